Context: an optimization exercise on an open-source flow, tuned for small area and a short achievable clock period. The choices shown serve that exercise and are no tape-out recipe.
Where RTL was checked, it was by simulation tests only, not by an equivalence proof against the original.
Runs are listed by start time; runs that overlapped did not see each other's results, and the first one shown may already differ from the original design.
Not every run is shown, and edits may drop behaviour that the tests do not exercise.
Only the layout flow was run in runs 1 to 4, 7 to 18, 21 to 28, 34 to 42, 44, 45, 48 to 51, 56, 58, 59, 61 to 63, 65, 66, 69 and 72 to 79; the RTL was not checked for function there.
Power is estimated from default activity; no workload was simulated.

<file path="design/flow/config.mk">
export PLATFORM = sky130hd
export DESIGN_NAME = multiplier
export DESIGN_NICKNAME = multiplier
export VERILOG_FILES = /design/flow/design.v
export SDC_FILE = /design/flow/constraint.sdc
export NUM_CORES = 8
export LEC_CHECK = 0
export CAP_MARGIN = 20
export CORE_MARGIN = 2
export CORE_UTILIZATION = 40
export SLEW_MARGIN = 20
</file>
<file path="design/flow/constraint.sdc">
create_clock -name core_clock -period 5.0 [get_ports {clk}]
set_input_delay 1.0000 -clock core_clock [delete_from_list [all_inputs] [get_ports {clk}]]
set_output_delay 1.0000 -clock core_clock [all_outputs]
set_load 0.01 [all_outputs]
</file>
<file path="design/flow/design.v">
module multiplier (
    input clk,
    input rst,
    input start,
    input [31:0] A,
    input [31:0] B,
    input [7:0] Physical_address_in,
    input [31:0] PC_in,
    output [63:0] Product,
    output reg done,
    output reg [7:0] Physical_address_out,
    output reg [31:0] PC_out
);
  reg r0_0;
  reg r0_1;
  reg r1_0;
  reg r2_0;
  reg r3_0;
  reg r4_0;
  reg r4_1;
  reg r4_2;
  reg r5_0;
  reg r5_1;
  reg r6_0;
  reg r6_1;
  reg r7_0;
  reg r7_1;
  reg r8_0;
  reg r8_1;
  reg r9_0;
  reg r9_1;
  reg r9_2;
  reg r9_3;
  reg r10_0;
  reg r10_1;
  reg r10_2;
  reg r11_0;
  reg r11_1;
  reg r11_2;
  reg r12_0;
  reg r12_1;
  reg r12_2;
  reg r13_0;
  reg r13_1;
  reg r13_2;
  reg r13_3;
  reg r13_4;
  reg r14_0;
  reg r14_1;
  reg r14_2;
  reg r14_3;
  reg r15_0;
  reg r15_1;
  reg r15_2;
  reg r15_3;
  reg r16_0;
  reg r16_1;
  reg r16_2;
  reg r16_3;
  reg r17_0;
  reg r17_1;
  reg r17_2;
  reg r17_3;
  reg r18_0;
  reg r18_1;
  reg r18_2;
  reg r18_3;
  reg r18_4;
  reg r18_5;
  reg r19_0;
  reg r19_1;
  reg r19_2;
  reg r19_3;
  reg r19_4;
  reg r20_0;
  reg r20_1;
  reg r20_2;
  reg r20_3;
  reg r20_4;
  reg r21_0;
  reg r21_1;
  reg r21_2;
  reg r21_3;
  reg r21_4;
  reg r22_0;
  reg r22_1;
  reg r22_2;
  reg r22_3;
  reg r22_4;
  reg r22_5;
  reg r22_6;
  reg r23_0;
  reg r23_1;
  reg r23_2;
  reg r23_3;
  reg r23_4;
  reg r23_5;
  reg r24_0;
  reg r24_1;
  reg r24_2;
  reg r24_3;
  reg r24_4;
  reg r24_5;
  reg r25_0;
  reg r25_1;
  reg r25_2;
  reg r25_3;
  reg r25_4;
  reg r25_5;
  reg r26_0;
  reg r26_1;
  reg r26_2;
  reg r26_3;
  reg r26_4;
  reg r26_5;
  reg r27_0;
  reg r27_1;
  reg r27_2;
  reg r27_3;
  reg r27_4;
  reg r27_5;
  reg r27_6;
  reg r27_7;
  reg r28_0;
  reg r28_1;
  reg r28_2;
  reg r28_3;
  reg r28_4;
  reg r28_5;
  reg r28_6;
  reg r29_0;
  reg r29_1;
  reg r29_2;
  reg r29_3;
  reg r29_4;
  reg r29_5;
  reg r29_6;
  reg r30_0;
  reg r30_1;
  reg r30_2;
  reg r30_3;
  reg r30_4;
  reg r30_5;
  reg r30_6;
  reg r31_0;
  reg r31_1;
  reg r31_2;
  reg r31_3;
  reg r31_4;
  reg r31_5;
  reg r31_6;
  reg r31_7;
  reg r31_8;
  reg r32_0;
  reg r32_1;
  reg r32_2;
  reg r32_3;
  reg r32_4;
  reg r32_5;
  reg r32_6;
  reg r33_0;
  reg r33_1;
  reg r33_2;
  reg r33_3;
  reg r33_4;
  reg r33_5;
  reg r33_6;
  reg r33_7;
  reg r33_8;
  reg r34_0;
  reg r34_1;
  reg r34_2;
  reg r34_3;
  reg r34_4;
  reg r34_5;
  reg r34_6;
  reg r34_7;
  reg r35_0;
  reg r35_1;
  reg r35_2;
  reg r35_3;
  reg r35_4;
  reg r35_5;
  reg r35_6;
  reg r36_0;
  reg r36_1;
  reg r36_2;
  reg r36_3;
  reg r36_4;
  reg r36_5;
  reg r36_6;
  reg r36_7;
  reg r36_8;
  reg r37_0;
  reg r37_1;
  reg r37_2;
  reg r37_3;
  reg r37_4;
  reg r37_5;
  reg r37_6;
  reg r38_0;
  reg r38_1;
  reg r38_2;
  reg r38_3;
  reg r38_4;
  reg r38_5;
  reg r38_6;
  reg r39_0;
  reg r39_1;
  reg r39_2;
  reg r39_3;
  reg r39_4;
  reg r39_5;
  reg r39_6;
  reg r39_7;
  reg r40_0;
  reg r40_1;
  reg r40_2;
  reg r40_3;
  reg r40_4;
  reg r40_5;
  reg r40_6;
  reg r41_0;
  reg r41_1;
  reg r41_2;
  reg r41_3;
  reg r41_4;
  reg r41_5;
  reg r42_0;
  reg r42_1;
  reg r42_2;
  reg r42_3;
  reg r42_4;
  reg r42_5;
  reg r43_0;
  reg r43_1;
  reg r43_2;
  reg r43_3;
  reg r43_4;
  reg r43_5;
  reg r43_6;
  reg r44_0;
  reg r44_1;
  reg r44_2;
  reg r44_3;
  reg r44_4;
  reg r44_5;
  reg r45_0;
  reg r45_1;
  reg r45_2;
  reg r45_3;
  reg r45_4;
  reg r46_0;
  reg r46_1;
  reg r46_2;
  reg r46_3;
  reg r46_4;
  reg r46_5;
  reg r46_6;
  reg r47_0;
  reg r47_1;
  reg r47_2;
  reg r47_3;
  reg r47_4;
  reg r48_0;
  reg r48_1;
  reg r48_2;
  reg r48_3;
  reg r48_4;
  reg r49_0;
  reg r49_1;
  reg r49_2;
  reg r49_3;
  reg r50_0;
  reg r50_1;
  reg r50_2;
  reg r50_3;
  reg r51_0;
  reg r51_1;
  reg r51_2;
  reg r51_3;
  reg r51_4;
  reg r52_0;
  reg r52_1;
  reg r52_2;
  reg r52_3;
  reg r53_0;
  reg r53_1;
  reg r53_2;
  reg r53_3;
  reg r53_4;
  reg r54_0;
  reg r54_1;
  reg r54_2;
  reg r54_3;
  reg r55_0;
  reg r55_1;
  reg r55_2;
  reg r56_0;
  reg r56_1;
  reg r56_2;
  reg r57_0;
  reg r57_1;
  reg r57_2;
  reg r57_3;
  reg r58_0;
  reg r58_1;
  reg r58_2;
  reg r59_0;
  reg r59_1;
  reg r60_0;
  reg r60_1;
  reg r61_0;
  reg r61_1;
  reg r61_2;
  reg r62_0;
  reg r62_1;
  reg r63_0;
  wire one0 = B[0] ^ 1'b0;
  wire two0 = B[1] ? (~B[0] & ~1'b0) : (B[0] & 1'b0);
  wire neg0 = B[1];
  wire pp0_0 = ((one0 & A[0]) | (two0 & 1'b0)) ^ neg0;
  wire pp0_1 = ((one0 & A[1]) | (two0 & A[0])) ^ neg0;
  wire pp0_2 = ((one0 & A[2]) | (two0 & A[1])) ^ neg0;
  wire pp0_3 = ((one0 & A[3]) | (two0 & A[2])) ^ neg0;
  wire pp0_4 = ((one0 & A[4]) | (two0 & A[3])) ^ neg0;
  wire pp0_5 = ((one0 & A[5]) | (two0 & A[4])) ^ neg0;
  wire pp0_6 = ((one0 & A[6]) | (two0 & A[5])) ^ neg0;
  wire pp0_7 = ((one0 & A[7]) | (two0 & A[6])) ^ neg0;
  wire pp0_8 = ((one0 & A[8]) | (two0 & A[7])) ^ neg0;
  wire pp0_9 = ((one0 & A[9]) | (two0 & A[8])) ^ neg0;
  wire pp0_10 = ((one0 & A[10]) | (two0 & A[9])) ^ neg0;
  wire pp0_11 = ((one0 & A[11]) | (two0 & A[10])) ^ neg0;
  wire pp0_12 = ((one0 & A[12]) | (two0 & A[11])) ^ neg0;
  wire pp0_13 = ((one0 & A[13]) | (two0 & A[12])) ^ neg0;
  wire pp0_14 = ((one0 & A[14]) | (two0 & A[13])) ^ neg0;
  wire pp0_15 = ((one0 & A[15]) | (two0 & A[14])) ^ neg0;
  wire pp0_16 = ((one0 & A[16]) | (two0 & A[15])) ^ neg0;
  wire pp0_17 = ((one0 & A[17]) | (two0 & A[16])) ^ neg0;
  wire pp0_18 = ((one0 & A[18]) | (two0 & A[17])) ^ neg0;
  wire pp0_19 = ((one0 & A[19]) | (two0 & A[18])) ^ neg0;
  wire pp0_20 = ((one0 & A[20]) | (two0 & A[19])) ^ neg0;
  wire pp0_21 = ((one0 & A[21]) | (two0 & A[20])) ^ neg0;
  wire pp0_22 = ((one0 & A[22]) | (two0 & A[21])) ^ neg0;
  wire pp0_23 = ((one0 & A[23]) | (two0 & A[22])) ^ neg0;
  wire pp0_24 = ((one0 & A[24]) | (two0 & A[23])) ^ neg0;
  wire pp0_25 = ((one0 & A[25]) | (two0 & A[24])) ^ neg0;
  wire pp0_26 = ((one0 & A[26]) | (two0 & A[25])) ^ neg0;
  wire pp0_27 = ((one0 & A[27]) | (two0 & A[26])) ^ neg0;
  wire pp0_28 = ((one0 & A[28]) | (two0 & A[27])) ^ neg0;
  wire pp0_29 = ((one0 & A[29]) | (two0 & A[28])) ^ neg0;
  wire pp0_30 = ((one0 & A[30]) | (two0 & A[29])) ^ neg0;
  wire pp0_31 = ((one0 & A[31]) | (two0 & A[30])) ^ neg0;
  wire pp0_32 = ((one0 & 1'b0) | (two0 & A[31])) ^ neg0;
  wire ns0 = ~B[1];
  wire one1 = B[2] ^ B[1];
  wire two1 = B[3] ? (~B[2] & ~B[1]) : (B[2] & B[1]);
  wire neg1 = B[3];
  wire pp1_0 = ((one1 & A[0]) | (two1 & 1'b0)) ^ neg1;
  wire pp1_1 = ((one1 & A[1]) | (two1 & A[0])) ^ neg1;
  wire pp1_2 = ((one1 & A[2]) | (two1 & A[1])) ^ neg1;
  wire pp1_3 = ((one1 & A[3]) | (two1 & A[2])) ^ neg1;
  wire pp1_4 = ((one1 & A[4]) | (two1 & A[3])) ^ neg1;
  wire pp1_5 = ((one1 & A[5]) | (two1 & A[4])) ^ neg1;
  wire pp1_6 = ((one1 & A[6]) | (two1 & A[5])) ^ neg1;
  wire pp1_7 = ((one1 & A[7]) | (two1 & A[6])) ^ neg1;
  wire pp1_8 = ((one1 & A[8]) | (two1 & A[7])) ^ neg1;
  wire pp1_9 = ((one1 & A[9]) | (two1 & A[8])) ^ neg1;
  wire pp1_10 = ((one1 & A[10]) | (two1 & A[9])) ^ neg1;
  wire pp1_11 = ((one1 & A[11]) | (two1 & A[10])) ^ neg1;
  wire pp1_12 = ((one1 & A[12]) | (two1 & A[11])) ^ neg1;
  wire pp1_13 = ((one1 & A[13]) | (two1 & A[12])) ^ neg1;
  wire pp1_14 = ((one1 & A[14]) | (two1 & A[13])) ^ neg1;
  wire pp1_15 = ((one1 & A[15]) | (two1 & A[14])) ^ neg1;
  wire pp1_16 = ((one1 & A[16]) | (two1 & A[15])) ^ neg1;
  wire pp1_17 = ((one1 & A[17]) | (two1 & A[16])) ^ neg1;
  wire pp1_18 = ((one1 & A[18]) | (two1 & A[17])) ^ neg1;
  wire pp1_19 = ((one1 & A[19]) | (two1 & A[18])) ^ neg1;
  wire pp1_20 = ((one1 & A[20]) | (two1 & A[19])) ^ neg1;
  wire pp1_21 = ((one1 & A[21]) | (two1 & A[20])) ^ neg1;
  wire pp1_22 = ((one1 & A[22]) | (two1 & A[21])) ^ neg1;
  wire pp1_23 = ((one1 & A[23]) | (two1 & A[22])) ^ neg1;
  wire pp1_24 = ((one1 & A[24]) | (two1 & A[23])) ^ neg1;
  wire pp1_25 = ((one1 & A[25]) | (two1 & A[24])) ^ neg1;
  wire pp1_26 = ((one1 & A[26]) | (two1 & A[25])) ^ neg1;
  wire pp1_27 = ((one1 & A[27]) | (two1 & A[26])) ^ neg1;
  wire pp1_28 = ((one1 & A[28]) | (two1 & A[27])) ^ neg1;
  wire pp1_29 = ((one1 & A[29]) | (two1 & A[28])) ^ neg1;
  wire pp1_30 = ((one1 & A[30]) | (two1 & A[29])) ^ neg1;
  wire pp1_31 = ((one1 & A[31]) | (two1 & A[30])) ^ neg1;
  wire pp1_32 = ((one1 & 1'b0) | (two1 & A[31])) ^ neg1;
  wire ns1 = ~B[3];
  wire one2 = B[4] ^ B[3];
  wire two2 = B[5] ? (~B[4] & ~B[3]) : (B[4] & B[3]);
  wire neg2 = B[5];
  wire pp2_0 = ((one2 & A[0]) | (two2 & 1'b0)) ^ neg2;
  wire pp2_1 = ((one2 & A[1]) | (two2 & A[0])) ^ neg2;
  wire pp2_2 = ((one2 & A[2]) | (two2 & A[1])) ^ neg2;
  wire pp2_3 = ((one2 & A[3]) | (two2 & A[2])) ^ neg2;
  wire pp2_4 = ((one2 & A[4]) | (two2 & A[3])) ^ neg2;
  wire pp2_5 = ((one2 & A[5]) | (two2 & A[4])) ^ neg2;
  wire pp2_6 = ((one2 & A[6]) | (two2 & A[5])) ^ neg2;
  wire pp2_7 = ((one2 & A[7]) | (two2 & A[6])) ^ neg2;
  wire pp2_8 = ((one2 & A[8]) | (two2 & A[7])) ^ neg2;
  wire pp2_9 = ((one2 & A[9]) | (two2 & A[8])) ^ neg2;
  wire pp2_10 = ((one2 & A[10]) | (two2 & A[9])) ^ neg2;
  wire pp2_11 = ((one2 & A[11]) | (two2 & A[10])) ^ neg2;
  wire pp2_12 = ((one2 & A[12]) | (two2 & A[11])) ^ neg2;
  wire pp2_13 = ((one2 & A[13]) | (two2 & A[12])) ^ neg2;
  wire pp2_14 = ((one2 & A[14]) | (two2 & A[13])) ^ neg2;
  wire pp2_15 = ((one2 & A[15]) | (two2 & A[14])) ^ neg2;
  wire pp2_16 = ((one2 & A[16]) | (two2 & A[15])) ^ neg2;
  wire pp2_17 = ((one2 & A[17]) | (two2 & A[16])) ^ neg2;
  wire pp2_18 = ((one2 & A[18]) | (two2 & A[17])) ^ neg2;
  wire pp2_19 = ((one2 & A[19]) | (two2 & A[18])) ^ neg2;
  wire pp2_20 = ((one2 & A[20]) | (two2 & A[19])) ^ neg2;
  wire pp2_21 = ((one2 & A[21]) | (two2 & A[20])) ^ neg2;
  wire pp2_22 = ((one2 & A[22]) | (two2 & A[21])) ^ neg2;
  wire pp2_23 = ((one2 & A[23]) | (two2 & A[22])) ^ neg2;
  wire pp2_24 = ((one2 & A[24]) | (two2 & A[23])) ^ neg2;
  wire pp2_25 = ((one2 & A[25]) | (two2 & A[24])) ^ neg2;
  wire pp2_26 = ((one2 & A[26]) | (two2 & A[25])) ^ neg2;
  wire pp2_27 = ((one2 & A[27]) | (two2 & A[26])) ^ neg2;
  wire pp2_28 = ((one2 & A[28]) | (two2 & A[27])) ^ neg2;
  wire pp2_29 = ((one2 & A[29]) | (two2 & A[28])) ^ neg2;
  wire pp2_30 = ((one2 & A[30]) | (two2 & A[29])) ^ neg2;
  wire pp2_31 = ((one2 & A[31]) | (two2 & A[30])) ^ neg2;
  wire pp2_32 = ((one2 & 1'b0) | (two2 & A[31])) ^ neg2;
  wire ns2 = ~B[5];
  wire one3 = B[6] ^ B[5];
  wire two3 = B[7] ? (~B[6] & ~B[5]) : (B[6] & B[5]);
  wire neg3 = B[7];
  wire pp3_0 = ((one3 & A[0]) | (two3 & 1'b0)) ^ neg3;
  wire pp3_1 = ((one3 & A[1]) | (two3 & A[0])) ^ neg3;
  wire pp3_2 = ((one3 & A[2]) | (two3 & A[1])) ^ neg3;
  wire pp3_3 = ((one3 & A[3]) | (two3 & A[2])) ^ neg3;
  wire pp3_4 = ((one3 & A[4]) | (two3 & A[3])) ^ neg3;
  wire pp3_5 = ((one3 & A[5]) | (two3 & A[4])) ^ neg3;
  wire pp3_6 = ((one3 & A[6]) | (two3 & A[5])) ^ neg3;
  wire pp3_7 = ((one3 & A[7]) | (two3 & A[6])) ^ neg3;
  wire pp3_8 = ((one3 & A[8]) | (two3 & A[7])) ^ neg3;
  wire pp3_9 = ((one3 & A[9]) | (two3 & A[8])) ^ neg3;
  wire pp3_10 = ((one3 & A[10]) | (two3 & A[9])) ^ neg3;
  wire pp3_11 = ((one3 & A[11]) | (two3 & A[10])) ^ neg3;
  wire pp3_12 = ((one3 & A[12]) | (two3 & A[11])) ^ neg3;
  wire pp3_13 = ((one3 & A[13]) | (two3 & A[12])) ^ neg3;
  wire pp3_14 = ((one3 & A[14]) | (two3 & A[13])) ^ neg3;
  wire pp3_15 = ((one3 & A[15]) | (two3 & A[14])) ^ neg3;
  wire pp3_16 = ((one3 & A[16]) | (two3 & A[15])) ^ neg3;
  wire pp3_17 = ((one3 & A[17]) | (two3 & A[16])) ^ neg3;
  wire pp3_18 = ((one3 & A[18]) | (two3 & A[17])) ^ neg3;
  wire pp3_19 = ((one3 & A[19]) | (two3 & A[18])) ^ neg3;
  wire pp3_20 = ((one3 & A[20]) | (two3 & A[19])) ^ neg3;
  wire pp3_21 = ((one3 & A[21]) | (two3 & A[20])) ^ neg3;
  wire pp3_22 = ((one3 & A[22]) | (two3 & A[21])) ^ neg3;
  wire pp3_23 = ((one3 & A[23]) | (two3 & A[22])) ^ neg3;
  wire pp3_24 = ((one3 & A[24]) | (two3 & A[23])) ^ neg3;
  wire pp3_25 = ((one3 & A[25]) | (two3 & A[24])) ^ neg3;
  wire pp3_26 = ((one3 & A[26]) | (two3 & A[25])) ^ neg3;
  wire pp3_27 = ((one3 & A[27]) | (two3 & A[26])) ^ neg3;
  wire pp3_28 = ((one3 & A[28]) | (two3 & A[27])) ^ neg3;
  wire pp3_29 = ((one3 & A[29]) | (two3 & A[28])) ^ neg3;
  wire pp3_30 = ((one3 & A[30]) | (two3 & A[29])) ^ neg3;
  wire pp3_31 = ((one3 & A[31]) | (two3 & A[30])) ^ neg3;
  wire pp3_32 = ((one3 & 1'b0) | (two3 & A[31])) ^ neg3;
  wire ns3 = ~B[7];
  wire one4 = B[8] ^ B[7];
  wire two4 = B[9] ? (~B[8] & ~B[7]) : (B[8] & B[7]);
  wire neg4 = B[9];
  wire pp4_0 = ((one4 & A[0]) | (two4 & 1'b0)) ^ neg4;
  wire pp4_1 = ((one4 & A[1]) | (two4 & A[0])) ^ neg4;
  wire pp4_2 = ((one4 & A[2]) | (two4 & A[1])) ^ neg4;
  wire pp4_3 = ((one4 & A[3]) | (two4 & A[2])) ^ neg4;
  wire pp4_4 = ((one4 & A[4]) | (two4 & A[3])) ^ neg4;
  wire pp4_5 = ((one4 & A[5]) | (two4 & A[4])) ^ neg4;
  wire pp4_6 = ((one4 & A[6]) | (two4 & A[5])) ^ neg4;
  wire pp4_7 = ((one4 & A[7]) | (two4 & A[6])) ^ neg4;
  wire pp4_8 = ((one4 & A[8]) | (two4 & A[7])) ^ neg4;
  wire pp4_9 = ((one4 & A[9]) | (two4 & A[8])) ^ neg4;
  wire pp4_10 = ((one4 & A[10]) | (two4 & A[9])) ^ neg4;
  wire pp4_11 = ((one4 & A[11]) | (two4 & A[10])) ^ neg4;
  wire pp4_12 = ((one4 & A[12]) | (two4 & A[11])) ^ neg4;
  wire pp4_13 = ((one4 & A[13]) | (two4 & A[12])) ^ neg4;
  wire pp4_14 = ((one4 & A[14]) | (two4 & A[13])) ^ neg4;
  wire pp4_15 = ((one4 & A[15]) | (two4 & A[14])) ^ neg4;
  wire pp4_16 = ((one4 & A[16]) | (two4 & A[15])) ^ neg4;
  wire pp4_17 = ((one4 & A[17]) | (two4 & A[16])) ^ neg4;
  wire pp4_18 = ((one4 & A[18]) | (two4 & A[17])) ^ neg4;
  wire pp4_19 = ((one4 & A[19]) | (two4 & A[18])) ^ neg4;
  wire pp4_20 = ((one4 & A[20]) | (two4 & A[19])) ^ neg4;
  wire pp4_21 = ((one4 & A[21]) | (two4 & A[20])) ^ neg4;
  wire pp4_22 = ((one4 & A[22]) | (two4 & A[21])) ^ neg4;
  wire pp4_23 = ((one4 & A[23]) | (two4 & A[22])) ^ neg4;
  wire pp4_24 = ((one4 & A[24]) | (two4 & A[23])) ^ neg4;
  wire pp4_25 = ((one4 & A[25]) | (two4 & A[24])) ^ neg4;
  wire pp4_26 = ((one4 & A[26]) | (two4 & A[25])) ^ neg4;
  wire pp4_27 = ((one4 & A[27]) | (two4 & A[26])) ^ neg4;
  wire pp4_28 = ((one4 & A[28]) | (two4 & A[27])) ^ neg4;
  wire pp4_29 = ((one4 & A[29]) | (two4 & A[28])) ^ neg4;
  wire pp4_30 = ((one4 & A[30]) | (two4 & A[29])) ^ neg4;
  wire pp4_31 = ((one4 & A[31]) | (two4 & A[30])) ^ neg4;
  wire pp4_32 = ((one4 & 1'b0) | (two4 & A[31])) ^ neg4;
  wire ns4 = ~B[9];
  wire one5 = B[10] ^ B[9];
  wire two5 = B[11] ? (~B[10] & ~B[9]) : (B[10] & B[9]);
  wire neg5 = B[11];
  wire pp5_0 = ((one5 & A[0]) | (two5 & 1'b0)) ^ neg5;
  wire pp5_1 = ((one5 & A[1]) | (two5 & A[0])) ^ neg5;
  wire pp5_2 = ((one5 & A[2]) | (two5 & A[1])) ^ neg5;
  wire pp5_3 = ((one5 & A[3]) | (two5 & A[2])) ^ neg5;
  wire pp5_4 = ((one5 & A[4]) | (two5 & A[3])) ^ neg5;
  wire pp5_5 = ((one5 & A[5]) | (two5 & A[4])) ^ neg5;
  wire pp5_6 = ((one5 & A[6]) | (two5 & A[5])) ^ neg5;
  wire pp5_7 = ((one5 & A[7]) | (two5 & A[6])) ^ neg5;
  wire pp5_8 = ((one5 & A[8]) | (two5 & A[7])) ^ neg5;
  wire pp5_9 = ((one5 & A[9]) | (two5 & A[8])) ^ neg5;
  wire pp5_10 = ((one5 & A[10]) | (two5 & A[9])) ^ neg5;
  wire pp5_11 = ((one5 & A[11]) | (two5 & A[10])) ^ neg5;
  wire pp5_12 = ((one5 & A[12]) | (two5 & A[11])) ^ neg5;
  wire pp5_13 = ((one5 & A[13]) | (two5 & A[12])) ^ neg5;
  wire pp5_14 = ((one5 & A[14]) | (two5 & A[13])) ^ neg5;
  wire pp5_15 = ((one5 & A[15]) | (two5 & A[14])) ^ neg5;
  wire pp5_16 = ((one5 & A[16]) | (two5 & A[15])) ^ neg5;
  wire pp5_17 = ((one5 & A[17]) | (two5 & A[16])) ^ neg5;
  wire pp5_18 = ((one5 & A[18]) | (two5 & A[17])) ^ neg5;
  wire pp5_19 = ((one5 & A[19]) | (two5 & A[18])) ^ neg5;
  wire pp5_20 = ((one5 & A[20]) | (two5 & A[19])) ^ neg5;
  wire pp5_21 = ((one5 & A[21]) | (two5 & A[20])) ^ neg5;
  wire pp5_22 = ((one5 & A[22]) | (two5 & A[21])) ^ neg5;
  wire pp5_23 = ((one5 & A[23]) | (two5 & A[22])) ^ neg5;
  wire pp5_24 = ((one5 & A[24]) | (two5 & A[23])) ^ neg5;
  wire pp5_25 = ((one5 & A[25]) | (two5 & A[24])) ^ neg5;
  wire pp5_26 = ((one5 & A[26]) | (two5 & A[25])) ^ neg5;
  wire pp5_27 = ((one5 & A[27]) | (two5 & A[26])) ^ neg5;
  wire pp5_28 = ((one5 & A[28]) | (two5 & A[27])) ^ neg5;
  wire pp5_29 = ((one5 & A[29]) | (two5 & A[28])) ^ neg5;
  wire pp5_30 = ((one5 & A[30]) | (two5 & A[29])) ^ neg5;
  wire pp5_31 = ((one5 & A[31]) | (two5 & A[30])) ^ neg5;
  wire pp5_32 = ((one5 & 1'b0) | (two5 & A[31])) ^ neg5;
  wire ns5 = ~B[11];
  wire one6 = B[12] ^ B[11];
  wire two6 = B[13] ? (~B[12] & ~B[11]) : (B[12] & B[11]);
  wire neg6 = B[13];
  wire pp6_0 = ((one6 & A[0]) | (two6 & 1'b0)) ^ neg6;
  wire pp6_1 = ((one6 & A[1]) | (two6 & A[0])) ^ neg6;
  wire pp6_2 = ((one6 & A[2]) | (two6 & A[1])) ^ neg6;
  wire pp6_3 = ((one6 & A[3]) | (two6 & A[2])) ^ neg6;
  wire pp6_4 = ((one6 & A[4]) | (two6 & A[3])) ^ neg6;
  wire pp6_5 = ((one6 & A[5]) | (two6 & A[4])) ^ neg6;
  wire pp6_6 = ((one6 & A[6]) | (two6 & A[5])) ^ neg6;
  wire pp6_7 = ((one6 & A[7]) | (two6 & A[6])) ^ neg6;
  wire pp6_8 = ((one6 & A[8]) | (two6 & A[7])) ^ neg6;
  wire pp6_9 = ((one6 & A[9]) | (two6 & A[8])) ^ neg6;
  wire pp6_10 = ((one6 & A[10]) | (two6 & A[9])) ^ neg6;
  wire pp6_11 = ((one6 & A[11]) | (two6 & A[10])) ^ neg6;
  wire pp6_12 = ((one6 & A[12]) | (two6 & A[11])) ^ neg6;
  wire pp6_13 = ((one6 & A[13]) | (two6 & A[12])) ^ neg6;
  wire pp6_14 = ((one6 & A[14]) | (two6 & A[13])) ^ neg6;
  wire pp6_15 = ((one6 & A[15]) | (two6 & A[14])) ^ neg6;
  wire pp6_16 = ((one6 & A[16]) | (two6 & A[15])) ^ neg6;
  wire pp6_17 = ((one6 & A[17]) | (two6 & A[16])) ^ neg6;
  wire pp6_18 = ((one6 & A[18]) | (two6 & A[17])) ^ neg6;
  wire pp6_19 = ((one6 & A[19]) | (two6 & A[18])) ^ neg6;
  wire pp6_20 = ((one6 & A[20]) | (two6 & A[19])) ^ neg6;
  wire pp6_21 = ((one6 & A[21]) | (two6 & A[20])) ^ neg6;
  wire pp6_22 = ((one6 & A[22]) | (two6 & A[21])) ^ neg6;
  wire pp6_23 = ((one6 & A[23]) | (two6 & A[22])) ^ neg6;
  wire pp6_24 = ((one6 & A[24]) | (two6 & A[23])) ^ neg6;
  wire pp6_25 = ((one6 & A[25]) | (two6 & A[24])) ^ neg6;
  wire pp6_26 = ((one6 & A[26]) | (two6 & A[25])) ^ neg6;
  wire pp6_27 = ((one6 & A[27]) | (two6 & A[26])) ^ neg6;
  wire pp6_28 = ((one6 & A[28]) | (two6 & A[27])) ^ neg6;
  wire pp6_29 = ((one6 & A[29]) | (two6 & A[28])) ^ neg6;
  wire pp6_30 = ((one6 & A[30]) | (two6 & A[29])) ^ neg6;
  wire pp6_31 = ((one6 & A[31]) | (two6 & A[30])) ^ neg6;
  wire pp6_32 = ((one6 & 1'b0) | (two6 & A[31])) ^ neg6;
  wire ns6 = ~B[13];
  wire one7 = B[14] ^ B[13];
  wire two7 = B[15] ? (~B[14] & ~B[13]) : (B[14] & B[13]);
  wire neg7 = B[15];
  wire pp7_0 = ((one7 & A[0]) | (two7 & 1'b0)) ^ neg7;
  wire pp7_1 = ((one7 & A[1]) | (two7 & A[0])) ^ neg7;
  wire pp7_2 = ((one7 & A[2]) | (two7 & A[1])) ^ neg7;
  wire pp7_3 = ((one7 & A[3]) | (two7 & A[2])) ^ neg7;
  wire pp7_4 = ((one7 & A[4]) | (two7 & A[3])) ^ neg7;
  wire pp7_5 = ((one7 & A[5]) | (two7 & A[4])) ^ neg7;
  wire pp7_6 = ((one7 & A[6]) | (two7 & A[5])) ^ neg7;
  wire pp7_7 = ((one7 & A[7]) | (two7 & A[6])) ^ neg7;
  wire pp7_8 = ((one7 & A[8]) | (two7 & A[7])) ^ neg7;
  wire pp7_9 = ((one7 & A[9]) | (two7 & A[8])) ^ neg7;
  wire pp7_10 = ((one7 & A[10]) | (two7 & A[9])) ^ neg7;
  wire pp7_11 = ((one7 & A[11]) | (two7 & A[10])) ^ neg7;
  wire pp7_12 = ((one7 & A[12]) | (two7 & A[11])) ^ neg7;
  wire pp7_13 = ((one7 & A[13]) | (two7 & A[12])) ^ neg7;
  wire pp7_14 = ((one7 & A[14]) | (two7 & A[13])) ^ neg7;
  wire pp7_15 = ((one7 & A[15]) | (two7 & A[14])) ^ neg7;
  wire pp7_16 = ((one7 & A[16]) | (two7 & A[15])) ^ neg7;
  wire pp7_17 = ((one7 & A[17]) | (two7 & A[16])) ^ neg7;
  wire pp7_18 = ((one7 & A[18]) | (two7 & A[17])) ^ neg7;
  wire pp7_19 = ((one7 & A[19]) | (two7 & A[18])) ^ neg7;
  wire pp7_20 = ((one7 & A[20]) | (two7 & A[19])) ^ neg7;
  wire pp7_21 = ((one7 & A[21]) | (two7 & A[20])) ^ neg7;
  wire pp7_22 = ((one7 & A[22]) | (two7 & A[21])) ^ neg7;
  wire pp7_23 = ((one7 & A[23]) | (two7 & A[22])) ^ neg7;
  wire pp7_24 = ((one7 & A[24]) | (two7 & A[23])) ^ neg7;
  wire pp7_25 = ((one7 & A[25]) | (two7 & A[24])) ^ neg7;
  wire pp7_26 = ((one7 & A[26]) | (two7 & A[25])) ^ neg7;
  wire pp7_27 = ((one7 & A[27]) | (two7 & A[26])) ^ neg7;
  wire pp7_28 = ((one7 & A[28]) | (two7 & A[27])) ^ neg7;
  wire pp7_29 = ((one7 & A[29]) | (two7 & A[28])) ^ neg7;
  wire pp7_30 = ((one7 & A[30]) | (two7 & A[29])) ^ neg7;
  wire pp7_31 = ((one7 & A[31]) | (two7 & A[30])) ^ neg7;
  wire pp7_32 = ((one7 & 1'b0) | (two7 & A[31])) ^ neg7;
  wire ns7 = ~B[15];
  wire one8 = B[16] ^ B[15];
  wire two8 = B[17] ? (~B[16] & ~B[15]) : (B[16] & B[15]);
  wire neg8 = B[17];
  wire pp8_0 = ((one8 & A[0]) | (two8 & 1'b0)) ^ neg8;
  wire pp8_1 = ((one8 & A[1]) | (two8 & A[0])) ^ neg8;
  wire pp8_2 = ((one8 & A[2]) | (two8 & A[1])) ^ neg8;
  wire pp8_3 = ((one8 & A[3]) | (two8 & A[2])) ^ neg8;
  wire pp8_4 = ((one8 & A[4]) | (two8 & A[3])) ^ neg8;
  wire pp8_5 = ((one8 & A[5]) | (two8 & A[4])) ^ neg8;
  wire pp8_6 = ((one8 & A[6]) | (two8 & A[5])) ^ neg8;
  wire pp8_7 = ((one8 & A[7]) | (two8 & A[6])) ^ neg8;
  wire pp8_8 = ((one8 & A[8]) | (two8 & A[7])) ^ neg8;
  wire pp8_9 = ((one8 & A[9]) | (two8 & A[8])) ^ neg8;
  wire pp8_10 = ((one8 & A[10]) | (two8 & A[9])) ^ neg8;
  wire pp8_11 = ((one8 & A[11]) | (two8 & A[10])) ^ neg8;
  wire pp8_12 = ((one8 & A[12]) | (two8 & A[11])) ^ neg8;
  wire pp8_13 = ((one8 & A[13]) | (two8 & A[12])) ^ neg8;
  wire pp8_14 = ((one8 & A[14]) | (two8 & A[13])) ^ neg8;
  wire pp8_15 = ((one8 & A[15]) | (two8 & A[14])) ^ neg8;
  wire pp8_16 = ((one8 & A[16]) | (two8 & A[15])) ^ neg8;
  wire pp8_17 = ((one8 & A[17]) | (two8 & A[16])) ^ neg8;
  wire pp8_18 = ((one8 & A[18]) | (two8 & A[17])) ^ neg8;
  wire pp8_19 = ((one8 & A[19]) | (two8 & A[18])) ^ neg8;
  wire pp8_20 = ((one8 & A[20]) | (two8 & A[19])) ^ neg8;
  wire pp8_21 = ((one8 & A[21]) | (two8 & A[20])) ^ neg8;
  wire pp8_22 = ((one8 & A[22]) | (two8 & A[21])) ^ neg8;
  wire pp8_23 = ((one8 & A[23]) | (two8 & A[22])) ^ neg8;
  wire pp8_24 = ((one8 & A[24]) | (two8 & A[23])) ^ neg8;
  wire pp8_25 = ((one8 & A[25]) | (two8 & A[24])) ^ neg8;
  wire pp8_26 = ((one8 & A[26]) | (two8 & A[25])) ^ neg8;
  wire pp8_27 = ((one8 & A[27]) | (two8 & A[26])) ^ neg8;
  wire pp8_28 = ((one8 & A[28]) | (two8 & A[27])) ^ neg8;
  wire pp8_29 = ((one8 & A[29]) | (two8 & A[28])) ^ neg8;
  wire pp8_30 = ((one8 & A[30]) | (two8 & A[29])) ^ neg8;
  wire pp8_31 = ((one8 & A[31]) | (two8 & A[30])) ^ neg8;
  wire pp8_32 = ((one8 & 1'b0) | (two8 & A[31])) ^ neg8;
  wire ns8 = ~B[17];
  wire one9 = B[18] ^ B[17];
  wire two9 = B[19] ? (~B[18] & ~B[17]) : (B[18] & B[17]);
  wire neg9 = B[19];
  wire pp9_0 = ((one9 & A[0]) | (two9 & 1'b0)) ^ neg9;
  wire pp9_1 = ((one9 & A[1]) | (two9 & A[0])) ^ neg9;
  wire pp9_2 = ((one9 & A[2]) | (two9 & A[1])) ^ neg9;
  wire pp9_3 = ((one9 & A[3]) | (two9 & A[2])) ^ neg9;
  wire pp9_4 = ((one9 & A[4]) | (two9 & A[3])) ^ neg9;
  wire pp9_5 = ((one9 & A[5]) | (two9 & A[4])) ^ neg9;
  wire pp9_6 = ((one9 & A[6]) | (two9 & A[5])) ^ neg9;
  wire pp9_7 = ((one9 & A[7]) | (two9 & A[6])) ^ neg9;
  wire pp9_8 = ((one9 & A[8]) | (two9 & A[7])) ^ neg9;
  wire pp9_9 = ((one9 & A[9]) | (two9 & A[8])) ^ neg9;
  wire pp9_10 = ((one9 & A[10]) | (two9 & A[9])) ^ neg9;
  wire pp9_11 = ((one9 & A[11]) | (two9 & A[10])) ^ neg9;
  wire pp9_12 = ((one9 & A[12]) | (two9 & A[11])) ^ neg9;
  wire pp9_13 = ((one9 & A[13]) | (two9 & A[12])) ^ neg9;
  wire pp9_14 = ((one9 & A[14]) | (two9 & A[13])) ^ neg9;
  wire pp9_15 = ((one9 & A[15]) | (two9 & A[14])) ^ neg9;
  wire pp9_16 = ((one9 & A[16]) | (two9 & A[15])) ^ neg9;
  wire pp9_17 = ((one9 & A[17]) | (two9 & A[16])) ^ neg9;
  wire pp9_18 = ((one9 & A[18]) | (two9 & A[17])) ^ neg9;
  wire pp9_19 = ((one9 & A[19]) | (two9 & A[18])) ^ neg9;
  wire pp9_20 = ((one9 & A[20]) | (two9 & A[19])) ^ neg9;
  wire pp9_21 = ((one9 & A[21]) | (two9 & A[20])) ^ neg9;
  wire pp9_22 = ((one9 & A[22]) | (two9 & A[21])) ^ neg9;
  wire pp9_23 = ((one9 & A[23]) | (two9 & A[22])) ^ neg9;
  wire pp9_24 = ((one9 & A[24]) | (two9 & A[23])) ^ neg9;
  wire pp9_25 = ((one9 & A[25]) | (two9 & A[24])) ^ neg9;
  wire pp9_26 = ((one9 & A[26]) | (two9 & A[25])) ^ neg9;
  wire pp9_27 = ((one9 & A[27]) | (two9 & A[26])) ^ neg9;
  wire pp9_28 = ((one9 & A[28]) | (two9 & A[27])) ^ neg9;
  wire pp9_29 = ((one9 & A[29]) | (two9 & A[28])) ^ neg9;
  wire pp9_30 = ((one9 & A[30]) | (two9 & A[29])) ^ neg9;
  wire pp9_31 = ((one9 & A[31]) | (two9 & A[30])) ^ neg9;
  wire pp9_32 = ((one9 & 1'b0) | (two9 & A[31])) ^ neg9;
  wire ns9 = ~B[19];
  wire one10 = B[20] ^ B[19];
  wire two10 = B[21] ? (~B[20] & ~B[19]) : (B[20] & B[19]);
  wire neg10 = B[21];
  wire pp10_0 = ((one10 & A[0]) | (two10 & 1'b0)) ^ neg10;
  wire pp10_1 = ((one10 & A[1]) | (two10 & A[0])) ^ neg10;
  wire pp10_2 = ((one10 & A[2]) | (two10 & A[1])) ^ neg10;
  wire pp10_3 = ((one10 & A[3]) | (two10 & A[2])) ^ neg10;
  wire pp10_4 = ((one10 & A[4]) | (two10 & A[3])) ^ neg10;
  wire pp10_5 = ((one10 & A[5]) | (two10 & A[4])) ^ neg10;
  wire pp10_6 = ((one10 & A[6]) | (two10 & A[5])) ^ neg10;
  wire pp10_7 = ((one10 & A[7]) | (two10 & A[6])) ^ neg10;
  wire pp10_8 = ((one10 & A[8]) | (two10 & A[7])) ^ neg10;
  wire pp10_9 = ((one10 & A[9]) | (two10 & A[8])) ^ neg10;
  wire pp10_10 = ((one10 & A[10]) | (two10 & A[9])) ^ neg10;
  wire pp10_11 = ((one10 & A[11]) | (two10 & A[10])) ^ neg10;
  wire pp10_12 = ((one10 & A[12]) | (two10 & A[11])) ^ neg10;
  wire pp10_13 = ((one10 & A[13]) | (two10 & A[12])) ^ neg10;
  wire pp10_14 = ((one10 & A[14]) | (two10 & A[13])) ^ neg10;
  wire pp10_15 = ((one10 & A[15]) | (two10 & A[14])) ^ neg10;
  wire pp10_16 = ((one10 & A[16]) | (two10 & A[15])) ^ neg10;
  wire pp10_17 = ((one10 & A[17]) | (two10 & A[16])) ^ neg10;
  wire pp10_18 = ((one10 & A[18]) | (two10 & A[17])) ^ neg10;
  wire pp10_19 = ((one10 & A[19]) | (two10 & A[18])) ^ neg10;
  wire pp10_20 = ((one10 & A[20]) | (two10 & A[19])) ^ neg10;
  wire pp10_21 = ((one10 & A[21]) | (two10 & A[20])) ^ neg10;
  wire pp10_22 = ((one10 & A[22]) | (two10 & A[21])) ^ neg10;
  wire pp10_23 = ((one10 & A[23]) | (two10 & A[22])) ^ neg10;
  wire pp10_24 = ((one10 & A[24]) | (two10 & A[23])) ^ neg10;
  wire pp10_25 = ((one10 & A[25]) | (two10 & A[24])) ^ neg10;
  wire pp10_26 = ((one10 & A[26]) | (two10 & A[25])) ^ neg10;
  wire pp10_27 = ((one10 & A[27]) | (two10 & A[26])) ^ neg10;
  wire pp10_28 = ((one10 & A[28]) | (two10 & A[27])) ^ neg10;
  wire pp10_29 = ((one10 & A[29]) | (two10 & A[28])) ^ neg10;
  wire pp10_30 = ((one10 & A[30]) | (two10 & A[29])) ^ neg10;
  wire pp10_31 = ((one10 & A[31]) | (two10 & A[30])) ^ neg10;
  wire pp10_32 = ((one10 & 1'b0) | (two10 & A[31])) ^ neg10;
  wire ns10 = ~B[21];
  wire one11 = B[22] ^ B[21];
  wire two11 = B[23] ? (~B[22] & ~B[21]) : (B[22] & B[21]);
  wire neg11 = B[23];
  wire pp11_0 = ((one11 & A[0]) | (two11 & 1'b0)) ^ neg11;
  wire pp11_1 = ((one11 & A[1]) | (two11 & A[0])) ^ neg11;
  wire pp11_2 = ((one11 & A[2]) | (two11 & A[1])) ^ neg11;
  wire pp11_3 = ((one11 & A[3]) | (two11 & A[2])) ^ neg11;
  wire pp11_4 = ((one11 & A[4]) | (two11 & A[3])) ^ neg11;
  wire pp11_5 = ((one11 & A[5]) | (two11 & A[4])) ^ neg11;
  wire pp11_6 = ((one11 & A[6]) | (two11 & A[5])) ^ neg11;
  wire pp11_7 = ((one11 & A[7]) | (two11 & A[6])) ^ neg11;
  wire pp11_8 = ((one11 & A[8]) | (two11 & A[7])) ^ neg11;
  wire pp11_9 = ((one11 & A[9]) | (two11 & A[8])) ^ neg11;
  wire pp11_10 = ((one11 & A[10]) | (two11 & A[9])) ^ neg11;
  wire pp11_11 = ((one11 & A[11]) | (two11 & A[10])) ^ neg11;
  wire pp11_12 = ((one11 & A[12]) | (two11 & A[11])) ^ neg11;
  wire pp11_13 = ((one11 & A[13]) | (two11 & A[12])) ^ neg11;
  wire pp11_14 = ((one11 & A[14]) | (two11 & A[13])) ^ neg11;
  wire pp11_15 = ((one11 & A[15]) | (two11 & A[14])) ^ neg11;
  wire pp11_16 = ((one11 & A[16]) | (two11 & A[15])) ^ neg11;
  wire pp11_17 = ((one11 & A[17]) | (two11 & A[16])) ^ neg11;
  wire pp11_18 = ((one11 & A[18]) | (two11 & A[17])) ^ neg11;
  wire pp11_19 = ((one11 & A[19]) | (two11 & A[18])) ^ neg11;
  wire pp11_20 = ((one11 & A[20]) | (two11 & A[19])) ^ neg11;
  wire pp11_21 = ((one11 & A[21]) | (two11 & A[20])) ^ neg11;
  wire pp11_22 = ((one11 & A[22]) | (two11 & A[21])) ^ neg11;
  wire pp11_23 = ((one11 & A[23]) | (two11 & A[22])) ^ neg11;
  wire pp11_24 = ((one11 & A[24]) | (two11 & A[23])) ^ neg11;
  wire pp11_25 = ((one11 & A[25]) | (two11 & A[24])) ^ neg11;
  wire pp11_26 = ((one11 & A[26]) | (two11 & A[25])) ^ neg11;
  wire pp11_27 = ((one11 & A[27]) | (two11 & A[26])) ^ neg11;
  wire pp11_28 = ((one11 & A[28]) | (two11 & A[27])) ^ neg11;
  wire pp11_29 = ((one11 & A[29]) | (two11 & A[28])) ^ neg11;
  wire pp11_30 = ((one11 & A[30]) | (two11 & A[29])) ^ neg11;
  wire pp11_31 = ((one11 & A[31]) | (two11 & A[30])) ^ neg11;
  wire pp11_32 = ((one11 & 1'b0) | (two11 & A[31])) ^ neg11;
  wire ns11 = ~B[23];
  wire one12 = B[24] ^ B[23];
  wire two12 = B[25] ? (~B[24] & ~B[23]) : (B[24] & B[23]);
  wire neg12 = B[25];
  wire pp12_0 = ((one12 & A[0]) | (two12 & 1'b0)) ^ neg12;
  wire pp12_1 = ((one12 & A[1]) | (two12 & A[0])) ^ neg12;
  wire pp12_2 = ((one12 & A[2]) | (two12 & A[1])) ^ neg12;
  wire pp12_3 = ((one12 & A[3]) | (two12 & A[2])) ^ neg12;
  wire pp12_4 = ((one12 & A[4]) | (two12 & A[3])) ^ neg12;
  wire pp12_5 = ((one12 & A[5]) | (two12 & A[4])) ^ neg12;
  wire pp12_6 = ((one12 & A[6]) | (two12 & A[5])) ^ neg12;
  wire pp12_7 = ((one12 & A[7]) | (two12 & A[6])) ^ neg12;
  wire pp12_8 = ((one12 & A[8]) | (two12 & A[7])) ^ neg12;
  wire pp12_9 = ((one12 & A[9]) | (two12 & A[8])) ^ neg12;
  wire pp12_10 = ((one12 & A[10]) | (two12 & A[9])) ^ neg12;
  wire pp12_11 = ((one12 & A[11]) | (two12 & A[10])) ^ neg12;
  wire pp12_12 = ((one12 & A[12]) | (two12 & A[11])) ^ neg12;
  wire pp12_13 = ((one12 & A[13]) | (two12 & A[12])) ^ neg12;
  wire pp12_14 = ((one12 & A[14]) | (two12 & A[13])) ^ neg12;
  wire pp12_15 = ((one12 & A[15]) | (two12 & A[14])) ^ neg12;
  wire pp12_16 = ((one12 & A[16]) | (two12 & A[15])) ^ neg12;
  wire pp12_17 = ((one12 & A[17]) | (two12 & A[16])) ^ neg12;
  wire pp12_18 = ((one12 & A[18]) | (two12 & A[17])) ^ neg12;
  wire pp12_19 = ((one12 & A[19]) | (two12 & A[18])) ^ neg12;
  wire pp12_20 = ((one12 & A[20]) | (two12 & A[19])) ^ neg12;
  wire pp12_21 = ((one12 & A[21]) | (two12 & A[20])) ^ neg12;
  wire pp12_22 = ((one12 & A[22]) | (two12 & A[21])) ^ neg12;
  wire pp12_23 = ((one12 & A[23]) | (two12 & A[22])) ^ neg12;
  wire pp12_24 = ((one12 & A[24]) | (two12 & A[23])) ^ neg12;
  wire pp12_25 = ((one12 & A[25]) | (two12 & A[24])) ^ neg12;
  wire pp12_26 = ((one12 & A[26]) | (two12 & A[25])) ^ neg12;
  wire pp12_27 = ((one12 & A[27]) | (two12 & A[26])) ^ neg12;
  wire pp12_28 = ((one12 & A[28]) | (two12 & A[27])) ^ neg12;
  wire pp12_29 = ((one12 & A[29]) | (two12 & A[28])) ^ neg12;
  wire pp12_30 = ((one12 & A[30]) | (two12 & A[29])) ^ neg12;
  wire pp12_31 = ((one12 & A[31]) | (two12 & A[30])) ^ neg12;
  wire pp12_32 = ((one12 & 1'b0) | (two12 & A[31])) ^ neg12;
  wire ns12 = ~B[25];
  wire one13 = B[26] ^ B[25];
  wire two13 = B[27] ? (~B[26] & ~B[25]) : (B[26] & B[25]);
  wire neg13 = B[27];
  wire pp13_0 = ((one13 & A[0]) | (two13 & 1'b0)) ^ neg13;
  wire pp13_1 = ((one13 & A[1]) | (two13 & A[0])) ^ neg13;
  wire pp13_2 = ((one13 & A[2]) | (two13 & A[1])) ^ neg13;
  wire pp13_3 = ((one13 & A[3]) | (two13 & A[2])) ^ neg13;
  wire pp13_4 = ((one13 & A[4]) | (two13 & A[3])) ^ neg13;
  wire pp13_5 = ((one13 & A[5]) | (two13 & A[4])) ^ neg13;
  wire pp13_6 = ((one13 & A[6]) | (two13 & A[5])) ^ neg13;
  wire pp13_7 = ((one13 & A[7]) | (two13 & A[6])) ^ neg13;
  wire pp13_8 = ((one13 & A[8]) | (two13 & A[7])) ^ neg13;
  wire pp13_9 = ((one13 & A[9]) | (two13 & A[8])) ^ neg13;
  wire pp13_10 = ((one13 & A[10]) | (two13 & A[9])) ^ neg13;
  wire pp13_11 = ((one13 & A[11]) | (two13 & A[10])) ^ neg13;
  wire pp13_12 = ((one13 & A[12]) | (two13 & A[11])) ^ neg13;
  wire pp13_13 = ((one13 & A[13]) | (two13 & A[12])) ^ neg13;
  wire pp13_14 = ((one13 & A[14]) | (two13 & A[13])) ^ neg13;
  wire pp13_15 = ((one13 & A[15]) | (two13 & A[14])) ^ neg13;
  wire pp13_16 = ((one13 & A[16]) | (two13 & A[15])) ^ neg13;
  wire pp13_17 = ((one13 & A[17]) | (two13 & A[16])) ^ neg13;
  wire pp13_18 = ((one13 & A[18]) | (two13 & A[17])) ^ neg13;
  wire pp13_19 = ((one13 & A[19]) | (two13 & A[18])) ^ neg13;
  wire pp13_20 = ((one13 & A[20]) | (two13 & A[19])) ^ neg13;
  wire pp13_21 = ((one13 & A[21]) | (two13 & A[20])) ^ neg13;
  wire pp13_22 = ((one13 & A[22]) | (two13 & A[21])) ^ neg13;
  wire pp13_23 = ((one13 & A[23]) | (two13 & A[22])) ^ neg13;
  wire pp13_24 = ((one13 & A[24]) | (two13 & A[23])) ^ neg13;
  wire pp13_25 = ((one13 & A[25]) | (two13 & A[24])) ^ neg13;
  wire pp13_26 = ((one13 & A[26]) | (two13 & A[25])) ^ neg13;
  wire pp13_27 = ((one13 & A[27]) | (two13 & A[26])) ^ neg13;
  wire pp13_28 = ((one13 & A[28]) | (two13 & A[27])) ^ neg13;
  wire pp13_29 = ((one13 & A[29]) | (two13 & A[28])) ^ neg13;
  wire pp13_30 = ((one13 & A[30]) | (two13 & A[29])) ^ neg13;
  wire pp13_31 = ((one13 & A[31]) | (two13 & A[30])) ^ neg13;
  wire pp13_32 = ((one13 & 1'b0) | (two13 & A[31])) ^ neg13;
  wire ns13 = ~B[27];
  wire one14 = B[28] ^ B[27];
  wire two14 = B[29] ? (~B[28] & ~B[27]) : (B[28] & B[27]);
  wire neg14 = B[29];
  wire pp14_0 = ((one14 & A[0]) | (two14 & 1'b0)) ^ neg14;
  wire pp14_1 = ((one14 & A[1]) | (two14 & A[0])) ^ neg14;
  wire pp14_2 = ((one14 & A[2]) | (two14 & A[1])) ^ neg14;
  wire pp14_3 = ((one14 & A[3]) | (two14 & A[2])) ^ neg14;
  wire pp14_4 = ((one14 & A[4]) | (two14 & A[3])) ^ neg14;
  wire pp14_5 = ((one14 & A[5]) | (two14 & A[4])) ^ neg14;
  wire pp14_6 = ((one14 & A[6]) | (two14 & A[5])) ^ neg14;
  wire pp14_7 = ((one14 & A[7]) | (two14 & A[6])) ^ neg14;
  wire pp14_8 = ((one14 & A[8]) | (two14 & A[7])) ^ neg14;
  wire pp14_9 = ((one14 & A[9]) | (two14 & A[8])) ^ neg14;
  wire pp14_10 = ((one14 & A[10]) | (two14 & A[9])) ^ neg14;
  wire pp14_11 = ((one14 & A[11]) | (two14 & A[10])) ^ neg14;
  wire pp14_12 = ((one14 & A[12]) | (two14 & A[11])) ^ neg14;
  wire pp14_13 = ((one14 & A[13]) | (two14 & A[12])) ^ neg14;
  wire pp14_14 = ((one14 & A[14]) | (two14 & A[13])) ^ neg14;
  wire pp14_15 = ((one14 & A[15]) | (two14 & A[14])) ^ neg14;
  wire pp14_16 = ((one14 & A[16]) | (two14 & A[15])) ^ neg14;
  wire pp14_17 = ((one14 & A[17]) | (two14 & A[16])) ^ neg14;
  wire pp14_18 = ((one14 & A[18]) | (two14 & A[17])) ^ neg14;
  wire pp14_19 = ((one14 & A[19]) | (two14 & A[18])) ^ neg14;
  wire pp14_20 = ((one14 & A[20]) | (two14 & A[19])) ^ neg14;
  wire pp14_21 = ((one14 & A[21]) | (two14 & A[20])) ^ neg14;
  wire pp14_22 = ((one14 & A[22]) | (two14 & A[21])) ^ neg14;
  wire pp14_23 = ((one14 & A[23]) | (two14 & A[22])) ^ neg14;
  wire pp14_24 = ((one14 & A[24]) | (two14 & A[23])) ^ neg14;
  wire pp14_25 = ((one14 & A[25]) | (two14 & A[24])) ^ neg14;
  wire pp14_26 = ((one14 & A[26]) | (two14 & A[25])) ^ neg14;
  wire pp14_27 = ((one14 & A[27]) | (two14 & A[26])) ^ neg14;
  wire pp14_28 = ((one14 & A[28]) | (two14 & A[27])) ^ neg14;
  wire pp14_29 = ((one14 & A[29]) | (two14 & A[28])) ^ neg14;
  wire pp14_30 = ((one14 & A[30]) | (two14 & A[29])) ^ neg14;
  wire pp14_31 = ((one14 & A[31]) | (two14 & A[30])) ^ neg14;
  wire pp14_32 = ((one14 & 1'b0) | (two14 & A[31])) ^ neg14;
  wire ns14 = ~B[29];
  wire one15 = B[30] ^ B[29];
  wire two15 = B[31] ? (~B[30] & ~B[29]) : (B[30] & B[29]);
  wire neg15 = B[31];
  wire pp15_0 = ((one15 & A[0]) | (two15 & 1'b0)) ^ neg15;
  wire pp15_1 = ((one15 & A[1]) | (two15 & A[0])) ^ neg15;
  wire pp15_2 = ((one15 & A[2]) | (two15 & A[1])) ^ neg15;
  wire pp15_3 = ((one15 & A[3]) | (two15 & A[2])) ^ neg15;
  wire pp15_4 = ((one15 & A[4]) | (two15 & A[3])) ^ neg15;
  wire pp15_5 = ((one15 & A[5]) | (two15 & A[4])) ^ neg15;
  wire pp15_6 = ((one15 & A[6]) | (two15 & A[5])) ^ neg15;
  wire pp15_7 = ((one15 & A[7]) | (two15 & A[6])) ^ neg15;
  wire pp15_8 = ((one15 & A[8]) | (two15 & A[7])) ^ neg15;
  wire pp15_9 = ((one15 & A[9]) | (two15 & A[8])) ^ neg15;
  wire pp15_10 = ((one15 & A[10]) | (two15 & A[9])) ^ neg15;
  wire pp15_11 = ((one15 & A[11]) | (two15 & A[10])) ^ neg15;
  wire pp15_12 = ((one15 & A[12]) | (two15 & A[11])) ^ neg15;
  wire pp15_13 = ((one15 & A[13]) | (two15 & A[12])) ^ neg15;
  wire pp15_14 = ((one15 & A[14]) | (two15 & A[13])) ^ neg15;
  wire pp15_15 = ((one15 & A[15]) | (two15 & A[14])) ^ neg15;
  wire pp15_16 = ((one15 & A[16]) | (two15 & A[15])) ^ neg15;
  wire pp15_17 = ((one15 & A[17]) | (two15 & A[16])) ^ neg15;
  wire pp15_18 = ((one15 & A[18]) | (two15 & A[17])) ^ neg15;
  wire pp15_19 = ((one15 & A[19]) | (two15 & A[18])) ^ neg15;
  wire pp15_20 = ((one15 & A[20]) | (two15 & A[19])) ^ neg15;
  wire pp15_21 = ((one15 & A[21]) | (two15 & A[20])) ^ neg15;
  wire pp15_22 = ((one15 & A[22]) | (two15 & A[21])) ^ neg15;
  wire pp15_23 = ((one15 & A[23]) | (two15 & A[22])) ^ neg15;
  wire pp15_24 = ((one15 & A[24]) | (two15 & A[23])) ^ neg15;
  wire pp15_25 = ((one15 & A[25]) | (two15 & A[24])) ^ neg15;
  wire pp15_26 = ((one15 & A[26]) | (two15 & A[25])) ^ neg15;
  wire pp15_27 = ((one15 & A[27]) | (two15 & A[26])) ^ neg15;
  wire pp15_28 = ((one15 & A[28]) | (two15 & A[27])) ^ neg15;
  wire pp15_29 = ((one15 & A[29]) | (two15 & A[28])) ^ neg15;
  wire pp15_30 = ((one15 & A[30]) | (two15 & A[29])) ^ neg15;
  wire pp15_31 = ((one15 & A[31]) | (two15 & A[30])) ^ neg15;
  wire pp15_32 = ((one15 & 1'b0) | (two15 & A[31])) ^ neg15;
  wire ns15 = ~B[31];
  wire pp16_0 = B[31] & A[0];
  wire pp16_1 = B[31] & A[1];
  wire pp16_2 = B[31] & A[2];
  wire pp16_3 = B[31] & A[3];
  wire pp16_4 = B[31] & A[4];
  wire pp16_5 = B[31] & A[5];
  wire pp16_6 = B[31] & A[6];
  wire pp16_7 = B[31] & A[7];
  wire pp16_8 = B[31] & A[8];
  wire pp16_9 = B[31] & A[9];
  wire pp16_10 = B[31] & A[10];
  wire pp16_11 = B[31] & A[11];
  wire pp16_12 = B[31] & A[12];
  wire pp16_13 = B[31] & A[13];
  wire pp16_14 = B[31] & A[14];
  wire pp16_15 = B[31] & A[15];
  wire pp16_16 = B[31] & A[16];
  wire pp16_17 = B[31] & A[17];
  wire pp16_18 = B[31] & A[18];
  wire pp16_19 = B[31] & A[19];
  wire pp16_20 = B[31] & A[20];
  wire pp16_21 = B[31] & A[21];
  wire pp16_22 = B[31] & A[22];
  wire pp16_23 = B[31] & A[23];
  wire pp16_24 = B[31] & A[24];
  wire pp16_25 = B[31] & A[25];
  wire pp16_26 = B[31] & A[26];
  wire pp16_27 = B[31] & A[27];
  wire pp16_28 = B[31] & A[28];
  wire pp16_29 = B[31] & A[29];
  wire pp16_30 = B[31] & A[30];
  wire pp16_31 = B[31] & A[31];
  wire s1 = B[3] ^ pp0_2 ^ pp1_0;
  wire c2 = (B[3] & pp0_2) | (B[3] & pp1_0) | (pp0_2 & pp1_0);
  wire s3 = pp0_3 ^ pp1_1 ^ c2;
  wire c4 = (pp0_3 & pp1_1) | (pp0_3 & c2) | (pp1_1 & c2);
  wire s5 = B[5] ^ pp0_4 ^ pp1_2;
  wire c6 = (B[5] & pp0_4) | (B[5] & pp1_2) | (pp0_4 & pp1_2);
  wire s7 = pp0_5 ^ pp1_3 ^ pp2_1;
  wire c8 = (pp0_5 & pp1_3) | (pp0_5 & pp2_1) | (pp1_3 & pp2_1);
  wire s9 = B[7] ^ pp0_6 ^ pp1_4;
  wire c10 = (B[7] & pp0_6) | (B[7] & pp1_4) | (pp0_6 & pp1_4);
  wire s11 = pp2_2 ^ pp3_0 ^ c8;
  wire c12 = (pp2_2 & pp3_0) | (pp2_2 & c8) | (pp3_0 & c8);
  wire s13 = pp0_7 ^ pp1_5 ^ pp2_3;
  wire c14 = (pp0_7 & pp1_5) | (pp0_7 & pp2_3) | (pp1_5 & pp2_3);
  wire s15 = pp3_1 ^ c10 ^ s13;
  wire c16 = (pp3_1 & c10) | (pp3_1 & s13) | (c10 & s13);
  wire s17 = B[9] ^ pp0_8 ^ pp1_6;
  wire c18 = (B[9] & pp0_8) | (B[9] & pp1_6) | (pp0_8 & pp1_6);
  wire s19 = pp2_4 ^ pp3_2 ^ pp4_0;
  wire c20 = (pp2_4 & pp3_2) | (pp2_4 & pp4_0) | (pp3_2 & pp4_0);
  wire s21 = c14 ^ s17 ^ s19;
  wire c22 = (c14 & s17) | (c14 & s19) | (s17 & s19);
  wire s23 = pp0_9 ^ pp1_7 ^ pp2_5;
  wire c24 = (pp0_9 & pp1_7) | (pp0_9 & pp2_5) | (pp1_7 & pp2_5);
  wire s25 = pp3_3 ^ pp4_1 ^ c18;
  wire c26 = (pp3_3 & pp4_1) | (pp3_3 & c18) | (pp4_1 & c18);
  wire s27 = B[11] ^ pp0_10 ^ pp1_8;
  wire c28 = (B[11] & pp0_10) | (B[11] & pp1_8) | (pp0_10 & pp1_8);
  wire s29 = pp2_6 ^ pp3_4 ^ pp4_2;
  wire c30 = (pp2_6 & pp3_4) | (pp2_6 & pp4_2) | (pp3_4 & pp4_2);
  wire s31 = pp5_0 ^ c24 ^ s27;
  wire c32 = (pp5_0 & c24) | (pp5_0 & s27) | (c24 & s27);
  wire s33 = pp0_11 ^ pp1_9 ^ pp2_7;
  wire c34 = (pp0_11 & pp1_9) | (pp0_11 & pp2_7) | (pp1_9 & pp2_7);
  wire s35 = pp3_5 ^ pp4_3 ^ pp5_1;
  wire c36 = (pp3_5 & pp4_3) | (pp3_5 & pp5_1) | (pp4_3 & pp5_1);
  wire s37 = c28 ^ c30 ^ s33;
  wire c38 = (c28 & c30) | (c28 & s33) | (c30 & s33);
  wire s39 = B[13] ^ pp0_12 ^ pp1_10;
  wire c40 = (B[13] & pp0_12) | (B[13] & pp1_10) | (pp0_12 & pp1_10);
  wire s41 = pp2_8 ^ pp3_6 ^ pp4_4;
  wire c42 = (pp2_8 & pp3_6) | (pp2_8 & pp4_4) | (pp3_6 & pp4_4);
  wire s43 = pp5_2 ^ pp6_0 ^ c34;
  wire c44 = (pp5_2 & pp6_0) | (pp5_2 & c34) | (pp6_0 & c34);
  wire s45 = c36 ^ s39 ^ s41;
  wire c46 = (c36 & s39) | (c36 & s41) | (s39 & s41);
  wire s47 = pp0_13 ^ pp1_11 ^ pp2_9;
  wire c48 = (pp0_13 & pp1_11) | (pp0_13 & pp2_9) | (pp1_11 & pp2_9);
  wire s49 = pp3_7 ^ pp4_5 ^ pp5_3;
  wire c50 = (pp3_7 & pp4_5) | (pp3_7 & pp5_3) | (pp4_5 & pp5_3);
  wire s51 = pp6_1 ^ c40 ^ c42;
  wire c52 = (pp6_1 & c40) | (pp6_1 & c42) | (c40 & c42);
  wire s53 = B[15] ^ pp0_14 ^ pp1_12;
  wire c54 = (B[15] & pp0_14) | (B[15] & pp1_12) | (pp0_14 & pp1_12);
  wire s55 = pp2_10 ^ pp3_8 ^ pp4_6;
  wire c56 = (pp2_10 & pp3_8) | (pp2_10 & pp4_6) | (pp3_8 & pp4_6);
  wire s57 = pp5_4 ^ pp6_2 ^ pp7_0;
  wire c58 = (pp5_4 & pp6_2) | (pp5_4 & pp7_0) | (pp6_2 & pp7_0);
  wire s59 = c48 ^ c50 ^ s53;
  wire c60 = (c48 & c50) | (c48 & s53) | (c50 & s53);
  wire s61 = pp0_15 ^ pp1_13 ^ pp2_11;
  wire c62 = (pp0_15 & pp1_13) | (pp0_15 & pp2_11) | (pp1_13 & pp2_11);
  wire s63 = pp3_9 ^ pp4_7 ^ pp5_5;
  wire c64 = (pp3_9 & pp4_7) | (pp3_9 & pp5_5) | (pp4_7 & pp5_5);
  wire s65 = pp6_3 ^ pp7_1 ^ c54;
  wire c66 = (pp6_3 & pp7_1) | (pp6_3 & c54) | (pp7_1 & c54);
  wire s67 = c56 ^ c58 ^ s61;
  wire c68 = (c56 & c58) | (c56 & s61) | (c58 & s61);
  wire s69 = B[17] ^ pp0_16 ^ pp1_14;
  wire c70 = (B[17] & pp0_16) | (B[17] & pp1_14) | (pp0_16 & pp1_14);
  wire s71 = pp2_12 ^ pp3_10 ^ pp4_8;
  wire c72 = (pp2_12 & pp3_10) | (pp2_12 & pp4_8) | (pp3_10 & pp4_8);
  wire s73 = pp5_6 ^ pp6_4 ^ pp7_2;
  wire c74 = (pp5_6 & pp6_4) | (pp5_6 & pp7_2) | (pp6_4 & pp7_2);
  wire s75 = pp8_0 ^ c62 ^ c64;
  wire c76 = (pp8_0 & c62) | (pp8_0 & c64) | (c62 & c64);
  wire s77 = s69 ^ s71 ^ s73;
  wire c78 = (s69 & s71) | (s69 & s73) | (s71 & s73);
  wire s79 = pp0_17 ^ pp1_15 ^ pp2_13;
  wire c80 = (pp0_17 & pp1_15) | (pp0_17 & pp2_13) | (pp1_15 & pp2_13);
  wire s81 = pp3_11 ^ pp4_9 ^ pp5_7;
  wire c82 = (pp3_11 & pp4_9) | (pp3_11 & pp5_7) | (pp4_9 & pp5_7);
  wire s83 = pp6_5 ^ pp7_3 ^ pp8_1;
  wire c84 = (pp6_5 & pp7_3) | (pp6_5 & pp8_1) | (pp7_3 & pp8_1);
  wire s85 = c70 ^ c72 ^ c74;
  wire c86 = (c70 & c72) | (c70 & c74) | (c72 & c74);
  wire s87 = s79 ^ s81 ^ s83;
  wire c88 = (s79 & s81) | (s79 & s83) | (s81 & s83);
  wire s89 = B[19] ^ pp0_18 ^ pp1_16;
  wire c90 = (B[19] & pp0_18) | (B[19] & pp1_16) | (pp0_18 & pp1_16);
  wire s91 = pp2_14 ^ pp3_12 ^ pp4_10;
  wire c92 = (pp2_14 & pp3_12) | (pp2_14 & pp4_10) | (pp3_12 & pp4_10);
  wire s93 = pp5_8 ^ pp6_6 ^ pp7_4;
  wire c94 = (pp5_8 & pp6_6) | (pp5_8 & pp7_4) | (pp6_6 & pp7_4);
  wire s95 = pp8_2 ^ pp9_0 ^ c80;
  wire c96 = (pp8_2 & pp9_0) | (pp8_2 & c80) | (pp9_0 & c80);
  wire s97 = c82 ^ c84 ^ s89;
  wire c98 = (c82 & c84) | (c82 & s89) | (c84 & s89);
  wire s99 = pp0_19 ^ pp1_17 ^ pp2_15;
  wire c100 = (pp0_19 & pp1_17) | (pp0_19 & pp2_15) | (pp1_17 & pp2_15);
  wire s101 = pp3_13 ^ pp4_11 ^ pp5_9;
  wire c102 = (pp3_13 & pp4_11) | (pp3_13 & pp5_9) | (pp4_11 & pp5_9);
  wire s103 = pp6_7 ^ pp7_5 ^ pp8_3;
  wire c104 = (pp6_7 & pp7_5) | (pp6_7 & pp8_3) | (pp7_5 & pp8_3);
  wire s105 = pp9_1 ^ c90 ^ c92;
  wire c106 = (pp9_1 & c90) | (pp9_1 & c92) | (c90 & c92);
  wire s107 = c94 ^ s99 ^ s101;
  wire c108 = (c94 & s99) | (c94 & s101) | (s99 & s101);
  wire s109 = B[21] ^ pp0_20 ^ pp1_18;
  wire c110 = (B[21] & pp0_20) | (B[21] & pp1_18) | (pp0_20 & pp1_18);
  wire s111 = pp2_16 ^ pp3_14 ^ pp4_12;
  wire c112 = (pp2_16 & pp3_14) | (pp2_16 & pp4_12) | (pp3_14 & pp4_12);
  wire s113 = pp5_10 ^ pp6_8 ^ pp7_6;
  wire c114 = (pp5_10 & pp6_8) | (pp5_10 & pp7_6) | (pp6_8 & pp7_6);
  wire s115 = pp8_4 ^ pp9_2 ^ pp10_0;
  wire c116 = (pp8_4 & pp9_2) | (pp8_4 & pp10_0) | (pp9_2 & pp10_0);
  wire s117 = c100 ^ c102 ^ c104;
  wire c118 = (c100 & c102) | (c100 & c104) | (c102 & c104);
  wire s119 = s109 ^ s111 ^ s113;
  wire c120 = (s109 & s111) | (s109 & s113) | (s111 & s113);
  wire s121 = pp0_21 ^ pp1_19 ^ pp2_17;
  wire c122 = (pp0_21 & pp1_19) | (pp0_21 & pp2_17) | (pp1_19 & pp2_17);
  wire s123 = pp3_15 ^ pp4_13 ^ pp5_11;
  wire c124 = (pp3_15 & pp4_13) | (pp3_15 & pp5_11) | (pp4_13 & pp5_11);
  wire s125 = pp6_9 ^ pp7_7 ^ pp8_5;
  wire c126 = (pp6_9 & pp7_7) | (pp6_9 & pp8_5) | (pp7_7 & pp8_5);
  wire s127 = pp9_3 ^ pp10_1 ^ c110;
  wire c128 = (pp9_3 & pp10_1) | (pp9_3 & c110) | (pp10_1 & c110);
  wire s129 = c112 ^ c114 ^ c116;
  wire c130 = (c112 & c114) | (c112 & c116) | (c114 & c116);
  wire s131 = s121 ^ s123 ^ s125;
  wire c132 = (s121 & s123) | (s121 & s125) | (s123 & s125);
  wire s133 = B[23] ^ pp0_22 ^ pp1_20;
  wire c134 = (B[23] & pp0_22) | (B[23] & pp1_20) | (pp0_22 & pp1_20);
  wire s135 = pp2_18 ^ pp3_16 ^ pp4_14;
  wire c136 = (pp2_18 & pp3_16) | (pp2_18 & pp4_14) | (pp3_16 & pp4_14);
  wire s137 = pp5_12 ^ pp6_10 ^ pp7_8;
  wire c138 = (pp5_12 & pp6_10) | (pp5_12 & pp7_8) | (pp6_10 & pp7_8);
  wire s139 = pp8_6 ^ pp9_4 ^ pp10_2;
  wire c140 = (pp8_6 & pp9_4) | (pp8_6 & pp10_2) | (pp9_4 & pp10_2);
  wire s141 = pp11_0 ^ c122 ^ c124;
  wire c142 = (pp11_0 & c122) | (pp11_0 & c124) | (c122 & c124);
  wire s143 = c126 ^ s133 ^ s135;
  wire c144 = (c126 & s133) | (c126 & s135) | (s133 & s135);
  wire s145 = pp0_23 ^ pp1_21 ^ pp2_19;
  wire c146 = (pp0_23 & pp1_21) | (pp0_23 & pp2_19) | (pp1_21 & pp2_19);
  wire s147 = pp3_17 ^ pp4_15 ^ pp5_13;
  wire c148 = (pp3_17 & pp4_15) | (pp3_17 & pp5_13) | (pp4_15 & pp5_13);
  wire s149 = pp6_11 ^ pp7_9 ^ pp8_7;
  wire c150 = (pp6_11 & pp7_9) | (pp6_11 & pp8_7) | (pp7_9 & pp8_7);
  wire s151 = pp9_5 ^ pp10_3 ^ pp11_1;
  wire c152 = (pp9_5 & pp10_3) | (pp9_5 & pp11_1) | (pp10_3 & pp11_1);
  wire s153 = c134 ^ c136 ^ c138;
  wire c154 = (c134 & c136) | (c134 & c138) | (c136 & c138);
  wire s155 = c140 ^ s145 ^ s147;
  wire c156 = (c140 & s145) | (c140 & s147) | (s145 & s147);
  wire s157 = B[25] ^ pp0_24 ^ pp1_22;
  wire c158 = (B[25] & pp0_24) | (B[25] & pp1_22) | (pp0_24 & pp1_22);
  wire s159 = pp2_20 ^ pp3_18 ^ pp4_16;
  wire c160 = (pp2_20 & pp3_18) | (pp2_20 & pp4_16) | (pp3_18 & pp4_16);
  wire s161 = pp5_14 ^ pp6_12 ^ pp7_10;
  wire c162 = (pp5_14 & pp6_12) | (pp5_14 & pp7_10) | (pp6_12 & pp7_10);
  wire s163 = pp8_8 ^ pp9_6 ^ pp10_4;
  wire c164 = (pp8_8 & pp9_6) | (pp8_8 & pp10_4) | (pp9_6 & pp10_4);
  wire s165 = pp11_2 ^ pp12_0 ^ c146;
  wire c166 = (pp11_2 & pp12_0) | (pp11_2 & c146) | (pp12_0 & c146);
  wire s167 = c148 ^ c150 ^ c152;
  wire c168 = (c148 & c150) | (c148 & c152) | (c150 & c152);
  wire s169 = s157 ^ s159 ^ s161;
  wire c170 = (s157 & s159) | (s157 & s161) | (s159 & s161);
  wire s171 = pp0_25 ^ pp1_23 ^ pp2_21;
  wire c172 = (pp0_25 & pp1_23) | (pp0_25 & pp2_21) | (pp1_23 & pp2_21);
  wire s173 = pp3_19 ^ pp4_17 ^ pp5_15;
  wire c174 = (pp3_19 & pp4_17) | (pp3_19 & pp5_15) | (pp4_17 & pp5_15);
  wire s175 = pp6_13 ^ pp7_11 ^ pp8_9;
  wire c176 = (pp6_13 & pp7_11) | (pp6_13 & pp8_9) | (pp7_11 & pp8_9);
  wire s177 = pp9_7 ^ pp10_5 ^ pp11_3;
  wire c178 = (pp9_7 & pp10_5) | (pp9_7 & pp11_3) | (pp10_5 & pp11_3);
  wire s179 = pp12_1 ^ c158 ^ c160;
  wire c180 = (pp12_1 & c158) | (pp12_1 & c160) | (c158 & c160);
  wire s181 = c162 ^ c164 ^ s171;
  wire c182 = (c162 & c164) | (c162 & s171) | (c164 & s171);
  wire s183 = s173 ^ s175 ^ s177;
  wire c184 = (s173 & s175) | (s173 & s177) | (s175 & s177);
  wire s185 = B[27] ^ pp0_26 ^ pp1_24;
  wire c186 = (B[27] & pp0_26) | (B[27] & pp1_24) | (pp0_26 & pp1_24);
  wire s187 = pp2_22 ^ pp3_20 ^ pp4_18;
  wire c188 = (pp2_22 & pp3_20) | (pp2_22 & pp4_18) | (pp3_20 & pp4_18);
  wire s189 = pp5_16 ^ pp6_14 ^ pp7_12;
  wire c190 = (pp5_16 & pp6_14) | (pp5_16 & pp7_12) | (pp6_14 & pp7_12);
  wire s191 = pp8_10 ^ pp9_8 ^ pp10_6;
  wire c192 = (pp8_10 & pp9_8) | (pp8_10 & pp10_6) | (pp9_8 & pp10_6);
  wire s193 = pp11_4 ^ pp12_2 ^ pp13_0;
  wire c194 = (pp11_4 & pp12_2) | (pp11_4 & pp13_0) | (pp12_2 & pp13_0);
  wire s195 = c172 ^ c174 ^ c176;
  wire c196 = (c172 & c174) | (c172 & c176) | (c174 & c176);
  wire s197 = c178 ^ s185 ^ s187;
  wire c198 = (c178 & s185) | (c178 & s187) | (s185 & s187);
  wire s199 = s189 ^ s191 ^ s193;
  wire c200 = (s189 & s191) | (s189 & s193) | (s191 & s193);
  wire s201 = pp0_27 ^ pp1_25 ^ pp2_23;
  wire c202 = (pp0_27 & pp1_25) | (pp0_27 & pp2_23) | (pp1_25 & pp2_23);
  wire s203 = pp3_21 ^ pp4_19 ^ pp5_17;
  wire c204 = (pp3_21 & pp4_19) | (pp3_21 & pp5_17) | (pp4_19 & pp5_17);
  wire s205 = pp6_15 ^ pp7_13 ^ pp8_11;
  wire c206 = (pp6_15 & pp7_13) | (pp6_15 & pp8_11) | (pp7_13 & pp8_11);
  wire s207 = pp9_9 ^ pp10_7 ^ pp11_5;
  wire c208 = (pp9_9 & pp10_7) | (pp9_9 & pp11_5) | (pp10_7 & pp11_5);
  wire s209 = pp12_3 ^ pp13_1 ^ c186;
  wire c210 = (pp12_3 & pp13_1) | (pp12_3 & c186) | (pp13_1 & c186);
  wire s211 = c188 ^ c190 ^ c192;
  wire c212 = (c188 & c190) | (c188 & c192) | (c190 & c192);
  wire s213 = c194 ^ s201 ^ s203;
  wire c214 = (c194 & s201) | (c194 & s203) | (s201 & s203);
  wire s215 = B[29] ^ pp0_28 ^ pp1_26;
  wire c216 = (B[29] & pp0_28) | (B[29] & pp1_26) | (pp0_28 & pp1_26);
  wire s217 = pp2_24 ^ pp3_22 ^ pp4_20;
  wire c218 = (pp2_24 & pp3_22) | (pp2_24 & pp4_20) | (pp3_22 & pp4_20);
  wire s219 = pp5_18 ^ pp6_16 ^ pp7_14;
  wire c220 = (pp5_18 & pp6_16) | (pp5_18 & pp7_14) | (pp6_16 & pp7_14);
  wire s221 = pp8_12 ^ pp9_10 ^ pp10_8;
  wire c222 = (pp8_12 & pp9_10) | (pp8_12 & pp10_8) | (pp9_10 & pp10_8);
  wire s223 = pp11_6 ^ pp12_4 ^ pp13_2;
  wire c224 = (pp11_6 & pp12_4) | (pp11_6 & pp13_2) | (pp12_4 & pp13_2);
  wire s225 = pp14_0 ^ c202 ^ c204;
  wire c226 = (pp14_0 & c202) | (pp14_0 & c204) | (c202 & c204);
  wire s227 = c206 ^ c208 ^ s215;
  wire c228 = (c206 & c208) | (c206 & s215) | (c208 & s215);
  wire s229 = s217 ^ s219 ^ s221;
  wire c230 = (s217 & s219) | (s217 & s221) | (s219 & s221);
  wire s231 = pp0_29 ^ pp1_27 ^ pp2_25;
  wire c232 = (pp0_29 & pp1_27) | (pp0_29 & pp2_25) | (pp1_27 & pp2_25);
  wire s233 = pp3_23 ^ pp4_21 ^ pp5_19;
  wire c234 = (pp3_23 & pp4_21) | (pp3_23 & pp5_19) | (pp4_21 & pp5_19);
  wire s235 = pp6_17 ^ pp7_15 ^ pp8_13;
  wire c236 = (pp6_17 & pp7_15) | (pp6_17 & pp8_13) | (pp7_15 & pp8_13);
  wire s237 = pp9_11 ^ pp10_9 ^ pp11_7;
  wire c238 = (pp9_11 & pp10_9) | (pp9_11 & pp11_7) | (pp10_9 & pp11_7);
  wire s239 = pp12_5 ^ pp13_3 ^ pp14_1;
  wire c240 = (pp12_5 & pp13_3) | (pp12_5 & pp14_1) | (pp13_3 & pp14_1);
  wire s241 = c216 ^ c218 ^ c220;
  wire c242 = (c216 & c218) | (c216 & c220) | (c218 & c220);
  wire s243 = c222 ^ c224 ^ s231;
  wire c244 = (c222 & c224) | (c222 & s231) | (c224 & s231);
  wire s245 = s233 ^ s235 ^ s237;
  wire c246 = (s233 & s235) | (s233 & s237) | (s235 & s237);
  wire s247 = B[31] ^ pp0_30 ^ pp1_28;
  wire c248 = (B[31] & pp0_30) | (B[31] & pp1_28) | (pp0_30 & pp1_28);
  wire s249 = pp2_26 ^ pp3_24 ^ pp4_22;
  wire c250 = (pp2_26 & pp3_24) | (pp2_26 & pp4_22) | (pp3_24 & pp4_22);
  wire s251 = pp5_20 ^ pp6_18 ^ pp7_16;
  wire c252 = (pp5_20 & pp6_18) | (pp5_20 & pp7_16) | (pp6_18 & pp7_16);
  wire s253 = pp8_14 ^ pp9_12 ^ pp10_10;
  wire c254 = (pp8_14 & pp9_12) | (pp8_14 & pp10_10) | (pp9_12 & pp10_10);
  wire s255 = pp11_8 ^ pp12_6 ^ pp13_4;
  wire c256 = (pp11_8 & pp12_6) | (pp11_8 & pp13_4) | (pp12_6 & pp13_4);
  wire s257 = pp14_2 ^ pp15_0 ^ c232;
  wire c258 = (pp14_2 & pp15_0) | (pp14_2 & c232) | (pp15_0 & c232);
  wire s259 = c234 ^ c236 ^ c238;
  wire c260 = (c234 & c236) | (c234 & c238) | (c236 & c238);
  wire s261 = c240 ^ s247 ^ s249;
  wire c262 = (c240 & s247) | (c240 & s249) | (s247 & s249);
  wire s263 = s251 ^ s253 ^ s255;
  wire c264 = (s251 & s253) | (s251 & s255) | (s253 & s255);
  wire s265 = pp0_31 ^ pp1_29 ^ pp2_27;
  wire c266 = (pp0_31 & pp1_29) | (pp0_31 & pp2_27) | (pp1_29 & pp2_27);
  wire s267 = pp3_25 ^ pp4_23 ^ pp5_21;
  wire c268 = (pp3_25 & pp4_23) | (pp3_25 & pp5_21) | (pp4_23 & pp5_21);
  wire s269 = pp6_19 ^ pp7_17 ^ pp8_15;
  wire c270 = (pp6_19 & pp7_17) | (pp6_19 & pp8_15) | (pp7_17 & pp8_15);
  wire s271 = pp9_13 ^ pp10_11 ^ pp11_9;
  wire c272 = (pp9_13 & pp10_11) | (pp9_13 & pp11_9) | (pp10_11 & pp11_9);
  wire s273 = pp12_7 ^ pp13_5 ^ pp14_3;
  wire c274 = (pp12_7 & pp13_5) | (pp12_7 & pp14_3) | (pp13_5 & pp14_3);
  wire s275 = pp15_1 ^ c248 ^ c250;
  wire c276 = (pp15_1 & c248) | (pp15_1 & c250) | (c248 & c250);
  wire s277 = c252 ^ c254 ^ c256;
  wire c278 = (c252 & c254) | (c252 & c256) | (c254 & c256);
  wire s279 = s265 ^ s267 ^ s269;
  wire c280 = (s265 & s267) | (s265 & s269) | (s267 & s269);
  wire s281 = pp16_0 ^ pp0_32 ^ pp1_30;
  wire c282 = (pp16_0 & pp0_32) | (pp16_0 & pp1_30) | (pp0_32 & pp1_30);
  wire s283 = pp2_28 ^ pp3_26 ^ pp4_24;
  wire c284 = (pp2_28 & pp3_26) | (pp2_28 & pp4_24) | (pp3_26 & pp4_24);
  wire s285 = pp5_22 ^ pp6_20 ^ pp7_18;
  wire c286 = (pp5_22 & pp6_20) | (pp5_22 & pp7_18) | (pp6_20 & pp7_18);
  wire s287 = pp8_16 ^ pp9_14 ^ pp10_12;
  wire c288 = (pp8_16 & pp9_14) | (pp8_16 & pp10_12) | (pp9_14 & pp10_12);
  wire s289 = pp11_10 ^ pp12_8 ^ pp13_6;
  wire c290 = (pp11_10 & pp12_8) | (pp11_10 & pp13_6) | (pp12_8 & pp13_6);
  wire s291 = pp14_4 ^ pp15_2 ^ c266;
  wire c292 = (pp14_4 & pp15_2) | (pp14_4 & c266) | (pp15_2 & c266);
  wire s293 = c268 ^ c270 ^ c272;
  wire c294 = (c268 & c270) | (c268 & c272) | (c270 & c272);
  wire s295 = c274 ^ s281 ^ s283;
  wire c296 = (c274 & s281) | (c274 & s283) | (s281 & s283);
  wire s297 = s285 ^ s287 ^ s289;
  wire c298 = (s285 & s287) | (s285 & s289) | (s287 & s289);
  wire s299 = 1'b1 ^ ns0 ^ pp16_1;
  wire c300 = (1'b1 & ns0) | (1'b1 & pp16_1) | (ns0 & pp16_1);
  wire s301 = s299 ^ pp1_31 ^ pp2_29;
  wire c302 = (s299 & pp1_31) | (s299 & pp2_29) | (pp1_31 & pp2_29);
  wire s303 = pp3_27 ^ pp4_25 ^ pp5_23;
  wire c304 = (pp3_27 & pp4_25) | (pp3_27 & pp5_23) | (pp4_25 & pp5_23);
  wire s305 = pp6_21 ^ pp7_19 ^ pp8_17;
  wire c306 = (pp6_21 & pp7_19) | (pp6_21 & pp8_17) | (pp7_19 & pp8_17);
  wire s307 = pp9_15 ^ pp10_13 ^ pp11_11;
  wire c308 = (pp9_15 & pp10_13) | (pp9_15 & pp11_11) | (pp10_13 & pp11_11);
  wire s309 = pp12_9 ^ pp13_7 ^ pp14_5;
  wire c310 = (pp12_9 & pp13_7) | (pp12_9 & pp14_5) | (pp13_7 & pp14_5);
  wire s311 = pp15_3 ^ c282 ^ c284;
  wire c312 = (pp15_3 & c282) | (pp15_3 & c284) | (c282 & c284);
  wire s313 = c286 ^ c288 ^ c290;
  wire c314 = (c286 & c288) | (c286 & c290) | (c288 & c290);
  wire s315 = s301 ^ s303 ^ s305;
  wire c316 = (s301 & s303) | (s301 & s305) | (s303 & s305);
  wire s317 = 1'b1 ^ pp16_2 ^ c300;
  wire c318 = (1'b1 & pp16_2) | (1'b1 & c300) | (pp16_2 & c300);
  wire s319 = pp1_32 ^ pp2_30 ^ pp3_28;
  wire c320 = (pp1_32 & pp2_30) | (pp1_32 & pp3_28) | (pp2_30 & pp3_28);
  wire s321 = pp4_26 ^ pp5_24 ^ pp6_22;
  wire c322 = (pp4_26 & pp5_24) | (pp4_26 & pp6_22) | (pp5_24 & pp6_22);
  wire s323 = pp7_20 ^ pp8_18 ^ pp9_16;
  wire c324 = (pp7_20 & pp8_18) | (pp7_20 & pp9_16) | (pp8_18 & pp9_16);
  wire s325 = pp10_14 ^ pp11_12 ^ pp12_10;
  wire c326 = (pp10_14 & pp11_12) | (pp10_14 & pp12_10) | (pp11_12 & pp12_10);
  wire s327 = pp13_8 ^ pp14_6 ^ pp15_4;
  wire c328 = (pp13_8 & pp14_6) | (pp13_8 & pp15_4) | (pp14_6 & pp15_4);
  wire s329 = s317 ^ c302 ^ c304;
  wire c330 = (s317 & c302) | (s317 & c304) | (c302 & c304);
  wire s331 = c306 ^ c308 ^ c310;
  wire c332 = (c306 & c308) | (c306 & c310) | (c308 & c310);
  wire s333 = s319 ^ s321 ^ s323;
  wire c334 = (s319 & s321) | (s319 & s323) | (s321 & s323);
  wire s335 = ns1 ^ pp16_3 ^ pp2_31;
  wire c336 = (ns1 & pp16_3) | (ns1 & pp2_31) | (pp16_3 & pp2_31);
  wire s337 = pp3_29 ^ pp4_27 ^ pp5_25;
  wire c338 = (pp3_29 & pp4_27) | (pp3_29 & pp5_25) | (pp4_27 & pp5_25);
  wire s339 = pp6_23 ^ pp7_21 ^ pp8_19;
  wire c340 = (pp6_23 & pp7_21) | (pp6_23 & pp8_19) | (pp7_21 & pp8_19);
  wire s341 = pp9_17 ^ pp10_15 ^ pp11_13;
  wire c342 = (pp9_17 & pp10_15) | (pp9_17 & pp11_13) | (pp10_15 & pp11_13);
  wire s343 = pp12_11 ^ pp13_9 ^ pp14_7;
  wire c344 = (pp12_11 & pp13_9) | (pp12_11 & pp14_7) | (pp13_9 & pp14_7);
  wire s345 = pp15_5 ^ c318 ^ c320;
  wire c346 = (pp15_5 & c318) | (pp15_5 & c320) | (c318 & c320);
  wire s347 = c322 ^ c324 ^ c326;
  wire c348 = (c322 & c324) | (c322 & c326) | (c324 & c326);
  wire s349 = c328 ^ s335 ^ s337;
  wire c350 = (c328 & s335) | (c328 & s337) | (s335 & s337);
  wire s351 = s339 ^ s341 ^ s343;
  wire c352 = (s339 & s341) | (s339 & s343) | (s341 & s343);
  wire s353 = 1'b1 ^ pp16_4 ^ pp2_32;
  wire c354 = (1'b1 & pp16_4) | (1'b1 & pp2_32) | (pp16_4 & pp2_32);
  wire s355 = pp3_30 ^ pp4_28 ^ pp5_26;
  wire c356 = (pp3_30 & pp4_28) | (pp3_30 & pp5_26) | (pp4_28 & pp5_26);
  wire s357 = pp6_24 ^ pp7_22 ^ pp8_20;
  wire c358 = (pp6_24 & pp7_22) | (pp6_24 & pp8_20) | (pp7_22 & pp8_20);
  wire s359 = pp9_18 ^ pp10_16 ^ pp11_14;
  wire c360 = (pp9_18 & pp10_16) | (pp9_18 & pp11_14) | (pp10_16 & pp11_14);
  wire s361 = pp12_12 ^ pp13_10 ^ pp14_8;
  wire c362 = (pp12_12 & pp13_10) | (pp12_12 & pp14_8) | (pp13_10 & pp14_8);
  wire s363 = pp15_6 ^ c336 ^ c338;
  wire c364 = (pp15_6 & c336) | (pp15_6 & c338) | (c336 & c338);
  wire s365 = c340 ^ c342 ^ c344;
  wire c366 = (c340 & c342) | (c340 & c344) | (c342 & c344);
  wire s367 = s353 ^ s355 ^ s357;
  wire c368 = (s353 & s355) | (s353 & s357) | (s355 & s357);
  wire s369 = ns2 ^ pp16_5 ^ pp3_31;
  wire c370 = (ns2 & pp16_5) | (ns2 & pp3_31) | (pp16_5 & pp3_31);
  wire s371 = pp4_29 ^ pp5_27 ^ pp6_25;
  wire c372 = (pp4_29 & pp5_27) | (pp4_29 & pp6_25) | (pp5_27 & pp6_25);
  wire s373 = pp7_23 ^ pp8_21 ^ pp9_19;
  wire c374 = (pp7_23 & pp8_21) | (pp7_23 & pp9_19) | (pp8_21 & pp9_19);
  wire s375 = pp10_17 ^ pp11_15 ^ pp12_13;
  wire c376 = (pp10_17 & pp11_15) | (pp10_17 & pp12_13) | (pp11_15 & pp12_13);
  wire s377 = pp13_11 ^ pp14_9 ^ pp15_7;
  wire c378 = (pp13_11 & pp14_9) | (pp13_11 & pp15_7) | (pp14_9 & pp15_7);
  wire s379 = c354 ^ c356 ^ c358;
  wire c380 = (c354 & c356) | (c354 & c358) | (c356 & c358);
  wire s381 = c360 ^ c362 ^ s369;
  wire c382 = (c360 & c362) | (c360 & s369) | (c362 & s369);
  wire s383 = s371 ^ s373 ^ s375;
  wire c384 = (s371 & s373) | (s371 & s375) | (s373 & s375);
  wire s385 = 1'b1 ^ pp16_6 ^ pp3_32;
  wire c386 = (1'b1 & pp16_6) | (1'b1 & pp3_32) | (pp16_6 & pp3_32);
  wire s387 = pp4_30 ^ pp5_28 ^ pp6_26;
  wire c388 = (pp4_30 & pp5_28) | (pp4_30 & pp6_26) | (pp5_28 & pp6_26);
  wire s389 = pp7_24 ^ pp8_22 ^ pp9_20;
  wire c390 = (pp7_24 & pp8_22) | (pp7_24 & pp9_20) | (pp8_22 & pp9_20);
  wire s391 = pp10_18 ^ pp11_16 ^ pp12_14;
  wire c392 = (pp10_18 & pp11_16) | (pp10_18 & pp12_14) | (pp11_16 & pp12_14);
  wire s393 = pp13_12 ^ pp14_10 ^ pp15_8;
  wire c394 = (pp13_12 & pp14_10) | (pp13_12 & pp15_8) | (pp14_10 & pp15_8);
  wire s395 = c370 ^ c372 ^ c374;
  wire c396 = (c370 & c372) | (c370 & c374) | (c372 & c374);
  wire s397 = c376 ^ c378 ^ s385;
  wire c398 = (c376 & c378) | (c376 & s385) | (c378 & s385);
  wire s399 = s387 ^ s389 ^ s391;
  wire c400 = (s387 & s389) | (s387 & s391) | (s389 & s391);
  wire s401 = ns3 ^ pp16_7 ^ pp4_31;
  wire c402 = (ns3 & pp16_7) | (ns3 & pp4_31) | (pp16_7 & pp4_31);
  wire s403 = pp5_29 ^ pp6_27 ^ pp7_25;
  wire c404 = (pp5_29 & pp6_27) | (pp5_29 & pp7_25) | (pp6_27 & pp7_25);
  wire s405 = pp8_23 ^ pp9_21 ^ pp10_19;
  wire c406 = (pp8_23 & pp9_21) | (pp8_23 & pp10_19) | (pp9_21 & pp10_19);
  wire s407 = pp11_17 ^ pp12_15 ^ pp13_13;
  wire c408 = (pp11_17 & pp12_15) | (pp11_17 & pp13_13) | (pp12_15 & pp13_13);
  wire s409 = pp14_11 ^ pp15_9 ^ c386;
  wire c410 = (pp14_11 & pp15_9) | (pp14_11 & c386) | (pp15_9 & c386);
  wire s411 = c388 ^ c390 ^ c392;
  wire c412 = (c388 & c390) | (c388 & c392) | (c390 & c392);
  wire s413 = c394 ^ s401 ^ s403;
  wire c414 = (c394 & s401) | (c394 & s403) | (s401 & s403);
  wire s415 = 1'b1 ^ pp16_8 ^ pp4_32;
  wire c416 = (1'b1 & pp16_8) | (1'b1 & pp4_32) | (pp16_8 & pp4_32);
  wire s417 = pp5_30 ^ pp6_28 ^ pp7_26;
  wire c418 = (pp5_30 & pp6_28) | (pp5_30 & pp7_26) | (pp6_28 & pp7_26);
  wire s419 = pp8_24 ^ pp9_22 ^ pp10_20;
  wire c420 = (pp8_24 & pp9_22) | (pp8_24 & pp10_20) | (pp9_22 & pp10_20);
  wire s421 = pp11_18 ^ pp12_16 ^ pp13_14;
  wire c422 = (pp11_18 & pp12_16) | (pp11_18 & pp13_14) | (pp12_16 & pp13_14);
  wire s423 = pp14_12 ^ pp15_10 ^ c402;
  wire c424 = (pp14_12 & pp15_10) | (pp14_12 & c402) | (pp15_10 & c402);
  wire s425 = c404 ^ c406 ^ c408;
  wire c426 = (c404 & c406) | (c404 & c408) | (c406 & c408);
  wire s427 = s415 ^ s417 ^ s419;
  wire c428 = (s415 & s417) | (s415 & s419) | (s417 & s419);
  wire s429 = ns4 ^ pp16_9 ^ pp5_31;
  wire c430 = (ns4 & pp16_9) | (ns4 & pp5_31) | (pp16_9 & pp5_31);
  wire s431 = pp6_29 ^ pp7_27 ^ pp8_25;
  wire c432 = (pp6_29 & pp7_27) | (pp6_29 & pp8_25) | (pp7_27 & pp8_25);
  wire s433 = pp9_23 ^ pp10_21 ^ pp11_19;
  wire c434 = (pp9_23 & pp10_21) | (pp9_23 & pp11_19) | (pp10_21 & pp11_19);
  wire s435 = pp12_17 ^ pp13_15 ^ pp14_13;
  wire c436 = (pp12_17 & pp13_15) | (pp12_17 & pp14_13) | (pp13_15 & pp14_13);
  wire s437 = pp15_11 ^ c416 ^ c418;
  wire c438 = (pp15_11 & c416) | (pp15_11 & c418) | (c416 & c418);
  wire s439 = c420 ^ c422 ^ s429;
  wire c440 = (c420 & c422) | (c420 & s429) | (c422 & s429);
  wire s441 = s431 ^ s433 ^ s435;
  wire c442 = (s431 & s433) | (s431 & s435) | (s433 & s435);
  wire s443 = 1'b1 ^ pp16_10 ^ pp5_32;
  wire c444 = (1'b1 & pp16_10) | (1'b1 & pp5_32) | (pp16_10 & pp5_32);
  wire s445 = pp6_30 ^ pp7_28 ^ pp8_26;
  wire c446 = (pp6_30 & pp7_28) | (pp6_30 & pp8_26) | (pp7_28 & pp8_26);
  wire s447 = pp9_24 ^ pp10_22 ^ pp11_20;
  wire c448 = (pp9_24 & pp10_22) | (pp9_24 & pp11_20) | (pp10_22 & pp11_20);
  wire s449 = pp12_18 ^ pp13_16 ^ pp14_14;
  wire c450 = (pp12_18 & pp13_16) | (pp12_18 & pp14_14) | (pp13_16 & pp14_14);
  wire s451 = pp15_12 ^ c430 ^ c432;
  wire c452 = (pp15_12 & c430) | (pp15_12 & c432) | (c430 & c432);
  wire s453 = c434 ^ c436 ^ s443;
  wire c454 = (c434 & c436) | (c434 & s443) | (c436 & s443);
  wire s455 = s445 ^ s447 ^ s449;
  wire c456 = (s445 & s447) | (s445 & s449) | (s447 & s449);
  wire s457 = ns5 ^ pp16_11 ^ pp6_31;
  wire c458 = (ns5 & pp16_11) | (ns5 & pp6_31) | (pp16_11 & pp6_31);
  wire s459 = pp7_29 ^ pp8_27 ^ pp9_25;
  wire c460 = (pp7_29 & pp8_27) | (pp7_29 & pp9_25) | (pp8_27 & pp9_25);
  wire s461 = pp10_23 ^ pp11_21 ^ pp12_19;
  wire c462 = (pp10_23 & pp11_21) | (pp10_23 & pp12_19) | (pp11_21 & pp12_19);
  wire s463 = pp13_17 ^ pp14_15 ^ pp15_13;
  wire c464 = (pp13_17 & pp14_15) | (pp13_17 & pp15_13) | (pp14_15 & pp15_13);
  wire s465 = c444 ^ c446 ^ c448;
  wire c466 = (c444 & c446) | (c444 & c448) | (c446 & c448);
  wire s467 = c450 ^ s457 ^ s459;
  wire c468 = (c450 & s457) | (c450 & s459) | (s457 & s459);
  wire s469 = 1'b1 ^ pp16_12 ^ pp6_32;
  wire c470 = (1'b1 & pp16_12) | (1'b1 & pp6_32) | (pp16_12 & pp6_32);
  wire s471 = pp7_30 ^ pp8_28 ^ pp9_26;
  wire c472 = (pp7_30 & pp8_28) | (pp7_30 & pp9_26) | (pp8_28 & pp9_26);
  wire s473 = pp10_24 ^ pp11_22 ^ pp12_20;
  wire c474 = (pp10_24 & pp11_22) | (pp10_24 & pp12_20) | (pp11_22 & pp12_20);
  wire s475 = pp13_18 ^ pp14_16 ^ pp15_14;
  wire c476 = (pp13_18 & pp14_16) | (pp13_18 & pp15_14) | (pp14_16 & pp15_14);
  wire s477 = c458 ^ c460 ^ c462;
  wire c478 = (c458 & c460) | (c458 & c462) | (c460 & c462);
  wire s479 = c464 ^ s469 ^ s471;
  wire c480 = (c464 & s469) | (c464 & s471) | (s469 & s471);
  wire s481 = ns6 ^ pp16_13 ^ pp7_31;
  wire c482 = (ns6 & pp16_13) | (ns6 & pp7_31) | (pp16_13 & pp7_31);
  wire s483 = pp8_29 ^ pp9_27 ^ pp10_25;
  wire c484 = (pp8_29 & pp9_27) | (pp8_29 & pp10_25) | (pp9_27 & pp10_25);
  wire s485 = pp11_23 ^ pp12_21 ^ pp13_19;
  wire c486 = (pp11_23 & pp12_21) | (pp11_23 & pp13_19) | (pp12_21 & pp13_19);
  wire s487 = pp14_17 ^ pp15_15 ^ c470;
  wire c488 = (pp14_17 & pp15_15) | (pp14_17 & c470) | (pp15_15 & c470);
  wire s489 = c472 ^ c474 ^ c476;
  wire c490 = (c472 & c474) | (c472 & c476) | (c474 & c476);
  wire s491 = s481 ^ s483 ^ s485;
  wire c492 = (s481 & s483) | (s481 & s485) | (s483 & s485);
  wire s493 = 1'b1 ^ pp16_14 ^ pp7_32;
  wire c494 = (1'b1 & pp16_14) | (1'b1 & pp7_32) | (pp16_14 & pp7_32);
  wire s495 = pp8_30 ^ pp9_28 ^ pp10_26;
  wire c496 = (pp8_30 & pp9_28) | (pp8_30 & pp10_26) | (pp9_28 & pp10_26);
  wire s497 = pp11_24 ^ pp12_22 ^ pp13_20;
  wire c498 = (pp11_24 & pp12_22) | (pp11_24 & pp13_20) | (pp12_22 & pp13_20);
  wire s499 = pp14_18 ^ pp15_16 ^ c482;
  wire c500 = (pp14_18 & pp15_16) | (pp14_18 & c482) | (pp15_16 & c482);
  wire s501 = c484 ^ c486 ^ s493;
  wire c502 = (c484 & c486) | (c484 & s493) | (c486 & s493);
  wire s503 = ns7 ^ pp16_15 ^ pp8_31;
  wire c504 = (ns7 & pp16_15) | (ns7 & pp8_31) | (pp16_15 & pp8_31);
  wire s505 = pp9_29 ^ pp10_27 ^ pp11_25;
  wire c506 = (pp9_29 & pp10_27) | (pp9_29 & pp11_25) | (pp10_27 & pp11_25);
  wire s507 = pp12_23 ^ pp13_21 ^ pp14_19;
  wire c508 = (pp12_23 & pp13_21) | (pp12_23 & pp14_19) | (pp13_21 & pp14_19);
  wire s509 = pp15_17 ^ c494 ^ c496;
  wire c510 = (pp15_17 & c494) | (pp15_17 & c496) | (c494 & c496);
  wire s511 = c498 ^ s503 ^ s505;
  wire c512 = (c498 & s503) | (c498 & s505) | (s503 & s505);
  wire s513 = 1'b1 ^ pp16_16 ^ pp8_32;
  wire c514 = (1'b1 & pp16_16) | (1'b1 & pp8_32) | (pp16_16 & pp8_32);
  wire s515 = pp9_30 ^ pp10_28 ^ pp11_26;
  wire c516 = (pp9_30 & pp10_28) | (pp9_30 & pp11_26) | (pp10_28 & pp11_26);
  wire s517 = pp12_24 ^ pp13_22 ^ pp14_20;
  wire c518 = (pp12_24 & pp13_22) | (pp12_24 & pp14_20) | (pp13_22 & pp14_20);
  wire s519 = pp15_18 ^ c504 ^ c506;
  wire c520 = (pp15_18 & c504) | (pp15_18 & c506) | (c504 & c506);
  wire s521 = c508 ^ s513 ^ s515;
  wire c522 = (c508 & s513) | (c508 & s515) | (s513 & s515);
  wire s523 = ns8 ^ pp16_17 ^ pp9_31;
  wire c524 = (ns8 & pp16_17) | (ns8 & pp9_31) | (pp16_17 & pp9_31);
  wire s525 = pp10_29 ^ pp11_27 ^ pp12_25;
  wire c526 = (pp10_29 & pp11_27) | (pp10_29 & pp12_25) | (pp11_27 & pp12_25);
  wire s527 = pp13_23 ^ pp14_21 ^ pp15_19;
  wire c528 = (pp13_23 & pp14_21) | (pp13_23 & pp15_19) | (pp14_21 & pp15_19);
  wire s529 = c514 ^ c516 ^ c518;
  wire c530 = (c514 & c516) | (c514 & c518) | (c516 & c518);
  wire s531 = s523 ^ s525 ^ s527;
  wire c532 = (s523 & s525) | (s523 & s527) | (s525 & s527);
  wire s533 = 1'b1 ^ pp16_18 ^ pp9_32;
  wire c534 = (1'b1 & pp16_18) | (1'b1 & pp9_32) | (pp16_18 & pp9_32);
  wire s535 = pp10_30 ^ pp11_28 ^ pp12_26;
  wire c536 = (pp10_30 & pp11_28) | (pp10_30 & pp12_26) | (pp11_28 & pp12_26);
  wire s537 = pp13_24 ^ pp14_22 ^ pp15_20;
  wire c538 = (pp13_24 & pp14_22) | (pp13_24 & pp15_20) | (pp14_22 & pp15_20);
  wire s539 = c524 ^ c526 ^ c528;
  wire c540 = (c524 & c526) | (c524 & c528) | (c526 & c528);
  wire s541 = s533 ^ s535 ^ s537;
  wire c542 = (s533 & s535) | (s533 & s537) | (s535 & s537);
  wire s543 = ns9 ^ pp16_19 ^ pp10_31;
  wire c544 = (ns9 & pp16_19) | (ns9 & pp10_31) | (pp16_19 & pp10_31);
  wire s545 = pp11_29 ^ pp12_27 ^ pp13_25;
  wire c546 = (pp11_29 & pp12_27) | (pp11_29 & pp13_25) | (pp12_27 & pp13_25);
  wire s547 = pp14_23 ^ pp15_21 ^ c534;
  wire c548 = (pp14_23 & pp15_21) | (pp14_23 & c534) | (pp15_21 & c534);
  wire s549 = c536 ^ c538 ^ s543;
  wire c550 = (c536 & c538) | (c536 & s543) | (c538 & s543);
  wire s551 = 1'b1 ^ pp16_20 ^ pp10_32;
  wire c552 = (1'b1 & pp16_20) | (1'b1 & pp10_32) | (pp16_20 & pp10_32);
  wire s553 = pp11_30 ^ pp12_28 ^ pp13_26;
  wire c554 = (pp11_30 & pp12_28) | (pp11_30 & pp13_26) | (pp12_28 & pp13_26);
  wire s555 = pp14_24 ^ pp15_22 ^ c544;
  wire c556 = (pp14_24 & pp15_22) | (pp14_24 & c544) | (pp15_22 & c544);
  wire s557 = c546 ^ s551 ^ s553;
  wire c558 = (c546 & s551) | (c546 & s553) | (s551 & s553);
  wire s559 = ns10 ^ pp16_21 ^ pp11_31;
  wire c560 = (ns10 & pp16_21) | (ns10 & pp11_31) | (pp16_21 & pp11_31);
  wire s561 = pp12_29 ^ pp13_27 ^ pp14_25;
  wire c562 = (pp12_29 & pp13_27) | (pp12_29 & pp14_25) | (pp13_27 & pp14_25);
  wire s563 = pp15_23 ^ c552 ^ c554;
  wire c564 = (pp15_23 & c552) | (pp15_23 & c554) | (c552 & c554);
  wire s565 = 1'b1 ^ pp16_22 ^ pp11_32;
  wire c566 = (1'b1 & pp16_22) | (1'b1 & pp11_32) | (pp16_22 & pp11_32);
  wire s567 = pp12_30 ^ pp13_28 ^ pp14_26;
  wire c568 = (pp12_30 & pp13_28) | (pp12_30 & pp14_26) | (pp13_28 & pp14_26);
  wire s569 = pp15_24 ^ c560 ^ c562;
  wire c570 = (pp15_24 & c560) | (pp15_24 & c562) | (c560 & c562);
  wire s571 = ns11 ^ pp16_23 ^ pp12_31;
  wire c572 = (ns11 & pp16_23) | (ns11 & pp12_31) | (pp16_23 & pp12_31);
  wire s573 = pp13_29 ^ pp14_27 ^ pp15_25;
  wire c574 = (pp13_29 & pp14_27) | (pp13_29 & pp15_25) | (pp14_27 & pp15_25);
  wire s575 = c566 ^ c568 ^ s571;
  wire c576 = (c566 & c568) | (c566 & s571) | (c568 & s571);
  wire s577 = 1'b1 ^ pp16_24 ^ pp12_32;
  wire c578 = (1'b1 & pp16_24) | (1'b1 & pp12_32) | (pp16_24 & pp12_32);
  wire s579 = pp13_30 ^ pp14_28 ^ pp15_26;
  wire c580 = (pp13_30 & pp14_28) | (pp13_30 & pp15_26) | (pp14_28 & pp15_26);
  wire s581 = c572 ^ c574 ^ s577;
  wire c582 = (c572 & c574) | (c572 & s577) | (c574 & s577);
  wire s583 = ns12 ^ pp16_25 ^ pp13_31;
  wire c584 = (ns12 & pp16_25) | (ns12 & pp13_31) | (pp16_25 & pp13_31);
  wire s585 = pp14_29 ^ pp15_27 ^ c578;
  wire c586 = (pp14_29 & pp15_27) | (pp14_29 & c578) | (pp15_27 & c578);
  wire s587 = 1'b1 ^ pp16_26 ^ pp13_32;
  wire c588 = (1'b1 & pp16_26) | (1'b1 & pp13_32) | (pp16_26 & pp13_32);
  wire s589 = pp14_30 ^ pp15_28 ^ c584;
  wire c590 = (pp14_30 & pp15_28) | (pp14_30 & c584) | (pp15_28 & c584);
  wire s591 = ns13 ^ pp16_27 ^ pp14_31;
  wire c592 = (ns13 & pp16_27) | (ns13 & pp14_31) | (pp16_27 & pp14_31);
  wire s593 = pp15_29 ^ c588 ^ s591;
  wire c594 = (pp15_29 & c588) | (pp15_29 & s591) | (c588 & s591);
  wire s595 = 1'b1 ^ pp16_28 ^ pp14_32;
  wire c596 = (1'b1 & pp16_28) | (1'b1 & pp14_32) | (pp16_28 & pp14_32);
  wire s597 = pp15_30 ^ c592 ^ s595;
  wire c598 = (pp15_30 & c592) | (pp15_30 & s595) | (c592 & s595);
  wire s599 = ns14 ^ pp16_29 ^ pp15_31;
  wire c600 = (ns14 & pp16_29) | (ns14 & pp15_31) | (pp16_29 & pp15_31);
  wire s601 = 1'b1 ^ pp16_30 ^ pp15_32;
  wire c602 = (1'b1 & pp16_30) | (1'b1 & pp15_32) | (pp16_30 & pp15_32);
  wire s603 = ns15 ^ pp16_31 ^ c602;
  wire c604 = (ns15 & pp16_31) | (ns15 & c602) | (pp16_31 & c602);
  wire s605 = r4_0 ^ r4_1;
  wire c606 = r4_0 & r4_1;
  wire s607 = r5_0 ^ r5_1;
  wire c608 = r5_0 & r5_1;
  wire s609 = r6_0 ^ r6_1;
  wire c610 = r6_0 & r6_1;
  wire s611 = r7_0 ^ r7_1;
  wire c612 = r7_0 & r7_1;
  wire s613 = r8_0 ^ r8_1;
  wire c614 = r8_0 & r8_1;
  wire s615 = r9_0 ^ r9_1 ^ r9_2;
  wire c616 = (r9_0 & r9_1) | (r9_0 & r9_2) | (r9_1 & r9_2);
  wire s617 = r9_3 ^ c614;
  wire c618 = r9_3 & c614;
  wire s619 = r10_0 ^ r10_1 ^ r10_2;
  wire c620 = (r10_0 & r10_1) | (r10_0 & r10_2) | (r10_1 & r10_2);
  wire s621 = c616 ^ c618;
  wire c622 = c616 & c618;
  wire s623 = r11_0 ^ r11_1 ^ r11_2;
  wire c624 = (r11_0 & r11_1) | (r11_0 & r11_2) | (r11_1 & r11_2);
  wire s625 = c620 ^ s623;
  wire c626 = c620 & s623;
  wire s627 = r12_0 ^ r12_1 ^ r12_2;
  wire c628 = (r12_0 & r12_1) | (r12_0 & r12_2) | (r12_1 & r12_2);
  wire s629 = c624 ^ s627;
  wire c630 = c624 & s627;
  wire s631 = r13_0 ^ r13_1 ^ r13_2;
  wire c632 = (r13_0 & r13_1) | (r13_0 & r13_2) | (r13_1 & r13_2);
  wire s633 = r13_3 ^ r13_4 ^ c628;
  wire c634 = (r13_3 & r13_4) | (r13_3 & c628) | (r13_4 & c628);
  wire s635 = s631 ^ c630;
  wire c636 = s631 & c630;
  wire s637 = r14_0 ^ r14_1 ^ r14_2;
  wire c638 = (r14_0 & r14_1) | (r14_0 & r14_2) | (r14_1 & r14_2);
  wire s639 = r14_3 ^ c632 ^ s637;
  wire c640 = (r14_3 & c632) | (r14_3 & s637) | (c632 & s637);
  wire s641 = c634 ^ c636;
  wire c642 = c634 & c636;
  wire s643 = r15_0 ^ r15_1 ^ r15_2;
  wire c644 = (r15_0 & r15_1) | (r15_0 & r15_2) | (r15_1 & r15_2);
  wire s645 = r15_3 ^ c638 ^ s643;
  wire c646 = (r15_3 & c638) | (r15_3 & s643) | (c638 & s643);
  wire s647 = c640 ^ s645;
  wire c648 = c640 & s645;
  wire s649 = r16_0 ^ r16_1 ^ r16_2;
  wire c650 = (r16_0 & r16_1) | (r16_0 & r16_2) | (r16_1 & r16_2);
  wire s651 = r16_3 ^ c644 ^ s649;
  wire c652 = (r16_3 & c644) | (r16_3 & s649) | (c644 & s649);
  wire s653 = c646 ^ s651;
  wire c654 = c646 & s651;
  wire s655 = r17_0 ^ r17_1 ^ r17_2;
  wire c656 = (r17_0 & r17_1) | (r17_0 & r17_2) | (r17_1 & r17_2);
  wire s657 = r17_3 ^ c650 ^ s655;
  wire c658 = (r17_3 & c650) | (r17_3 & s655) | (c650 & s655);
  wire s659 = c652 ^ s657;
  wire c660 = c652 & s657;
  wire s661 = r18_0 ^ r18_1 ^ r18_2;
  wire c662 = (r18_0 & r18_1) | (r18_0 & r18_2) | (r18_1 & r18_2);
  wire s663 = r18_3 ^ r18_4 ^ r18_5;
  wire c664 = (r18_3 & r18_4) | (r18_3 & r18_5) | (r18_4 & r18_5);
  wire s665 = c656 ^ s661 ^ s663;
  wire c666 = (c656 & s661) | (c656 & s663) | (s661 & s663);
  wire s667 = c658 ^ s665;
  wire c668 = c658 & s665;
  wire s669 = r19_0 ^ r19_1 ^ r19_2;
  wire c670 = (r19_0 & r19_1) | (r19_0 & r19_2) | (r19_1 & r19_2);
  wire s671 = r19_3 ^ r19_4 ^ c662;
  wire c672 = (r19_3 & r19_4) | (r19_3 & c662) | (r19_4 & c662);
  wire s673 = c664 ^ s669 ^ c666;
  wire c674 = (c664 & s669) | (c664 & c666) | (s669 & c666);
  wire s675 = s671 ^ c668;
  wire c676 = s671 & c668;
  wire s677 = r20_0 ^ r20_1 ^ r20_2;
  wire c678 = (r20_0 & r20_1) | (r20_0 & r20_2) | (r20_1 & r20_2);
  wire s679 = r20_3 ^ r20_4 ^ c670;
  wire c680 = (r20_3 & r20_4) | (r20_3 & c670) | (r20_4 & c670);
  wire s681 = s677 ^ c672 ^ s679;
  wire c682 = (s677 & c672) | (s677 & s679) | (c672 & s679);
  wire s683 = c674 ^ s681;
  wire c684 = c674 & s681;
  wire s685 = r21_0 ^ r21_1 ^ r21_2;
  wire c686 = (r21_0 & r21_1) | (r21_0 & r21_2) | (r21_1 & r21_2);
  wire s687 = r21_3 ^ r21_4 ^ c678;
  wire c688 = (r21_3 & r21_4) | (r21_3 & c678) | (r21_4 & c678);
  wire s689 = s685 ^ c680 ^ s687;
  wire c690 = (s685 & c680) | (s685 & s687) | (c680 & s687);
  wire s691 = c682 ^ s689;
  wire c692 = c682 & s689;
  wire s693 = r22_0 ^ r22_1 ^ r22_2;
  wire c694 = (r22_0 & r22_1) | (r22_0 & r22_2) | (r22_1 & r22_2);
  wire s695 = r22_3 ^ r22_4 ^ r22_5;
  wire c696 = (r22_3 & r22_4) | (r22_3 & r22_5) | (r22_4 & r22_5);
  wire s697 = r22_6 ^ c686 ^ s693;
  wire c698 = (r22_6 & c686) | (r22_6 & s693) | (c686 & s693);
  wire s699 = s695 ^ c688 ^ s697;
  wire c700 = (s695 & c688) | (s695 & s697) | (c688 & s697);
  wire s701 = c690 ^ s699;
  wire c702 = c690 & s699;
  wire s703 = r23_0 ^ r23_1 ^ r23_2;
  wire c704 = (r23_0 & r23_1) | (r23_0 & r23_2) | (r23_1 & r23_2);
  wire s705 = r23_3 ^ r23_4 ^ r23_5;
  wire c706 = (r23_3 & r23_4) | (r23_3 & r23_5) | (r23_4 & r23_5);
  wire s707 = c694 ^ c696 ^ s703;
  wire c708 = (c694 & c696) | (c694 & s703) | (c696 & s703);
  wire s709 = s705 ^ c698 ^ s707;
  wire c710 = (s705 & c698) | (s705 & s707) | (c698 & s707);
  wire s711 = c700 ^ s709;
  wire c712 = c700 & s709;
  wire s713 = r24_0 ^ r24_1 ^ r24_2;
  wire c714 = (r24_0 & r24_1) | (r24_0 & r24_2) | (r24_1 & r24_2);
  wire s715 = r24_3 ^ r24_4 ^ r24_5;
  wire c716 = (r24_3 & r24_4) | (r24_3 & r24_5) | (r24_4 & r24_5);
  wire s717 = c704 ^ c706 ^ s713;
  wire c718 = (c704 & c706) | (c704 & s713) | (c706 & s713);
  wire s719 = s715 ^ c708 ^ s717;
  wire c720 = (s715 & c708) | (s715 & s717) | (c708 & s717);
  wire s721 = c710 ^ s719;
  wire c722 = c710 & s719;
  wire s723 = r25_0 ^ r25_1 ^ r25_2;
  wire c724 = (r25_0 & r25_1) | (r25_0 & r25_2) | (r25_1 & r25_2);
  wire s725 = r25_3 ^ r25_4 ^ r25_5;
  wire c726 = (r25_3 & r25_4) | (r25_3 & r25_5) | (r25_4 & r25_5);
  wire s727 = c714 ^ c716 ^ s723;
  wire c728 = (c714 & c716) | (c714 & s723) | (c716 & s723);
  wire s729 = s725 ^ c718 ^ s727;
  wire c730 = (s725 & c718) | (s725 & s727) | (c718 & s727);
  wire s731 = c720 ^ s729;
  wire c732 = c720 & s729;
  wire s733 = r26_0 ^ r26_1 ^ r26_2;
  wire c734 = (r26_0 & r26_1) | (r26_0 & r26_2) | (r26_1 & r26_2);
  wire s735 = r26_3 ^ r26_4 ^ r26_5;
  wire c736 = (r26_3 & r26_4) | (r26_3 & r26_5) | (r26_4 & r26_5);
  wire s737 = c724 ^ c726 ^ s733;
  wire c738 = (c724 & c726) | (c724 & s733) | (c726 & s733);
  wire s739 = s735 ^ c728 ^ s737;
  wire c740 = (s735 & c728) | (s735 & s737) | (c728 & s737);
  wire s741 = c730 ^ s739;
  wire c742 = c730 & s739;
  wire s743 = r27_0 ^ r27_1 ^ r27_2;
  wire c744 = (r27_0 & r27_1) | (r27_0 & r27_2) | (r27_1 & r27_2);
  wire s745 = r27_3 ^ r27_4 ^ r27_5;
  wire c746 = (r27_3 & r27_4) | (r27_3 & r27_5) | (r27_4 & r27_5);
  wire s747 = r27_6 ^ r27_7 ^ c734;
  wire c748 = (r27_6 & r27_7) | (r27_6 & c734) | (r27_7 & c734);
  wire s749 = c736 ^ s743 ^ s745;
  wire c750 = (c736 & s743) | (c736 & s745) | (s743 & s745);
  wire s751 = c738 ^ s747 ^ s749;
  wire c752 = (c738 & s747) | (c738 & s749) | (s747 & s749);
  wire s753 = c740 ^ s751;
  wire c754 = c740 & s751;
  wire s755 = r28_0 ^ r28_1 ^ r28_2;
  wire c756 = (r28_0 & r28_1) | (r28_0 & r28_2) | (r28_1 & r28_2);
  wire s757 = r28_3 ^ r28_4 ^ r28_5;
  wire c758 = (r28_3 & r28_4) | (r28_3 & r28_5) | (r28_4 & r28_5);
  wire s759 = r28_6 ^ c744 ^ c746;
  wire c760 = (r28_6 & c744) | (r28_6 & c746) | (c744 & c746);
  wire s761 = s755 ^ s757 ^ c748;
  wire c762 = (s755 & s757) | (s755 & c748) | (s757 & c748);
  wire s763 = c750 ^ s759 ^ s761;
  wire c764 = (c750 & s759) | (c750 & s761) | (s759 & s761);
  wire s765 = c752 ^ c754;
  wire c766 = c752 & c754;
  wire s767 = r29_0 ^ r29_1 ^ r29_2;
  wire c768 = (r29_0 & r29_1) | (r29_0 & r29_2) | (r29_1 & r29_2);
  wire s769 = r29_3 ^ r29_4 ^ r29_5;
  wire c770 = (r29_3 & r29_4) | (r29_3 & r29_5) | (r29_4 & r29_5);
  wire s771 = r29_6 ^ c756 ^ c758;
  wire c772 = (r29_6 & c756) | (r29_6 & c758) | (c756 & c758);
  wire s773 = s767 ^ s769 ^ c760;
  wire c774 = (s767 & s769) | (s767 & c760) | (s769 & c760);
  wire s775 = s771 ^ c762 ^ s773;
  wire c776 = (s771 & c762) | (s771 & s773) | (c762 & s773);
  wire s777 = c764 ^ s775;
  wire c778 = c764 & s775;
  wire s779 = r30_0 ^ r30_1 ^ r30_2;
  wire c780 = (r30_0 & r30_1) | (r30_0 & r30_2) | (r30_1 & r30_2);
  wire s781 = r30_3 ^ r30_4 ^ r30_5;
  wire c782 = (r30_3 & r30_4) | (r30_3 & r30_5) | (r30_4 & r30_5);
  wire s783 = r30_6 ^ c768 ^ c770;
  wire c784 = (r30_6 & c768) | (r30_6 & c770) | (c768 & c770);
  wire s785 = s779 ^ s781 ^ c772;
  wire c786 = (s779 & s781) | (s779 & c772) | (s781 & c772);
  wire s787 = s783 ^ c774 ^ s785;
  wire c788 = (s783 & c774) | (s783 & s785) | (c774 & s785);
  wire s789 = c776 ^ s787;
  wire c790 = c776 & s787;
  wire s791 = r31_0 ^ r31_1 ^ r31_2;
  wire c792 = (r31_0 & r31_1) | (r31_0 & r31_2) | (r31_1 & r31_2);
  wire s793 = r31_3 ^ r31_4 ^ r31_5;
  wire c794 = (r31_3 & r31_4) | (r31_3 & r31_5) | (r31_4 & r31_5);
  wire s795 = r31_6 ^ r31_7 ^ r31_8;
  wire c796 = (r31_6 & r31_7) | (r31_6 & r31_8) | (r31_7 & r31_8);
  wire s797 = c780 ^ c782 ^ s791;
  wire c798 = (c780 & c782) | (c780 & s791) | (c782 & s791);
  wire s799 = s793 ^ s795 ^ c784;
  wire c800 = (s793 & s795) | (s793 & c784) | (s795 & c784);
  wire s801 = s797 ^ c786 ^ s799;
  wire c802 = (s797 & c786) | (s797 & s799) | (c786 & s799);
  wire s803 = c788 ^ s801;
  wire c804 = c788 & s801;
  wire s805 = r32_0 ^ r32_1 ^ r32_2;
  wire c806 = (r32_0 & r32_1) | (r32_0 & r32_2) | (r32_1 & r32_2);
  wire s807 = r32_3 ^ r32_4 ^ r32_5;
  wire c808 = (r32_3 & r32_4) | (r32_3 & r32_5) | (r32_4 & r32_5);
  wire s809 = r32_6 ^ c792 ^ c794;
  wire c810 = (r32_6 & c792) | (r32_6 & c794) | (c792 & c794);
  wire s811 = c796 ^ s805 ^ s807;
  wire c812 = (c796 & s805) | (c796 & s807) | (s805 & s807);
  wire s813 = c798 ^ s809 ^ s811;
  wire c814 = (c798 & s809) | (c798 & s811) | (s809 & s811);
  wire s815 = c800 ^ s813 ^ c802;
  wire c816 = (c800 & s813) | (c800 & c802) | (s813 & c802);
  wire s817 = r33_0 ^ r33_1 ^ r33_2;
  wire c818 = (r33_0 & r33_1) | (r33_0 & r33_2) | (r33_1 & r33_2);
  wire s819 = r33_3 ^ r33_4 ^ r33_5;
  wire c820 = (r33_3 & r33_4) | (r33_3 & r33_5) | (r33_4 & r33_5);
  wire s821 = r33_6 ^ r33_7 ^ r33_8;
  wire c822 = (r33_6 & r33_7) | (r33_6 & r33_8) | (r33_7 & r33_8);
  wire s823 = c806 ^ c808 ^ s817;
  wire c824 = (c806 & c808) | (c806 & s817) | (c808 & s817);
  wire s825 = s819 ^ s821 ^ c810;
  wire c826 = (s819 & s821) | (s819 & c810) | (s821 & c810);
  wire s827 = c812 ^ s823 ^ s825;
  wire c828 = (c812 & s823) | (c812 & s825) | (s823 & s825);
  wire s829 = c814 ^ s827;
  wire c830 = c814 & s827;
  wire s831 = r34_0 ^ r34_1 ^ r34_2;
  wire c832 = (r34_0 & r34_1) | (r34_0 & r34_2) | (r34_1 & r34_2);
  wire s833 = r34_3 ^ r34_4 ^ r34_5;
  wire c834 = (r34_3 & r34_4) | (r34_3 & r34_5) | (r34_4 & r34_5);
  wire s835 = r34_6 ^ r34_7 ^ c818;
  wire c836 = (r34_6 & r34_7) | (r34_6 & c818) | (r34_7 & c818);
  wire s837 = c820 ^ c822 ^ s831;
  wire c838 = (c820 & c822) | (c820 & s831) | (c822 & s831);
  wire s839 = s833 ^ c824 ^ s835;
  wire c840 = (s833 & c824) | (s833 & s835) | (c824 & s835);
  wire s841 = s837 ^ c826 ^ s839;
  wire c842 = (s837 & c826) | (s837 & s839) | (c826 & s839);
  wire s843 = c828 ^ s841;
  wire c844 = c828 & s841;
  wire s845 = r35_0 ^ r35_1 ^ r35_2;
  wire c846 = (r35_0 & r35_1) | (r35_0 & r35_2) | (r35_1 & r35_2);
  wire s847 = r35_3 ^ r35_4 ^ r35_5;
  wire c848 = (r35_3 & r35_4) | (r35_3 & r35_5) | (r35_4 & r35_5);
  wire s849 = r35_6 ^ c832 ^ c834;
  wire c850 = (r35_6 & c832) | (r35_6 & c834) | (c832 & c834);
  wire s851 = s845 ^ s847 ^ c836;
  wire c852 = (s845 & s847) | (s845 & c836) | (s847 & c836);
  wire s853 = c838 ^ s849 ^ c840;
  wire c854 = (c838 & s849) | (c838 & c840) | (s849 & c840);
  wire s855 = s851 ^ c842 ^ s853;
  wire c856 = (s851 & c842) | (s851 & s853) | (c842 & s853);
  wire s857 = r36_0 ^ r36_1 ^ r36_2;
  wire c858 = (r36_0 & r36_1) | (r36_0 & r36_2) | (r36_1 & r36_2);
  wire s859 = r36_3 ^ r36_4 ^ r36_5;
  wire c860 = (r36_3 & r36_4) | (r36_3 & r36_5) | (r36_4 & r36_5);
  wire s861 = r36_6 ^ r36_7 ^ r36_8;
  wire c862 = (r36_6 & r36_7) | (r36_6 & r36_8) | (r36_7 & r36_8);
  wire s863 = c846 ^ c848 ^ s857;
  wire c864 = (c846 & c848) | (c846 & s857) | (c848 & s857);
  wire s865 = s859 ^ s861 ^ c850;
  wire c866 = (s859 & s861) | (s859 & c850) | (s861 & c850);
  wire s867 = s863 ^ c852 ^ s865;
  wire c868 = (s863 & c852) | (s863 & s865) | (c852 & s865);
  wire s869 = c854 ^ s867;
  wire c870 = c854 & s867;
  wire s871 = r37_0 ^ r37_1 ^ r37_2;
  wire c872 = (r37_0 & r37_1) | (r37_0 & r37_2) | (r37_1 & r37_2);
  wire s873 = r37_3 ^ r37_4 ^ r37_5;
  wire c874 = (r37_3 & r37_4) | (r37_3 & r37_5) | (r37_4 & r37_5);
  wire s875 = r37_6 ^ c858 ^ c860;
  wire c876 = (r37_6 & c858) | (r37_6 & c860) | (c858 & c860);
  wire s877 = c862 ^ s871 ^ s873;
  wire c878 = (c862 & s871) | (c862 & s873) | (s871 & s873);
  wire s879 = c864 ^ s875 ^ s877;
  wire c880 = (c864 & s875) | (c864 & s877) | (s875 & s877);
  wire s881 = c866 ^ s879 ^ c868;
  wire c882 = (c866 & s879) | (c866 & c868) | (s879 & c868);
  wire s883 = r38_0 ^ r38_1 ^ r38_2;
  wire c884 = (r38_0 & r38_1) | (r38_0 & r38_2) | (r38_1 & r38_2);
  wire s885 = r38_3 ^ r38_4 ^ r38_5;
  wire c886 = (r38_3 & r38_4) | (r38_3 & r38_5) | (r38_4 & r38_5);
  wire s887 = r38_6 ^ c872 ^ c874;
  wire c888 = (r38_6 & c872) | (r38_6 & c874) | (c872 & c874);
  wire s889 = s883 ^ s885 ^ c876;
  wire c890 = (s883 & s885) | (s883 & c876) | (s885 & c876);
  wire s891 = c878 ^ s887 ^ s889;
  wire c892 = (c878 & s887) | (c878 & s889) | (s887 & s889);
  wire s893 = c880 ^ s891;
  wire c894 = c880 & s891;
  wire s895 = r39_0 ^ r39_1 ^ r39_2;
  wire c896 = (r39_0 & r39_1) | (r39_0 & r39_2) | (r39_1 & r39_2);
  wire s897 = r39_3 ^ r39_4 ^ r39_5;
  wire c898 = (r39_3 & r39_4) | (r39_3 & r39_5) | (r39_4 & r39_5);
  wire s899 = r39_6 ^ r39_7 ^ c884;
  wire c900 = (r39_6 & r39_7) | (r39_6 & c884) | (r39_7 & c884);
  wire s901 = c886 ^ s895 ^ s897;
  wire c902 = (c886 & s895) | (c886 & s897) | (s895 & s897);
  wire s903 = c888 ^ s899 ^ s901;
  wire c904 = (c888 & s899) | (c888 & s901) | (s899 & s901);
  wire s905 = c890 ^ s903 ^ c892;
  wire c906 = (c890 & s903) | (c890 & c892) | (s903 & c892);
  wire s907 = r40_0 ^ r40_1 ^ r40_2;
  wire c908 = (r40_0 & r40_1) | (r40_0 & r40_2) | (r40_1 & r40_2);
  wire s909 = r40_3 ^ r40_4 ^ r40_5;
  wire c910 = (r40_3 & r40_4) | (r40_3 & r40_5) | (r40_4 & r40_5);
  wire s911 = r40_6 ^ c896 ^ c898;
  wire c912 = (r40_6 & c896) | (r40_6 & c898) | (c896 & c898);
  wire s913 = s907 ^ s909 ^ c900;
  wire c914 = (s907 & s909) | (s907 & c900) | (s909 & c900);
  wire s915 = c902 ^ s911 ^ s913;
  wire c916 = (c902 & s911) | (c902 & s913) | (s911 & s913);
  wire s917 = c904 ^ s915;
  wire c918 = c904 & s915;
  wire s919 = r41_0 ^ r41_1 ^ r41_2;
  wire c920 = (r41_0 & r41_1) | (r41_0 & r41_2) | (r41_1 & r41_2);
  wire s921 = r41_3 ^ r41_4 ^ r41_5;
  wire c922 = (r41_3 & r41_4) | (r41_3 & r41_5) | (r41_4 & r41_5);
  wire s923 = c908 ^ c910 ^ s919;
  wire c924 = (c908 & c910) | (c908 & s919) | (c910 & s919);
  wire s925 = s921 ^ c912 ^ s923;
  wire c926 = (s921 & c912) | (s921 & s923) | (c912 & s923);
  wire s927 = c914 ^ s925 ^ c916;
  wire c928 = (c914 & s925) | (c914 & c916) | (s925 & c916);
  wire s929 = r42_0 ^ r42_1 ^ r42_2;
  wire c930 = (r42_0 & r42_1) | (r42_0 & r42_2) | (r42_1 & r42_2);
  wire s931 = r42_3 ^ r42_4 ^ r42_5;
  wire c932 = (r42_3 & r42_4) | (r42_3 & r42_5) | (r42_4 & r42_5);
  wire s933 = c920 ^ c922 ^ s929;
  wire c934 = (c920 & c922) | (c920 & s929) | (c922 & s929);
  wire s935 = s931 ^ c924 ^ s933;
  wire c936 = (s931 & c924) | (s931 & s933) | (c924 & s933);
  wire s937 = c926 ^ s935;
  wire c938 = c926 & s935;
  wire s939 = r43_0 ^ r43_1 ^ r43_2;
  wire c940 = (r43_0 & r43_1) | (r43_0 & r43_2) | (r43_1 & r43_2);
  wire s941 = r43_3 ^ r43_4 ^ r43_5;
  wire c942 = (r43_3 & r43_4) | (r43_3 & r43_5) | (r43_4 & r43_5);
  wire s943 = r43_6 ^ c930 ^ c932;
  wire c944 = (r43_6 & c930) | (r43_6 & c932) | (c930 & c932);
  wire s945 = s939 ^ s941 ^ c934;
  wire c946 = (s939 & s941) | (s939 & c934) | (s941 & c934);
  wire s947 = s943 ^ c936 ^ s945;
  wire c948 = (s943 & c936) | (s943 & s945) | (c936 & s945);
  wire s949 = r44_0 ^ r44_1 ^ r44_2;
  wire c950 = (r44_0 & r44_1) | (r44_0 & r44_2) | (r44_1 & r44_2);
  wire s951 = r44_3 ^ r44_4 ^ r44_5;
  wire c952 = (r44_3 & r44_4) | (r44_3 & r44_5) | (r44_4 & r44_5);
  wire s953 = c940 ^ c942 ^ s949;
  wire c954 = (c940 & c942) | (c940 & s949) | (c942 & s949);
  wire s955 = s951 ^ c944 ^ s953;
  wire c956 = (s951 & c944) | (s951 & s953) | (c944 & s953);
  wire s957 = c946 ^ s955;
  wire c958 = c946 & s955;
  wire s959 = r45_0 ^ r45_1 ^ r45_2;
  wire c960 = (r45_0 & r45_1) | (r45_0 & r45_2) | (r45_1 & r45_2);
  wire s961 = r45_3 ^ r45_4 ^ c950;
  wire c962 = (r45_3 & r45_4) | (r45_3 & c950) | (r45_4 & c950);
  wire s963 = c952 ^ s959 ^ c954;
  wire c964 = (c952 & s959) | (c952 & c954) | (s959 & c954);
  wire s965 = s961 ^ c956 ^ s963;
  wire c966 = (s961 & c956) | (s961 & s963) | (c956 & s963);
  wire s967 = r46_0 ^ r46_1 ^ r46_2;
  wire c968 = (r46_0 & r46_1) | (r46_0 & r46_2) | (r46_1 & r46_2);
  wire s969 = r46_3 ^ r46_4 ^ r46_5;
  wire c970 = (r46_3 & r46_4) | (r46_3 & r46_5) | (r46_4 & r46_5);
  wire s971 = r46_6 ^ c960 ^ s967;
  wire c972 = (r46_6 & c960) | (r46_6 & s967) | (c960 & s967);
  wire s973 = s969 ^ c962 ^ s971;
  wire c974 = (s969 & c962) | (s969 & s971) | (c962 & s971);
  wire s975 = c964 ^ s973;
  wire c976 = c964 & s973;
  wire s977 = r47_0 ^ r47_1 ^ r47_2;
  wire c978 = (r47_0 & r47_1) | (r47_0 & r47_2) | (r47_1 & r47_2);
  wire s979 = r47_3 ^ r47_4 ^ c968;
  wire c980 = (r47_3 & r47_4) | (r47_3 & c968) | (r47_4 & c968);
  wire s981 = c970 ^ s977 ^ c972;
  wire c982 = (c970 & s977) | (c970 & c972) | (s977 & c972);
  wire s983 = s979 ^ c974 ^ s981;
  wire c984 = (s979 & c974) | (s979 & s981) | (c974 & s981);
  wire s985 = r48_0 ^ r48_1 ^ r48_2;
  wire c986 = (r48_0 & r48_1) | (r48_0 & r48_2) | (r48_1 & r48_2);
  wire s987 = r48_3 ^ r48_4 ^ c978;
  wire c988 = (r48_3 & r48_4) | (r48_3 & c978) | (r48_4 & c978);
  wire s989 = s985 ^ c980 ^ s987;
  wire c990 = (s985 & c980) | (s985 & s987) | (c980 & s987);
  wire s991 = c982 ^ s989;
  wire c992 = c982 & s989;
  wire s993 = r49_0 ^ r49_1 ^ r49_2;
  wire c994 = (r49_0 & r49_1) | (r49_0 & r49_2) | (r49_1 & r49_2);
  wire s995 = r49_3 ^ c986 ^ s993;
  wire c996 = (r49_3 & c986) | (r49_3 & s993) | (c986 & s993);
  wire s997 = c988 ^ s995 ^ c990;
  wire c998 = (c988 & s995) | (c988 & c990) | (s995 & c990);
  wire s999 = r50_0 ^ r50_1 ^ r50_2;
  wire c1000 = (r50_0 & r50_1) | (r50_0 & r50_2) | (r50_1 & r50_2);
  wire s1001 = r50_3 ^ c994 ^ s999;
  wire c1002 = (r50_3 & c994) | (r50_3 & s999) | (c994 & s999);
  wire s1003 = c996 ^ s1001;
  wire c1004 = c996 & s1001;
  wire s1005 = r51_0 ^ r51_1 ^ r51_2;
  wire c1006 = (r51_0 & r51_1) | (r51_0 & r51_2) | (r51_1 & r51_2);
  wire s1007 = r51_3 ^ r51_4 ^ c1000;
  wire c1008 = (r51_3 & r51_4) | (r51_3 & c1000) | (r51_4 & c1000);
  wire s1009 = s1005 ^ c1002 ^ s1007;
  wire c1010 = (s1005 & c1002) | (s1005 & s1007) | (c1002 & s1007);
  wire s1011 = r52_0 ^ r52_1 ^ r52_2;
  wire c1012 = (r52_0 & r52_1) | (r52_0 & r52_2) | (r52_1 & r52_2);
  wire s1013 = r52_3 ^ c1006 ^ s1011;
  wire c1014 = (r52_3 & c1006) | (r52_3 & s1011) | (c1006 & s1011);
  wire s1015 = c1008 ^ s1013;
  wire c1016 = c1008 & s1013;
  wire s1017 = r53_0 ^ r53_1 ^ r53_2;
  wire c1018 = (r53_0 & r53_1) | (r53_0 & r53_2) | (r53_1 & r53_2);
  wire s1019 = r53_3 ^ r53_4 ^ c1012;
  wire c1020 = (r53_3 & r53_4) | (r53_3 & c1012) | (r53_4 & c1012);
  wire s1021 = s1017 ^ c1014 ^ s1019;
  wire c1022 = (s1017 & c1014) | (s1017 & s1019) | (c1014 & s1019);
  wire s1023 = r54_0 ^ r54_1 ^ r54_2;
  wire c1024 = (r54_0 & r54_1) | (r54_0 & r54_2) | (r54_1 & r54_2);
  wire s1025 = r54_3 ^ c1018 ^ s1023;
  wire c1026 = (r54_3 & c1018) | (r54_3 & s1023) | (c1018 & s1023);
  wire s1027 = c1020 ^ s1025;
  wire c1028 = c1020 & s1025;
  wire s1029 = r55_0 ^ r55_1 ^ r55_2;
  wire c1030 = (r55_0 & r55_1) | (r55_0 & r55_2) | (r55_1 & r55_2);
  wire s1031 = c1024 ^ s1029 ^ c1026;
  wire c1032 = (c1024 & s1029) | (c1024 & c1026) | (s1029 & c1026);
  wire s1033 = r56_0 ^ r56_1 ^ r56_2;
  wire c1034 = (r56_0 & r56_1) | (r56_0 & r56_2) | (r56_1 & r56_2);
  wire s1035 = c1030 ^ s1033;
  wire c1036 = c1030 & s1033;
  wire s1037 = r57_0 ^ r57_1 ^ r57_2;
  wire c1038 = (r57_0 & r57_1) | (r57_0 & r57_2) | (r57_1 & r57_2);
  wire s1039 = r57_3 ^ c1034 ^ s1037;
  wire c1040 = (r57_3 & c1034) | (r57_3 & s1037) | (c1034 & s1037);
  wire s1041 = r58_0 ^ r58_1 ^ r58_2;
  wire c1042 = (r58_0 & r58_1) | (r58_0 & r58_2) | (r58_1 & r58_2);
  wire s1043 = c1038 ^ s1041;
  wire c1044 = c1038 & s1041;
  wire s1045 = r59_0 ^ r59_1 ^ c1042;
  wire c1046 = (r59_0 & r59_1) | (r59_0 & c1042) | (r59_1 & c1042);
  wire s1047 = r60_0 ^ r60_1;
  wire c1048 = r60_0 & r60_1;
  wire s1049 = r61_0 ^ r61_1 ^ r61_2;
  wire c1050 = (r61_0 & r61_1) | (r61_0 & r61_2) | (r61_1 & r61_2);
  wire s1051 = r62_0 ^ r62_1;
  wire c1052 = r62_0 & r62_1;
  always @(posedge clk) begin
    done <= start & ~rst;
    Physical_address_out <= Physical_address_in;
    PC_out <= PC_in;
    r0_0 <= B[1];
    r0_1 <= pp0_0;
    r1_0 <= pp0_1;
    r2_0 <= s1;
    r3_0 <= s3;
    r4_0 <= pp2_0;
    r4_1 <= s5;
    r4_2 <= c4;
    r5_0 <= c6;
    r5_1 <= s7;
    r6_0 <= s9;
    r6_1 <= s11;
    r7_0 <= c12;
    r7_1 <= s15;
    r8_0 <= c16;
    r8_1 <= s21;
    r9_0 <= c20;
    r9_1 <= s23;
    r9_2 <= c22;
    r9_3 <= s25;
    r10_0 <= s29;
    r10_1 <= c26;
    r10_2 <= s31;
    r11_0 <= s35;
    r11_1 <= c32;
    r11_2 <= s37;
    r12_0 <= c38;
    r12_1 <= s43;
    r12_2 <= s45;
    r13_0 <= s47;
    r13_1 <= s49;
    r13_2 <= c44;
    r13_3 <= c46;
    r13_4 <= s51;
    r14_0 <= s55;
    r14_1 <= s57;
    r14_2 <= c52;
    r14_3 <= s59;
    r15_0 <= s63;
    r15_1 <= c60;
    r15_2 <= s65;
    r15_3 <= s67;
    r16_0 <= c66;
    r16_1 <= c68;
    r16_2 <= s75;
    r16_3 <= s77;
    r17_0 <= c76;
    r17_1 <= c78;
    r17_2 <= s85;
    r17_3 <= s87;
    r18_0 <= s91;
    r18_1 <= s93;
    r18_2 <= c86;
    r18_3 <= c88;
    r18_4 <= s95;
    r18_5 <= s97;
    r19_0 <= s103;
    r19_1 <= c96;
    r19_2 <= c98;
    r19_3 <= s105;
    r19_4 <= s107;
    r20_0 <= s115;
    r20_1 <= c106;
    r20_2 <= c108;
    r20_3 <= s117;
    r20_4 <= s119;
    r21_0 <= c118;
    r21_1 <= c120;
    r21_2 <= s127;
    r21_3 <= s129;
    r21_4 <= s131;
    r22_0 <= s137;
    r22_1 <= s139;
    r22_2 <= c128;
    r22_3 <= c130;
    r22_4 <= c132;
    r22_5 <= s141;
    r22_6 <= s143;
    r23_0 <= s149;
    r23_1 <= s151;
    r23_2 <= c142;
    r23_3 <= c144;
    r23_4 <= s153;
    r23_5 <= s155;
    r24_0 <= s163;
    r24_1 <= c154;
    r24_2 <= c156;
    r24_3 <= s165;
    r24_4 <= s167;
    r24_5 <= s169;
    r25_0 <= c166;
    r25_1 <= c168;
    r25_2 <= c170;
    r25_3 <= s179;
    r25_4 <= s181;
    r25_5 <= s183;
    r26_0 <= c180;
    r26_1 <= c182;
    r26_2 <= c184;
    r26_3 <= s195;
    r26_4 <= s197;
    r26_5 <= s199;
    r27_0 <= s205;
    r27_1 <= s207;
    r27_2 <= c196;
    r27_3 <= c198;
    r27_4 <= c200;
    r27_5 <= s209;
    r27_6 <= s211;
    r27_7 <= s213;
    r28_0 <= s223;
    r28_1 <= c210;
    r28_2 <= c212;
    r28_3 <= c214;
    r28_4 <= s225;
    r28_5 <= s227;
    r28_6 <= s229;
    r29_0 <= s239;
    r29_1 <= c226;
    r29_2 <= c228;
    r29_3 <= c230;
    r29_4 <= s241;
    r29_5 <= s243;
    r29_6 <= s245;
    r30_0 <= c242;
    r30_1 <= c244;
    r30_2 <= c246;
    r30_3 <= s257;
    r30_4 <= s259;
    r30_5 <= s261;
    r30_6 <= s263;
    r31_0 <= s271;
    r31_1 <= s273;
    r31_2 <= c258;
    r31_3 <= c260;
    r31_4 <= c262;
    r31_5 <= c264;
    r31_6 <= s275;
    r31_7 <= s277;
    r31_8 <= s279;
    r32_0 <= c276;
    r32_1 <= c278;
    r32_2 <= c280;
    r32_3 <= s291;
    r32_4 <= s293;
    r32_5 <= s295;
    r32_6 <= s297;
    r33_0 <= s307;
    r33_1 <= s309;
    r33_2 <= c292;
    r33_3 <= c294;
    r33_4 <= c296;
    r33_5 <= c298;
    r33_6 <= s311;
    r33_7 <= s313;
    r33_8 <= s315;
    r34_0 <= s325;
    r34_1 <= s327;
    r34_2 <= c312;
    r34_3 <= c314;
    r34_4 <= c316;
    r34_5 <= s329;
    r34_6 <= s331;
    r34_7 <= s333;
    r35_0 <= c330;
    r35_1 <= c332;
    r35_2 <= c334;
    r35_3 <= s345;
    r35_4 <= s347;
    r35_5 <= s349;
    r35_6 <= s351;
    r36_0 <= s359;
    r36_1 <= s361;
    r36_2 <= c346;
    r36_3 <= c348;
    r36_4 <= c350;
    r36_5 <= c352;
    r36_6 <= s363;
    r36_7 <= s365;
    r36_8 <= s367;
    r37_0 <= s377;
    r37_1 <= c364;
    r37_2 <= c366;
    r37_3 <= c368;
    r37_4 <= s379;
    r37_5 <= s381;
    r37_6 <= s383;
    r38_0 <= s393;
    r38_1 <= c380;
    r38_2 <= c382;
    r38_3 <= c384;
    r38_4 <= s395;
    r38_5 <= s397;
    r38_6 <= s399;
    r39_0 <= s405;
    r39_1 <= s407;
    r39_2 <= c396;
    r39_3 <= c398;
    r39_4 <= c400;
    r39_5 <= s409;
    r39_6 <= s411;
    r39_7 <= s413;
    r40_0 <= s421;
    r40_1 <= c410;
    r40_2 <= c412;
    r40_3 <= c414;
    r40_4 <= s423;
    r40_5 <= s425;
    r40_6 <= s427;
    r41_0 <= c424;
    r41_1 <= c426;
    r41_2 <= c428;
    r41_3 <= s437;
    r41_4 <= s439;
    r41_5 <= s441;
    r42_0 <= c438;
    r42_1 <= c440;
    r42_2 <= c442;
    r42_3 <= s451;
    r42_4 <= s453;
    r42_5 <= s455;
    r43_0 <= s461;
    r43_1 <= s463;
    r43_2 <= c452;
    r43_3 <= c454;
    r43_4 <= c456;
    r43_5 <= s465;
    r43_6 <= s467;
    r44_0 <= s473;
    r44_1 <= s475;
    r44_2 <= c466;
    r44_3 <= c468;
    r44_4 <= s477;
    r44_5 <= s479;
    r45_0 <= c478;
    r45_1 <= c480;
    r45_2 <= s487;
    r45_3 <= s489;
    r45_4 <= s491;
    r46_0 <= s495;
    r46_1 <= s497;
    r46_2 <= c488;
    r46_3 <= c490;
    r46_4 <= c492;
    r46_5 <= s499;
    r46_6 <= s501;
    r47_0 <= s507;
    r47_1 <= c500;
    r47_2 <= c502;
    r47_3 <= s509;
    r47_4 <= s511;
    r48_0 <= s517;
    r48_1 <= c510;
    r48_2 <= c512;
    r48_3 <= s519;
    r48_4 <= s521;
    r49_0 <= c520;
    r49_1 <= c522;
    r49_2 <= s529;
    r49_3 <= s531;
    r50_0 <= c530;
    r50_1 <= c532;
    r50_2 <= s539;
    r50_3 <= s541;
    r51_0 <= s545;
    r51_1 <= c540;
    r51_2 <= c542;
    r51_3 <= s547;
    r51_4 <= s549;
    r52_0 <= c548;
    r52_1 <= c550;
    r52_2 <= s555;
    r52_3 <= s557;
    r53_0 <= s559;
    r53_1 <= s561;
    r53_2 <= c556;
    r53_3 <= c558;
    r53_4 <= s563;
    r54_0 <= s565;
    r54_1 <= s567;
    r54_2 <= c564;
    r54_3 <= s569;
    r55_0 <= s573;
    r55_1 <= c570;
    r55_2 <= s575;
    r56_0 <= s579;
    r56_1 <= c576;
    r56_2 <= s581;
    r57_0 <= c580;
    r57_1 <= s583;
    r57_2 <= c582;
    r57_3 <= s585;
    r58_0 <= s587;
    r58_1 <= c586;
    r58_2 <= s589;
    r59_0 <= c590;
    r59_1 <= s593;
    r60_0 <= c594;
    r60_1 <= s597;
    r61_0 <= c596;
    r61_1 <= s599;
    r61_2 <= c598;
    r62_0 <= c600;
    r62_1 <= s601;
    r63_0 <= s603;
  end
  wire [63:0] X = {r63_0, s1051, c1048, s1047, c1044, s1043, c1036, s1035, c1028, s1027, c1016, s1015, c1004, s1003, c992, s991, c976, s975, c958, s957, c938, s937, c918, s917, c894, s893, c870, s869, c844, c830, s829, c804, c790, c778, c766, s763, c742, c732, c722, c712, c702, c692, c684, c676, s673, c660, c654, c648, c642, s639, s633, c626, c622, s619, s615, c612, c610, c608, c606, r4_2, r3_0, r2_0, r1_0, r0_0};
  wire [63:0] Y = {c1052, c1050, s1049, c1046, s1045, c1040, s1039, c1032, s1031, c1022, s1021, c1010, s1009, c998, s997, c984, s983, c966, s965, c948, s947, c928, s927, c906, s905, c882, s881, c856, s855, s843, c816, s815, s803, s789, s777, s765, s753, s741, s731, s721, s711, s701, s691, s683, s675, s667, s659, s653, s647, s641, s635, s629, s625, s621, s617, s613, s611, s609, s607, s605, 1'b0, 1'b0, 1'b0, r0_1};
  assign Product = X + Y;
endmodule
</file>
<file path="design/flow/run.sh">
#!/bin/bash
# synth_recipe.tcl (not shown) runs the flow's synth.tcl, then flattens the netlist and writes it again
# the make line also repeats each setting of config.mk as NAME=value (left out here)
make -C /OpenROAD-flow-scripts/flow DESIGN_CONFIG=/design/flow/config.mk WORK_HOME=/design/flow/orfs CLKGATE_MAP_FILE= SYNTH_SCRIPT=/design/flow/synth_recipe.tcl finish
</file>
==> flow_summary_export.csv, run 1 <==
group,metric,value,unit
worst_setup_path,endpoint,"Product[56]",
floorplan,die_area,0.08423,sq mm
cells_and_area,largest_reg_flops,32,
floorplan,num_rows,104,
outcome,status,"complete, but fails checks",
hold_path,hold_class,"in2reg",
drt,firstDrtPassIters,6,
sta,relSlewSlack,0.2475,
synth,synth_edf_count,0,
synth,synth_warnings,1,
drt,viasPerCell,5.665,
cts,cts_buffers,40,
synth,seq_area_frac_synth,0.2114,
sta,fin_crit,6.311,ns
worst_setup_path,path_depth,20,
worst_setup_path,crit_top_cell,"fa_1",
drt,drt_iter0_drc,2880,
run,drv_cap,0,
floorplan,fp.coreArea,0.08081,sq mm
grt,grt_max_degree,47,
synth,synth-async-reset-ratio,0,
synth,synthCells,3341,
synth,synth-seq-cells,346,
placement,globalplace.congestion,0.9011,
cts,cts_hold_buffers,0,
cts,clockBufferDepth,3,
worst_setup_path,crit_slowest_cell,"fa_1",
grt,grt_pass1_wl,176800,um
grt,antenna_found_initial,9,
worst_setup_path,critPathKind,"reg2out",
cells_and_area,final_nets,4362,
worst_setup_path,worstSetupStartpointType,"register",
sta,worstMarginPinSlew,1.129,ns
floorplan,die_x,290.2,um
worst_setup_path,crit_family,"adder cells",
synth,ys_types,59,
synth,synthFlopType,"dfxtp_1",
cts,clk_root_buffer_cell,"clkbuf_16",
grt,globalRouteOverflowTotal,0,
worst_setup_path,worstPathRequired,4.00,ns
sta,whs,0.8536,ns
worst_setup_path,crit_fanout,4,
worst_setup_path,max_stage_delay,0.53,ns
grt,grt_usage,0.2794,
cts,clk_pin_slew_worst_paths,0.07,ns
floorplan,initial_core_util,0.4055,
worst_setup_path,cp-end-kind,"output port",
drt,wire_per_inst,25.16,um
drt,vias,26800,
worst_setup_path,cp_cell_sequence,"inv_2 -> fa_1 -> inv_1 -> fa_1 -> inv_1 -> fa_1 -> inv_2 -> ha_4 -> ha_4 -> nand2_2 -> o211ai_1 -> a41o_1 -> nand3_4 -> nor4_4 -> a21oi_4 -> o31a_1 -> buf_12 -> o21a_1 -> o311a_1 -> buf_2",
grt,grt_pass1_vias,28120,
sta,rsz0062_at_grt,"yes",
drt,drt-total-wl,119000,um
sta,max_freq,158.5,MHz
sta,setup_viol,43,
cells_and_area,drive_gt1_frac,0.2256,
drt,ant_nets,0,
outcome,so.violations,"setup timing",
sta,drv_slew,0,
synth,netlist_area,0.03277,sq mm
cells_and_area,regMostFlops,"PC_out",
drt,post-route-drc-count,0,
cells_and_area,reg_top3,"PC_out (32), Physical_address_out (8)",
cells_and_area,area_growth,24.60,%
cts,clock_sinks,346,
floorplan,die_h,290.2,um
worst_setup_path,cp.arrival,5.31,ns
synth,avgSynthCellArea,9.808,sq um
worst_setup_path,crit_start,"r22_2$_DFF_P_",
sta,worst_slack,-1.311,ns
floorplan,num_io_pins,212,
sta,period_share,1.262,
placement,port_buffers,211,
cts,tritoncts,"yes",
cts,h-tree-depth,2,
sta,final-hold-violation-count,0,
placement,hpwlAfterDp,83380,um
worst_setup_path,critPathBufInv,6,
synth_stat cells (6+ instances only):
| master | instances | area (sq um) |
|---|---|---|
| buf_1 | 39 | 146.4 |
| clkinv_1 | 6 | 22.52 |
| o21ai_0 | 41 | 205.2 |
| a22oi_1 | 466 | 3498 |
| o21bai_1 | 22 | 165.2 |
| mux2_2 | 16 | 180.2 |
| clkbuf_1 | 259 | 972.2 |
| nor2_1 | 29 | 108.9 |
| xnor2_1 | 514 | 4502 |
| and3_1 | 8 | 50.05 |
| nand4_1 | 18 | 112.6 |
| ha_1 | 151 | 1889 |
| a31oi_1 | 15 | 93.84 |
| fa_1 | 464 | 9289 |
| o211ai_1 | 6 | 45.04 |
| nor3_1 | 19 | 95.09 |
| nand2_1 | 104 | 390.4 |
| a21oi_1 | 96 | 480.5 |
| xor2_1 | 59 | 516.8 |
| and4_1 | 6 | 52.55 |
| a21o_1 | 22 | 165.2 |
| nand3_1 | 12 | 60.06 |
| and2_1 | 19 | 118.9 |
| clkbuf_2 | 9 | 45.04 |
| a31o_2 | 15 | 131.4 |
| inv_1 | 487 | 1828 |
| buf_2 | 12 | 60.06 |
| dfxtp_1 | 346 | 6927 |
| o31ai_1 | 23 | 172.7 |
how the worst min path moves through the flow:
stage | from | endpoint | cells past startpoint
3_3_place_gp | Physical_address_in[2] | Physical_address_out[2]$_DFF_P_ | 1
5_1_grt | PC_in[13] | PC_out[13]$_DFF_P_ | 1
2_1_floorplan | PC_in[0] | PC_out[0]$_DFF_P_ | 0
6_report | PC_in[6] | PC_out[6]$_DFF_P_ | 1
3_5_place_dp | PC_in[0] | PC_out[0]$_DFF_P_ | 1
4_1_cts | PC_in[13] | PC_out[13]$_DFF_P_ | 1
kinds of logic (layout without fill, tap and decap cells):
logic type | count (synthesis) | after routing | share of synthesized area
AND/OR/NAND/NOR | 236 | 236 | 0.03448
other | 0 | 1 | 0
adder cells (fa/ha/maj) | 615 | 615 | 0.3411
XOR/XNOR | 573 | 573 | 0.1532
AO/OA/AOI/OAI | 739 | 739 | 0.1601
flip-flops | 346 | 346 | 0.2114
buffers and inverters | 816 | 1145 | 0.09427
multiplexers | 16 | 16 | 0.005498
cell usage in the layout, fill, tap and decap left out, types with 55 or more instances in the layout:
cell type,count
ha_1,106
fa_1,433
buf_2,68
xor2_1,55
buf_4,302
dfxtp_1,324
xnor2_1,503
inv_1,451
buf_6,56
nand2_1,91
clkdlybuf4s50_1,128
a22oi_1,465
a21oi_1,71
layer usage:
metal  up-vias  wire length (um)  GRT usage
met2      1655             53160     0.4362
met4        10              6755     0.1447
met5         -                68          0
met3       401             13470    0.08122
li1      11440                 -          -
met1     13290             45590     0.3514
metrics by stage:
stage	TNS (ns)	instance area [sq um]	instances	util	worst slack [ns]
2_1_floorplan	-2.077	33230	3341	-	-0.2886
3_3_place_gp	-41.40	37830	4614	0.4681	-1.506
3_5_place_dp	-41.66	37830	4614	0.4681	-1.504
6_report	-37.60	40830	4731	0.5053	-1.311
5_1_grt	-45.94	40830	4730	0.5052	-1.496
4_1_cts	-39.46	40430	4715	0.5003	-1.477
layout make-up:
type                       instances  area, sq um
inverter                         497         1871
tap                             1060         1326
sequential                       346         6954
clock inverter                    19        193.9
clock buffer                      53         1162
timing repair buffer             576         4911
multi-input combinational       2179        24410
antenna                            1        2.502
fill                            7309        39980
what timing repair did:
action	in CTS	in global routing
pin swaps	128	107
endpoints found under the setup margin	49	48
buffers inserted	36	24
resized for setup	442	89
Power of run 1 is left out: the tool's default activity adds up to more than one toggle a clock period on the data nets, which glitch-free logic cannot reach.
## Run 2: large edit since run 1, in outline
design/flow/design.v: 2308 -> 2148 lines; modules unchanged: 0
  multiplier: edited, 2308 -> 2148 lines, shown in part
==> module multiplier as of run 2, first 86 of 2148 lines <==
module multiplier (
    input clk,
    input rst,
    input start,
    input [31:0] A,
    input [31:0] B,
    input [7:0] Physical_address_in,
    input [31:0] PC_in,
    output [63:0] Product,
    output reg done,
    output reg [7:0] Physical_address_out,
    output reg [31:0] PC_out
);
  reg r0_0;
  reg r0_1;
  reg r1_0;
  reg r2_0;
  reg r3_0;
  reg r4_0;
  reg r5_0;
  reg r5_1;
  reg r5_2;
  reg r6_0;
  reg r6_1;
  reg r7_0;
  reg r7_1;
  reg r8_0;
  reg r8_1;
  reg r9_0;
  reg r9_1;
  reg r10_0;
  reg r10_1;
  reg r11_0;
  reg r11_1;
  reg r12_0;
  reg r12_1;
  reg r13_0;
  reg r13_1;
  reg r13_2;
  reg r13_3;
  reg r14_0;
  reg r14_1;
  reg r14_2;
  reg r15_0;
  reg r15_1;
  reg r15_2;
  reg r16_0;
  reg r16_1;
  reg r16_2;
  reg r17_0;
  reg r17_1;
  reg r17_2;
  reg r18_0;
  reg r18_1;
  reg r18_2;
  reg r19_0;
  reg r19_1;
  reg r19_2;
  reg r19_3;
  reg r19_4;
  reg r20_0;
  reg r20_1;
  reg r20_2;
  reg r20_3;
  reg r21_0;
  reg r21_1;
  reg r21_2;
  reg r21_3;
  reg r22_0;
  reg r22_1;
  reg r22_2;
  reg r22_3;
  reg r23_0;
  reg r23_1;
  reg r23_2;
  reg r23_3;
  reg r24_0;
  reg r24_1;
  reg r24_2;
  reg r24_3;
  reg r25_0;
  reg r25_1;
  reg r25_2;
  reg r25_3;
  reg r26_0;
  reg r26_1;
==> flow_summary_export.csv, run 2 <==
group,metric,value,unit
cells_and_area,non_clock_buffer_count,581,
hold_path,hold_class,"in2reg",
placement,globalplace.congestion,0.9701,
synth,avgSynthCellArea,9.541,sq um
cells_and_area,num_antenna_cells,0,
outcome,so.violations,"setup timing",
cells_and_area,area_growth,23.86,%
grt,grt_max_degree,68,
sta,fin_tns_setup,-19.56,ns
worst_setup_path,critPathBufInv,9,
drt,drt_iter0_drc,2894,
sta,setup_viol,33,
drt,met3_length,13060,um
cts,clk_root_buffer_cell,"clkbuf_16",
sta,worst_slack,-0.9393,ns
synth,synth_top_area_frac,0.2985,
worst_setup_path,path_depth,21,
sta,drv_slew,0,
placement,hpwlAfterDp,82970,um
cells_and_area,nFlopsAndLatches,266,
hold_path,min_from,"PC_in[30]",
cells_and_area,fillers,7095,
placement,port_buffers,211,
floorplan,die_area,0.08022,sq mm
sta,max_freq,168.4,MHz
outcome,status,"complete, but fails checks",
cells_and_area,final_cells,4640,
placement,dpl.cell_count,4552,
grt,met2_usage,0.3951,
cells_and_area,layout.nonclk_buf_frac,0.1313,
cts,h-tree-depth,1,
worst_setup_path,crit_slowest_cell,"fa_1",
hold_path,whs_endpoint,"PC_out[30]$_DFF_P_",
drt,m1WireLength,47000,um
[run 2: cell types whose count changed after synthesis, moves of 9 or more]
cell | before | now
dfxtp_1 | 346 | 266
inv_1 | 487 | 509
nor2_1 | 29 | 43
buf_2 | 12 | 1
clkbuf_2 | 9 | 0
o21ai_0 | 41 | 32
[run 2: kinds of logic after synthesis]
family,count (synthesis),synth area share
xor gates and xnor gates,576,0.1617
AOI/OAI and AO/OA,733,0.1675
DFF,266,0.1707
buffers and inverters,820,0.09909
and+or+nand+nor,245,0.03727
muxes,15,0.005416
adders and majority gates,614,0.3582
[run 2: worst max-delay path by stage]
stage,start,endpoint,slack (ns)
after global routing,r34_2$_DFF_P_,Product[63],-1.11
after CTS,r34_2$_DFF_P_,Product[61],-0.90
final,r34_2$_DFF_P_,Product[56],-0.94
after floorplan,r34_2$_DFF_P_,Product[57],-0.07
after detailed placement,r28_0$_DFF_P_,Product[54],-0.90
after global placement,r29_0$_DFF_P_,Product[54],-0.88
Power of run 2 is left out for the same reason.
## Run 3: large edit since run 2, in outline
design/flow/design.v: 2148 -> 2156 lines; modules unchanged: 0
  multiplier: edited, 2148 -> 2148 lines, shown in part
  FA: new, 4 lines
  HA: new, 4 lines
==> module multiplier as of run 3, first 48 of 2148 lines <==
module multiplier (
    input clk,
    input rst,
    input start,
    input [31:0] A,
    input [31:0] B,
    input [7:0] Physical_address_in,
    input [31:0] PC_in,
    output [63:0] Product,
    output reg done,
    output reg [7:0] Physical_address_out,
    output reg [31:0] PC_out
);
  reg r0_0;
  reg r0_1;
  reg r1_0;
  reg r2_0;
  reg r3_0;
  reg r4_0;
  reg r5_0;
  reg r5_1;
  reg r5_2;
  reg r6_0;
  reg r6_1;
  reg r7_0;
  reg r7_1;
  reg r8_0;
  reg r8_1;
  reg r9_0;
  reg r9_1;
  reg r10_0;
  reg r10_1;
  reg r11_0;
  reg r11_1;
  reg r12_0;
  reg r12_1;
  reg r13_0;
  reg r13_1;
  reg r13_2;
  reg r13_3;
  reg r14_0;
  reg r14_1;
  reg r14_2;
  reg r15_0;
  reg r15_1;
  reg r15_2;
  reg r16_0;
  reg r16_1;
==> module FA as of run 3 <==
module FA (input a, input b, input c, output s, output co);
  assign s = a ^ b ^ c;
  assign co = (a & b) | (a & c) | (b & c);
endmodule
==> module HA as of run 3 <==
module HA (input a, input b, output s, output co);
  assign s = a ^ b;
  assign co = a & b;
endmodule
--- a/design/flow/config.mk
+++ b/design/flow/config.mk
@@ -9,3 +9,5 @@
 export CORE_MARGIN = 2
 export CORE_UTILIZATION = 40
 export SLEW_MARGIN = 20
+export SYNTH_HIERARCHICAL = 1
+export SYNTH_MINIMUM_KEEP_SIZE = 0
==> flow_summary_export.csv, run 3 <==
group,metric,value,unit
floorplan,die_area,0.07672,sq mm
floorplan,die_h,277.0,um
drt,drt_iter0_drc,2865,
synth,synth.largest_area_cell,"fa_1",
synth,yosys.area_share.simple,0.05084,
sta,fin_tns_setup,-18.35,ns
sta,worst_slack,-0.8810,ns
synth,synthAdderAreaFrac,0.3802,
cells_and_area,fillers,6703,
placement,port_buffers,211,
cells_and_area,area_growth,23.07,%
grt,globalRouteOverflowTotal,0,
worst_setup_path,crit_start,"r34_0$_DFF_P_",
drt,met3_length,12960,um
grt,grt_pass1_wl,166200,um
drt,wl_met2,49790,um
placement,dpl.cell_count,4009,
sta,drv_slew,0,
placement,dp_slack,-0.8653,ns
cts,clk_root_buffer_cell,"clkbuf_16",
grt,met2_usage,0.4429,
sta,setup_viol,32,
outcome,status,"complete, but fails checks",
synth,synth-xor-area-share,0.1581,
synth,synthMuxAreaShare,0.006423,
hold_path,hold_class,"in2reg",
synth,synthCells,2876,
cts,h-tree-depth,1,
cells_and_area,final_cells,4094,
synth,synth_top_area_frac,0.3244,
worst_setup_path,critPathBufInv,1,
drt,top_layer,"met5",
sta,max_freq,170.0,MHz
drt,drt-total-wl,111600,um
cts,cts_resized,313,
cts,tritoncts,"yes",
synth,synth_compound_area_frac,0.1785,
drt,m1WireLength,44170,um
placement,globalplace.congestion,0.9037,
synth,synth_top_family_by_area,"adder cells",
synth,avgSynthCellArea,10.36,sq um
placement,hpwlAfterDp,76990,um
hold_path,min_from,"Physical_address_in[5]",
cells_and_area,reg_top3,"PC_out (32), Physical_address_out (8)",
grt,grt_max_degree,68,
grt,grt_usage,0.2846,
worst_setup_path,crit_slowest_cell,"fa_1",
outcome,so.violations,"setup timing",
synth,synthFlopType,"dfxtp_1",
==> run 3: changes by cell type after synthesis, moves of 11 or more <==
cell      before  now
a21o_1        22   42
and2_1        18   37
xor2_1        62   24
o21ai_0       32   63
nand3_1       13   46
ha_1         149  133
a21oi_1      104   89
buf_2          1   12
nand2_1      108  147
a31o_2        15    0
clkbuf_1     263  284
o31ai_1       17    5
inv_1        509   44
fa_1         465  483
==> run 3: cell type report <==
| class | count | area share |
|---|---|---|
| Antenna cell | 2 | 0.0001364 |
| Clock buffer | 32 | 0.02125 |
| Clock inverter | 24 | 0.008562 |
| Inverter | 44 | 0.004502 |
| Multi-Input combinational cell | 2256 | 0.6639 |
| Sequential cell | 266 | 0.1455 |
| Tap cell | 969 | 0.03305 |
| Timing Repair Buffer | 501 | 0.1231 |
==> run 3: worst paths after layout <==
kind                                           to  slack (ns)  cells after the start
setup / recovery                      Product[60]       -0.88                     13
hold / removal    Physical_address_out[5]$_DFF_P_        0.83                      1
Power of run 3 is left out for the same reason.
--- run 4: outline of the changes from run 3 ---
design/flow/design.v: 2156 -> 2050 lines; modules unchanged: 2
  multiplier: edited, 2148 -> 2042 lines, shown in part
==> module multiplier as of run 4, first 86 of 2042 lines <==
module multiplier (
    input clk,
    input rst,
    input start,
    input [31:0] A,
    input [31:0] B,
    input [7:0] Physical_address_in,
    input [31:0] PC_in,
    output [63:0] Product,
    output reg done,
    output reg [7:0] Physical_address_out,
    output reg [31:0] PC_out
);
  reg r0_0;
  reg r0_1;
  reg r1_0;
  reg r2_0;
  reg r3_0;
  reg r4_0;
  reg r5_0;
  reg r6_0;
  reg r7_0;
  reg r7_1;
  reg r7_2;
  reg r8_0;
  reg r8_1;
  reg r9_0;
  reg r9_1;
  reg r10_0;
  reg r10_1;
  reg r11_0;
  reg r11_1;
  reg r12_0;
  reg r12_1;
  reg r13_0;
  reg r13_1;
  reg r14_0;
  reg r14_1;
  reg r15_0;
  reg r15_1;
  reg r16_0;
  reg r16_1;
  reg r17_0;
  reg r17_1;
  reg r18_0;
  reg r18_1;
  reg r19_0;
  reg r19_1;
  reg r19_2;
  reg r19_3;
  reg r20_0;
  reg r20_1;
  reg r20_2;
  reg r21_0;
  reg r21_1;
  reg r21_2;
  reg r22_0;
  reg r22_1;
  reg r22_2;
  reg r23_0;
  reg r23_1;
  reg r23_2;
  reg r24_0;
  reg r24_1;
  reg r24_2;
  reg r25_0;
  reg r25_1;
  reg r25_2;
  reg r26_0;
  reg r26_1;
  reg r26_2;
  reg r27_0;
  reg r27_1;
  reg r27_2;
  reg r28_0;
  reg r28_1;
  reg r28_2;
  reg r28_3;
  reg r28_4;
  reg r29_0;
  reg r29_1;
  reg r29_2;
  reg r29_3;
  reg r30_0;
  reg r30_1;
  reg r30_2;
==> flow_summary_export.csv, run 4 <==
group,metric,value,unit
grt,grt_pass1_wl,158500,um
floorplan,die_area,0.07327,sq mm
synth,synth-xor-area-share,0.1675,
hold_path,hold_class,"in2reg",
synth,synth_top_area_frac,0.3420,
sta,whs,0.8480,ns
synth,avgSynthCellArea,10.26,sq um
grt,grt_usage,0.2830,
cts,h-tree-depth,1,
cts,clk_root_buffer_cell,"clkbuf_16",
hold_path,whs_endpoint,"PC_out[29]$_DFF_P_",
hold_path,min_from,"PC_in[29]",
sta,worst_slack,-0.4699,ns
drt,top_layer,"met5",
hold_path,hold_depth,1,
synth,synthCells,2772,
grt,grt_max_degree,61,
outcome,so.violations,"setup timing",
sta,setup_viol,26,
worst_setup_path,crit_start,"r27_2$_DFF_P_",
cts,cts_hold_buffers,0,
synth,synth_compound_area_frac,0.1786,
sta,drv_slew,0,
floorplan,die_h,270.7,um
synth,synthFlopType,"dfxtp_1",
drt,m1WireLength,40120,um
cts,cts_resized,281,
cells_and_area,fillers,6170,
placement,globalplace.congestion,0.9031,
cells_and_area,area_growth,23.60,%
cells_and_area,design_area,0.03516,sq mm
synth,synth.most_common_cell,"xnor2_1",
sta,fin_tns_setup,-6.276,ns
grt,globalRouteOverflowTotal,0,
drt,drt_iter0_drc,2615,
synth,synth_area_leaders,"fa_1 34%, xnor2_1 16%, dfxtp_1 15%",
synth,synth.largest_area_cell,"fa_1",
sta,max_freq,182.8,MHz
synth,synthMuxAreaShare,0.005937,
synth,synth_top_family_by_area,"adder cells",
worst_setup_path,crit_slowest_cell,"fa_1",
cells_and_area,reg_top3,"PC_out (32), Physical_address_out (8)",
drt,met3_length,11180,um
drt,wl_met2,49610,um
outcome,status,"complete, but fails checks",
worst_setup_path,critPathBufInv,5,
synth,yosys.area_share.simple,0.05154,
placement,port_buffers,211,
synth,synthAdderAreaFrac,0.3978,
## run 4: cell count changes in the layout (fill, tap and decap cells not counted), moves of 9 or more
cell     previous run  this run
fa_2               20        11
buf_4             227       215
ha_4               32        20
xor2_1             20        30
nand2_1           132       118
buf_12             28        50
fa_1              463       475
a21o_1             42        21
dfxtp_1           257       207
## run 4: area by class of cell
class	count	area share
inverter	44	0.004697
sequential	213	0.1215
antenna	6	0.0004270
clock inverter	10	0.005480
multi-input combinational	2209	0.6756
timing repair buffer	508	0.1383
clock buffer	35	0.02060
tap	940	0.03345
## run 4: through the flow
stage                     cells    util  setup slack, ns
final                      3965  0.5004          -0.4699
after global routing       3963  0.5003          -0.6144
after CTS                  3946  0.4955          -0.5171
after detailed placement   3878  0.4705          -0.7734
after global placement     3878  0.4705          -0.7582
after floorplan            2787       -          0.04740
## run 4: modules after synthesis, one instance, submodules excluded
module	area (sq um)	flops+latches	times used	cells inside
HA	12.51	0	40	1
multiplier	18220	213	1	2246
FA	20.02	0	486	1
Power of run 4 is left out for the same reason.
--- run 5: outline of the changes from run 4 ---
design/flow/design.v: 2050 -> 4238 lines; modules unchanged: 2
  multiplier: edited, 2042 -> 2554 lines, not shown
  FAX: new, 6 lines, not shown
  XOR2: new, 3 lines
  MAJ: new, 3 lines, not shown
  BENC: new, 5 lines, not shown
  PPSEL: new, 3 lines, not shown
  CPA: new, 1638 lines, not shown
  INV: new, 3 lines
  NAND2: new, 3 lines, not shown
  NOR2: new, 3 lines
  XNOR2: new, 3 lines, not shown
  AOI21: new, 3 lines, not shown
  OAI21: new, 3 lines, not shown
==> module XOR2 as of run 5 <==
module XOR2 (input a, input b, output y);
  assign y = a ^ b;
endmodule
==> module INV as of run 5 <==
module INV (input a, output y);
  assign y = ~a;
endmodule
==> module NOR2 as of run 5 <==
module NOR2 (input a, input b, output y);
  assign y = ~(a | b);
endmodule
--- a/design/flow/config.mk
+++ b/design/flow/config.mk
@@ -8,6 +8,7 @@
 export CAP_MARGIN = 20
 export CORE_MARGIN = 2
 export CORE_UTILIZATION = 40
+export SETUP_SLACK_MARGIN = 0
 export SLEW_MARGIN = 20
 export SYNTH_HIERARCHICAL = 1
 export SYNTH_MINIMUM_KEEP_SIZE = 0
==> flow_summary_export.csv, run 5 <==
group,metric,value,unit
outcome,status,"no timing/DRC/antenna violations",
synth,synth_area_leaders,"fa_1 31%, a22oi_2 20%, xnor2_1 16%",
cells_and_area,final_util,0.4894,
worst_setup_path,critPathBufInv,2,
worst_setup_path,crit_slowest_cell,"fa_1",
floorplan,tapCellCount,1040,
drt,m1WireLength,48960,um
sta,worst_slack,0.07997,ns
cells_and_area,reg_top3,"PC_out (32), Physical_address_out (8)",
cells_and_area,num_antenna_cells,7,
cells_and_area,non_clock_buffer_count,395,
cells_and_area,final-clk-cell-share,0.02254,
cells_and_area,area_growth,21.07,%
synth,synth_compound_area_frac,0.2693,
grt,grt_max_degree,39,
synth,synthCells,2786,
cells_and_area,multi_input_area_share,0.7161,
cells_and_area,num-nonclk-inverters,94,
cells_and_area,nFlopsAndLatches,229,
floorplan,die_h,283.8,um
drt,met3_length,7981,um
sta,whs,0.8873,ns
synth,synthAdderAreaFrac,0.3252,
synth,synthMuxAreaShare,0,
hold_path,hold_depth,1,
drt,top_layer,"met5",
placement,dpl.cell_count,4216,
cells_and_area,dominant_cells,"multi-input gates",
placement,dp_slack,-0.01527,ns
cells_and_area,clkbuf_count,34,
cells_and_area,multi_input_gates,2458,
synth,synth_top_area_frac,0.3068,
sta,max_freq,203.3,MHz
grt,grt_usage,0.2787,
synth,synth.largest_area_cell,"fa_1",
grt,globalRouteOverflowTotal,0,
synth,synth_top_family_by_area,"adder cells",
cts,clk_root_buffer_cell,"clkbuf_16",
floorplan,die_area,0.08055,sq mm
placement,globalplace.congestion,0.9697,
cells_and_area,final_cells,4271,
cells_and_area,fillers,7097,
synth,yosys.area_share.simple,0.05366,
cts,cts_resized,19,
drt,wl_met2,52350,um
sta,setup_viol,0,
cells_and_area,seq_share,0.1209,
worst_setup_path,crit_start,"r26_0$_DFF_P_",
hold_path,min_from,"PC_in[30]",
-- run 5: kinds of logic (layout without fill, tap and decap cells) --
logic type,after synthesis,after routing
xor gates and xnor gates,671,671
adders and majority gates,526,526
DFF,229,229
buffers and inverters,118,537
and+or+nand+nor,413,413
AOI/OAI and AO/OA,827,827
other,2,28
-- run 5: per-module statistics from Yosys, one instance, submodules excluded --
module | copies in the design | cells inside | flip-flops and latches | area, sq um
XNOR2 | 42 | 1 | 0 | 8.758
NOR2 | 147 | 1 | 0 | 3.754
CPA | 1 | 1 | 0 | 7.507
HA | 46 | 1 | 0 | 12.51
OAI21 | 168 | 1 | 0 | 5.005
XOR2 | 85 | 1 | 0 | 8.758
INV | 78 | 1 | 0 | 3.754
PPSEL | 496 | 2 | 0 | 21.27
BENC | 16 | 5 | 0 | 32.53
multiplier | 1 | 351 | 229 | 5334
AOI21 | 147 | 1 | 0 | 8.758
FA | 480 | 1 | 0 | 20.02
NAND2 | 169 | 1 | 0 | 3.754
Testbench counts for the RTL of run 5, summed over its fixed seeds: latency 24,000, ops 24,000.
Power of run 5 is not shown: the default activity estimate is doubtful for this run.
==> run 6: changes to the inputs <==
--- a/design/flow/config.mk
+++ b/design/flow/config.mk
@@ -8,7 +8,7 @@
 export CAP_MARGIN = 20
 export CORE_MARGIN = 2
 export CORE_UTILIZATION = 40
-export SETUP_SLACK_MARGIN = 0
+export SETUP_SLACK_MARGIN = 1
 export SLEW_MARGIN = 20
 export SYNTH_HIERARCHICAL = 1
 export SYNTH_MINIMUM_KEEP_SIZE = 0
==> flow_summary_export.csv, run 6 <==
group,metric,value,unit
outcome,status,"no timing/DRC/antenna violations",
cells_and_area,final_common_cell,"xnor2_1",
synth,yosys.area_share.simple,0.05366,
floorplan,tapCellCount,1040,
cells_and_area,final_cells,4499,
cells_and_area,area_growth,38.78,%
cells_and_area,dominant_cells,"multi-input gates",
cells_and_area,fillers,6486,
cells_and_area,num-nonclk-inverters,94,
synth,synthAdderAreaFrac,0.3252,
grt,grt_max_degree,41,
sta,final-hold-violation-count,0,
synth,synthCells,2786,
grt,globalRouteOverflowTotal,0,
cells_and_area,multi_input_area_share,0.7000,
cells_and_area,multi_input_gates,2458,
worst_setup_path,crit_slowest_cell,"fa_1",
placement,globalplace.congestion,0.9464,
cells_and_area,nFlopsAndLatches,229,
worst_setup_path,cp-end-kind,"output port",
cells_and_area,drive_gt1_frac,0.5428,
floorplan,num_rows,102,
cells_and_area,seq_share,0.1059,
hold_path,hold_depth,1,
cells_and_area,final_util,0.5610,
cells_and_area,clkbuf_count,30,
floorplan,die_h,283.8,um
worst_setup_path,worstSetupStartpointType,"register",
synth,synth_area_leaders,"fa_1 31%, a22oi_2 20%, xnor2_1 16%",
cts,cts_resized,751,
placement,dpl.cell_count,4222,
worst_setup_path,crit_start,"r29_2$_DFF_P_",
synth,synth_top_family_by_area,"adder cells",
floorplan,num_io_pins,212,
synth,synth.largest_area_cell,"fa_1",
sta,relSlewSlack,0.4994,
sta,drv_slew,0,
worst_setup_path,critPathBufInv,4,
cells_and_area,reg_top3,"PC_out (32), Physical_address_out (8)",
worst_setup_path,max_stage_delay,0.57,ns
floorplan,die_area,0.08055,sq mm
sta,max_freq,232.8,MHz
sta,setup_viol,0,
synth,synth_top_area_frac,0.3068,
cells_and_area,final-seq-area,0.004601,sq mm
synth,synth_compound_area_frac,0.2693,
grt,grt_usage,0.2866,
hold_path,min_from,"PC_in[6]",
synth,synthMuxAreaShare,0,
-- run 6: cell counts after synthesis --
No cell type changed its count.
-- run 6: Yosys stat by module (local to each module, per instance), a selection --
module	cells	area (sq um)	times used
XNOR2	1	8.758	42
XOR2	1	8.758	85
AOI21	1	8.758	147
PPSEL	2	21.27	496
OAI21	1	5.005	168
BENC	5	32.53	16
CPA	1	7.507	1
NAND2	1	3.754	169
-- run 6: stage by stage --
| stage | hold WS (ns) | setup WS (ns) | cell area (sq um) |
|---|---|---|---|
| 2_1_floorplan | 1.028 | 0.4492 | 32270 |
| 3_3_place_gp | 1.450 | -0.02549 | 37070 |
| 3_5_place_dp | 1.452 | -0.03967 | 37070 |
| 4_1_cts | 0.8704 | 0.7382 | 40990 |
| 5_1_grt | 0.8775 | 0.6279 | 43460 |
| 6_report | 0.8956 | 0.7053 | 43460 |
-- run 6: metal layers --
metal | track usage | wire [um]
met1 | 0.3950 | 51300
met2 | 0.4668 | 56880
met3 | 0.04574 | 9222
met4 | 0.07804 | 5122
met5 | 0 | 85
Power of run 6 is left out: the tool's default activity adds up to more than one toggle a clock period on the data nets, which glitch-free logic cannot reach.
--- run 7: outline of the changes from run 6 ---
design/flow/design.v: 4238 -> 3988 lines; modules unchanged: 13
  multiplier: edited, 2554 -> 2432 lines, shown in part
  CPA: edited, 1638 -> 1510 lines, not shown
==> module multiplier as of run 7, first 60 of 2432 lines <==
module multiplier (
    input clk,
    input rst,
    input start,
    input [31:0] A,
    input [31:0] B,
    input [7:0] Physical_address_in,
    input [31:0] PC_in,
    output [63:0] Product,
    output reg done,
    output reg [7:0] Physical_address_out,
    output reg [31:0] PC_out
);
  reg r0_0;
  reg r0_1;
  reg r1_0;
  reg r2_0;
  reg r2_1;
  reg r3_0;
  reg r3_1;
  reg r4_0;
  reg r4_1;
  reg r5_0;
  reg r5_1;
  reg r6_0;
  reg r6_1;
  reg r7_0;
  reg r7_1;
  reg r8_0;
  reg r8_1;
  reg r9_0;
  reg r9_1;
  reg r10_0;
  reg r10_1;
  reg r11_0;
  reg r11_1;
  reg r12_0;
  reg r12_1;
  reg r13_0;
  reg r13_1;
  reg r14_0;
  reg r14_1;
  reg r15_0;
  reg r15_1;
  reg r16_0;
  reg r16_1;
  reg r17_0;
  reg r17_1;
  reg r18_0;
  reg r18_1;
  reg r19_0;
  reg r19_1;
  reg r20_0;
  reg r20_1;
  reg r21_0;
  reg r21_1;
  reg r22_0;
  reg r22_1;
  reg r23_0;
  reg r23_1;
--- a/design/flow/config.mk
+++ b/design/flow/config.mk
@@ -8,7 +8,7 @@
 export CAP_MARGIN = 20
 export CORE_MARGIN = 2
 export CORE_UTILIZATION = 40
-export SETUP_SLACK_MARGIN = 1
+export SETUP_SLACK_MARGIN = 0.5
 export SLEW_MARGIN = 20
 export SYNTH_HIERARCHICAL = 1
 export SYNTH_MINIMUM_KEEP_SIZE = 0
==> flow_summary_export.csv, run 7 <==
group,metric,value,unit
outcome,status,"no timing/DRC/antenna violations",
worst_setup_path,cp-end-kind,"register",
grt,met2_usage,0.4138,
hold_path,min_from,"PC_in[7]",
cells_and_area,seq_share,0.08134,
placement,placed_area,0.03971,sq mm
worst_setup_path,worstSetupStartpointType,"input pin",
cts,cts_resized,4,
cts,tritoncts,"yes",
drt,ant_nets,0,
hold_path,hold_depth,1,
cells_and_area,reg_top3,"PC_out (32), Physical_address_out (8)",
cells_and_area,dominant_cells,"multi-input gates",
cts,clockBufferDepth,2,
cells_and_area,area_growth,21.44,%
grt,grt_max_degree,37,
floorplan,die_h,295.8,um
sta,final-hold-violation-count,0,
grt,antenna_found_initial,5,
sta,max_freq,226.6,MHz
worst_setup_path,max_stage_delay,0.51,ns
cells_and_area,multi_input_gates,3431,
cells_and_area,clkbuf_count,18,
cells_and_area,multi_input_area_share,0.7666,
grt,grt_busiest_layer,"met2",
grt,use_met1,0.3661,
placement,globalplace.congestion,0.9482,
grt,use_met3,0.04077,
grt,globalRouteOverflowTotal,0,
drt,met3_length,8318,um
cells_and_area,fillers,8016,
sta,drv_slew,0,
sta,setup_viol,0,
cells_and_area,drive_gt1_frac,0.3788,
cells_and_area,num-nonclk-inverters,32,
worst_setup_path,critPathBufInv,2,
drt,top_layer,"met5",
synth,synthCells,3621,
sta,relSlewSlack,0.4480,
worst_setup_path,crit_slowest_cell,"clkdlybuf4s50_1",
floorplan,num_io_pins,212,
run,drv_cap,0,
cells_and_area,final_common_cell,"xor2_1",
cells_and_area,design_area,0.04135,sq mm
drt,m1WireLength,54390,um
floorplan,tapCellCount,1134,
floorplan,die_area,0.08747,sq mm
floorplan,num_rows,106,
cells_and_area,final-seq-area,0.003363,sq mm
## run 7: metrics by stage
step                setup slack [ns]  instances  TNS [ns]  utilization  hold slack, ns
CTS                           0.5083       5209         0       0.4802          0.9534
floorplan                     0.5227       3654         0            -           1.028
finish                        0.5876       5236         0       0.4925          0.9842
global route                  0.4569       5235         0       0.4925          0.9637
detailed placement          -0.02643       5176  -0.02643       0.4730           1.452
global placement            -0.01702       5176  -0.01702       0.4730           1.449
## run 7: how the worst max path moves through the flow
stage                     start       endpoint  slack (ns)  cells after the start
after floorplan           B[30]  r44_1$_DFF_P_        0.52                     12
after global placement    B[12]  r32_0$_DFF_P_       -0.02                     16
after detailed placement  B[12]  r32_0$_DFF_P_       -0.03                     16
after CTS                 B[12]  r32_0$_DFF_P_        0.51                     16
after global routing      B[22]  r38_1$_DFF_P_        0.46                     15
final                     B[22]  r38_1$_DFF_P_        0.59                     15
Power of run 7 is not shown: the default activity estimate is doubtful for this run.
--- run 8: outline of the changes from run 7 ---
design/flow/design.v: 3988 -> 3988 lines; modules unchanged: 14
  multiplier: edited, 2432 -> 2432 lines, not shown
==> flow_summary_export.csv, run 8 <==
group,metric,value,unit
sta,setup_viol,0,
worst_setup_path,cp-end-kind,"register",
sta,rsz0062_at_grt,"yes",
drt,top_layer,"met4",
cells_and_area,reg_top3,"PC_out (32), Physical_address_out (8)",
cells_and_area,final-seq-area,0.003363,sq mm
worst_setup_path,critPathKind,"in2reg",
cells_and_area,area_growth,28.17,%
hold_path,min_from,"PC_in[10]",
cells_and_area,fillers,7111,
outcome,status,"no timing/DRC/antenna violations",
run,drv_cap,0,
worst_setup_path,max_stage_delay,0.55,ns
cells_and_area,final_util,0.5183,
cells_and_area,final_cells,4627,
placement,dpl.cell_count,4489,
sta,worst_slack,0.5311,ns
cts,clockBufferDepth,2,
worst_setup_path,worstPathRequired,5.35,ns
worst_setup_path,crit_slowest_cell,"fa_1",
cells_and_area,num_antenna_cells,0,
sta,final-hold-violation-count,0,
drt,met3_length,7213,um
cells_and_area,final_common_cell,"xnor2_1",
worst_setup_path,crit_start,"B[18]",
worst_setup_path,endpoint,"r51_1$_DFF_P_",
sta,relSlewSlack,0.4653,
floorplan,die_area,0.08057,sq mm
cells_and_area,drive_gt1_frac,0.3934,
grt,grt_max_degree,60,
synth,synthCells,2998,
floorplan,num_rows,102,
placement,placed_area,0.03765,sq mm
grt,globalRouteOverflowTotal,0,
drt,ant_nets,0,
floorplan,die_h,283.9,um
cts,tritoncts,"yes",
cells_and_area,design_area,0.04015,sq mm
hold_path,hold_class,"in2reg",
hold_path,hold_depth,1,
drt,m1WireLength,52430,um
floorplan,num_io_pins,212,
placement,dp_slack,-0.1137,ns
placement,globalplace.congestion,0.9412,
sta,fin_tns_setup,0,ns
grt,antenna_found_initial,1,
sta,max_freq,223.8,MHz
sta,drv_slew,0,
drt,viasPerCell,5.663,
run 8: layout make-up:
class                      count  share of cell area
multi-input combinational   2797              0.7235
tap                         1040             0.03241
sequential                   168             0.08376
clock inverter                14            0.003957
timing repair buffer         558              0.1424
clock buffer                  18             0.01094
inverter                      32            0.002991
run 8: routing by layer:
metal  global-route usage  vias up
li1                     -    11700
met1               0.3821    13390
met2               0.4299      967
met3              0.03473      144
met4              0.06786        0
met5                    0        -
run 8: worst max-delay path, delay by kind of cell:
| kind | cells | cell delay (ns) |
|---|---|---|
| buffers and inverters | 4 | 1.02 |
| adder cells (fa/ha/maj) | 5 | 2.27 |
| AO/OA/AOI/OAI | 1 | 0.20 |
| XOR/XNOR | 2 | 0.31 |
run 8: what timing repair did:
action                                  4_1_cts  5_1_grt
gates cloned                                  1       13
setup buffers                                 5       87
endpoints found under the setup margin        9       54
resized for setup                             8      107
pin swaps                                     4       97
hold buffers                                  0        0
Power of run 8 is not shown: the default activity estimate is doubtful for this run.
==> run 9: changes to the inputs <==
==> design/flow/design.v: back to that of run 7 <==
--- a/design/flow/config.mk
+++ b/design/flow/config.mk
@@ -8,7 +8,7 @@
 export CAP_MARGIN = 20
 export CORE_MARGIN = 2
 export CORE_UTILIZATION = 40
-export SETUP_SLACK_MARGIN = 0.5
+export SETUP_SLACK_MARGIN = 1.0
 export SLEW_MARGIN = 20
 export SYNTH_HIERARCHICAL = 1
 export SYNTH_MINIMUM_KEEP_SIZE = 0
==> flow_summary_export.csv, run 9 <==
group,metric,value,unit
outcome,status,"no timing/DRC/antenna violations",
grt,grt_max_degree,51,
sta,setup_viol,0,
sta,max_freq,249.4,MHz
floorplan,num_io_pins,212,
cells_and_area,design_area,0.04449,sq mm
placement,placed_area,0.04023,sq mm
drt,met3_length,8939,um
worst_setup_path,critPathKind,"reg2out",
sta,worst_slack,0.9909,ns
cells_and_area,final_util,0.5299,
run,drv_cap,0,
sta,rsz0062_at_grt,"yes",
placement,dp_slack,0.03846,ns
sta,fin_tns_setup,0,ns
floorplan,die_area,0.08747,sq mm
sta,drv_slew,0,
floorplan,num_rows,106,
cells_and_area,final_common_cell,"xor2_1",
grt,grt_pass1_vias,29350,
drt,top_layer,"met4",
worst_setup_path,crit_family,"buffers and inverters",
cts,h-tree-depth,4,
sta,period_share,0.8018,
cts,clock_sinks,168,
cells_and_area,num_antenna_cells,0,
cts,clockBufferDepth,2,
grt,antenna_found_initial,0,
hold_path,hold_class,"in2reg",
drt,viasPerCell,5.622,
cells_and_area,drive_gt1_frac,0.4631,
placement,globalplace.congestion,0.9398,
sta,relSlewSlack,0.4586,
grt,globalRouteOverflowTotal,0,
sta,final-hold-violation-count,0,
worst_setup_path,crit_slowest_cell,"clkdlybuf4s50_1",
worst_setup_path,worstPathRequired,4.00,ns
worst_setup_path,crit_top_cell,"o21ai_2",
drt,m1WireLength,55970,um
worst_setup_path,max_stage_delay,0.58,ns
synth,synthCells,3621,
cts,tritoncts,"yes",
worst_setup_path,critPathBufInv,2,
worst_setup_path,cp-end-kind,"output port",
cells_and_area,reg_top3,"PC_out (32), Physical_address_out (8)",
floorplan,die_h,295.8,um
cts,cts_hold_buffers,0,
cells_and_area,area_growth,30.66,%
drt,ant_nets,0,
## run 9: metal layers
layer  up-vias  global-route usage
met1     14760              0.3722
met2      1143              0.4490
met5         -                   0
li1      14000                   -
met3       259             0.04639
met4         0              0.1019
## run 9: final cells by class
| class | instances | area (sq um) |
|---|---|---|
| repair buffers | 567 | 5505 |
| fillers | 7719 | 39470 |
| well taps | 1134 | 1419 |
| inverters | 32 | 120.1 |
| clock buffers | 17 | 425.4 |
| clock inverters | 15 | 182.7 |
| flip-flops and latches | 168 | 3392 |
| multi-input cells | 3431 | 33440 |
## run 9: worst paths after layout
path                           from                 end  slack, ns  depth (start not counted)
worst max-delay path  r12_0$_DFF_P_         Product[61]       0.99                         10
worst min-delay path      PC_in[13]  PC_out[13]$_DFF_P_       0.95                          1
## run 9: timing repair
item                       in CTS  in global routing
gates resized for setup       219                298
setup endpoints to repair     125                112
pin swaps                      30                119
setup buffers                  29                101
cloned                          4                  4
Power of run 9 is not shown: the default activity estimate is doubtful for this run.
==> run 10: changes to the inputs <==
--- a/design/flow/config.mk
+++ b/design/flow/config.mk
@@ -8,7 +8,7 @@
 export CAP_MARGIN = 20
 export CORE_MARGIN = 2
 export CORE_UTILIZATION = 40
-export SETUP_SLACK_MARGIN = 1.0
+export SETUP_SLACK_MARGIN = 1.5
 export SLEW_MARGIN = 20
 export SYNTH_HIERARCHICAL = 1
 export SYNTH_MINIMUM_KEEP_SIZE = 0
==> flow_summary_export.csv, run 10 <==
group,metric,value,unit
outcome,status,"no timing/DRC/antenna violations",
worst_setup_path,critPathKind,"in2reg",
run,drv_cap,0,
sta,period_share,0.8065,
cts,cts_resized,881,
synth,synth_warnings,7,
cts,clockBufferDepth,2,
sta,rsz0062_at_grt,"yes",
placement,dp_slack,-0.02274,ns
placement,placed_area,0.04034,sq mm
drt,ant_nets,0,
floorplan,num_rows,106,
sta,fin_tns_setup,0,ns
cts,h-tree-depth,4,
drt,viasPerCell,5.669,
worst_setup_path,cp-end-kind,"register",
cts,cts_setup_buffers,298,
sta,setup_viol,0,
grt,globalRouteOverflowTotal,0,
cts,tritoncts,"yes",
worst_setup_path,crit_start,"B[8]",
worst_setup_path,cp_cell_sequence,"buf_12 -> nand2b_4 -> o22ai_4 -> buf_12 -> buf_12 -> a22oi_2 -> xnor2_2 -> xor2_1 -> xor2_1 -> xor2_1 -> xor2_2 -> maj3_2 -> maj3_2 -> xor2_1 -> xor2_1 -> buf_4 -> maj3_2",
floorplan,die_area,0.08747,sq mm
sta,final-hold-violation-count,0,
grt,grt_max_degree,37,
cells_and_area,reg_top3,"PC_out (32), Physical_address_out (8)",
cells_and_area,final_common_cell,"xor2_1",
floorplan,num_io_pins,212,
sta,drv_slew,0,
cts,clock_sinks,168,
floorplan,die_h,295.8,um
worst_setup_path,worstPathRequired,5.34,ns
floorplan,die_x,295.8,um
sta,max_freq,248.0,MHz
worst_setup_path,crit_family,"XOR/XNOR gates",
worst_setup_path,critPathBufInv,4,
cells_and_area,drive_gt1_frac,0.5830,
cts,cts_hold_buffers,0,
hold_path,hold_depth,1,
worst_setup_path,path_depth,17,
hold_path,hold_class,"in2reg",
cells_and_area,design_area,0.05023,sq mm
cells_and_area,area_growth,47.54,%
worst_setup_path,endpoint,"r37_0$_DFF_P_",
worst_setup_path,max_stage_delay,0.34,ns
worst_setup_path,crit_top_cell,"xor2_1",
placement,globalplace.congestion,0.9487,
cells_and_area,final_util,0.5984,
sta,worst_slack,0.9676,ns
==> run 10: cell types whose count changed in the layout (fill, tap and decap cells not counted), sizes merged <==
cell | previous run | this run
buf | 397 | 739
bufinv | 1 | 3
clkbuf | 35 | 31
clkdlybuf4s15 | 0 | 1
clkdlybuf4s50 | 128 | 87
clkinv | 7 | 3
clkinvlp | 1 | 2
diode | 0 | 1
dlymetal6s2s | 14 | 5
==> run 10: cell type report <==
type / count / area, sq um
Antenna cell: 1 / 2.502
Inverter: 32 / 127.6
Clock buffer: 18 / 439.2
Multi-Input combinational cell: 3431 / 35930
Clock inverter: 14 / 185.2
Fill cell: 6958 / 33720
Timing Repair Buffer: 855 / 8671
Sequential cell: 168 / 3461
Tap cell: 1134 / 1419
==> run 10: per-layer routing <==
layer  GRT usage  wire (um)  share of wire
met1      0.3954      57580           0.42
met2      0.4789      61730           0.45
met3     0.05306      11260          0.082
met4      0.1174       6237          0.046
met5           0          0              0
Power of run 10 is not shown: the default activity estimate is doubtful for this run.
==> run 11: changes to the inputs <==
==> design/flow/flow/run.sh (new file) <==
#!/bin/bash
# Layout flow: the standard ORFS flow (standard.sh) with extra ORFS
# settings read from flow/knobs.txt (one VAR=value per line).
set -euo pipefail
knobs=()
while IFS= read -r line; do
  [[ -z "$line" || "$line" == \#* ]] && continue
  knobs+=("$line")
done < flow/knobs.txt
bash standard.sh "${knobs[@]}" finish > standard.log 2>&1
==> design/flow/flow/knobs.txt (new file) <==
RECOVER_POWER=100
BUFFER_PORTS_ARGS=-buffer_cell sky130_fd_sc_hd__buf_2
==> design/flow/standard.sh (new file) <==
#!/bin/bash
# synth_recipe.tcl (not shown) runs the flow's synth.tcl, then flattens the netlist and writes it again
# the make line also repeats each setting of config.mk as NAME=value (left out here)
make -C /OpenROAD-flow-scripts/flow DESIGN_CONFIG=/design/flow/config.mk WORK_HOME=/design/flow/orfs CLKGATE_MAP_FILE= SYNTH_SCRIPT=/design/flow/synth_recipe.tcl "${@:-finish}"
--- a/design/flow/config.mk
+++ b/design/flow/config.mk
@@ -8,7 +8,7 @@
 export CAP_MARGIN = 20
 export CORE_MARGIN = 2
 export CORE_UTILIZATION = 40
-export SETUP_SLACK_MARGIN = 1.5
+export SETUP_SLACK_MARGIN = 1.0
 export SLEW_MARGIN = 20
 export SYNTH_HIERARCHICAL = 1
 export SYNTH_MINIMUM_KEEP_SIZE = 0
removed: design/flow/run.sh
==> flow_summary_export.csv, run 11 <==
group,metric,value,unit
outcome,status,"no timing/DRC/antenna violations",
worst_setup_path,endpoint,"r45_1$_DFF_P_",
worst_setup_path,cp_cell_sequence,"buf_6 -> nand2b_4 -> o22ai_1 -> buf_12 -> buf_12 -> nand2_2 -> xnor2_2 -> xor2_1 -> xor2_1 -> buf_4 -> maj3_2 -> xor2_2 -> xor2_1 -> xor2_1 -> xor2_1 -> xor2_1 -> xor2_1",
cells_and_area,clkbuf_count,18,
cts,clock_sinks,168,
cells_and_area,fillers,7920,
sta,final-hold-violation-count,0,
grt,use_met1,0.3798,
drt,top_layer,"met5",
run,drv_cap,0,
drt,met3_length,9614,um
placement,globalplace.congestion,0.9464,
worst_setup_path,crit_family,"XOR/XNOR gates",
cells_and_area,multi_input_area_share,0.7625,
sta,worst_slack,0.5270,ns
worst_setup_path,worstPathRequired,5.31,ns
grt,globalRouteOverflowTotal,0,
floorplan,tapCellCount,1134,
floorplan,num_rows,106,
cts,clockBufferDepth,2,
cts,tritoncts,"yes",
sta,rsz0062_at_grt,"yes",
placement,dp_slack,0.2689,ns
synth,synth_warnings,7,
worst_setup_path,crit_top_cell,"xor2_1",
worst_setup_path,max_stage_delay,0.53,ns
drt,wl_met2,55830,um
sta,max_freq,223.6,MHz
floorplan,die_x,295.8,um
cells_and_area,multi_input_gates,3431,
drt,viasPerCell,5.705,
worst_setup_path,path_depth,17,
cells_and_area,layout.nonclk_buf_frac,0.1087,
drt,ant_nets,0,
-- run 11: per-stage QoR --
step,hold WS (ns),area [sq um],util
2_1_floorplan,1.028,35060,-
3_3_place_gp,1.103,38790,0.4621
3_5_place_dp,1.104,38790,0.4621
4_1_cts,0.6230,40040,0.4770
5_1_grt,0.6236,42450,0.5057
6_report,0.6517,42460,0.5057
-- run 11: timing repair --
action / CTS / global route
gates cloned: 8 / 15
endpoints found under the setup margin: 47 / 57
buffers inserted: 17 / 132
resized for setup: 44 / 211
pin swaps: 8 / 154
-- run 11: worst min-delay path by stage --
stage,end,start,slack [ns],cells past startpoint
after floorplan,PC_out[0]$_DFF_P_,PC_in[0],1.03,0
after global placement,PC_out[8]$_DFF_P_,PC_in[8],1.10,1
after detailed placement,PC_out[2]$_DFF_P_,PC_in[2],1.10,1
after CTS,PC_out[8]$_DFF_P_,PC_in[8],0.62,1
after global routing,PC_out[8]$_DFF_P_,PC_in[8],0.62,1
final,PC_out[2]$_DFF_P_,PC_in[2],0.65,1
Power of run 11 is not shown: the default activity estimate is doubtful for this run.
## Run 12: large edit since run 11, in outline
design/flow/design.v: 3988 -> 5044 lines; modules unchanged: 12
  multiplier: edited, 2432 -> 3488 lines, not shown
  BENC: edited, 5 -> 5 lines
  PPSEL: edited, 3 -> 3 lines
==> module BENC as of run 12 <==
module BENC (input x2, input x1, input x0, output one, output two, output sgn);
  assign one = x1 ^ x0;
  assign two = ~one & (x2 ^ x1);
  assign sgn = x2 & ~(x1 & x0);
endmodule
==> module PPSEL as of run 12 <==
module PPSEL (input one, input two, input x, input xm, output pp);
  assign pp = (one & x) | (two & xm);
endmodule
removed: design/flow/flow/run.sh
removed: design/flow/flow/knobs.txt
removed: design/flow/standard.sh
==> design/flow/run.sh (new file) <==
#!/bin/bash
# synth_recipe.tcl (not shown) runs the flow's synth.tcl, then flattens the netlist and writes it again
# the make line also repeats each setting of config.mk as NAME=value (left out here)
make -C /OpenROAD-flow-scripts/flow DESIGN_CONFIG=/design/flow/config.mk WORK_HOME=/design/flow/orfs CLKGATE_MAP_FILE= SYNTH_SCRIPT=/design/flow/synth_recipe.tcl finish
==> flow_summary_export.csv, run 12 <==
group,metric,value,unit
outcome,status,"no timing/DRC/antenna violations",
cts,clk_pin_slew_worst_paths,0.08,ns
sta,whs,0.9396,ns
drt,viasPerCell,5.694,
drt,wire_per_inst,23.33,um
synth,avgSynthCellArea,8.972,sq um
cells_and_area,final_common_cell,"xor2_1",
sta,fin_tns_setup,0,ns
cells_and_area,final_cells,5286,
cells_and_area,clkbuf_count,17,
cts,clock_sinks,168,
drt,firstDrtPassIters,6,
worst_setup_path,worstPathRequired,4.00,ns
placement,dp_slack,0.05194,ns
cells_and_area,multi_input_area_share,0.7357,
placement,globalplace.congestion,0.9549,
cells_and_area,fillers,7267,
cells_and_area,num_antenna_cells,0,
drt,top_layer,"met5",
cells_and_area,largest_reg_flops,32,
drt,wl_met2,54880,um
floorplan,die_x,287.6,um
sta,rsz0062_at_grt,"yes",
synth,netlist_area,0.03217,sq mm
drt,met3_length,9198,um
drt,ant_nets,0,
cells_and_area,final_util,0.5345,
hold_path,hold_class,"in2reg",
floorplan,num_rows,103,
cts,clk_root_buffer_cell,"clkbuf_16",
grt,globalRouteOverflowTotal,0,
floorplan,die_h,287.6,um
cts,clockBufferDepth,2,
sta,worst_slack,1.021,ns
cells_and_area,layout.nonclk_buf_frac,0.1365,
run,drv_cap,0,
placement,placed_area,0.03747,sq mm
floorplan,tapCellCount,1050,
cts,h-tree-depth,4,
drt,drt-total-wl,123300,um
cts,tritoncts,"yes",
sta,max_freq,251.3,MHz
sta,final-hold-violation-count,0,
cells_and_area,design_area,0.04236,sq mm
cells_and_area,multi_input_gates,3419,
placement,hpwlAfterDp,97810,um
worst_setup_path,critPathKind,"reg2out",
floorplan,die_area,0.08270,sq mm
synth,synth_warnings,7,
run 12: final timing paths:
path	startpoint	end	slack [ns]	cells past startpoint
setup / recovery	r19_0$_DFF_P_	Product[53]	1.02	9
hold / removal	B[1]	r0_0$_DFF_P_	0.94	2
run 12: timing repair:
item                       in CTS  in global routing
setup endpoints to repair     120                105
setup buffers                  70                123
gates cloned                    6                 13
gates resized for setup       192                271
pin swaps                      58                191
run 12: critical path, stage by stage (launching register included):
cell,delay [ns]
dfxtp_1,0.36
xnor2_2,0.31
nor2_1,0.14
nand2_1,0.22
o21ai_2,0.12
a21oi_2,0.21
o21ai_4,0.12
a21oi_2,0.22
xor2_1,0.23
clkdlybuf4s50_1,0.58
run 12: layer usage:
layer	up-vias	track usage
met5	-	0
met4	2	0.08763
met3	209	0.04382
met2	1193	0.4456
met1	14690	0.3693
li1	14000	-
Power of run 12 is not shown: the default activity estimate is doubtful for this run.
==> run 13: changes to the inputs <==
--- a/design/flow/config.mk
+++ b/design/flow/config.mk
@@ -8,7 +8,7 @@
 export CAP_MARGIN = 20
 export CORE_MARGIN = 2
 export CORE_UTILIZATION = 40
-export SETUP_SLACK_MARGIN = 1.0
+export SETUP_SLACK_MARGIN = 0.5
 export SLEW_MARGIN = 20
 export SYNTH_HIERARCHICAL = 1
 export SYNTH_MINIMUM_KEEP_SIZE = 0
==> flow_summary_export.csv, run 13 <==
group,metric,value,unit
worst_setup_path,endpoint,"Product[57]",
sta,whs,0.9804,ns
cts,clock_sinks,168,
cells_and_area,final_common_cell,"xor2_1",
hold_path,hold_depth,1,
placement,hpwlAfterDp,99690,um
floorplan,die_h,287.6,um
cts,clk_pin_slew_worst_paths,0.07,ns
worst_setup_path,critPathKind,"reg2out",
outcome,status,"no timing/DRC/antenna violations",
worst_setup_path,crit_top_cell,"a21oi_2",
grt,met2_usage,0.4379,
cts,h-tree-depth,4,
sta,max_freq,226.2,MHz
drt,top_layer,"met4",
grt,grt_busiest_layer,"met2",
grt,use_met3,0.03693,
synth,netlist_area,0.03217,sq mm
hold_path,whs_endpoint,"PC_out[24]$_DFF_P_",
sta,rsz0062_at_grt,"no",
synth,synth_warnings,7,
worst_setup_path,critPathBufInv,1,
cells_and_area,design_area,0.03832,sq mm
worst_setup_path,crit_family,"compound AO/OA/AOI/OAI gates",
drt,drt-total-wl,115100,um
drt,firstDrtPassIters,5,
floorplan,num_rows,103,
cts,clk_root_buffer_cell,"clkbuf_16",
drt,ant_nets,0,
hold_path,hold_class,"in2reg",
worst_setup_path,worstPathRequired,4.00,ns
cells_and_area,final_cells,5120,
sta,final-hold-violation-count,0,
cells_and_area,largest_reg_flops,32,
worst_setup_path,max_stage_delay,0.59,ns
placement,dp_slack,0.1352,ns
grt,use_met1,0.3666,
cts,tritoncts,"yes",
drt,wire_per_inst,22.48,um
floorplan,die_area,0.08270,sq mm
cts,clockBufferDepth,2,
sta,worst_slack,0.5790,ns
hold_path,min_from,"PC_in[24]",
placement,globalplace.congestion,0.9428,
run,drv_cap,0,
grt,globalRouteOverflowTotal,0,
drt,wl_met2,50640,um
floorplan,fp.coreArea,0.07926,sq mm
sta,fin_tns_setup,0,ns
==> run 13: cell types whose count changed in the layout (fill, tap and decap cells not counted), moves of 24 or more <==
cell             before   now
xor2_2              110    10
buf_12               44    20
o21ai_1             126   167
dlymetal6s2s_1       30     1
xnor2_4              28     0
xnor2_1              44    90
o21ai_2              33     1
buf_4               294   191
nor2_1              101   147
nor2_2               41     1
clkdlybuf4s50_1     145   194
xor2_1             1405  1505
==> run 13: layout make-up <==
class                           instances  area (sq um)
Fill cell                            7809         40940
Tap cell                             1050          1314
Timing Repair Buffer                  425          3902
Multi-Input combinational cell       3413         29060
Clock buffer                           17         425.4
Sequential cell                       168          3363
Clock inverter                         15         137.6
Inverter                               32         120.1
==> run 13: what timing repair did <==
item / in CTS / in global routing
resized for setup: 2 / 24
gates cloned: 0 / 0
hold buffers: 0 / 0
pin swaps: 0 / 7
setup endpoints to repair: 2 / 27
setup buffers: 0 / 6
Power of run 13 is not shown: the default activity estimate is doubtful for this run.
==> run 14: changes to the inputs <==
==> design/flow/flow/run.sh (new file) <==
#!/bin/bash
# Layout flow: the standard ORFS flow (standard.sh) with extra ORFS
# settings read from flow/knobs.txt (one VAR=value per line).
set -euo pipefail
knobs=()
while IFS= read -r line; do
  [[ -z "$line" || "$line" == \#* ]] && continue
  knobs+=("$line")
done < flow/knobs.txt
bash standard.sh "${knobs[@]}" finish > standard.log 2>&1
==> design/flow/flow/knobs.txt (new file) <==
BUFFER_PORTS_ARGS=-buffer_cell sky130_fd_sc_hd__buf_4
==> design/flow/standard.sh (new file) <==
#!/bin/bash
# synth_recipe.tcl (not shown) runs the flow's synth.tcl, then flattens the netlist and writes it again
# the make line also repeats each setting of config.mk as NAME=value (left out here)
make -C /OpenROAD-flow-scripts/flow DESIGN_CONFIG=/design/flow/config.mk WORK_HOME=/design/flow/orfs CLKGATE_MAP_FILE= SYNTH_SCRIPT=/design/flow/synth_recipe.tcl "${@:-finish}"
removed: design/flow/run.sh
==> flow_summary_export.csv, run 14 <==
group,metric,value,unit
outcome,status,"no timing/DRC/antenna violations",
drt,m1WireLength,53080,um
worst_setup_path,max_stage_delay,0.55,ns
placement,hpwlAfterDp,96080,um
sta,final-hold-violation-count,0,
placement,dp_slack,0.1345,ns
floorplan,die_h,287.6,um
cells_and_area,largest_reg_flops,32,
drt,wire_per_inst,22.64,um
drt,ant_nets,0,
drt,wl_met2,48430,um
floorplan,num_rows,103,
sta,whs,0.6312,ns
cts,h-tree-depth,4,
cells_and_area,final_common_cell,"xor2_1",
drt,drt-total-wl,112800,um
floorplan,die_area,0.08270,sq mm
drt,firstDrtPassIters,6,
cts,clockBufferDepth,2,
floorplan,initial_core_util,0.4058,
sta,rsz0062_at_grt,"no",
sta,max_freq,230.0,MHz
placement,globalplace.congestion,0.9199,
cts,clk_pin_slew_worst_paths,0.08,ns
worst_setup_path,crit_family,"XOR/XNOR gates",
cts,cts_hold_buffers,0,
hold_path,hold_class,"in2reg",
worst_setup_path,critPathBufInv,3,
worst_setup_path,worstPathRequired,5.40,ns
worst_setup_path,cp_cell_sequence,"buf_4 -> buf_4 -> nor2b_1 -> inv_1 -> maj3_2 -> xor2_1 -> xor2_1 -> xor2_1 -> xor2_1 -> maj3_2 -> xor2_1 -> xor2_1 -> maj3_2",
run,drv_cap,0,
cells_and_area,final_cell_mix,"1515 x xor2_1, 528 x a22o_1, 479 x maj3_2",
cts,cts_setup_buffers,0,
sta,relSlewSlack,0.4092,
synth,netlist_area,0.03217,sq mm
sta,worst_slack,0.6515,ns
grt,use_met1,0.3681,
sta,fin_tns_setup,0,ns
grt,use_met3,0.04136,
cts,clk_root_buffer_cell,"clkbuf_16",
synth,synth_warnings,7,
cells_and_area,fillers,7912,
worst_setup_path,critPathKind,"in2reg",
drt,top_layer,"met5",
grt,met2_usage,0.4153,
floorplan,fp.coreArea,0.07926,sq mm
cts,tritoncts,"yes",
cts,clock_sinks,168,
grt,globalRouteOverflowTotal,0,
## run 14: area by class of cell
cell class	instances	area, sq um	share of cell area
antenna	1	2.502	0.00006857
clock buffer	17	425.4	0.01166
clock inverter	15	200.2	0.005486
inverter	32	120.1	0.003291
multi-input combinational	3413	28900	0.7920
sequential	168	3363	0.09216
tap	1050	1314	0.03600
timing repair buffer	287	2167	0.05938
## run 14: final timing paths
kind / start / to / slack (ns) / depth (start not counted)
max: B[5] / r40_0$_DFF_P_ / 0.65 / 13
min: Physical_address_in[2] / Physical_address_out[2]$_DFF_P_ / 0.63 / 1
## run 14: through the flow
step,instance area (sq um),cells
2_1_floorplan,32400,3616
3_3_place_gp,35860,4950
3_5_place_dp,35860,4950
4_1_cts,36490,4982
5_1_grt,36490,4982
6_report,36490,4983
## run 14: timing repair
| action | 4_1_cts | 5_1_grt |
|---|---|---|
| setup endpoints to repair | 0 | 2 |
| endpoints found under the hold margin | 0 | 0 |
| resized for setup | 0 | 1 |
Power of run 14 is not shown: the default activity estimate is doubtful for this run.
==> run 15: changes to the inputs <==
--- a/design/flow/config.mk
+++ b/design/flow/config.mk
@@ -8,7 +8,7 @@
 export CAP_MARGIN = 20
 export CORE_MARGIN = 2
 export CORE_UTILIZATION = 40
-export SETUP_SLACK_MARGIN = 0.5
+export SETUP_SLACK_MARGIN = 1.0
 export SLEW_MARGIN = 20
 export SYNTH_HIERARCHICAL = 1
 export SYNTH_MINIMUM_KEEP_SIZE = 0
==> flow_summary_export.csv, run 15 <==
group,metric,value,unit
outcome,status,"no timing/DRC/antenna violations",
synth,synth_warnings,7,
sta,max_freq,248.7,MHz
cells_and_area,final_common_cell,"xor2_1",
drt,wire_per_inst,22.87,um
placement,globalplace.congestion,0.9678,
cells_and_area,fillers,7705,
floorplan,tapCellCount,1050,
cells_and_area,num-nonclk-inverters,32,
cells_and_area,nFlopsAndLatches,168,
cells_and_area,largest_reg_flops,32,
cells_and_area,final-clk-cell-share,0.01587,
worst_setup_path,worstPathRequired,5.30,ns
run,drv_cap,0,
floorplan,fp.coreArea,0.07926,sq mm
cells_and_area,dominant_cells,"multi-input gates",
placement,dpl.cell_count,4948,
cts,cts_resized,23,
floorplan,die_h,287.6,um
cells_and_area,clkbuf_count,18,
cts,clk_pin_slew_worst_paths,0.08,ns
worst_setup_path,critPathKind,"in2reg",
synth,netlist_area,0.03217,sq mm
sta,rsz0062_at_grt,"yes",
cts,cts_hold_buffers,0,
floorplan,num_rows,103,
drt,ant_nets,0,
floorplan,initial_core_util,0.4058,
cells_and_area,num_antenna_cells,1,
cells_and_area,multi_input_area_share,0.7860,
placement,placed_area,0.03603,sq mm
cells_and_area,multiInputGateArea,0.02986,sq mm
hold_path,hold_class,"in2reg",
cts,clock_sinks,168,
cells_and_area,non_clock_buffer_count,333,
cells_and_area,final_cell_mix,"1466 x xor2_1, 528 x a22o_1, 479 x maj3_2",
cells_and_area,layout.nonclk_buf_frac,0.07185,
sta,relSlewSlack,0.4434,
placement,hpwlAfterDp,95260,um
cells_and_area,final_cells,5037,
cells_and_area,seq_share,0.08851,
cts,cts_setup_buffers,8,
cts,h-tree-depth,4,
cells_and_area,multi_input_gates,3421,
sta,fin_tns_setup,0,ns
floorplan,die_area,0.08270,sq mm
drt,drt-total-wl,115200,um
drt,firstDrtPassIters,5,
cells_and_area,design_area,0.03800,sq mm
[run 15: worst paths after layout]
check	cells past startpoint	slack, ns	end	from
worst max-delay path	13	0.98	r23_1$_DFF_P_	B[0]
worst min-delay path	1	0.63	Physical_address_out[7]$_DFF_P_	Physical_address_in[7]
[run 15: worst max-delay path: stages]
cell and delay (ns):
buf_4 0.15, ha_4 0.33, nor2_4 0.26, buf_4 0.19
a22o_1 0.17, xor2_1 0.19, xor2_1 0.39, xor2_1 0.21
xor2_1 0.12, maj3_2 0.35, maj3_2 0.36, xor2_1 0.19
xor2_1 0.42
[run 15: per-stage QoR]
step	setup slack, ns	utilization
5_1_grt	0.9723	0.4794
3_3_place_gp	0.4106	0.4546
3_5_place_dp	0.3811	0.4546
6_report	0.9786	0.4794
2_1_floorplan	0.9230	-
4_1_cts	0.9547	0.4655
[run 15: layer usage]
metal / global-route usage / part of all wire
met5: 0 / 0
met3: 0.04739 / 0.076
met2: 0.4284 / 0.44
met4: 0.08932 / 0.037
met1: 0.3604 / 0.45
Power of run 15 is not shown: the default activity estimate is doubtful for this run.
==> run 16: changes to the inputs <==
--- a/design/flow/config.mk
+++ b/design/flow/config.mk
@@ -8,7 +8,7 @@
 export CAP_MARGIN = 20
 export CORE_MARGIN = 2
 export CORE_UTILIZATION = 40
-export SETUP_SLACK_MARGIN = 1.0
+export SETUP_SLACK_MARGIN = 1.4
 export SLEW_MARGIN = 20
 export SYNTH_HIERARCHICAL = 1
 export SYNTH_MINIMUM_KEEP_SIZE = 0
==> flow_summary_export.csv, run 16 <==
group,metric,value,unit
cells_and_area,final_util,0.5563,
placement,hpwlAfterDp,94890,um
drt,wire_per_inst,23.56,um
cells_and_area,num_antenna_cells,0,
worst_setup_path,max_stage_delay,0.35,ns
floorplan,tapCellCount,1050,
worst_setup_path,critPathKind,"in2reg",
drt,ant_nets,0,
placement,globalplace.congestion,0.9873,
cells_and_area,num-nonclk-inverters,32,
worst_setup_path,cp_cell_sequence,"buf_12 -> ha_4 -> nor2_4 -> a22o_1 -> xor2_1 -> xor2_1 -> xor2_1 -> xor2_2 -> maj3_2 -> maj3_2 -> maj3_2 -> xor2_1 -> xor2_1",
cts,clock_sinks,168,
cells_and_area,multi_input_area_share,0.7575,
cells_and_area,final_common_cell,"xor2_1",
floorplan,num_rows,103,
cells_and_area,final_cell_mix,"1296 x xor2_1, 478 x maj3_2, 468 x a22o_1",
drt,drt-total-wl,123900,um
outcome,status,"no timing/DRC/antenna violations",
floorplan,fp.coreArea,0.07926,sq mm
sta,rsz0062_at_grt,"yes",
worst_setup_path,crit_family,"adder cells",
cells_and_area,largest_reg_flops,32,
cells_and_area,nFlopsAndLatches,168,
floorplan,die_area,0.08270,sq mm
worst_setup_path,crit_slowest_cell,"maj3_2",
worst_setup_path,critPathBufInv,1,
floorplan,initial_core_util,0.4058,
floorplan,die_h,287.6,um
cells_and_area,final-clk-cell-share,0.01351,
cts,h-tree-depth,4,
cells_and_area,fillers,6981,
cells_and_area,non_clock_buffer_count,553,
worst_setup_path,crit_top_cell,"xor2_1",
cells_and_area,layout.nonclk_buf_frac,0.1194,
[run 16: stage by stage]
stage               hold WS [ns]  area [sq um]  instances  setup slack, ns
floorplan                  1.028         32650       3616           0.9230
global route              0.6072         44090       5258            1.021
CTS                       0.6044         39750       5117            1.229
finish                    0.6395         44090       5258            1.064
global placement           1.105         36030       4940           0.1766
detailed placement         1.106         36030       4940           0.1614
[run 16: routing by layer]
layer,up-vias,GRT usage,routed length (um)
met5,-,0,13
met4,2,0.08854,5113
li1,13860,-,-
met3,244,0.03914,9927
met2,1263,0.4445,54350
met1,14900,0.3876,54480
[run 16: final timing paths]
path | endpoint | start | slack, ns | depth (start not counted)
worst max-delay path | r41_1$_DFF_P_ | B[6] | 1.06 | 13
worst min-delay path | PC_out[5]$_DFF_P_ | PC_in[5] | 0.64 | 1
[run 16: timing repair]
action,4_1_cts,5_1_grt
hold endpoints to repair,0,0
pin swaps,183,433
gates cloned,13,9
endpoints found under the setup margin,119,116
setup buffers,132,132
resized for setup,292,521
Power of run 16 is not shown: the default activity estimate is doubtful for this run.
--- run 17: outline of the changes from run 16 ---
design/flow/design.v: 5044 -> 5057 lines; modules unchanged: 13
  multiplier: edited, 3488 -> 3490 lines, not shown
  HAN: new, 4 lines
  FA1: new, 4 lines
  PPSELN: new, 3 lines
  CPA: edited, 1510 -> 1510 lines, not shown
==> module HAN as of run 17 <==
module HAN (input a, input b, output s, output co);
  assign s = ~(a ^ b);
  assign co = a | b;
endmodule
==> module FA1 as of run 17 <==
module FA1 (input a, input b, output s, output co);
  assign s = ~(a ^ b);
  assign co = a | b;
endmodule
==> module PPSELN as of run 17 <==
module PPSELN (input one, input two, input x, input xm, output pp);
  assign pp = ~((one & x) | (two & xm));
endmodule
--- a/design/flow/config.mk
+++ b/design/flow/config.mk
@@ -8,7 +8,7 @@
 export CAP_MARGIN = 20
 export CORE_MARGIN = 2
 export CORE_UTILIZATION = 40
-export SETUP_SLACK_MARGIN = 1.4
+export SETUP_SLACK_MARGIN = 1.0
 export SLEW_MARGIN = 20
 export SYNTH_HIERARCHICAL = 1
 export SYNTH_MINIMUM_KEEP_SIZE = 0
==> flow_summary_export.csv, run 17 <==
group,metric,value,unit
grt,met2_usage,0.4237,
worst_setup_path,cp.arrival,2.99,ns
cts,clock_sinks,168,
cells_and_area,final_util,0.4789,
sta,worst_slack,1.012,ns
cells_and_area,final_cell_mix,"1482 x xor2_1, 528 x a22oi_2, 465 x maj3_2",
hold_path,min_from,"PC_in[29]",
floorplan,die_x,298.0,um
cells_and_area,largest_reg_flops,32,
cts,h-tree-depth,4,
worst_setup_path,critPathKind,"reg2out",
placement,hpwlAfterDp,99890,um
placement,dpl.cell_count,5195,
floorplan,fp.coreArea,0.08541,sq mm
drt,wire_per_inst,23.00,um
drt,met3_length,6687,um
drt,drt-total-wl,121800,um
worst_setup_path,crit_top_cell,"nand2_1",
placement,port_buffers,211,
cells_and_area,num_antenna_cells,0,
drt,m1WireLength,56310,um
grt,use_met3,0.03179,
worst_setup_path,critPathBufInv,2,
cells_and_area,design_area,0.04090,sq mm
grt,grt_busiest_layer,"met2",
worst_setup_path,crit_family,"simple AND/OR/NAND/NOR gates",
placement,placed_area,0.03876,sq mm
worst_setup_path,max_stage_delay,0.52,ns
sta,rsz0062_at_grt,"yes",
floorplan,die_area,0.08882,sq mm
floorplan,num_rows,107,
grt,use_met1,0.3639,
placement,globalplace.congestion,0.9305,
floorplan,die_h,298.0,um
cells_and_area,final_common_cell,"xor2_1",
cells_and_area,final_cells,5294,
sta,whs,0.6187,ns
drt,ant_nets,0,
cells_and_area,final_nets,4318,
hold_path,hold_depth,1,
hold_path,whs_endpoint,"PC_out[29]$_DFF_P_",
cells_and_area,fillers,8362,
outcome,status,"no timing/DRC/antenna violations",
worst_setup_path,crit_slowest_cell,"dfxtp_1",
drt,wl_met2,54600,um
placement,dp_slack,0.2790,ns
worst_setup_path,cp_cell_sequence,"xor2_1 -> buf_4 -> nand2_1 -> nor2_1 -> nand2_1 -> nor2_1 -> nand2_1 -> o21ai_1 -> xor2_1 -> buf_4",
drt,top_layer,"met4",
floorplan,initial_core_util,0.4049,
==> run 17: timing repair <==
item	CTS	global route
setup buffers	13	53
pin swaps	5	29
resized for setup	41	112
endpoints found under the setup margin	74	81
gates cloned	1	0
==> run 17: worst max-delay path by stage <==
stage | slack [ns] | start | to | depth (start not counted)
after CTS | 0.94 | r48_0$_DFF_P_ | Product[49] | 9
after floorplan | 0.61 | B[3] | r39_1$_DFF_P_ | 12
after global placement | 0.34 | B[1] | r35_1$_DFF_P_ | 13
final | 1.01 | r41_0$_DFF_P_ | Product[49] | 10
after detailed placement | 0.28 | B[11] | r44_1$_DFF_P_ | 15
after global routing | 0.94 | B[9] | r39_0$_DFF_P_ | 13
==> run 17: final cells by class <==
class | count | share of cell area
Clock buffer | 17 | 0.01040
Multi-Input combinational cell | 3356 | 0.7686
Tap cell | 1144 | 0.03499
Inverter | 208 | 0.01909
Timing Repair Buffer | 386 | 0.08033
Clock inverter | 15 | 0.004283
Sequential cell | 168 | 0.08235
Power of run 17 is not shown: the default activity estimate is doubtful for this run.
--- run 18: outline of the changes from run 17 ---
design/flow/design.v: 5057 -> 5066 lines; modules unchanged: 15
  HAN: edited, 4 -> 4 lines, not shown
  OR2: new, 3 lines, not shown
  FA1: edited, 4 -> 4 lines, not shown
  BENC: edited, 5 -> 5 lines, not shown
  BTWO: new, 3 lines, not shown
  BSGN: new, 3 lines, not shown
==> design/flow/flow/run.sh (replaced) <==
#!/bin/bash
# Layout flow: the standard ORFS flow (standard.sh) with extra ORFS
# settings read from flow/knobs.txt (one VAR=value per line; @FLOW@ stands
# for this flow folder). Its output goes to standard.log.
set -euo pipefail
flowdir="$(pwd)/flow"
knobs=()
while IFS= read -r line; do
  [[ -z "$line" || "$line" == \#* ]] && continue
  knobs+=("${line//@FLOW@/$flowdir}")
done < flow/knobs.txt
bash standard.sh "${knobs[@]}" finish > standard.log 2>&1
==> design/flow/flow/downsize.tcl (new file) <==
# Start the layout from the smallest drive strength of every logic cell that
# synthesis sized up; the flow's timing repair then sizes up what needs it.
set n 0
foreach inst [[ord::get_db_block] getInsts] {
  set m [[$inst getMaster] getName]
  if {![regexp {^(sky130_fd_sc_hd__[a-z0-9]+)_([0-9]+)$} $m -> base size]} { continue }
  if {$size <= 1} { continue }
  if {[string match "*df*" $base] || [string match "*conb*" $base] || [string match "*clk*" $base]} { continue }
  set small [get_lib_cells -quiet ${base}_1]
  if {$small == ""} { continue }
  replace_cell [$inst getName] $small
  incr n
}
puts "downsize: $n cells set to drive strength 1"
==> design/flow/flow/knobs.txt (replaced) <==
BUFFER_PORTS_ARGS=-buffer_cell sky130_fd_sc_hd__buf_4
PRE_FLOORPLAN_TCL=@FLOW@/downsize.tcl
==> flow_summary_export.csv, run 18 <==
group,metric,value,unit
outcome,status,"no timing/DRC/antenna violations",
cells_and_area,final_util,0.4987,
floorplan,die_area,0.07757,sq mm
placement,hpwlAfterDp,95530,um
floorplan,tapCellCount,969,
cells_and_area,final_nets,4148,
worst_setup_path,cp.arrival,4.29,ns
drt,wl_met2,51880,um
cts,h-tree-depth,4,
drt,drt-total-wl,117200,um
cells_and_area,final_common_cell,"xor2_1",
worst_setup_path,critPathBufInv,2,
worst_setup_path,max_stage_delay,0.42,ns
floorplan,initial_core_util,0.4042,
sta,rsz0062_at_grt,"yes",
floorplan,fp.coreArea,0.07457,sq mm
cells_and_area,multi_input_area_share,0.7663,
cells_and_area,seq_share,0.09043,
floorplan,die_x,278.5,um
placement,globalplace.congestion,0.9739,
cells_and_area,nFlopsAndLatches,168,
cts,clock_sinks,168,
floorplan,die_h,278.5,um
worst_setup_path,crit_family,"XOR/XNOR gates",
cells_and_area,final-clk-cell-share,0.01521,
cells_and_area,multi_input_gates,3418,
cells_and_area,fillers,7240,
cells_and_area,dominant_cells,"multi-input gates",
cells_and_area,num_antenna_cells,0,
cells_and_area,final_cells,5009,
sta,whs,0.6453,ns
worst_setup_path,crit_top_cell,"xor2_1",
cells_and_area,largest_reg_flops,32,
cells_and_area,final_cell_mix,"1476 x xor2_1, 438 x a22oi_1, 338 x buf_4",
## run 18: metal layers
layer	vias to the layer above	track usage
met1	14060	0.3898
li1	13610	-
met2	1219	0.4590
met4	0	0.1175
met5	-	0
met3	242	0.03669
## run 18: path summary, 6_finish.rpt
check | end | cells past startpoint | startpoint
worst max-delay path | r35_0$_DFF_P_ | 13 | B[15]
worst min-delay path | Physical_address_out[5]$_DFF_P_ | 1 | Physical_address_in[5]
## run 18: metrics by stage
| step | instance area (sq um) | setup WS, ns |
|---|---|---|
| 2_1_floorplan | 31310 | 0.9704 |
| 3_3_place_gp | 35010 | 0.3564 |
| 3_5_place_dp | 35010 | 0.3276 |
| 4_1_cts | 36010 | 0.9543 |
| 5_1_grt | 37190 | 0.9558 |
| 6_report | 37190 | 1.013 |
## run 18: repair_timing
| item | CTS | global route |
|---|---|---|
| setup endpoints to repair | 67 | 78 |
| resized for setup | 22 | 117 |
| hold buffers | 0 | 0 |
| buffers inserted | 25 | 39 |
| pin swaps | 13 | 30 |
| cloned | 0 | 4 |
Power of run 18 is not shown: the default activity estimate is doubtful for this run.
==> run 19: too many edits to list; what changed since run 18 <==
design/flow/design.v: 5066 -> 5066 lines; modules unchanged: 19
  multiplier: edited, 3490 -> 3490 lines, not shown
  CPA: edited, 1510 -> 1510 lines, not shown
==> flow_summary_export.csv, run 19 <==
group,metric,value,unit
worst_setup_path,max_stage_delay,0.42,ns
cells_and_area,final_util,0.4922,
cells_and_area,final_cells,5023,
hold_path,hold_class,"in2reg",
cells_and_area,final_common_cell,"xor2_1",
sta,worst_slack,1.022,ns
placement,port_buffers,211,
cells_and_area,design_area,0.03744,sq mm
worst_setup_path,cp.arrival,4.32,ns
grt,grt_max_degree,43,
floorplan,die_area,0.07923,sq mm
worst_setup_path,crit_start,"B[10]",
floorplan,die_x,281.5,um
placement,dpl.cell_count,4913,
placement,placed_area,0.03498,sq mm
sta,fin_tns_setup,0,ns
drt,drt-total-wl,116400,um
sta,drv_slew,0,
cts,cts_setup_buffers,17,
grt,grt_pass1_vias,27250,
hold_path,whs_endpoint,"PC_out[11]$_DFF_P_",
drt,post-route-drc-count,0,
outcome,status,"no timing/DRC/antenna violations",
hold_path,hold_depth,1,
floorplan,die_h,281.5,um
cells_and_area,largest_reg_flops,32,
cts,clock_sinks,168,
sta,rsz0062_at_grt,"yes",
placement,hpwlAfterDp,94070,um
hold_path,min_from,"PC_in[11]",
sta,setup_viol,0,
cells_and_area,final_nets,4131,
cts,cts_hold_buffers,0,
sta,final-hold-violation-count,0,
placement,globalplace.congestion,0.9637,
cells_and_area,final_cell_mix,"1450 x xor2_1, 527 x a22o_1, 383 x maj3_1",
cells_and_area,num_antenna_cells,0,
cts,h-tree-depth,4,
cts,cts_resized,52,
worst_setup_path,endpoint,"r24_1$_DFF_P_",
drt,vias,28750,
floorplan,initial_core_util,0.4048,
worst_setup_path,crit_top_cell,"maj3_1",
cts,clk_root_buffer_cell,"clkbuf_16",
floorplan,fp.coreArea,0.07608,sq mm
sta,whs,0.6339,ns
run,drv_cap,0,
placement,dp_slack,0.3027,ns
cts,clk_pin_slew_worst_paths,0.08,ns
## run 19: critical path, delay by kind of cell
kind,cells,cell delay [ns]
adders and majority gates,4,1.66
xor gates and xnor gates,2,0.56
AOI/OAI and AO/OA,2,0.37
buffers and inverters,3,0.54
and+or+nand+nor,1,0.19
## run 19: layer usage
| metal | part of all wire | GRT usage | wire length (um) |
|---|---|---|---|
| met1 | 0.45 | 0.3871 | 52690 |
| met2 | 0.44 | 0.4478 | 50740 |
| met3 | 0.076 | 0.04284 | 8878 |
| met4 | 0.035 | 0.09070 | 4018 |
| met5 | 0.00023 | 0 | 27 |
## run 19: final cells by class
type / instances / area [sq um]
well taps: 1030 / 1289
multi-input cells: 3400 / 28920
fillers: 7413 / 38630
flip-flops and latches: 168 / 3363
clock inverters: 15 / 200.2
repair buffers: 361 / 3128
clock buffers: 17 / 425.4
inverters: 32 / 120.1
Testbench counts for the RTL of run 19, summed over its fixed seeds: latency 24,000, ops 24,000.
Power of run 19 is not shown: the default activity estimate is doubtful for this run.
==> run 20: changes to the inputs <==
--- a/design/flow/config.mk
+++ b/design/flow/config.mk
@@ -8,7 +8,7 @@
 export CAP_MARGIN = 20
 export CORE_MARGIN = 2
 export CORE_UTILIZATION = 40
-export SETUP_SLACK_MARGIN = 1.0
+export SETUP_SLACK_MARGIN = 1.2
 export SLEW_MARGIN = 20
 export SYNTH_HIERARCHICAL = 1
 export SYNTH_MINIMUM_KEEP_SIZE = 0
==> flow_summary_export.csv, run 20 <==
group,metric,value,unit
cts,clk_root_buffer_cell,"clkbuf_16",
worst_setup_path,critPathBufInv,4,
grt,grt_max_degree,43,
placement,hpwlAfterDp,94020,um
cells_and_area,final_nets,4225,
drt,post-route-drc-count,0,
run,drv_cap,0,
outcome,status,"no timing/DRC/antenna violations",
floorplan,fp.coreArea,0.07608,sq mm
sta,setup_viol,0,
grt,use_met1,0.3858,
drt,met3_length,10460,um
cts,h-tree-depth,4,
placement,port_buffers,211,
sta,fin_tns_setup,0,ns
cts,cts_resized,192,
sta,final-hold-violation-count,0,
drt,m1WireLength,52210,um
cells_and_area,largest_reg_flops,32,
drt,drt-total-wl,122800,um
floorplan,die_area,0.07923,sq mm
drt,wl_met2,54640,um
cts,clk_pin_slew_worst_paths,0.08,ns
worst_setup_path,cp-end-kind,"register",
drt,top_layer,"met5",
synth,synth_warnings,7,
worst_setup_path,crit_start,"B[9]",
worst_setup_path,max_stage_delay,0.36,ns
worst_setup_path,endpoint,"r36_1$_DFF_P_",
sta,rsz0062_at_grt,"yes",
grt,grt_pass1_vias,28260,
grt,met2_usage,0.4732,
floorplan,initial_core_util,0.4048,
sta,drv_slew,0,
floorplan,die_h,281.5,um
placement,dp_slack,0.3304,ns
floorplan,die_x,281.5,um
cts,cts_hold_buffers,0,
sta,whs,0.6244,ns
cells_and_area,final_util,0.5314,
cts,clock_sinks,168,
hold_path,min_from,"PC_in[29]",
cells_and_area,final_cell_mix,"1361 x xor2_1, 508 x a22o_1, 356 x buf_4",
cells_and_area,num_antenna_cells,0,
grt,grt_busiest_layer,"met2",
cells_and_area,final_common_cell,"xor2_1",
worst_setup_path,cp.arrival,4.28,ns
worst_setup_path,crit_family,"XOR/XNOR gates",
placement,globalplace.congestion,0.9535,
## run 20: worst min path at each step
stage	slack, ns	end	cells past startpoint
floorplan	1.03	PC_out[0]$_DFF_P_	0
CTS	0.59	PC_out[29]$_DFF_P_	1
global route	0.60	PC_out[28]$_DFF_P_	1
finish	0.62	PC_out[29]$_DFF_P_	1
global placement	1.10	PC_out[4]$_DFF_P_	1
detailed placement	1.11	PC_out[18]$_DFF_P_	1
## run 20: area by class of cell
cell class	count	area, sq um
Clock buffer	18	429.2
Sequential cell	168	3374
Multi-Input combinational cell	3401	30490
Inverter	32	120.1
Fill cell	7038	35650
Tap cell	1030	1289
Clock inverter	14	183.9
Timing Repair Buffer	454	4544
## run 20: per-stage QoR
stage	cell area [sq um]	cells
after floorplan	31560	3591
after global placement	35160	4918
after detailed placement	35160	4918
after CTS	37970	5033
after global routing	40430	5117
final	40430	5117
Power of run 20 is not shown: the default activity estimate is doubtful for this run.
--- run 21: outline of the changes from run 20 ---
design/flow/design.v: 5066 -> 5066 lines; modules unchanged: 20
  multiplier: edited, 3490 -> 3490 lines, not shown
--- a/design/flow/config.mk
+++ b/design/flow/config.mk
@@ -8,7 +8,7 @@
 export CAP_MARGIN = 20
 export CORE_MARGIN = 2
 export CORE_UTILIZATION = 40
-export SETUP_SLACK_MARGIN = 1.2
+export SETUP_SLACK_MARGIN = 1.0
 export SLEW_MARGIN = 20
 export SYNTH_HIERARCHICAL = 1
 export SYNTH_MINIMUM_KEEP_SIZE = 0
==> flow_summary_export.csv, run 21 <==
group,metric,value,unit
placement,port_buffers,211,
cells_and_area,largest_reg_flops,32,
floorplan,die_x,272.4,um
sta,setup_viol,0,
drt,met3_length,10870,um
hold_path,min_from,"Physical_address_in[1]",
placement,globalplace.congestion,0.9809,
floorplan,fp.coreArea,0.07136,sq mm
grt,met2_usage,0.4476,
sta,drv_slew,0,
hold_path,whs_endpoint,"Physical_address_out[1]$_DFF_P_",
cells_and_area,final_common_cell,"xor2_1",
placement,placed_area,0.03332,sq mm
cells_and_area,final_util,0.5012,
cts,clock_sinks,168,
worst_setup_path,cp-end-kind,"register",
sta,rsz0062_at_grt,"yes",
cts,clk_root_buffer_cell,"clkbuf_16",
cells_and_area,final_nets,3863,
floorplan,num_rows,98,
sta,whs,0.6166,ns
cts,cts_hold_buffers,0,
cts,cts_resized,61,
drt,wl_met2,49300,um
floorplan,die_h,272.4,um
drt,top_layer,"met4",
hold_path,hold_depth,1,
cts,h-tree-depth,4,
floorplan,die_area,0.07423,sq mm
drt,drt-total-wl,111200,um
floorplan,initial_core_util,0.4039,
worst_setup_path,max_stage_delay,0.44,ns
outcome,status,"no timing/DRC/antenna violations",
sta,final-hold-violation-count,0,
cells_and_area,design_area,0.03577,sq mm
sta,fin_tns_setup,0,ns
drt,m1WireLength,47590,um
worst_setup_path,critPathBufInv,1,
drt,post-route-drc-count,0,
cells_and_area,final_cell_mix,"928 x xor2_1, 528 x a22o_1, 298 x buf_4",
grt,grt_pass1_vias,25890,
run,drv_cap,0,
grt,use_met1,0.3887,
sta,fin_crit,3.991,ns
placement,hpwlAfterDp,89120,um
worst_setup_path,crit_family,"adder cells",
grt,grt_busiest_layer,"met2",
synth,synth_warnings,7,
cts,clk_pin_slew_worst_paths,0.08,ns
run 21: area by class of cell:
type	count	area (sq um)	area share
Multi-Input combinational cell	2871	27170	0.7595
Sequential cell	168	3369	0.09420
Timing Repair Buffer	358	3297	0.09217
Tap cell	950	1189	0.03323
Clock buffer	17	425.4	0.01189
Clock inverter	15	201.4	0.005632
Inverter	32	120.1	0.003358
Antenna cell	1	2.502	0.00006996
run 21: worst max path at each step:
stage	startpoint	depth (start not counted)	to
after global placement	B[1]	12	r39_0$_DFF_P_
final	B[2]	11	r27_1$_DFF_P_
after CTS	B[5]	13	r27_1$_DFF_P_
after detailed placement	B[11]	13	r34_1$_DFF_P_
after floorplan	B[10]	8	r22_0$_DFF_P_
after global routing	B[2]	13	r27_1$_DFF_P_
run 21: per-stage QoR:
stage,instances,setup WS [ns]
floorplan,3064,0.9552
global placement,4320,0.3416
detailed placement,4320,0.3440
CTS,4368,0.9269
global route,4411,0.9101
finish,4412,1.009
Power of run 21 is not shown: the default activity estimate is doubtful for this run.
==> run 22: too many edits to list; what changed since run 21 <==
design/flow/design.v: 5066 -> 4550 lines; modules unchanged: 20
  CPA: edited, 1510 -> 994 lines, not shown
==> flow_summary_export.csv, run 22 <==
group,metric,value,unit
sta,drv_slew,0,
drt,wl_met2,49400,um
grt,use_met1,0.3846,
placement,placed_area,0.03234,sq mm
cts,clk_root_buffer_cell,"clkbuf_16",
worst_setup_path,crit_family,"adder cells",
outcome,status,"no timing/DRC/antenna violations",
grt,grt_busiest_layer,"met2",
synth,synth_warnings,7,
placement,port_buffers,211,
hold_path,hold_depth,1,
sta,worst_slack,0.9613,ns
worst_setup_path,cp-end-kind,"register",
drt,post-route-drc-count,0,
placement,globalplace.congestion,0.9403,
placement,hpwlAfterDp,84920,um
cells_and_area,largest_reg_flops,32,
drt,m1WireLength,44620,um
cells_and_area,design_area,0.03510,sq mm
cts,h-tree-depth,4,
cells_and_area,final_util,0.5118,
grt,grt_usage,0.3015,
cells_and_area,final_cell_mix,"902 x xor2_1, 527 x a22o_1, 314 x buf_4",
grt,grt_pass1_vias,24990,
cells_and_area,final_nets,3634,
placement,dp_slack,0.1821,ns
floorplan,die_area,0.07136,sq mm
floorplan,fp.coreArea,0.06859,sq mm
hold_path,min_from,"PC_in[20]",
drt,top_layer,"met5",
cells_and_area,final_common_cell,"xor2_1",
sta,final-hold-violation-count,0,
hold_path,whs_endpoint,"PC_out[20]$_DFF_P_",
cts,clock_sinks,168,
sta,rsz0062_at_grt,"yes",
worst_setup_path,max_stage_delay,0.41,ns
floorplan,die_h,267.1,um
floorplan,num_rows,96,
cts,cts_resized,97,
floorplan,initial_core_util,0.4038,
placement,dpl.cell_count,4055,
cts,clk_pin_slew_worst_paths,0.08,ns
sta,fin_tns_setup,0,ns
run,drv_cap,0,
worst_setup_path,critPathBufInv,1,
drt,firstDrtPassIters,6,
floorplan,die_x,267.1,um
grt,met2_usage,0.4713,
sta,setup_viol,0,
run 22: changes by cell type in the layout (fill, tap and decap cells not counted), moves of 8 or more:
cell,previous run,this run
a21oi_1,134,40
a21oi_2,13,25
buf_4,298,314
buf_6,17,30
nand2_1,185,130
nor2_1,147,48
nor2_2,0,18
o21ai_1,163,94
o21ai_4,1,9
xnor2_1,50,86
xnor2_2,39,29
xor2_1,928,902
run 22: worst max path at each step:
stage	start	endpoint	cells after the start
finish	A[29]	r43_1$_DFF_P_	11
CTS	r44_1$_DFF_P_	Product[47]	10
floorplan	B[10]	r22_0$_DFF_P_	8
global placement	B[7]	r22_0$_DFF_P_	10
global route	A[29]	r43_1$_DFF_P_	11
detailed placement	B[9]	r42_1$_DFF_P_	12
run 22: final cells by class:
cell class	count	area [sq um]
Fill cell	6278	33490
Multi-Input combinational cell	2606	26110
Timing Repair Buffer	394	3751
Sequential cell	168	3368
Tap cell	931	1165
Clock buffer	18	439.2
Clock inverter	14	146.4
Inverter	32	120.1
Antenna cell	1	2.502
Power of run 22 is not shown: the default activity estimate is doubtful for this run.
## Run 23: large edit since run 22, in outline
design/flow/design.v: 4550 -> 5066 lines; modules unchanged: 19
  multiplier: edited, 3490 -> 3490 lines, not shown
  CPA: edited, 994 -> 1510 lines, not shown
==> flow_summary_export.csv, run 23 <==
group,metric,value,unit
floorplan,die_area,0.07352,sq mm
floorplan,num_rows,97,
sta,drv_slew,0,
cells_and_area,final_cell_mix,"831 x xor2_1, 525 x a22o_1, 296 x buf_4",
cells_and_area,dominant_cells,"multi-input gates",
cells_and_area,non_clock_buffer_count,381,
worst_setup_path,critPathBufInv,2,
worst_setup_path,cp.arrival,4.33,ns
worst_setup_path,cp-end-kind,"register",
sta,final-hold-violation-count,0,
cells_and_area,multi_input_gates,2795,
worst_setup_path,crit_fanout,6,
sta,setup_viol,0,
cells_and_area,layout.nonclk_buf_frac,0.1051,
placement,hpwlAfterDp,87930,um
floorplan,tapCellCount,940,
cells_and_area,fillers,6590,
cts,cts_resized,69,
cells_and_area,final_util,0.5137,
floorplan,initial_core_util,0.4055,
run,drv_cap,0,
cells_and_area,largest_reg_flops,32,
outcome,status,"no timing/DRC/antenna violations",
cts,clock_sinks,168,
cells_and_area,multiInputGateArea,0.02707,sq mm
floorplan,die_h,271.2,um
cells_and_area,final-seq-area,0.003366,sq mm
worst_setup_path,max_stage_delay,0.56,ns
cells_and_area,final_common_cell,"xor2_1",
floorplan,fp.coreArea,0.07039,sq mm
cts,clk_root_buffer_cell,"clkbuf_16",
sta,rsz0062_at_grt,"yes",
drt,firstDrtPassIters,6,
cells_and_area,nFlopsAndLatches,168,
cells_and_area,final_nets,3847,
cells_and_area,num-nonclk-inverters,32,
drt,post-route-drc-count,0,
cts,cts_hold_buffers,0,
grt,grt_usage,0.2889,
cells_and_area,seq_share,0.09307,
cells_and_area,multi_input_area_share,0.7486,
floorplan,die_x,271.2,um
cts,h-tree-depth,4,
placement,port_buffers,211,
cells_and_area,clkbuf_count,18,
synth,synth_warnings,7,
cells_and_area,final-clk-cell-share,0.01702,
cts,clk_pin_slew_worst_paths,0.08,ns
cells_and_area,num_antenna_cells,5,
==> run 23: through the flow <==
stage	setup WS [ns]	instance area, sq um	setup TNS (ns)	std cells
after floorplan	0.8738	29410	0	2990
after global placement	-0.03158	33080	-0.03158	4230
after detailed placement	-0.05270	33080	-0.07333	4230
after CTS	0.9229	34560	0	4299
after global routing	0.9445	36150	0	4348
final	1.012	36160	0	4353
==> run 23: worst paths after layout <==
kind | from | to | slack [ns] | cells past startpoint
min | Physical_address_in[7] | Physical_address_out[7]$_DFF_P_ | 0.64 | 1
max | B[0] | r35_0$_DFF_P_ | 1.01 | 11
==> run 23: per-layer routing <==
layer	wire length, um	vias to the layer above	global-route usage
met2	49500	1491	0.4460
met3	11290	262	0.06174
li1	-	11480	-
met1	47940	13000	0.3992
met5	48	-	0
met4	4367	4	0.1016
Power of run 23 is not shown: the default activity estimate is doubtful for this run.
==> run 24: changes to the inputs <==
==> design/flow/design.v: back to that of run 22 <==
==> design/flow/flow/knobs.txt (replaced) <==
BUFFER_PORTS_ARGS=-buffer_cell sky130_fd_sc_hd__buf_1
PRE_FLOORPLAN_TCL=@FLOW@/downsize.tcl
==> flow_summary_export.csv, run 24 <==
group,metric,value,unit
cells_and_area,design_area,0.03564,sq mm
sta,final-hold-violation-count,0,
floorplan,die_area,0.07136,sq mm
worst_setup_path,cp-end-kind,"register",
hold_path,hold_depth,1,
cells_and_area,num_antenna_cells,0,
cts,clock_sinks,168,
cts,tritoncts,"yes",
sta,worst_slack,1.016,ns
hold_path,whs_endpoint,"PC_out[20]$_DFF_P_",
cts,cts_hold_buffers,0,
cts,clk_root_buffer_cell,"clkbuf_16",
sta,rsz0062_at_grt,"yes",
cells_and_area,largest_reg_flops,32,
worst_setup_path,critPathBufInv,5,
placement,dpl.cell_count,4116,
cts,cts_resized,109,
floorplan,num_rows,96,
sta,relSlewSlack,0.4069,
drt,firstDrtPassIters,6,
cells_and_area,fillers,6213,
cells_and_area,final_cells,4256,
placement,placed_area,0.03235,sq mm
floorplan,initial_core_util,0.4038,
cts,h-tree-depth,4,
cells_and_area,reg_top3,"PC_out (32), Physical_address_out (8)",
cts,clk_pin_slew_worst_paths,0.08,ns
synth,synth_warnings,7,
drt,post-route-drc-count,0,
drt,vias,25780,
worst_setup_path,max_stage_delay,0.39,ns
outcome,status,"no timing/DRC/antenna violations",
grt,grt_pass1_wl,165000,um
placement,dp_slack,-0.02642,ns
sta,setup_viol,0,
floorplan,die_h,267.1,um
placement,hpwlAfterDp,87460,um
sta,drv_slew,0,
cells_and_area,final_nets,3727,
worst_setup_path,cp.arrival,4.36,ns
run,drv_cap,0,
floorplan,die_x,267.1,um
placement,port_buffers,211,
hold_path,min_from,"PC_in[20]",
sta,fin_tns_setup,0,ns
worst_setup_path,crit_fanout,16,
sta,fin_crit,3.984,ns
grt,grt_usage,0.3141,
cells_and_area,final_common_cell,"xor2_1",
-- run 24: per-layer routing --
layer,routed length (um),global-route usage
met5,0,0
met1,47010,0.4121
met2,52100,0.4873
met4,6111,0.1465
met3,12090,0.07448
-- run 24: worst max path at each step --
stage                  start       endpoint  slack (ns)  depth (start not counted)
2_1_floorplan          B[10]  r22_0$_DFF_P_        0.96                          8
3_3_place_gp            B[9]  r42_1$_DFF_P_        0.04                         14
3_5_place_dp            B[9]  r42_1$_DFF_P_       -0.03                         14
4_1_cts        r30_1$_DFF_P_    Product[45]        0.96                         11
5_1_grt        r25_0$_DFF_P_    Product[49]        0.94                         11
6_report               B[13]  r37_0$_DFF_P_        1.02                         15
-- run 24: cell type report --
class | count | area [sq um] | share of cell area
timing repair buffer | 484 | 4155 | 0.1166
sequential | 168 | 3369 | 0.09455
clock buffer | 17 | 425.4 | 0.01194
inverter | 32 | 120.1 | 0.003370
tap | 931 | 1165 | 0.03269
clock inverter | 15 | 170.2 | 0.004775
multi-input combinational | 2609 | 26230 | 0.7361
Power of run 24 is not shown: the default activity estimate is doubtful for this run.
==> run 25: changes to the inputs <==
==> design/flow/flow/knobs.txt (replaced) <==
BUFFER_PORTS_ARGS=-buffer_cell sky130_fd_sc_hd__buf_2
PRE_FLOORPLAN_TCL=@FLOW@/downsize.tcl
==> flow_summary_export.csv, run 25 <==
group,metric,value,unit
floorplan,die_x,267.1,um
sta,setup_viol,0,
cts,clk_root_buffer_cell,"clkbuf_16",
drt,vias,25930,
cells_and_area,reg_top3,"PC_out (32), Physical_address_out (8)",
run,drv_cap,0,
floorplan,die_h,267.1,um
cts,clock_sinks,168,
sta,whs,0.5969,ns
hold_path,min_from,"PC_in[5]",
hold_path,whs_endpoint,"PC_out[5]$_DFF_P_",
drt,post-route-drc-count,0,
floorplan,die_area,0.07136,sq mm
sta,relSlewSlack,0.2813,
placement,port_buffers,211,
cts,tritoncts,"yes",
worst_setup_path,endpoint,"r53_1$_DFF_P_",
floorplan,initial_core_util,0.4038,
sta,rsz0062_at_grt,"yes",
cts,cts_hold_buffers,0,
cts,cts_resized,116,
cts,h-tree-depth,4,
sta,final-hold-violation-count,0,
cells_and_area,design_area,0.03604,sq mm
sta,worst_slack,0.9644,ns
cts,cts_buffers,17,
placement,placed_area,0.03204,sq mm
cells_and_area,final_common_cell,"xor2_1",
sta,fin_tns_setup,0,ns
sta,drv_slew,0,
cells_and_area,final_nets,3736,
placement,dp_slack,0.02413,ns
grt,grt_pass1_wl,167100,um
cells_and_area,largest_reg_flops,32,
synth,synth_warnings,7,
floorplan,num_rows,96,
worst_setup_path,crit_start,"B[23]",
worst_setup_path,cp-end-kind,"register",
cells_and_area,final_cells,4266,
grt,globalRouteOverflowTotal,0,
outcome,status,"no timing/DRC/antenna violations",
placement,dpl.cell_count,4087,
drt,firstDrtPassIters,6,
grt,grt_usage,0.3206,
cts,clk_pin_slew_worst_paths,0.08,ns
cells_and_area,final_cell_mix,"888 x xor2_1, 518 x a22o_1, 230 x fa_1",
hold_path,hold_depth,1,
worst_setup_path,cp.arrival,4.38,ns
worst_setup_path,crit_fanout,13,
[run 25: layout make-up]
| class | count | area, sq um |
|---|---|---|
| clock inverter | 15 | 156.4 |
| inverter | 32 | 120.1 |
| multi-input combinational | 2611 | 26430 |
| timing repair buffer | 491 | 4382 |
| antenna | 1 | 2.502 |
| clock buffer | 17 | 425.4 |
| fill | 6181 | 32540 |
| sequential | 168 | 3367 |
| tap | 931 | 1165 |
[run 25: critical path, cell delays in order]
cell and delay (ns):
buf_4 0.24, xor2_2 0.83, a22o_1 0.37, fa_1 0.48
fa_1 0.46, fa_1 0.47, fa_1 0.51
[run 25: routing by layer]
| layer | GRT usage | routed length [um] |
|---|---|---|
| met3 | 0.07494 | 12810 |
| met5 | 0 | 16 |
| met2 | 0.4878 | 52110 |
| met1 | 0.4193 | 47250 |
| met4 | 0.1760 | 7273 |
Power of run 25 is not shown: the default activity estimate is doubtful for this run.
==> run 26: changes to the inputs <==
==> design/flow/flow/knobs.txt (replaced) <==
BUFFER_PORTS_ARGS=-buffer_cell sky130_fd_sc_hd__buf_1
PRE_FLOORPLAN_TCL=@FLOW@/downsize.tcl
--- a/design/flow/config.mk
+++ b/design/flow/config.mk
@@ -12,3 +12,4 @@
 export SLEW_MARGIN = 20
 export SYNTH_HIERARCHICAL = 1
 export SYNTH_MINIMUM_KEEP_SIZE = 0
+export TNS_END_PERCENT = 5
==> flow_summary_export.csv, run 26 <==
group,metric,value,unit
outcome,status,"no timing/DRC/antenna violations",
hold_path,min_from,"PC_in[6]",
floorplan,num_rows,96,
drt,vias,25590,
drt,met3_length,12320,um
floorplan,initial_core_util,0.4038,
grt,met2_usage,0.4932,
sta,whs,0.5731,ns
hold_path,hold_depth,1,
drt,post-route-drc-count,0,
cells_and_area,final_common_cell,"xor2_1",
placement,dpl.cell_count,4098,
cells_and_area,num_antenna_cells,0,
grt,use_met1,0.4029,
placement,dp_slack,0.01957,ns
floorplan,die_area,0.07136,sq mm
placement,placed_area,0.03212,sq mm
cts,clock_sinks,168,
grt,grt_usage,0.3131,
drt,m1WireLength,46530,um
grt,use_met3,0.07282,
sta,final-hold-violation-count,0,
worst_setup_path,cp-end-kind,"output port",
cells_and_area,design_area,0.03540,sq mm
cells_and_area,largest_reg_flops,32,
grt,grt_pass1_wl,163800,um
floorplan,die_h,267.1,um
sta,drv_slew,0,
sta,setup_viol,0,
sta,relSlewSlack,0.2235,
cells_and_area,fillers,6211,
cts,cts_buffers,17,
sta,worst_slack,0.9451,ns
sta,rsz0062_at_grt,"yes",
grt,grt_busiest_layer,"met2",
worst_setup_path,cp.arrival,3.05,ns
cells_and_area,reg_top3,"PC_out (32), Physical_address_out (8)",
worst_setup_path,cp_cell_sequence,"xnor2_2 -> buf_4 -> nor2_4 -> a21oi_1 -> o21ai_2 -> a21oi_2 -> o21ai_1 -> a21oi_2 -> o21ai_1 -> xnor2_1 -> clkbuf_2",
drt,wl_met2,53370,um
worst_setup_path,crit_family,"compound AO/OA/AOI/OAI gates",
worst_setup_path,max_stage_delay,0.35,ns
run,drv_cap,0,
cells_and_area,final_cell_mix,"896 x xor2_1, 525 x a22o_1, 235 x fa_1",
grt,globalRouteOverflowTotal,0,
placement,port_buffers,211,
worst_setup_path,crit_start,"r29_0$_DFF_P_",
worst_setup_path,critPathBufInv,2,
drt,firstDrtPassIters,6,
sta,fin_tns_setup,0,ns
==> run 26: cell type report <==
cell class,count,area [sq um],area share
multi-input cells,2612,26280,0.7424
clock inverters,14,146.4,0.004136
clock buffers,18,439.2,0.01241
inverters,32,120.1,0.003393
repair buffers,456,3875,0.1095
flip-flops and latches,168,3372,0.09526
well taps,931,1165,0.03291
==> run 26: repair_timing <==
action                     4_1_cts  5_1_grt
gates resized for setup        108      197
buffers inserted                34       39
hold buffers                     0        0
hold endpoints to repair         0        0
setup endpoints to repair      122      107
gates cloned                     9       19
pin swaps                       22       76
==> run 26: how the worst max path moves through the flow <==
| stage | end | cells past startpoint |
|---|---|---|
| CTS | r43_0$_DFF_P_ | 14 |
| global route | Product[21] | 10 |
| floorplan | r22_0$_DFF_P_ | 8 |
| finish | Product[39] | 11 |
| detailed placement | r45_0$_DFF_P_ | 12 |
| global placement | r45_0$_DFF_P_ | 12 |
Power of run 26 is not shown: the default activity estimate is doubtful for this run.
==> run 27: changes to the inputs <==
--- a/design/flow/config.mk
+++ b/design/flow/config.mk
@@ -12,4 +12,4 @@
 export SLEW_MARGIN = 20
 export SYNTH_HIERARCHICAL = 1
 export SYNTH_MINIMUM_KEEP_SIZE = 0
-export TNS_END_PERCENT = 5
+export TNS_END_PERCENT = 30
==> flow_summary_export.csv, run 27 <==
group,metric,value,unit
outcome,status,"no timing/DRC/antenna violations",
floorplan,die_area,0.07136,sq mm
worst_setup_path,cp_cell_sequence,"nand2_1 -> o21ai_4 -> a21oi_1 -> o21ai_1 -> a21oi_1 -> o21ai_1 -> a21oi_1 -> buf_4 -> o21ai_1 -> xnor2_1 -> buf_1",
cells_and_area,largest_reg_flops,32,
sta,whs,0.5855,ns
worst_setup_path,crit_family,"compound AO/OA/AOI/OAI gates",
drt,vias,25660,
cts,cts_buffers,17,
sta,relSlewSlack,0.4020,
sta,fin_tns_setup,0,ns
sta,rsz0062_at_grt,"yes",
grt,grt_usage,0.3169,
cts,cts_setup_buffers,25,
sta,drv_slew,0,
cells_and_area,num_antenna_cells,0,
worst_setup_path,path_depth,11,
grt,use_met1,0.4084,
grt,antenna_found_initial,3,
floorplan,die_h,267.1,um
floorplan,num_rows,96,
worst_setup_path,critPathBufInv,2,
grt,use_met3,0.08339,
cts,cts_hold_buffers,0,
worst_setup_path,crit_start,"r26_0$_DFF_P_",
cts,clock_sinks,168,
worst_setup_path,cp-end-kind,"output port",
cells_and_area,final_cell_mix,"890 x xor2_1, 525 x a22o_1, 231 x fa_1",
cts,cts_resized,117,
grt,met2_usage,0.4913,
grt,grt_pass1_wl,165600,um
cts,clk_pin_slew_worst_paths,0.08,ns
cells_and_area,final_common_cell,"xor2_1",
worst_setup_path,endpoint,"Product[51]",
sta,setup_viol,0,
hold_path,hold_depth,1,
drt,post-route-drc-count,0,
cells_and_area,fillers,6194,
grt,globalRouteOverflowTotal,0,
grt,grt_pass1_vias,25430,
grt,grt_busiest_layer,"met2",
placement,dp_slack,0.04467,ns
sta,worst_slack,0.9906,ns
hold_path,min_from,"PC_in[24]",
sta,final-hold-violation-count,0,
run,drv_cap,0,
worst_setup_path,max_stage_delay,0.40,ns
placement,port_buffers,211,
worst_setup_path,cp.arrival,3.01,ns
drt,firstDrtPassIters,7,
==> run 27: metrics by stage <==
| step | area [sq um] | utilization | cells |
|---|---|---|---|
| 2_1_floorplan | 28510 | - | 2806 |
| 3_3_place_gp | 32250 | 0.4703 | 4105 |
| 3_5_place_dp | 32250 | 0.4703 | 4105 |
| 4_1_cts | 33890 | 0.4941 | 4173 |
| 5_1_grt | 35830 | 0.5223 | 4256 |
| 6_report | 35830 | 0.5223 | 4256 |
==> run 27: per-layer routing <==
metal | wire, um | up-vias
met4 | 7154 | 2
li1 | - | 11000
met2 | 52240 | 1547
met5 | 17 | -
met3 | 11630 | 345
met1 | 47510 | 12770
==> run 27: final cells by class <==
class	count	area, sq um	area share
clock buffer	17	425.4	0.01187
tap	931	1165	0.03252
clock inverter	15	155.1	0.004331
inverter	32	120.1	0.003353
timing repair buffer	484	4184	0.1168
multi-input combinational	2609	26400	0.7370
sequential	168	3372	0.09412
Power of run 27 is not shown: the default activity estimate is doubtful for this run.
==> run 28: changes to the inputs <==
--- a/design/flow/config.mk
+++ b/design/flow/config.mk
@@ -7,9 +7,9 @@
 export LEC_CHECK = 0
 export CAP_MARGIN = 20
 export CORE_MARGIN = 2
-export CORE_UTILIZATION = 40
+export CORE_UTILIZATION = 55
+export PLACE_DENSITY = 0.7
 export SETUP_SLACK_MARGIN = 1.0
 export SLEW_MARGIN = 20
 export SYNTH_HIERARCHICAL = 1
 export SYNTH_MINIMUM_KEEP_SIZE = 0
-export TNS_END_PERCENT = 30
==> flow_summary_export.csv, run 28 <==
group,metric,value,unit
outcome,status,"no timing/DRC/antenna violations",
grt,grt_usage,0.4053,
cts,cts_hold_buffers,0,
cts,clk_pin_slew_worst_paths,0.08,ns
placement,dp_slack,0.08557,ns
worst_setup_path,critPathBufInv,3,
sta,rsz0062_at_grt,"yes",
placement,dpl.cell_count,3836,
synth,synth_warnings,7,
worst_setup_path,cp_cell_sequence,"buf_4 -> buf_8 -> buf_12 -> xor2_1 -> a22o_1 -> fa_1 -> xor2_2 -> xor2_1 -> xor2_1 -> maj3_2 -> xor2_1 -> xor2_1 -> xor2_1",
sta,drv_slew,0,
cells_and_area,final_common_cell,"xor2_1",
sta,setup_viol,0,
drt,vias,26560,
grt,grt_pass1_wl,158700,um
cells_and_area,final_util,0.7122,
sta,relSlewSlack,0.4649,
worst_setup_path,cp.arrival,4.50,ns
hold_path,hold_depth,1,
cts,h-tree-depth,4,
drt,firstDrtPassIters,6,
cells_and_area,largest_reg_flops,32,
cells_and_area,final_cell_mix,"887 x xor2_1, 516 x a22o_1, 229 x fa_1",
sta,fin_tns_setup,0,ns
grt,use_met3,0.1614,
grt,grt_busiest_layer,"met2",
floorplan,num_rows,82,
grt,antenna_found_initial,3,
floorplan,die_h,228.4,um
grt,globalRouteOverflowTotal,0,
drt,drt-total-wl,112900,um
cells_and_area,design_area,0.03558,sq mm
run,drv_cap,0,
sta,final-hold-violation-count,0,
worst_setup_path,crit_family,"XOR/XNOR gates",
worst_setup_path,path_depth,13,
grt,grt_pass1_vias,25840,
cells_and_area,final_cells,3985,
drt,post-route-drc-count,0,
grt,use_met1,0.5052,
floorplan,die_area,0.05217,sq mm
worst_setup_path,max_stage_delay,0.49,ns
grt,grt_max_degree,49,
sta,whs,0.5923,ns
placement,placed_area,0.03178,sq mm
placement,port_buffers,211,
cts,clock_sinks,168,
cells_and_area,fillers,3722,
grt,met2_usage,0.5986,
-- run 28: worst paths after layout --
check	end	from	slack, ns
max	r29_1$_DFF_P_	B[9]	0.88
min	PC_out[10]$_DFF_P_	PC_in[10]	0.59
-- run 28: layout make-up --
cell class	count	area [sq um]	share of cell area
inverters	32	120.1	0.003376
clock inverters	15	200.2	0.005626
clock buffers	17	425.4	0.01196
diodes	3	7.507	0.0002110
repair buffers	469	4223	0.1187
flip-flops and latches	168	3364	0.09455
well taps	672	840.8	0.02363
multi-input cells	2609	26400	0.7420
-- run 28: what timing repair did --
action / CTS / global route
endpoints found under the hold margin: 0 / 0
buffers inserted: 23 / 61
setup endpoints to repair: 110 / 96
pin swaps: 29 / 139
cloned: 15 / 15
resized for setup: 121 / 223
-- run 28: per-layer routing --
metal | routed length, um | share of wire
met1 | 40890 | 0.36
met2 | 46830 | 0.41
met4 | 8029 | 0.071
met5 | 158 | 0.0014
met3 | 16990 | 0.15
Power of run 28 is not shown: the default activity estimate is doubtful for this run.
==> run 29: too many edits to list; what changed since run 28 <==
design/flow/design.v: 4550 -> 4550 lines; modules unchanged: 19
  multiplier: edited, 3490 -> 3490 lines, not shown
  CPA: edited, 994 -> 994 lines, not shown
==> design/flow/config.mk (replaced) <==
export PLATFORM = sky130hd
export DESIGN_NAME = multiplier
export DESIGN_NICKNAME = multiplier
export VERILOG_FILES = /design/flow/design.v
export SDC_FILE = /design/flow/constraint.sdc
export NUM_CORES = 8
export LEC_CHECK = 0
export CAP_MARGIN = 5
export CORE_MARGIN = 2
export CORE_UTILIZATION = 40
export SETUP_SLACK_MARGIN = 1.0
export SLEW_MARGIN = 5
export SYNTH_HIERARCHICAL = 1
export SYNTH_MINIMUM_KEEP_SIZE = 0
==> flow_summary_export.csv, run 29 <==
group,metric,value,unit
outcome,status,"no timing/DRC/antenna violations",
synth,synth_warnings,7,
cells_and_area,largest_reg_flops,32,
cells_and_area,clkbuf_count,17,
cts,cts_setup_buffers,14,
cells_and_area,multi_input_gates,2633,
drt,drt-total-wl,109600,um
cells_and_area,final_util,0.5190,
floorplan,die_h,264,um
cells_and_area,non_clock_buffer_count,443,
grt,grt_max_degree,38,
cts,cts_resized,122,
run,drv_cap,0,
placement,port_buffers,211,
drt,vias,24950,
cells_and_area,multi_input_area_share,0.7384,
sta,final-hold-violation-count,0,
hold_path,whs_endpoint,"PC_out[28]$_DFF_P_",
worst_setup_path,cp.arrival,4.39,ns
sta,fin_tns_setup,0,ns
cells_and_area,multiInputGateArea,0.02569,sq mm
hold_path,min_from,"PC_in[28]",
grt,antenna_found_initial,3,
worst_setup_path,critPathBufInv,4,
floorplan,tapCellCount,873,
worst_setup_path,crit_start,"B[12]",
cells_and_area,seq_share,0.09687,
cells_and_area,dominant_cells,"multi-input gates",
drt,firstDrtPassIters,7,
sta,whs,0.5579,ns
floorplan,die_area,0.06970,sq mm
grt,globalRouteOverflowTotal,0,
sta,rsz0062_at_grt,"yes",
drt,post-route-drc-count,0,
run 29: where the power goes:
group	total [W]	switching [W]	internal [W]
logic	0.0210	0.0124	0.00867
registers	0.00271	0.000497	0.00221
clock network	0.00148	0.000789	0.000694
total	0.0252	0.0137	0.0116
run 29: through the flow:
step                      std cells  setup slack, ns
after floorplan                2837           0.7619
after global placement         4077           0.1551
after detailed placement       4077           0.1363
after CTS                      4131           0.9181
after global routing           4183           0.9144
final                          4184            1.004
run 29: how the worst max path moves through the flow:
stage,end,cells after the start
6_report,r44_0$_DFF_P_,13
5_1_grt,r27_1$_DFF_P_,15
4_1_cts,Product[57],10
3_5_place_dp,r42_1$_DFF_P_,15
3_3_place_gp,r42_1$_DFF_P_,15
2_1_floorplan,r43_0$_DFF_P_,9
run 29: routing by layer:
metal  track usage  vias up  wire length, um  share of wire
met5             0        -                0              0
met4        0.1731        0             6771          0.062
met3       0.05863      277            10300          0.094
met2        0.4752     1449            49140           0.45
met1        0.3862    12270            43410           0.40
li1              -    10950                -              -
Testbench counts for the RTL of run 29, summed over its fixed seeds: latency 24,000, ops 24,000.
==> run 30: changes to the inputs <==
--- a/design/flow/config.mk
+++ b/design/flow/config.mk
@@ -5,10 +5,11 @@
 export SDC_FILE = /design/flow/constraint.sdc
 export NUM_CORES = 8
 export LEC_CHECK = 0
-export CAP_MARGIN = 5
+export CAP_MARGIN = 20
 export CORE_MARGIN = 2
 export CORE_UTILIZATION = 40
+export PLACE_DENSITY = 0.5
 export SETUP_SLACK_MARGIN = 1.0
-export SLEW_MARGIN = 5
+export SLEW_MARGIN = 20
 export SYNTH_HIERARCHICAL = 1
 export SYNTH_MINIMUM_KEEP_SIZE = 0
==> flow_summary_export.csv, run 30 <==
group,metric,value,unit
outcome,status,"no timing/DRC/antenna violations",
grt,grt_max_degree,70,
sta,worst_slack,1.005,ns
cells_and_area,non_clock_buffer_count,488,
cts,tritoncts,"yes",
power,switching_share,0.5407,
sta,rsz0062_at_grt,"yes",
drt,firstDrtPassIters,6,
placement,dp_slack,0.002994,ns
drt,drt-total-wl,120400,um
power,p_sw,0.01391,W
grt,antenna_found_initial,2,
floorplan,die_area,0.06970,sq mm
power,powerDensity,724.8,mW/mm^2
hold_path,hold_class,"in2reg",
drt,post-route-drc-count,0,
grt,globalRouteOverflowTotal,0,
worst_setup_path,max_stage_delay,0.41,ns
cells_and_area,dominant_cells,"multi-input gates",
power,clkPwrFrac,0.057,
drt,viasPerCell,6.034,
worst_setup_path,crit_start,"B[9]",
floorplan,num_rows,95,
sta,whs,0.5807,ns
run,drv_cap,0,
hold_path,min_from,"PC_in[0]",
power,intPower,0.01181,W
power,top_power_group,"combinational cells",
drt,vias,25500,
worst_setup_path,worstPathRequired,5.39,ns
cells_and_area,clkbuf_count,17,
power,seqPwrFrac,0.106,
sta,fin_tns_setup,0,ns
floorplan,die_h,264,um
power,p_comb_frac,0.836,
placement,port_buffers,211,
cells_and_area,reg_top3,"PC_out (32), Physical_address_out (8)",
cells_and_area,multiInputGateArea,0.02596,sq mm
cells_and_area,multi_input_gates,2633,
floorplan,tapCellCount,873,
power,comb-power,0.0215,W
cells_and_area,multi_input_area_share,0.7315,
cells_and_area,seq_share,0.09520,
worst_setup_path,cp.arrival,4.39,ns
sta,final-hold-violation-count,0,
worst_setup_path,critPathBufInv,2,
cells_and_area,largest_reg_flops,32,
synth,synth_warnings,7,
power,seq-power,0.00274,W
[run 30: repair_timing]
item	in CTS	in global routing
hold buffers	0	0
gates resized for setup	165	264
endpoints found under the setup margin	106	96
buffers inserted	24	44
pin swaps	14	112
cloned	8	7
[run 30: path summary, 6_finish.rpt]
check	to	depth (start not counted)	slack, ns
setup / recovery	r43_0$_DFF_P_	13	1.00
hold / removal	PC_out[0]$_DFF_P_	1	0.58
[run 30: stage by stage]
step / std cells / area [sq um] / power, W / util
2_1_floorplan: 2837 / 27860 / 0.01622 / -
3_3_place_gp: 4111 / 31960 / 0.02202 / 0.4768
3_5_place_dp: 4111 / 31960 / 0.02229 / 0.4768
4_1_cts: 4175 / 33770 / 0.02453 / 0.5037
5_1_grt: 4226 / 35490 / 0.02751 / 0.5293
6_report: 4226 / 35490 / 0.02572 / 0.5293
[run 30: layer usage]
layer,up-vias,wire length (um),global-route usage
met1,12940,50210,0.4463
met4,2,6632,0.1594
met2,1291,54170,0.5316
met3,268,9298,0.05639
met5,-,103,0
li1,11000,-,-
==> run 31: changes to the inputs <==
--- a/design/flow/config.mk
+++ b/design/flow/config.mk
@@ -8,7 +8,6 @@
 export CAP_MARGIN = 20
 export CORE_MARGIN = 2
 export CORE_UTILIZATION = 40
-export PLACE_DENSITY = 0.5
 export SETUP_SLACK_MARGIN = 1.0
 export SLEW_MARGIN = 20
 export SYNTH_HIERARCHICAL = 1
==> flow_summary_export.csv, run 31 <==
group,metric,value,unit
worst_setup_path,endpoint,"r44_0$_DFF_P_",
synth,synth_warnings,7,
hold_path,min_from,"PC_in[28]",
hold_path,hold_depth,1,
sta,final-hold-violation-count,0,
placement,dpl.cell_count,4077,
power,p_total,0.02523,W
grt,use_met3,0.05863,
drt,drt-total-wl,109600,um
worst_setup_path,crit_start,"B[12]",
grt,met2_usage,0.4752,
cells_and_area,final_nets,3680,
cts,tritoncts,"yes",
drt,post-route-drc-count,0,
drt,viasPerCell,5.964,
worst_setup_path,critPathBufInv,4,
sta,rsz0062_at_grt,"yes",
power,comb-power,0.0210,W
worst_setup_path,worstPathRequired,5.40,ns
drt,top_layer,"met4",
floorplan,num_rows,95,
floorplan,die_h,264,um
grt,grt_busiest_layer,"met2",
grt,globalRouteOverflowTotal,0,
cells_and_area,reg_top3,"PC_out (32), Physical_address_out (8)",
power,seqPwrFrac,0.107,
drt,m1WireLength,43410,um
power,top_power_group,"combinational cells",
drt,wl_met2,49140,um
power,switching_share,0.5415,
outcome,status,"no timing/DRC/antenna violations",
worst_setup_path,cp.arrival,4.39,ns
power,p_comb_frac,0.834,
cells_and_area,largest_reg_flops,32,
hold_path,whs_endpoint,"PC_out[28]$_DFF_P_",
hold_path,hold_class,"in2reg",
worst_setup_path,max_stage_delay,0.43,ns
cells_and_area,drive_gt1_frac,0.2037,
grt,use_met1,0.3862,
drt,firstDrtPassIters,7,
placement,port_buffers,211,
power,clkPwrFrac,0.059,
cts,clockBufferDepth,2,
sta,fin_tns_setup,0,ns
worst_setup_path,path_depth,13,
cells_and_area,final_cells,4184,
drt,met3_length,10300,um
worst_setup_path,crit_slowest_cell,"maj3_1",
power,intPower,0.01157,W
run 31: metrics by stage:
step | utilization | area [sq um] | hold slack (ns) | worst slack, ns
finish | 0.5190 | 34800 | 0.5579 | 1.004
global route | 0.5190 | 34790 | 0.5478 | 0.9144
CTS | 0.4941 | 33120 | 0.5339 | 0.9181
detailed placement | 0.4705 | 31550 | 1.093 | 0.1363
global placement | 0.4705 | 31550 | 1.091 | 0.1551
floorplan | - | 27860 | 1.028 | 0.7619
run 31: repair_timing:
action | CTS | global route
cloned | 8 | 9
gates resized for setup | 122 | 257
pin swaps | 15 | 91
setup buffers | 14 | 41
setup endpoints to repair | 104 | 91
run 31: cell type report:
cell class,instances,area [sq um],area share
repair buffers,443,3871,0.1113
clock inverters,15,214.0,0.006149
inverters,32,120.1,0.003452
well taps,873,1092,0.03139
diodes,3,7.507,0.0002157
multi-input cells,2633,25690,0.7384
flip-flops and latches,168,3371,0.09687
clock buffers,17,425.4,0.01223
==> run 32: changes to the inputs <==
--- a/design/flow/config.mk
+++ b/design/flow/config.mk
@@ -8,7 +8,7 @@
 export CAP_MARGIN = 20
 export CORE_MARGIN = 2
 export CORE_UTILIZATION = 40
-export SETUP_SLACK_MARGIN = 1.0
+export SETUP_SLACK_MARGIN = 0.9
 export SLEW_MARGIN = 20
 export SYNTH_HIERARCHICAL = 1
 export SYNTH_MINIMUM_KEEP_SIZE = 0
==> flow_summary_export.csv, run 32 <==
group,metric,value,unit
sta,rsz0062_at_grt,"yes",
drt,wl_met2,48320,um
worst_setup_path,crit_slowest_cell,"buf_1",
drt,viasPerCell,5.915,
cells_and_area,nFlopsAndLatches,168,
cells_and_area,final_cells,4155,
cells_and_area,num-nonclk-inverters,32,
cells_and_area,multiInputGateArea,0.02527,sq mm
grt,use_met1,0.3854,
cells_and_area,largest_reg_flops,32,
cells_and_area,final-clk-cell-share,0.01876,
cells_and_area,final_util,0.5043,
worst_setup_path,endpoint,"r26_0$_DFF_P_",
cells_and_area,multi_input_area_share,0.7475,
power,clkPwrFrac,0.060,
drt,m1WireLength,44230,um
worst_setup_path,cp.arrival,4.48,ns
hold_path,hold_class,"in2reg",
cts,cts_resized,59,
power,seqPwrFrac,0.108,
power,top_power_group,"combinational cells",
drt,post-route-drc-count,0,
grt,met2_usage,0.4701,
sta,fin_tns_setup,0,ns
cells_and_area,design_area,0.03381,sq mm
sta,whs,0.5680,ns
drt,drt-total-wl,107600,um
drt,top_layer,"met5",
cells_and_area,multi_input_gates,2633,
cells_and_area,seq_share,0.09963,
worst_setup_path,crit_start,"A[1]",
power,switching_share,0.5468,
placement,placed_area,0.03162,sq mm
cells_and_area,reg_top3,"PC_out (32), Physical_address_out (8)",
power,p_total,0.02472,W
sta,final-hold-violation-count,0,
cells_and_area,dominant_cells,"multi-input gates",
power,p_comb_frac,0.833,
grt,globalRouteOverflowTotal,0,
outcome,status,"no timing/DRC/antenna violations",
floorplan,tapCellCount,873,
cells_and_area,clkbuf_count,17,
cts,cts_setup_buffers,5,
sta,worst_slack,0.9112,ns
placement,port_buffers,211,
floorplan,num_rows,95,
worst_setup_path,max_stage_delay,0.68,ns
cells_and_area,drive_gt1_frac,0.1579,
synth,synth_warnings,7,
run 32: cell types whose count changed in the layout (fill, tap and decap cells not counted), moves of 11 or more:
cell     delta
maj3_1     +48
o21ai_1    +13
nor2_1     +12
xor2_2     -19
maj3_2     -48
a22oi_1    +11
a22oi_2    -11
xor2_1     +17
run 32: worst min-delay path by stage:
| stage | start | depth (start not counted) | endpoint | slack, ns |
|---|---|---|---|---|
| 2_1_floorplan | PC_in[0] | 0 | PC_out[0]$_DFF_P_ | 1.03 |
| 3_3_place_gp | PC_in[26] | 1 | PC_out[26]$_DFF_P_ | 1.09 |
| 3_5_place_dp | PC_in[0] | 1 | PC_out[0]$_DFF_P_ | 1.09 |
| 4_1_cts | PC_in[0] | 1 | PC_out[0]$_DFF_P_ | 0.55 |
| 5_1_grt | PC_in[23] | 1 | PC_out[23]$_DFF_P_ | 0.55 |
| 6_report | PC_in[31] | 1 | PC_out[31]$_DFF_P_ | 0.57 |
==> run 33: changes to the inputs <==
--- a/design/flow/config.mk
+++ b/design/flow/config.mk
@@ -8,7 +8,7 @@
 export CAP_MARGIN = 20
 export CORE_MARGIN = 2
 export CORE_UTILIZATION = 40
-export SETUP_SLACK_MARGIN = 0.9
+export SETUP_SLACK_MARGIN = 1.1
 export SLEW_MARGIN = 20
 export SYNTH_HIERARCHICAL = 1
 export SYNTH_MINIMUM_KEEP_SIZE = 0
==> flow_summary_export.csv, run 33 <==
group,metric,value,unit
floorplan,fp.coreArea,0.06704,sq mm
worst_setup_path,cp.arrival,3.00,ns
drt,drt-total-wl,113200,um
cells_and_area,final_util,0.5465,
sta,fin_tns_setup,0,ns
power,top_power_group,"combinational cells",
grt,use_met1,0.3840,
drt,m1WireLength,44530,um
cells_and_area,final_cell_mix,"885 x xor2_1, 445 x a22oi_1, 224 x fa_1",
placement,placed_area,0.03174,sq mm
grt,met2_usage,0.4693,
cts,clk_pin_slew_worst_paths,0.08,ns
sta,worstMarginPinSlew,0.5503,ns
drt,post-route-drc-count,0,
cells_and_area,design_area,0.03663,sq mm
grt,grt_max_degree,41,
floorplan,initial_core_util,0.4033,
floorplan,num_rows,95,
drt,top_layer,"met4",
sta,worst_slack,0.9976,ns
hold_path,hold_class,"in2reg",
drt,wl_met2,49770,um
grt,antenna_found_initial,3,
power,p_comb_frac,0.845,
synth,synth_warnings,7,
cts,h-tree-depth,4,
power,clkPwrFrac,0.054,
outcome,status,"no timing/DRC/antenna violations",
cells_and_area,largest_reg_flops,32,
sta,whs,0.5672,ns
placement,port_buffers,211,
power,p_leak,13.15,nW
drt,viasPerCell,5.996,
sta,final-hold-violation-count,0,
grt,globalRouteOverflowTotal,0,
power,p_total,0.02754,W
power,switching_share,0.5313,
placement,dpl.cell_count,4095,
drt,met3_length,10410,um
sta,rsz0062_at_grt,"yes",
drt,wire_per_inst,26.52,um
cells_and_area,final_cells,4269,
floorplan,num_io_pins,212,
power,seqPwrFrac,0.101,
run,drv_cap,0,
cells_and_area,reg_top3,"PC_out (32), Physical_address_out (8)",
power,comb-power,0.0233,W
cells_and_area,drive_gt1_frac,0.2841,
cts,clockBufferDepth,2,
[run 33: timing repair]
action	CTS	global route
gates resized for setup	201	435
buffers inserted	28	93
pin swaps	34	202
cloned	7	11
endpoints found under the setup margin	118	102
[run 33: worst max-delay path, stage by stage (launching register included)]
cell and delay [ns]:
dfxtp_1 0.39, xor2_2 0.27, nand2_1 0.24, nor2_2 0.22, nand2_1 0.15, nor2_2 0.18, nand2_1 0.11, o21ai_4 0.21
a21oi_2 0.10, xnor2_2 0.42, buf_1 0.20
[run 33: layout make-up]
class	instances	area, sq um	area share
Inverter	32	120.1	0.003279
Antenna cell	3	7.507	0.0002049
Clock buffer	17	425.4	0.01161
Sequential cell	168	3395	0.09266
Tap cell	873	1092	0.02982
Multi-Input combinational cell	2633	26660	0.7279
Timing Repair Buffer	528	4721	0.1289
Clock inverter	15	209.0	0.005704
[run 33: final timing paths]
path     startpoint           endpoint  cells after the start
max   r27_1$_DFF_P_        Product[35]                     10
min        PC_in[2]  PC_out[2]$_DFF_P_                      1
## Run 34: large edit since run 33, in outline
design/flow/design.v: 4550 -> 4553 lines; modules unchanged: 20
  multiplier: edited, 3490 -> 3493 lines, not shown
--- a/design/flow/config.mk
+++ b/design/flow/config.mk
@@ -8,7 +8,7 @@
 export CAP_MARGIN = 20
 export CORE_MARGIN = 2
 export CORE_UTILIZATION = 40
-export SETUP_SLACK_MARGIN = 1.1
+export SETUP_SLACK_MARGIN = 0.9
 export SLEW_MARGIN = 20
 export SYNTH_HIERARCHICAL = 1
 export SYNTH_MINIMUM_KEEP_SIZE = 0
==> flow_summary_export.csv, run 34 <==
group,metric,value,unit
floorplan,num_io_pins,212,
synth,synth_warnings,7,
cells_and_area,largest_reg_flops,32,
hold_path,hold_depth,1,
cts,cts_setup_buffers,2,
sta,worstMarginPinSlew,0.9013,ns
placement,port_buffers,211,
sta,final-hold-violation-count,0,
cts,clockBufferDepth,2,
placement,placed_area,0.03360,sq mm
cts,cts_resized,36,
worst_setup_path,cp_cell_sequence,"xor2_4 -> a21oi_2 -> o21ai_1 -> a21oi_1 -> o21ai_1 -> a21oi_1 -> buf_4 -> o21ai_2 -> a21oi_1 -> xnor2_1 -> buf_1",
cells_and_area,design_area,0.03528,sq mm
worst_setup_path,max_stage_delay,0.37,ns
drt,wire_per_inst,22.07,um
floorplan,initial_core_util,0.4047,
hold_path,hold_class,"in2reg",
outcome,status,"no timing/DRC/antenna violations",
worst_setup_path,crit_start,"r21_0$_DFF_P_",
worst_setup_path,critPathBufInv,2,
hold_path,min_from,"Physical_address_in[0]",
worst_setup_path,crit_family,"compound AO/OA/AOI/OAI gates",
worst_setup_path,crit_top_cell,"a21oi_1",
drt,viasPerCell,5.674,
worst_setup_path,cp.arrival,3.04,ns
cells_and_area,final_cell_mix,"1504 x xor2_1, 465 x a22oi_1, 395 x maj3_1",
sta,fin_tns_setup,0,ns
worst_setup_path,crit_slowest_cell,"dfxtp_1",
cells_and_area,final-seq-area,0.003363,sq mm
worst_setup_path,path_depth,11,
drt,drt-total-wl,105500,um
worst_setup_path,endpoint,"Product[59]",
cts,clk_pin_slew_worst_paths,0.09,ns
grt,grt_max_degree,39,
==> run 34: through the flow <==
step | cells | worst slack (ns) | utilization | hold slack (ns)
2_1_floorplan | 3367 | 0.8739 | - | 1.028
3_3_place_gp | 4713 | 0.3888 | 0.4684 | 1.092
3_5_place_dp | 4713 | 0.3447 | 0.4684 | 1.093
4_1_cts | 4747 | 0.8988 | 0.4792 | 0.5945
5_1_grt | 4781 | 0.8457 | 0.4918 | 0.5964
6_report | 4782 | 0.9556 | 0.4918 | 0.6159
==> run 34: cell type report <==
cell class	count	share of cell area
diodes	1	0.00007094
clock buffers	17	0.01206
clock inverters	15	0.005037
inverters	32	0.003405
multi-input cells	3164	0.7637
flip-flops and latches	168	0.09534
well taps	950	0.03370
repair buffers	435	0.08672
==> run 34: routing by layer <==
metal,global-route usage,wire (um),up-vias
met2,0.4320,47280,1029
met1,0.3719,47690,13160
met5,0,0,-
li1,-,-,12810
met4,0.08801,3004,0
met3,0.03842,7545,139
Power of run 34 is not shown: the default activity estimate is doubtful for this run.
==> run 35: too many edits to list; what changed since run 34 <==
design/flow/design.v: 4553 -> 4553 lines; modules unchanged: 20
  multiplier: edited, 3493 -> 3493 lines, not shown
==> flow_summary_export.csv, run 35 <==
group,metric,value,unit
outcome,status,"no timing/DRC/antenna violations",
worst_setup_path,path_depth,11,
worst_setup_path,cp.arrival,4.49,ns
placement,placed_area,0.03200,sq mm
sta,worstMarginPinSlew,0.7728,ns
floorplan,num_io_pins,212,
power,p_leak,12.32,nW
synth,synth_warnings,7,
cts,tritoncts,"yes",
worst_setup_path,cp_cell_sequence,"clkbuf_4 -> buf_12 -> a21boi_1 -> inv_1 -> fa_2 -> maj3_2 -> xor2_1 -> xor2_1 -> maj3_2 -> maj3_2 -> maj3_1",
cts,clk_root_buffer_cell,"clkbuf_16",
worst_setup_path,max_stage_delay,0.52,ns
worst_setup_path,crit_top_cell,"maj3_2",
worst_setup_path,worstSetupStartpointType,"input pin",
grt,grt_max_degree,42,
grt,globalRouteOverflowTotal,0,
grt,grt_usage,0.3126,
sta,worst_slack,0.8950,ns
sta,fin_tns_setup,0,ns
floorplan,die_x,263.0,um
placement,dp_slack,0.2176,ns
worst_setup_path,crit_family,"adder cells",
sta,final-hold-violation-count,0,
placement,dpl.cell_count,4035,
cts,clockBufferDepth,2,
sta,fin_crit,4.105,ns
drt,viasPerCell,6.125,
cells_and_area,final_cell_mix,"877 x xor2_1, 418 x a22oi_1, 265 x fa_1",
worst_setup_path,crit_slowest_cell,"a21boi_1",
worst_setup_path,crit_start,"B[27]",
run,drv_cap,0,
cells_and_area,design_area,0.03451,sq mm
sta,relSlewSlack,0.4848,
sta,whs,0.5869,ns
worst_setup_path,endpoint,"r31_0$_DFF_P_",
placement,hpwlAfterDp,87470,um
floorplan,initial_core_util,0.4058,
placement,port_buffers,211,
cells_and_area,final_cells,4134,
cells_and_area,final-seq-area,0.003367,sq mm
hold_path,hold_depth,1,
drt,wire_per_inst,27.78,um
drt,drt-total-wl,114800,um
power,p_total,0.02560,W
hold_path,min_from,"PC_in[5]",
cells_and_area,final_util,0.5221,
hold_path,hold_class,"in2reg",
cells_and_area,largest_reg_flops,32,
worst_setup_path,critPathBufInv,3,
## run 35: what timing repair did
action                                  CTS  global route
pin swaps                                 3            35
buffers inserted                          5            48
cloned                                    1            12
endpoints found under the setup margin   49            79
gates resized for setup                  55           169
## run 35: layer usage
metal / vias up / global-route usage / part of all wire
met1: 12630 / 0.4072 / 0.40
met3: 288 / 0.07805 / 0.11
met5: - / 0.004158 / 0
met2: 1626 / 0.4765 / 0.44
met4: 0 / 0.1668 / 0.056
li1: 10780 / - / -
## run 35: cell type report
cell class | instances | area share
diodes | 1 | 0.00007252
clock buffers | 18 | 0.01273
clock inverters | 14 | 0.004025
inverters | 32 | 0.003481
multi-input cells | 2574 | 0.7409
flip-flops and latches | 168 | 0.09757
well taps | 864 | 0.03133
repair buffers | 463 | 0.1099
## run 35: where the power goes
group          leakage (nW)  switching, W  internal (W)
logic                  10.6        0.0126       0.00893
clock network         0.278      0.000682      0.000669
registers              1.42      0.000507       0.00219
total                  12.3        0.0138        0.0118
==> run 36: too many edits to list; what changed since run 35 <==
design/flow/design.v: 4553 -> 4644 lines; modules unchanged: 19
  multiplier: edited, 3493 -> 3589 lines, not shown
  removed: BENC
==> flow_summary_export.csv, run 36 <==
group,metric,value,unit
cts,tritoncts,"yes",
hold_path,min_from,"Physical_address_in[6]",
worst_setup_path,worstSetupStartpointType,"input pin",
run,drv_cap,0,
grt,grt_usage,0.2787,
sta,relSlewSlack,0.4429,
floorplan,num_io_pins,212,
drt,wl_met2,48250,um
drt,wire_per_inst,22.48,um
cells_and_area,largest_reg_flops,32,
placement,hpwlAfterDp,92200,um
worst_setup_path,crit_family,"XOR/XNOR gates",
drt,viasPerCell,5.648,
outcome,status,"no timing/DRC/antenna violations",
cts,clk_root_buffer_cell,"clkbuf_16",
worst_setup_path,cp.arrival,4.44,ns
worst_setup_path,max_stage_delay,0.53,ns
grt,globalRouteOverflowTotal,0,
cells_and_area,final_cell_mix,"1514 x xor2_1, 519 x a22oi_1, 463 x maj3_1",
grt,grt_busiest_layer,"met2",
cells_and_area,design_area,0.03533,sq mm
hold_path,hold_class,"in2reg",
cts,clockBufferDepth,2,
drt,top_layer,"met5",
synth,synth_warnings,7,
worst_setup_path,endpoint,"r38_0$_DFF_P_",
sta,worstMarginPinSlew,0.8339,ns
sta,fin_tns_setup,0,ns
worst_setup_path,critPathBufInv,2,
placement,port_buffers,211,
worst_setup_path,cp_cell_sequence,"clkbuf_4 -> buf_6 -> a21boi_1 -> xor2_1 -> xor2_1 -> xor2_1 -> xor2_1 -> xor2_1 -> xor2_1 -> maj3_1 -> maj3_1 -> maj3_1",
grt,grt_max_degree,46,
worst_setup_path,crit_top_cell,"xor2_1",
sta,final-hold-violation-count,0,
## run 36: cell type report
type | count | area, sq um | area share
multi-input combinational | 3233 | 26910 | 0.7619
sequential | 168 | 3363 | 0.09521
timing repair buffer | 449 | 3167 | 0.08965
tap | 959 | 1200 | 0.03397
clock buffer | 19 | 442.9 | 0.01254
inverter | 32 | 120.1 | 0.003400
clock inverter | 13 | 112.6 | 0.003188
antenna | 2 | 5.005 | 0.0001417
## run 36: timing repair
action / in CTS / in global routing
setup buffers: 7 / 13
cloned: 1 / 7
pin swaps: 6 / 21
gates resized for setup: 43 / 144
endpoints found under the setup margin: 55 / 76
## run 36: metrics by stage
step | cells | hold slack, ns | setup WS, ns | utilization
after CTS | 4853 | 0.5777 | 0.8825 | 0.4728
after detailed placement | 4813 | 1.093 | 0.2123 | 0.4608
final | 4875 | 0.6134 | 0.9096 | 0.4842
after floorplan | 3434 | 1.028 | 0.9055 | -
after global routing | 4875 | 0.5818 | 0.8494 | 0.4842
after global placement | 4813 | 1.092 | 0.1897 | 0.4608
Power of run 36 is not shown: the default activity estimate is doubtful for this run.
==> run 37: too many edits to list; what changed since run 36 <==
design/flow/design.v: 4644 -> 4644 lines; modules unchanged: 19
  multiplier: edited, 3589 -> 3589 lines, not shown
==> flow_summary_export.csv, run 37 <==
group,metric,value,unit
outcome,status,"no timing/DRC/antenna violations",
placement,dp_slack,0.1389,ns
sta,whs,0.6320,ns
hold_path,hold_class,"in2reg",
worst_setup_path,cp.arrival,4.47,ns
drt,viasPerCell,5.847,
grt,globalRouteOverflowTotal,0,
cells_and_area,largest_reg_flops,32,
worst_setup_path,cp_cell_sequence,"clkbuf_4 -> buf_6 -> o22ai_4 -> buf_4 -> a22oi_1 -> xor2_1 -> xor2_2 -> maj3_1 -> maj3_1 -> maj3_1 -> maj3_1 -> maj3_1",
placement,dpl.cell_count,4142,
worst_setup_path,crit_top_cell,"maj3_1",
sta,worstMarginPinSlew,0.7375,ns
hold_path,min_from,"Physical_address_in[4]",
worst_setup_path,max_stage_delay,0.43,ns
cells_and_area,multiInputGateArea,0.02507,sq mm
synth,synth_warnings,7,
placement,hpwlAfterDp,83900,um
floorplan,initial_core_util,0.4047,
placement,port_buffers,211,
cells_and_area,final-seq-area,0.003368,sq mm
sta,worst_slack,0.8668,ns
grt,grt_max_degree,47,
cts,clockBufferDepth,2,
worst_setup_path,critPathKind,"in2reg",
cells_and_area,design_area,0.03384,sq mm
cells_and_area,final_cells,4225,
cts,clk_root_buffer_cell,"clkbuf_16",
run,drv_cap,0,
cells_and_area,final_cell_mix,"909 x xor2_1, 505 x a22oi_1, 284 x fa_1",
sta,final-hold-violation-count,0,
worst_setup_path,worstSetupStartpointType,"input pin",
cts,tritoncts,"yes",
power,p_sw,0.01295,W
sta,relSlewSlack,0.5084,
[run 37: what timing repair did]
item | 4_1_cts | 5_1_grt
cloned | 2 | 9
gates resized for setup | 65 | 159
pin swaps | 8 | 31
hold buffers | 0 | 0
endpoints found under the setup margin | 82 | 80
buffers inserted | 16 | 22
[run 37: layout make-up]
class	count	area share
inverter	32	0.003550
sequential	168	0.09955
tap	873	0.03228
clock buffer	17	0.01257
timing repair buffer	475	0.1056
antenna	2	0.0001479
clock inverter	15	0.005214
multi-input combinational	2643	0.7410
[run 37: metal layers]
metal,GRT usage,vias to the layer above,routed length (um)
met5,0,-,0
met3,0.05351,166,8840
met4,0.1054,0,4061
met2,0.4395,1291,45450
li1,-,11050,-
met1,0.3898,12200,44510
[run 37: critical path, delay by kind of cell]
family                   cells  cell delay (ns)
adder cells (fa/ha/maj)      5             2.02
buffers and inverters        3             0.57
XOR/XNOR                     2             0.48
AO/OA/AOI/OAI                2             0.39
==> run 38: changes to the inputs <==
--- a/design/flow/config.mk
+++ b/design/flow/config.mk
@@ -8,7 +8,7 @@
 export CAP_MARGIN = 20
 export CORE_MARGIN = 2
 export CORE_UTILIZATION = 40
-export SETUP_SLACK_MARGIN = 0.9
+export SETUP_SLACK_MARGIN = 0.6
 export SLEW_MARGIN = 20
 export SYNTH_HIERARCHICAL = 1
 export SYNTH_MINIMUM_KEEP_SIZE = 0
==> flow_summary_export.csv, run 38 <==
group,metric,value,unit
cells_and_area,num_antenna_cells,1,
cells_and_area,num-nonclk-inverters,32,
power,seqPwrFrac,0.110,
cells_and_area,multi_input_gates,2641,
cells_and_area,layout.nonclk_buf_frac,0.08776,
cts,clockBufferDepth,2,
placement,hpwlAfterDp,83340,um
cells_and_area,largest_reg_flops,32,
cells_and_area,non_clock_buffer_count,426,
cells_and_area,clkbuf_count,18,
grt,grt_pass1_wl,145300,um
cts,cts_resized,3,
worst_setup_path,crit_top_cell,"maj3_1",
worst_setup_path,critPathKind,"in2reg",
sta,relSlewSlack,0.4583,
placement,port_buffers,211,
worst_setup_path,crit_family,"adder cells",
cts,clk_root_buffer_cell,"clkbuf_16",
grt,use_met3,0.06660,
power,p_sw,0.01231,W
cells_and_area,nFlopsAndLatches,168,
cts,cts_hold_buffers,0,
power,clock_power,0.00130,W
drt,viasPerCell,5.783,
cells_and_area,final_cell_mix,"971 x xor2_1, 528 x a22oi_1, 295 x fa_1",
cells_and_area,dominant_cells,"multi-input gates",
grt,globalRouteOverflowTotal,0,
cells_and_area,final-clk-cell-share,0.01781,
cts,tritoncts,"yes",
floorplan,tapCellCount,873,
cells_and_area,multi_input_area_share,0.7509,
power,p_comb_frac,0.833,
grt,met2_usage,0.4170,
grt,grt_max_degree,46,
synth,synth_warnings,7,
worst_setup_path,worstSetupStartpointType,"input pin",
sta,final-hold-violation-count,0,
grt,use_met1,0.3852,
worst_setup_path,max_stage_delay,0.53,ns
grt,grt_busiest_layer,"met2",
cts,cts_setup_buffers,0,
cells_and_area,final-seq-area,0.003363,sq mm
cells_and_area,seq_share,0.1055,
cells_and_area,multiInputGateArea,0.02395,sq mm
sta,worstMarginPinSlew,0.8125,ns
run,drv_cap,0,
outcome,status,"no timing/DRC/antenna violations",
worst_setup_path,critPathBufInv,2,
hold_path,hold_class,"in2reg",
[run 38: layer usage]
metal	part of all wire	vias to the layer above
li1	-	10970
met1	0.44	11790
met2	0.43	1219
met3	0.10	152
met4	0.028	4
met5	0.00031	-
[run 38: final timing paths]
path,startpoint,end,slack [ns]
max,B[7],r42_0$_DFF_P_,0.68
min,PC_in[8],PC_out[8]$_DFF_P_,0.64
[run 38: stage by stage]
stage / total power, W / instances / instance area, sq um / worst slack (ns) / hold WS (ns)
5_1_grt: 0.02487 / 4172 / 31890 / 0.5179 / 0.6145
2_1_floorplan: 0.01587 / 2845 / 27360 / 0.5589 / 1.028
3_5_place_dp: 0.02147 / 4140 / 31230 / 0.1435 / 1.093
6_report: 0.02293 / 4173 / 31890 / 0.6843 / 0.6376
4_1_cts: 0.02284 / 4172 / 31810 / 0.5543 / 0.6084
3_3_place_gp: 0.02122 / 4140 / 31230 / 0.1180 / 1.091
==> run 39: changes to the inputs <==
--- a/design/flow/config.mk
+++ b/design/flow/config.mk
@@ -8,7 +8,7 @@
 export CAP_MARGIN = 20
 export CORE_MARGIN = 2
 export CORE_UTILIZATION = 40
-export SETUP_SLACK_MARGIN = 0.6
+export SETUP_SLACK_MARGIN = 0.75
 export SLEW_MARGIN = 20
 export SYNTH_HIERARCHICAL = 1
 export SYNTH_MINIMUM_KEEP_SIZE = 0
==> flow_summary_export.csv, run 39 <==
group,metric,value,unit
sta,relSlewSlack,0.3973,
placement,hpwlAfterDp,83150,um
cts,tritoncts,"yes",
cts,clockBufferDepth,2,
placement,port_buffers,211,
synth,synth_warnings,7,
run,drv_cap,0,
grt,grt_max_degree,76,
worst_setup_path,worstSetupStartpointType,"input pin",
power,p_sw,0.01257,W
grt,antenna_found_initial,2,
cells_and_area,multiInputGateArea,0.02434,sq mm
cells_and_area,drive_gt1_frac,0.1116,
sta,worstMarginPinSlew,0.9022,ns
power,seqPwrFrac,0.109,
cts,h-tree-depth,4,
cts,cts_resized,15,
worst_setup_path,crit_start,"B[4]",
worst_setup_path,endpoint,"r38_0$_DFF_P_",
power,p_comb_frac,0.831,
hold_path,whs_endpoint,"PC_out[22]$_DFF_P_",
power,clock_power,0.00141,W
power,vdd_drop_max,0.4420,mV
grt,grt_pass1_wl,146500,um
cells_and_area,final_cell_mix,"942 x xor2_1, 520 x a22oi_1, 295 x fa_1",
power,p_total,0.02356,W
drt,viasPerCell,5.760,
sta,worst_slack,0.7799,ns
cells_and_area,largest_reg_flops,32,
sta,whs,0.6447,ns
hold_path,min_from,"PC_in[22]",
cells_and_area,design_area,0.03246,sq mm
sta,final-hold-violation-count,0,
drt,post-route-drc-count,0,
worst_setup_path,critPathKind,"in2reg",
power,clkPwrFrac,0.060,
cells_and_area,final-seq-area,0.003363,sq mm
cts,cts_setup_buffers,0,
placement,dp_slack,0.1420,ns
cts,clk_root_buffer_cell,"clkbuf_16",
grt,globalRouteOverflowTotal,0,
cells_and_area,final_cells,4180,
cts,clk_pin_slew_worst_paths,0.07,ns
hold_path,hold_class,"in2reg",
placement,dpl.cell_count,4143,
outcome,status,"no timing/DRC/antenna violations",
placement,globalplace.congestion,0.9723,
placement,placed_area,0.03141,sq mm
cts,cts_hold_buffers,0,
==> run 39: cell type report <==
cell class                      instances  share of cell area
Inverter                               32            0.003700
Antenna cell                            1          0.00007708
Sequential cell                       168              0.1036
Clock inverter                         14            0.005627
Clock buffer                           18             0.01353
Multi-Input combinational cell       2641              0.7499
Tap cell                              873             0.03365
Timing Repair Buffer                  433             0.08996
==> run 39: metal layers <==
metal	wire, um	global-route usage	vias to the layer above
met5	25	0	-
met4	3233	0.09162	4
met3	9679	0.06196	150
met2	42750	0.4210	1090
met1	43410	0.3857	11900
li1	-	-	10930
==> run 39: worst max-delay path, stage by stage <==
cell and delay [ns]:
buf_1 0.07, buf_4 0.21, nand2b_1 0.14, o22ai_2 0.08, clkbuf_4 0.20, a22oi_1 0.27, xor2_1 0.29, xor2_2 0.26
xor2_1 0.20, xor2_1 0.15, maj3_1 0.40, maj3_1 0.45, maj3_1 0.42, maj3_1 0.35
==> run 40: changes to the inputs <==
--- a/design/flow/config.mk
+++ b/design/flow/config.mk
@@ -8,7 +8,7 @@
 export CAP_MARGIN = 20
 export CORE_MARGIN = 2
 export CORE_UTILIZATION = 40
-export SETUP_SLACK_MARGIN = 0.75
+export SETUP_SLACK_MARGIN = 0.45
 export SLEW_MARGIN = 20
 export SYNTH_HIERARCHICAL = 1
 export SYNTH_MINIMUM_KEEP_SIZE = 0
==> flow_summary_export.csv, run 40 <==
group,metric,value,unit
power,clock_power,0.00140,W
power,clkPwrFrac,0.061,
cells_and_area,multiInputGateArea,0.02377,sq mm
cells_and_area,final-clk-cell-share,0.01972,
drt,top_layer,"met5",
hold_path,min_from,"Physical_address_in[1]",
cells_and_area,non_clock_buffer_count,411,
cells_and_area,layout.nonclk_buf_frac,0.08273,
cts,tritoncts,"yes",
grt,grt_busiest_layer,"met2",
cts,clockBufferDepth,2,
cells_and_area,final_cell_mix,"977 x xor2_1, 528 x a22oi_1, 295 x fa_1",
drt,viasPerCell,5.770,
sta,worstMarginPinSlew,0.7889,ns
power,p_sw,0.01234,W
power,seqPwrFrac,0.110,
grt,use_met3,0.04468,
grt,grt_pass1_wl,144400,um
worst_setup_path,critPathKind,"in2reg",
cells_and_area,nFlopsAndLatches,168,
placement,globalplace.congestion,0.9906,
grt,use_met1,0.3946,
power,p_comb_frac,0.830,
worst_setup_path,critPathBufInv,2,
power,vdd_drop_max,0.4112,mV
cells_and_area,drive_gt1_frac,0.07674,
cells_and_area,final-seq-area,0.003363,sq mm
grt,met2_usage,0.4119,
grt,antenna_found_initial,6,
hold_path,hold_class,"in2reg",
cts,h-tree-depth,4,
cells_and_area,seq_share,0.1065,
worst_setup_path,worstSetupStartpointType,"input pin",
cts,clk_pin_slew_worst_paths,0.07,ns
worst_setup_path,crit_family,"adder cells",
floorplan,tapCellCount,873,
outcome,status,"no timing/DRC/antenna violations",
cts,cts_resized,3,
drt,met3_length,9099,um
cts,cts_setup_buffers,0,
cells_and_area,multi_input_area_share,0.7523,
cts,cts_hold_buffers,0,
placement,port_buffers,211,
worst_setup_path,cp_cell_sequence,"clkbuf_2 -> buf_4 -> xor2_1 -> a22oi_1 -> fa_1 -> fa_1 -> fa_1 -> maj3_1 -> maj3_1",
drt,m1WireLength,43940,um
cts,clk_root_buffer_cell,"clkbuf_16",
cells_and_area,dominant_cells,"multi-input gates",
drt,post-route-drc-count,0,
cells_and_area,num-nonclk-inverters,32,
run 40: cell types whose count changed in the layout (fill, tap and decap cells not counted), sizes merged:
cell,before,now
inv,39,40
buf,418,396
clkinv,2,3
clkinvlp,2,0
diode,1,5
run 40: worst max-delay path by stage:
| stage | startpoint | to | slack [ns] | cells after the start |
|---|---|---|---|---|
| floorplan | B[10] | r39_0$_DFF_P_ | 0.45 | 9 |
| CTS | r23_1$_DFF_P_ | Product[61] | 0.55 | 10 |
| global route | r23_1$_DFF_P_ | Product[61] | 0.47 | 10 |
| finish | B[5] | r24_0$_DFF_P_ | 0.50 | 9 |
| global placement | B[4] | r26_0$_DFF_P_ | 0.21 | 11 |
| detailed placement | B[4] | r26_0$_DFF_P_ | 0.19 | 11 |
run 40: stage by stage:
stage | hold WS (ns) | std cells
4_1_cts | 0.6242 | 4157
2_1_floorplan | 1.028 | 2845
6_report | 0.6494 | 4162
3_3_place_gp | 1.092 | 4125
3_5_place_dp | 1.093 | 4125
5_1_grt | 0.6289 | 4159
==> run 41: changes to the inputs <==
--- a/design/flow/config.mk
+++ b/design/flow/config.mk
@@ -8,7 +8,7 @@
 export CAP_MARGIN = 20
 export CORE_MARGIN = 2
 export CORE_UTILIZATION = 40
-export SETUP_SLACK_MARGIN = 0.45
+export SETUP_SLACK_MARGIN = 0.3
 export SLEW_MARGIN = 20
 export SYNTH_HIERARCHICAL = 1
 export SYNTH_MINIMUM_KEEP_SIZE = 0
==> flow_summary_export.csv, run 41 <==
group,metric,value,unit
outcome,status,"no timing/DRC/antenna violations",
sta,fin_tns_setup,0,ns
worst_setup_path,critPathBufInv,1,
grt,grt_busiest_layer,"met2",
placement,globalplace.congestion,0.9906,
synth,synth_warnings,7,
cells_and_area,drive_gt1_frac,0.07613,
hold_path,hold_class,"in2reg",
power,clkPwrFrac,0.061,
cts,cts_buffers,17,
power,intPower,0.01068,W
worst_setup_path,critPathKind,"reg2out",
power,comb-power,0.0191,W
grt,met2_usage,0.4118,
cells_and_area,final_cells,4161,
grt,grt_pass1_wl,144400,um
cts,cts_resized,0,
drt,post-route-drc-count,0,
cts,tritoncts,"yes",
drt,m1WireLength,44040,um
grt,grt_max_degree,46,
grt,antenna_found_initial,6,
cells_and_area,final_nets,3684,
power,seqPwrFrac,0.110,
placement,dpl.cell_count,4125,
cts,clockBufferDepth,2,
cts,clk_pin_slew_worst_paths,0.08,ns
sta,period_share,0.9200,
worst_setup_path,worstSetupStartpointType,"register",
grt,use_met1,0.3946,
cells_and_area,fillers,6558,
power,p_comb_frac,0.829,
power,p_sw,0.01233,W
sta,worstMarginPinSlew,0.7895,ns
cells_and_area,largest_reg_flops,32,
placement,port_buffers,211,
power,switching_share,0.5358,
power,vdd_drop_max,0.4103,mV
cts,cts_setup_buffers,0,
cts,h-tree-depth,4,
drt,top_layer,"met5",
worst_setup_path,cp_cell_sequence,"xor2_1 -> a21oi_1 -> o21ai_1 -> a21oi_1 -> o21ai_1 -> a21oi_1 -> o21ai_1 -> a21oi_1 -> xnor2_1 -> buf_1",
grt,use_met3,0.04468,
sta,final-hold-violation-count,0,
cts,clk_root_buffer_cell,"clkbuf_16",
drt,viasPerCell,5.779,
drt,met3_length,8883,um
worst_setup_path,crit_family,"compound AO/OA/AOI/OAI gates",
cts,cts_hold_buffers,0,
==> run 41: metrics by stage <==
step	worst slack (ns)	hold WS [ns]	total power (W)	util	area, sq um
floorplan	0.4518	1.028	0.01586	-	27250
global placement	0.2072	1.092	0.02125	0.4599	30940
detailed placement	0.1933	1.093	0.02151	0.4599	30940
CTS	0.4181	0.6242	0.02294	0.4692	31570
global route	0.2600	0.6289	0.02489	0.4694	31580
finish	0.4000	0.6484	0.02301	0.4695	31580
==> run 41: cell type report <==
type,instances,area (sq um),share of cell area
tap,873,1092,0.03458
timing repair buffer,411,2614,0.08276
clock inverter,14,183.9,0.005823
sequential,168,3363,0.1065
multi-input combinational,2641,23760,0.7523
clock buffer,18,439.2,0.01390
antenna,4,10.01,0.0003169
inverter,32,120.1,0.003803
==> run 41: final timing paths <==
kind | start | endpoint | slack, ns | depth (start not counted)
max | r23_1$_DFF_P_ | Product[59] | 0.40 | 10
min | Physical_address_in[1] | Physical_address_out[1]$_DFF_P_ | 0.65 | 1
## Run 42: large edit since run 41, in outline
design/flow/design.v: 4644 -> 4644 lines; modules unchanged: 19
  multiplier: edited, 3589 -> 3589 lines, not shown
--- a/design/flow/config.mk
+++ b/design/flow/config.mk
@@ -8,7 +8,7 @@
 export CAP_MARGIN = 20
 export CORE_MARGIN = 2
 export CORE_UTILIZATION = 40
-export SETUP_SLACK_MARGIN = 0.3
+export SETUP_SLACK_MARGIN = 0.6
 export SLEW_MARGIN = 20
 export SYNTH_HIERARCHICAL = 1
 export SYNTH_MINIMUM_KEEP_SIZE = 0
==> flow_summary_export.csv, run 42 <==
group,metric,value,unit
cells_and_area,design_area,0.03159,sq mm
cells_and_area,final_util,0.4787,
cells_and_area,drive_gt1_frac,0.09784,
cts,clockBufferDepth,2,
sta,fin_tns_setup,0,ns
sta,period_share,0.8729,
grt,use_met1,0.4067,
outcome,status,"no timing/DRC/antenna violations",
drt,m1WireLength,45330,um
drt,top_layer,"met4",
hold_path,hold_class,"in2reg",
floorplan,fp.coreArea,0.06598,sq mm
worst_setup_path,cp_cell_sequence,"buf_2 -> buf_12 -> buf_4 -> xor2_1 -> a22oi_1 -> fa_1 -> fa_1 -> maj3_1 -> maj3_1 -> xor2_1 -> xor2_1 -> xor2_1",
worst_setup_path,crit_family,"adder cells",
cells_and_area,largest_reg_flops,32,
cts,h-tree-depth,4,
power,vdd_drop_max,0.4816,mV
floorplan,die_h,262.4,um
grt,grt_pass1_wl,155400,um
grt,grt_max_degree,41,
grt,antenna_found_initial,2,
synth,synth_warnings,7,
cells_and_area,fillers,6194,
cts,cts_buffers,17,
cells_and_area,final_cells,4015,
sta,whs,0.6170,ns
worst_setup_path,critPathBufInv,3,
grt,grt_busiest_layer,"met2",
grt,grt_pass1_vias,24460,
placement,placed_area,0.03066,sq mm
drt,post-route-drc-count,0,
placement,dp_slack,0.03228,ns
drt,ant_nets,0,
sta,worstMarginPinSlew,0.7967,ns
power,p_total,0.02424,W
worst_setup_path,worstSetupStartpointType,"input pin",
drt,drt_iter0_drc,2792,
cts,clk_pin_slew_worst_paths,0.08,ns
placement,dpl.cell_count,3977,
grt,met2_usage,0.4769,
cts,tritoncts,"yes",
cells_and_area,final_nets,3616,
drt,met3_length,9116,um
cts,cts_hold_buffers,0,
sta,worst_slack,0.6357,ns
placement,port_buffers,211,
cts,clk_root_buffer_cell,"clkbuf_16",
drt,viasPerCell,5.958,
worst_setup_path,critPathKind,"in2reg",
run 42: power by group:
group / switching (W) / internal (W)
registers: 0.000366 / 0.00219
clock network: 0.000717 / 0.000736
logic: 0.0123 / 0.00792
total: 0.0134 / 0.0109
run 42: final cells by class:
type	instances	area (sq um)	share of cell area
Multi-Input combinational cell	2505	23610	0.7476
Sequential cell	168	3363	0.1065
Timing Repair Buffer	411	2760	0.08738
Tap cell	864	1081	0.03422
Clock buffer	17	425.4	0.01347
Clock inverter	15	215.2	0.006813
Inverter	32	120.1	0.003803
Antenna cell	3	7.507	0.0002377
run 42: what timing repair did:
action                                  CTS  global route
setup buffers                             0             1
pin swaps                                 0             3
resized for setup                         7            51
endpoints found under the setup margin   13            61
gates cloned                              0             2
endpoints found under the hold margin     0             0
run 42: path summary, 6_finish.rpt:
check / startpoint / to / slack [ns] / cells after the start
hold / removal: PC_in[12] / PC_out[12]$_DFF_P_ / 0.62 / 1
setup / recovery: B[15] / r39_1$_DFF_P_ / 0.64 / 12
## Run 43: large edit since run 42, in outline
design/flow/design.v: 4644 -> 4644 lines; modules unchanged: 19
  multiplier: edited, 3589 -> 3589 lines, not shown
==> flow_summary_export.csv, run 43 <==
group,metric,value,unit
power,clock_power,0.00138,W
power,top_power_group,"combinational cells",
power,seq-power,0.00252,W
cells_and_area,multi_input_gates,2433,
cts,clockBufferDepth,2,
cts,clk_root_buffer_cell,"clkbuf_16",
drt,drt_iter0_drc,2558,
hold_path,hold_class,"in2reg",
hold_path,min_from,"PC_in[5]",
placement,port_buffers,211,
power,seqPwrFrac,0.112,
cells_and_area,num_antenna_cells,0,
power,p_comb_frac,0.826,
cells_and_area,layout.nonclk_buf_frac,0.09043,
drt,m1WireLength,42540,um
worst_setup_path,crit_family,"adder cells",
drt,viasPerCell,5.924,
drt,post-route-drc-count,0,
grt,grt_pass1_vias,23520,
outcome,status,"no timing/DRC/antenna violations",
power,p_total,0.02238,W
sta,worstMarginPinSlew,0.8114,ns
grt,grt_busiest_layer,"met2",
worst_setup_path,critPathBufInv,2,
floorplan,tapCellCount,864,
grt,use_met1,0.3993,
cts,cts_hold_buffers,0,
cts,cts_resized,10,
cells_and_area,seq_share,0.1073,
hold_path,hold_depth,1,
grt,met2_usage,0.4436,
sta,period_share,0.8675,
cells_and_area,nFlopsAndLatches,168,
sta,fin_tns_setup,0,ns
floorplan,fp.coreArea,0.06563,sq mm
power,comb-power,0.0185,W
power,clkPwrFrac,0.062,
cells_and_area,clkbuf_count,17,
power,p_sw,0.01201,W
floorplan,die_h,261.1,um
power,switching_share,0.5366,
cells_and_area,drive_gt1_frac,0.1020,
cells_and_area,multi_input_area_share,0.7443,
drt,ant_nets,0,
cts,tritoncts,"yes",
grt,grt_max_degree,44,
cells_and_area,final_nets,3581,
cells_and_area,fillers,6353,
cells_and_area,final-seq-area,0.003363,sq mm
-- run 43: how the worst max path moves through the flow --
| stage | start | end | slack [ns] | depth (start not counted) |
|---|---|---|---|---|
| after floorplan | B[6] | r40_0$_DFF_P_ | 0.60 | 9 |
| after global placement | B[19] | r46_1$_DFF_P_ | 0.09 | 10 |
| after detailed placement | B[19] | r45_1$_DFF_P_ | 0.03 | 10 |
| after CTS | r1_0$_DFF_P_ | Product[57] | 0.62 | 10 |
| after global routing | r19_1$_DFF_P_ | Product[29] | 0.54 | 10 |
| final | B[25] | r28_0$_DFF_P_ | 0.66 | 9 |
-- run 43: stage by stage --
step	setup WS, ns	hold slack (ns)	instance area, sq um	utilization	std cells
6_report	0.6623	0.6211	31350	0.4777	3941
2_1_floorplan	0.6048	1.028	26730	-	2637
3_3_place_gp	0.08779	1.093	30580	0.4660	3909
3_5_place_dp	0.03048	1.093	30580	0.4660	3909
4_1_cts	0.6241	0.5965	31240	0.4759	3941
5_1_grt	0.5417	0.6053	31350	0.4777	3941
Testbench counts for the RTL of run 43, summed over its fixed seeds: latency 24,000, ops 24,000.
==> run 44: changes to the inputs <==
==> design/flow/design.v: back to that of run 37 <==
--- a/design/flow/flow/downsize.tcl
+++ b/design/flow/flow/downsize.tcl
@@ -5,7 +5,7 @@
   set m [[$inst getMaster] getName]
   if {![regexp {^(sky130_fd_sc_hd__[a-z0-9]+)_([0-9]+)$} $m -> base size]} { continue }
   if {$size <= 1} { continue }
-  if {[string match "*df*" $base] || [string match "*conb*" $base] || [string match "*clk*" $base]} { continue }
+  if {[string match "*df*" $base] || [string match "*conb*" $base] || [string match "*clk*" $base] || [string match "*maj3*" $base]} { continue }
   set small [get_lib_cells -quiet ${base}_1]
   if {$small == ""} { continue }
   replace_cell [$inst getName] $small
==> flow_summary_export.csv, run 44 <==
group,metric,value,unit
outcome,status,"no timing/DRC/antenna violations",
grt,use_met1,0.3795,
worst_setup_path,max_stage_delay,0.55,ns
power,p_total,0.02356,W
drt,post-route-drc-count,0,
power,seq-power,0.00255,W
power,clkPwrFrac,0.061,
placement,placed_area,0.03092,sq mm
power,seqPwrFrac,0.108,
hold_path,min_from,"PC_in[10]",
cts,cts_hold_buffers,0,
floorplan,num_io_pins,212,
drt,viasPerCell,5.815,
grt,grt_pass1_vias,23330,
sta,period_share,0.8530,
worst_setup_path,worstPathRequired,5.42,ns
hold_path,hold_depth,1,
floorplan,die_h,265.9,um
grt,grt_busiest_layer,"met2",
cts,cts_resized,7,
power,clock_power,0.00143,W
power,p_sw,0.01250,W
sta,fin_tns_setup,0,ns
placement,port_buffers,211,
grt,met2_usage,0.4331,
drt,drt_iter0_drc,2794,
worst_setup_path,endpoint,"r37_1$_DFF_P_",
hold_path,hold_class,"in2reg",
floorplan,fp.coreArea,0.06823,sq mm
worst_setup_path,crit_start,"B[7]",
cts,tritoncts,"yes",
cells_and_area,final_util,0.4634,
cells_and_area,design_area,0.03161,sq mm
sta,worst_slack,0.7350,ns
cells_and_area,final_cells,4144,
cells_and_area,final_nets,3662,
cells_and_area,reg_top3,"PC_out (32), Physical_address_out (8)",
cts,clk_root_buffer_cell,"clkbuf_16",
placement,dpl.cell_count,4112,
sta,whs,0.5979,ns
power,top_power_group,"combinational cells",
cts,clockBufferDepth,2,
sta,max_freq,234.5,MHz
placement,dp_slack,0.2403,ns
grt,grt_max_degree,41,
sta,fin_crit,4.265,ns
power,p_comb_frac,0.831,
drt,ant_nets,0,
cells_and_area,drive_gt1_frac,0.1273,
-- run 44: cell count changes in the layout (fill, tap and decap cells not counted), sizes merged --
cell	delta
clkbuf	-7
diode	+1
bufinv	+3
maj3	+104
fa	-104
inv	-4
buf	-14
xor2	+208
clkinv	-5
clkinvlp	+3
-- run 44: final cells by class --
class / count / area [sq um]
diodes: 1 / 2.502
clock buffers: 19 / 442.9
clock inverters: 12 / 166.4
fillers: 6664 / 36610
inverters: 32 / 120.1
multi-input cells: 2641 / 24050
flip-flops and latches: 168 / 3363
well taps: 882 / 1104
repair buffers: 389 / 2364
-- run 44: worst max-delay path: cells and delay by family --
family	cells	cell delay, ns
AOI/OAI and AO/OA	1	0.49
xor gates and xnor gates	9	1.87
buffers and inverters	2	0.76
adders and majority gates	1	0.55
-- run 44: routing by layer --
layer,up-vias,part of all wire
met5,-,0.00041
met1,11770,0.43
met2,1200,0.44
li1,10930,-
met3,193,0.088
met4,6,0.039
==> run 45: too many edits to list; what changed since run 44 <==
design/flow/design.v: 4644 -> 4644 lines; modules unchanged: 19
  multiplier: edited, 3589 -> 3589 lines, not shown
--- a/design/flow/flow/downsize.tcl
+++ b/design/flow/flow/downsize.tcl
@@ -5,7 +5,7 @@
   set m [[$inst getMaster] getName]
   if {![regexp {^(sky130_fd_sc_hd__[a-z0-9]+)_([0-9]+)$} $m -> base size]} { continue }
   if {$size <= 1} { continue }
-  if {[string match "*df*" $base] || [string match "*conb*" $base] || [string match "*clk*" $base] || [string match "*maj3*" $base]} { continue }
+  if {[string match "*df*" $base] || [string match "*conb*" $base] || [string match "*clk*" $base]} { continue }
   set small [get_lib_cells -quiet ${base}_1]
   if {$small == ""} { continue }
   replace_cell [$inst getName] $small
==> flow_summary_export.csv, run 45 <==
group,metric,value,unit
floorplan,fp.coreArea,0.06423,sq mm
synth,synth_warnings,7,
floorplan,num_io_pins,212,
drt,viasPerCell,5.980,
placement,dpl.cell_count,3821,
cells_and_area,largest_reg_flops,32,
hold_path,hold_class,"in2reg",
sta,fin_crit,4.509,ns
cts,cts_resized,94,
cells_and_area,nFlopsAndLatches,168,
cts,clk_root_buffer_cell,"clkbuf_16",
power,p_total,0.02140,W
cells_and_area,num-nonclk-inverters,32,
cells_and_area,reg_top3,"PC_out (32), Physical_address_out (8)",
placement,placed_area,0.03097,sq mm
floorplan,die_h,258.6,um
cells_and_area,dominant_cells,"multi-input gates",
power,p_leak,12.14,nW
drt,ant_nets,0,
cells_and_area,multi_input_gates,2293,
cells_and_area,fillers,5844,
sta,whs,0.6166,ns
cts,cts_hold_buffers,0,
worst_setup_path,worstPathRequired,5.34,ns
floorplan,tapCellCount,855,
cts,clockBufferDepth,2,
worst_setup_path,crit_top_cell,"fa_2",
cells_and_area,drive_gt1_frac,0.1894,
sta,max_freq,221.8,MHz
worst_setup_path,crit_family,"adder cells",
cts,tritoncts,"yes",
cells_and_area,clkbuf_count,17,
sta,period_share,0.9018,
grt,grt_pass1_vias,24320,
grt,grt_max_degree,38,
cells_and_area,final_nets,3637,
placement,port_buffers,211,
cells_and_area,layout.nonclk_buf_frac,0.1291,
cells_and_area,multi_input_area_share,0.7154,
worst_setup_path,max_stage_delay,0.58,ns
outcome,status,"no timing/DRC/antenna violations",
cells_and_area,non_clock_buffer_count,538,
drt,post-route-drc-count,0,
cells_and_area,final-clk-cell-share,0.01818,
cells_and_area,design_area,0.03318,sq mm
placement,dp_slack,-0.1323,ns
sta,fin_tns_setup,0,ns
synth,synthCells,2490,
cells_and_area,final_cells,3920,
[run 45: changes by cell type in the layout (fill, tap and decap cells not counted), sizes merged, moves of 3 or more]
| cell | delta |
|---|---|
| xor2 | -348 |
| fa | +174 |
| maj3 | -174 |
| buf | +145 |
| clkinv | +5 |
| bufinv | -3 |
[run 45: per-layer routing]
metal  global-route usage  share of wire  up-vias
met2               0.4997           0.46     1266
met4               0.1336          0.045        6
met1               0.4128           0.40    11990
met5                    0        0.00027        -
met3              0.05800          0.090      253
li1                     -              -     9930
[run 45: path summary, 6_finish.rpt]
check	startpoint	end	cells past startpoint
max	B[7]	r38_1$_DFF_P_	11
min	PC_in[5]	PC_out[5]$_DFF_P_	1
[run 45: power breakdown]
group	switching [W]	internal, W	leakage (nW)
clock network	0.000687	0.000674	0.287
registers	0.000415	0.00219	1.42
logic	0.0103	0.00709	10.4
total	0.0114	0.00995	12.1
==> run 46: changes to the inputs <==
==> design/flow/design.v: back to that of run 43 <==
--- a/design/flow/config.mk
+++ b/design/flow/config.mk
@@ -8,7 +8,7 @@
 export CAP_MARGIN = 20
 export CORE_MARGIN = 2
 export CORE_UTILIZATION = 40
-export SETUP_SLACK_MARGIN = 0.6
+export SETUP_SLACK_MARGIN = 0.7
 export SLEW_MARGIN = 20
 export SYNTH_HIERARCHICAL = 1
 export SYNTH_MINIMUM_KEEP_SIZE = 0
==> flow_summary_export.csv, run 46 <==
group,metric,value,unit
drt,post-route-drc-count,0,
hold_path,min_from,"PC_in[14]",
outcome,status,"no timing/DRC/antenna violations",
grt,met2_usage,0.4665,
grt,grt_pass1_vias,24150,
grt,grt_busiest_layer,"met2",
sta,fin_tns_setup,0,ns
floorplan,die_h,261.1,um
hold_path,hold_class,"in2reg",
worst_setup_path,worstPathRequired,5.34,ns
cells_and_area,drive_gt1_frac,0.1419,
cts,cts_resized,28,
drt,top_layer,"met5",
cells_and_area,dominant_cells,"multi-input gates",
floorplan,die_x,261.1,um
drt,ant_nets,0,
floorplan,fp.coreArea,0.06563,sq mm
grt,grt_max_degree,48,
sta,max_freq,231.9,MHz
cts,tritoncts,"yes",
cells_and_area,fillers,6108,
grt,use_met3,0.05778,
worst_setup_path,crit_top_cell,"maj3_1",
cells_and_area,layout.nonclk_buf_frac,0.1044,
placement,port_buffers,211,
cts,cts_hold_buffers,0,
floorplan,num_io_pins,212,
cells_and_area,non_clock_buffer_count,469,
drt,m1WireLength,44740,um
sta,period_share,0.8625,
grt,grt_pass1_wl,152900,um
placement,dp_slack,-0.003601,ns
cells_and_area,final-clk-cell-share,0.01882,
cells_and_area,largest_reg_flops,32,
synth,synthCells,2630,
cells_and_area,nFlopsAndLatches,168,
floorplan,tapCellCount,864,
grt,use_met1,0.4192,
cells_and_area,reg_top3,"PC_out (32), Physical_address_out (8)",
grt,antenna_found_initial,1,
synth,synth_warnings,7,
cells_and_area,multi_input_area_share,0.7365,
power,p_leak,11.86,nW
drt,met3_length,9628,um
drt,viasPerCell,5.932,
cts,clk_root_buffer_cell,"clkbuf_16",
sta,whs,0.6185,ns
worst_setup_path,crit_start,"B[5]",
worst_setup_path,max_stage_delay,0.65,ns
run 46: where the power goes:
group / leakage (nW) / switching (W) / internal [W]
Sequential: 1.42 / 0.000398 / 0.00219
Combinational: 10.1 / 0.0117 / 0.00797
Clock: 0.298 / 0.000642 / 0.000760
run 46: worst paths after layout:
path	end	slack, ns	cells past startpoint
setup / recovery	r34_0$_DFF_P_	0.69	10
hold / removal	PC_out[14]$_DFF_P_	0.62	1
run 46: metrics by stage:
stage | util | total power [W] | area, sq um | cells
3_3_place_gp | 0.4717 | 0.02126 | 30960 | 3942
6_report | 0.4955 | 0.02366 | 32520 | 4000
5_1_grt | 0.4955 | 0.02546 | 32520 | 4000
4_1_cts | 0.4849 | 0.02310 | 31830 | 3985
2_1_floorplan | - | 0.01488 | 26950 | 2637
3_5_place_dp | 0.4717 | 0.02156 | 30960 | 3942
run 46: worst max-delay path, delay by kind of cell:
family	cells	cell delay [ns]
xor+xnor	1	0.27
buf+inv	2	0.45
fa+ha+maj	6	2.73
compound gates	1	0.17
Testbench counts for the RTL of run 46, summed over its fixed seeds: latency 24,000, ops 24,000.
==> run 47: changes to the inputs <==
--- a/design/flow/flow/downsize.tcl
+++ b/design/flow/flow/downsize.tcl
@@ -5,7 +5,7 @@
   set m [[$inst getMaster] getName]
   if {![regexp {^(sky130_fd_sc_hd__[a-z0-9]+)_([0-9]+)$} $m -> base size]} { continue }
   if {$size <= 1} { continue }
-  if {[string match "*df*" $base] || [string match "*conb*" $base] || [string match "*clk*" $base]} { continue }
+  if {[string match "*df*" $base] || [string match "*conb*" $base] || [string match "*clk*" $base] || [string match "*maj3*" $base]} { continue }
   set small [get_lib_cells -quiet ${base}_1]
   if {$small == ""} { continue }
   replace_cell [$inst getName] $small
--- a/design/flow/config.mk
+++ b/design/flow/config.mk
@@ -8,7 +8,7 @@
 export CAP_MARGIN = 20
 export CORE_MARGIN = 2
 export CORE_UTILIZATION = 40
-export SETUP_SLACK_MARGIN = 0.7
+export SETUP_SLACK_MARGIN = 0.6
 export SLEW_MARGIN = 20
 export SYNTH_HIERARCHICAL = 1
 export SYNTH_MINIMUM_KEEP_SIZE = 0
==> flow_summary_export.csv, run 47 <==
group,metric,value,unit
placement,dpl.cell_count,3879,
grt,grt_pass1_vias,23790,
drt,post-route-drc-count,0,
synth,synthCells,2630,
floorplan,die_area,0.06841,sq mm
worst_setup_path,critPathBufInv,2,
floorplan,die_x,261.6,um
sta,worst_slack,0.6079,ns
cts,tritoncts,"yes",
worst_setup_path,crit_top_cell,"fa_1",
floorplan,num_io_pins,212,
grt,use_met1,0.3768,
sta,relSlewSlack,0.4048,
cts,cts_resized,6,
sta,fin_tns_setup,0,ns
drt,viasPerCell,5.917,
sta,max_freq,227.7,MHz
cells_and_area,drive_gt1_frac,0.1074,
sta,worstMarginPinSlew,0.8898,ns
hold_path,hold_class,"in2reg",
outcome,status,"no timing/DRC/antenna violations",
drt,m1WireLength,41740,um
sta,period_share,0.8784,
cells_and_area,final_cells,3915,
drt,wl_met2,46160,um
grt,antenna_found_initial,7,
hold_path,hold_depth,1,
worst_setup_path,crit_family,"adder cells",
cts,cts_hold_buffers,0,
cells_and_area,final_util,0.4698,
synth,synth_warnings,7,
worst_setup_path,path_depth,9,
drt,met3_length,8959,um
cts,clk_root_buffer_cell,"clkbuf_16",
floorplan,die_h,261.6,um
placement,dp_slack,0.08358,ns
grt,grt_pass1_wl,148500,um
worst_setup_path,max_stage_delay,0.57,ns
sta,whs,0.6243,ns
grt,met2_usage,0.4722,
drt,ant_nets,0,
placement,port_buffers,211,
cells_and_area,largest_reg_flops,32,
grt,use_met3,0.06978,
cells_and_area,reg_top3,"PC_out (32), Physical_address_out (8)",
power,p_leak,11.25,nW
grt,grt_busiest_layer,"met2",
grt,grt_max_degree,42,
cts,clockBufferDepth,2,
==> run 47: worst paths after layout <==
| check | startpoint | to |
|---|---|---|
| max | B[15] | r23_1$_DFF_P_ |
| min | PC_in[0] | PC_out[0]$_DFF_P_ |
==> run 47: where the power goes <==
part           switching, W  internal, W  leakage [nW]
clock              0.000658     0.000718         0.296
combinational        0.0114      0.00771          9.54
sequential         0.000385      0.00219          1.42
total                0.0124       0.0106          11.3
==> run 47: through the flow <==
stage                     power (W)  instance area, sq um
after CTS                   0.02286                 30800
after global placement      0.02106                 30170
after floorplan             0.01530                 26710
after detailed placement    0.02142                 30170
final                       0.02302                 30880
after global routing        0.02486                 30880
==> run 47: cell type report <==
type                    count  area [sq um]  share of cell area
clock inverters            14         178.9            0.005793
inverters                  32         120.1            0.003889
repair buffers            382          2414             0.07815
clock buffers              17         425.4             0.01377
diodes                      5         12.51           0.0004051
flip-flops and latches    168          3363              0.1089
multi-input cells        2433         23290              0.7541
well taps                 864          1081             0.03500
--- run 48: outline of the changes from run 47 ---
design/flow/design.v: 4644 -> 4596 lines; modules unchanged: 19
  multiplier: edited, 3589 -> 3541 lines, not shown
==> flow_summary_export.csv, run 48 <==
group,metric,value,unit
hold_path,hold_class,"in2reg",
worst_setup_path,crit_top_cell,"fa_1",
cts,cts_resized,6,
worst_setup_path,crit_family,"adder cells",
sta,fin_tns_setup,0,ns
cts,clk_pin_slew_worst_paths,0.08,ns
sta,whs,0.5812,ns
drt,viasPerCell,6.176,
floorplan,die_x,259.6,um
cts,clockBufferDepth,2,
worst_setup_path,critPathBufInv,3,
sta,relSlewSlack,0.5346,
cts,tritoncts,"yes",
cells_and_area,final_util,0.4804,
worst_setup_path,path_depth,11,
grt,grt_max_degree,41,
synth,synth_warnings,7,
cells_and_area,final_nets,3460,
sta,max_freq,228.3,MHz
cells_and_area,final_common_cell,"xor2_1",
cells_and_area,design_area,0.03102,sq mm
floorplan,die_h,259.6,um
floorplan,die_area,0.06739,sq mm
floorplan,num_io_pins,212,
grt,antenna_found_initial,2,
cts,clk_root_buffer_cell,"clkbuf_16",
worst_setup_path,max_stage_delay,0.59,ns
drt,vias,23540,
outcome,status,"no timing/DRC/antenna violations",
power,p_leak,11.14,nW
grt,grt_pass1_wl,153400,um
cells_and_area,final_cells,3812,
cts,cts_hold_buffers,0,
sta,worstMarginPinSlew,0.6966,ns
placement,dp_slack,0.005346,ns
drt,ant_nets,0,
cells_and_area,largest_reg_flops,32,
cells_and_area,reg_top3,"PC_out (32), Physical_address_out (8)",
placement,port_buffers,211,
placement,dpl.cell_count,3779,
hold_path,hold_depth,1,
grt,grt_pass1_vias,23700,
sta,worst_slack,0.6199,ns
power,p_total,0.02359,W
synth,synthCells,2566,
sta,period_share,0.8760,
cells_and_area,drive_gt1_frac,0.1086,
drt,post-route-drc-count,0,
placement,placed_area,0.03032,sq mm
==> run 48: where the power goes <==
part,leakage [nW],internal [W],switching (W)
combinational,9.43,0.00799,0.0116
sequential,1.42,0.00219,0.000427
clock,0.288,0.000679,0.000700
==> run 48: final cells by class <==
class                      count  area (sq um)  share of cell area
sequential                   168          3363              0.1084
multi-input combinational   2366         23220              0.7486
inverter                      32         120.1            0.003872
tap                          855          1070             0.03448
antenna                        1         2.502          0.00008066
timing repair buffer         358          2653             0.08550
clock buffer                  18         439.2             0.01416
clock inverter                14         150.1            0.004840
==> run 48: final timing paths <==
kind / end / from
worst min-delay path: PC_out[21]$_DFF_P_ / PC_in[21]
worst max-delay path: r26_1$_DFF_P_ / B[21]
==> run 48: metal layers <==
metal  vias to the layer above  GRT usage  wire (um)
met3                       259    0.08382      12180
met5                         -          0          0
met1                     11760     0.4209      42740
met2                      1651     0.4581      45370
li1                       9879          -          -
met4                         0     0.1367       4744
## Run 49: large edit since run 48, in outline
design/flow/design.v: 4596 -> 4644 lines; modules unchanged: 18
  multiplier: edited, 3541 -> 3589 lines, not shown
  CPA: edited, 994 -> 994 lines, not shown
==> flow_summary_export.csv, run 49 <==
group,metric,value,unit
worst_setup_path,crit_family,"adder cells",
cells_and_area,design_area,0.03180,sq mm
worst_setup_path,crit_start,"B[8]",
cts,clockBufferDepth,2,
drt,viasPerCell,6.013,
floorplan,die_area,0.07005,sq mm
cts,tritoncts,"yes",
outcome,status,"no timing/DRC/antenna violations",
power,p_total,0.02315,W
grt,grt_busiest_layer,"met2",
drt,ant_nets,0,
grt,grt_pass1_vias,24440,
sta,whs,0.6199,ns
drt,met3_length,9695,um
sta,period_share,0.8841,
cells_and_area,final_nets,3574,
synth,synth_warnings,7,
placement,port_buffers,211,
worst_setup_path,crit_top_cell,"xor2_1",
grt,antenna_found_initial,3,
grt,met2_usage,0.4536,
hold_path,whs_endpoint,"PC_out[16]$_DFF_P_",
drt,post-route-drc-count,0,
cells_and_area,final_util,0.4726,
cts,cts_resized,10,
grt,grt_pass1_wl,152000,um
cells_and_area,final-seq-area,0.003363,sq mm
power,p_leak,13.24,nW
drt,m1WireLength,42650,um
worst_setup_path,endpoint,"r41_1$_DFF_P_",
sta,worstMarginPinSlew,0.7828,ns
sta,fin_tns_setup,0,ns
cells_and_area,final_common_cell,"xor2_1",
grt,globalRouteOverflowTotal,0,
worst_setup_path,max_stage_delay,0.57,ns
drt,top_layer,"met4",
drt,vias,23540,
cts,cts_hold_buffers,0,
sta,relSlewSlack,0.4777,
worst_setup_path,path_depth,12,
grt,use_met3,0.06400,
cts,clk_pin_slew_worst_paths,0.08,ns
cells_and_area,drive_gt1_frac,0.1158,
drt,wl_met2,45450,um
hold_path,min_from,"PC_in[16]",
floorplan,die_x,264.7,um
hold_path,hold_depth,1,
worst_setup_path,critPathBufInv,1,
floorplan,num_io_pins,212,
run 49: through the flow:
| stage | cells | worst slack, ns |
|---|---|---|
| 4_1_cts | 3902 | 0.5659 |
| 3_3_place_gp | 3870 | -0.3360 |
| 3_5_place_dp | 3870 | -0.4268 |
| 5_1_grt | 3914 | 0.4907 |
| 2_1_floorplan | 2606 | 0.6093 |
| 6_report | 3915 | 0.5797 |
run 49: report_power, final:
group | total [W] | switching (W) | internal (W)
clock network | 0.00140 | 0.000680 | 0.000718
logic | 0.0191 | 0.0111 | 0.00800
registers | 0.00262 | 0.000430 | 0.00219
run 49: final cells by class:
class / count / area share
Multi-Input combinational cell: 2403 / 0.7549
Sequential cell: 168 / 0.1058
Timing Repair Buffer: 405 / 0.08204
Tap cell: 873 / 0.03435
Clock buffer: 17 / 0.01338
Clock inverter: 15 / 0.005627
Inverter: 32 / 0.003778
Antenna cell: 2 / 0.0001574
==> run 50: too many edits to list; what changed since run 49 <==
design/flow/design.v: 4644 -> 5160 lines; modules unchanged: 18
  multiplier: edited, 3589 -> 3589 lines, not shown
  CPA: edited, 994 -> 1510 lines, not shown
==> flow_summary_export.csv, run 50 <==
group,metric,value,unit
cells_and_area,drive_gt1_frac,0.1041,
cells_and_area,clkbuf_count,17,
worst_setup_path,path_depth,9,
sta,fin_tns_setup,0,ns
cells_and_area,final_cells,4257,
grt,globalRouteOverflowTotal,0,
hold_path,hold_depth,1,
grt,grt_pass1_vias,24910,
worst_setup_path,crit_start,"r9_0$_DFF_P_",
power,seqPwrFrac,0.106,
floorplan,num_io_pins,212,
synth,synth_warnings,7,
hold_path,whs_endpoint,"Physical_address_out[5]$_DFF_P_",
floorplan,die_x,267.0,um
cells_and_area,dominant_cells,"multi-input gates",
cells_and_area,multi_input_area_share,0.7591,
drt,ant_nets,0,
cells_and_area,layout.nonclk_buf_frac,0.07899,
drt,met3_length,8584,um
outcome,status,"no timing/DRC/antenna violations",
power,clkPwrFrac,0.052,
worst_setup_path,max_stage_delay,0.50,ns
grt,antenna_found_initial,2,
worst_setup_path,endpoint,"Product[59]",
floorplan,tapCellCount,931,
worst_setup_path,crit_family,"compound AO/OA/AOI/OAI gates",
cts,tritoncts,"yes",
worst_setup_path,critPathBufInv,1,
cells_and_area,non_clock_buffer_count,402,
cells_and_area,seq_share,0.1045,
cells_and_area,design_area,0.03217,sq mm
cells_and_area,final_common_cell,"xor2_1",
grt,met2_usage,0.4547,
sta,relSlewSlack,0.5047,
cells_and_area,num-nonclk-inverters,32,
cells_and_area,final-clk-cell-share,0.01735,
power,p_sw,0.01330,W
hold_path,min_from,"Physical_address_in[5]",
floorplan,die_area,0.07128,sq mm
drt,top_layer,"met5",
sta,worstMarginPinSlew,0.7404,ns
cells_and_area,final_nets,3829,
power,p_comb_frac,0.842,
power,p_leak,11.63,nW
grt,grt_busiest_layer,"met2",
drt,vias,24570,
cts,cts_hold_buffers,0,
placement,dpl.cell_count,4224,
cts,clockBufferDepth,2,
==> run 50: timing repair <==
action,in CTS,in global routing
pin swaps,0,0
endpoints found under the setup margin,4,28
buffers inserted,0,0
resized for setup,1,23
==> run 50: per-stage QoR <==
stage	total power (W)	utilization	setup WS [ns]
2_1_floorplan	0.01619	-	0.5846
3_3_place_gp	0.02241	0.4594	0.08862
3_5_place_dp	0.02271	0.4594	0.04929
4_1_cts	0.02404	0.4676	0.6157
5_1_grt	0.02629	0.4690	0.6060
6_report	0.02421	0.4691	0.6205
==> run 50: power groups by stage <==
stage / combinational (W) / sequential (W) / clock, W
floorplan: 0.0137 / 0.00249 / 0
global placement: 0.0198 / 0.00260 / 0
detailed placement: 0.0201 / 0.00261 / 0
CTS: 0.0202 / 0.00257 / 0.00129
global route: 0.0223 / 0.00264 / 0.00134
finish: 0.0204 / 0.00257 / 0.00125
==> run 51: too many edits to list; what changed since run 50 <==
design/flow/design.v: 5160 -> 4644 lines; modules unchanged: 18
  multiplier: edited, 3589 -> 3589 lines, not shown
  CPA: edited, 1510 -> 994 lines, not shown
==> flow_summary_export.csv, run 51 <==
group,metric,value,unit
cells_and_area,final_cells,3896,
floorplan,die_x,260.7,um
cells_and_area,final_common_cell,"xor2_1",
sta,worstMarginPinSlew,0.7394,ns
sta,worst_slack,0.6336,ns
drt,firstDrtPassIters,6,
sta,relSlewSlack,0.5071,
floorplan,die_area,0.06794,sq mm
grt,use_met1,0.4285,
cts,cts_resized,6,
worst_setup_path,crit_start,"B[25]",
worst_setup_path,endpoint,"r45_1$_DFF_P_",
floorplan,num_io_pins,212,
hold_path,hold_depth,1,
cts,tritoncts,"yes",
cells_and_area,drive_gt1_frac,0.1178,
grt,globalRouteOverflowTotal,0,
placement,dpl.cell_count,3860,
grt,grt_busiest_layer,"met2",
grt,met2_usage,0.4597,
cts,cts_setup_buffers,0,
drt,vias,23170,
sta,fin_tns_setup,0,ns
synth,synth_warnings,7,
cts,clk_root_buffer_cell,"clkbuf_16",
cts,clockBufferDepth,2,
placement,dp_slack,-0.08782,ns
cts,cts_hold_buffers,0,
grt,antenna_found_initial,2,
cells_and_area,multiInputGateArea,0.02328,sq mm
placement,port_buffers,211,
worst_setup_path,critPathKind,"in2reg",
floorplan,die_h,260.7,um
drt,ant_nets,0,
drt,met3_length,8778,um
sta,final-hold-violation-count,0,
cts,clk_pin_slew_worst_paths,0.07,ns
cells_and_area,final_nets,3555,
grt,grt_pass1_vias,23650,
outcome,status,"no timing/DRC/antenna violations",
power,p_leak,11.45,nW
worst_setup_path,worstSetupStartpointType,"input pin",
cts,h-tree-depth,4,
drt,viasPerCell,5.946,
hold_path,whs_endpoint,"PC_out[31]$_DFF_P_",
hold_path,min_from,"PC_in[31]",
drt,top_layer,"met4",
cells_and_area,regMostFlops,"PC_out",
power,p_total,0.02303,W
==> run 51: final cells by class <==
cell class / instances / share of cell area
antenna: 2 / 0.0001599
clock buffer: 18 / 0.01403
clock inverter: 14 / 0.005635
inverter: 32 / 0.003836
multi-input combinational: 2391 / 0.7434
sequential: 168 / 0.1074
tap: 864 / 0.03453
timing repair buffer: 407 / 0.09096
==> run 51: report_power, final <==
part	internal [W]	leakage [nW]	switching, W	total, W
Combinational	0.00770	9.73	0.0114	0.0191
Clock	0.000733	0.302	0.000658	0.00139
Sequential	0.00219	1.42	0.000364	0.00255
==> run 51: stage by stage <==
step	utilization	cell area [sq um]
floorplan	-	26580
global placement	0.4640	30400
detailed placement	0.4640	30400
CTS	0.4738	31040
global route	0.4779	31310
finish	0.4779	31310
==> run 51: critical path: stages <==
cell	delay (ns)
clkbuf_2	0.26
buf_4	0.41
nand2_1	0.13
o22ai_2	0.33
a22oi_1	0.16
fa_1	0.51
fa_1	0.42
fa_1	0.53
fa_1	0.53
fa_1	0.42
==> run 52: changes to the inputs <==
==> design/flow/design.v: back to that of run 43 <==
--- a/design/flow/config.mk
+++ b/design/flow/config.mk
@@ -8,6 +8,7 @@
 export CAP_MARGIN = 20
 export CORE_MARGIN = 2
 export CORE_UTILIZATION = 40
+export GPL_ROUTABILITY_DRIVEN = 0
 export SETUP_SLACK_MARGIN = 0.6
 export SLEW_MARGIN = 20
 export SYNTH_HIERARCHICAL = 1
==> flow_summary_export.csv, run 52 <==
group,metric,value,unit
placement,port_buffers,211,
grt,met2_usage,0.4605,
worst_setup_path,crit_family,"adder cells",
cells_and_area,multiInputGateArea,0.02328,sq mm
cells_and_area,final_nets,3561,
grt,globalRouteOverflowTotal,0,
power,switching_share,0.5403,
worst_setup_path,critPathBufInv,1,
floorplan,die_h,261.6,um
drt,top_layer,"met5",
drt,met3_length,10100,um
sta,fin_tns_setup,0,ns
cells_and_area,final_util,0.4707,
power,p_leak,11.30,nW
floorplan,die_x,261.6,um
cells_and_area,regMostFlops,"PC_out",
power,clock_power,0.00129,W
outcome,status,"no timing/DRC/antenna violations",
power,seqPwrFrac,0.110,
cells_and_area,multi_input_area_share,0.7522,
cts,h-tree-depth,4,
worst_setup_path,cp_cell_sequence,"buf_1 -> nand2_1 -> o22ai_2 -> a22oi_1 -> fa_1 -> fa_1 -> fa_1 -> xor2_1 -> xor2_1 -> xor2_1 -> xor2_1",
sta,final-hold-violation-count,0,
worst_setup_path,max_stage_delay,0.63,ns
cts,clk_root_buffer_cell,"clkbuf_16",
power,top_power_group,"combinational cells",
cells_and_area,num_antenna_cells,2,
drt,viasPerCell,6.005,
sta,relSlewSlack,0.5374,
cells_and_area,clkbuf_count,18,
power,intPower,0.01063,W
cts,clk_pin_slew_worst_paths,0.08,ns
cells_and_area,non_clock_buffer_count,392,
cells_and_area,dominant_cells,"multi-input gates",
cells_and_area,layout.nonclk_buf_frac,0.08203,
cells_and_area,nFlopsAndLatches,168,
floorplan,die_area,0.06841,sq mm
grt,antenna_found_initial,6,
cts,tritoncts,"yes",
worst_setup_path,critPathKind,"in2reg",
worst_setup_path,worstSetupStartpointType,"input pin",
cells_and_area,final_common_cell,"xor2_1",
drt,firstDrtPassIters,9,
worst_setup_path,crit_slowest_cell,"fa_1",
cells_and_area,num-nonclk-inverters,32,
power,p_comb_frac,0.834,
worst_setup_path,crit_top_cell,"xor2_1",
drt,vias,23560,
sta,worstMarginPinSlew,0.6924,ns
## run 52: cell count changes in the layout (fill, tap and decap cells not counted), sizes merged
cell      before  now
fa           420  399
xor2         727  769
bufinv         1    0
buf          383  374
inv           41   39
clkinv         4    6
clkbuf        42   36
clkinvlp       0    1
maj3          49   70
## run 52: per-stage QoR
step / cell area, sq um / setup WS, ns / instances
after CTS: 30840 / 0.5739 / 3920
final: 30950 / 0.6310 / 3923
after floorplan: 26710 / 0.5846 / 2637
after global placement: 30260 / 0.1960 / 3888
after detailed placement: 30260 / 0.1248 / 3888
after global routing: 30940 / 0.5094 / 3922
## run 52: path summary, 6_finish.rpt
check | start | end | slack [ns] | cells past startpoint
setup / recovery | B[16] | r29_1$_DFF_P_ | 0.63 | 11
hold / removal | PC_in[23] | PC_out[23]$_DFF_P_ | 0.64 | 1
## run 52: timing repair
item	CTS	global route
hold buffers	0	0
pin swaps	0	1
gates resized for setup	6	27
endpoints found under the setup margin	9	30
gates cloned	0	1
Testbench counts for the RTL of run 52, summed over its fixed seeds: latency 24,000, ops 24,000.
==> run 53: changes to the inputs <==
--- a/design/flow/config.mk
+++ b/design/flow/config.mk
@@ -8,7 +8,7 @@
 export CAP_MARGIN = 20
 export CORE_MARGIN = 2
 export CORE_UTILIZATION = 40
-export GPL_ROUTABILITY_DRIVEN = 0
+export PLACE_DENSITY = 0.7
 export SETUP_SLACK_MARGIN = 0.6
 export SLEW_MARGIN = 20
 export SYNTH_HIERARCHICAL = 1
==> flow_summary_export.csv, run 53 <==
group,metric,value,unit
cells_and_area,num_antenna_cells,4,
grt,antenna_found_initial,6,
floorplan,die_area,0.06841,sq mm
cts,cts_resized,1,
grt,grt_pass1_wl,140000,um
drt,wire_per_inst,23.99,um
drt,viasPerCell,5.876,
worst_setup_path,crit_start,"B[23]",
worst_setup_path,endpoint,"r46_1$_DFF_P_",
placement,placed_area,0.03024,sq mm
cells_and_area,final_util,0.4701,
cts,clk_pin_slew_worst_paths,0.08,ns
cells_and_area,multiInputGateArea,0.02326,sq mm
cells_and_area,regMostFlops,"PC_out",
cells_and_area,dominant_cells,"multi-input gates",
drt,firstDrtPassIters,6,
power,p_leak,11.29,nW
floorplan,die_x,261.6,um
cells_and_area,nFlopsAndLatches,168,
drt,drt_iter0_drc,2877,
hold_path,min_from,"Physical_address_in[4]",
hold_path,hold_depth,1,
sta,final-hold-violation-count,0,
grt,globalRouteOverflowTotal,0,
grt,met2_usage,0.4256,
outcome,status,"no timing/DRC/antenna violations",
cells_and_area,layout.nonclk_buf_frac,0.08064,
floorplan,die_h,261.6,um
cts,clk_root_buffer_cell,"clkbuf_16",
placement,dpl.cell_count,3892,
cells_and_area,final_common_cell,"xor2_1",
cells_and_area,clkbuf_count,19,
sta,worstMarginPinSlew,0.6799,ns
cells_and_area,final_cells,3928,
drt,vias,23080,
cells_and_area,design_area,0.03091,sq mm
sta,fin_tns_setup,0,ns
worst_setup_path,critPathKind,"in2reg",
placement,port_buffers,211,
cts,tritoncts,"yes",
cts,h-tree-depth,4,
sta,worst_slack,0.6648,ns
worst_setup_path,worstSetupStartpointType,"input pin",
cells_and_area,num-nonclk-inverters,32,
cells_and_area,multi_input_area_share,0.7526,
cells_and_area,final_nets,3564,
hold_path,whs_endpoint,"Physical_address_out[4]$_DFF_P_",
cts,cts_hold_buffers,0,
placement,dp_slack,-0.06623,ns
-- run 53: cell types whose count changed in the layout (fill, tap and decap cells not counted), sizes merged --
cell,change
buf,+5
clkinv,-3
clkinvlp,+2
diode,+2
bufinv,+1
clkbuf,-1
inv,-1
-- run 53: critical path: stages --
cell	delay, ns
clkbuf_2	0.40
buf_4	0.38
xor2_1	0.25
a22oi_1	0.15
fa_1	0.60
fa_1	0.44
fa_1	0.39
fa_1	0.51
fa_1	0.49
-- run 53: metal layers --
layer / wire length [um] / part of all wire / vias to the layer above
met5: 13 / 0.00014 / -
met3: 10340 / 0.11 / 207
met4: 3995 / 0.042 / 2
met2: 42070 / 0.45 / 1329
li1: - / - / 10170
met1: 37810 / 0.40 / 11370
-- run 53: power by group --
group,leakage (nW),internal (W),switching (W)
Sequential,1.42,0.00219,0.000375
Combinational,9.59,0.00782,0.0110
Clock,0.276,0.000713,0.000621
Total,11.3,0.0107,0.0120
==> run 54: changes to the inputs <==
--- a/design/flow/config.mk
+++ b/design/flow/config.mk
@@ -8,7 +8,7 @@
 export CAP_MARGIN = 20
 export CORE_MARGIN = 2
 export CORE_UTILIZATION = 40
-export PLACE_DENSITY = 0.7
+export PLACE_DENSITY = 0.8
 export SETUP_SLACK_MARGIN = 0.6
 export SLEW_MARGIN = 20
 export SYNTH_HIERARCHICAL = 1
==> flow_summary_export.csv, run 54 <==
group,metric,value,unit
outcome,status,"no timing/DRC/antenna violations",
sta,final-hold-violation-count,0,
grt,antenna_found_initial,3,
worst_setup_path,crit_family,"adder cells",
drt,vias,23580,
cells_and_area,regMostFlops,"PC_out",
placement,port_buffers,211,
cts,clk_pin_slew_worst_paths,0.08,ns
worst_setup_path,critPathKind,"in2reg",
worst_setup_path,crit_slowest_cell,"fa_1",
cells_and_area,final_nets,3551,
worst_setup_path,critPathBufInv,3,
grt,globalRouteOverflowTotal,0,
grt,grt_pass1_wl,138300,um
placement,placed_area,0.03014,sq mm
drt,wl_met2,40920,um
worst_setup_path,worstSetupStartpointType,"input pin",
cells_and_area,final_cells,3915,
worst_setup_path,crit_top_cell,"fa_1",
floorplan,die_area,0.06841,sq mm
cts,h-tree-depth,4,
floorplan,die_x,261.6,um
sta,fin_tns_setup,0,ns
cells_and_area,design_area,0.03093,sq mm
floorplan,die_h,261.6,um
drt,firstDrtPassIters,6,
drt,wire_per_inst,23.61,um
grt,met2_usage,0.4158,
sta,worst_slack,0.6497,ns
cts,tritoncts,"yes",
drt,m1WireLength,34660,um
cts,cts_hold_buffers,0,
cells_and_area,final_util,0.4704,
placement,dp_slack,-0.04810,ns
power,p_leak,11.26,nW
drt,top_layer,"met4",
drt,viasPerCell,6.023,
hold_path,hold_depth,1,
worst_setup_path,cp_cell_sequence,"clkbuf_2 -> buf_4 -> buf_4 -> xor2_1 -> a22oi_1 -> fa_1 -> fa_1 -> fa_1 -> fa_1 -> xor2_1 -> xor2_1",
drt,drt_iter0_drc,3258,
cts,clk_root_buffer_cell,"clkbuf_16",
sta,max_freq,229.9,MHz
placement,dpl.cell_count,3878,
sta,worstMarginPinSlew,0.7383,ns
placement,globalplace.congestion,1.023,
drt,met3_length,11260,um
cells_and_area,final_common_cell,"xor2_1",
cells_and_area,largest_reg_flops,32,
worst_setup_path,path_depth,11,
[run 54: path summary, 6_finish.rpt]
kind	startpoint	to	slack, ns
worst min-delay path	PC_in[5]	PC_out[5]$_DFF_P_	0.63
worst max-delay path	B[9]	r26_1$_DFF_P_	0.65
[run 54: power breakdown]
part / switching, W / leakage [nW] / internal (W)
registers: 0.000365 / 1.42 / 0.00219
clock network: 0.000680 / 0.297 / 0.000685
logic: 0.0112 / 9.55 / 0.00770
[run 54: cell type report]
type / instances / area (sq um) / area share
multi-input combinational: 2433 / 23300 / 0.7533
timing repair buffer: 382 / 2427 / 0.07849
sequential: 168 / 3363 / 0.1087
clock inverter: 15 / 202.7 / 0.006554
inverter: 32 / 120.1 / 0.003884
antenna: 4 / 10.01 / 0.0003237
tap: 864 / 1081 / 0.03495
clock buffer: 17 / 425.4 / 0.01376
[run 54: timing repair]
action                                  4_1_cts  5_1_grt
resized for setup                             6       31
cloned                                        0        1
pin swaps                                     0        2
endpoints found under the setup margin       12       37
==> run 55: changes to the inputs <==
--- a/design/flow/config.mk
+++ b/design/flow/config.mk
@@ -8,7 +8,8 @@
 export CAP_MARGIN = 20
 export CORE_MARGIN = 2
 export CORE_UTILIZATION = 40
-export PLACE_DENSITY = 0.8
+export CTS_BUF_LIST = sky130_fd_sc_hd__clkbuf_4 sky130_fd_sc_hd__clkbuf_8
+export PLACE_DENSITY = 0.7
 export SETUP_SLACK_MARGIN = 0.6
 export SLEW_MARGIN = 20
 export SYNTH_HIERARCHICAL = 1
==> flow_summary_export.csv, run 55 <==
group,metric,value,unit
cts,tritoncts,"yes",
cts,cts_hold_buffers,0,
drt,top_layer,"met5",
cells_and_area,final_nets,3564,
worst_setup_path,critPathBufInv,1,
hold_path,min_from,"Physical_address_in[4]",
floorplan,die_area,0.06841,sq mm
grt,antenna_found_initial,6,
placement,dp_slack,-0.06623,ns
cells_and_area,final-seq-area,0.003363,sq mm
worst_setup_path,endpoint,"r28_0$_DFF_P_",
sta,max_freq,228.4,MHz
power,clkPwrFrac,0.045,
placement,globalplace.congestion,0.9663,
hold_path,whs_endpoint,"Physical_address_out[4]$_DFF_P_",
drt,viasPerCell,5.844,
placement,port_buffers,211,
grt,grt_pass1_wl,139000,um
drt,met3_length,10700,um
cells_and_area,final_common_cell,"xor2_1",
cells_and_area,final_cells,3927,
placement,dpl.cell_count,3892,
power,intPower,0.01043,W
drt,wire_per_inst,23.87,um
power,seqPwrFrac,0.114,
grt,globalRouteOverflowTotal,0,
drt,m1WireLength,37100,um
worst_setup_path,critPathKind,"in2reg",
cells_and_area,largest_reg_flops,32,
cells_and_area,multiInputGateArea,0.02325,sq mm
outcome,status,"no timing/DRC/antenna violations",
grt,met2_usage,0.4227,
power,comb-power,0.0188,W
power,p_sw,0.01197,W
power,seq-power,0.00256,W
sta,worst_slack,0.6208,ns
worst_setup_path,worstSetupStartpointType,"input pin",
floorplan,die_h,261.6,um
power,p_leak,11.19,nW
drt,wl_met2,41720,um
worst_setup_path,crit_slowest_cell,"xor2_1",
sta,worstMarginPinSlew,0.8574,ns
sta,fin_tns_setup,0,ns
power,top_power_group,"combinational cells",
worst_setup_path,cp_cell_sequence,"clkbuf_2 -> xor2_1 -> a22oi_1 -> fa_1 -> fa_1 -> fa_1 -> fa_1 -> maj3_2",
drt,drt_iter0_drc,2800,
power,p_comb_frac,0.841,
power,switching_share,0.5342,
worst_setup_path,crit_start,"B[9]",
==> run 55: what timing repair did <==
item                       CTS  global route
cloned                       0             0
buffers inserted             0             0
setup endpoints to repair    8            13
resized for setup            2            11
==> run 55: metrics by stage <==
step / cell area [sq um] / total power, W / util / hold slack, ns
2_1_floorplan: 26710 / 0.01530 / - / 1.028
3_3_place_gp: 30240 / 0.02077 / 0.4600 / 1.092
3_5_place_dp: 30240 / 0.02123 / 0.4600 / 1.093
4_1_cts: 30640 / 0.02227 / 0.4660 / 0.5229
5_1_grt: 30680 / 0.02429 / 0.4667 / 0.5372
6_report: 30690 / 0.02240 / 0.4668 / 0.5718
==> run 55: layout make-up <==
| class | count | area share |
|---|---|---|
| Antenna cell | 3 | 0.0002446 |
| Clock buffer | 19 | 0.008317 |
| Clock inverter | 13 | 0.004403 |
| Inverter | 32 | 0.003914 |
| Multi-Input combinational cell | 2433 | 0.7577 |
| Sequential cell | 168 | 0.1096 |
| Tap cell | 864 | 0.03523 |
| Timing Repair Buffer | 395 | 0.08060 |
## Run 56: large edit since run 55, in outline
design/flow/design.v: 4644 -> 4726 lines; modules unchanged: 19
  CPA: edited, 994 -> 1076 lines, shown in part
==> module CPA, changes in run 56, first 25 of 1033 lines <==
@@ -380,615 +380,697 @@
   wire n190;
   NAND2 u_n190 (.a(n127), .b(n126), .y(n190));
   wire n191;
-  OAI21 u_n191 (.a(n130), .b(n128), .c(n129), .y(n191));
+  INV u_n191 (.a(n128), .y(n191));
   wire n192;
-  OAI21 u_n192 (.a(n132), .b(n129), .c(n131), .y(n192));
+  AOI21 u_n192 (.a(n66), .b(n191), .c(n3), .y(n192));
   wire n193;
-  NOR2 u_n193 (.a(n132), .b(n130), .y(n193));
+  OAI21 u_n193 (.a(n130), .b(n128), .c(n129), .y(n193));
   wire n194;
-  OAI21 u_n194 (.a(n134), .b(n131), .c(n133), .y(n194));
+  INV u_n194 (.a(n131), .y(n194));
   wire n195;
-  NOR2 u_n195 (.a(n134), .b(n132), .y(n195));
+  AOI21 u_n195 (.a(n70), .b(n194), .c(n7), .y(n195));
   wire n196;
-  OAI21 u_n196 (.a(n136), .b(n133), .c(n135), .y(n196));
+  INV u_n196 (.a(n132), .y(n196));
   wire n197;
-  NOR2 u_n197 (.a(n136), .b(n134), .y(n197));
+  NAND2 u_n197 (.a(n70), .b(n196), .y(n197));
   wire n198;
--- a/design/flow/config.mk
+++ b/design/flow/config.mk
@@ -8,7 +8,6 @@
 export CAP_MARGIN = 20
 export CORE_MARGIN = 2
 export CORE_UTILIZATION = 40
-export CTS_BUF_LIST = sky130_fd_sc_hd__clkbuf_4 sky130_fd_sc_hd__clkbuf_8
 export PLACE_DENSITY = 0.7
 export SETUP_SLACK_MARGIN = 0.6
 export SLEW_MARGIN = 20
==> flow_summary_export.csv, run 56 <==
group,metric,value,unit
worst_setup_path,crit_slowest_cell,"buf_1",
cells_and_area,seq_share,0.1086,
worst_setup_path,critPathBufInv,2,
drt,drt_iter0_drc,2556,
sta,worstMarginPinSlew,0.9775,ns
cells_and_area,final_nets,3595,
cells_and_area,non_clock_buffer_count,385,
cells_and_area,multi_input_area_share,0.7504,
cells_and_area,clkbuf_count,17,
floorplan,die_x,262.3,um
cells_and_area,dominant_cells,"multi-input gates",
cells_and_area,num-nonclk-inverters,73,
placement,port_buffers,211,
cells_and_area,num_antenna_cells,4,
cells_and_area,multi_input_gates,2433,
worst_setup_path,cp_cell_sequence,"buf_1 -> buf_4 -> xor2_1 -> a22oi_1 -> fa_1 -> fa_1 -> fa_1 -> xor2_1 -> xor2_1 -> xor2_1 -> xor2_1",
outcome,status,"no timing/DRC/antenna violations",
cells_and_area,largest_reg_flops,32,
floorplan,tapCellCount,864,
cells_and_area,final-clk-cell-share,0.01940,
sta,whs,0.5833,ns
cells_and_area,final_common_cell,"xor2_1",
cts,clk_root_buffer_cell,"clkbuf_16",
worst_setup_path,cp.arrival,4.71,ns
cells_and_area,final_util,0.4701,
sta,fin_tns_setup,0,ns
placement,placed_area,0.03030,sq mm
cells_and_area,final-seq-area,0.003363,sq mm
worst_setup_path,critPathKind,"in2reg",
grt,antenna_found_initial,8,
cells_and_area,regMostFlops,"PC_out",
cells_and_area,layout.nonclk_buf_frac,0.07742,
grt,globalRouteOverflowTotal,0,
cells_and_area,design_area,0.03096,sq mm
drt,viasPerCell,5.786,
grt,grt_pass1_wl,134700,um
cells_and_area,nFlopsAndLatches,168,
drt,wire_per_inst,21.80,um
power,p_leak,11.53,nW
worst_setup_path,worstSetupStartpointType,"input pin",
cells_and_area,final_cells,3959,
placement,dpl.cell_count,3921,
cells_and_area,multiInputGateArea,0.02323,sq mm
floorplan,die_h,262.3,um
sta,max_freq,233.1,MHz
cts,cts_hold_buffers,0,
cts,cts_resized,3,
cts,cts_setup_buffers,1,
worst_setup_path,crit_top_cell,"xor2_1",
[run 56: final timing paths]
check / start / end / slack [ns] / cells after the start
worst max-delay path: A[0] / r30_1$_DFF_P_ / 0.71 / 11
worst min-delay path: PC_in[13] / PC_out[13]$_DFF_P_ / 0.58 / 1
[run 56: power by group]
group / switching, W / internal [W]
clock network: 0.000716 / 0.000672
registers: 0.000340 / 0.00219
logic: 0.0100 / 0.00762
total: 0.0111 / 0.0105
[run 56: metal layers]
layer | global-route usage | up-vias | share of wire
met1 | 0.3200 | 11320 | 0.40
met4 | 0.1050 | 6 | 0.038
met3 | 0.06222 | 193 | 0.094
li1 | - | 10240 | -
met5 | 0 | - | 0.00047
met2 | 0.4030 | 1149 | 0.46
[run 56: metrics by stage]
stage                     setup WS [ns]  total power, W
after floorplan                  0.5846         0.01539
after global placement           0.2446         0.01964
after detailed placement         0.2389         0.02003
after CTS                        0.5930         0.02163
after global routing             0.6130         0.02386
final                            0.7100         0.02154
==> run 57: changes to the inputs <==
==> design/flow/design.v: back to that of run 43 <==
--- a/design/flow/config.mk
+++ b/design/flow/config.mk
@@ -9,7 +9,7 @@
 export CORE_MARGIN = 2
 export CORE_UTILIZATION = 40
 export PLACE_DENSITY = 0.7
-export SETUP_SLACK_MARGIN = 0.6
+export SETUP_SLACK_MARGIN = 0.7
 export SLEW_MARGIN = 20
 export SYNTH_HIERARCHICAL = 1
 export SYNTH_MINIMUM_KEEP_SIZE = 0
==> flow_summary_export.csv, run 57 <==
group,metric,value,unit
placement,placed_area,0.03050,sq mm
grt,use_met3,0.06785,
worst_setup_path,critPathKind,"in2reg",
power,p_leak,11.43,nW
cts,cts_hold_buffers,0,
floorplan,die_h,261.6,um
power,p_total,0.02256,W
sta,worst_slack,0.7125,ns
grt,met2_usage,0.4222,
hold_path,hold_depth,1,
worst_setup_path,crit_slowest_cell,"fa_1",
cells_and_area,dominant_cells,"multi-input gates",
cells_and_area,final_common_cell,"xor2_1",
hold_path,whs_endpoint,"PC_out[10]$_DFF_P_",
grt,globalRouteOverflowTotal,0,
grt,grt_pass1_wl,141000,um
cells_and_area,seq_share,0.1073,
drt,top_layer,"met5",
drt,m1WireLength,39030,um
sta,worstMarginPinSlew,0.6182,ns
cells_and_area,layout.nonclk_buf_frac,0.08458,
cells_and_area,final-seq-area,0.003363,sq mm
cells_and_area,regMostFlops,"PC_out",
drt,wire_per_inst,24.29,um
worst_setup_path,crit_top_cell,"fa_1",
hold_path,min_from,"PC_in[10]",
worst_setup_path,cp_cell_sequence,"clkbuf_4 -> buf_4 -> xor2_1 -> a22oi_1 -> fa_1 -> fa_1 -> fa_1 -> fa_1 -> maj3_2 -> maj3_2",
cells_and_area,final_cells,3927,
grt,use_met1,0.3740,
grt,grt_busiest_layer,"met2",
placement,port_buffers,211,
floorplan,tapCellCount,864,
cells_and_area,num_antenna_cells,3,
cells_and_area,multiInputGateArea,0.02355,sq mm
sta,fin_tns_setup,0,ns
cells_and_area,multi_input_gates,2433,
outcome,status,"no timing/DRC/antenna violations",
sta,whs,0.5971,ns
drt,wl_met2,41880,um
grt,antenna_found_initial,5,
cells_and_area,nFlopsAndLatches,168,
cells_and_area,design_area,0.03135,sq mm
drt,drt_iter0_drc,2718,
cells_and_area,final_util,0.4768,
cells_and_area,largest_reg_flops,32,
worst_setup_path,worstSetupStartpointType,"input pin",
floorplan,die_x,261.6,um
placement,dp_slack,-0.2323,ns
cells_and_area,multi_input_area_share,0.7511,
-- run 57: power breakdown --
| part | switching [W] | internal (W) | total, W |
|---|---|---|---|
| logic | 0.0109 | 0.00772 | 0.0186 |
| clock network | 0.000635 | 0.000714 | 0.00135 |
| registers | 0.000385 | 0.00219 | 0.00257 |
-- run 57: worst max-delay path by stage --
| stage | end | slack (ns) | depth (start not counted) | start |
|---|---|---|---|---|
| 2_1_floorplan | r45_1$_DFF_P_ | 0.72 | 8 | B[30] |
| 6_report | r42_0$_DFF_P_ | 0.71 | 10 | B[17] |
| 5_1_grt | Product[63] | 0.68 | 11 | r21_1$_DFF_P_ |
| 3_3_place_gp | r49_1$_DFF_P_ | -0.24 | 8 | B[17] |
| 3_5_place_dp | r49_1$_DFF_P_ | -0.23 | 8 | B[17] |
| 4_1_cts | r35_1$_DFF_P_ | 0.72 | 13 | B[9] |
-- run 57: timing repair --
action,CTS,global route
setup endpoints to repair,20,53
gates resized for setup,7,48
pin swaps,0,1
gates cloned,0,2
buffers inserted,0,1
Testbench counts for the RTL of run 57, summed over its fixed seeds: latency 24,000, ops 24,000.
==> run 58: changes to the inputs <==
==> design/flow/design.v: back to that of run 56 <==
--- a/design/flow/config.mk
+++ b/design/flow/config.mk
@@ -9,7 +9,7 @@
 export CORE_MARGIN = 2
 export CORE_UTILIZATION = 40
 export PLACE_DENSITY = 0.7
-export SETUP_SLACK_MARGIN = 0.7
+export SETUP_SLACK_MARGIN = 0.65
 export SLEW_MARGIN = 20
 export SYNTH_HIERARCHICAL = 1
 export SYNTH_MINIMUM_KEEP_SIZE = 0
==> flow_summary_export.csv, run 58 <==
group,metric,value,unit
floorplan,die_h,262.3,um
cells_and_area,final_cells,3971,
drt,wire_per_inst,22.04,um
sta,drv_slew,0,
grt,antenna_found_initial,5,
placement,port_buffers,211,
cts,cts_setup_buffers,1,
worst_setup_path,critPathKind,"in2reg",
worst_setup_path,worstSetupStartpointType,"input pin",
floorplan,tapCellCount,864,
cells_and_area,final_util,0.4740,
power,p_total,0.02160,W
worst_setup_path,crit_top_cell,"fa_1",
worst_setup_path,crit_start,"B[17]",
cells_and_area,multi_input_area_share,0.7512,
drt,ant_nets,0,
cells_and_area,final_common_cell,"xor2_1",
sta,fin_tns_setup,0,ns
outcome,status,"no timing/DRC/antenna violations",
sta,worstMarginPinSlew,0.8572,ns
cells_and_area,clkbuf_count,17,
power,vdd_drop_max,0.5609,mV
cts,cts_hold_buffers,0,
cells_and_area,drive_gt1_frac,0.1171,
grt,globalRouteOverflowTotal,0,
sta,whs,0.5730,ns
hold_path,whs_endpoint,"Physical_address_out[7]$_DFF_P_",
cells_and_area,seq_share,0.1077,
worst_setup_path,cp_cell_sequence,"clkbuf_2 -> buf_4 -> a21boi_1 -> fa_1 -> fa_1 -> fa_1 -> fa_1 -> fa_1",
cells_and_area,final-seq-area,0.003363,sq mm
cells_and_area,design_area,0.03122,sq mm
sta,worst_slack,0.7282,ns
placement,placed_area,0.03046,sq mm
cells_and_area,largest_reg_flops,32,
cts,cts_resized,3,
worst_setup_path,crit_slowest_cell,"a21boi_1",
drt,drt_iter0_drc,2500,
placement,dp_slack,0.1118,ns
hold_path,min_from,"Physical_address_in[7]",
drt,viasPerCell,5.809,
cells_and_area,regMostFlops,"PC_out",
cells_and_area,multi_input_gates,2433,
hold_path,hold_depth,1,
cells_and_area,num_antenna_cells,6,
cells_and_area,layout.nonclk_buf_frac,0.07839,
cells_and_area,nFlopsAndLatches,168,
synth,synthCells,2671,
cells_and_area,multiInputGateArea,0.02345,sq mm
power,p_leak,11.62,nW
-- run 58: layer usage --
| metal | vias up | GRT usage | part of all wire |
|---|---|---|---|
| li1 | 10250 | - | - |
| met1 | 11440 | 0.3270 | 0.41 |
| met2 | 1179 | 0.4056 | 0.46 |
| met3 | 201 | 0.06803 | 0.093 |
| met4 | 4 | 0.09536 | 0.035 |
| met5 | - | 0 | 0.00030 |
-- run 58: worst max path at each step --
stage,endpoint,slack [ns],cells past startpoint
2_1_floorplan,r39_0$_DFF_P_,0.65,8
3_3_place_gp,r35_1$_DFF_P_,0.19,12
3_5_place_dp,r35_1$_DFF_P_,0.11,12
4_1_cts,Product[45],0.64,13
5_1_grt,Product[36],0.64,13
6_report,r49_1$_DFF_P_,0.73,8
-- run 58: power breakdown --
part	switching (W)	leakage, nW	total (W)	internal, W
clock	0.000677	0.284	0.00138	0.000704
combinational	0.0100	9.92	0.0177	0.00763
sequential	0.000354	1.42	0.00254	0.00219
total	0.0111	11.6	0.0216	0.0105
--- run 59: outline of the changes from run 58 ---
design/flow/design.v: 4726 -> 4774 lines; modules unchanged: 19
  multiplier: edited, 3589 -> 3637 lines, not shown
--- a/design/flow/config.mk
+++ b/design/flow/config.mk
@@ -9,7 +9,7 @@
 export CORE_MARGIN = 2
 export CORE_UTILIZATION = 40
 export PLACE_DENSITY = 0.7
-export SETUP_SLACK_MARGIN = 0.65
+export SETUP_SLACK_MARGIN = 0.6
 export SLEW_MARGIN = 20
 export SYNTH_HIERARCHICAL = 1
 export SYNTH_MINIMUM_KEEP_SIZE = 0
==> flow_summary_export.csv, run 59 <==
group,metric,value,unit
outcome,status,"no timing/DRC/antenna violations",
cells_and_area,final_cells,4076,
worst_setup_path,crit_slowest_cell,"xor2_1",
sta,final-hold-violation-count,0,
cells_and_area,nFlopsAndLatches,168,
cells_and_area,layout.nonclk_buf_frac,0.08602,
cells_and_area,largest_reg_flops,32,
cells_and_area,design_area,0.03161,sq mm
worst_setup_path,cp.arrival,4.72,ns
sta,worst_slack,0.6609,ns
grt,antenna_found_initial,7,
cts,cts_resized,6,
synth,synthCells,2735,
drt,vias,23470,
sta,drv_slew,0,
cells_and_area,num_antenna_cells,5,
cts,clockBufferDepth,2,
placement,hpwlAfterDp,71380,um
cts,cts_buffers,17,
drt,drt_iter0_drc,2330,
sta,fin_tns_setup,0,ns
power,p_total,0.02158,W
cells_and_area,drive_gt1_frac,0.1094,
placement,dp_slack,0.1398,ns
placement,port_buffers,211,
cells_and_area,seq_share,0.1064,
worst_setup_path,crit_top_cell,"fa_1",
hold_path,whs_endpoint,"PC_out[24]$_DFF_P_",
cells_and_area,multi_input_gates,2500,
cts,cts_hold_buffers,0,
floorplan,tapCellCount,873,
worst_setup_path,critPathKind,"in2reg",
worst_setup_path,crit_start,"B[21]",
hold_path,hold_depth,1,
placement,placed_area,0.03089,sq mm
worst_setup_path,cp_cell_sequence,"clkbuf_2 -> xor2_1 -> a22oi_1 -> fa_1 -> fa_1 -> fa_1 -> fa_1 -> fa_1",
drt,viasPerCell,5.758,
cells_and_area,final_common_cell,"xor2_1",
cells_and_area,clkbuf_count,17,
floorplan,die_h,264.2,um
cells_and_area,multi_input_area_share,0.7455,
cells_and_area,multiInputGateArea,0.02356,sq mm
sta,worstMarginPinSlew,0.7893,ns
cells_and_area,final_util,0.4706,
cells_and_area,regMostFlops,"PC_out",
power,vdd_drop_max,0.3983,mV
drt,wire_per_inst,21.17,um
hold_path,min_from,"PC_in[24]",
grt,globalRouteOverflowTotal,0,
run 59: cell count changes in the layout (fill, tap and decap cells not counted), moves of 3 or more:
| cell | previous run | this run |
|---|---|---|
| clkbuf_2 | 9 | 15 |
| buf_12 | 18 | 23 |
| a21oi_1 | 103 | 106 |
| nand2b_1 | 32 | 48 |
| o22ai_2 | 25 | 2 |
| nand2_1 | 140 | 156 |
| buf_4 | 162 | 189 |
| clkbuf_4 | 5 | 1 |
| xor2_2 | 20 | 4 |
| o22ai_1 | 6 | 46 |
| xor2_1 | 759 | 791 |
| conb_1 | 9 | 12 |
run 59: where the power goes:
group	switching [W]	total [W]	internal, W
registers	0.000358	0.00255	0.00219
clock network	0.000692	0.00136	0.000664
logic	0.0100	0.0177	0.00764
run 59: routing by layer:
layer	track usage	vias to the layer above	wire length, um
met5	0	-	42
met4	0.1060	6	3491
met3	0.05565	191	7672
met2	0.4031	1126	40060
met1	0.3231	11620	35010
li1	-	10530	-
==> run 60: too many edits to list; what changed since run 59 <==
design/flow/design.v: 4774 -> 4758 lines; modules unchanged: 19
  multiplier: edited, 3637 -> 3621 lines, not shown
==> flow_summary_export.csv, run 60 <==
group,metric,value,unit
outcome,status,"no timing/DRC/antenna violations",
worst_setup_path,cp_cell_sequence,"xor2_1 -> xor2_1 -> xor2_2 -> nand2_1 -> nor2_2 -> a21oi_1 -> buf_4 -> o21ai_4 -> inv_4 -> o21ai_1 -> a21oi_1 -> xnor2_1 -> clkbuf_2",
grt,met2_usage,0.4099,
drt,m1WireLength,37500,um
floorplan,die_h,265.4,um
power,seqPwrFrac,0.118,
synth,synthCells,2759,
sta,final-hold-violation-count,0,
grt,grt_busiest_layer,"met2",
power,clkPwrFrac,0.065,
power,switching_share,0.5268,
power,vdd_drop_max,0.5218,mV
power,seq-power,0.00269,W
drt,firstDrtPassIters,8,
cts,cts_buffers,17,
power,top_power_group,"combinational cells",
cts,clockBufferDepth,2,
hold_path,min_from,"PC_in[16]",
drt,vias,23390,
cells_and_area,final_common_cell,"xor2_1",
cells_and_area,regMostFlops,"PC_out",
placement,hpwlAfterDp,72210,um
sta,drv_slew,0,
worst_setup_path,crit_start,"r36_0$_DFF_P_",
placement,port_buffers,211,
hold_path,hold_depth,1,
grt,antenna_found_initial,7,
grt,use_met1,0.3350,
drt,top_layer,"met5",
power,clock_power,0.00147,W
cells_and_area,largest_reg_flops,32,
drt,ant_nets,0,
cells_and_area,multiInputGateArea,0.02351,sq mm
drt,wire_per_inst,22.11,um
cts,cts_hold_buffers,0,
power,p_comb_frac,0.817,
worst_setup_path,crit_slowest_cell,"dfxtp_1",
cts,cts_resized,13,
sta,worstMarginPinSlew,0.8420,ns
cells_and_area,drive_gt1_frac,0.1099,
power,intPower,0.01076,W
power,p_sw,0.01198,W
drt,met3_length,7615,um
grt,globalRouteOverflowTotal,0,
sta,fin_tns_setup,0,ns
worst_setup_path,cp.arrival,3.22,ns
hold_path,whs_endpoint,"PC_out[16]$_DFF_P_",
power,comb-power,0.0186,W
grt,use_met3,0.04582,
run 60: area by class of cell:
class | count | share of cell area
diodes | 3 | 0.0002387
clock buffers | 17 | 0.01353
clock inverters | 15 | 0.006485
inverters | 73 | 0.008793
multi-input cells | 2505 | 0.7476
flip-flops and latches | 184 | 0.1171
well taps | 873 | 0.03473
repair buffers | 381 | 0.07149
run 60: per-stage QoR:
| step | worst slack, ns | util | power [W] | area (sq um) |
|---|---|---|---|---|
| 2_1_floorplan | 0.7500 | - | 0.01567 | 27350 |
| 3_3_place_gp | 0.5039 | 0.4539 | 0.02049 | 30590 |
| 3_5_place_dp | 0.3970 | 0.4539 | 0.02079 | 30590 |
| 4_1_cts | 0.6101 | 0.4640 | 0.02250 | 31280 |
| 5_1_grt | 0.5440 | 0.4666 | 0.02493 | 31450 |
| 6_report | 0.7837 | 0.4666 | 0.02275 | 31450 |
Testbench counts for the RTL of run 60, summed over its fixed seeds: latency 24,000, ops 24,000.
==> run 61: changes to the inputs <==
==> design/flow/design.v: back to that of run 56 <==
--- a/design/flow/config.mk
+++ b/design/flow/config.mk
@@ -9,7 +9,7 @@
 export CORE_MARGIN = 2
 export CORE_UTILIZATION = 40
 export PLACE_DENSITY = 0.7
-export SETUP_SLACK_MARGIN = 0.6
+export SETUP_SLACK_MARGIN = 0.5
 export SLEW_MARGIN = 20
 export SYNTH_HIERARCHICAL = 1
 export SYNTH_MINIMUM_KEEP_SIZE = 0
==> flow_summary_export.csv, run 61 <==
group,metric,value,unit
outcome,status,"no timing/DRC/antenna violations",
grt,antenna_found_initial,14,
cells_and_area,regMostFlops,"PC_out",
cells_and_area,clkbuf_count,17,
cts,clockBufferDepth,2,
power,vdd_drop_max,0.4942,mV
placement,hpwlAfterDp,69150,um
cells_and_area,dominant_cells,"multi-input gates",
cts,clk_pin_slew_worst_paths,0.08,ns
cells_and_area,multi_input_area_share,0.7482,
cells_and_area,final_common_cell,"xor2_1",
worst_setup_path,cp_cell_sequence,"clkbuf_2 -> buf_4 -> a21boi_1 -> inv_1 -> fa_1 -> fa_1 -> fa_1 -> fa_1 -> fa_1",
cells_and_area,layout.nonclk_buf_frac,0.07982,
floorplan,die_h,262.3,um
placement,dp_slack,0.2214,ns
cts,cts_buffers,17,
cells_and_area,drive_gt1_frac,0.09744,
cells_and_area,design_area,0.03090,sq mm
cells_and_area,largest_reg_flops,32,
placement,placed_area,0.03026,sq mm
hold_path,hold_class,"in2reg",
drt,ant_nets,0,
sta,drv_slew,0,
sta,fin_tns_setup,0,ns
grt,globalRouteOverflowTotal,0,
drt,firstDrtPassIters,8,
worst_setup_path,crit_slowest_cell,"fa_1",
placement,port_buffers,211,
power,p_total,0.02138,W
drt,wire_per_inst,21.95,um
sta,final-hold-violation-count,0,
sta,worstMarginPinSlew,0.9444,ns
cells_and_area,num_antenna_cells,6,
grt,grt_usage,0.2510,
cells_and_area,non_clock_buffer_count,383,
cells_and_area,num-nonclk-inverters,73,
worst_setup_path,worstSetupStartpointType,"input pin",
drt,vias,23060,
synth,synthCells,2671,
cells_and_area,final-seq-area,0.003363,sq mm
floorplan,tapCellCount,864,
sta,setup_viol,0,
worst_setup_path,cp.arrival,4.70,ns
cts,cts_hold_buffers,0,
sta,worst_slack,0.6767,ns
cells_and_area,final-clk-cell-share,0.01871,
cells_and_area,nFlopsAndLatches,168,
cells_and_area,multiInputGateArea,0.02312,sq mm
cells_and_area,seq_share,0.1089,
[run 61: final timing paths]
path	startpoint	endpoint	slack [ns]	cells after the start
worst min-delay path	PC_in[8]	PC_out[8]$_DFF_P_	0.58	1
worst max-delay path	B[17]	r19_1$_DFF_P_	0.68	9
[run 61: through the flow]
step | cells | utilization
2_1_floorplan | 2678 | -
3_3_place_gp | 3919 | 0.4594
3_5_place_dp | 3919 | 0.4594
4_1_cts | 3952 | 0.4685
5_1_grt | 3959 | 0.4691
6_report | 3959 | 0.4691
[run 61: timing repair]
action	4_1_cts	5_1_grt
resized for setup	3	4
buffers inserted	1	1
endpoints found under the setup margin	29	30
pin swaps	0	1
[run 61: metal layers]
layer,share of wire,global-route usage
met1,0.40,0.3197
met2,0.47,0.4098
met3,0.085,0.05519
met4,0.039,0.1084
met5,0.00082,0
[run 61: report_power, final]
group,internal [W],switching (W)
logic,0.00753,0.00997
clock network,0.000663,0.000686
registers,0.00219,0.000339
--- run 62: outline of the changes from run 61 ---
design/flow/design.v: 4726 -> 4758 lines; modules unchanged: 19
  multiplier: edited, 3589 -> 3621 lines, not shown
--- a/design/flow/config.mk
+++ b/design/flow/config.mk
@@ -9,7 +9,7 @@
 export CORE_MARGIN = 2
 export CORE_UTILIZATION = 40
 export PLACE_DENSITY = 0.7
-export SETUP_SLACK_MARGIN = 0.5
+export SETUP_SLACK_MARGIN = 0.6
 export SLEW_MARGIN = 20
 export SYNTH_HIERARCHICAL = 1
 export SYNTH_MINIMUM_KEEP_SIZE = 0
==> flow_summary_export.csv, run 62 <==
group,metric,value,unit
outcome,status,"no timing/DRC/antenna violations",
worst_setup_path,crit_slowest_cell,"a21boi_1",
cells_and_area,multi_input_area_share,0.7451,
cells_and_area,dominant_cells,"multi-input gates",
drt,wire_per_inst,22.27,um
hold_path,min_from,"Physical_address_in[2]",
placement,dp_slack,0.3044,ns
cells_and_area,largest_reg_flops,32,
sta,final-hold-violation-count,0,
power,p_comb_frac,0.810,
cells_and_area,multiInputGateArea,0.02317,sq mm
cells_and_area,clkbuf_count,17,
grt,met2_usage,0.4043,
grt,use_met3,0.06295,
cts,cts_buffers,17,
worst_setup_path,endpoint,"r37_0$_DFF_P_",
hold_path,whs_endpoint,"Physical_address_out[2]$_DFF_P_",
power,intPower,0.01058,W
drt,ant_nets,0,
sta,fin_tns_setup,0,ns
sta,worst_slack,0.7843,ns
worst_setup_path,cp.arrival,4.61,ns
placement,port_buffers,211,
cells_and_area,regMostFlops,"PC_out",
drt,m1WireLength,34790,um
cells_and_area,num_antenna_cells,7,
cts,clockBufferDepth,2,
sta,drv_slew,0,
sta,setup_viol,0,
cells_and_area,seq_share,0.1185,
sta,worstMarginPinSlew,0.9002,ns
cells_and_area,non_clock_buffer_count,381,
cells_and_area,drive_gt1_frac,0.1010,
drt,met3_length,8442,um
hold_path,hold_depth,1,
floorplan,tapCellCount,873,
cts,cts_hold_buffers,0,
cells_and_area,final-clk-cell-share,0.02080,
power,seqPwrFrac,0.124,
drt,firstDrtPassIters,7,
worst_setup_path,cp_cell_sequence,"clkbuf_2 -> buf_4 -> a21boi_1 -> fa_1 -> fa_1 -> fa_1 -> fa_1 -> maj3_2",
power,seq-power,0.00274,W
grt,use_met1,0.3190,
power,clkPwrFrac,0.066,
grt,antenna_found_initial,11,
placement,hpwlAfterDp,69230,um
drt,top_layer,"met5",
floorplan,die_h,263.3,um
cells_and_area,final-seq-area,0.003684,sq mm
==> run 62: cell types whose count changed in the layout (fill, tap and decap cells not counted), sizes merged, moves of 4 or more <==
cell    before  now
fa         399  411
xor2       779  755
inv         81   77
clkinv       6   10
dfxtp      168  184
maj3        70   58
==> run 62: per-stage QoR <==
| step | total power, W | area (sq um) | instances | util |
|---|---|---|---|---|
| final | 0.02207 | 31100 | 3959 | 0.4647 |
| after global routing | 0.02412 | 31090 | 3957 | 0.4646 |
| after CTS | 0.02165 | 30850 | 3943 | 0.4610 |
| after detailed placement | 0.01984 | 30120 | 3909 | 0.4500 |
| after global placement | 0.01951 | 30120 | 3909 | 0.4500 |
| after floorplan | 0.01487 | 26930 | 2670 | - |
==> run 62: repair_timing <==
item	in CTS	in global routing
gates resized for setup	16	32
pin swaps	4	21
setup endpoints to repair	23	23
endpoints found under the hold margin	0	0
setup buffers	2	9
==> run 63: changes to the inputs <==
--- a/design/flow/config.mk
+++ b/design/flow/config.mk
@@ -9,7 +9,7 @@
 export CORE_MARGIN = 2
 export CORE_UTILIZATION = 40
 export PLACE_DENSITY = 0.7
-export SETUP_SLACK_MARGIN = 0.6
+export SETUP_SLACK_MARGIN = 0.8
 export SLEW_MARGIN = 20
 export SYNTH_HIERARCHICAL = 1
 export SYNTH_MINIMUM_KEEP_SIZE = 0
==> flow_summary_export.csv, run 63 <==
group,metric,value,unit
outcome,status,"no timing/DRC/antenna violations",
worst_setup_path,endpoint,"Product[53]",
worst_setup_path,cp.arrival,3.15,ns
cts,cts_buffers,17,
cells_and_area,final-seq-area,0.003699,sq mm
placement,globalplace.congestion,0.9547,
cells_and_area,regMostFlops,"PC_out",
sta,drv_slew,0,
drt,met3_length,7939,um
hold_path,hold_depth,1,
cells_and_area,final-clk-cell-share,0.01989,
grt,antenna_found_initial,8,
cells_and_area,final_cell_mix,"735 x xor2_1, 528 x a22oi_1, 411 x fa_1",
drt,wl_met2,41460,um
worst_setup_path,crit_top_cell,"xor2_1",
placement,dp_slack,0.2847,ns
cells_and_area,clkbuf_count,17,
drt,m1WireLength,36010,um
drt,wire_per_inst,22.27,um
cells_and_area,seq_share,0.1160,
cells_and_area,drive_gt1_frac,0.1397,
hold_path,whs_endpoint,"PC_out[26]$_DFF_P_",
drt,firstDrtPassIters,6,
floorplan,tapCellCount,873,
cells_and_area,dominant_cells,"multi-input gates",
cells_and_area,final_cells,4002,
worst_setup_path,crit_family,"compound AO/OA/AOI/OAI gates",
cts,cts_hold_buffers,0,
grt,use_met3,0.05378,
worst_setup_path,crit_slowest_cell,"dfxtp_1",
sta,setup_viol,0,
cells_and_area,multiInputGateArea,0.02348,sq mm
sta,final-hold-violation-count,0,
placement,hpwlAfterDp,70110,um
drt,top_layer,"met5",
cells_and_area,multi_input_area_share,0.7363,
cts,tritoncts,"yes",
sta,fin_tns_setup,0,ns
hold_path,min_from,"PC_in[26]",
sta,worstMarginPinSlew,0.9186,ns
cells_and_area,num_antenna_cells,7,
cts,clockBufferDepth,2,
floorplan,die_h,263.3,um
drt,post-route-drc-count,0,
cells_and_area,final_util,0.4765,
sta,worst_slack,0.8542,ns
grt,use_met1,0.3275,
drt,ant_nets,0,
grt,met2_usage,0.4090,
==> run 63: cell types whose count changed in the layout (fill, tap and decap cells not counted), sizes merged <==
cell      before  now
clkbuf        33   36
buf          365  405
clkinvlp       1    2
inv           77   81
clkinv        10    5
==> run 63: where the power goes <==
part | leakage, nW | switching [W] | internal, W
Clock | 0.306 | 0.000777 | 0.000697
Sequential | 1.55 | 0.000444 | 0.00232
Combinational | 10.1 | 0.0107 | 0.00819
Total | 11.9 | 0.0120 | 0.0112
==> run 63: per-stage QoR <==
stage | hold WS [ns] | instance area, sq um
floorplan | 1.028 | 27070
global placement | 1.091 | 30500
detailed placement | 1.094 | 30500
CTS | 0.5192 | 31380
global route | 0.5267 | 31890
finish | 0.5655 | 31890
==> run 63: what timing repair did <==
item,CTS,global route
buffers inserted,17,20
gates resized for setup,31,94
pin swaps,17,58
setup endpoints to repair,40,53
==> run 64: changes to the inputs <==
==> design/flow/design.v: back to that of run 60 <==
--- a/design/flow/config.mk
+++ b/design/flow/config.mk
@@ -9,7 +9,7 @@
 export CORE_MARGIN = 2
 export CORE_UTILIZATION = 40
 export PLACE_DENSITY = 0.7
-export SETUP_SLACK_MARGIN = 0.8
+export SETUP_SLACK_MARGIN = 0.9
 export SLEW_MARGIN = 20
 export SYNTH_HIERARCHICAL = 1
 export SYNTH_MINIMUM_KEEP_SIZE = 0
==> flow_summary_export.csv, run 64 <==
group,metric,value,unit
sta,max_freq,240.9,MHz
floorplan,die_h,265.4,um
cells_and_area,final_cells,4088,
power,clkPwrFrac,0.059,
cells_and_area,final_cell_mix,"829 x xor2_1, 528 x a22oi_1, 363 x fa_1",
placement,placed_area,0.03068,sq mm
grt,antenna_found_initial,11,
cts,clk_root_buffer_cell,"clkbuf_16",
power,p_comb_frac,0.830,
drt,top_layer,"met5",
cells_and_area,drive_gt1_frac,0.1629,
drt,met3_length,8013,um
drt,m1WireLength,36100,um
floorplan,initial_core_util,0.4054,
drt,wire_per_inst,21.78,um
sta,worst_slack,0.8491,ns
worst_setup_path,crit_slowest_cell,"dfxtp_2",
drt,ant_nets,0,
sta,drv_slew,0,
cells_and_area,design_area,0.03232,sq mm
worst_setup_path,cp.arrival,3.15,ns
cells_and_area,regMostFlops,"PC_out",
placement,hpwlAfterDp,70710,um
floorplan,num_io_pins,212,
power,top_power_group,"combinational cells",
drt,firstDrtPassIters,7,
cells_and_area,final_util,0.4795,
power,clock_power,0.00146,W
cells_and_area,final_common_cell,"xor2_1",
placement,globalplace.congestion,0.9381,
placement,dp_slack,0.3589,ns
outcome,status,"no timing/DRC/antenna violations",
sta,fin_tns_setup,0,ns
power,switching_share,0.5160,
power,p_sw,0.01273,W
power,intPower,0.01195,W
worst_setup_path,crit_family,"XOR/XNOR gates",
sta,fin_crit,4.151,ns
cts,clockBufferDepth,2,
power,comb-power,0.0205,W
cts,cts_hold_buffers,0,
sta,whs,0.5747,ns
sta,worstMarginPinSlew,0.8410,ns
grt,grt_pass1_wl,136900,um
sta,final-hold-violation-count,0,
cts,tritoncts,"yes",
sta,setup_viol,0,
worst_setup_path,cp_cell_sequence,"xor2_1 -> xor2_1 -> xor2_1 -> a21oi_2 -> o21ai_2 -> a21oi_2 -> buf_6 -> o21ai_4 -> buf_8 -> a21oi_2 -> o21ai_1 -> xor2_1 -> buf_2",
power,seq-power,0.00273,W
-- run 64: final timing paths --
kind | startpoint | to | slack (ns) | cells after the start
max | r33_0$_DFF_P_ | Product[61] | 0.85 | 13
min | PC_in[21] | PC_out[21]$_DFF_P_ | 0.57 | 1
-- run 64: metal layers --
| metal | up-vias | global-route usage |
|---|---|---|
| met2 | 1161 | 0.4104 |
| met3 | 179 | 0.05462 |
| met4 | 10 | 0.09406 |
| met1 | 11720 | 0.3257 |
| li1 | 10590 | - |
| met5 | - | 0 |
-- run 64: layout make-up --
type,instances,area (sq um)
Tap cell,873,1092
Inverter,73,284.0
Antenna cell,4,10.01
Sequential cell,184,3701
Clock inverter,15,205.2
Multi-Input combinational cell,2505,24050
Fill cell,6244,35080
Timing Repair Buffer,417,2552
Clock buffer,17,425.4
-- run 64: timing repair --
action / in CTS / in global routing
resized for setup: 53 / 142
endpoints found under the hold margin: 0 / 0
pin swaps: 33 / 53
setup buffers: 32 / 14
setup endpoints to repair: 44 / 65
Testbench counts for the RTL of run 64, summed over its fixed seeds: latency 24,000, ops 24,000.
--- run 65: outline of the changes from run 64 ---
design/flow/design.v: 4758 -> 4766 lines; modules unchanged: 19
  multiplier: edited, 3621 -> 3629 lines, shown in part
==> module multiplier, changes in run 65, first 48 of 207 lines <==
@@ -11,6 +11,12 @@
     output reg [7:0] Physical_address_out,
     output reg [31:0] PC_out
 );
+  reg r26_0;
+  reg r26_1;
+  reg r26_2;
+  reg r27_0;
+  reg r27_1;
+  reg r27_2;
   reg r28_0;
   reg r28_1;
   reg r28_2;
@@ -59,6 +65,12 @@
   reg r43_0;
   reg r43_1;
   reg r43_2;
+  reg r44_0;
+  reg r44_1;
+  reg r44_2;
+  reg r45_0;
+  reg r45_1;
+  reg r45_2;
   reg r0_0;
   reg r0_1;
   reg r1_0;
@@ -110,16 +122,8 @@
   reg r24_1;
   reg r25_0;
   reg r25_1;
-  reg r26_0;
-  reg r26_1;
-  reg r27_0;
-  reg r27_1;
-  reg r28_3;
-  reg r44_0;
-  reg r45_0;
-  reg r45_1;
+  reg r26_3;
   reg r46_0;
-  reg r46_1;
   reg r47_0;
   reg r47_1;
   reg r48_0;
@@ -3152,7 +3156,7 @@
   FA u_211 (.a(s79), .b(s80), .c(s81), .s(s211), .co(c211));
   FA u_212 (.a(c78), .b(c79), .c(c80), .s(s212), .co(c212));
   FA u_213 (.a(s82), .b(s83), .c(s84), .s(s213), .co(c213));
--- a/design/flow/config.mk
+++ b/design/flow/config.mk
@@ -9,7 +9,7 @@
 export CORE_MARGIN = 2
 export CORE_UTILIZATION = 40
 export PLACE_DENSITY = 0.7
-export SETUP_SLACK_MARGIN = 0.9
+export SETUP_SLACK_MARGIN = 0.75
 export SLEW_MARGIN = 20
 export SYNTH_HIERARCHICAL = 1
 export SYNTH_MINIMUM_KEEP_SIZE = 0
==> flow_summary_export.csv, run 65 <==
group,metric,value,unit
worst_setup_path,crit_slowest_cell,"dfxtp_1",
sta,final-hold-violation-count,0,
worst_setup_path,crit_family,"compound AO/OA/AOI/OAI gates",
sta,rsz0062_at_grt,"yes",
sta,max_freq,241.4,MHz
cells_and_area,drive_gt1_frac,0.1258,
power,intPower,0.01108,W
floorplan,die_h,265.2,um
grt,grt_max_degree,32,
worst_setup_path,cp_cell_sequence,"xor2_1 -> xor2_1 -> xor2_2 -> a21oi_1 -> o21ai_1 -> a21oi_1 -> o21ai_1 -> a21oi_2 -> inv_1 -> buf_12 -> a21oi_1 -> xnor2_1 -> buf_1",
power,p_sw,0.01231,W
cells_and_area,final_cell_mix,"804 x xor2_1, 528 x a22oi_1, 377 x fa_1",
placement,hpwlAfterDp,71100,um
cts,cts_buffers,17,
cells_and_area,final_common_cell,"xor2_1",
cts,clockBufferDepth,2,
sta,worstMarginPinSlew,0.8355,ns
power,clock_power,0.00150,W
floorplan,num_io_pins,212,
worst_setup_path,cp.arrival,3.14,ns
cts,tritoncts,"yes",
sta,drv_slew,0,
drt,wire_per_inst,22.10,um
outcome,status,"no timing/DRC/antenna violations",
sta,setup_viol,0,
power,switching_share,0.5264,
worst_setup_path,path_depth,13,
power,seq-power,0.00277,W
placement,globalplace.congestion,0.9628,
drt,ant_nets,0,
grt,grt_pass1_wl,136300,um
cells_and_area,design_area,0.03169,sq mm
placement,placed_area,0.03053,sq mm
sta,fin_tns_setup,0,ns
power,top_power_group,"combinational cells",
sta,fin_crit,4.143,ns
drt,firstDrtPassIters,7,
cts,clk_root_buffer_cell,"clkbuf_16",
power,clkPwrFrac,0.064,
floorplan,initial_core_util,0.4048,
grt,antenna_found_initial,10,
cells_and_area,final_cells,4047,
sta,whs,0.5707,ns
sta,worst_slack,0.8575,ns
hold_path,hold_depth,1,
cells_and_area,regMostFlops,"PC_out",
power,comb-power,0.0191,W
worst_setup_path,crit_top_cell,"a21oi_1",
power,p_leak,11.86,nW
==> run 65: metal layers <==
| layer | up-vias | share of wire | global-route usage |
|---|---|---|---|
| met4 | 14 | 0.033 | 0.09620 |
| met2 | 1177 | 0.47 | 0.4114 |
| met1 | 11660 | 0.41 | 0.3271 |
| met3 | 189 | 0.087 | 0.05517 |
| li1 | 10480 | - | - |
| met5 | - | 0.0011 | 0 |
==> run 65: worst paths after layout <==
check	startpoint	end	slack (ns)
max	r29_0$_DFF_P_	Product[48]	0.86
min	PC_in[4]	PC_out[4]$_DFF_P_	0.57
==> run 65: area by class of cell <==
type,count,area (sq um)
antenna,3,7.507
tap,873,1092
clock buffer,17,425.4
fill,6342,35710
inverter,73,280.3
multi-input combinational,2477,23530
timing repair buffer,401,2361
sequential,188,3779
clock inverter,15,212.7
==> run 65: timing repair <==
item | 4_1_cts | 5_1_grt
resized for setup | 25 | 62
buffers inserted | 5 | 19
pin swaps | 14 | 44
endpoints found under the setup margin | 32 | 31
--- run 66: outline of the changes from run 65 ---
design/flow/design.v: 4766 -> 4754 lines; modules unchanged: 19
  multiplier: edited, 3629 -> 3617 lines, not shown
==> flow_summary_export.csv, run 66 <==
group,metric,value,unit
outcome,status,"no timing/DRC/antenna violations",
power,switching_share,0.5236,
cts,clockBufferDepth,2,
power,comb-power,0.0193,W
sta,rsz0062_at_grt,"yes",
sta,drv_slew,0,
floorplan,initial_core_util,0.4053,
placement,hpwlAfterDp,71050,um
cells_and_area,multiInputGateArea,0.02366,sq mm
cells_and_area,clkbuf_count,17,
power,p_sw,0.01227,W
power,p_leak,11.88,nW
power,seq-power,0.00268,W
cells_and_area,drive_gt1_frac,0.1274,
cells_and_area,nFlopsAndLatches,182,
power,intPower,0.01116,W
grt,antenna_found_initial,7,
cts,tritoncts,"yes",
cells_and_area,final_cell_mix,"848 x xor2_1, 528 x a22oi_1, 359 x fa_1",
grt,grt_max_degree,46,
cells_and_area,multi_input_area_share,0.7480,
cells_and_area,dominant_cells,"multi-input gates",
sta,worstMarginPinSlew,0.7937,ns
floorplan,num_io_pins,212,
cts,clk_root_buffer_cell,"clkbuf_16",
cells_and_area,layout.nonclk_buf_frac,0.07356,
power,clkPwrFrac,0.061,
drt,wire_per_inst,22.16,um
cells_and_area,multi_input_gates,2513,
sta,worst_slack,0.8363,ns
placement,globalplace.congestion,0.9351,
floorplan,die_h,265.3,um
cells_and_area,final-clk-cell-share,0.01914,
cells_and_area,fillers,6327,
## run 66: path summary, 6_finish.rpt
path,start,end,depth (start not counted)
worst max-delay path,r33_1$_DFF_P_,Product[54],13
worst min-delay path,PC_in[15],PC_out[15]$_DFF_P_,1
## run 66: layer usage
metal  GRT usage  vias to the layer above  part of all wire
li1            -                    10580                 -
met1      0.3286                    11810              0.41
met2      0.4104                     1212              0.47
met3     0.05434                      235             0.085
met4      0.1096                        6             0.039
met5    0.004158                        -           0.00073
## run 66: repair_timing
| action | 4_1_cts | 5_1_grt |
|---|---|---|
| setup buffers | 9 | 17 |
| pin swaps | 13 | 29 |
| resized for setup | 25 | 71 |
| endpoints found under the setup margin | 34 | 35 |
## run 66: through the flow
step                      utilization  hold slack [ns]  cells  area, sq um
after CTS                      0.4642           0.5194   4050        31280
after detailed placement       0.4527            1.093   4009        30510
after global routing           0.4693           0.5330   4072        31630
after global placement         0.4527            1.091   4009        30510
after floorplan                     -            1.028   2772        27350
final                          0.4694           0.5615   4074        31640
==> run 67: changes to the inputs <==
==> design/flow/design.v: back to that of run 60 <==
==> flow_summary_export.csv, run 67 <==
group,metric,value,unit
drt,top_layer,"met5",
grt,use_met3,0.07119,
drt,drt_iter0_drc,2658,
cts,tritoncts,"yes",
worst_setup_path,cp_cell_sequence,"xor2_2 -> xor2_1 -> xor2_1 -> a21oi_2 -> o21ai_4 -> a21oi_4 -> o21ai_4 -> inv_4 -> o21ai_1 -> a21oi_1 -> xnor2_1 -> clkbuf_2",
drt,m1WireLength,35770,um
cells_and_area,drive_gt1_frac,0.1214,
cells_and_area,final_util,0.4692,
sta,drv_slew,0,
power,p_leak,11.79,nW
drt,wire_per_inst,22.08,um
cells_and_area,dominant_cells,"multi-input gates",
grt,use_met1,0.3181,
cells_and_area,multi_input_gates,2505,
placement,hpwlAfterDp,71720,um
cells_and_area,final_cell_mix,"833 x xor2_1, 528 x a22oi_1, 363 x fa_1",
cells_and_area,nFlopsAndLatches,184,
sta,rsz0062_at_grt,"yes",
grt,met2_usage,0.4049,
grt,grt_busiest_layer,"met2",
cells_and_area,multiInputGateArea,0.02368,sq mm
sta,worstMarginPinSlew,0.8438,ns
drt,wl_met2,41530,um
hold_path,whs_endpoint,"PC_out[20]$_DFF_P_",
cells_and_area,clkbuf_count,17,
cells_and_area,multi_input_area_share,0.7489,
floorplan,die_h,265.4,um
hold_path,min_from,"PC_in[20]",
drt,firstDrtPassIters,6,
placement,globalplace.congestion,0.9639,
cells_and_area,final-clk-cell-share,0.02034,
cells_and_area,final_common_cell,"xor2_1",
floorplan,initial_core_util,0.4054,
worst_setup_path,crit_start,"r33_0$_DFF_P_",
cells_and_area,final_nets,3647,
cts,clk_root_buffer_cell,"clkbuf_16",
grt,antenna_found_initial,14,
drt,met3_length,8742,um
outcome,status,"no timing/DRC/antenna violations",
cts,clockBufferDepth,2,
hold_path,hold_depth,1,
worst_setup_path,path_depth,12,
power,powerDensity,731.4,mW/mm^2
grt,grt_max_degree,31,
worst_setup_path,endpoint,"Product[62]",
cells_and_area,layout.nonclk_buf_frac,0.07024,
floorplan,num_io_pins,212,
cells_and_area,fillers,6331,
cts,cts_buffers,17,
run 67: per-stage QoR:
stage / power [W] / cells / hold slack, ns / area [sq um] / setup slack (ns)
after floorplan: 0.01568 / 2766 / 1.028 / 27360 / 0.7979
after global placement: 0.02041 / 4010 / 1.091 / 30550 / 0.2376
after detailed placement: 0.02080 / 4010 / 1.094 / 30550 / 0.2062
after CTS: 0.02269 / 4046 / 0.5074 / 31310 / 0.7288
after global routing: 0.02528 / 4060 / 0.5305 / 31620 / 0.7236
final: 0.02313 / 4061 / 0.5617 / 31620 / 0.8914
run 67: repair_timing:
item / CTS / global route
resized for setup: 20 / 53
pin swaps: 5 / 27
buffers inserted: 4 / 6
endpoints found under the setup margin: 48 / 63
run 67: power breakdown:
group | internal (W) | total (W) | switching [W]
Clock | 0.000705 | 0.00150 | 0.000795
Combinational | 0.00788 | 0.0189 | 0.0110
Sequential | 0.00231 | 0.00271 | 0.000399
Testbench counts for the RTL of run 67, summed over its fixed seeds: latency 24,000, ops 24,000.
==> run 68: changes to the inputs <==
--- a/design/flow/config.mk
+++ b/design/flow/config.mk
@@ -9,7 +9,7 @@
 export CORE_MARGIN = 2
 export CORE_UTILIZATION = 40
 export PLACE_DENSITY = 0.7
-export SETUP_SLACK_MARGIN = 0.75
+export SETUP_SLACK_MARGIN = 0.7
 export SLEW_MARGIN = 20
 export SYNTH_HIERARCHICAL = 1
 export SYNTH_MINIMUM_KEEP_SIZE = 0
==> flow_summary_export.csv, run 68 <==
group,metric,value,unit
outcome,status,"no timing/DRC/antenna violations",
run,drv_cap,0,
sta,worst_slack,0.8126,ns
drt,top_layer,"met5",
drt,wire_per_inst,22.11,um
placement,dp_slack,0.3970,ns
grt,grt_max_degree,38,
drt,wl_met2,41530,um
drt,firstDrtPassIters,6,
floorplan,num_io_pins,212,
floorplan,initial_core_util,0.4054,
cts,tritoncts,"yes",
cells_and_area,reg_top3,"PC_out (32), Physical_address_out (8)",
cells_and_area,largest_reg_flops,32,
cells_and_area,drive_gt1_frac,0.1170,
sta,period_share,0.8375,
drt,ant_nets,0,
sta,fin_crit,4.187,ns
placement,globalplace.congestion,0.9733,
drt,drt_iter0_drc,2555,
power,p_leak,11.85,nW
worst_setup_path,cp_cell_sequence,"xor2_1 -> xor2_1 -> xor2_1 -> nand2_1 -> nor2_4 -> nand2_2 -> o21ai_4 -> clkinv_4 -> o21ai_1 -> a21oi_1 -> xnor2_1 -> clkbuf_2",
cts,cts_resized,17,
drt,m1WireLength,37540,um
grt,use_met3,0.04582,
grt,use_met1,0.3353,
drt,vias,23420,
grt,grt_busiest_layer,"met2",
sta,drv_slew,0,
floorplan,die_h,265.4,um
hold_path,min_from,"PC_in[16]",
sta,relSlewSlack,0.4384,
sta,rsz0062_at_grt,"yes",
placement,port_buffers,211,
power,p_total,0.02316,W
placement,hpwlAfterDp,72210,um
grt,antenna_found_initial,7,
sta,worstMarginPinSlew,0.8424,ns
cts,cts_setup_buffers,8,
cells_and_area,final_nets,3655,
worst_setup_path,cp-end-kind,"output port",
worst_setup_path,crit_start,"r43_0$_DFF_P_",
cells_and_area,final_common_cell,"xor2_1",
power,powerDensity,733.5,mW/mm^2
drt,post-route-drc-count,0,
grt,met2_usage,0.4107,
cells_and_area,final_cell_mix,"847 x xor2_1, 528 x a22oi_1, 363 x fa_1",
cts,clk_root_buffer_cell,"clkbuf_16",
cts,cts_buffers,17,
run 68: area by class of cell:
type                       count  area (sq um)
inverter                      73         279.0
fill                        6285         35820
clock buffer                  17         425.4
tap                          873          1092
antenna                        4         10.01
clock inverter                15         203.9
timing repair buffer         393          2359
sequential                   184          3686
multi-input combinational   2505         23520
run 68: worst paths after layout:
path                                  to  depth (start not counted)
worst min-delay path  PC_out[16]$_DFF_P_                          1
worst max-delay path         Product[50]                         12
run 68: power by group:
group          internal [W]  switching, W  total [W]
logic               0.00805        0.0110     0.0190
registers           0.00231      0.000382    0.00269
clock network      0.000695      0.000772    0.00147
total                0.0111        0.0121     0.0232
run 68: per-stage QoR:
stage	hold slack, ns	std cells	util	area [sq um]
final	0.5774	4064	0.4686	31580
after CTS	0.5362	4046	0.4652	31350
after detailed placement	1.093	4006	0.4539	30590
after global routing	0.5517	4063	0.4685	31580
after floorplan	1.028	2766	-	27350
after global placement	1.092	4006	0.4539	30590
--- run 69: outline of the changes from run 68 ---
design/flow/design.v: 4758 -> 4758 lines; modules unchanged: 19
  multiplier: edited, 3621 -> 3621 lines, not shown
--- a/design/flow/config.mk
+++ b/design/flow/config.mk
@@ -9,7 +9,7 @@
 export CORE_MARGIN = 2
 export CORE_UTILIZATION = 40
 export PLACE_DENSITY = 0.7
-export SETUP_SLACK_MARGIN = 0.7
+export SETUP_SLACK_MARGIN = 0.75
 export SLEW_MARGIN = 20
 export SYNTH_HIERARCHICAL = 1
 export SYNTH_MINIMUM_KEEP_SIZE = 0
==> flow_summary_export.csv, run 69 <==
group,metric,value,unit
outcome,status,"no timing/DRC/antenna violations",
cts,tritoncts,"yes",
cts,cts_resized,26,
power,powerDensity,738.9,mW/mm^2
cells_and_area,design_area,0.03204,sq mm
power,seq-power,0.00270,W
sta,relSlewSlack,0.3741,
grt,use_met3,0.04892,
power,switching_share,0.5262,
grt,antenna_found_initial,5,
drt,ant_nets,0,
cells_and_area,final-seq-area,0.003684,sq mm
power,seqPwrFrac,0.114,
power,clkPwrFrac,0.058,
floorplan,num_io_pins,212,
power,p_leak,11.98,nW
power,p_comb_frac,0.827,
power,intPower,0.01122,W
sta,drv_slew,0,
drt,wire_per_inst,20.79,um
power,comb-power,0.0196,W
cells_and_area,largest_reg_flops,32,
sta,rsz0062_at_grt,"yes",
cells_and_area,drive_gt1_frac,0.1302,
drt,wl_met2,40770,um
drt,drt_iter0_drc,2551,
floorplan,initial_core_util,0.4042,
drt,vias,23800,
floorplan,die_h,267.3,um
placement,globalplace.congestion,0.9600,
run,drv_cap,0,
cts,cts_setup_buffers,7,
cells_and_area,final_common_cell,"xor2_1",
power,top_power_group,"combinational cells",
power,p_total,0.02367,W
placement,placed_area,0.03106,sq mm
power,clock_power,0.00138,W
cells_and_area,fillers,6607,
drt,top_layer,"met5",
sta,whs,0.5862,ns
worst_setup_path,cp_cell_sequence,"xor2_1 -> xor2_1 -> xor2_1 -> a21oi_2 -> o21ai_2 -> a21oi_4 -> o21ai_4 -> inv_2 -> o21ai_1 -> a21oi_1 -> xnor2_1 -> buf_1",
grt,use_met1,0.3208,
drt,post-route-drc-count,0,
cts,cts_buffers,17,
sta,period_share,0.8153,
cells_and_area,final_cell_mix,"929 x xor2_1, 528 x a22oi_1, 317 x fa_1",
drt,m1WireLength,36600,um
power,p_sw,0.01245,W
cells_and_area,reg_top3,"PC_out (32), Physical_address_out (8)",
[run 69: metrics by stage]
| stage | setup slack (ns) | utilization | instances |
|---|---|---|---|
| after global placement | 0.5388 | 0.4528 | 4161 |
| after floorplan | 0.8320 | - | 2858 |
| after detailed placement | 0.5224 | 0.4528 | 4161 |
| after CTS | 0.7651 | 0.4634 | 4200 |
| after global routing | 0.6790 | 0.4670 | 4212 |
| final | 0.9236 | 0.4671 | 4214 |
[run 69: final cells by class]
| cell class | count | area share |
|---|---|---|
| clock buffer | 19 | 0.01351 |
| antenna | 4 | 0.0003124 |
| clock inverter | 13 | 0.004179 |
| tap | 931 | 0.03636 |
| sequential | 184 | 0.1150 |
| inverter | 73 | 0.008553 |
| multi-input combinational | 2597 | 0.7500 |
| timing repair buffer | 393 | 0.07206 |
[run 69: final timing paths]
kind	end	slack, ns	start	depth (start not counted)
worst max-delay path	Product[51]	0.92	r33_0$_DFF_P_	12
worst min-delay path	Physical_address_out[2]$_DFF_P_	0.59	Physical_address_in[2]	1
==> run 70: changes to the inputs <==
==> design/flow/design.v: back to that of run 60 <==
--- a/design/flow/config.mk
+++ b/design/flow/config.mk
@@ -7,7 +7,7 @@
 export LEC_CHECK = 0
 export CAP_MARGIN = 20
 export CORE_MARGIN = 2
-export CORE_UTILIZATION = 40
+export CORE_UTILIZATION = 35
 export PLACE_DENSITY = 0.7
 export SETUP_SLACK_MARGIN = 0.75
 export SLEW_MARGIN = 20
==> flow_summary_export.csv, run 70 <==
group,metric,value,unit
outcome,status,"no timing/DRC/antenna violations",
power,powerDensity,750.7,mW/mm^2
drt,wire_per_inst,21.62,um
drt,drt_iter0_drc,2390,
hold_path,min_from,"PC_in[13]",
placement,placed_area,0.03084,sq mm
sta,relSlewSlack,0.4774,
cells_and_area,final_common_cell,"xor2_1",
cells_and_area,reg_top3,"PC_out (32), Physical_address_out (8)",
drt,m1WireLength,38070,um
drt,post-route-drc-count,0,
placement,dpl.cell_count,4180,
sta,period_share,0.8234,
grt,use_met3,0.04727,
cells_and_area,layout.nonclk_buf_frac,0.07742,
drt,vias,23610,
placement,dp_slack,0.3551,ns
cells_and_area,num_antenna_cells,2,
sta,worst_slack,0.8829,ns
cells_and_area,dominant_cells,"multi-input gates",
floorplan,tapCellCount,1040,
sta,rsz0062_at_grt,"yes",
cells_and_area,design_area,0.03208,sq mm
run,drv_cap,0,
cells_and_area,nFlopsAndLatches,184,
drt,ant_nets,0,
hold_path,hold_depth,1,
drt,wl_met2,42550,um
floorplan,num_io_pins,212,
cells_and_area,largest_reg_flops,32,
cells_and_area,multi_input_gates,2505,
cells_and_area,multi_input_area_share,0.7396,
sta,whs,0.5674,ns
grt,antenna_found_initial,9,
sta,drv_slew,0,
drt,top_layer,"met5",
floorplan,die_h,283.4,um
placement,globalplace.congestion,0.9354,
cells_and_area,clkbuf_count,18,
sta,max_freq,242.9,MHz
cells_and_area,final_cell_mix,"834 x xor2_1, 528 x a22oi_1, 363 x fa_1",
cells_and_area,drive_gt1_frac,0.1393,
cts,tritoncts,"yes",
cts,cts_buffers,17,
worst_setup_path,critPathKind,"in2reg",
cells_and_area,fillers,7665,
cells_and_area,num-nonclk-inverters,73,
cells_and_area,final-seq-area,0.003699,sq mm
sta,fin_crit,4.117,ns
-- run 70: power breakdown --
part	internal, W	switching [W]
combinational	0.00854	0.0114
sequential	0.00232	0.000407
clock	0.000667	0.000763
total	0.0115	0.0126
-- run 70: repair_timing --
item,4_1_cts,5_1_grt
buffers inserted,10,20
setup endpoints to repair,36,31
pin swaps,15,50
gates resized for setup,24,96
-- run 70: how the worst max path moves through the flow --
stage | slack (ns) | to | from | cells after the start
2_1_floorplan | 0.80 | r38_0$_DFF_P_ | B[6] | 8
4_1_cts | 0.74 | Product[63] | r36_0$_DFF_P_ | 13
3_5_place_dp | 0.36 | r21_0$_DFF_P_ | B[19] | 9
3_3_place_gp | 0.42 | r27_1$_DFF_P_ | B[19] | 12
5_1_grt | 0.68 | Product[36] | r31_0$_DFF_P_ | 14
6_report | 0.88 | r21_0$_DFF_P_ | B[19] | 9
Testbench counts for the RTL of run 70, summed over its fixed seeds: latency 24,000, ops 24,000.
==> run 71: changes to the inputs <==
--- a/design/flow/config.mk
+++ b/design/flow/config.mk
@@ -7,7 +7,7 @@
 export LEC_CHECK = 0
 export CAP_MARGIN = 20
 export CORE_MARGIN = 2
-export CORE_UTILIZATION = 35
+export CORE_UTILIZATION = 45
 export PLACE_DENSITY = 0.7
 export SETUP_SLACK_MARGIN = 0.75
 export SLEW_MARGIN = 20
==> flow_summary_export.csv, run 71 <==
group,metric,value,unit
drt,drt_iter0_drc,2756,
sta,max_freq,244.0,MHz
hold_path,hold_depth,1,
floorplan,die_h,250.4,um
placement,dpl.cell_count,3907,
worst_setup_path,critPathKind,"reg2out",
power,comb-power,0.0193,W
power,seq-power,0.00272,W
worst_setup_path,crit_start,"r38_0$_DFF_P_",
cts,cts_buffers,17,
sta,fin_tns_setup,0,ns
grt,antenna_found_initial,11,
cts,tritoncts,"yes",
drt,wire_per_inst,22.59,um
drt,ant_nets,0,
cts,cts_resized,25,
worst_setup_path,endpoint,"Product[58]",
power,intPower,0.01119,W
placement,globalplace.congestion,0.9947,
worst_setup_path,path_depth,14,
sta,relSlewSlack,0.4647,
sta,period_share,0.8198,
cells_and_area,largest_reg_flops,32,
power,seqPwrFrac,0.116,
cells_and_area,final_common_cell,"xor2_1",
power,powerDensity,743.1,mW/mm^2
grt,grt_pass1_vias,23800,
drt,vias,23830,
drt,wl_met2,40580,um
power,clock_power,0.00142,W
run,drv_cap,0,
outcome,status,"no timing/DRC/antenna violations",
grt,grt_pass1_wl,137100,um
cts,cts_setup_buffers,10,
power,clkPwrFrac,0.061,
grt,use_met3,0.08085,
power,top_power_group,"combinational cells",
synth,synthCells,2759,
sta,fin_crit,4.099,ns
power,p_comb_frac,0.824,
sta,setup_viol,0,
floorplan,num_io_pins,212,
drt,post-route-drc-count,0,
power,switching_share,0.5225,
hold_path,min_from,"PC_in[14]",
power,p_sw,0.01224,W
cells_and_area,final_cell_mix,"837 x xor2_1, 528 x a22oi_1, 363 x fa_1",
cells_and_area,fillers,5562,
power,p_leak,11.84,nW
==> run 71: stage by stage <==
step | power (W) | instance area (sq um) | setup slack [ns] | utilization
6_report | 0.02343 | 31530 | 0.9012 | 0.5234
5_1_grt | 0.02556 | 31530 | 0.7101 | 0.5234
4_1_cts | 0.02278 | 31140 | 0.7595 | 0.5169
3_5_place_dp | 0.02070 | 30380 | 0.4277 | 0.5042
3_3_place_gp | 0.02038 | 30380 | 0.4294 | 0.5042
2_1_floorplan | 0.01568 | 27360 | 0.7979 | -
==> run 71: final cells by class <==
| cell class | instances | area, sq um | area share |
|---|---|---|---|
| diodes | 7 | 17.52 | 0.0005555 |
| clock buffers | 18 | 439.2 | 0.01393 |
| clock inverters | 14 | 150.1 | 0.004762 |
| inverters | 73 | 276.5 | 0.008769 |
| multi-input cells | 2505 | 23630 | 0.7493 |
| flip-flops and latches | 184 | 3691 | 0.1171 |
| well taps | 782 | 978.4 | 0.03103 |
| repair buffers | 394 | 2351 | 0.07456 |
--- run 72: outline of the changes from run 71 ---
design/flow/design.v: 4758 -> 4822 lines; modules unchanged: 19
  multiplier: edited, 3621 -> 3685 lines, not shown
--- a/design/flow/config.mk
+++ b/design/flow/config.mk
@@ -7,7 +7,7 @@
 export LEC_CHECK = 0
 export CAP_MARGIN = 20
 export CORE_MARGIN = 2
-export CORE_UTILIZATION = 45
+export CORE_UTILIZATION = 40
 export PLACE_DENSITY = 0.7
 export SETUP_SLACK_MARGIN = 0.75
 export SLEW_MARGIN = 20
==> flow_summary_export.csv, run 72 <==
group,metric,value,unit
power,intPower,0.01135,W
cells_and_area,non_clock_buffer_count,424,
worst_setup_path,critPathKind,"in2reg",
grt,use_met3,0.05748,
cts,tritoncts,"yes",
power,switching_share,0.5264,
cells_and_area,clkbuf_count,17,
sta,worst_slack,0.8341,ns
drt,post-route-drc-count,0,
grt,antenna_found_initial,14,
run,drv_cap,0,
cells_and_area,largest_reg_flops,32,
drt,ant_nets,0,
power,p_sw,0.01262,W
floorplan,num_io_pins,212,
floorplan,die_h,266.5,um
cells_and_area,final-seq-area,0.003686,sq mm
power,clkPwrFrac,0.060,
placement,globalplace.congestion,0.9708,
cells_and_area,layout.nonclk_buf_frac,0.07736,
power,powerDensity,743.0,mW/mm^2
drt,vias,23860,
synth,synthCells,2791,
cells_and_area,num_antenna_cells,6,
cells_and_area,final-clk-cell-share,0.01923,
sta,max_freq,240.0,MHz
cells_and_area,fillers,6517,
cts,cts_buffers,17,
placement,dp_slack,0.3000,ns
placement,placed_area,0.03109,sq mm
power,p_leak,12.36,nW
placement,dpl.cell_count,4079,
sta,setup_viol,0,
drt,wire_per_inst,21.67,um
cells_and_area,multi_input_area_share,0.7459,
cells_and_area,final_util,0.4713,
power,p_total,0.02397,W
outcome,status,"no timing/DRC/antenna violations",
cells_and_area,dominant_cells,"multi-input gates",
grt,grt_pass1_wl,136800,um
cells_and_area,final_common_cell,"xor2_1",
sta,period_share,0.8332,
cells_and_area,multi_input_gates,2539,
cells_and_area,seq_share,0.1142,
grt,grt_pass1_vias,23580,
sta,fin_tns_setup,0,ns
drt,wl_met2,41080,um
sta,fin_crit,4.166,ns
cells_and_area,multiInputGateArea,0.02407,sq mm
-- run 72: final timing paths --
| kind | from | to | cells past startpoint |
|---|---|---|---|
| hold / removal | PC_in[0] | PC_out[0]$_DFF_P_ | 1 |
| setup / recovery | B[5] | r37_0$_DFF_P_ | 11 |
-- run 72: power by group through the flow --
stage / combinational (W) / clock [W] / sequential, W
final: 0.0198 / 0.00145 / 0.00273
after global routing: 0.0218 / 0.00156 / 0.00280
after CTS: 0.0191 / 0.00150 / 0.00272
after detailed placement: 0.0188 / 0 / 0.00275
after global placement: 0.0184 / 0 / 0.00273
after floorplan: 0.0136 / 0 / 0.00268
-- run 72: what timing repair did --
action | in CTS | in global routing
pin swaps | 6 | 32
gates resized for setup | 22 | 57
setup endpoints to repair | 32 | 49
buffers inserted | 2 | 21
## Run 73: large edit since run 72, in outline
design/flow/design.v: 4822 -> 4886 lines; modules unchanged: 19
  multiplier: edited, 3685 -> 3749 lines, not shown
==> flow_summary_export.csv, run 73 <==
group,metric,value,unit
drt,post-route-drc-count,0,
hold_path,whs_endpoint,"PC_out[20]$_DFF_P_",
power,powerDensity,749.8,mW/mm^2
cells_and_area,final_common_cell,"xor2_1",
cells_and_area,seq_share,0.1126,
sta,fin_crit,4.260,ns
power,p_leak,12.60,nW
cells_and_area,dominant_cells,"multi-input gates",
grt,grt_pass1_vias,24250,
cts,tritoncts,"yes",
cells_and_area,layout.nonclk_buf_frac,0.08454,
grt,antenna_found_initial,9,
floorplan,num_io_pins,212,
placement,globalplace.congestion,0.9743,
placement,placed_area,0.03151,sq mm
grt,use_met3,0.06096,
sta,fin_tns_setup,0,ns
sta,max_freq,234.8,MHz
run,drv_cap,0,
cts,cts_buffers,17,
sta,worst_slack,0.7402,ns
sta,setup_viol,0,
power,switching_share,0.5228,
hold_path,min_from,"PC_in[20]",
power,clkPwrFrac,0.059,
worst_setup_path,worstPathRequired,5.42,ns
outcome,status,"no timing/DRC/antenna violations",
cells_and_area,final_util,0.4771,
power,p_sw,0.01285,W
drt,vias,24310,
cells_and_area,final-seq-area,0.003692,sq mm
cts,cts_resized,31,
cells_and_area,multi_input_area_share,0.7396,
worst_setup_path,max_stage_delay,0.57,ns
cells_and_area,non_clock_buffer_count,445,
cells_and_area,multiInputGateArea,0.02424,sq mm
cells_and_area,num_antenna_cells,1,
sta,period_share,0.8520,
cells_and_area,multi_input_gates,2573,
cells_and_area,largest_reg_flops,32,
placement,dpl.cell_count,4183,
cts,cts_setup_buffers,8,
worst_setup_path,critPathKind,"in2reg",
floorplan,die_h,267.6,um
worst_setup_path,path_depth,13,
power,p_total,0.02458,W
cells_and_area,final-clk-cell-share,0.01905,
drt,ant_nets,0,
grt,grt_pass1_wl,139400,um
==> run 73: worst max path at each step <==
stage / to / slack [ns] / from
2_1_floorplan: r28_3$_DFF_P_ / 0.77 / B[1]
3_3_place_gp: r51_0$_DFF_P_ / 0.19 / B[19]
3_5_place_dp: r44_0$_DFF_P_ / 0.16 / B[23]
4_1_cts: Product[61] / 0.76 / r35_1$_DFF_P_
5_1_grt: Product[62] / 0.60 / r29_1$_DFF_P_
6_report: r27_1$_DFF_P_ / 0.74 / B[18]
==> run 73: layer usage <==
metal,up-vias,share of wire,routed length [um]
li1,10910,-,-
met1,11900,0.40,36600
met2,1253,0.46,42080
met3,226,0.096,8787
met4,16,0.041,3723
met5,-,0.0011,99
==> run 73: power groups by stage <==
stage	Combinational, W	Clock (W)	Sequential (W)
detailed placement	0.0188	0	0.00275
global route	0.0225	0.00155	0.00281
finish	0.0204	0.00145	0.00274
CTS	0.0194	0.00150	0.00273
global placement	0.0184	0	0.00273
floorplan	0.0136	0	0.00268
## Run 74: large edit since run 73, in outline
design/flow/design.v: 4886 -> 4797 lines; modules unchanged: 19
  multiplier: edited, 3749 -> 3653 lines, not shown
  FAT: new, 4 lines
  MUX2: new, 3 lines
==> module FAT as of run 74 <==
module FAT (input a, input b, input c, output s, output co);
  XOR2 u_s (.a(b), .b(c), .y(s));
  MUX2 u_c (.s(b), .a0(a), .a1(c), .y(co));
endmodule
==> module MUX2 as of run 74 <==
module MUX2 (input s, input a0, input a1, output y);
  assign y = s ? a1 : a0;
endmodule
==> flow_summary_export.csv, run 74 <==
group,metric,value,unit
power,p_leak,12.05,nW
sta,max_freq,240.3,MHz
power,seq-power,0.00269,W
cts,cts_setup_buffers,2,
hold_path,whs_endpoint,"PC_out[5]$_DFF_P_",
power,vdd_drop_max,0.5135,mV
power,comb-power,0.0189,W
drt,drt_iter0_drc,2413,
cells_and_area,regMostFlops,"PC_out",
worst_setup_path,critPathKind,"reg2out",
cells_and_area,final-seq-area,0.003684,sq mm
worst_setup_path,worstPathRequired,4.00,ns
cts,tritoncts,"yes",
floorplan,num_io_pins,212,
cts,clock_sinks,184,
cells_and_area,multiInputGateArea,0.02422,sq mm
sta,fin_crit,4.161,ns
placement,dpl.cell_count,4194,
power,p_total,0.02310,W
power,p_sw,0.01204,W
cells_and_area,final_util,0.4687,
grt,use_met3,0.05562,
cells_and_area,design_area,0.03226,sq mm
worst_setup_path,crit_family,"compound AO/OA/AOI/OAI gates",
power,powerDensity,716.0,mW/mm^2
grt,antenna_found_initial,15,
cells_and_area,final_common_cell,"xor2_1",
drt,vias,24300,
sta,period_share,0.8323,
cts,cts_resized,25,
grt,grt_pass1_wl,136600,um
power,clock_power,0.00150,W
power,clkPwrFrac,0.065,
power,switching_share,0.5214,
sta,setup_viol,0,
worst_setup_path,path_depth,11,
outcome,status,"no timing/DRC/antenna violations",
sta,fin_tns_setup,0,ns
drt,drt-total-wl,89060,um
hold_path,hold_depth,1,
floorplan,die_h,267.9,um
cells_and_area,largest_reg_flops,32,
placement,globalplace.congestion,0.9623,
cts,cts_buffers,17,
sta,worst_slack,0.8386,ns
worst_setup_path,max_stage_delay,0.40,ns
placement,placed_area,0.03119,sq mm
power,top_power_group,"combinational cells",
hold_path,min_from,"PC_in[5]",
## run 74: cell type report
class	instances	area share
Antenna cell	7	0.0005431
Clock buffer	17	0.01319
Clock inverter	15	0.006594
Inverter	73	0.008611
Multi-Input combinational cell	2627	0.7509
Sequential cell	184	0.1142
Tap cell	931	0.03611
Timing Repair Buffer	390	0.06982
## run 74: worst max-delay path by stage
| stage | start | endpoint | slack [ns] |
|---|---|---|---|
| detailed placement | B[11] | r23_1$_DFF_P_ | 0.40 |
| CTS | r31_1$_DFF_P_ | Product[50] | 0.75 |
| finish | r34_1$_DFF_P_ | Product[51] | 0.84 |
| floorplan | B[10] | r27_1$_DFF_P_ | 0.81 |
| global placement | B[11] | r23_1$_DFF_P_ | 0.46 |
| global route | r34_1$_DFF_P_ | Product[51] | 0.67 |
## run 74: metal layers
| layer | part of all wire | vias up |
|---|---|---|
| met3 | 0.084 | 257 |
| met5 | 0.00095 | - |
| li1 | - | 10970 |
| met4 | 0.044 | 12 |
| met1 | 0.41 | 11830 |
| met2 | 0.46 | 1226 |
==> run 75: too many edits to list; what changed since run 74 <==
design/flow/design.v: 4797 -> 4813 lines; modules unchanged: 21
  multiplier: edited, 3653 -> 3669 lines, not shown
==> flow_summary_export.csv, run 75 <==
group,metric,value,unit
sta,setup_viol,0,
power,clock_power,0.00136,W
sta,period_share,0.8214,
power,top_power_group,"combinational cells",
grt,use_met3,0.04930,
drt,drt-total-wl,90110,um
worst_setup_path,crit_family,"XOR/XNOR gates",
power,p_sw,0.01224,W
drt,met3_length,7457,um
grt,antenna_found_initial,9,
cts,cts_resized,26,
worst_setup_path,crit_start,"B[23]",
worst_setup_path,critPathBufInv,2,
drt,drt_iter0_drc,2647,
cts,cts_buffers,17,
placement,globalplace.congestion,0.9379,
power,clkPwrFrac,0.059,
hold_path,whs_endpoint,"PC_out[27]$_DFF_P_",
worst_setup_path,worstPathRequired,5.43,ns
cts,tritoncts,"yes",
power,vdd_drop_max,0.5322,mV
floorplan,num_io_pins,212,
floorplan,die_h,267.9,um
cts,cts_setup_buffers,3,
sta,fin_tns_setup,0,ns
cts,clock_sinks,188,
power,powerDensity,720.6,mW/mm^2
power,comb-power,0.0191,W
worst_setup_path,critPathKind,"in2reg",
run,drv_cap,0,
cells_and_area,design_area,0.03214,sq mm
cells_and_area,final_common_cell,"xor2_1",
worst_setup_path,max_stage_delay,0.53,ns
outcome,status,"no timing/DRC/antenna violations",
cells_and_area,regMostFlops,"PC_out",
power,switching_share,0.5285,
power,p_leak,11.94,nW
drt,vias,24190,
placement,placed_area,0.03109,sq mm
drt,wl_met2,42170,um
grt,grt_pass1_wl,137000,um
drt,m1WireLength,36900,um
grt,grt_usage,0.2483,
hold_path,hold_depth,1,
sta,max_freq,243.5,MHz
power,seq-power,0.00274,W
grt,grt_busiest_layer,"met2",
hold_path,min_from,"PC_in[27]",
sta,drv_slew,0,
## run 75: how the worst max path moves through the flow
stage,end,slack [ns],depth (start not counted)
CTS,Product[50],0.75,11
global route,Product[36],0.72,12
detailed placement,r34_1$_DFF_P_,0.38,12
finish,r24_1$_DFF_P_,0.89,11
floorplan,r47_0$_DFF_P_,0.82,8
global placement,r34_1$_DFF_P_,0.48,12
## run 75: area by class of cell
cell class	count	area, sq um
fillers	6476	36690
multi-input cells	2611	24220
flip-flops and latches	188	3765
repair buffers	375	2143
well taps	931	1165
clock buffers	20	436.7
inverters	73	277.8
clock inverters	12	121.4
diodes	4	10.01
## run 75: per-stage QoR
step           worst slack, ns  cells  hold WS (ns)
6_report                0.8929   4214        0.5814
5_1_grt                 0.7200   4213        0.5582
4_1_cts                 0.7462   4202        0.5354
3_5_place_dp            0.3842   4167         1.093
3_3_place_gp            0.4805   4167         1.091
2_1_floorplan           0.8225   2876         1.028
## Run 76: large edit since run 75, in outline
design/flow/design.v: 4813 -> 4813 lines; modules unchanged: 21
  multiplier: edited, 3669 -> 3669 lines, not shown
==> flow_summary_export.csv, run 76 <==
group,metric,value,unit
outcome,status,"no timing/DRC/antenna violations",
sta,final-hold-violation-count,0,
cts,clock_sinks,188,
cells_and_area,num-nonclk-inverters,73,
cts,cts_buffers,17,
grt,antenna_found_initial,8,
cells_and_area,regMostFlops,"PC_out",
synth,synth_warnings,7,
cells_and_area,dominant_cells,"multi-input gates",
cells_and_area,multiInputGateArea,0.02380,sq mm
cells_and_area,fillers,6491,
floorplan,die_h,265.9,um
cells_and_area,multi_input_area_share,0.7481,
power,seq-power,0.00273,W
grt,grt_usage,0.2507,
cts,cts_setup_buffers,1,
sta,period_share,0.8285,
power,clock_power,0.00143,W
cells_and_area,layout.nonclk_buf_frac,0.07088,
cells_and_area,final-clk-cell-share,0.01896,
placement,globalplace.congestion,0.9488,
sta,setup_viol,0,
cells_and_area,nFlopsAndLatches,188,
power,p_leak,11.87,nW
worst_setup_path,max_stage_delay,0.54,ns
cells_and_area,seq_share,0.1183,
power,powerDensity,707.5,mW/mm^2
drt,vias,23540,
floorplan,tapCellCount,882,
cells_and_area,final_common_cell,"xor2_1",
drt,drt_iter0_drc,2616,
cts,tritoncts,"yes",
run,drv_cap,0,
cells_and_area,final-seq-area,0.003764,sq mm
drt,drt-total-wl,88980,um
cells_and_area,non_clock_buffer_count,390,
power,comb-power,0.0183,W
power,switching_share,0.5256,
sta,fin_tns_setup,0,ns
sta,whs,0.5763,ns
drt,met3_length,7779,um
power,clkPwrFrac,0.064,
cells_and_area,num_antenna_cells,6,
cells_and_area,multi_input_gates,2511,
power,p_sw,0.01183,W
power,top_power_group,"combinational cells",
worst_setup_path,critPathKind,"in2reg",
grt,grt_pass1_wl,136400,um
power,vdd_drop_max,0.5184,mV
[run 76: changes by cell type in the layout (fill, tap and decap cells not counted), sizes merged, moves of 5 or more]
cell	previous run	this run
clkbuf	38	33
inv	72	80
fa	310	360
buf	357	375
xor2	957	857
maj3	139	89
[run 76: final timing paths]
kind                  cells after the start  slack (ns)           endpoint  startpoint
worst max-delay path                     12        0.86      r34_1$_DFF_P_       B[11]
worst min-delay path                      1        0.58  PC_out[0]$_DFF_P_    PC_in[0]
[run 76: per-stage QoR]
stage | utilization | std cells | area, sq um | setup slack [ns]
floorplan | - | 2776 | 27550 | 0.7619
global route | 0.4662 | 4080 | 31810 | 0.6798
detailed placement | 0.4522 | 4041 | 30850 | 0.3078
finish | 0.4663 | 4082 | 31810 | 0.8577
CTS | 0.4630 | 4074 | 31590 | 0.7226
global placement | 0.4522 | 4041 | 30850 | 0.3236
[run 76: per-layer routing]
metal	vias to the layer above	GRT usage
li1	10580	-
met1	11600	0.3244
met2	1137	0.4037
met3	219	0.05148
met4	8	0.1133
met5	-	0
==> run 77: changes to the inputs <==
--- a/design/flow/config.mk
+++ b/design/flow/config.mk
@@ -9,7 +9,7 @@
 export CORE_MARGIN = 2
 export CORE_UTILIZATION = 40
 export PLACE_DENSITY = 0.7
-export SETUP_SLACK_MARGIN = 0.75
+export SETUP_SLACK_MARGIN = 0.65
 export SLEW_MARGIN = 20
 export SYNTH_HIERARCHICAL = 1
 export SYNTH_MINIMUM_KEEP_SIZE = 0
==> flow_summary_export.csv, run 77 <==
group,metric,value,unit
cts,clock_sinks,188,
grt,use_met1,0.3219,
cells_and_area,final_util,0.4606,
cells_and_area,non_clock_buffer_count,383,
power,clock_power,0.00140,W
cts,tritoncts,"yes",
cells_and_area,seq_share,0.1198,
power,powerDensity,698.7,mW/mm^2
grt,grt_pass1_wl,135700,um
cells_and_area,fillers,6525,
sta,period_share,0.8317,
grt,met2_usage,0.4060,
power,switching_share,0.5246,
floorplan,tapCellCount,882,
cells_and_area,nFlopsAndLatches,188,
worst_setup_path,endpoint,"Product[49]",
grt,antenna_found_initial,8,
power,p_leak,11.75,nW
power,top_power_group,"combinational cells",
power,seq-power,0.00272,W
cells_and_area,num_antenna_cells,3,
hold_path,whs_endpoint,"PC_out[12]$_DFF_P_",
grt,grt_usage,0.2503,
cells_and_area,multi_input_area_share,0.7488,
placement,globalplace.congestion,0.9538,
run,drv_cap,0,
drt,vias,23520,
sta,final-hold-violation-count,0,
outcome,status,"no timing/DRC/antenna violations",
worst_setup_path,crit_start,"r39_1$_DFF_P_",
placement,dpl.cell_count,4037,
cells_and_area,final-seq-area,0.003764,sq mm
cells_and_area,final_cells,4072,
grt,use_met3,0.05490,
drt,met3_length,7802,um
worst_setup_path,critPathKind,"reg2out",
power,p_sw,0.01152,W
worst_setup_path,path_depth,11,
drt,drt-total-wl,88640,um
cells_and_area,final-clk-cell-share,0.01824,
worst_setup_path,max_stage_delay,0.40,ns
drt,drt_iter0_drc,2549,
cells_and_area,dominant_cells,"multi-input gates",
hold_path,min_from,"PC_in[12]",
synth,synth_warnings,7,
cells_and_area,design_area,0.03143,sq mm
cells_and_area,layout.nonclk_buf_frac,0.06916,
power,clkPwrFrac,0.064,
floorplan,die_h,265.9,um
[run 77: cell count changes in the layout (fill, tap and decap cells not counted), moves of 3 or more]
cell,previous run,this run
a21oi_1,101,104
xor2_2,19,8
o21ai_2,4,1
inv_6,3,6
diode_2,6,3
nor2_4,5,2
o22ai_2,15,0
o21ai_1,70,74
o22ai_1,17,32
a21oi_4,3,0
xor2_1,838,849
buf_4,170,165
[run 77: metrics by stage]
stage | hold WS [ns] | worst slack (ns)
6_report | 0.5675 | 0.8414
5_1_grt | 0.5463 | 0.6529
4_1_cts | 0.5217 | 0.6563
3_5_place_dp | 1.093 | 0.4135
3_3_place_gp | 1.092 | 0.4177
2_1_floorplan | 1.028 | 0.7059
[run 77: repair_timing]
action	CTS	global route
pin swaps	0	1
gates resized for setup	12	15
endpoints found under the setup margin	31	26
==> run 78: changes to the inputs <==
--- a/design/flow/config.mk
+++ b/design/flow/config.mk
@@ -9,7 +9,7 @@
 export CORE_MARGIN = 2
 export CORE_UTILIZATION = 40
 export PLACE_DENSITY = 0.7
-export SETUP_SLACK_MARGIN = 0.65
+export SETUP_SLACK_MARGIN = 0.5
 export SLEW_MARGIN = 20
 export SYNTH_HIERARCHICAL = 1
 export SYNTH_MINIMUM_KEEP_SIZE = 0
==> flow_summary_export.csv, run 78 <==
group,metric,value,unit
grt,grt_pass1_wl,135600,um
run,drv_cap,0,
worst_setup_path,critPathKind,"reg2out",
floorplan,fp.coreArea,0.06823,sq mm
drt,met3_length,7930,um
placement,port_buffers,211,
grt,antenna_found_initial,8,
power,p_total,0.02181,W
cts,cts_resized,5,
placement,hpwlAfterDp,71340,um
cells_and_area,largest_reg_flops,32,
power,switching_share,0.5242,
cts,tritoncts,"yes",
cts,clock_sinks,188,
power,top_power_group,"combinational cells",
worst_setup_path,worstSetupStartpointType,"register",
power,p_leak,11.74,nW
power,clock_power,0.00140,W
sta,period_share,0.8545,
cells_and_area,final_cells,4072,
sta,worst_slack,0.7275,ns
cells_and_area,fillers,6529,
grt,grt_usage,0.2502,
sta,whs,0.5669,ns
grt,met2_usage,0.4055,
floorplan,num_rows,96,
power,clkPwrFrac,0.064,
placement,dp_slack,0.4135,ns
synth,synth_warnings,7,
cells_and_area,design_area,0.03134,sq mm
power,seqPwrFrac,0.125,
placement,globalplace.congestion,0.9538,
drt,vias,23620,
drt,drt_iter0_drc,2528,
placement,dpl.cell_count,4037,
outcome,status,"no timing/DRC/antenna violations",
drt,drt-total-wl,88680,um
power,seq-power,0.00272,W
grt,use_met1,0.3218,
cells_and_area,final_util,0.4593,
floorplan,die_h,265.9,um
hold_path,hold_class,"in2reg",
cts,clockBufferDepth,2,
power,p_sw,0.01143,W
power,powerDensity,695.8,mW/mm^2
grt,use_met3,0.05490,
worst_setup_path,cp-end-kind,"output port",
sta,final-hold-violation-count,0,
worst_setup_path,worstPathRequired,4.00,ns
run 78: critical path, stage by stage (launching register included):
cell	delay, ns
dfxtp_1	0.35
mux2_1	0.37
xor2_1	0.26
a21oi_1	0.17
o21ai_2	0.26
a21oi_1	0.10
buf_4	0.19
o21ai_4	0.26
buf_4	0.23
a21oi_1	0.08
o21ai_1	0.10
xor2_1	0.16
buf_1	0.22
run 78: cell type report:
type                    count  area [sq um]  share of cell area
clock inverters            15         147.6            0.004711
clock buffers              17         425.4             0.01357
flip-flops and latches    188          3764              0.1201
multi-input cells        2511         23450              0.7483
diodes                      3         7.507           0.0002395
inverters                  73         274.0            0.008744
well taps                 882          1104             0.03521
repair buffers            383          2166             0.06911
run 78: worst paths after layout:
kind                           from                 end  slack, ns
worst max-delay path  r32_1$_DFF_P_         Product[49]       0.73
worst min-delay path      PC_in[12]  PC_out[12]$_DFF_P_       0.57
--- run 79: outline of the changes from run 78 ---
design/flow/design.v: 4813 -> 4813 lines; modules unchanged: 21
  multiplier: edited, 3669 -> 3669 lines, shown in part
==> module multiplier, changes in run 79, first 14 of 201 lines <==
@@ -3082,27 +3082,27 @@
   FA u_118 (.a(pp10_10), .b(pp11_8), .c(pp12_6), .s(s118), .co(c118));
   FA u_119 (.a(pp13_4), .b(pp14_2), .c(pp15_0), .s(s119), .co(c119));
   FA u_120 (.a(c31), .b(s35), .c(c29), .s(s120), .co(c120));
-  FAX u_121 (.a(c30), .b(s32), .c(s33), .s(s121), .co(c121));
+  FA u_121 (.a(c30), .b(s32), .c(s33), .s(s121), .co(c121));
   FA u_122 (.a(pp11_9), .b(pp12_7), .c(pp13_5), .s(s122), .co(c122));
   FA u_123 (.a(pp14_3), .b(pp15_1), .c(c35), .s(s123), .co(c123));
   FA u_124 (.a(s39), .b(c32), .c(c33), .s(s124), .co(c124));
-  FAX u_125 (.a(c34), .b(s36), .c(s37), .s(s125), .co(c125));
+  FA u_125 (.a(c34), .b(s36), .c(s37), .s(s125), .co(c125));
   FA u_126 (.a(pp11_10), .b(pp12_8), .c(pp13_6), .s(s126), .co(c126));
   FA u_127 (.a(pp14_4), .b(pp15_2), .c(c39), .s(s127), .co(c127));
   FA u_128 (.a(c36), .b(c37), .c(c38), .s(s128), .co(c128));
--- a/design/flow/config.mk
+++ b/design/flow/config.mk
@@ -9,7 +9,7 @@
 export CORE_MARGIN = 2
 export CORE_UTILIZATION = 40
 export PLACE_DENSITY = 0.7
-export SETUP_SLACK_MARGIN = 0.5
+export SETUP_SLACK_MARGIN = 0.65
 export SLEW_MARGIN = 20
 export SYNTH_HIERARCHICAL = 1
 export SYNTH_MINIMUM_KEEP_SIZE = 0
==> flow_summary_export.csv, run 79 <==
group,metric,value,unit
outcome,status,"no timing/DRC/antenna violations",
floorplan,tapCellCount,873,
sta,period_share,0.8517,
floorplan,fp.coreArea,0.06728,sq mm
floorplan,num_rows,95,
cells_and_area,clkbuf_count,17,
cells_and_area,layout.nonclk_buf_frac,0.07834,
drt,drt_iter0_drc,2649,
cts,clockBufferDepth,2,
worst_setup_path,max_stage_delay,0.58,ns
floorplan,die_h,264.7,um
placement,dp_slack,0.2093,ns
drt,drt-total-wl,91040,um
hold_path,hold_class,"in2reg",
cts,tritoncts,"yes",
synth,synth_warnings,7,
cts,clock_sinks,188,
cells_and_area,multi_input_gates,2455,
drt,vias,23530,
sta,worst_slack,0.7417,ns
sta,final-hold-violation-count,0,
cells_and_area,final-clk-cell-share,0.02026,
sta,whs,0.5676,ns
cells_and_area,dominant_cells,"multi-input gates",
run,drv_cap,0,
cts,cts_resized,15,
worst_setup_path,critPathKind,"in2reg",
grt,grt_usage,0.2587,
placement,dpl.cell_count,3972,
cells_and_area,num-nonclk-inverters,73,
worst_setup_path,cp_cell_sequence,"clkbuf_2 -> buf_4 -> xor2_1 -> a22oi_1 -> fa_1 -> fa_1 -> fa_1 -> fa_1 -> fa_1",
cells_and_area,final-seq-area,0.003764,sq mm
worst_setup_path,cp-end-kind,"register",
cells_and_area,non_clock_buffer_count,392,
worst_setup_path,crit_slowest_cell,"fa_1",
worst_setup_path,crit_top_cell,"fa_1",
worst_setup_path,worstPathRequired,5.37,ns
cells_and_area,final_cells,4021,
cells_and_area,largest_reg_flops,32,
placement,globalplace.congestion,0.9591,
power,p_leak,11.82,nW
placement,port_buffers,211,
cells_and_area,fillers,6363,
cells_and_area,final_util,0.4701,
cells_and_area,multiInputGateArea,0.02335,sq mm
cells_and_area,nFlopsAndLatches,188,
worst_setup_path,worstSetupStartpointType,"input pin",
cells_and_area,num_antenna_cells,8,
grt,grt_pass1_wl,138900,um
run 79: worst max-delay path: cells and delay by family:
| family | cells | cell delay [ns] |
|---|---|---|
| fa+ha+maj | 5 | 2.37 |
| xor+xnor | 1 | 0.28 |
| buf+inv | 2 | 0.79 |
| compound gates | 1 | 0.17 |
run 79: metal layers:
metal	track usage	part of all wire
met3	0.05806	0.094
met1	0.3362	0.40
met5	0	0.00033
met2	0.4135	0.46
met4	0.1133	0.042
run 79: path summary, 6_finish.rpt:
path	startpoint	to	slack, ns
max	B[21]	r49_1$_DFF_P_	0.74
min	PC_in[28]	PC_out[28]$_DFF_P_	0.57
run 79: power groups by stage:
stage          registers (W)  clock network [W]  logic (W)
6_report             0.00272            0.00148     0.0182
4_1_cts              0.00273            0.00153     0.0180
2_1_floorplan        0.00269                  0     0.0125
3_3_place_gp         0.00274                  0     0.0172
3_5_place_dp         0.00276                  0     0.0175
5_1_grt              0.00279            0.00158     0.0201
==> run 80: changes to the inputs <==
==> design/flow/design.v: back to that of run 60 <==
==> design/flow/flow/knobs.txt (replaced) <==
BUFFER_PORTS_ARGS=-buffer_cell sky130_fd_sc_hd__buf_1
PRE_FLOORPLAN_TCL=@FLOW@/downsize.tcl
SETUP_MOVE_SEQUENCE=unbuffer,sizeup,swap
--- a/design/flow/config.mk
+++ b/design/flow/config.mk
@@ -9,7 +9,7 @@
 export CORE_MARGIN = 2
 export CORE_UTILIZATION = 40
 export PLACE_DENSITY = 0.7
-export SETUP_SLACK_MARGIN = 0.65
+export SETUP_SLACK_MARGIN = 0.75
 export SLEW_MARGIN = 20
 export SYNTH_HIERARCHICAL = 1
 export SYNTH_MINIMUM_KEEP_SIZE = 0
==> flow_summary_export.csv, run 80 <==
group,metric,value,unit
drt,met3_length,8635,um
floorplan,die_h,265.4,um
drt,drt_iter0_drc,2637,
cells_and_area,layout.nonclk_buf_frac,0.06811,
floorplan,die_x,265.4,um
worst_setup_path,cp-end-kind,"output port",
run,drv_cap,0,
grt,use_met1,0.3177,
placement,dp_slack,0.2062,ns
synth,synth_warnings,7,
grt,grt_busiest_layer,"met2",
floorplan,fp.coreArea,0.06740,sq mm
cells_and_area,multi_input_gates,2505,
drt,drt-total-wl,89710,um
grt,grt_usage,0.2530,
worst_setup_path,critPathBufInv,2,
worst_setup_path,cp_cell_sequence,"xor2_2 -> xor2_2 -> xor2_2 -> a21oi_4 -> o21ai_4 -> a21oi_4 -> o21ai_4 -> clkinv_4 -> o21ai_2 -> a21oi_1 -> xnor2_1 -> buf_2",
placement,dpl.cell_count,4010,
cells_and_area,fillers,6335,
floorplan,num_rows,95,
cells_and_area,clkbuf_count,17,
sta,whs,0.5622,ns
worst_setup_path,worstPathRequired,4.00,ns
power,p_leak,11.77,nW
worst_setup_path,crit_slowest_cell,"dfxtp_2",
grt,met2_usage,0.4053,
cells_and_area,largest_reg_flops,32,
cells_and_area,final-clk-cell-share,0.02034,
cts,clockBufferDepth,2,
drt,m1WireLength,35840,um
placement,port_buffers,211,
worst_setup_path,crit_top_cell,"xor2_2",
floorplan,tapCellCount,873,
cells_and_area,multiInputGateArea,0.02374,sq mm
hold_path,hold_class,"in2reg",
sta,fin_crit,4.216,ns
cts,tritoncts,"yes",
cells_and_area,non_clock_buffer_count,375,
outcome,status,"no timing/DRC/antenna violations",
cells_and_area,final-seq-area,0.003690,sq mm
cts,clock_sinks,184,
drt,wl_met2,41390,um
worst_setup_path,critPathKind,"reg2out",
cells_and_area,final_util,0.4691,
sta,worst_slack,0.7843,ns
cells_and_area,num-nonclk-inverters,73,
worst_setup_path,crit_family,"compound AO/OA/AOI/OAI gates",
cells_and_area,final_cells,4051,
grt,grt_pass1_wl,136500,um
## run 80: cell count changes in the layout (fill, tap and decap cells not counted), sizes merged
cell | previous run | this run
xor2 | 801 | 851
maj3 | 61 | 106
fa | 388 | 363
buf | 373 | 352
mux2 | 20 | 0
clkbuf | 36 | 40
dfxtp | 188 | 184
clkinvlp | 1 | 0
diode | 8 | 9
inv | 82 | 83
## run 80: worst paths after layout
| kind | endpoint | depth (start not counted) | from |
|---|---|---|---|
| max | Product[62] | 12 | r33_0$_DFF_P_ |
| min | PC_out[20]$_DFF_P_ | 1 | PC_in[20] |
## run 80: report_power, final
group / internal [W] / switching, W
registers: 0.00231 / 0.000403
logic: 0.00774 / 0.0110
clock network: 0.000705 / 0.000794
total: 0.0108 / 0.0122
## run 80: what timing repair did
item	4_1_cts	5_1_grt
pin swaps	8	33
endpoints found under the hold margin	0	0
resized for setup	27	67
endpoints found under the setup margin	48	63
Testbench counts for the RTL of run 80, summed over its fixed seeds: latency 24,000, ops 24,000.
==> run 81: changes to the inputs <==
==> design/flow/flow/knobs.txt (replaced) <==
BUFFER_PORTS_ARGS=-buffer_cell sky130_fd_sc_hd__buf_1
PRE_FLOORPLAN_TCL=@FLOW@/downsize.tcl
SETUP_MOVE_SEQUENCE=sizeup,swap,buffer,clone
==> flow_summary_export.csv, run 81 <==
group,metric,value,unit
cells_and_area,multiInputGateArea,0.02368,sq mm
cells_and_area,fillers,6331,
sta,whs,0.5617,ns
floorplan,fp.coreArea,0.06740,sq mm
power,seqPwrFrac,0.117,
cts,tritoncts,"yes",
grt,use_met1,0.3181,
cts,cts_resized,20,
power,intPower,0.01089,W
worst_setup_path,cp_cell_sequence,"xor2_2 -> xor2_1 -> xor2_1 -> a21oi_2 -> o21ai_4 -> a21oi_4 -> o21ai_4 -> inv_4 -> o21ai_1 -> a21oi_1 -> xnor2_1 -> clkbuf_2",
cells_and_area,largest_reg_flops,32,
cells_and_area,final-seq-area,0.003686,sq mm
worst_setup_path,cp-end-kind,"output port",
power,p_comb_frac,0.818,
floorplan,die_x,265.4,um
worst_setup_path,path_depth,12,
worst_setup_path,critPathBufInv,2,
drt,drt-total-wl,89670,um
outcome,status,"no timing/DRC/antenna violations",
cells_and_area,multi_input_gates,2505,
worst_setup_path,crit_start,"r33_0$_DFF_P_",
grt,met2_usage,0.4049,
drt,wl_met2,41530,um
hold_path,hold_class,"in2reg",
synth,synth_warnings,7,
cells_and_area,clkbuf_count,17,
worst_setup_path,crit_slowest_cell,"dfxtp_2",
drt,drt_iter0_drc,2658,
cells_and_area,non_clock_buffer_count,385,
cells_and_area,final-clk-cell-share,0.02034,
power,top_power_group,"combinational cells",
cts,clockBufferDepth,2,
power,p_leak,11.79,nW
cells_and_area,layout.nonclk_buf_frac,0.07024,
power,switching_share,0.5291,
power,clkPwrFrac,0.065,
floorplan,tapCellCount,873,
cells_and_area,num-nonclk-inverters,73,
grt,grt_pass1_wl,136600,um
drt,met3_length,8742,um
grt,grt_usage,0.2531,
worst_setup_path,endpoint,"Product[62]",
worst_setup_path,crit_family,"compound AO/OA/AOI/OAI gates",
floorplan,die_h,265.4,um
sta,fin_crit,4.109,ns
grt,grt_busiest_layer,"met2",
power,seq-power,0.00271,W
placement,port_buffers,211,
sta,worst_slack,0.8914,ns
-- run 81: through the flow --
stage / utilization / cells / instance area, sq um / power [W]
floorplan: - / 2766 / 27360 / 0.01568
global placement: 0.4534 / 4010 / 30550 / 0.02041
detailed placement: 0.4534 / 4010 / 30550 / 0.02080
CTS: 0.4645 / 4046 / 31310 / 0.02269
global route: 0.4691 / 4060 / 31620 / 0.02528
finish: 0.4692 / 4061 / 31620 / 0.02313
-- run 81: how the worst min path moves through the flow --
stage                         start  slack, ns  cells after the start                  to
after floorplan            PC_in[0]       1.03                      0   PC_out[0]$_DFF_P_
after global placement    PC_in[14]       1.09                      1  PC_out[14]$_DFF_P_
after detailed placement   PC_in[4]       1.09                      1   PC_out[4]$_DFF_P_
after CTS                  PC_in[4]       0.51                      1   PC_out[4]$_DFF_P_
after global routing       PC_in[2]       0.53                      1   PC_out[2]$_DFF_P_
final                     PC_in[20]       0.56                      1  PC_out[20]$_DFF_P_

-- afterwards: timing with drivers on the ports --
The flow's constraints put no driver on any port. The routed layouts listed below were extracted and timed again, unchanged, in two steps.
Step 1 assumes that a clkbuf_16 drives the clock port and a buf_2 every other input.
Step 2 also shifts input and output timing later by t, the mid clock arrival at the registers, as if the neighbouring blocks saw the same clock.
Three values: ideal, step 1, step 2; two values: the first two.
run | shift t [ns] | setup WS [ns] | hold WS [ns] | latest minus earliest clock arrival (ns) | worst data-port slew with drivers (ns)
run 1 | 0.651 | -1.311 / -1.376 / -0.725 | 0.854 / 0.812 / 1.464 | 0.031 / 0.031 | 0.13
run 2 | 0.659 | -0.939 / -1.002 / -0.342 | 0.819 / 0.778 / 1.438 | 0.090 / 0.089 | 0.09
run 3 | 0.667 | -0.881 / -0.944 / -0.277 | 0.827 / 0.792 / 1.459 | 0.016 / 0.016 | 0.19
run 4 | 0.631 | -0.470 / -0.522 / 0.049 | 0.848 / 0.818 / 1.449 | 0.036 / 0.036 | 0.16
run 5 | 0.607 | 0.080 / 0.013 / -0.060 | 0.887 / 0.846 / 1.453 | 0.020 / 0.020 | 0.23
run 6 | 0.597 | 0.705 / 0.646 / 0.330 | 0.896 / 0.861 / 1.458 | 0.020 / 0.020 | 0.27
run 7 | 0.506 | 0.588 / 0.529 / 0.120 | 0.984 / 0.952 / 1.458 | 0.016 / 0.016 | 0.11
run 8 | 0.530 | 0.531 / 0.507 / 0.038 | 0.957 / 0.923 / 1.453 | 0.028 / 0.028 | 0.07
run 9 | 0.548 | 0.991 / 0.928 / 0.468 | 0.947 / 0.912 / 1.461 | 0.017 / 0.017 | 0.11
run 10 | 0.516 | 0.968 / 0.966 / 0.450 | 0.746 / 0.722 / 1.238 | 0.018 / 0.018 | 0.08
run 11 | 0.503 | 0.527 / 0.510 / 0.047 | 0.652 / 0.620 / 1.123 | 0.020 / 0.020 | 0.11
run 12 | 0.499 | 1.021 / 0.967 / 0.545 | 0.940 / 0.916 / 1.415 | 0.016 / 0.016 | 0.09
run 13 | 0.516 | 0.579 / 0.518 / 0.142 | 0.980 / 0.945 / 1.461 | 0.016 / 0.016 | 0.08
run 14 | 0.512 | 0.652 / 0.670 / 0.158 | 0.631 / 0.604 / 1.116 | 0.016 / 0.016 | 0.11
run 15 | 0.518 | 0.979 / 1.010 / 0.492 | 0.632 / 0.601 / 1.119 | 0.015 / 0.016 | 0.09
run 16 | 0.507 | 1.064 / 1.073 / 0.566 | 0.639 / 0.610 / 1.117 | 0.011 / 0.012 | 0.10
run 17 | 0.534 | 1.012 / 0.950 / 0.472 | 0.619 / 0.586 / 1.120 | 0.011 / 0.011 | 0.13
run 18 | 0.494 | 1.013 / 1.022 / 0.531 | 0.645 / 0.621 / 1.115 | 0.013 / 0.014 | 0.09
run 19 | 0.506 | 1.022 / 1.038 / 0.532 | 0.634 / 0.610 / 1.117 | 0.012 / 0.013 | 0.07
run 20 | 0.508 | 1.066 / 0.974 / 0.466 | 0.624 / 0.606 / 1.114 | 0.018 / 0.018 | 0.25
run 21 | 0.532 | 1.009 / 0.988 / 0.481 | 0.617 / 0.584 / 1.116 | 0.021 / 0.021 | 0.17
run 22 | 0.559 | 0.961 / 0.954 / 0.428 | 0.592 / 0.561 / 1.120 | 0.028 / 0.028 | 0.08
run 23 | 0.504 | 1.012 / 0.941 / 0.436 | 0.637 / 0.614 / 1.118 | 0.015 / 0.015 | 0.15
run 24 | 0.570 | 1.016 / 0.955 / 0.461 | 0.580 / 0.541 / 1.111 | 0.030 / 0.030 | 0.07
run 25 | 0.555 | 0.964 / 0.989 / 0.434 | 0.597 / 0.560 / 1.115 | 0.018 / 0.018 | 0.09
run 26 | 0.573 | 0.945 / 0.883 / 0.423 | 0.573 / 0.535 / 1.107 | 0.028 / 0.029 | 0.07
run 27 | 0.555 | 0.991 / 0.931 / 0.443 | 0.585 / 0.548 / 1.103 | 0.022 / 0.022 | 0.07
run 28 | 0.560 | 0.876 / 0.904 / 0.344 | 0.592 / 0.554 / 1.114 | 0.036 / 0.036 | 0.09
run 29 | 0.575 | 1.004 / 0.973 / 0.418 | 0.558 / 0.518 / 1.094 | 0.023 / 0.023 | 0.12
run 30 | 0.559 | 1.005 / 0.979 / 0.460 | 0.581 / 0.543 / 1.102 | 0.020 / 0.020 | 0.09
run 31 | 0.575 | 1.004 / 0.973 / 0.418 | 0.558 / 0.518 / 1.094 | 0.023 / 0.023 | 0.12
run 32 | 0.562 | 0.911 / 0.915 / 0.374 | 0.568 / 0.535 / 1.098 | 0.017 / 0.017 | 0.12
run 33 | 0.578 | 0.998 / 0.931 / 0.403 | 0.567 / 0.524 / 1.102 | 0.024 / 0.024 | 0.16
run 34 | 0.518 | 0.956 / 0.905 / 0.467 | 0.616 / 0.586 / 1.104 | 0.023 / 0.023 | 0.09
run 35 | 0.556 | 0.895 / 0.840 / 0.288 | 0.587 / 0.553 / 1.109 | 0.019 / 0.018 | 0.21
run 36 | 0.513 | 0.910 / 0.897 / 0.384 | 0.613 / 0.593 / 1.106 | 0.016 / 0.016 | 0.11
run 37 | 0.501 | 0.867 / 0.875 / 0.374 | 0.632 / 0.608 / 1.109 | 0.026 / 0.026 | 0.12
run 38 | 0.495 | 0.684 / 0.681 / 0.186 | 0.638 / 0.613 / 1.108 | 0.027 / 0.028 | 0.18
run 39 | 0.487 | 0.780 / 0.765 / 0.282 | 0.645 / 0.621 / 1.109 | 0.029 / 0.029 | 0.12
run 40 | 0.487 | 0.501 / 0.515 / 0.028 | 0.649 / 0.623 / 1.110 | 0.021 / 0.021 | 0.14
run 41 | 0.487 | 0.400 / 0.352 / 0.037 | 0.648 / 0.622 / 1.109 | 0.022 / 0.022 | 0.15
run 42 | 0.505 | 0.636 / 0.635 / 0.139 | 0.617 / 0.594 / 1.099 | 0.029 / 0.028 | 0.15
run 43 | 0.509 | 0.662 / 0.660 / 0.174 | 0.621 / 0.599 / 1.108 | 0.020 / 0.020 | 0.07
run 44 | 0.534 | 0.735 / 0.686 / 0.191 | 0.598 / 0.566 / 1.101 | 0.025 / 0.025 | 0.10
run 45 | 0.522 | 0.491 / 0.447 / -0.075 | 0.617 / 0.590 / 1.112 | 0.014 / 0.014 | 0.14
run 46 | 0.512 | 0.688 / 0.713 / 0.200 | 0.618 / 0.595 / 1.107 | 0.018 / 0.017 | 0.20
run 47 | 0.504 | 0.608 / 0.631 / 0.127 | 0.624 / 0.601 / 1.105 | 0.021 / 0.021 | 0.23
run 48 | 0.548 | 0.620 / 0.573 / 0.092 | 0.581 / 0.561 / 1.109 | 0.020 / 0.019 | 0.08
run 49 | 0.514 | 0.580 / 0.588 / 0.074 | 0.620 / 0.595 / 1.109 | 0.025 / 0.025 | 0.16
run 50 | 0.486 | 0.621 / 0.574 / 0.187 | 0.638 / 0.615 / 1.101 | 0.015 / 0.015 | 0.09
run 51 | 0.512 | 0.634 / 0.591 / 0.079 | 0.621 / 0.590 / 1.102 | 0.012 / 0.012 | 0.11
run 52 | 0.493 | 0.631 / 0.635 / 0.141 | 0.637 / 0.615 / 1.108 | 0.024 / 0.023 | 0.24
run 53 | 0.509 | 0.665 / 0.685 / 0.176 | 0.622 / 0.601 / 1.110 | 0.020 / 0.020 | 0.10
run 54 | 0.500 | 0.650 / 0.639 / 0.139 | 0.632 / 0.607 / 1.107 | 0.024 / 0.024 | 0.13
run 55 | 0.552 | 0.621 / 0.604 / 0.052 | 0.572 / 0.552 / 1.104 | 0.034 / 0.034 | 0.11
run 56 | 0.554 | 0.710 / 0.686 / 0.132 | 0.583 / 0.547 / 1.101 | 0.031 / 0.031 | 0.12
run 57 | 0.531 | 0.712 / 0.714 / 0.183 | 0.597 / 0.571 / 1.102 | 0.018 / 0.018 | 0.10
run 58 | 0.566 | 0.728 / 0.689 / 0.123 | 0.573 / 0.535 / 1.101 | 0.016 / 0.016 | 0.13
run 59 | 0.553 | 0.661 / 0.640 / 0.087 | 0.588 / 0.548 / 1.101 | 0.014 / 0.014 | 0.12
run 60 | 0.550 | 0.784 / 0.730 / 0.295 | 0.576 / 0.546 / 1.096 | 0.020 / 0.020 | 0.13
run 61 | 0.561 | 0.677 / 0.648 / 0.112 | 0.582 / 0.542 / 1.103 | 0.017 / 0.017 | 0.13
run 62 | 0.570 | 0.784 / 0.724 / 0.239 | 0.564 / 0.525 / 1.094 | 0.022 / 0.021 | 0.15
run 63 | 0.572 | 0.854 / 0.793 / 0.298 | 0.565 / 0.530 / 1.102 | 0.022 / 0.023 | 0.14
run 64 | 0.560 | 0.849 / 0.787 / 0.319 | 0.575 / 0.538 / 1.098 | 0.026 / 0.027 | 0.21
run 65 | 0.567 | 0.857 / 0.794 / 0.316 | 0.571 / 0.535 / 1.101 | 0.031 / 0.031 | 0.15
run 66 | 0.571 | 0.836 / 0.772 / 0.328 | 0.561 / 0.520 / 1.091 | 0.026 / 0.026 | 0.12
run 67 | 0.571 | 0.891 / 0.828 / 0.329 | 0.562 / 0.522 / 1.093 | 0.027 / 0.027 | 0.17
run 68 | 0.549 | 0.813 / 0.759 / 0.321 | 0.577 / 0.547 / 1.096 | 0.021 / 0.022 | 0.12
run 69 | 0.559 | 0.924 / 0.863 / 0.413 | 0.586 / 0.552 / 1.111 | 0.036 / 0.036 | 0.12
run 70 | 0.565 | 0.883 / 0.826 / 0.304 | 0.567 / 0.533 / 1.097 | 0.027 / 0.027 | 0.11
run 71 | 0.570 | 0.901 / 0.837 / 0.315 | 0.572 / 0.532 / 1.102 | 0.028 / 0.028 | 0.14
run 72 | 0.571 | 0.834 / 0.857 / 0.300 | 0.564 / 0.524 / 1.095 | 0.030 / 0.030 | 0.12
run 73 | 0.558 | 0.740 / 0.745 / 0.187 | 0.580 / 0.543 / 1.101 | 0.026 / 0.026 | 0.10
run 74 | 0.563 | 0.839 / 0.770 / 0.380 | 0.583 / 0.539 / 1.102 | 0.019 / 0.020 | 0.11
run 75 | 0.560 | 0.893 / 0.852 / 0.340 | 0.581 / 0.541 / 1.101 | 0.020 / 0.020 | 0.13
run 76 | 0.554 | 0.858 / 0.806 / 0.251 | 0.576 / 0.534 / 1.088 | 0.029 / 0.029 | 0.14
run 77 | 0.571 | 0.841 / 0.778 / 0.329 | 0.568 / 0.527 / 1.097 | 0.034 / 0.033 | 0.12
run 78 | 0.573 | 0.727 / 0.662 / 0.338 | 0.567 / 0.525 / 1.098 | 0.034 / 0.034 | 0.12
run 79 | 0.566 | 0.742 / 0.725 / 0.195 | 0.568 / 0.531 / 1.097 | 0.019 / 0.019 | 0.18
run 80 | 0.572 | 0.784 / 0.720 / 0.326 | 0.562 / 0.522 / 1.093 | 0.025 / 0.025 | 0.17
run 81 | 0.571 | 0.891 / 0.828 / 0.329 | 0.562 / 0.522 / 1.093 | 0.027 / 0.027 | 0.17
Met with ideal ports but missed after step 2: setup timing in run 5 and run 45.
